From an optimization exercise on the open Yosys and OpenROAD flow, aimed at small area, a short achievable clock period and few clock cycles per item; shortcuts taken in it are not production practice.
RTL that was checked went through simulation tests only; none was proved equivalent to the original.
Order is by start time. A run may have started before the one above it ended, and the first run may already hold edits.
The series may have gaps, and a smaller design here may also do less where the tests do not look.
The RTL of runs 4, 5, 7 and 8 was laid out without a check of its function.
Power figures rest on the tool's default switching activity, not on a simulated workload.

==> flow/design.v <==
module eyeriss_conv (
	input clk,
	input reset,
	input [15:0] act_in,
	input [15:0] filt_in,
	input load_en_wght,
	input load_en_act,
	input start,
	output [47:0] pe_out,
	output logic compute_done,
	output logic load_done
);
	logic [15:0] act_q, filt_q;
	always_ff @(posedge clk) begin
		act_q <= act_in;
		filt_q <= filt_in;
	end
	logic la_act, lw_act, a_valid, w_valid;
	logic [4:0] lcnt;
	logic lw_fin;
	assign lw_fin = lw_act && lcnt == 5'd9;
	always_ff @(posedge clk) begin
		if (reset) begin
			la_act <= 1'b0;
			lw_act <= 1'b0;
			a_valid <= 1'b0;
			w_valid <= 1'b0;
			load_done <= 1'b0;
			lcnt <= 5'd0;
		end else begin
			load_done <= 1'b0;
			if (load_en_act) begin
				la_act <= 1'b1;
				a_valid <= 1'b0;
				lcnt <= 5'd1;
			end else if (load_en_wght) begin
				lw_act <= 1'b1;
				w_valid <= 1'b0;
				lcnt <= 5'd1;
			end else begin
				lcnt <= lcnt + 5'd1;
				if (la_act) begin
					load_done <= lcnt == 5'd24;
					if (lcnt == 5'd25) begin
						la_act <= 1'b0;
						a_valid <= 1'b1;
					end
				end
				if (lw_act) begin
					load_done <= lcnt == 5'd8;
					if (lcnt == 5'd9) begin
						lw_act <= 1'b0;
						w_valid <= 1'b1;
					end
				end
			end
		end
	end
	logic [15:0] W [0:8];
	always_ff @(posedge clk) begin
		if (lw_act) begin
			W[0] <= filt_q;
			for (int k = 1; k < 9; k++) W[k] <= W[k-1];
		end
	end
	logic [15:0] A [0:24];
	logic [15:0] src;
	logic rot;
	assign src = la_act ? act_q : A[24];
	always_ff @(posedge clk) begin
		if (la_act || rot) begin
			A[0] <= src;
			for (int k = 1; k < 25; k++) A[k] <= A[k-1];
		end
	end
	logic run, live, req;
	logic [5:0] e;
	logic [2:0] rdy, rdy_nx;
	logic ld, awe, afirst, alast;
	logic [2:0] xs0, xs1, xs2;
	logic [1:0] wsel, arow;
	logic [3:0] aidx;
	logic [15:0] xn0, xn1, xn2;
	localparam int EMAX = 34;
	always_comb begin
		ld = 1'b0; xs0 = 3'd0; xs1 = 3'd0; xs2 = 3'd0; wsel = 2'd0;
		awe = 1'b0; aidx = 4'd0; afirst = 1'b0; arow = 2'd0; alast = 1'b0;
		case (e)
			6'd3: begin ld = 1'b1; xs0 = 3'd0; xs1 = 3'd0; xs2 = 3'd0; wsel = 2'd0; end
			6'd4: begin ld = 1'b1; xs0 = 3'd0; xs1 = 3'd0; xs2 = 3'd0; wsel = 2'd0; end
			6'd5: begin ld = 1'b1; xs0 = 3'd0; xs1 = 3'd0; xs2 = 3'd0; wsel = 2'd0; awe = 1'b1; aidx = 4'd0; arow = 2'd0; afirst = 1'b1; end
			6'd6: begin awe = 1'b1; aidx = 4'd1; arow = 2'd0; afirst = 1'b1; end
			6'd7: begin awe = 1'b1; aidx = 4'd2; arow = 2'd0; afirst = 1'b1; end
			6'd8: begin ld = 1'b1; xs0 = 3'd0; xs1 = 3'd0; xs2 = 3'd0; wsel = 2'd1; end
			6'd9: begin wsel = 2'd0; end
			6'd10: begin ld = 1'b1; xs0 = 3'd1; xs1 = 3'd1; xs2 = 3'd1; wsel = 2'd1; awe = 1'b1; aidx = 4'd0; arow = 2'd0; end
			6'd11: begin wsel = 2'd0; awe = 1'b1; aidx = 4'd3; arow = 2'd1; afirst = 1'b1; end
			6'd12: begin ld = 1'b1; xs0 = 3'd2; xs1 = 3'd2; xs2 = 3'd2; wsel = 2'd1; awe = 1'b1; aidx = 4'd1; arow = 2'd0; end
			6'd13: begin wsel = 2'd0; awe = 1'b1; aidx = 4'd4; arow = 2'd1; afirst = 1'b1; end
			6'd14: begin ld = 1'b1; xs0 = 3'd1; xs1 = 3'd1; xs2 = 3'd1; wsel = 2'd2; awe = 1'b1; aidx = 4'd2; arow = 2'd0; end
			6'd15: begin wsel = 2'd1; awe = 1'b1; aidx = 4'd5; arow = 2'd1; afirst = 1'b1; end
			6'd16: begin wsel = 2'd0; awe = 1'b1; aidx = 4'd0; arow = 2'd0; end
			6'd17: begin ld = 1'b1; xs0 = 3'd3; xs1 = 3'd3; xs2 = 3'd3; wsel = 2'd2; awe = 1'b1; aidx = 4'd3; arow = 2'd1; end
			6'd18: begin wsel = 2'd1; awe = 1'b1; aidx = 4'd6; arow = 2'd2; afirst = 1'b1; end
			6'd19: begin wsel = 2'd0; awe = 1'b1; aidx = 4'd1; arow = 2'd0; end
			6'd20: begin ld = 1'b1; xs0 = 3'd4; xs1 = 3'd4; xs2 = 3'd4; wsel = 2'd2; awe = 1'b1; aidx = 4'd4; arow = 2'd1; end
			6'd21: begin wsel = 2'd1; awe = 1'b1; aidx = 4'd7; arow = 2'd2; afirst = 1'b1; end
			6'd22: begin wsel = 2'd0; awe = 1'b1; aidx = 4'd2; arow = 2'd0; alast = 1'b1; end
			6'd23: begin ld = 1'b1; xs0 = 3'd4; xs1 = 3'd4; xs2 = 3'd4; wsel = 2'd2; awe = 1'b1; aidx = 4'd5; arow = 2'd1; end
			6'd24: begin wsel = 2'd1; awe = 1'b1; aidx = 4'd8; arow = 2'd2; afirst = 1'b1; end
			6'd25: begin ld = 1'b1; xs0 = 3'd5; xs1 = 3'd5; xs2 = 3'd5; wsel = 2'd2; awe = 1'b1; aidx = 4'd3; arow = 2'd1; end
			6'd26: begin wsel = 2'd1; awe = 1'b1; aidx = 4'd6; arow = 2'd2; end
			6'd27: begin ld = 1'b1; xs0 = 3'd5; xs1 = 3'd5; xs2 = 3'd5; wsel = 2'd2; awe = 1'b1; aidx = 4'd4; arow = 2'd1; end
			6'd28: begin wsel = 2'd1; awe = 1'b1; aidx = 4'd7; arow = 2'd2; end
			6'd29: begin ld = 1'b1; xs0 = 3'd3; xs1 = 3'd3; xs2 = 3'd3; wsel = 2'd2; awe = 1'b1; aidx = 4'd5; arow = 2'd1; alast = 1'b1; end
			6'd30: begin ld = 1'b1; xs0 = 3'd2; xs1 = 3'd2; xs2 = 3'd2; wsel = 2'd2; awe = 1'b1; aidx = 4'd8; arow = 2'd2; end
			6'd31: begin ld = 1'b1; xs0 = 3'd1; xs1 = 3'd1; xs2 = 3'd1; wsel = 2'd2; awe = 1'b1; aidx = 4'd6; arow = 2'd2; end
			6'd32: begin awe = 1'b1; aidx = 4'd7; arow = 2'd2; end
			6'd33: begin awe = 1'b1; aidx = 4'd8; arow = 2'd2; alast = 1'b1; end
			default: ;
		endcase
	end
	always_comb begin
		case (xs0)
			3'd0: xn0 = A[1];
			3'd1: xn0 = A[2];
			3'd2: xn0 = A[3];
			3'd3: xn0 = A[4];
			3'd4: xn0 = A[6];
			default: xn0 = A[7];
		endcase
	end
	always_comb begin
		case (xs1)
			3'd0: xn1 = A[0];
			3'd1: xn1 = A[1];
			3'd2: xn1 = A[2];
			3'd3: xn1 = A[3];
			3'd4: xn1 = A[5];
			default: xn1 = A[6];
		endcase
	end
	always_comb begin
		case (xs2)
			3'd0: xn2 = src;
			3'd1: xn2 = A[0];
			3'd2: xn2 = A[1];
			3'd3: xn2 = A[2];
			3'd4: xn2 = A[4];
			default: xn2 = A[5];
		endcase
	end
	assign rot = run && !live && e <= 6'd25;
	always_comb begin
		rdy_nx = rdy;
		if (run && awe && alast && !req) rdy_nx[arow] = 1'b1;
		if (load_en_act || lw_fin) rdy_nx = 3'b000;
	end
	always_ff @(posedge clk) begin
		if (reset) begin
			run <= 1'b0;
			live <= 1'b0;
			req <= 1'b0;
			e <= 6'd0;
			rdy <= 3'b000;
		end else begin
			rdy <= rdy_nx;
			if (run) begin
				e <= e + 6'd1;
				if (e == EMAX) run <= 1'b0;
			end
			if (load_en_act) begin
				run <= w_valid;
				live <= 1'b1;
				e <= 6'd1;
				req <= 1'b0;
			end else if (lw_fin) begin
				req <= a_valid;
			end else if (req && !la_act && !rot) begin
				run <= 1'b1;
				live <= 1'b0;
				e <= 6'd1;
				req <= 1'b0;
			end
		end
	end
	logic [15:0] x0, x1, x2, w0, w1, w2;
	always_ff @(posedge clk) begin
		if (ld) begin
			x0 <= xn0;
			x1 <= xn1;
			x2 <= xn2;
		end
		case (wsel)
			2'd0: begin w0 <= W[8]; w1 <= W[7]; w2 <= W[6]; end
			2'd1: begin w0 <= W[5]; w1 <= W[4]; w2 <= W[3]; end
			default: begin w0 <= W[2]; w1 <= W[1]; w2 <= W[0]; end
		endcase
	end
	logic [15:0] dot;
	always_ff @(posedge clk)
		dot <= x0 * w0 + x1 * w1 + x2 * w2;
	logic [15:0] O [0:8];
	logic [15:0] acc_old, acc_new;
	assign acc_old = afirst ? 16'd0 : O[aidx];
	assign acc_new = acc_old + dot;
	always_ff @(posedge clk) begin
		for (int n = 0; n < 9; n++)
			if (run && awe && aidx == n) O[n] <= acc_new;
	end
	logic [1:0] row_cnt, row_disp;
	logic pend;
	always_ff @(posedge clk) begin
		if (reset) begin
			row_cnt <= 2'd0;
			row_disp <= 2'd0;
			pend <= 1'b0;
			compute_done <= 1'b0;
		end else if (start) begin
			row_disp <= row_cnt;
			row_cnt <= (row_cnt == 2'd2) ? 2'd0 : row_cnt + 2'd1;
			compute_done <= rdy_nx[row_cnt];
			pend <= !rdy_nx[row_cnt];
		end else if (pend) begin
			compute_done <= rdy_nx[row_disp];
			pend <= !rdy_nx[row_disp];
		end else begin
			compute_done <= 1'b0;
		end
	end
	assign pe_out = (row_disp == 2'd0) ? {O[2], O[1], O[0]} :
	                (row_disp == 2'd1) ? {O[5], O[4], O[3]} :
	                                     {O[8], O[7], O[6]};
endmodule
==> flow/run.sh <==
#!/bin/bash
# synth_recipe.tcl (not shown) runs the flow's synth.tcl, then flattens the netlist and writes it again
# the make line also repeats each setting of config.mk as NAME=value (left out here)
make -C /OpenROAD-flow-scripts/flow DESIGN_CONFIG=/design/flow/config.mk WORK_HOME=/design/flow/orfs CLKGATE_MAP_FILE= SYNTH_SCRIPT=/design/flow/synth_recipe.tcl finish
==> flow/config.mk <==
export PLATFORM = sky130hd
export DESIGN_NAME = eyeriss_conv
export DESIGN_NICKNAME = eyeriss_conv
export VERILOG_FILES = /design/flow/design.v
export SDC_FILE = /design/flow/constraint.sdc
export NUM_CORES = 4
export LEC_CHECK = 0
export CAP_MARGIN = 20
export CORE_MARGIN = 2
export CORE_UTILIZATION = 45
export SLEW_MARGIN = 20
==> flow/constraint.sdc <==
create_clock -name core_clock -period 10.0 [get_ports {clk}]
set_input_delay 2.0000 -clock core_clock [delete_from_list [all_inputs] [get_ports {clk}]]
set_output_delay 2.0000 -clock core_clock [all_outputs]
set_load 0.01 [all_outputs]
==> results by group, run 1 <==
Run status
  • Status: complete, no violations

Timing
  • Min Clock Period, post-route: around 7100 ps
  • Hold Vio Cnt, Final: 0
  • Post-route setup slack: 2860 ps
  • Final period utilization: between 70% and 80%
  • Unrepaired setup endpoints after global routing: false
  • Worst slew pin tran: 1070 ps
  • Max-slew headroom: 28.6%
  • Hold_ws: between 400 and 500 ps
  • Final TNS setup: 0 ps
  • Max Slew Vio Count: 0
  • FMAX: approximately 0.14 GHz
  • Skew final: about 61 ps
  • Finish-stage setup viols: 0

Synthesis
  • Synthesized area per cell: roughly 13 um2
  • Netlist cell types: 76
  • Number of synthesized flops with an enable pin: around 740
  • Synth Net Count: 3902
  • Seq/Total Area, Yosys: ~55%
  • Compound-Gate Fraction of Synth Area: 6.09%
  • Synth Area in Simple Gates: around 8.8%
  • Primary FF master, synth: edfxtp_1
  • Yosys top cell by area: edfxtp_1
  • Adder-cell share of the synthesized area: 17.6%
  • Gate count after technology mapping: roughly 3.4k
  • Synth Area in XOR/XNOR: about 2.5%
  • #FFs+latches synth: 860
  • Mux share of post-synthesis cell area: between 4 and 5%
  • Async SR Flop Fraction: 0%
  • Cell Area, Synth: ~44000 um2
  • YS warnings: 4
  • Area contributors post-synth: edfxtp_1 (50%), fa_1 (13%), dfxtp_1 (5.6%)
  • Largest family of logic cells by synthesized area: adder cells
  • Post-synth top area share: approximately 50%

Route
  • Antenna-violating nets left: 0
  • WL/cell: 20.5 um
  • Via count: between 20k and 30k
  • Vias per cell: 5.22
  • 1st-iter DRT viols: ~2k
  • DRC: 0
  • Drt pass-1 iters: 7
  • Routed WL: between 90000 and 100000 um

GRT
  • GR Layer Usage met2: around a third
  • Gr usage total: roughly 20%
  • Pin count of the biggest net entering global routing: between 100 and 150
  • Vias in the first global route: around 26k
  • Initial antenna violation count: 0
  • Overflow left after global routing: 0
  • GRT Max-Usage Layer: met2
  • Met1 usage: a little over a quarter
  • First-pass GRT wire length: 154000 um
  • M3 GR Usage: a little over 3%

Critical path
  • Crit path to: dot[15]
  • CP endpoint kind: flip-flop
  • R2R depth: 21
  • Setup Crit Path Kind: reg2reg
  • Worst r2r src: w1[1]
  • Reg2reg end: dot[15]
  • R2r setup slk: approximately 2900 ps
  • Critical path origin: w1[1]
  • CP startpoint kind: flip-flop
  • Crit path DAT: 7740 ps
  • Req. time, crit path: 10600 ps
  • Worst-path maximum fanout: 15

Clock network
  • Skew-Pair Late Insertion Delay: ~700 ps
  • CTS H-tree depth: 3
  • CTS Root Cell: clkbuf_16
  • Clock Pin Slew Worst Setup and Hold Paths: about 60 ps
  • CTS Buf Count: 90
  • CTS-repair resized insts: 0
  • # Post-CTS Setup Buffers: 0
  • Clock tree sinks: 860
  • Post-CTS Hold Fix Bufs: 0
  • Clock tree buffer depth: 3
  • CTS tree: yes

Floorplanning
  • IO Pins: 87
  • Die span in y: ~320 um
  • Initial Utilization: between 40% and 50%
  • Die area: just over 100000 um2
  • # rows: between 100 and 150
  • Core Area: around 100000 um2
  • Width of the die: between 300 and 400 um

Finish
  • Final nets: between 3k and 4k
  • Register area: 24600 um2
  • Multi-input combinational cell area: 17800 um2
  • Fin cells: between 4k and 5k
  • Share of cells above drive strength 1: between 7 and 8%
  • Fillcell total: ~8.3k
  • Layout area overhead: 12.0%

Power and ir drop
  • VDD IR-drop max: just under 0.6 mV
  • Leakage: roughly 0.018 uW
  • Pwr Density: 245 nW/um2

Placement
  • Placer Congestion: approximately 0.9
  • Cell Count Post-Placement: about 4.7k
  • IO buf count: 86
  • Pre-CTS WS: 2860 ps
  • DPL Wire Length: ~69000 um

Hold path
  • Tightest Hold Check Type: reg2reg
  • Worst hold stages: 0

Run
  • Max_cap viols: 0
==> cell type report <==
class	count	share of cell area [%]
inverters	395	3.00
flip-flops and latches	860	49.5
well taps	1287	3.24
repair buffers	131	2.51
diodes	1	0.00504
clock buffers	119	4.88
multi-input cells	2016	35.8
clock inverters	45	1.05
==> report_power, final <==
group | switching [uW] | internal, uW | total [uW] | leakage (uW)
Combinational | 2450 | 1970 | 4430 | 0.00914
Sequential | 99.5 | 4330 | 4430 | 0.00792
Clock | 1420 | 1910 | 3330 | 0.00143
==> logic make-up (layout without fill, tap and decap cells) <==
family          count (synthesis)  after routing
compound gates                430            430
flops                         860            860
simple gates                  803            803
fa+ha+maj                     451            451
mux                           207            207
other cells                     0              1
xor+xnor                      125            125
buf+inv                       538            690
==> cells in the final DEF, fill, tap and decap left out, types with 27 or more instances in the layout <==
cell type | synthesis | layout
xnor2_1 | 102 | 102
nand2_1 | 356 | 356
mux2_2 | 54 | 54
edfxtp_1 | 736 | 736
clkdlybuf4s50_1 | 0 | 86
ha_1 | 162 | 162
buf_4 | 12 | 41
a21oi_1 | 82 | 80
nor2_1 | 76 | 66
o21ai_0 | 174 | 174
a221oi_1 | 27 | 27
dfxtp_1 | 124 | 121
and2_1 | 273 | 273
mux2i_1 | 153 | 153
inv_1 | 395 | 394
clkbuf_16 | 0 | 92
a22oi_1 | 29 | 29
fa_1 | 289 | 289
nor3_1 | 34 | 30
==> registers in the layout (all words and copies together), names as in the netlist, 2 cells and up <==
signal    flops
e             6
row_cnt       2
rdy           3
row_disp      2
filt_q       16
W           144
x1           16
x0           16
act_q        16
dot          16
w1           16
w2           16
w0           16
lcnt          5
A           400
x2           16
O           144
==> through the flow <==
step	total power [uW]	util [%]	area, um2
2_1_floorplan	7850	-	44400
3_3_place_gp	8850	47.6	46700
3_5_place_dp	8920	47.6	46700
4_1_cts	12300	50.6	49600
5_1_grt	13000	50.7	49700
6_report	12200	50.7	49700
==> how the worst min path moves through the flow <==
stage                           to       start
final                      W[0][1]   filt_q[1]
after global routing      W[0][11]  filt_q[11]
after CTS                  W[0][1]   filt_q[1]
after detailed placement  W[0][14]  filt_q[14]
after global placement     W[0][2]   filt_q[2]
after floorplan            W[0][0]   filt_q[0]
==> critical path: stages (launching register included) <==
cell and delay, ps:
dfxtp_1 730, nand2_1 160, fa_1 540, fa_1 540, inv_1 50, fa_1 490, inv_1 50, fa_1 530
inv_1 50, fa_1 540, fa_1 440, fa_1 470, fa_1 490, inv_1 50, fa_1 480, inv_1 50
ha_1 360, and3_1 220, a211o_1 310, a21o_1 190, a21oi_1 170, xnor2_1 130
==> layer usage <==
| layer | vias to the layer above | wire length [um] |
|---|---|---|
| met3 | 150 | 4680 |
| met1 | 12700 | 43900 |
| li1 | 11800 | - |
| met4 | 0 | 3020 |
| met5 | - | 0 |
| met2 | 636 | 47900 |
==> synth_stat cells (all sizes together) (3+ instances only) <==
master  count
edfxtp    736
inv       395
nand2     357
fa        289
and2      273
o21ai     179
ha        162
mux2i     153
dfxtp     124
xnor2     102
clkbuf     88
a21oi      83
nor2       78
buf        55
mux2       54
nor3       36
a22oi      30
a221oi     27
a31oi      26
xor2       23
a21o       15
a222oi     14
nand2b     14
nand3      14
nor2b      11
o22ai      10
a211oi      6
o21a        4
o221ai      4
or3         4
a32oi       3
nand4       3
o211ai      3
Testbench counts, summed over its fixed seeds: cycles 7,730, rows 576.
==> run 2: changes to the inputs <==
==> flow/design.v (replaced) <==
module MAC (
	input clk,
	input [15:0] x0, x1, x2,
	input [23:0] e0, e1, e2,
	output logic [15:0] dot
);
	wire p1, p2, p3, p4, p5, p6, p7, p8, p9, p10, p11, p12, p13, p14, p15, p16, p17, p18, p19, p20, p21, p22, p23, p24, p25, p26, p27, p28, p29, p30, p31, p32, p33, p34, p35, p36, p37, p38, p39, p40, p41, p42, p43, p44, p45, p46, p47, p48, p49, p50, p51, p52, p53, p54, p55, p56, p57, p58, p59, p60, p61, p62, p63, p64, p65, p66, p67, p68, p69, p70, p71, p72, p73, p74, p75, p76, p77, p78, p79, p80, p81, p82, p83, p84, p85, p86, p87, p88, p89, p90, p91, p92, p93, p94, p95, p96, p97, p98, p99, p100, p101, p102, p103, p104, p105, p106, p107, p108, p109, p110, p111, p112, p113, p114, p115, p116, p117, p118, p119, p120, p121, p122, p123, p124, p125, p126, p127, p128, p129, p130, p131, p132, p133, p134, p135, p136, p137, p138, p139, p140, p141, p142, p143, p144, p145, p146, p147, p148, p149, p150, p151, p152, p153, p154, p155, p156, p157, p158, p159, p160, p161, p162, p163, p164, p165, p166, p167, p168, p169, p170, p171, p172, p173, p174, p175, p176, p177, p178, p179, p180, p181, p182, p183, p184, p185, p186, p187, p188, p189, p190, p191, p192, p193, p194, p195, p196, p197, p198, p199, p200, p201, p202, p203, p204, p205, p206, p207, p208, p209, p210, p211, p212, p213, p214, p215, p216, s217, c218, s219, c220, s221, c222, s223, c224, s225, c226, s227, c228, s229, c230, s231, c232, s233, c234, s235, c236, s237, c238, s239, c240, s241, c242, s243, s245, s247, s249, s251, s253, s255, c256, s257, c258, s259, c260, s261, c262, s263, c264, s265, c266, s267, c268, s269, c270, s271, c272, s273, c274, s275, c276, s277, c278, s279, c280, s281, c282, s283, c284, s285, c286, s287, c288, s289, c290, s291, c292, s293, c294, s295, c296, s297, c298, s299, c300, s301, c302, s303, c304, s305, c306, s307, c308, s309, c310, s311, c312, s313, c314, s315, c316, s317, c318, s319, c320, s321, c322, s323, c324, s325, c326, s327, s329, s331, s333, s335, s337, s339, c340, s341, c342, s343, c344, s345, c346, s347, c348, s349, c350, s351, c352, s353, c354, s355, c356, s357, c358, s359, c360, s361, c362, s363, c364, s365, c366, s367, c368, s369, c370, s371, c372, s373, c374, s375, c376, s377, c378, s379, c380, s381, c382, s383, c384, s385, c386, s387, c388, s389, c390, s391, c392, s393, c394, s395, c396, s397, c398, s399, c400, s401, c402, s403, c404, s405, c406, s407, c408, s409, c410, s411, c412, s413, c414, s415, s417, s419, s421, s423, c424, s425, c426, s427, c428, s429, c430, s431, c432, s433, c434, s435, c436, s437, c438, s439, c440, s441, c442, s443, c444, s445, c446, s447, c448, s449, c450, s451, c452, s453, c454, s455, c456, s457, c458, s459, c460, s461, c462, s463, c464, s465, c466, s467, c468, s469, c470, s471, c472, s473, c474, s475, c476, s477, c478, s479, c480, s481, c482, s483, c484, s485, c486, s487, c488, s489, c490, s491, c492, s493, s495, s497, s499, c500, s501, c502, s503, c504, s505, c506, s507, c508, s509, c510, s511, c512, s513, c514, s515, c516, s517, c518, s519, c520, s521, c522, s523, c524, s525, c526, s527, c528, s529, c530, s531, c532, s533, c534, s535, c536, s537, c538, s539, c540, s541, c542, s543, c544, s545, c546, s547, c548, s549, c550, s551, s553, s555, c556, s557, c558, s559, c560, s561, c562, s563, c564, s565, c566, s567, c568, s569, c570, s571, c572, s573, c574, s575, c576, s577, c578, s579, c580, s581, c582, s583, c584, s585, s587, c588, s589, c590, s591, c592, s593, c594, s595, c596, s597, c598, s599, c600, s601, c602, s603, c604, s605, c606, s607, c608, s609, c610, s611, c612, s613, c614, s615, c616, s617;
	logic ra0, ra1, ra2, ra3, ra4, ra5, ra6, ra7, ra8, ra9, ra10, ra11, ra12, ra13, ra14, ra15, ra16, ra17, ra18, ra19, ra20, ra21, ra22, ra23, ra24, ra25, ra26, ra27, ra28, ra29, ra30, ra31, ra32, ra33, ra34, ra35, ra36, ra37, ra38, ra39, ra40, ra41, ra42, ra43, ra44, ra45, ra46, ra47, ra48, ra49, ra50, ra51, ra52, ra53, ra54, ra55, ra56, ra57, ra58, ra59, ra60, ra61, ra62, ra63, ra64, ra65, ra66, ra67, ra68, ra69, ra70, ra71, ra72, ra73, ra74, ra75, ra76, ra77, ra78, ra79, ra80, ra81, ra82, ra83, ra84, ra85, ra86, ra87, ra88, ra89, ra90, ra91, ra92;
	assign p1 = (e0[0] & x0[0]) ^ e0[2];
	assign p2 = ((e0[0] & x0[1]) | (e0[1] & x0[0])) ^ e0[2];
	assign p3 = ((e0[0] & x0[2]) | (e0[1] & x0[1])) ^ e0[2];
	assign p4 = ((e0[0] & x0[3]) | (e0[1] & x0[2])) ^ e0[2];
	assign p5 = ((e0[0] & x0[4]) | (e0[1] & x0[3])) ^ e0[2];
	assign p6 = ((e0[0] & x0[5]) | (e0[1] & x0[4])) ^ e0[2];
	assign p7 = ((e0[0] & x0[6]) | (e0[1] & x0[5])) ^ e0[2];
	assign p8 = ((e0[0] & x0[7]) | (e0[1] & x0[6])) ^ e0[2];
	assign p9 = ((e0[0] & x0[8]) | (e0[1] & x0[7])) ^ e0[2];
	assign p10 = ((e0[0] & x0[9]) | (e0[1] & x0[8])) ^ e0[2];
	assign p11 = ((e0[0] & x0[10]) | (e0[1] & x0[9])) ^ e0[2];
	assign p12 = ((e0[0] & x0[11]) | (e0[1] & x0[10])) ^ e0[2];
	assign p13 = ((e0[0] & x0[12]) | (e0[1] & x0[11])) ^ e0[2];
	assign p14 = ((e0[0] & x0[13]) | (e0[1] & x0[12])) ^ e0[2];
	assign p15 = ((e0[0] & x0[14]) | (e0[1] & x0[13])) ^ e0[2];
	assign p16 = ((e0[0] & x0[15]) | (e0[1] & x0[14])) ^ e0[2];
	assign p17 = (e0[3] & x0[0]) ^ e0[5];
	assign p18 = ((e0[3] & x0[1]) | (e0[4] & x0[0])) ^ e0[5];
	assign p19 = ((e0[3] & x0[2]) | (e0[4] & x0[1])) ^ e0[5];
	assign p20 = ((e0[3] & x0[3]) | (e0[4] & x0[2])) ^ e0[5];
	assign p21 = ((e0[3] & x0[4]) | (e0[4] & x0[3])) ^ e0[5];
	assign p22 = ((e0[3] & x0[5]) | (e0[4] & x0[4])) ^ e0[5];
	assign p23 = ((e0[3] & x0[6]) | (e0[4] & x0[5])) ^ e0[5];
	assign p24 = ((e0[3] & x0[7]) | (e0[4] & x0[6])) ^ e0[5];
	assign p25 = ((e0[3] & x0[8]) | (e0[4] & x0[7])) ^ e0[5];
	assign p26 = ((e0[3] & x0[9]) | (e0[4] & x0[8])) ^ e0[5];
	assign p27 = ((e0[3] & x0[10]) | (e0[4] & x0[9])) ^ e0[5];
	assign p28 = ((e0[3] & x0[11]) | (e0[4] & x0[10])) ^ e0[5];
	assign p29 = ((e0[3] & x0[12]) | (e0[4] & x0[11])) ^ e0[5];
	assign p30 = ((e0[3] & x0[13]) | (e0[4] & x0[12])) ^ e0[5];
	assign p31 = (e0[6] & x0[0]) ^ e0[8];
	assign p32 = ((e0[6] & x0[1]) | (e0[7] & x0[0])) ^ e0[8];
	assign p33 = ((e0[6] & x0[2]) | (e0[7] & x0[1])) ^ e0[8];
	assign p34 = ((e0[6] & x0[3]) | (e0[7] & x0[2])) ^ e0[8];
	assign p35 = ((e0[6] & x0[4]) | (e0[7] & x0[3])) ^ e0[8];
	assign p36 = ((e0[6] & x0[5]) | (e0[7] & x0[4])) ^ e0[8];
	assign p37 = ((e0[6] & x0[6]) | (e0[7] & x0[5])) ^ e0[8];
	assign p38 = ((e0[6] & x0[7]) | (e0[7] & x0[6])) ^ e0[8];
	assign p39 = ((e0[6] & x0[8]) | (e0[7] & x0[7])) ^ e0[8];
	assign p40 = ((e0[6] & x0[9]) | (e0[7] & x0[8])) ^ e0[8];
	assign p41 = ((e0[6] & x0[10]) | (e0[7] & x0[9])) ^ e0[8];
	assign p42 = ((e0[6] & x0[11]) | (e0[7] & x0[10])) ^ e0[8];
	assign p43 = (e0[9] & x0[0]) ^ e0[11];
	assign p44 = ((e0[9] & x0[1]) | (e0[10] & x0[0])) ^ e0[11];
	assign p45 = ((e0[9] & x0[2]) | (e0[10] & x0[1])) ^ e0[11];
	assign p46 = ((e0[9] & x0[3]) | (e0[10] & x0[2])) ^ e0[11];
	assign p47 = ((e0[9] & x0[4]) | (e0[10] & x0[3])) ^ e0[11];
	assign p48 = ((e0[9] & x0[5]) | (e0[10] & x0[4])) ^ e0[11];
	assign p49 = ((e0[9] & x0[6]) | (e0[10] & x0[5])) ^ e0[11];
	assign p50 = ((e0[9] & x0[7]) | (e0[10] & x0[6])) ^ e0[11];
	assign p51 = ((e0[9] & x0[8]) | (e0[10] & x0[7])) ^ e0[11];
	assign p52 = ((e0[9] & x0[9]) | (e0[10] & x0[8])) ^ e0[11];
	assign p53 = (e0[12] & x0[0]) ^ e0[14];
	assign p54 = ((e0[12] & x0[1]) | (e0[13] & x0[0])) ^ e0[14];
	assign p55 = ((e0[12] & x0[2]) | (e0[13] & x0[1])) ^ e0[14];
	assign p56 = ((e0[12] & x0[3]) | (e0[13] & x0[2])) ^ e0[14];
	assign p57 = ((e0[12] & x0[4]) | (e0[13] & x0[3])) ^ e0[14];
	assign p58 = ((e0[12] & x0[5]) | (e0[13] & x0[4])) ^ e0[14];
	assign p59 = ((e0[12] & x0[6]) | (e0[13] & x0[5])) ^ e0[14];
	assign p60 = ((e0[12] & x0[7]) | (e0[13] & x0[6])) ^ e0[14];
	assign p61 = (e0[15] & x0[0]) ^ e0[17];
	assign p62 = ((e0[15] & x0[1]) | (e0[16] & x0[0])) ^ e0[17];
	assign p63 = ((e0[15] & x0[2]) | (e0[16] & x0[1])) ^ e0[17];
	assign p64 = ((e0[15] & x0[3]) | (e0[16] & x0[2])) ^ e0[17];
	assign p65 = ((e0[15] & x0[4]) | (e0[16] & x0[3])) ^ e0[17];
	assign p66 = ((e0[15] & x0[5]) | (e0[16] & x0[4])) ^ e0[17];
	assign p67 = (e0[18] & x0[0]) ^ e0[20];
	assign p68 = ((e0[18] & x0[1]) | (e0[19] & x0[0])) ^ e0[20];
	assign p69 = ((e0[18] & x0[2]) | (e0[19] & x0[1])) ^ e0[20];
	assign p70 = ((e0[18] & x0[3]) | (e0[19] & x0[2])) ^ e0[20];
	assign p71 = (e0[21] & x0[0]) ^ e0[23];
	assign p72 = ((e0[21] & x0[1]) | (e0[22] & x0[0])) ^ e0[23];
	assign p73 = (e1[0] & x1[0]) ^ e1[2];
	assign p74 = ((e1[0] & x1[1]) | (e1[1] & x1[0])) ^ e1[2];
	assign p75 = ((e1[0] & x1[2]) | (e1[1] & x1[1])) ^ e1[2];
	assign p76 = ((e1[0] & x1[3]) | (e1[1] & x1[2])) ^ e1[2];
	assign p77 = ((e1[0] & x1[4]) | (e1[1] & x1[3])) ^ e1[2];
	assign p78 = ((e1[0] & x1[5]) | (e1[1] & x1[4])) ^ e1[2];
	assign p79 = ((e1[0] & x1[6]) | (e1[1] & x1[5])) ^ e1[2];
	assign p80 = ((e1[0] & x1[7]) | (e1[1] & x1[6])) ^ e1[2];
	assign p81 = ((e1[0] & x1[8]) | (e1[1] & x1[7])) ^ e1[2];
	assign p82 = ((e1[0] & x1[9]) | (e1[1] & x1[8])) ^ e1[2];
	assign p83 = ((e1[0] & x1[10]) | (e1[1] & x1[9])) ^ e1[2];
	assign p84 = ((e1[0] & x1[11]) | (e1[1] & x1[10])) ^ e1[2];
	assign p85 = ((e1[0] & x1[12]) | (e1[1] & x1[11])) ^ e1[2];
	assign p86 = ((e1[0] & x1[13]) | (e1[1] & x1[12])) ^ e1[2];
	assign p87 = ((e1[0] & x1[14]) | (e1[1] & x1[13])) ^ e1[2];
	assign p88 = ((e1[0] & x1[15]) | (e1[1] & x1[14])) ^ e1[2];
	assign p89 = (e1[3] & x1[0]) ^ e1[5];
	assign p90 = ((e1[3] & x1[1]) | (e1[4] & x1[0])) ^ e1[5];
	assign p91 = ((e1[3] & x1[2]) | (e1[4] & x1[1])) ^ e1[5];
	assign p92 = ((e1[3] & x1[3]) | (e1[4] & x1[2])) ^ e1[5];
	assign p93 = ((e1[3] & x1[4]) | (e1[4] & x1[3])) ^ e1[5];
	assign p94 = ((e1[3] & x1[5]) | (e1[4] & x1[4])) ^ e1[5];
	assign p95 = ((e1[3] & x1[6]) | (e1[4] & x1[5])) ^ e1[5];
	assign p96 = ((e1[3] & x1[7]) | (e1[4] & x1[6])) ^ e1[5];
	assign p97 = ((e1[3] & x1[8]) | (e1[4] & x1[7])) ^ e1[5];
	assign p98 = ((e1[3] & x1[9]) | (e1[4] & x1[8])) ^ e1[5];
	assign p99 = ((e1[3] & x1[10]) | (e1[4] & x1[9])) ^ e1[5];
	assign p100 = ((e1[3] & x1[11]) | (e1[4] & x1[10])) ^ e1[5];
	assign p101 = ((e1[3] & x1[12]) | (e1[4] & x1[11])) ^ e1[5];
	assign p102 = ((e1[3] & x1[13]) | (e1[4] & x1[12])) ^ e1[5];
	assign p103 = (e1[6] & x1[0]) ^ e1[8];
	assign p104 = ((e1[6] & x1[1]) | (e1[7] & x1[0])) ^ e1[8];
	assign p105 = ((e1[6] & x1[2]) | (e1[7] & x1[1])) ^ e1[8];
	assign p106 = ((e1[6] & x1[3]) | (e1[7] & x1[2])) ^ e1[8];
	assign p107 = ((e1[6] & x1[4]) | (e1[7] & x1[3])) ^ e1[8];
	assign p108 = ((e1[6] & x1[5]) | (e1[7] & x1[4])) ^ e1[8];
	assign p109 = ((e1[6] & x1[6]) | (e1[7] & x1[5])) ^ e1[8];
	assign p110 = ((e1[6] & x1[7]) | (e1[7] & x1[6])) ^ e1[8];
	assign p111 = ((e1[6] & x1[8]) | (e1[7] & x1[7])) ^ e1[8];
	assign p112 = ((e1[6] & x1[9]) | (e1[7] & x1[8])) ^ e1[8];
	assign p113 = ((e1[6] & x1[10]) | (e1[7] & x1[9])) ^ e1[8];
	assign p114 = ((e1[6] & x1[11]) | (e1[7] & x1[10])) ^ e1[8];
	assign p115 = (e1[9] & x1[0]) ^ e1[11];
	assign p116 = ((e1[9] & x1[1]) | (e1[10] & x1[0])) ^ e1[11];
	assign p117 = ((e1[9] & x1[2]) | (e1[10] & x1[1])) ^ e1[11];
	assign p118 = ((e1[9] & x1[3]) | (e1[10] & x1[2])) ^ e1[11];
	assign p119 = ((e1[9] & x1[4]) | (e1[10] & x1[3])) ^ e1[11];
	assign p120 = ((e1[9] & x1[5]) | (e1[10] & x1[4])) ^ e1[11];
	assign p121 = ((e1[9] & x1[6]) | (e1[10] & x1[5])) ^ e1[11];
	assign p122 = ((e1[9] & x1[7]) | (e1[10] & x1[6])) ^ e1[11];
	assign p123 = ((e1[9] & x1[8]) | (e1[10] & x1[7])) ^ e1[11];
	assign p124 = ((e1[9] & x1[9]) | (e1[10] & x1[8])) ^ e1[11];
	assign p125 = (e1[12] & x1[0]) ^ e1[14];
	assign p126 = ((e1[12] & x1[1]) | (e1[13] & x1[0])) ^ e1[14];
	assign p127 = ((e1[12] & x1[2]) | (e1[13] & x1[1])) ^ e1[14];
	assign p128 = ((e1[12] & x1[3]) | (e1[13] & x1[2])) ^ e1[14];
	assign p129 = ((e1[12] & x1[4]) | (e1[13] & x1[3])) ^ e1[14];
	assign p130 = ((e1[12] & x1[5]) | (e1[13] & x1[4])) ^ e1[14];
	assign p131 = ((e1[12] & x1[6]) | (e1[13] & x1[5])) ^ e1[14];
	assign p132 = ((e1[12] & x1[7]) | (e1[13] & x1[6])) ^ e1[14];
	assign p133 = (e1[15] & x1[0]) ^ e1[17];
	assign p134 = ((e1[15] & x1[1]) | (e1[16] & x1[0])) ^ e1[17];
	assign p135 = ((e1[15] & x1[2]) | (e1[16] & x1[1])) ^ e1[17];
	assign p136 = ((e1[15] & x1[3]) | (e1[16] & x1[2])) ^ e1[17];
	assign p137 = ((e1[15] & x1[4]) | (e1[16] & x1[3])) ^ e1[17];
	assign p138 = ((e1[15] & x1[5]) | (e1[16] & x1[4])) ^ e1[17];
	assign p139 = (e1[18] & x1[0]) ^ e1[20];
	assign p140 = ((e1[18] & x1[1]) | (e1[19] & x1[0])) ^ e1[20];
	assign p141 = ((e1[18] & x1[2]) | (e1[19] & x1[1])) ^ e1[20];
	assign p142 = ((e1[18] & x1[3]) | (e1[19] & x1[2])) ^ e1[20];
	assign p143 = (e1[21] & x1[0]) ^ e1[23];
	assign p144 = ((e1[21] & x1[1]) | (e1[22] & x1[0])) ^ e1[23];
	assign p145 = (e2[0] & x2[0]) ^ e2[2];
	assign p146 = ((e2[0] & x2[1]) | (e2[1] & x2[0])) ^ e2[2];
	assign p147 = ((e2[0] & x2[2]) | (e2[1] & x2[1])) ^ e2[2];
	assign p148 = ((e2[0] & x2[3]) | (e2[1] & x2[2])) ^ e2[2];
	assign p149 = ((e2[0] & x2[4]) | (e2[1] & x2[3])) ^ e2[2];
	assign p150 = ((e2[0] & x2[5]) | (e2[1] & x2[4])) ^ e2[2];
	assign p151 = ((e2[0] & x2[6]) | (e2[1] & x2[5])) ^ e2[2];
	assign p152 = ((e2[0] & x2[7]) | (e2[1] & x2[6])) ^ e2[2];
	assign p153 = ((e2[0] & x2[8]) | (e2[1] & x2[7])) ^ e2[2];
	assign p154 = ((e2[0] & x2[9]) | (e2[1] & x2[8])) ^ e2[2];
	assign p155 = ((e2[0] & x2[10]) | (e2[1] & x2[9])) ^ e2[2];
	assign p156 = ((e2[0] & x2[11]) | (e2[1] & x2[10])) ^ e2[2];
	assign p157 = ((e2[0] & x2[12]) | (e2[1] & x2[11])) ^ e2[2];
	assign p158 = ((e2[0] & x2[13]) | (e2[1] & x2[12])) ^ e2[2];
	assign p159 = ((e2[0] & x2[14]) | (e2[1] & x2[13])) ^ e2[2];
	assign p160 = ((e2[0] & x2[15]) | (e2[1] & x2[14])) ^ e2[2];
	assign p161 = (e2[3] & x2[0]) ^ e2[5];
	assign p162 = ((e2[3] & x2[1]) | (e2[4] & x2[0])) ^ e2[5];
	assign p163 = ((e2[3] & x2[2]) | (e2[4] & x2[1])) ^ e2[5];
	assign p164 = ((e2[3] & x2[3]) | (e2[4] & x2[2])) ^ e2[5];
	assign p165 = ((e2[3] & x2[4]) | (e2[4] & x2[3])) ^ e2[5];
	assign p166 = ((e2[3] & x2[5]) | (e2[4] & x2[4])) ^ e2[5];
	assign p167 = ((e2[3] & x2[6]) | (e2[4] & x2[5])) ^ e2[5];
	assign p168 = ((e2[3] & x2[7]) | (e2[4] & x2[6])) ^ e2[5];
	assign p169 = ((e2[3] & x2[8]) | (e2[4] & x2[7])) ^ e2[5];
	assign p170 = ((e2[3] & x2[9]) | (e2[4] & x2[8])) ^ e2[5];
	assign p171 = ((e2[3] & x2[10]) | (e2[4] & x2[9])) ^ e2[5];
	assign p172 = ((e2[3] & x2[11]) | (e2[4] & x2[10])) ^ e2[5];
	assign p173 = ((e2[3] & x2[12]) | (e2[4] & x2[11])) ^ e2[5];
	assign p174 = ((e2[3] & x2[13]) | (e2[4] & x2[12])) ^ e2[5];
	assign p175 = (e2[6] & x2[0]) ^ e2[8];
	assign p176 = ((e2[6] & x2[1]) | (e2[7] & x2[0])) ^ e2[8];
	assign p177 = ((e2[6] & x2[2]) | (e2[7] & x2[1])) ^ e2[8];
	assign p178 = ((e2[6] & x2[3]) | (e2[7] & x2[2])) ^ e2[8];
	assign p179 = ((e2[6] & x2[4]) | (e2[7] & x2[3])) ^ e2[8];
	assign p180 = ((e2[6] & x2[5]) | (e2[7] & x2[4])) ^ e2[8];
	assign p181 = ((e2[6] & x2[6]) | (e2[7] & x2[5])) ^ e2[8];
	assign p182 = ((e2[6] & x2[7]) | (e2[7] & x2[6])) ^ e2[8];
	assign p183 = ((e2[6] & x2[8]) | (e2[7] & x2[7])) ^ e2[8];
	assign p184 = ((e2[6] & x2[9]) | (e2[7] & x2[8])) ^ e2[8];
	assign p185 = ((e2[6] & x2[10]) | (e2[7] & x2[9])) ^ e2[8];
	assign p186 = ((e2[6] & x2[11]) | (e2[7] & x2[10])) ^ e2[8];
	assign p187 = (e2[9] & x2[0]) ^ e2[11];
	assign p188 = ((e2[9] & x2[1]) | (e2[10] & x2[0])) ^ e2[11];
	assign p189 = ((e2[9] & x2[2]) | (e2[10] & x2[1])) ^ e2[11];
	assign p190 = ((e2[9] & x2[3]) | (e2[10] & x2[2])) ^ e2[11];
	assign p191 = ((e2[9] & x2[4]) | (e2[10] & x2[3])) ^ e2[11];
	assign p192 = ((e2[9] & x2[5]) | (e2[10] & x2[4])) ^ e2[11];
	assign p193 = ((e2[9] & x2[6]) | (e2[10] & x2[5])) ^ e2[11];
	assign p194 = ((e2[9] & x2[7]) | (e2[10] & x2[6])) ^ e2[11];
	assign p195 = ((e2[9] & x2[8]) | (e2[10] & x2[7])) ^ e2[11];
	assign p196 = ((e2[9] & x2[9]) | (e2[10] & x2[8])) ^ e2[11];
	assign p197 = (e2[12] & x2[0]) ^ e2[14];
	assign p198 = ((e2[12] & x2[1]) | (e2[13] & x2[0])) ^ e2[14];
	assign p199 = ((e2[12] & x2[2]) | (e2[13] & x2[1])) ^ e2[14];
	assign p200 = ((e2[12] & x2[3]) | (e2[13] & x2[2])) ^ e2[14];
	assign p201 = ((e2[12] & x2[4]) | (e2[13] & x2[3])) ^ e2[14];
	assign p202 = ((e2[12] & x2[5]) | (e2[13] & x2[4])) ^ e2[14];
	assign p203 = ((e2[12] & x2[6]) | (e2[13] & x2[5])) ^ e2[14];
	assign p204 = ((e2[12] & x2[7]) | (e2[13] & x2[6])) ^ e2[14];
	assign p205 = (e2[15] & x2[0]) ^ e2[17];
	assign p206 = ((e2[15] & x2[1]) | (e2[16] & x2[0])) ^ e2[17];
	assign p207 = ((e2[15] & x2[2]) | (e2[16] & x2[1])) ^ e2[17];
	assign p208 = ((e2[15] & x2[3]) | (e2[16] & x2[2])) ^ e2[17];
	assign p209 = ((e2[15] & x2[4]) | (e2[16] & x2[3])) ^ e2[17];
	assign p210 = ((e2[15] & x2[5]) | (e2[16] & x2[4])) ^ e2[17];
	assign p211 = (e2[18] & x2[0]) ^ e2[20];
	assign p212 = ((e2[18] & x2[1]) | (e2[19] & x2[0])) ^ e2[20];
	assign p213 = ((e2[18] & x2[2]) | (e2[19] & x2[1])) ^ e2[20];
	assign p214 = ((e2[18] & x2[3]) | (e2[19] & x2[2])) ^ e2[20];
	assign p215 = (e2[21] & x2[0]) ^ e2[23];
	assign p216 = ((e2[21] & x2[1]) | (e2[22] & x2[0])) ^ e2[23];
	assign s217 = p11 ^ p25 ^ p37;
	assign c218 = (p11 & p25) | (p11 & p37) | (p25 & p37);
	assign s219 = p13 ^ p27 ^ p39;
	assign c220 = (p13 & p27) | (p13 & p39) | (p27 & p39);
	assign s221 = p49 ^ p57 ^ p63;
	assign c222 = (p49 & p57) | (p49 & p63) | (p57 & p63);
	assign s223 = p67 ^ e0[20];
	assign c224 = p67 & e0[20];
	assign s225 = p14 ^ p28 ^ p40;
	assign c226 = (p14 & p28) | (p14 & p40) | (p28 & p40);
	assign s227 = p50 ^ p58 ^ p64;
	assign c228 = (p50 & p58) | (p50 & p64) | (p58 & p64);
	assign s229 = p68 ^ p86;
	assign c230 = p68 & p86;
	assign s231 = p15 ^ p29 ^ p41;
	assign c232 = (p15 & p29) | (p15 & p41) | (p29 & p41);
	assign s233 = p51 ^ p59 ^ p65;
	assign c234 = (p51 & p59) | (p51 & p65) | (p59 & p65);
	assign s235 = p69 ^ p71 ^ e0[23];
	assign c236 = (p69 & p71) | (p69 & e0[23]) | (p71 & e0[23]);
	assign s237 = p87 ^ p101 ^ p113;
	assign c238 = (p87 & p101) | (p87 & p113) | (p101 & p113);
	assign s239 = p123 ^ p131 ^ p137;
	assign c240 = (p123 & p131) | (p123 & p137) | (p131 & p137);
	assign s241 = p141 ^ p143;
	assign c242 = p141 & p143;
	assign s243 = p16 ^ p30 ^ p42;
	assign s245 = p52 ^ p60 ^ p66;
	assign s247 = p70 ^ p72 ^ p88;
	assign s249 = p102 ^ p114 ^ p124;
	assign s251 = p132 ^ p138 ^ p142;
	assign s253 = p144 ^ p160;
	assign s255 = p7 ^ p21 ^ p33;
	assign c256 = (p7 & p21) | (p7 & p33) | (p21 & p33);
	assign s257 = p9 ^ p23 ^ p35;
	assign c258 = (p9 & p23) | (p9 & p35) | (p23 & p35);
	assign s259 = p45 ^ p53 ^ e0[14];
	assign c260 = (p45 & p53) | (p45 & e0[14]) | (p53 & e0[14]);
	assign s261 = p81 ^ p95;
	assign c262 = p81 & p95;
	assign s263 = p10 ^ p24 ^ p36;
	assign c264 = (p10 & p24) | (p10 & p36) | (p24 & p36);
	assign s265 = p46 ^ p54 ^ p82;
	assign c266 = (p46 & p54) | (p46 & p82) | (p54 & p82);
	assign s267 = p96 ^ p108;
	assign c268 = p96 & p108;
	assign s269 = s217 ^ p47 ^ p55;
	assign c270 = (s217 & p47) | (s217 & p55) | (p47 & p55);
	assign s271 = p61 ^ e0[17] ^ p83;
	assign c272 = (p61 & e0[17]) | (p61 & p83) | (e0[17] & p83);
	assign s273 = p97 ^ p109 ^ p119;
	assign c274 = (p97 & p109) | (p97 & p119) | (p109 & p119);
	assign s275 = p127 ^ p133 ^ e1[17];
	assign c276 = (p127 & p133) | (p127 & e1[17]) | (p133 & e1[17]);
	assign s277 = p155 ^ p169;
	assign c278 = p155 & p169;
	assign s279 = p12 ^ p26 ^ p38;
	assign c280 = (p12 & p26) | (p12 & p38) | (p26 & p38);
	assign s281 = p48 ^ p56 ^ p62;
	assign c282 = (p48 & p56) | (p48 & p62) | (p56 & p62);
	assign s283 = p84 ^ p98 ^ p110;
	assign c284 = (p84 & p98) | (p84 & p110) | (p98 & p110);
	assign s285 = p120 ^ p128 ^ p134;
	assign c286 = (p120 & p128) | (p120 & p134) | (p128 & p134);
	assign s287 = p156 ^ p170 ^ p182;
	assign c288 = (p156 & p170) | (p156 & p182) | (p170 & p182);
	assign s289 = p192 ^ p200;
	assign c290 = p192 & p200;
	assign s291 = s219 ^ s221 ^ s223;
	assign c292 = (s219 & s221) | (s219 & s223) | (s221 & s223);
	assign s293 = p85 ^ p99 ^ p111;
	assign c294 = (p85 & p99) | (p85 & p111) | (p99 & p111);
	assign s295 = p121 ^ p129 ^ p135;
	assign c296 = (p121 & p129) | (p121 & p135) | (p129 & p135);
	assign s297 = p139 ^ e1[20] ^ p157;
	assign c298 = (p139 & e1[20]) | (p139 & p157) | (e1[20] & p157);
	assign s299 = p171 ^ p183 ^ p193;
	assign c300 = (p171 & p183) | (p171 & p193) | (p183 & p193);
	assign s301 = p201 ^ p207 ^ p211;
	assign c302 = (p201 & p207) | (p201 & p211) | (p207 & p211);
	assign s303 = s225 ^ s227 ^ s229;
	assign c304 = (s225 & s227) | (s225 & s229) | (s227 & s229);
	assign s305 = p100 ^ p112 ^ p122;
	assign c306 = (p100 & p112) | (p100 & p122) | (p112 & p122);
	assign s307 = p130 ^ p136 ^ p140;
	assign c308 = (p130 & p136) | (p130 & p140) | (p136 & p140);
	assign s309 = p158 ^ p172 ^ p184;
	assign c310 = (p158 & p172) | (p158 & p184) | (p172 & p184);
	assign s311 = p194 ^ p202 ^ p208;
	assign c312 = (p194 & p202) | (p194 & p208) | (p202 & p208);
	assign s313 = p212 ^ c220 ^ c222;
	assign c314 = (p212 & c220) | (p212 & c222) | (c220 & c222);
	assign s315 = s231 ^ s233 ^ s235;
	assign c316 = (s231 & s233) | (s231 & s235) | (s233 & s235);
	assign s317 = s237 ^ s239 ^ s241;
	assign c318 = (s237 & s239) | (s237 & s241) | (s239 & s241);
	assign s319 = e1[23] ^ p159 ^ p173;
	assign c320 = (e1[23] & p159) | (e1[23] & p173) | (p159 & p173);
	assign s321 = p185 ^ p195 ^ p203;
	assign c322 = (p185 & p195) | (p185 & p203) | (p195 & p203);
	assign s323 = p209 ^ p213 ^ p215;
	assign c324 = (p209 & p213) | (p209 & p215) | (p213 & p215);
	assign s325 = e2[23] ^ c226 ^ c228;
	assign c326 = (e2[23] & c226) | (e2[23] & c228) | (c226 & c228);
	assign s327 = s243 ^ s245 ^ s247;
	assign s329 = s249 ^ s251 ^ s253;
	assign s331 = p174 ^ p186 ^ p196;
	assign s333 = p204 ^ p210 ^ p214;
	assign s335 = p216 ^ c232 ^ c234;
	assign s337 = c236 ^ c238 ^ c240;
	assign s339 = p5 ^ p19 ^ p31;
	assign c340 = (p5 & p19) | (p5 & p31) | (p19 & p31);
	assign s341 = e0[8] ^ p77;
	assign c342 = e0[8] & p77;
	assign s343 = p6 ^ p20 ^ p32;
	assign c344 = (p6 & p20) | (p6 & p32) | (p20 & p32);
	assign s345 = s255 ^ p43 ^ e0[11];
	assign c346 = (s255 & p43) | (s255 & e0[11]) | (p43 & e0[11]);
	assign s347 = p79 ^ p93 ^ p105;
	assign c348 = (p79 & p93) | (p79 & p105) | (p93 & p105);
	assign s349 = p115 ^ e1[11];
	assign c350 = p115 & e1[11];
	assign s351 = p8 ^ p22 ^ p34;
	assign c352 = (p8 & p22) | (p8 & p34) | (p22 & p34);
	assign s353 = p44 ^ p80 ^ p94;
	assign c354 = (p44 & p80) | (p44 & p94) | (p80 & p94);
	assign s355 = p106 ^ p116 ^ p152;
	assign c356 = (p106 & p116) | (p106 & p152) | (p116 & p152);
	assign s357 = p166 ^ p178;
	assign c358 = p166 & p178;
	assign s359 = s257 ^ s259 ^ s261;
	assign c360 = (s257 & s259) | (s257 & s261) | (s259 & s261);
	assign s361 = p107 ^ p117 ^ p125;
	assign c362 = (p107 & p117) | (p107 & p125) | (p117 & p125);
	assign s363 = e1[14] ^ p153 ^ p167;
	assign c364 = (e1[14] & p153) | (e1[14] & p167) | (p153 & p167);
	assign s365 = p179 ^ p189 ^ p197;
	assign c366 = (p179 & p189) | (p179 & p197) | (p189 & p197);
	assign s367 = s263 ^ s265 ^ s267;
	assign c368 = (s263 & s265) | (s263 & s267) | (s265 & s267);
	assign s369 = p118 ^ p126 ^ p154;
	assign c370 = (p118 & p126) | (p118 & p154) | (p126 & p154);
	assign s371 = p168 ^ p180 ^ p190;
	assign c372 = (p168 & p180) | (p168 & p190) | (p180 & p190);
	assign s373 = p198 ^ c258 ^ c260;
	assign c374 = (p198 & c258) | (p198 & c260) | (c258 & c260);
	assign s375 = s269 ^ s271 ^ s273;
	assign c376 = (s269 & s271) | (s269 & s273) | (s271 & s273);
	assign s377 = s275 ^ s277 ^ p181;
	assign c378 = (s275 & s277) | (s275 & p181) | (s277 & p181);
	assign s379 = p191 ^ p199 ^ p205;
	assign c380 = (p191 & p199) | (p191 & p205) | (p199 & p205);
	assign s381 = e2[17] ^ c264 ^ c266;
	assign c382 = (e2[17] & c264) | (e2[17] & c266) | (c264 & c266);
	assign s383 = s279 ^ s281 ^ s283;
	assign c384 = (s279 & s281) | (s279 & s283) | (s281 & s283);
	assign s385 = s285 ^ s287 ^ s289;
	assign c386 = (s285 & s287) | (s285 & s289) | (s287 & s289);
	assign s387 = p206 ^ c218 ^ c270;
	assign c388 = (p206 & c218) | (p206 & c270) | (c218 & c270);
	assign s389 = c272 ^ c274 ^ c276;
	assign c390 = (c272 & c274) | (c272 & c276) | (c274 & c276);
	assign s391 = s291 ^ s293 ^ s295;
	assign c392 = (s291 & s293) | (s291 & s295) | (s293 & s295);
	assign s393 = s297 ^ s299 ^ s301;
	assign c394 = (s297 & s299) | (s297 & s301) | (s299 & s301);
	assign s395 = e2[20] ^ c280 ^ c282;
	assign c396 = (e2[20] & c280) | (e2[20] & c282) | (c280 & c282);
	assign s397 = c284 ^ c286 ^ c288;
	assign c398 = (c284 & c286) | (c284 & c288) | (c286 & c288);
	assign s399 = s303 ^ s305 ^ s307;
	assign c400 = (s303 & s305) | (s303 & s307) | (s305 & s307);
	assign s401 = s309 ^ s311 ^ s313;
	assign c402 = (s309 & s311) | (s309 & s313) | (s311 & s313);
	assign s403 = c224 ^ c292 ^ c294;
	assign c404 = (c224 & c292) | (c224 & c294) | (c292 & c294);
	assign s405 = c296 ^ c298 ^ c300;
	assign c406 = (c296 & c298) | (c296 & c300) | (c298 & c300);
	assign s407 = s315 ^ s317 ^ s319;
	assign c408 = (s315 & s317) | (s315 & s319) | (s317 & s319);
	assign s409 = s321 ^ s323 ^ s325;
	assign c410 = (s321 & s323) | (s321 & s325) | (s323 & s325);
	assign s411 = c230 ^ c304 ^ c306;
	assign c412 = (c230 & c304) | (c230 & c306) | (c304 & c306);
	assign s413 = c308 ^ c310 ^ c312;
	assign c414 = (c308 & c310) | (c308 & c312) | (c310 & c312);
	assign s415 = s327 ^ s329 ^ s331;
	assign s417 = s333 ^ s335 ^ s337;
	assign s419 = c242 ^ c316 ^ c318;
	assign s421 = c320 ^ c322 ^ c324;
	assign s423 = p3 ^ p17 ^ e0[5];
	assign c424 = (p3 & p17) | (p3 & e0[5]) | (p17 & e0[5]);
	assign s425 = p75 ^ p89;
	assign c426 = p75 & p89;
	assign s427 = p4 ^ p18 ^ p76;
	assign c428 = (p4 & p18) | (p4 & p76) | (p18 & p76);
	assign s429 = s339 ^ s341 ^ p91;
	assign c430 = (s339 & s341) | (s339 & p91) | (s341 & p91);
	assign s431 = p103 ^ e1[8] ^ p149;
	assign c432 = (p103 & e1[8]) | (p103 & p149) | (e1[8] & p149);
	assign s433 = s343 ^ p78 ^ p92;
	assign c434 = (s343 & p78) | (s343 & p92) | (p78 & p92);
	assign s435 = p104 ^ p150 ^ p164;
	assign c436 = (p104 & p150) | (p104 & p164) | (p150 & p164);
	assign s437 = p176 ^ c340;
	assign c438 = p176 & c340;
	assign s439 = s345 ^ s347 ^ s349;
	assign c440 = (s345 & s347) | (s345 & s349) | (s347 & s349);
	assign s441 = p151 ^ p165 ^ p177;
	assign c442 = (p151 & p165) | (p151 & p177) | (p165 & p177);
	assign s443 = p187 ^ e2[11] ^ c344;
	assign c444 = (p187 & e2[11]) | (p187 & c344) | (e2[11] & c344);
	assign s445 = s351 ^ s353 ^ s355;
	assign c446 = (s351 & s353) | (s351 & s355) | (s353 & s355);
	assign s447 = s357 ^ p188 ^ c256;
	assign c448 = (s357 & p188) | (s357 & c256) | (p188 & c256);
	assign s449 = c346 ^ c348 ^ c350;
	assign c450 = (c346 & c348) | (c346 & c350) | (c348 & c350);
	assign s451 = s359 ^ s361 ^ s363;
	assign c452 = (s359 & s361) | (s359 & s363) | (s361 & s363);
	assign s453 = s365 ^ e2[14] ^ c352;
	assign c454 = (s365 & e2[14]) | (s365 & c352) | (e2[14] & c352);
	assign s455 = c354 ^ c356 ^ c358;
	assign c456 = (c354 & c356) | (c354 & c358) | (c356 & c358);
	assign s457 = s367 ^ s369 ^ s371;
	assign c458 = (s367 & s369) | (s367 & s371) | (s369 & s371);
	assign s459 = s373 ^ c262 ^ c360;
	assign c460 = (s373 & c262) | (s373 & c360) | (c262 & c360);
	assign s461 = c362 ^ c364 ^ c366;
	assign c462 = (c362 & c364) | (c362 & c366) | (c364 & c366);
	assign s463 = s375 ^ s377 ^ s379;
	assign c464 = (s375 & s377) | (s375 & s379) | (s377 & s379);
	assign s465 = s381 ^ c268 ^ c368;
	assign c466 = (s381 & c268) | (s381 & c368) | (c268 & c368);
	assign s467 = c370 ^ c372 ^ c374;
	assign c468 = (c370 & c372) | (c370 & c374) | (c372 & c374);
	assign s469 = s383 ^ s385 ^ s387;
	assign c470 = (s383 & s385) | (s383 & s387) | (s385 & s387);
	assign s471 = s389 ^ c278 ^ c376;
	assign c472 = (s389 & c278) | (s389 & c376) | (c278 & c376);
	assign s473 = c378 ^ c380 ^ c382;
	assign c474 = (c378 & c380) | (c378 & c382) | (c380 & c382);
	assign s475 = s391 ^ s393 ^ s395;
	assign c476 = (s391 & s393) | (s391 & s395) | (s393 & s395);
	assign s477 = s397 ^ c290 ^ c384;
	assign c478 = (s397 & c290) | (s397 & c384) | (c290 & c384);
	assign s479 = c386 ^ c388 ^ c390;
	assign c480 = (c386 & c388) | (c386 & c390) | (c388 & c390);
	assign s481 = s399 ^ s401 ^ s403;
	assign c482 = (s399 & s401) | (s399 & s403) | (s401 & s403);
	assign s483 = s405 ^ c302 ^ c392;
	assign c484 = (s405 & c302) | (s405 & c392) | (c302 & c392);
	assign s485 = c394 ^ c396 ^ c398;
	assign c486 = (c394 & c396) | (c394 & c398) | (c396 & c398);
	assign s487 = s407 ^ s409 ^ s411;
	assign c488 = (s407 & s409) | (s407 & s411) | (s409 & s411);
	assign s489 = s413 ^ c314 ^ c400;
	assign c490 = (s413 & c314) | (s413 & c400) | (c314 & c400);
	assign s491 = c402 ^ c404 ^ c406;
	assign c492 = (c402 & c404) | (c402 & c406) | (c404 & c406);
	assign s493 = s415 ^ s417 ^ s419;
	assign s495 = s421 ^ c326 ^ c408;
	assign s497 = c410 ^ c412 ^ c414;
	assign s499 = ra0 ^ ra1 ^ ra2;
	assign c500 = (ra0 & ra1) | (ra0 & ra2) | (ra1 & ra2);
	assign s501 = ra9 ^ ra10 ^ ra11;
	assign c502 = (ra9 & ra10) | (ra9 & ra11) | (ra10 & ra11);
	assign s503 = ra15 ^ ra16 ^ ra17;
	assign c504 = (ra15 & ra16) | (ra15 & ra17) | (ra16 & ra17);
	assign s505 = ra18 ^ ra19;
	assign c506 = ra18 & ra19;
	assign s507 = ra21 ^ ra22 ^ ra23;
	assign c508 = (ra21 & ra22) | (ra21 & ra23) | (ra22 & ra23);
	assign s509 = ra24 ^ ra25 ^ ra26;
	assign c510 = (ra24 & ra25) | (ra24 & ra26) | (ra25 & ra26);
	assign s511 = ra27 ^ ra28 ^ ra29;
	assign c512 = (ra27 & ra28) | (ra27 & ra29) | (ra28 & ra29);
	assign s513 = ra30 ^ ra31 ^ ra32;
	assign c514 = (ra30 & ra31) | (ra30 & ra32) | (ra31 & ra32);
	assign s515 = ra33 ^ ra34 ^ ra35;
	assign c516 = (ra33 & ra34) | (ra33 & ra35) | (ra34 & ra35);
	assign s517 = ra36 ^ ra37 ^ ra38;
	assign c518 = (ra36 & ra37) | (ra36 & ra38) | (ra37 & ra38);
	assign s519 = ra39 ^ ra40 ^ ra41;
	assign c520 = (ra39 & ra40) | (ra39 & ra41) | (ra40 & ra41);
	assign s521 = ra42 ^ ra43 ^ ra44;
	assign c522 = (ra42 & ra43) | (ra42 & ra44) | (ra43 & ra44);
	assign s523 = ra45 ^ ra46 ^ ra47;
	assign c524 = (ra45 & ra46) | (ra45 & ra47) | (ra46 & ra47);
	assign s525 = ra48 ^ ra49 ^ ra50;
	assign c526 = (ra48 & ra49) | (ra48 & ra50) | (ra49 & ra50);
	assign s527 = ra51 ^ ra52 ^ ra53;
	assign c528 = (ra51 & ra52) | (ra51 & ra53) | (ra52 & ra53);
	assign s529 = ra54 ^ ra55 ^ ra56;
	assign c530 = (ra54 & ra55) | (ra54 & ra56) | (ra55 & ra56);
	assign s531 = ra57 ^ ra58 ^ ra59;
	assign c532 = (ra57 & ra58) | (ra57 & ra59) | (ra58 & ra59);
	assign s533 = ra60 ^ ra61 ^ ra62;
	assign c534 = (ra60 & ra61) | (ra60 & ra62) | (ra61 & ra62);
	assign s535 = ra63 ^ ra64 ^ ra65;
	assign c536 = (ra63 & ra64) | (ra63 & ra65) | (ra64 & ra65);
	assign s537 = ra66 ^ ra67 ^ ra68;
	assign c538 = (ra66 & ra67) | (ra66 & ra68) | (ra67 & ra68);
	assign s539 = ra69 ^ ra70 ^ ra71;
	assign c540 = (ra69 & ra70) | (ra69 & ra71) | (ra70 & ra71);
	assign s541 = ra72 ^ ra73 ^ ra74;
	assign c542 = (ra72 & ra73) | (ra72 & ra74) | (ra73 & ra74);
	assign s543 = ra75 ^ ra76 ^ ra77;
	assign c544 = (ra75 & ra76) | (ra75 & ra77) | (ra76 & ra77);
	assign s545 = ra78 ^ ra79 ^ ra80;
	assign c546 = (ra78 & ra79) | (ra78 & ra80) | (ra79 & ra80);
	assign s547 = ra81 ^ ra82 ^ ra83;
	assign c548 = (ra81 & ra82) | (ra81 & ra83) | (ra82 & ra83);
	assign s549 = ra84 ^ ra85 ^ ra86;
	assign c550 = (ra84 & ra85) | (ra84 & ra86) | (ra85 & ra86);
	assign s551 = ra87 ^ ra88 ^ ra89;
	assign s553 = ra90 ^ ra91 ^ ra92;
	assign s555 = s499 ^ ra3;
	assign c556 = s499 & ra3;
	assign s557 = ra6 ^ ra7 ^ ra8;
	assign c558 = (ra6 & ra7) | (ra6 & ra8) | (ra7 & ra8);
	assign s559 = s501 ^ ra12 ^ ra13;
	assign c560 = (s501 & ra12) | (s501 & ra13) | (ra12 & ra13);
	assign s561 = s503 ^ s505 ^ ra20;
	assign c562 = (s503 & s505) | (s503 & ra20) | (s505 & ra20);
	assign s563 = s507 ^ s509 ^ c504;
	assign c564 = (s507 & s509) | (s507 & c504) | (s509 & c504);
	assign s565 = s511 ^ s513 ^ c508;
	assign c566 = (s511 & s513) | (s511 & c508) | (s513 & c508);
	assign s567 = s515 ^ s517 ^ c512;
	assign c568 = (s515 & s517) | (s515 & c512) | (s517 & c512);
	assign s569 = s519 ^ s521 ^ c516;
	assign c570 = (s519 & s521) | (s519 & c516) | (s521 & c516);
	assign s571 = s523 ^ s525 ^ c520;
	assign c572 = (s523 & s525) | (s523 & c520) | (s525 & c520);
	assign s573 = s527 ^ s529 ^ c524;
	assign c574 = (s527 & s529) | (s527 & c524) | (s529 & c524);
	assign s575 = s531 ^ s533 ^ c528;
	assign c576 = (s531 & s533) | (s531 & c528) | (s533 & c528);
	assign s577 = s535 ^ s537 ^ c532;
	assign c578 = (s535 & s537) | (s535 & c532) | (s537 & c532);
	assign s579 = s539 ^ s541 ^ c536;
	assign c580 = (s539 & s541) | (s539 & c536) | (s541 & c536);
	assign s581 = s543 ^ s545 ^ c540;
	assign c582 = (s543 & s545) | (s543 & c540) | (s545 & c540);
	assign s583 = s547 ^ s549 ^ c544;
	assign c584 = (s547 & s549) | (s547 & c544) | (s549 & c544);
	assign s585 = s551 ^ s553 ^ c548;
	assign s587 = s555 ^ ra4;
	assign c588 = s555 & ra4;
	assign s589 = s557 ^ c500 ^ c556;
	assign c590 = (s557 & c500) | (s557 & c556) | (c500 & c556);
	assign s591 = s559 ^ ra14 ^ c558;
	assign c592 = (s559 & ra14) | (s559 & c558) | (ra14 & c558);
	assign s593 = s561 ^ c502 ^ c560;
	assign c594 = (s561 & c502) | (s561 & c560) | (c502 & c560);
	assign s595 = s563 ^ c506 ^ c562;
	assign c596 = (s563 & c506) | (s563 & c562) | (c506 & c562);
	assign s597 = s565 ^ c510 ^ c564;
	assign c598 = (s565 & c510) | (s565 & c564) | (c510 & c564);
	assign s599 = s567 ^ c514 ^ c566;
	assign c600 = (s567 & c514) | (s567 & c566) | (c514 & c566);
	assign s601 = s569 ^ c518 ^ c568;
	assign c602 = (s569 & c518) | (s569 & c568) | (c518 & c568);
	assign s603 = s571 ^ c522 ^ c570;
	assign c604 = (s571 & c522) | (s571 & c570) | (c522 & c570);
	assign s605 = s573 ^ c526 ^ c572;
	assign c606 = (s573 & c526) | (s573 & c572) | (c526 & c572);
	assign s607 = s575 ^ c530 ^ c574;
	assign c608 = (s575 & c530) | (s575 & c574) | (c530 & c574);
	assign s609 = s577 ^ c534 ^ c576;
	assign c610 = (s577 & c534) | (s577 & c576) | (c534 & c576);
	assign s611 = s579 ^ c538 ^ c578;
	assign c612 = (s579 & c538) | (s579 & c578) | (c538 & c578);
	assign s613 = s581 ^ c542 ^ c580;
	assign c614 = (s581 & c542) | (s581 & c580) | (c542 & c580);
	assign s615 = s583 ^ c546 ^ c582;
	assign c616 = (s583 & c546) | (s583 & c582) | (c546 & c582);
	assign s617 = s585 ^ c550 ^ c584;
	always_ff @(posedge clk) begin
		ra0 <= p1;
		ra1 <= e0[2];
		ra2 <= p73;
		ra3 <= e1[2];
		ra4 <= p145;
		ra5 <= e2[2];
		ra6 <= p2;
		ra7 <= p74;
		ra8 <= p146;
		ra9 <= s423;
		ra10 <= s425;
		ra11 <= e1[5];
		ra12 <= p147;
		ra13 <= p161;
		ra14 <= e2[5];
		ra15 <= s427;
		ra16 <= p90;
		ra17 <= p148;
		ra18 <= p162;
		ra19 <= c424;
		ra20 <= c426;
		ra21 <= s429;
		ra22 <= s431;
		ra23 <= p163;
		ra24 <= p175;
		ra25 <= e2[8];
		ra26 <= c428;
		ra27 <= s433;
		ra28 <= s435;
		ra29 <= s437;
		ra30 <= c342;
		ra31 <= c430;
		ra32 <= c432;
		ra33 <= s439;
		ra34 <= s441;
		ra35 <= s443;
		ra36 <= c434;
		ra37 <= c436;
		ra38 <= c438;
		ra39 <= s445;
		ra40 <= s447;
		ra41 <= s449;
		ra42 <= c440;
		ra43 <= c442;
		ra44 <= c444;
		ra45 <= s451;
		ra46 <= s453;
		ra47 <= s455;
		ra48 <= c446;
		ra49 <= c448;
		ra50 <= c450;
		ra51 <= s457;
		ra52 <= s459;
		ra53 <= s461;
		ra54 <= c452;
		ra55 <= c454;
		ra56 <= c456;
		ra57 <= s463;
		ra58 <= s465;
		ra59 <= s467;
		ra60 <= c458;
		ra61 <= c460;
		ra62 <= c462;
		ra63 <= s469;
		ra64 <= s471;
		ra65 <= s473;
		ra66 <= c464;
		ra67 <= c466;
		ra68 <= c468;
		ra69 <= s475;
		ra70 <= s477;
		ra71 <= s479;
		ra72 <= c470;
		ra73 <= c472;
		ra74 <= c474;
		ra75 <= s481;
		ra76 <= s483;
		ra77 <= s485;
		ra78 <= c476;
		ra79 <= c478;
		ra80 <= c480;
		ra81 <= s487;
		ra82 <= s489;
		ra83 <= s491;
		ra84 <= c482;
		ra85 <= c484;
		ra86 <= c486;
		ra87 <= s493;
		ra88 <= s495;
		ra89 <= s497;
		ra90 <= c488;
		ra91 <= c490;
		ra92 <= c492;
		dot <= {s617, s615, s613, s611, s609, s607, s605, s603, s601, s599, s597, s595, s593, s591, s589, s587} + {c616, c614, c612, c610, c608, c606, c604, c602, c600, c598, c596, c594, c592, c590, c588, ra5};
	end
endmodule
module eyeriss_conv (
	input clk,
	input reset,
	input [15:0] act_in,
	input [15:0] filt_in,
	input load_en_wght,
	input load_en_act,
	input start,
	output [47:0] pe_out,
	output logic compute_done,
	output logic load_done
);
	logic [15:0] act_q, filt_q;
	always_ff @(posedge clk) begin
		act_q <= act_in;
		filt_q <= filt_in;
	end
	logic la_act, lw_act, a_valid, w_valid;
	logic [4:0] lcnt;
	logic lw_fin;
	assign lw_fin = lw_act && lcnt == 5'd9;
	always_ff @(posedge clk) begin
		if (reset) begin
			la_act <= 1'b0;
			lw_act <= 1'b0;
			a_valid <= 1'b0;
			w_valid <= 1'b0;
			load_done <= 1'b0;
			lcnt <= 5'd0;
		end else begin
			load_done <= 1'b0;
			if (load_en_act) begin
				la_act <= 1'b1;
				a_valid <= 1'b0;
				lcnt <= 5'd1;
			end else if (load_en_wght) begin
				lw_act <= 1'b1;
				w_valid <= 1'b0;
				lcnt <= 5'd1;
			end else begin
				lcnt <= lcnt + 5'd1;
				if (la_act) begin
					load_done <= lcnt == 5'd24;
					if (lcnt == 5'd25) begin
						la_act <= 1'b0;
						a_valid <= 1'b1;
					end
				end
				if (lw_act) begin
					load_done <= lcnt == 5'd8;
					if (lcnt == 5'd9) begin
						lw_act <= 1'b0;
						w_valid <= 1'b1;
					end
				end
			end
		end
	end
	logic [15:0] W [0:8];
	always_ff @(posedge clk) begin
		if (lw_act) begin
			W[0] <= filt_q;
			for (int k = 1; k < 9; k++) W[k] <= W[k-1];
		end
	end
	logic [15:0] A [0:24];
	logic [15:0] src;
	logic [4:0] ph;
	assign src = la_act ? act_q : A[24];
	always_ff @(posedge clk) begin
		A[0] <= src;
		for (int k = 1; k < 25; k++) A[k] <= A[k-1];
	end
	always_ff @(posedge clk) begin
		if (la_act && lcnt == 5'd25) ph <= 5'd0;
		else ph <= (ph == 5'd24) ? 5'd0 : ph + 5'd1;
	end
	logic run, live, req;
	logic [5:0] e;
	logic [2:0] rdy, rdy_nx;
	logic ld, awe, afirst, alast, ld_n, awe_n, afirst_n, alast_n;
	logic [2:0] xs0, xs1, xs2, xs0_n, xs1_n, xs2_n;
	logic [1:0] wsel, arow, wsel_n, arow_n;
	logic [3:0] aidx, aidx_n;
	logic restart;
	logic [15:0] xn0, xn1, xn2;
	localparam int EMAX = 35;
	always_comb begin
		ld_n = 1'b0; xs0_n = 3'd0; xs1_n = 3'd0; xs2_n = 3'd0; wsel_n = 2'd0;
		awe_n = 1'b0; aidx_n = 4'd0; afirst_n = 1'b0; arow_n = 2'd0; alast_n = 1'b0;
		case (e)
			6'd2: begin ld_n = 1'b1; xs0_n = 3'd0; xs1_n = 3'd0; xs2_n = 3'd0; wsel_n = 2'd0; end
			6'd3: begin ld_n = 1'b1; xs0_n = 3'd0; xs1_n = 3'd0; xs2_n = 3'd0; wsel_n = 2'd0; end
			6'd4: begin ld_n = 1'b1; xs0_n = 3'd0; xs1_n = 3'd0; xs2_n = 3'd0; wsel_n = 2'd0; end
			6'd5: begin awe_n = 1'b1; aidx_n = 4'd0; arow_n = 2'd0; afirst_n = 1'b1; end
			6'd6: begin awe_n = 1'b1; aidx_n = 4'd1; arow_n = 2'd0; afirst_n = 1'b1; end
			6'd7: begin ld_n = 1'b1; xs0_n = 3'd0; xs1_n = 3'd0; xs2_n = 3'd0; wsel_n = 2'd1; awe_n = 1'b1; aidx_n = 4'd2; arow_n = 2'd0; afirst_n = 1'b1; end
			6'd8: begin wsel_n = 2'd0; end
			6'd9: begin ld_n = 1'b1; xs0_n = 3'd1; xs1_n = 3'd1; xs2_n = 3'd1; wsel_n = 2'd1; end
			6'd10: begin wsel_n = 2'd0; awe_n = 1'b1; aidx_n = 4'd0; arow_n = 2'd0; end
			6'd11: begin ld_n = 1'b1; xs0_n = 3'd2; xs1_n = 3'd2; xs2_n = 3'd2; wsel_n = 2'd1; awe_n = 1'b1; aidx_n = 4'd3; arow_n = 2'd1; afirst_n = 1'b1; end
			6'd12: begin wsel_n = 2'd0; awe_n = 1'b1; aidx_n = 4'd1; arow_n = 2'd0; end
			6'd13: begin ld_n = 1'b1; xs0_n = 3'd1; xs1_n = 3'd1; xs2_n = 3'd1; wsel_n = 2'd2; awe_n = 1'b1; aidx_n = 4'd4; arow_n = 2'd1; afirst_n = 1'b1; end
			6'd14: begin wsel_n = 2'd1; awe_n = 1'b1; aidx_n = 4'd2; arow_n = 2'd0; end
			6'd15: begin wsel_n = 2'd0; awe_n = 1'b1; aidx_n = 4'd5; arow_n = 2'd1; afirst_n = 1'b1; end
			6'd16: begin ld_n = 1'b1; xs0_n = 3'd3; xs1_n = 3'd3; xs2_n = 3'd3; wsel_n = 2'd2; awe_n = 1'b1; aidx_n = 4'd0; arow_n = 2'd0; end
			6'd17: begin wsel_n = 2'd1; awe_n = 1'b1; aidx_n = 4'd3; arow_n = 2'd1; end
			6'd18: begin wsel_n = 2'd0; awe_n = 1'b1; aidx_n = 4'd6; arow_n = 2'd2; afirst_n = 1'b1; end
			6'd19: begin ld_n = 1'b1; xs0_n = 3'd4; xs1_n = 3'd4; xs2_n = 3'd4; wsel_n = 2'd2; awe_n = 1'b1; aidx_n = 4'd1; arow_n = 2'd0; end
			6'd20: begin wsel_n = 2'd1; awe_n = 1'b1; aidx_n = 4'd4; arow_n = 2'd1; end
			6'd21: begin wsel_n = 2'd0; awe_n = 1'b1; aidx_n = 4'd7; arow_n = 2'd2; afirst_n = 1'b1; end
			6'd22: begin ld_n = 1'b1; xs0_n = 3'd4; xs1_n = 3'd4; xs2_n = 3'd4; wsel_n = 2'd2; awe_n = 1'b1; aidx_n = 4'd2; arow_n = 2'd0; alast_n = 1'b1; end
			6'd23: begin wsel_n = 2'd1; awe_n = 1'b1; aidx_n = 4'd5; arow_n = 2'd1; end
			6'd24: begin ld_n = 1'b1; xs0_n = 3'd5; xs1_n = 3'd5; xs2_n = 3'd5; wsel_n = 2'd2; awe_n = 1'b1; aidx_n = 4'd8; arow_n = 2'd2; afirst_n = 1'b1; end
			6'd25: begin wsel_n = 2'd1; awe_n = 1'b1; aidx_n = 4'd3; arow_n = 2'd1; end
			6'd26: begin ld_n = 1'b1; xs0_n = 3'd6; xs1_n = 3'd6; xs2_n = 3'd6; wsel_n = 2'd2; awe_n = 1'b1; aidx_n = 4'd6; arow_n = 2'd2; end
			6'd27: begin wsel_n = 2'd1; awe_n = 1'b1; aidx_n = 4'd4; arow_n = 2'd1; end
			6'd28: begin ld_n = 1'b1; xs0_n = 3'd5; xs1_n = 3'd5; xs2_n = 3'd5; wsel_n = 2'd2; awe_n = 1'b1; aidx_n = 4'd7; arow_n = 2'd2; end
			6'd29: begin ld_n = 1'b1; xs0_n = 3'd5; xs1_n = 3'd5; xs2_n = 3'd5; wsel_n = 2'd2; awe_n = 1'b1; aidx_n = 4'd5; arow_n = 2'd1; alast_n = 1'b1; end
			6'd30: begin ld_n = 1'b1; xs0_n = 3'd5; xs1_n = 3'd5; xs2_n = 3'd5; wsel_n = 2'd2; awe_n = 1'b1; aidx_n = 4'd8; arow_n = 2'd2; end
			6'd31: begin awe_n = 1'b1; aidx_n = 4'd6; arow_n = 2'd2; end
			6'd32: begin awe_n = 1'b1; aidx_n = 4'd7; arow_n = 2'd2; end
			6'd33: begin awe_n = 1'b1; aidx_n = 4'd8; arow_n = 2'd2; alast_n = 1'b1; end
			default: ;
		endcase
	end
	always_comb begin
		case (xs0)
			3'd0: xn0 = A[1];
			3'd1: xn0 = A[2];
			3'd2: xn0 = A[3];
			3'd3: xn0 = A[4];
			3'd4: xn0 = A[6];
			3'd5: xn0 = A[7];
			default: xn0 = A[8];
		endcase
	end
	always_comb begin
		case (xs1)
			3'd0: xn1 = A[0];
			3'd1: xn1 = A[1];
			3'd2: xn1 = A[2];
			3'd3: xn1 = A[3];
			3'd4: xn1 = A[5];
			3'd5: xn1 = A[6];
			default: xn1 = A[7];
		endcase
	end
	always_comb begin
		case (xs2)
			3'd0: xn2 = src;
			3'd1: xn2 = A[0];
			3'd2: xn2 = A[1];
			3'd3: xn2 = A[2];
			3'd4: xn2 = A[4];
			3'd5: xn2 = A[5];
			default: xn2 = A[6];
		endcase
	end
	assign restart = load_en_act || (!lw_fin && req && !la_act && ph == 5'd24);
	always_ff @(posedge clk) begin
		if (reset || restart) begin
			ld <= 1'b0; xs0 <= 3'd0; xs1 <= 3'd0; xs2 <= 3'd0; wsel <= 2'd0;
			awe <= 1'b0; aidx <= 4'd0; afirst <= 1'b0; arow <= 2'd0; alast <= 1'b0;
		end else begin
			ld <= ld_n; xs0 <= xs0_n; xs1 <= xs1_n; xs2 <= xs2_n; wsel <= wsel_n;
			awe <= awe_n; aidx <= aidx_n; afirst <= afirst_n; arow <= arow_n; alast <= alast_n;
		end
	end
	always_comb begin
		rdy_nx = rdy;
		if (run && awe && alast && !req) rdy_nx[arow] = 1'b1;
		if (load_en_act || lw_fin) rdy_nx = 3'b000;
	end
	always_ff @(posedge clk) begin
		if (reset) begin
			run <= 1'b0;
			live <= 1'b0;
			req <= 1'b0;
			e <= 6'd0;
			rdy <= 3'b000;
		end else begin
			rdy <= rdy_nx;
			if (run) begin
				e <= e + 6'd1;
				if (e == EMAX) run <= 1'b0;
			end
			if (load_en_act) begin
				run <= w_valid;
				live <= 1'b1;
				e <= 6'd1;
				req <= 1'b0;
			end else if (lw_fin) begin
				req <= a_valid;
			end else if (req && !la_act && ph == 5'd24) begin
				run <= 1'b1;
				live <= 1'b0;
				e <= 6'd1;
				req <= 1'b0;
			end
		end
	end
	function automatic [23:0] booth(input [15:0] w);
		logic [16:0] ww;
		ww = {w, 1'b0};
		for (int m = 0; m < 8; m++) begin
			booth[3*m]   = ww[2*m+1] ^ ww[2*m];
			booth[3*m+1] = (ww[2*m+2] & ~ww[2*m+1] & ~ww[2*m]) | (~ww[2*m+2] & ww[2*m+1] & ww[2*m]);
			booth[3*m+2] = ww[2*m+2];
		end
	endfunction
	logic [15:0] x0, x1, x2;
	logic [23:0] e0, e1, e2;
	always_ff @(posedge clk) begin
		if (ld) begin
			x0 <= xn0;
			x1 <= xn1;
			x2 <= xn2;
		end
		case (wsel)
			2'd0: begin e0 <= booth(W[8]); e1 <= booth(W[7]); e2 <= booth(W[6]); end
			2'd1: begin e0 <= booth(W[5]); e1 <= booth(W[4]); e2 <= booth(W[3]); end
			default: begin e0 <= booth(W[2]); e1 <= booth(W[1]); e2 <= booth(W[0]); end
		endcase
	end
	logic [15:0] dot;
	MAC mac (.clk(clk), .x0(x0), .x1(x1), .x2(x2), .e0(e0), .e1(e1), .e2(e2), .dot(dot));
	logic [15:0] O [0:8];
	logic [15:0] acc_old, acc_new;
	assign acc_old = afirst ? 16'd0 : O[aidx];
	assign acc_new = acc_old + dot;
	always_ff @(posedge clk) begin
		for (int n = 0; n < 9; n++)
			if (run && awe && aidx == n) O[n] <= acc_new;
	end
	logic [1:0] row_cnt, row_disp;
	logic pend;
	always_ff @(posedge clk) begin
		if (reset) begin
			row_cnt <= 2'd0;
			row_disp <= 2'd0;
			pend <= 1'b0;
			compute_done <= 1'b0;
		end else if (start) begin
			row_disp <= row_cnt;
			row_cnt <= (row_cnt == 2'd2) ? 2'd0 : row_cnt + 2'd1;
			compute_done <= rdy_nx[row_cnt];
			pend <= !rdy_nx[row_cnt];
		end else if (pend) begin
			compute_done <= rdy_nx[row_disp];
			pend <= !rdy_nx[row_disp];
		end else begin
			compute_done <= 1'b0;
		end
	end
	assign pe_out = (row_disp == 2'd0) ? {O[2], O[1], O[0]} :
	                (row_disp == 2'd1) ? {O[5], O[4], O[3]} :
	                                     {O[8], O[7], O[6]};
endmodule
--- a/flow/config.mk
+++ b/flow/config.mk
@@ -6,6 +6,8 @@
 export NUM_CORES = 4
 export LEC_CHECK = 0
+export ABC_CLOCK_PERIOD_IN_PS = 3000
 export CAP_MARGIN = 20
 export CORE_MARGIN = 2
 export CORE_UTILIZATION = 45
+export SETUP_SLACK_MARGIN = 5
 export SLEW_MARGIN = 20
==> run 2 against run 1 <==
Still clean on timing, DRC and antenna; worst setup slack better by 2200 ps; core utilization rose by 0.62 points; power increased by 5.4%; synthesized area fell by 5.7%; worst hold slack worse by 84 ps; die area is 5.7% lower; critical endpoint is now pe_out[46]; largest cell class unchanged.
==> results by group, run 2 <==
Run status
  • Status: complete, no violations (unchanged)

Route
  • Vias per cell: 5.39 (was 5.22)
  • WL/cell: 20.1 um (was 20.5 um)
  • Routed WL: 99200 um (was 99500 um)
  • 1st-iter DRT viols: 2478 (was 2035)
  • Antenna-violating nets left: 0 (unchanged)
  • DRC: 0 (unchanged)
  • Via count: 26.6k (was 25.4k)
  • Drt pass-1 iters: 6 (was 7)

Floorplanning
  • Initial Utilization: 45.5% (was 45.3%)
  • Die span in y: 309 um (was 318 um)
  • # rows: 111 (was 115)
  • Width of the die: 309 um (was 318 um)
  • IO Pins: 87 (unchanged)
  • Die area: 95400 um2 (was 101000 um2)
  • Core Area: 91900 um2 (was 98000 um2)

Finish
  • Register area: 23300 um2 (was 24600 um2)
  • Largest regs: A x400, O x144, W x144 (unchanged)
  • Largest register FFs: 400 (unchanged)
  • Final nets: 3857 (was 3982)
  • Share of cells above drive strength 1: 8.29% (was 7.46%)
  • Layout area overhead: 12.8% (was 12.0%)
  • Most flops, register: A (unchanged)
  • N_diodes: 0 (was 1)
  • Leading cell type in the layout, fill and taps excluded: dfxtp_1 (was edfxtp_1)
  • Fillcell total: 8071 (was 8342)
  • Commonest non-fill, non-tap cells in the layout: dfxtp_1 (651), edfxtp_1 (336), nand2_1 (256), nor2_1 (233), a22oi_1 (221) (was edfxtp_1 (736), inv_1 (394), nand2_1 (356), fa_1 (289), and2_1 (273))
  • Multi-input combinational cell area: 16900 um2 (was 17800 um2)
  • Fin cells: 4934 (was 4854)

Timing
  • Hold Vio Cnt, Final: 0 (unchanged)
  • Min Clock Period, post-route: 4890 ps (was 7140 ps)
  • Unrepaired setup endpoints after global routing: false (unchanged)
  • Max Slew Vio Count: 0 (unchanged)
  • Finish-stage setup viols: 0 (unchanged)
  • Final period utilization: 48.9% (was 71.4%)
  • Max-slew headroom: 23.4% (was 28.6%)
  • Worst slew pin tran: 1140 ps (was 1070 ps)
  • Skew final: 42.1 ps (was 61.4 ps)
  • Final TNS setup: 0 ps (unchanged)
  • FMAX: 0.204 GHz (was 0.140 GHz)

Critical path
  • Setup Crit Path Kind: reg2out (was reg2reg)
  • Crit path DAT: 2890 ps (was 7740 ps)
  • Worst-path maximum fanout: 51 (was 15)
  • CP startpoint kind: flip-flop (unchanged)
  • Crit-path leading delay family: buffers and inverters (was adder cells)
  • CP max stage delay: 670 ps (was 730 ps)
  • Critical Path, Cell by Cell: buf_4, mux2i_1, o21ai_0, clkdlybuf4s50_1 (was nand2_1, fa_1, fa_1, inv_1, fa_1, inv_1, fa_1, inv_1, fa_1, fa_1, fa_1, fa_1, inv_1, fa_1, inv_1, ha_1, and3_1, a211o_1, a21o_1, a21oi_1, xnor2_1)
  • Critical path origin: row_disp[0] (was w1[1])
  • Req. time, crit path: 8000 ps (was 10600 ps)
  • CP endpoint kind: primary output (was flip-flop)
  • WP buf/inv: 2 (was 5)
  • Worst r2r src: aidx[3] (was w1[1])
  • CP max stage cell: buf_4 (was dfxtp_1)

Power and ir drop
  • Switching Share: 31.3% (was 32.6%)
  • Leakage: 0.0177 uW (was 0.0185 uW)
  • VDD IR-drop max: 0.278 mV (was 0.582 mV)
  • Pwr Density: 272 nW/um2 (was 245 nW/um2)
  • Switching power: 4020 uW (was 3970 uW)
  • Comb pwr share: 31.4% (was 36.3%)
  • Flop pwr share: 39.5% (was 36.4%)
  • Pint: 8810 uW (was 8210 uW)
  • Clock power frac: 29.1% (was 27.3%)

Clock network
  • Skew-Pair Late Insertion Delay: 670 ps (was 700 ps)
  • CTS Root Cell: clkbuf_16 (unchanged)
  • Clock Pin Slew Worst Setup and Hold Paths: 70 ps (was 60 ps)
  • CTS H-tree depth: 3 (unchanged)
  • Post-CTS Hold Fix Bufs: 0 (unchanged)
  • CTS Buf Count: 98 (was 90)
  • Clock tree sinks: 996 (was 860)
  • CTS tree: yes (unchanged)
  • Clock tree buffer depth: 3 (unchanged)

GRT
  • Vias in the first global route: 26.3k (was 25.7k)
  • Pin count of the biggest net entering global routing: 100 (was 115)
  • First-pass GRT wire length: 154000 um (about the same)
  • Gr usage total: 20.9% (was 19.9%)
  • Overflow left after global routing: 0 (unchanged)
  • Initial antenna violation count: 0 (unchanged)

Synthesis
  • #FFs+latches synth: 996 (was 860)
  • Compound-Gate Fraction of Synth Area: 13.2% (was 6.09%)
  • Synth Net Count: 3830 (was 3902)
  • Synth Area in Simple Gates: 6.06% (was 8.82%)
  • Async SR Flop Fraction: 0% (unchanged)
  • Number of synthesized flops with an enable pin: 336 (was 736)
  • Cell Area, Synth: 41800 um2 (was 44400 um2)
  • Primary FF master, synth: dfxtp_1 (was edfxtp_1)
  • Mux share of post-synthesis cell area: 4.02% (was 4.82%)
  • Synth Area in XOR/XNOR: 7.72% (was 2.47%)
  • Adder-cell share of the synthesized area: 9.17% (was 17.6%)
  • Gate count after technology mapping: 3580 (was 3414)
  • Seq/Total Area, Yosys: 55.7% (was 55.4%)
  • Most frequent cell after synthesis: dfxtp_1 (was edfxtp_1)
  • YS warnings: 5 (was 4)
  • Netlist cell types: 69 (was 76)
  • Area contributors post-synth: dfxtp_1 (32%), edfxtp_1 (24%), fa_1 (7.5%) (was edfxtp_1 (50%), fa_1 (13%), dfxtp_1 (5.6%))
  • Yosys top cell by area: dfxtp_1 (was edfxtp_1)
  • Largest family of logic cells by synthesized area: compound AO/OA/AOI/OAI gates (was adder cells)
  • Synthesized area per cell: 11.7 um2 (was 13.0 um2)
  • Post-synth top area share: 31.6% (was 49.8%)
  • Commonest cells in the netlist: dfxtp_1 (660), edfxtp_1 (336), nand2_1 (256) (was edfxtp_1 (736), inv_1 (395), nand2_1 (356))

Placement
  • Placer Congestion: 0.893 (was 0.887)
  • Cell Count Post-Placement: 4746 (was 4685)
  • DPL Wire Length: 67200 um (was 68900 um)
  • IO buf count: 86 (unchanged)

Run
  • Max_cap viols: 0 (unchanged)

Hold path
  • Tightest Hold Check Type: reg2reg (unchanged)
  • Hold Path Origin: A[12][12] (was filt_q[1])
==> run 2: cell types whose count changed after synthesis, moves of 159 or more <==
cell,before,now
and2_1,273,3
nor2_1,76,235
inv_1,395,211
edfxtp_1,736,336
a22oi_1,29,221
dfxtp_1,124,660
==> run 2: worst register-to-register path: stages, from the launching register on <==
cell and delay (ps):
dfxtp_1 670, nand2b_1 550, nor3_2 70, buf_4 240, a221oi_1 320, a31oi_1 130
ha_1 240, inv_1 70, fa_1 210, inv_1 50, a21oi_1 170, o21bai_1 120
a21o_1 210, a221o_1 380, a211oi_1 270, o21bai_1 140, xor2_1 480
==> run 2: final timing paths <==
kind / to / slack [ps] / depth (start not counted)
worst max-delay path: pe_out[46] / 5110 / 4
worst min register to register: A[13][12] / 320 / 0
worst min-delay path: A[13][12] / 320 / 0
worst max register to register: O[0][14] / 5380 / 16
==> run 2: area by class of cell <==
class | count | share of cell area (%)
tap | 1243 | 3.30
timing repair buffer | 136 | 2.61
clock buffer | 139 | 6.19
sequential | 996 | 49.4
multi-input combinational | 2160 | 35.8
inverter | 215 | 1.71
clock inverter | 45 | 0.965
==> run 2: what timing repair did <==
action,in CTS,in global routing
gates resized for setup,0,1
endpoints found under the setup margin,0,45
buffers inserted,0,4
==> run 2: cells by family (layout without fill, tap and decap cells) <==
kind of cell,Yosys count,count (layout)
simple gates,596,596
mux,159,159
compound gates,827,827
xor+xnor,365,365
flops,996,996
buf+inv,424,535
fa+ha+maj,213,213
==> run 2: metrics by stage <==
| stage | hold WS, ps | worst slack (ps) | util, % | total power (uW) | area (um2) |
|---|---|---|---|---|---|
| 2_1_floorplan | 310 | 6320 | - | 8220 | 41800 |
| 3_3_place_gp | 310 | 5200 | 47.6 | 9210 | 43800 |
| 3_5_place_dp | 312 | 5070 | 47.6 | 9280 | 43800 |
| 4_1_cts | 321 | 5020 | 51.3 | 13000 | 47100 |
| 5_1_grt | 325 | 5000 | 51.3 | 13700 | 47200 |
| 6_report | 318 | 5110 | 51.3 | 12800 | 47200 |
==> run 2: power groups by stage <==
stage | logic (uW) | registers [uW] | clock network [uW]
floorplan | 3180 | 5040 | 0
global placement | 4060 | 5150 | 0
detailed placement | 4130 | 5150 | 0
CTS | 4150 | 5070 | 3830
global route | 4630 | 5110 | 3990
finish | 4030 | 5070 | 3740
==> run 2: metal layers <==
layer | vias up | wire length, um | global-route usage, %
met5 | - | 0 | 0
met4 | 0 | 3850 | 9.02
met3 | 207 | 5700 | 2.73
met2 | 911 | 46200 | 33.8
met1 | 12900 | 43500 | 28.2
li1 | 12600 | - | -
Testbench counts for the RTL of run 2, summed over its fixed seeds: cycles 7,922, rows 576.
==> run 3: changes to the inputs <==
--- a/flow/config.mk
+++ b/flow/config.mk
@@ -6,8 +6,6 @@
 export NUM_CORES = 4
 export LEC_CHECK = 0
-export ABC_CLOCK_PERIOD_IN_PS = 3000
 export CAP_MARGIN = 20
 export CORE_MARGIN = 2
 export CORE_UTILIZATION = 45
-export SETUP_SLACK_MARGIN = 5
 export SLEW_MARGIN = 20
==> run 3 against run 2 <==
Still clean; largest cell class unchanged; worst hold slack worse by 0.74 ps; largest power group unchanged; first-iteration DRC count rose by 13%; clock skew fell by 2.6 ps; power grew 0.76%; flip-flop and latch count unchanged; critical endpoint is now pe_out[29]; combinational power is 1% higher; core utilization grew 0.080 points.
==> results by group, run 3 <==
Synthesis
  • Netlist cell types: 69 (unchanged)
  • Cell Area, Synth: 41800 um2 (unchanged)
  • Synth Net Count: 3830 (unchanged)
  • Async SR Flop Fraction: 0% (unchanged)
  • Number of synthesized flops with an enable pin: 336 (unchanged)
  • #FFs+latches synth: 996 (unchanged)
  • Commonest cells in the netlist: dfxtp_1 (660), edfxtp_1 (336), nand2_1 (256) (unchanged)
  • Primary FF master, synth: dfxtp_1 (unchanged)
  • Yosys top cell by area: dfxtp_1 (unchanged)
  • Post-synth top area share: 31.6% (unchanged)
  • Most frequent cell after synthesis: dfxtp_1 (unchanged)
  • Synthesized area per cell: 11.7 um2 (unchanged)
  • YS warnings: 5 (unchanged)
  • Seq/Total Area, Yosys: 55.7% (unchanged)
  • Area contributors post-synth: dfxtp_1 (32%), edfxtp_1 (24%), fa_1 (7.5%) (unchanged)
  • Gate count after technology mapping: 3580 (unchanged)

GRT
  • Vias in the first global route: 26.6k (was 26.3k)
  • Pin count of the biggest net entering global routing: 91 (was 100)
  • Gr usage total: 21.0% (was 20.9%)
  • First-pass GRT wire length: 155000 um (was 154000 um)
  • Overflow left after global routing: 0 (unchanged)
  • Initial antenna violation count: 0 (unchanged)

Critical path
  • CP endpoint kind: primary output (unchanged)
  • Critical path origin: row_disp[0] (unchanged)
  • CP startpoint kind: flip-flop (unchanged)
  • Crit path DAT: 2950 ps (was 2890 ps)
  • Worst r2r src: aidx[3] (unchanged)
  • Critical Path, Cell by Cell: buf_4, mux2i_1, o21ai_0, clkdlybuf4s50_1 (unchanged)
  • CP max stage cell: buf_4 (unchanged)
  • CP max stage delay: 660 ps (was 670 ps)
  • Req. time, crit path: 8000 ps (about the same)
  • Setup Crit Path Kind: reg2out (unchanged)
  • R2R depth: 16 (unchanged)
  • Worst-path maximum fanout: 48 (was 51)

Clock network
  • CTS-repair resized insts: 0 (unchanged)
  • CTS H-tree depth: 3 (unchanged)
  • CTS Root Cell: clkbuf_16 (unchanged)
  • Clock tree buffer depth: 3 (unchanged)
  • CTS tree: yes (unchanged)
  • CTS Buf Count: 99 (was 98)
  • Clock Pin Slew Worst Setup and Hold Paths: 60 ps (was 70 ps)
  • Skew-Pair Late Insertion Delay: 680 ps (was 670 ps)
  • # Post-CTS Setup Buffers: 0 (unchanged)
  • Post-CTS Hold Fix Bufs: 0 (unchanged)
  • Clock tree sinks: 996 (unchanged)

Timing
  • Min Clock Period, post-route: 4950 ps (was 4890 ps)
  • Hold_ws: 318 ps (about the same)
  • Max-slew headroom: 26.4% (was 23.4%)
  • Finish-stage setup viols: 0 (unchanged)
  • Unrepaired setup endpoints after global routing: false (unchanged)
  • Hold Vio Cnt, Final: 0 (unchanged)
  • Worst slew pin tran: 1100 ps (was 1140 ps)
  • Final TNS setup: 0 ps (unchanged)
  • Final period utilization: 49.5% (was 48.9%)
  • Skew final: 39.5 ps (was 42.1 ps)
  • FMAX: 0.202 GHz (was 0.204 GHz)
  • Max Slew Vio Count: 0 (unchanged)

Finish
  • Largest regs: A x400, O x144, W x144 (unchanged)
  • Fin cells: 4938 (was 4934)
  • Share of cells above drive strength 1: 8.25% (was 8.29%)
  • Fillcell total: 8078 (was 8071)
  • Leading cell type in the layout, fill and taps excluded: dfxtp_1 (unchanged)
  • Final nets: 3859 (was 3857)
  • Core Util, Final: 51.4% (was 51.3%)
  • Commonest non-fill, non-tap cells in the layout: dfxtp_1 (650), edfxtp_1 (336), nand2_1 (256), nor2_1 (235), a22oi_1 (221) (was dfxtp_1 (651), edfxtp_1 (336), nand2_1 (256), nor2_1 (233), a22oi_1 (221))
  • N_diodes: 0 (unchanged)
  • Multi-input combinational cell area: 16900 um2 (about the same)
  • Layout area overhead: 13.0% (was 12.8%)
  • Largest register FFs: 400 (unchanged)
  • Most flops, register: A (unchanged)
  • Register area: 23300 um2 (about the same)

Run status
  • Status: complete, no violations (unchanged)

Route
  • DRC: 0 (unchanged)
  • Antenna-violating nets left: 0 (unchanged)
  • Via count: 26.5k (was 26.6k)
  • Routed WL: 99500 um (was 99200 um)
  • Drt pass-1 iters: 7 (was 6)
  • 1st-iter DRT viols: 2795 (was 2478)
  • Vias per cell: 5.36 (was 5.39)
  • WL/cell: 20.2 um (was 20.1 um)

Floorplanning
  • Width of the die: 309 um (unchanged)
  • Core Area: 91900 um2 (unchanged)
  • Initial Utilization: 45.5% (unchanged)
  • Die span in y: 309 um (unchanged)
  • # rows: 111 (unchanged)
  • Die area: 95400 um2 (unchanged)
  • IO Pins: 87 (unchanged)

Placement
  • IO buf count: 86 (unchanged)
  • Placer Congestion: 0.886 (was 0.893)
  • DPL Wire Length: 67700 um (was 67200 um)
  • Cell Count Post-Placement: 4751 (was 4746)

Power and ir drop
  • Pwr Total: 12900 uW (was 12800 uW)
  • Pwr Density: 274 nW/um2 (was 272 nW/um2)
  • Leakage: 0.0177 uW (about the same)
  • VDD IR-drop max: 0.242 mV (was 0.278 mV)

Hold path
  • Hold Path Origin: A[23][12] (was A[12][12])
  • Tightest Hold Check Type: reg2reg (unchanged)
  • Worst hold stages: 0 (unchanged)

Run
  • Max_cap viols: 0 (unchanged)
run 3: cell counts after synthesis:
No cell type changed its count.
run 3: cell families (layout without fill, tap and decap cells):
| logic type | count (synthesis) | after routing | synth area share, % |
|---|---|---|---|
| AO/OA/AOI/OAI | 827 | 827 | 13.2 |
| flip-flops | 996 | 996 | 55.7 |
| adder cells (fa/ha/maj) | 213 | 213 | 9.17 |
| XOR/XNOR | 365 | 365 | 7.72 |
| multiplexers | 159 | 159 | 4.02 |
| buffers and inverters | 424 | 539 | 4.09 |
| AND/OR/NAND/NOR | 596 | 596 | 6.06 |
run 3: path summary, 6_finish.rpt:
path	end	slack (ps)
worst min register to register	A[24][12]	320
worst max-delay path	pe_out[29]	5050
worst max register to register	O[1][14]	5400
worst min-delay path	A[24][12]	320
run 3: where the power goes:
part           switching, uW  internal (uW)
combinational           2230           1840
clock                   1590           2210
sequential               246           4820
total                   4070           8870
run 3: layer usage:
layer  vias to the layer above  track usage (%)  routed length, um
li1                      12600                -                  -
met1                     12900             28.2              44000
met2                       825             34.6              46800
met3                       209             2.54               5070
met4                         0             8.17               3650
met5                         -                0                  0
run 3: cell type report:
cell class / instances / area share (%)
sequential: 996 / 49.4
clock buffer: 138 / 6.16
timing repair buffer: 137 / 2.63
clock inverter: 49 / 1.15
tap: 1243 / 3.29
multi-input combinational: 2160 / 35.7
inverter: 215 / 1.71
run 3: stage by stage:
stage,worst slack (ps),instance area [um2]
2_1_floorplan,4690,41800
3_3_place_gp,5600,43800
3_5_place_dp,5490,43800
4_1_cts,5100,47300
5_1_grt,4950,47300
6_report,5050,47300
run 3: worst max-delay path: cells and delay by family, from the launching register on:
kind,cells,cell delay [ps]
AOI/OAI and AO/OA,1,380
DFF,1,340
buffers and inverters,2,1280
muxes,1,170
==> run 4: changes to the inputs <==
--- a/flow/design.v
+++ b/flow/design.v
@@ -784,4 +784,5 @@
 	logic [3:0] aidx, aidx_n;
 	logic restart;
+	logic [8:0] awr, ard;	 
 	logic [15:0] xn0, xn1, xn2;
 	localparam int EMAX = 35;
@@ -863,5 +864,10 @@
 			ld <= 1'b0; xs0 <= 3'd0; xs1 <= 3'd0; xs2 <= 3'd0; wsel <= 2'd0;
 			awe <= 1'b0; aidx <= 4'd0; afirst <= 1'b0; arow <= 2'd0; alast <= 1'b0;
+			awr <= 9'd0; ard <= 9'd0;
 		end else begin
+			for (int n = 0; n < 9; n++) begin
+				awr[n] <= awe_n && aidx_n == n;
+				ard[n] <= awe_n && !afirst_n && aidx_n == n;
+			end
 			ld <= ld_n; xs0 <= xs0_n; xs1 <= xs1_n; xs2 <= xs2_n; wsel <= wsel_n;
 			awe <= awe_n; aidx <= aidx_n; afirst <= afirst_n; arow <= arow_n; alast <= alast_n;
@@ -928,11 +934,15 @@
 	logic [15:0] O [0:8];
 	logic [15:0] acc_old, acc_new;
-	assign acc_old = afirst ? 16'd0 : O[aidx];
+	always_comb begin
+		acc_old = 16'd0;
+		for (int n = 0; n < 9; n++) acc_old = acc_old | ({16{ard[n]}} & O[n]);
+	end
 	assign acc_new = acc_old + dot;
 	always_ff @(posedge clk) begin
 		for (int n = 0; n < 9; n++)
-			if (run && awe && aidx == n) O[n] <= acc_new;
+			if (run && awr[n]) O[n] <= acc_new;
 	end
 	logic [1:0] row_cnt, row_disp;
+	logic [2:0] rs;	 
 	logic pend;
 	always_ff @(posedge clk) begin
@@ -940,8 +950,10 @@
 			row_cnt <= 2'd0;
 			row_disp <= 2'd0;
+			rs <= 3'b001;
 			pend <= 1'b0;
 			compute_done <= 1'b0;
 		end else if (start) begin
 			row_disp <= row_cnt;
+			rs <= {row_cnt == 2'd2, row_cnt == 2'd1, row_cnt == 2'd0};
 			row_cnt <= (row_cnt == 2'd2) ? 2'd0 : row_cnt + 2'd1;
 			compute_done <= rdy_nx[row_cnt];
@@ -954,6 +966,6 @@
 		end
 	end
-	assign pe_out = (row_disp == 2'd0) ? {O[2], O[1], O[0]} :
-	                (row_disp == 2'd1) ? {O[5], O[4], O[3]} :
-	                                     {O[8], O[7], O[6]};
+	assign pe_out = ({48{rs[0]}} & {O[2], O[1], O[0]}) |
+	                ({48{rs[1]}} & {O[5], O[4], O[3]}) |
+	                ({48{rs[2]}} & {O[8], O[7], O[6]});
 endmodule
==> flow/flow/run.sh (new file) <==
#!/bin/bash
# The standard ORFS flow, with repair_timing aiming for a larger setup margin
# (the clock period and constraints are unchanged).
set -euo pipefail
MARGIN=$(cat flow/margin.txt)
bash standard.sh SETUP_SLACK_MARGIN=$MARGIN finish > standard.log 2>&1
==> flow/flow/margin.txt (new file) <==
6.5
==> flow/standard.sh (new file) <==
#!/bin/bash
# synth_recipe.tcl (not shown) runs the flow's synth.tcl, then flattens the netlist and writes it again
# the make line also repeats each setting of config.mk as NAME=value (left out here)
make -C /OpenROAD-flow-scripts/flow DESIGN_CONFIG=/design/flow/config.mk WORK_HOME=/design/flow/orfs CLKGATE_MAP_FILE= SYNTH_SCRIPT=/design/flow/synth_recipe.tcl "${@:-finish}"
--- a/flow/config.mk
+++ b/flow/config.mk
@@ -6,4 +6,5 @@
 export NUM_CORES = 4
 export LEC_CHECK = 0
+export ABC_CLOCK_PERIOD_IN_PS = 3000
 export CAP_MARGIN = 20
 export CORE_MARGIN = 2
removed: flow/run.sh
==> run 4 against run 3 <==
Critical path depth increased by 1; worst setup slack better by 950 ps; sequential power down 1%; synthesized cell count shrank 0.17%; fmax increased by 24%; final cell count increased by 0.67%; critical path type unchanged; largest cell class unchanged; largest power group unchanged.
==> results by group, run 4 <==
Finish
  • Multi-input combinational cell area: 16800 um2 (was 16900 um2)
  • Largest register FFs: 400 (unchanged)
  • N_diodes: 0 (unchanged)
  • Leading cell type in the layout, fill and taps excluded: dfxtp_1 (unchanged)
  • Fillcell total: 8060 (was 8078)
  • Final nets: 3880 (was 3859)
  • Largest regs: A x400, O x144, W x144 (unchanged)
  • Layout area overhead: 14.5% (was 13.0%)
  • Register area: 23700 um2 (was 23300 um2)
  • Most flops, register: A (unchanged)
  • Share of cells above drive strength 1: 12.3% (was 8.25%)
  • Core Util, Final: 51.8% (was 51.4%)
  • Fin area: 48100 um2 (was 47300 um2)
  • Commonest non-fill, non-tap cells in the layout: dfxtp_1 (639), edfxtp_1 (336), inv_1 (253), nor2_1 (239), a22oi_1 (224) (was dfxtp_1 (650), edfxtp_1 (336), nand2_1 (256), nor2_1 (235), a22oi_1 (221))

Synthesis
  • Async SR Flop Fraction: 0% (unchanged)
  • Synth Area in Simple Gates: 6.07% (was 6.06%)
  • Synth Net Count: 3823 (was 3830)
  • Primary FF master, synth: dfxtp_1 (unchanged)
  • Area contributors post-synth: dfxtp_1 (32%), edfxtp_1 (24%), fa_1 (7.4%) (was dfxtp_1 (32%), edfxtp_1 (24%), fa_1 (7.5%))
  • Post-synth top area share: 32.2% (was 31.6%)
  • Adder-cell share of the synthesized area: 9.10% (was 9.17%)
  • Number of synthesized flops with an enable pin: 336 (unchanged)
  • Compound-Gate Fraction of Synth Area: 13.6% (was 13.2%)
  • Most frequent cell after synthesis: dfxtp_1 (unchanged)
  • Netlist cell types: 79 (was 69)
  • #FFs+latches synth: 1011 (was 996)
  • Mux share of post-synthesis cell area: 2.97% (was 4.02%)
  • Largest family of logic cells by synthesized area: compound AO/OA/AOI/OAI gates (unchanged)
  • Synth Area in XOR/XNOR: 7.56% (was 7.72%)
  • Commonest cells in the netlist: dfxtp_1 (675), edfxtp_1 (336), inv_1 (257) (was dfxtp_1 (660), edfxtp_1 (336), nand2_1 (256))
  • Cell Area, Synth: 42000 um2 (was 41800 um2)
  • Gate count after technology mapping: 3574 (was 3580)
  • Seq/Total Area, Yosys: 56.2% (was 55.7%)
  • Yosys top cell by area: dfxtp_1 (unchanged)
  • Synthesized area per cell: 11.8 um2 (was 11.7 um2)
  • YS warnings: 5 (unchanged)

Clock network
  • Skew-Pair Late Insertion Delay: 710 ps (was 680 ps)
  • CTS Root Cell: clkbuf_16 (unchanged)
  • CTS H-tree depth: 3 (unchanged)
  • Clock Pin Slew Worst Setup and Hold Paths: 60 ps (about the same)
  • CTS Buf Count: 102 (was 99)
  • Clock tree buffer depth: 3 (unchanged)
  • Clock tree sinks: 1011 (was 996)
  • CTS tree: yes (unchanged)

Route
  • 1st-iter DRT viols: 2919 (was 2795)
  • Drt pass-1 iters: 9 (was 7)
  • Via count: 27.1k (was 26.5k)
  • DRC: 0 (unchanged)
  • Antenna-violating nets left: 0 (unchanged)
  • Routed WL: 102000 um (was 99500 um)
  • Vias per cell: 5.45 (was 5.36)
  • WL/cell: 20.6 um (was 20.2 um)

Hold path
  • Tightest Hold Check Type: reg2reg (unchanged)
  • Worst hold stages: 0 (unchanged)
  • Hold Path Origin: A[13][11] (was A[23][12])

Floorplanning
  • Die span in y: 310 um (was 309 um)
  • IO Pins: 87 (unchanged)
  • Width of the die: 310 um (was 309 um)
  • Core Area: 92900 um2 (was 91900 um2)
  • Initial Utilization: 45.2% (was 45.5%)
  • # rows: 112 (was 111)
  • Die area: 95800 um2 (was 95400 um2)

Power and ir drop
  • Pwr Density: 288 nW/um2 (was 274 nW/um2)
  • VDD IR-drop max: 0.478 mV (was 0.242 mV)
  • Leakage: 0.0184 uW (was 0.0177 uW)

Critical path
  • WP buf/inv: 4 (was 2)
  • CP max stage delay: 400 ps (was 660 ps)
  • Worst r2r src: mac.ra59 (was aidx[3])
  • Critical path origin: rs[0] (was row_disp[0])
  • R2r setup slk: 6410 ps (was 5400 ps)
  • R2R depth: 13 (was 16)
  • Worst-path maximum fanout: 6 (was 48)
  • Req. time, crit path: 8000 ps (about the same)
  • Crit path DAT: 2000 ps (was 2950 ps)
  • Critical Path, Cell by Cell: buf_8, clkbuf_16, a222oi_1, inv_1, buf_2 (was buf_4, mux2i_1, o21ai_0, clkdlybuf4s50_1)
  • CP endpoint kind: primary output (unchanged)
  • CP max stage cell: dfxtp_4 (was buf_4)
  • Crit-path leading delay family: buffers and inverters (unchanged)
  • Worst path depth: 5 (was 4)
  • CP startpoint kind: flip-flop (unchanged)
  • Setup Crit Path Kind: reg2out (unchanged)

GRT
  • Pin count of the biggest net entering global routing: 96 (was 91)
  • Initial antenna violation count: 0 (unchanged)
  • First-pass GRT wire length: 158000 um (was 155000 um)
  • Vias in the first global route: 26.4k (was 26.6k)
  • Overflow left after global routing: 0 (unchanged)
  • Gr usage total: 21.3% (was 21.0%)

Timing
  • Final period utilization: 40.0% (was 49.5%)
  • Hold_ws: 314 ps (was 318 ps)
  • Finish-stage setup viols: 0 (unchanged)
  • Unrepaired setup endpoints after global routing: true (was false)
  • Max Slew Vio Count: 0 (unchanged)
  • Worst slew pin tran: 1170 ps (was 1100 ps)
  • Final TNS setup: 0 ps (unchanged)
  • Max-slew headroom: 22.1% (was 26.4%)
  • Hold Vio Cnt, Final: 0 (unchanged)
  • Min Clock Period, post-route: 4000 ps (was 4950 ps)
  • Skew final: 76.8 ps (was 39.5 ps)
  • FMAX: 0.250 GHz (was 0.202 GHz)

Placement
  • IO buf count: 86 (unchanged)
  • DPL Wire Length: 66900 um (was 67700 um)
  • Placer Congestion: 0.887 (was 0.886)
  • Dpl cell area: 43800 um2 (about the same)

Run
  • Max_cap viols: 0 (unchanged)

Run status
  • Status: complete, no violations (unchanged)
-- run 4: cell types whose count changed in the layout (fill, tap and decap cells not counted), sizes merged, moves of 16 or more --
cell | before | now
a222oi | 15 | 64
a31oi | 23 | 7
buf | 51 | 120
clkdlybuf4s50 | 86 | 35
inv | 219 | 263
mux2i | 114 | 66
nand2 | 256 | 211
o21ai | 151 | 93
-- run 4: worst reg2reg max path: stages, from the launching register on --
cell	delay [ps]
dfxtp_1	300
inv_1	50
fa_1	530
inv_1	50
fa_1	490
fa_1	610
ha_4	240
a21o_1	190
a21oi_2	120
o21ai_1	100
a221o_1	380
a21o_1	200
a21oi_2	140
xnor2_1	70
-- run 4: routing by layer --
| layer | up-vias | track usage, % | wire [um] |
|---|---|---|---|
| met3 | 210 | 3.08 | 6330 |
| met1 | 13200 | 29.2 | 45200 |
| met4 | 0 | 8.41 | 3670 |
| li1 | 12700 | - | - |
| met2 | 1020 | 34.2 | 47000 |
| met5 | - | 0 | 0 |
-- run 4: path summary, 6_finish.rpt --
| kind | endpoint |
|---|---|
| worst min-delay path | A[14][11] |
| worst min register to register | A[14][11] |
| worst max register to register | mac.dot[15] |
| worst max-delay path | pe_out[35] |
-- run 4: power by group --
| part | internal, uW | switching [uW] |
|---|---|---|
| Clock | 2350 | 1610 |
| Combinational | 2420 | 2470 |
| Sequential | 4770 | 239 |
| Total | 9540 | 4330 |
-- run 4: stage by stage --
step / instances / total power [uW] / worst slack, ps
finish: 4971 / 13900 / 6000
global route: 4971 / 14700 / 5910
CTS: 4945 / 13700 / 5980
detailed placement: 4731 / 9290 / 5490
global placement: 4731 / 9240 / 5580
floorplan: 3574 / 8260 / 6470
-- run 4: final cells by class --
| type | instances | area share [%] |
|---|---|---|
| Clock inverter | 43 | 1.10 |
| Tap cell | 1254 | 3.26 |
| Timing Repair Buffer | 164 | 3.01 |
| Clock buffer | 147 | 6.42 |
| Multi-Input combinational cell | 2090 | 35.0 |
| Inverter | 262 | 2.04 |
| Sequential cell | 1011 | 49.2 |
-- run 4: cell families after synthesis --
group | Yosys count
adder cells (fa/ha/maj) | 212
multiplexers | 115
buffers and inverters | 474
XOR/XNOR | 362
AND/OR/NAND/NOR | 584
AO/OA/AOI/OAI | 816
flip-flops | 1011
-- run 4: what timing repair did --
action / in CTS / in global routing
setup endpoints to repair: 142 / 134
hold buffers: 0 / 0
gates cloned: 4 / 2
setup buffers: 20 / 24
pin swaps: 82 / 53
hold endpoints to repair: 0 / 0
resized for setup: 239 / 43
==> run 5: changes to the inputs <==
--- a/flow/design.v
+++ b/flow/design.v
@@ -966,6 +966,16 @@
 		end
 	end
-	assign pe_out = ({48{rs[0]}} & {O[2], O[1], O[0]}) |
-	                ({48{rs[1]}} & {O[5], O[4], O[3]}) |
-	                ({48{rs[2]}} & {O[8], O[7], O[6]});
+	logic [2:0] sel;
+	logic [47:0] pe_q;
+	assign sel = start ? {row_cnt == 2'd2, row_cnt == 2'd1, row_cnt == 2'd0} : rs;
+	always_ff @(posedge clk) begin
+		for (int i = 0; i < 3; i++) begin
+			logic [15:0] v;
+			v = 16'd0;
+			for (int R = 0; R < 3; R++)
+				v = v | ({16{sel[R]}} & ((run && awr[3*R+i]) ? acc_new : O[3*R+i]));
+			pe_q[16*i +: 16] <= v;
+		end
+	end
+	assign pe_out = pe_q;
 endmodule
==> run 5 against run 4 <==
Still clean on timing, DRC and antenna; worst hold slack improved by 7.1 ps; core utilization rose by 0.45 points; non-clock buffer count rose by 18; clock-buffer cell count fell by 2.
==> results by group, run 5 <==
Run status
  • Status: complete, no violations (unchanged)

Critical path
  • CP max stage cell: fa_1 (was dfxtp_4)
  • Setup Crit Path Kind: reg2reg (was reg2out)
  • Req. time, crit path: 10600 ps (was 8000 ps)
  • CP max stage delay: 560 ps (was 400 ps)
  • Critical Path, Cell by Cell: fa_1, inv_2, fa_1, inv_1, fa_1, ha_4, a21o_1, a21o_1, a2111oi_4, o21ai_2, o41a_1, a21o_1, a21oi_2, xnor2_1 (was buf_8, clkbuf_16, a222oi_1, inv_1, buf_2)
  • WP buf/inv: 2 (was 4)
  • Crit-path leading delay family: adder cells (was buffers and inverters)
  • CP startpoint kind: flip-flop (unchanged)
  • Worst-path maximum fanout: 2 (was 6)
  • Crit path DAT: 4550 ps (was 2000 ps)
  • CP endpoint kind: flip-flop (was primary output)

Route
  • Antenna-violating nets left: 0 (unchanged)
  • Drt pass-1 iters: 7 (was 9)
  • Vias per cell: 5.39 (was 5.45)
  • 1st-iter DRT viols: 2516 (was 2919)
  • Routed WL: 107000 um (was 102000 um)
  • WL/cell: 20.0 um (was 20.6 um)
  • Met2 wire length: 49900 um (was 47000 um)
  • Via count: 28.8k (was 27.1k)
  • Top Layer Used: met4 (unchanged)
  • Met3 wire length: 6180 um (was 6330 um)
  • DRC: 0 (unchanged)
  • WL met1: 46800 um (was 45200 um)

Synthesis
  • Gate count after technology mapping: 3937 (was 3574)
  • Synth Net Count: 4190 (was 3823)
  • Synthesized area per cell: 10.9 um2 (was 11.8 um2)
  • Seq/Total Area, Yosys: 53.9% (was 56.2%)
  • Primary FF master, synth: dfxtp_1 (unchanged)
  • Commonest cells in the netlist: dfxtp_1 (868), nand2_1 (383), nor2_1 (274) (was dfxtp_1 (675), edfxtp_1 (336), inv_1 (257))
  • #FFs+latches synth: 1060 (was 1011)
  • Yosys top cell by area: dfxtp_1 (unchanged)
  • Area contributors post-synth: dfxtp_1 (40%), edfxtp_1 (13%), fa_1 (7.3%) (was dfxtp_1 (32%), edfxtp_1 (24%), fa_1 (7.4%))
  • Post-synth top area share: 40.4% (was 32.2%)
  • YS warnings: 5 (unchanged)
  • Number of synthesized flops with an enable pin: 192 (was 336)
  • Netlist cell types: 68 (was 79)
  • Async SR Flop Fraction: 0% (unchanged)
  • Cell Area, Synth: 43000 um2 (was 42000 um2)
  • Most frequent cell after synthesis: dfxtp_1 (unchanged)

GRT
  • Pin count of the biggest net entering global routing: 81 (was 96)
  • Initial antenna violation count: 0 (unchanged)
  • Gr usage total: 21.6% (was 21.3%)
  • First-pass GRT wire length: 166000 um (was 158000 um)
  • Overflow left after global routing: 0 (unchanged)
  • Vias in the first global route: 28.4k (was 26.4k)

Floorplanning
  • IO Pins: 87 (unchanged)
  • Core Area: 94900 um2 (was 92900 um2)
  • Die area: 98000 um2 (was 95800 um2)
  • Die span in y: 313 um (was 310 um)
  • # rows: 113 (was 112)
  • Initial Utilization: 45.3% (was 45.2%)
  • Width of the die: 313 um (was 310 um)

Clock network
  • Clock tree sinks: 1060 (was 1011)
  • Clock Pin Slew Worst Setup and Hold Paths: 60 ps (about the same)
  • Post-CTS Hold Fix Bufs: 0 (unchanged)
  • CTS H-tree depth: 3 (unchanged)
  • CTS tree: yes (unchanged)
  • Clock tree buffer depth: 3 (unchanged)
  • CTS Buf Count: 106 (was 102)
  • Skew-Pair Late Insertion Delay: 710 ps (about the same)
  • CTS Root Cell: clkbuf_16 (unchanged)

Timing
  • Final period utilization: 39.5% (was 40.0%)
  • Skew final: 45.6 ps (was 76.8 ps)
  • Unrepaired setup endpoints after global routing: true (unchanged)
  • Worst slew pin tran: 1120 ps (was 1170 ps)
  • FMAX: 0.253 GHz (was 0.250 GHz)
  • Hold_ws: 321 ps (was 314 ps)
  • Max-slew headroom: 24.8% (was 22.1%)
  • Final TNS setup: 0 ps (unchanged)
  • Finish-stage setup viols: 0 (unchanged)
  • Max Slew Vio Count: 0 (unchanged)
  • Min Clock Period, post-route: 3950 ps (was 4000 ps)
  • Hold Vio Cnt, Final: 0 (unchanged)

Hold path
  • Tightest Hold Check Type: reg2reg (unchanged)

Placement
  • DPL Wire Length: 71800 um (was 66900 um)
  • Placer Congestion: 0.897 (was 0.887)
  • IO buf count: 86 (unchanged)

Finish
  • Largest register FFs: 400 (unchanged)
  • Fillcell total: 8286 (was 8060)
  • Share of cells above drive strength 1: 11.0% (was 12.3%)
  • Commonest non-fill, non-tap cells in the layout: dfxtp_1 (840), nand2_1 (380), nor2_1 (272), a22oi_1 (237), o21ai_0 (202) (was dfxtp_1 (639), edfxtp_1 (336), inv_1 (253), nor2_1 (239), a22oi_1 (224))
  • Most flops, register: A (unchanged)
  • Leading cell type in the layout, fill and taps excluded: dfxtp_1 (unchanged)
  • Layout area overhead: 15.4% (was 14.5%)
  • Final nets: 4241 (was 3880)
  • Largest regs: A x400, O x144, W x144 (unchanged)

Power and ir drop
  • Pwr Density: 283 nW/um2 (was 288 nW/um2)
  • Leakage: 0.0193 uW (was 0.0184 uW)
  • VDD IR-drop max: 0.331 mV (was 0.478 mV)

Run
  • Max_cap viols: 0 (unchanged)
-- run 5: layout make-up --
class / instances / area [um2] / share of cell area (%)
Sequential cell: 1060 / 23200 / 46.8
Inverter: 174 / 653 / 1.32
Antenna cell: 1 / 2.50 / 0.00505
Clock buffer: 145 / 3090 / 6.22
Tap cell: 1265 / 1580 / 3.19
Clock inverter: 49 / 637 / 1.28
Multi-Input combinational cell: 2464 / 18700 / 37.8
Timing Repair Buffer: 182 / 1710 / 3.44
-- run 5: layer usage --
metal / up-vias / track usage, %
li1: 13800 / -
met1: 13800 / 28.8
met2: 939 / 35.3
met3: 223 / 3.06
met4: 0 / 9.17
met5: - / 0
-- run 5: power breakdown --
group / leakage [uW] / internal (uW) / switching [uW]
clock: 0.00182 / 2410 / 1710
combinational: 0.00846 / 2410 / 2450
sequential: 0.00898 / 4790 / 247
-- run 5: repair_timing --
| action | CTS | global route |
|---|---|---|
| gates cloned | 1 | 3 |
| buffers inserted | 28 | 23 |
| pin swaps | 14 | 40 |
| endpoints found under the setup margin | 180 | 121 |
| gates resized for setup | 100 | 98 |
-- run 5: logic make-up after synthesis --
family,count (synthesis),synth area share [%]
xor+xnor,361,7.36
flops,1060,53.9
fa+ha+maj,216,9.02
mux,138,3.58
simple gates,770,7.33
compound gates,978,15.1
buf+inv,414,3.72
-- run 5: worst paths after layout --
check                start          end  slack [ps]  depth (start not counted)
hold / removal    A[20][6]     A[21][6]         320                          0
setup / recovery  mac.ra11  mac.dot[14]        6050                         14
hold reg to reg   A[20][6]     A[21][6]         320                          0
setup reg to reg  mac.ra11  mac.dot[14]        6050                         14
-- run 5: through the flow --
step,util [%],setup WS [ps],cells,total power (uW),cell area [um2]
floorplan,-,6260,3937,8240,43000
global placement,47.3,5490,5090,9140,44800
detailed placement,47.3,5440,5090,9220,44800
CTS,51.7,6040,5313,13800,49000
global route,52.3,5880,5339,15000,49600
finish,52.3,6050,5340,14000,49600
==> run 6: changes to the inputs <==
--- a/flow/design.v
+++ b/flow/design.v
@@ -3,5 +3,5 @@
 	input [15:0] x0, x1, x2,
 	input [23:0] e0, e1, e2,
-	output logic [15:0] dot
+	output logic [15:0] ds, dc
 );
 	wire p1, p2, p3, p4, p5, p6, p7, p8, p9, p10, p11, p12, p13, p14, p15, p16, p17, p18, p19, p20, p21, p22, p23, p24, p25, p26, p27, p28, p29, p30, p31, p32, p33, p34, p35, p36, p37, p38, p39, p40, p41, p42, p43, p44, p45, p46, p47, p48, p49, p50, p51, p52, p53, p54, p55, p56, p57, p58, p59, p60, p61, p62, p63, p64, p65, p66, p67, p68, p69, p70, p71, p72, p73, p74, p75, p76, p77, p78, p79, p80, p81, p82, p83, p84, p85, p86, p87, p88, p89, p90, p91, p92, p93, p94, p95, p96, p97, p98, p99, p100, p101, p102, p103, p104, p105, p106, p107, p108, p109, p110, p111, p112, p113, p114, p115, p116, p117, p118, p119, p120, p121, p122, p123, p124, p125, p126, p127, p128, p129, p130, p131, p132, p133, p134, p135, p136, p137, p138, p139, p140, p141, p142, p143, p144, p145, p146, p147, p148, p149, p150, p151, p152, p153, p154, p155, p156, p157, p158, p159, p160, p161, p162, p163, p164, p165, p166, p167, p168, p169, p170, p171, p172, p173, p174, p175, p176, p177, p178, p179, p180, p181, p182, p183, p184, p185, p186, p187, p188, p189, p190, p191, p192, p193, p194, p195, p196, p197, p198, p199, p200, p201, p202, p203, p204, p205, p206, p207, p208, p209, p210, p211, p212, p213, p214, p215, p216, s217, c218, s219, c220, s221, c222, s223, c224, s225, c226, s227, c228, s229, c230, s231, c232, s233, c234, s235, c236, s237, c238, s239, c240, s241, c242, s243, s245, s247, s249, s251, s253, s255, c256, s257, c258, s259, c260, s261, c262, s263, c264, s265, c266, s267, c268, s269, c270, s271, c272, s273, c274, s275, c276, s277, c278, s279, c280, s281, c282, s283, c284, s285, c286, s287, c288, s289, c290, s291, c292, s293, c294, s295, c296, s297, c298, s299, c300, s301, c302, s303, c304, s305, c306, s307, c308, s309, c310, s311, c312, s313, c314, s315, c316, s317, c318, s319, c320, s321, c322, s323, c324, s325, c326, s327, s329, s331, s333, s335, s337, s339, c340, s341, c342, s343, c344, s345, c346, s347, c348, s349, c350, s351, c352, s353, c354, s355, c356, s357, c358, s359, c360, s361, c362, s363, c364, s365, c366, s367, c368, s369, c370, s371, c372, s373, c374, s375, c376, s377, c378, s379, c380, s381, c382, s383, c384, s385, c386, s387, c388, s389, c390, s391, c392, s393, c394, s395, c396, s397, c398, s399, c400, s401, c402, s403, c404, s405, c406, s407, c408, s409, c410, s411, c412, s413, c414, s415, s417, s419, s421, s423, c424, s425, c426, s427, c428, s429, c430, s431, c432, s433, c434, s435, c436, s437, c438, s439, c440, s441, c442, s443, c444, s445, c446, s447, c448, s449, c450, s451, c452, s453, c454, s455, c456, s457, c458, s459, c460, s461, c462, s463, c464, s465, c466, s467, c468, s469, c470, s471, c472, s473, c474, s475, c476, s477, c478, s479, c480, s481, c482, s483, c484, s485, c486, s487, c488, s489, c490, s491, c492, s493, s495, s497, s499, c500, s501, c502, s503, c504, s505, c506, s507, c508, s509, c510, s511, c512, s513, c514, s515, c516, s517, c518, s519, c520, s521, c522, s523, c524, s525, c526, s527, c528, s529, c530, s531, c532, s533, c534, s535, c536, s537, c538, s539, c540, s541, c542, s543, c544, s545, c546, s547, c548, s549, c550, s551, s553, s555, c556, s557, c558, s559, c560, s561, c562, s563, c564, s565, c566, s567, c568, s569, c570, s571, c572, s573, c574, s575, c576, s577, c578, s579, c580, s581, c582, s583, c584, s585, s587, c588, s589, c590, s591, c592, s593, c594, s595, c596, s597, c598, s599, c600, s601, c602, s603, c604, s605, c606, s607, c608, s609, c610, s611, c612, s613, c614, s615, c616, s617;
@@ -696,5 +696,6 @@
 		ra91 <= c490;
 		ra92 <= c492;
-		dot <= {s617, s615, s613, s611, s609, s607, s605, s603, s601, s599, s597, s595, s593, s591, s589, s587} + {c616, c614, c612, c610, c608, c606, c604, c602, c600, c598, c596, c594, c592, c590, c588, ra5};
+		ds <= {s617, s615, s613, s611, s609, s607, s605, s603, s601, s599, s597, s595, s593, s591, s589, s587};
+		dc <= {c616, c614, c612, c610, c608, c606, c604, c602, c600, c598, c596, c594, c592, c590, c588, ra5};
 	end
 endmodule
@@ -779,10 +780,10 @@
 	logic [5:0] e;
 	logic [2:0] rdy, rdy_nx;
-	logic ld, awe, afirst, alast, ld_n, awe_n, afirst_n, alast_n;
-	logic [2:0] xs0, xs1, xs2, xs0_n, xs1_n, xs2_n;
-	logic [1:0] wsel, arow, wsel_n, arow_n;
-	logic [3:0] aidx, aidx_n;
+	logic ld, awe, afirst, alast, ld_n, awe_n, afirst_n, alast_n, p_ld, p_awe, p_afirst, p_alast;
+	logic [2:0] xs0, xs1, xs2, xs0_n, xs1_n, xs2_n, p_xs0, p_xs1, p_xs2;
+	logic [1:0] wsel, arow, wsel_n, arow_n, p_wsel, p_arow;
+	logic [3:0] aidx, aidx_n, p_aidx;
 	logic restart;
-	logic [8:0] awr, ard;	 
+	logic [8:0] awr;	 
 	logic [15:0] xn0, xn1, xn2;
 	localparam int EMAX = 35;
@@ -791,36 +792,36 @@
 		awe_n = 1'b0; aidx_n = 4'd0; afirst_n = 1'b0; arow_n = 2'd0; alast_n = 1'b0;
 		case (e)
+			6'd1: begin ld_n = 1'b1; xs0_n = 3'd0; xs1_n = 3'd0; xs2_n = 3'd0; wsel_n = 2'd0; end
 			6'd2: begin ld_n = 1'b1; xs0_n = 3'd0; xs1_n = 3'd0; xs2_n = 3'd0; wsel_n = 2'd0; end
 			6'd3: begin ld_n = 1'b1; xs0_n = 3'd0; xs1_n = 3'd0; xs2_n = 3'd0; wsel_n = 2'd0; end
-			6'd4: begin ld_n = 1'b1; xs0_n = 3'd0; xs1_n = 3'd0; xs2_n = 3'd0; wsel_n = 2'd0; end
-			6'd5: begin awe_n = 1'b1; aidx_n = 4'd0; arow_n = 2'd0; afirst_n = 1'b1; end
-			6'd6: begin awe_n = 1'b1; aidx_n = 4'd1; arow_n = 2'd0; afirst_n = 1'b1; end
-			6'd7: begin ld_n = 1'b1; xs0_n = 3'd0; xs1_n = 3'd0; xs2_n = 3'd0; wsel_n = 2'd1; awe_n = 1'b1; aidx_n = 4'd2; arow_n = 2'd0; afirst_n = 1'b1; end
-			6'd8: begin wsel_n = 2'd0; end
-			6'd9: begin ld_n = 1'b1; xs0_n = 3'd1; xs1_n = 3'd1; xs2_n = 3'd1; wsel_n = 2'd1; end
-			6'd10: begin wsel_n = 2'd0; awe_n = 1'b1; aidx_n = 4'd0; arow_n = 2'd0; end
-			6'd11: begin ld_n = 1'b1; xs0_n = 3'd2; xs1_n = 3'd2; xs2_n = 3'd2; wsel_n = 2'd1; awe_n = 1'b1; aidx_n = 4'd3; arow_n = 2'd1; afirst_n = 1'b1; end
-			6'd12: begin wsel_n = 2'd0; awe_n = 1'b1; aidx_n = 4'd1; arow_n = 2'd0; end
-			6'd13: begin ld_n = 1'b1; xs0_n = 3'd1; xs1_n = 3'd1; xs2_n = 3'd1; wsel_n = 2'd2; awe_n = 1'b1; aidx_n = 4'd4; arow_n = 2'd1; afirst_n = 1'b1; end
-			6'd14: begin wsel_n = 2'd1; awe_n = 1'b1; aidx_n = 4'd2; arow_n = 2'd0; end
-			6'd15: begin wsel_n = 2'd0; awe_n = 1'b1; aidx_n = 4'd5; arow_n = 2'd1; afirst_n = 1'b1; end
-			6'd16: begin ld_n = 1'b1; xs0_n = 3'd3; xs1_n = 3'd3; xs2_n = 3'd3; wsel_n = 2'd2; awe_n = 1'b1; aidx_n = 4'd0; arow_n = 2'd0; end
-			6'd17: begin wsel_n = 2'd1; awe_n = 1'b1; aidx_n = 4'd3; arow_n = 2'd1; end
-			6'd18: begin wsel_n = 2'd0; awe_n = 1'b1; aidx_n = 4'd6; arow_n = 2'd2; afirst_n = 1'b1; end
-			6'd19: begin ld_n = 1'b1; xs0_n = 3'd4; xs1_n = 3'd4; xs2_n = 3'd4; wsel_n = 2'd2; awe_n = 1'b1; aidx_n = 4'd1; arow_n = 2'd0; end
-			6'd20: begin wsel_n = 2'd1; awe_n = 1'b1; aidx_n = 4'd4; arow_n = 2'd1; end
-			6'd21: begin wsel_n = 2'd0; awe_n = 1'b1; aidx_n = 4'd7; arow_n = 2'd2; afirst_n = 1'b1; end
-			6'd22: begin ld_n = 1'b1; xs0_n = 3'd4; xs1_n = 3'd4; xs2_n = 3'd4; wsel_n = 2'd2; awe_n = 1'b1; aidx_n = 4'd2; arow_n = 2'd0; alast_n = 1'b1; end
-			6'd23: begin wsel_n = 2'd1; awe_n = 1'b1; aidx_n = 4'd5; arow_n = 2'd1; end
-			6'd24: begin ld_n = 1'b1; xs0_n = 3'd5; xs1_n = 3'd5; xs2_n = 3'd5; wsel_n = 2'd2; awe_n = 1'b1; aidx_n = 4'd8; arow_n = 2'd2; afirst_n = 1'b1; end
-			6'd25: begin wsel_n = 2'd1; awe_n = 1'b1; aidx_n = 4'd3; arow_n = 2'd1; end
-			6'd26: begin ld_n = 1'b1; xs0_n = 3'd6; xs1_n = 3'd6; xs2_n = 3'd6; wsel_n = 2'd2; awe_n = 1'b1; aidx_n = 4'd6; arow_n = 2'd2; end
-			6'd27: begin wsel_n = 2'd1; awe_n = 1'b1; aidx_n = 4'd4; arow_n = 2'd1; end
-			6'd28: begin ld_n = 1'b1; xs0_n = 3'd5; xs1_n = 3'd5; xs2_n = 3'd5; wsel_n = 2'd2; awe_n = 1'b1; aidx_n = 4'd7; arow_n = 2'd2; end
-			6'd29: begin ld_n = 1'b1; xs0_n = 3'd5; xs1_n = 3'd5; xs2_n = 3'd5; wsel_n = 2'd2; awe_n = 1'b1; aidx_n = 4'd5; arow_n = 2'd1; alast_n = 1'b1; end
-			6'd30: begin ld_n = 1'b1; xs0_n = 3'd5; xs1_n = 3'd5; xs2_n = 3'd5; wsel_n = 2'd2; awe_n = 1'b1; aidx_n = 4'd8; arow_n = 2'd2; end
-			6'd31: begin awe_n = 1'b1; aidx_n = 4'd6; arow_n = 2'd2; end
-			6'd32: begin awe_n = 1'b1; aidx_n = 4'd7; arow_n = 2'd2; end
-			6'd33: begin awe_n = 1'b1; aidx_n = 4'd8; arow_n = 2'd2; alast_n = 1'b1; end
+			6'd4: begin awe_n = 1'b1; aidx_n = 4'd0; arow_n = 2'd0; afirst_n = 1'b1; end
+			6'd5: begin awe_n = 1'b1; aidx_n = 4'd1; arow_n = 2'd0; afirst_n = 1'b1; end
+			6'd6: begin ld_n = 1'b1; xs0_n = 3'd0; xs1_n = 3'd0; xs2_n = 3'd0; wsel_n = 2'd1; awe_n = 1'b1; aidx_n = 4'd2; arow_n = 2'd0; afirst_n = 1'b1; end
+			6'd7: begin wsel_n = 2'd0; end
+			6'd8: begin ld_n = 1'b1; xs0_n = 3'd1; xs1_n = 3'd1; xs2_n = 3'd1; wsel_n = 2'd1; end
+			6'd9: begin wsel_n = 2'd0; awe_n = 1'b1; aidx_n = 4'd0; arow_n = 2'd0; end
+			6'd10: begin ld_n = 1'b1; xs0_n = 3'd2; xs1_n = 3'd2; xs2_n = 3'd2; wsel_n = 2'd1; awe_n = 1'b1; aidx_n = 4'd3; arow_n = 2'd1; afirst_n = 1'b1; end
+			6'd11: begin wsel_n = 2'd0; awe_n = 1'b1; aidx_n = 4'd1; arow_n = 2'd0; end
+			6'd12: begin ld_n = 1'b1; xs0_n = 3'd1; xs1_n = 3'd1; xs2_n = 3'd1; wsel_n = 2'd2; awe_n = 1'b1; aidx_n = 4'd4; arow_n = 2'd1; afirst_n = 1'b1; end
+			6'd13: begin wsel_n = 2'd1; awe_n = 1'b1; aidx_n = 4'd2; arow_n = 2'd0; end
+			6'd14: begin wsel_n = 2'd0; awe_n = 1'b1; aidx_n = 4'd5; arow_n = 2'd1; afirst_n = 1'b1; end
+			6'd15: begin ld_n = 1'b1; xs0_n = 3'd3; xs1_n = 3'd3; xs2_n = 3'd3; wsel_n = 2'd2; awe_n = 1'b1; aidx_n = 4'd0; arow_n = 2'd0; end
+			6'd16: begin wsel_n = 2'd1; awe_n = 1'b1; aidx_n = 4'd3; arow_n = 2'd1; end
+			6'd17: begin wsel_n = 2'd0; awe_n = 1'b1; aidx_n = 4'd6; arow_n = 2'd2; afirst_n = 1'b1; end
+			6'd18: begin ld_n = 1'b1; xs0_n = 3'd4; xs1_n = 3'd4; xs2_n = 3'd4; wsel_n = 2'd2; awe_n = 1'b1; aidx_n = 4'd1; arow_n = 2'd0; end
+			6'd19: begin wsel_n = 2'd1; awe_n = 1'b1; aidx_n = 4'd4; arow_n = 2'd1; end
+			6'd20: begin wsel_n = 2'd0; awe_n = 1'b1; aidx_n = 4'd7; arow_n = 2'd2; afirst_n = 1'b1; end
+			6'd21: begin ld_n = 1'b1; xs0_n = 3'd4; xs1_n = 3'd4; xs2_n = 3'd4; wsel_n = 2'd2; awe_n = 1'b1; aidx_n = 4'd2; arow_n = 2'd0; alast_n = 1'b1; end
+			6'd22: begin wsel_n = 2'd1; awe_n = 1'b1; aidx_n = 4'd5; arow_n = 2'd1; end
+			6'd23: begin ld_n = 1'b1; xs0_n = 3'd5; xs1_n = 3'd5; xs2_n = 3'd5; wsel_n = 2'd2; awe_n = 1'b1; aidx_n = 4'd8; arow_n = 2'd2; afirst_n = 1'b1; end
+			6'd24: begin wsel_n = 2'd1; awe_n = 1'b1; aidx_n = 4'd3; arow_n = 2'd1; end
+			6'd25: begin ld_n = 1'b1; xs0_n = 3'd6; xs1_n = 3'd6; xs2_n = 3'd6; wsel_n = 2'd2; awe_n = 1'b1; aidx_n = 4'd6; arow_n = 2'd2; end
+			6'd26: begin wsel_n = 2'd1; awe_n = 1'b1; aidx_n = 4'd4; arow_n = 2'd1; end
+			6'd27: begin ld_n = 1'b1; xs0_n = 3'd5; xs1_n = 3'd5; xs2_n = 3'd5; wsel_n = 2'd2; awe_n = 1'b1; aidx_n = 4'd7; arow_n = 2'd2; end
+			6'd28: begin ld_n = 1'b1; xs0_n = 3'd5; xs1_n = 3'd5; xs2_n = 3'd5; wsel_n = 2'd2; awe_n = 1'b1; aidx_n = 4'd5; arow_n = 2'd1; alast_n = 1'b1; end
+			6'd29: begin ld_n = 1'b1; xs0_n = 3'd5; xs1_n = 3'd5; xs2_n = 3'd5; wsel_n = 2'd2; awe_n = 1'b1; aidx_n = 4'd8; arow_n = 2'd2; end
+			6'd30: begin awe_n = 1'b1; aidx_n = 4'd6; arow_n = 2'd2; end
+			6'd31: begin awe_n = 1'b1; aidx_n = 4'd7; arow_n = 2'd2; end
+			6'd32: begin awe_n = 1'b1; aidx_n = 4'd8; arow_n = 2'd2; alast_n = 1'b1; end
 			default: ;
 		endcase
@@ -862,14 +863,15 @@
 	always_ff @(posedge clk) begin
 		if (reset || restart) begin
+			p_ld <= 1'b0; p_xs0 <= 3'd0; p_xs1 <= 3'd0; p_xs2 <= 3'd0; p_wsel <= 2'd0;
+			p_awe <= 1'b0; p_aidx <= 4'd0; p_afirst <= 1'b0; p_arow <= 2'd0; p_alast <= 1'b0;
 			ld <= 1'b0; xs0 <= 3'd0; xs1 <= 3'd0; xs2 <= 3'd0; wsel <= 2'd0;
 			awe <= 1'b0; aidx <= 4'd0; afirst <= 1'b0; arow <= 2'd0; alast <= 1'b0;
-			awr <= 9'd0; ard <= 9'd0;
+			awr <= 9'd0;
 		end else begin
-			for (int n = 0; n < 9; n++) begin
-				awr[n] <= awe_n && aidx_n == n;
-				ard[n] <= awe_n && !afirst_n && aidx_n == n;
-			end
-			ld <= ld_n; xs0 <= xs0_n; xs1 <= xs1_n; xs2 <= xs2_n; wsel <= wsel_n;
-			awe <= awe_n; aidx <= aidx_n; afirst <= afirst_n; arow <= arow_n; alast <= alast_n;
+			p_ld <= ld_n; p_xs0 <= xs0_n; p_xs1 <= xs1_n; p_xs2 <= xs2_n; p_wsel <= wsel_n;
+			p_awe <= awe_n; p_aidx <= aidx_n; p_afirst <= afirst_n; p_arow <= arow_n; p_alast <= alast_n;
+			ld <= p_ld; xs0 <= p_xs0; xs1 <= p_xs1; xs2 <= p_xs2; wsel <= p_wsel;
+			awe <= p_awe; aidx <= p_aidx; afirst <= p_afirst; arow <= p_arow; alast <= p_alast;
+			for (int n = 0; n < 9; n++) awr[n] <= p_awe && p_aidx == n;
 		end
 	end
@@ -930,13 +932,16 @@
 		endcase
 	end
-	logic [15:0] dot;
-	MAC mac (.clk(clk), .x0(x0), .x1(x1), .x2(x2), .e0(e0), .e1(e1), .e2(e2), .dot(dot));
+	logic [15:0] ds, dc;
+	MAC mac (.clk(clk), .x0(x0), .x1(x1), .x2(x2), .e0(e0), .e1(e1), .e2(e2), .ds(ds), .dc(dc));
 	logic [15:0] O [0:8];
-	logic [15:0] acc_old, acc_new;
-	always_comb begin
-		acc_old = 16'd0;
-		for (int n = 0; n < 9; n++) acc_old = acc_old | ({16{ard[n]}} & O[n]);
+	logic [15:0] acc_pre, acc_new;
+	always_ff @(posedge clk) begin
+		logic [15:0] v;
+		v = 16'd0;
+		for (int n = 0; n < 9; n++)
+			v = v | ({16{p_awe && !p_afirst && p_aidx == n}} & O[n]);
+		acc_pre <= v;
 	end
-	assign acc_new = acc_old + dot;
+	assign acc_new = acc_pre + ds + dc;
 	always_ff @(posedge clk) begin
 		for (int n = 0; n < 9; n++)
==> flow/flow/run.sh (replaced) <==
#!/bin/bash
# The standard ORFS flow with two changes to how the layout is made (the clock
# period and constraints are unchanged):
#  - repair_timing aims for the setup margin in flow/margin.txt;
#  - ports are buffered with buf_4 instead of the default buffer cell.
set -euo pipefail
MARGIN=$(cat flow/margin.txt)
bash standard.sh SETUP_SLACK_MARGIN=$MARGIN "BUFFER_PORTS_ARGS=-buffer_cell sky130_fd_sc_hd__buf_4" finish > standard.log 2>&1
==> flow/flow/margin.txt (replaced) <==
6.7
==> run 6 against run 5 <==
Clock skew fell by 19 ps; die area rose by 1.4%; sequential power rose by 3%; combinational power fell by 37%; still clean; worst setup slack improved by 640 ps; critical path depth fell by 4; synthesized cell count fell by 0.97%; fmax rose by 19%; final cell count fell by 0.11%.
==> results by group, run 6 <==
Power and ir drop
  • Comb pwr share: 24.5% (was 34.7%)
  • Leakage: 0.0189 uW (was 0.0193 uW)
  • Switching Share: 31.0% (was 31.4%)
  • Pint: 8660 uW (was 9620 uW)
  • Switching power: 3890 uW (was 4410 uW)
  • VDD IR-drop max: 0.165 mV (was 0.331 mV)
  • Flop pwr share: 41.5% (was 35.9%)
  • Pwr Density: 251 nW/um2 (was 283 nW/um2)
  • Clock power frac: 34.0% (was 29.4%)

Critical path
  • CP most frequent cell: fa_1
  • WP buf/inv: 4 (was 2)
  • Req. time, crit path: 10580 ps (was 10600 ps)
  • Setup Crit Path Kind: reg2reg (unchanged)
  • Critical path origin: x0[6] (was mac.ra11)
  • Worst-path maximum fanout: 8 (was 2)
  • Worst path depth: 10 (was 14)
  • R2r setup slk: 6690 ps (was 6050 ps)
  • Worst r2r src: x0[6] (was mac.ra11)
  • Crit-path leading delay family: adder cells (unchanged)
  • CP startpoint kind: flip-flop (unchanged)
  • Crit path to: mac.ra75 (was mac.dot[14])
  • Reg2reg end: mac.ra75 (was mac.dot[14])
  • CP max stage cell: fa_1 (unchanged)
  • CP max stage delay: 540 ps (was 560 ps)
  • Crit path DAT: 3890 ps (was 4550 ps)
  • R2R depth: 10 (was 14)
  • CP endpoint kind: flip-flop (unchanged)
  • Critical Path, Cell by Cell: buf_4, a22oi_2, xor2_2, fa_1, inv_2, fa_1, inv_1, fa_1, inv_1, fa_1 (was fa_1, inv_2, fa_1, inv_1, fa_1, ha_4, a21o_1, a21o_1, a2111oi_4, o21ai_2, o41a_1, a21o_1, a21oi_2, xnor2_1)

Placement
  • DPL Wire Length: 73800 um (was 71800 um)
  • Placer Congestion: 0.920 (was 0.897)
  • IO buf count: 86 (unchanged)
  • Cell Count Post-Placement: 5072 (was 5090)
  • Dpl cell area: 45300 um2 (was 44800 um2)

Timing
  • FMAX: 0.302 GHz (was 0.253 GHz)
  • Skew final: 26.6 ps (was 45.6 ps)
  • Min Clock Period, post-route: 3310 ps (was 3950 ps)
  • Final period utilization: 33.1% (was 39.5%)
  • Finish-stage setup viols: 0 (unchanged)
  • Worst slew pin tran: 1220 ps (was 1120 ps)
  • Unrepaired setup endpoints after global routing: true (unchanged)
  • Max-slew headroom: 18.3% (was 24.8%)
  • Final TNS setup: 0 ps (unchanged)
  • Hold Vio Cnt, Final: 0 (unchanged)
  • Max Slew Vio Count: 0 (unchanged)

Synthesis
  • Yosys top cell by area: dfxtp_1 (unchanged)
  • Post-synth top area share: 41.6% (was 40.4%)
  • YS warnings: 5 (unchanged)
  • Number of synthesized flops with an enable pin: 192 (unchanged)
  • Area contributors post-synth: dfxtp_1 (42%), edfxtp_1 (13%), fa_1 (7.8%) (was dfxtp_1 (40%), edfxtp_1 (13%), fa_1 (7.3%))
  • Cell Area, Synth: 43600 um2 (was 43000 um2)
  • Commonest cells in the netlist: dfxtp_1 (906), nand2_1 (373), a22oi_1 (259) (was dfxtp_1 (868), nand2_1 (383), nor2_1 (274))
  • Primary FF master, synth: dfxtp_1 (unchanged)
  • Async SR Flop Fraction: 0% (unchanged)
  • Gate count after technology mapping: 3899 (was 3937)
  • Synth Net Count: 4149 (was 4190)
  • Synthesized area per cell: 11.2 um2 (was 10.9 um2)
  • Netlist cell types: 83 (was 68)
  • Most frequent cell after synthesis: dfxtp_1 (unchanged)
  • Seq/Total Area, Yosys: 54.9% (was 53.9%)
  • #FFs+latches synth: 1098 (was 1060)

Finish
  • Share of cells above drive strength 1: 13.5% (was 11.0%)
  • Largest register FFs: 400 (unchanged)
  • N_diodes: 0 (was 1)
  • Leading cell type in the layout, fill and taps excluded: dfxtp_1 (unchanged)
  • Fin area: 49900 um2 (was 49600 um2)
  • Fin cells: 5334 (was 5340)
  • Commonest non-fill, non-tap cells in the layout: dfxtp_1 (874), nand2_1 (372), a22oi_1 (240), nor2_1 (238), xnor2_1 (228) (was dfxtp_1 (840), nand2_1 (380), nor2_1 (272), a22oi_1 (237), o21ai_0 (202))
  • Layout area overhead: 14.6% (was 15.4%)
  • Most flops, register: A (unchanged)
  • Final nets: 4213 (was 4241)
  • Fillcell total: 8501 (was 8286)
  • Largest regs: A x400, O x144, W x144 (unchanged)

Route
  • Drt pass-1 iters: 8 (was 7)
  • Routed WL: 111000 um (was 107000 um)
  • WL/cell: 20.8 um (was 20.0 um)
  • 1st-iter DRT viols: 2580 (was 2516)
  • Antenna-violating nets left: 0 (unchanged)
  • Vias per cell: 5.53 (was 5.39)
  • DRC: 0 (unchanged)
  • Via count: 29.5k (was 28.8k)

Clock network
  • CTS Root Cell: clkbuf_16 (unchanged)
  • Skew-Pair Late Insertion Delay: 700 ps (was 710 ps)
  • CTS tree: yes (unchanged)
  • Clock tree sinks: 1098 (was 1060)
  • CTS Buf Count: 111 (was 106)
  • Clock Pin Slew Worst Setup and Hold Paths: 70 ps (was 60 ps)
  • CTS H-tree depth: 3 (unchanged)
  • Clock tree buffer depth: 3 (unchanged)
  • Post-CTS Hold Fix Bufs: 0 (unchanged)

GRT
  • Overflow left after global routing: 0 (unchanged)
  • Pin count of the biggest net entering global routing: 92 (was 81)
  • First-pass GRT wire length: 170000 um (was 166000 um)
  • Vias in the first global route: 28.5k (was 28.4k)
  • Gr usage total: 22.1% (was 21.6%)
  • Initial antenna violation count: 1 (was 0)

Floorplanning
  • Core Area: 96300 um2 (was 94900 um2)
  • Die span in y: 315 um (was 313 um)
  • IO Pins: 87 (unchanged)
  • # rows: 114 (was 113)
  • Width of the die: 315 um (was 313 um)
  • Initial Utilization: 45.2% (was 45.3%)
  • Die area: 99300 um2 (was 98000 um2)

Run
  • Max_cap viols: 0 (unchanged)

Run status
  • Status: complete, no violations (unchanged)

Hold path
  • Tightest Hold Check Type: reg2reg (unchanged)
==> run 6: cell type report <==
class | instances | area (um2) | area share, %
well taps | 1276 | 1600 | 3.20
inverters | 132 | 500 | 1.00
flip-flops and latches | 1098 | 24000 | 48.0
repair buffers | 184 | 1410 | 2.82
clock buffers | 158 | 3280 | 6.57
clock inverters | 50 | 577 | 1.16
multi-input cells | 2436 | 18600 | 37.3
==> run 6: logic make-up after synthesis <==
group                    synth area share, %
buffers and inverters                   3.24
flip-flops                              54.9
multiplexers                            3.95
AO/OA/AOI/OAI                           14.5
adder cells (fa/ha/maj)                 9.05
XOR/XNOR                                6.94
AND/OR/NAND/NOR                         7.49
==> run 6: routing by layer <==
metal / wire (um) / global-route usage (%)
met5: 0 / 0
met4: 3590 / 7.45
met3: 7890 / 3.89
met2: 50500 / 34.9
met1: 49100 / 30.6
==> run 6: power by group through the flow <==
stage	clock (uW)	sequential [uW]	combinational, uW
5_1_grt	4540	5260	3460
2_1_floorplan	0	5210	2010
3_3_place_gp	0	5300	2720
3_5_place_dp	0	5310	2760
4_1_cts	4360	5210	2850
6_report	4260	5210	3080
==> run 6: per-stage QoR <==
stage	power [uW]	hold slack [ps]	setup WS, ps	util [%]
floorplan	7220	310	6700	-
global placement	8020	310	6130	47.1
detailed placement	8070	312	6080	47.1
CTS	12400	319	6700	51.3
global route	13300	326	6570	51.9
finish	12600	318	6690	51.9
==> run 6: worst min path at each step <==
stage               startpoint   endpoint  cells past startpoint
floorplan              A[9][0]   A[10][0]                      0
global placement      A[16][8]   A[17][8]                      0
detailed placement    A[12][3]   A[13][3]                      0
CTS                  A[17][13]  A[18][13]                      0
global route          A[20][9]   A[21][9]                      0
finish               A[13][13]  A[14][13]                      0
==> run 6: repair_timing <==
| action | 4_1_cts | 5_1_grt |
|---|---|---|
| pin swaps | 2 | 35 |
| cloned | 0 | 3 |
| endpoints found under the setup margin | 55 | 47 |
| resized for setup | 24 | 53 |
| buffers inserted | 17 | 33 |
| hold endpoints to repair | 0 | 0 |
==> run 6: worst reg2reg max path: cells and delay by family, from the launching register on <==
kind,cells,cell delay (ps)
AOI/OAI and AO/OA,1,170
DFF,1,530
buffers and inverters,4,380
adders and majority gates,4,2010
xor gates and xnor gates,1,110
Testbench counts for the RTL of run 6, summed over its fixed seeds: cycles 7,922, rows 576.
==> run 7: changes to the inputs <==
--- a/flow/design.v
+++ b/flow/design.v
@@ -6,5 +6,5 @@
 );
 	wire p1, p2, p3, p4, p5, p6, p7, p8, p9, p10, p11, p12, p13, p14, p15, p16, p17, p18, p19, p20, p21, p22, p23, p24, p25, p26, p27, p28, p29, p30, p31, p32, p33, p34, p35, p36, p37, p38, p39, p40, p41, p42, p43, p44, p45, p46, p47, p48, p49, p50, p51, p52, p53, p54, p55, p56, p57, p58, p59, p60, p61, p62, p63, p64, p65, p66, p67, p68, p69, p70, p71, p72, p73, p74, p75, p76, p77, p78, p79, p80, p81, p82, p83, p84, p85, p86, p87, p88, p89, p90, p91, p92, p93, p94, p95, p96, p97, p98, p99, p100, p101, p102, p103, p104, p105, p106, p107, p108, p109, p110, p111, p112, p113, p114, p115, p116, p117, p118, p119, p120, p121, p122, p123, p124, p125, p126, p127, p128, p129, p130, p131, p132, p133, p134, p135, p136, p137, p138, p139, p140, p141, p142, p143, p144, p145, p146, p147, p148, p149, p150, p151, p152, p153, p154, p155, p156, p157, p158, p159, p160, p161, p162, p163, p164, p165, p166, p167, p168, p169, p170, p171, p172, p173, p174, p175, p176, p177, p178, p179, p180, p181, p182, p183, p184, p185, p186, p187, p188, p189, p190, p191, p192, p193, p194, p195, p196, p197, p198, p199, p200, p201, p202, p203, p204, p205, p206, p207, p208, p209, p210, p211, p212, p213, p214, p215, p216, s217, c218, s219, c220, s221, c222, s223, c224, s225, c226, s227, c228, s229, c230, s231, c232, s233, c234, s235, c236, s237, c238, s239, c240, s241, c242, s243, s245, s247, s249, s251, s253, s255, c256, s257, c258, s259, c260, s261, c262, s263, c264, s265, c266, s267, c268, s269, c270, s271, c272, s273, c274, s275, c276, s277, c278, s279, c280, s281, c282, s283, c284, s285, c286, s287, c288, s289, c290, s291, c292, s293, c294, s295, c296, s297, c298, s299, c300, s301, c302, s303, c304, s305, c306, s307, c308, s309, c310, s311, c312, s313, c314, s315, c316, s317, c318, s319, c320, s321, c322, s323, c324, s325, c326, s327, s329, s331, s333, s335, s337, s339, c340, s341, c342, s343, c344, s345, c346, s347, c348, s349, c350, s351, c352, s353, c354, s355, c356, s357, c358, s359, c360, s361, c362, s363, c364, s365, c366, s367, c368, s369, c370, s371, c372, s373, c374, s375, c376, s377, c378, s379, c380, s381, c382, s383, c384, s385, c386, s387, c388, s389, c390, s391, c392, s393, c394, s395, c396, s397, c398, s399, c400, s401, c402, s403, c404, s405, c406, s407, c408, s409, c410, s411, c412, s413, c414, s415, s417, s419, s421, s423, c424, s425, c426, s427, c428, s429, c430, s431, c432, s433, c434, s435, c436, s437, c438, s439, c440, s441, c442, s443, c444, s445, c446, s447, c448, s449, c450, s451, c452, s453, c454, s455, c456, s457, c458, s459, c460, s461, c462, s463, c464, s465, c466, s467, c468, s469, c470, s471, c472, s473, c474, s475, c476, s477, c478, s479, c480, s481, c482, s483, c484, s485, c486, s487, c488, s489, c490, s491, c492, s493, s495, s497, s499, c500, s501, c502, s503, c504, s505, c506, s507, c508, s509, c510, s511, c512, s513, c514, s515, c516, s517, c518, s519, c520, s521, c522, s523, c524, s525, c526, s527, c528, s529, c530, s531, c532, s533, c534, s535, c536, s537, c538, s539, c540, s541, c542, s543, c544, s545, c546, s547, c548, s549, c550, s551, s553, s555, c556, s557, c558, s559, c560, s561, c562, s563, c564, s565, c566, s567, c568, s569, c570, s571, c572, s573, c574, s575, c576, s577, c578, s579, c580, s581, c582, s583, c584, s585, s587, c588, s589, c590, s591, c592, s593, c594, s595, c596, s597, c598, s599, c600, s601, c602, s603, c604, s605, c606, s607, c608, s609, c610, s611, c612, s613, c614, s615, c616, s617;
-	logic ra0, ra1, ra2, ra3, ra4, ra5, ra6, ra7, ra8, ra9, ra10, ra11, ra12, ra13, ra14, ra15, ra16, ra17, ra18, ra19, ra20, ra21, ra22, ra23, ra24, ra25, ra26, ra27, ra28, ra29, ra30, ra31, ra32, ra33, ra34, ra35, ra36, ra37, ra38, ra39, ra40, ra41, ra42, ra43, ra44, ra45, ra46, ra47, ra48, ra49, ra50, ra51, ra52, ra53, ra54, ra55, ra56, ra57, ra58, ra59, ra60, ra61, ra62, ra63, ra64, ra65, ra66, ra67, ra68, ra69, ra70, ra71, ra72, ra73, ra74, ra75, ra76, ra77, ra78, ra79, ra80, ra81, ra82, ra83, ra84, ra85, ra86, ra87, ra88, ra89, ra90, ra91, ra92;
+	logic ra0, ra1, ra2, ra3, ra4, ra5, ra6, ra7, ra8, ra9, ra10, ra11, ra12, ra13, ra14, ra15, ra16, ra17, ra18, ra19, ra20, ra21, ra22, ra23, ra24, ra25, ra26, ra27, ra28, ra29, ra30, ra31, ra32, ra33, ra34, ra35, ra36, ra37, ra38, ra39, ra40, ra41, ra42, ra43, ra44, ra45, ra46, ra47, ra48, ra49, ra50, ra51, ra52, ra53, ra54, ra55, ra56, ra57, ra58, ra59, ra60, ra61, ra62, ra63, ra64, ra65, ra66, ra67, ra68, ra69, ra70, ra71, ra72, ra73, ra74, ra75, ra76, ra77, ra78, ra79, ra80, ra81, ra82, ra83, ra84, ra85, ra86, ra87, ra88, ra89, ra90, ra91, ra92, ra93, ra94, ra95, ra96, ra97, ra98, ra99, ra100, ra101, ra102, ra103, ra104, ra105, ra106, ra107, ra108, ra109, ra110, ra111, ra112, ra113, ra114, ra115, ra116, ra117, ra118, ra119, ra120, ra121, ra122, ra123, ra124, ra125, ra126, ra127, ra128, ra129, ra130, ra131;
 	assign p1 = (e0[0] & x0[0]) ^ e0[2];
 	assign p2 = ((e0[0] & x0[1]) | (e0[1] & x0[0])) ^ e0[2];
@@ -413,139 +413,139 @@
 	assign s419 = c242 ^ c316 ^ c318;
 	assign s421 = c320 ^ c322 ^ c324;
-	assign s423 = p3 ^ p17 ^ e0[5];
-	assign c424 = (p3 & p17) | (p3 & e0[5]) | (p17 & e0[5]);
-	assign s425 = p75 ^ p89;
-	assign c426 = p75 & p89;
-	assign s427 = p4 ^ p18 ^ p76;
-	assign c428 = (p4 & p18) | (p4 & p76) | (p18 & p76);
-	assign s429 = s339 ^ s341 ^ p91;
-	assign c430 = (s339 & s341) | (s339 & p91) | (s341 & p91);
-	assign s431 = p103 ^ e1[8] ^ p149;
-	assign c432 = (p103 & e1[8]) | (p103 & p149) | (e1[8] & p149);
-	assign s433 = s343 ^ p78 ^ p92;
-	assign c434 = (s343 & p78) | (s343 & p92) | (p78 & p92);
-	assign s435 = p104 ^ p150 ^ p164;
-	assign c436 = (p104 & p150) | (p104 & p164) | (p150 & p164);
-	assign s437 = p176 ^ c340;
-	assign c438 = p176 & c340;
-	assign s439 = s345 ^ s347 ^ s349;
-	assign c440 = (s345 & s347) | (s345 & s349) | (s347 & s349);
-	assign s441 = p151 ^ p165 ^ p177;
-	assign c442 = (p151 & p165) | (p151 & p177) | (p165 & p177);
-	assign s443 = p187 ^ e2[11] ^ c344;
-	assign c444 = (p187 & e2[11]) | (p187 & c344) | (e2[11] & c344);
-	assign s445 = s351 ^ s353 ^ s355;
-	assign c446 = (s351 & s353) | (s351 & s355) | (s353 & s355);
-	assign s447 = s357 ^ p188 ^ c256;
-	assign c448 = (s357 & p188) | (s357 & c256) | (p188 & c256);
-	assign s449 = c346 ^ c348 ^ c350;
-	assign c450 = (c346 & c348) | (c346 & c350) | (c348 & c350);
-	assign s451 = s359 ^ s361 ^ s363;
-	assign c452 = (s359 & s361) | (s359 & s363) | (s361 & s363);
-	assign s453 = s365 ^ e2[14] ^ c352;
-	assign c454 = (s365 & e2[14]) | (s365 & c352) | (e2[14] & c352);
-	assign s455 = c354 ^ c356 ^ c358;
-	assign c456 = (c354 & c356) | (c354 & c358) | (c356 & c358);
-	assign s457 = s367 ^ s369 ^ s371;
-	assign c458 = (s367 & s369) | (s367 & s371) | (s369 & s371);
-	assign s459 = s373 ^ c262 ^ c360;
-	assign c460 = (s373 & c262) | (s373 & c360) | (c262 & c360);
-	assign s461 = c362 ^ c364 ^ c366;
-	assign c462 = (c362 & c364) | (c362 & c366) | (c364 & c366);
-	assign s463 = s375 ^ s377 ^ s379;
-	assign c464 = (s375 & s377) | (s375 & s379) | (s377 & s379);
-	assign s465 = s381 ^ c268 ^ c368;
-	assign c466 = (s381 & c268) | (s381 & c368) | (c268 & c368);
-	assign s467 = c370 ^ c372 ^ c374;
-	assign c468 = (c370 & c372) | (c370 & c374) | (c372 & c374);
-	assign s469 = s383 ^ s385 ^ s387;
-	assign c470 = (s383 & s385) | (s383 & s387) | (s385 & s387);
-	assign s471 = s389 ^ c278 ^ c376;
-	assign c472 = (s389 & c278) | (s389 & c376) | (c278 & c376);
-	assign s473 = c378 ^ c380 ^ c382;
-	assign c474 = (c378 & c380) | (c378 & c382) | (c380 & c382);
-	assign s475 = s391 ^ s393 ^ s395;
-	assign c476 = (s391 & s393) | (s391 & s395) | (s393 & s395);
-	assign s477 = s397 ^ c290 ^ c384;
-	assign c478 = (s397 & c290) | (s397 & c384) | (c290 & c384);
-	assign s479 = c386 ^ c388 ^ c390;
-	assign c480 = (c386 & c388) | (c386 & c390) | (c388 & c390);
-	assign s481 = s399 ^ s401 ^ s403;
-	assign c482 = (s399 & s401) | (s399 & s403) | (s401 & s403);
-	assign s483 = s405 ^ c302 ^ c392;
-	assign c484 = (s405 & c302) | (s405 & c392) | (c302 & c392);
-	assign s485 = c394 ^ c396 ^ c398;
-	assign c486 = (c394 & c396) | (c394 & c398) | (c396 & c398);
-	assign s487 = s407 ^ s409 ^ s411;
-	assign c488 = (s407 & s409) | (s407 & s411) | (s409 & s411);
-	assign s489 = s413 ^ c314 ^ c400;
-	assign c490 = (s413 & c314) | (s413 & c400) | (c314 & c400);
-	assign s491 = c402 ^ c404 ^ c406;
-	assign c492 = (c402 & c404) | (c402 & c406) | (c404 & c406);
-	assign s493 = s415 ^ s417 ^ s419;
-	assign s495 = s421 ^ c326 ^ c408;
-	assign s497 = c410 ^ c412 ^ c414;
+	assign s423 = ra9 ^ ra10 ^ ra11;
+	assign c424 = (ra9 & ra10) | (ra9 & ra11) | (ra10 & ra11);
+	assign s425 = ra12 ^ ra13;
+	assign c426 = ra12 & ra13;
+	assign s427 = ra18 ^ ra19 ^ ra20;
+	assign c428 = (ra18 & ra19) | (ra18 & ra20) | (ra19 & ra20);
+	assign s429 = ra24 ^ ra25 ^ ra26;
+	assign c430 = (ra24 & ra25) | (ra24 & ra26) | (ra25 & ra26);
+	assign s431 = ra27 ^ ra28 ^ ra29;
+	assign c432 = (ra27 & ra28) | (ra27 & ra29) | (ra28 & ra29);
+	assign s433 = ra33 ^ ra34 ^ ra35;
+	assign c434 = (ra33 & ra34) | (ra33 & ra35) | (ra34 & ra35);
+	assign s435 = ra36 ^ ra37 ^ ra38;
+	assign c436 = (ra36 & ra37) | (ra36 & ra38) | (ra37 & ra38);
+	assign s437 = ra39 ^ ra40;
+	assign c438 = ra39 & ra40;
+	assign s439 = ra42 ^ ra43 ^ ra44;
+	assign c440 = (ra42 & ra43) | (ra42 & ra44) | (ra43 & ra44);
+	assign s441 = ra45 ^ ra46 ^ ra47;
+	assign c442 = (ra45 & ra46) | (ra45 & ra47) | (ra46 & ra47);
+	assign s443 = ra48 ^ ra49 ^ ra50;
+	assign c444 = (ra48 & ra49) | (ra48 & ra50) | (ra49 & ra50);
+	assign s445 = ra51 ^ ra52 ^ ra53;
+	assign c446 = (ra51 & ra52) | (ra51 & ra53) | (ra52 & ra53);
+	assign s447 = ra54 ^ ra55 ^ ra56;
+	assign c448 = (ra54 & ra55) | (ra54 & ra56) | (ra55 & ra56);
+	assign s449 = ra57 ^ ra58 ^ ra59;
+	assign c450 = (ra57 & ra58) | (ra57 & ra59) | (ra58 & ra59);
+	assign s451 = ra60 ^ ra61 ^ ra62;
+	assign c452 = (ra60 & ra61) | (ra60 & ra62) | (ra61 & ra62);
+	assign s453 = ra63 ^ ra64 ^ ra65;
+	assign c454 = (ra63 & ra64) | (ra63 & ra65) | (ra64 & ra65);
+	assign s455 = ra66 ^ ra67 ^ ra68;
+	assign c456 = (ra66 & ra67) | (ra66 & ra68) | (ra67 & ra68);
+	assign s457 = ra69 ^ ra70 ^ ra71;
+	assign c458 = (ra69 & ra70) | (ra69 & ra71) | (ra70 & ra71);
+	assign s459 = ra72 ^ ra73 ^ ra74;
+	assign c460 = (ra72 & ra73) | (ra72 & ra74) | (ra73 & ra74);
+	assign s461 = ra75 ^ ra76 ^ ra77;
+	assign c462 = (ra75 & ra76) | (ra75 & ra77) | (ra76 & ra77);
+	assign s463 = ra78 ^ ra79 ^ ra80;
+	assign c464 = (ra78 & ra79) | (ra78 & ra80) | (ra79 & ra80);
+	assign s465 = ra81 ^ ra82 ^ ra83;
+	assign c466 = (ra81 & ra82) | (ra81 & ra83) | (ra82 & ra83);
+	assign s467 = ra84 ^ ra85 ^ ra86;
+	assign c468 = (ra84 & ra85) | (ra84 & ra86) | (ra85 & ra86);
+	assign s469 = ra87 ^ ra88 ^ ra89;
+	assign c470 = (ra87 & ra88) | (ra87 & ra89) | (ra88 & ra89);
+	assign s471 = ra90 ^ ra91 ^ ra92;
+	assign c472 = (ra90 & ra91) | (ra90 & ra92) | (ra91 & ra92);
+	assign s473 = ra93 ^ ra94 ^ ra95;
+	assign c474 = (ra93 & ra94) | (ra93 & ra95) | (ra94 & ra95);
+	assign s475 = ra96 ^ ra97 ^ ra98;
+	assign c476 = (ra96 & ra97) | (ra96 & ra98) | (ra97 & ra98);
+	assign s477 = ra99 ^ ra100 ^ ra101;
+	assign c478 = (ra99 & ra100) | (ra99 & ra101) | (ra100 & ra101);
+	assign s479 = ra102 ^ ra103 ^ ra104;
+	assign c480 = (ra102 & ra103) | (ra102 & ra104) | (ra103 & ra104);
+	assign s481 = ra105 ^ ra106 ^ ra107;
+	assign c482 = (ra105 & ra106) | (ra105 & ra107) | (ra106 & ra107);
+	assign s483 = ra108 ^ ra109 ^ ra110;
+	assign c484 = (ra108 & ra109) | (ra108 & ra110) | (ra109 & ra110);
+	assign s485 = ra111 ^ ra112 ^ ra113;
+	assign c486 = (ra111 & ra112) | (ra111 & ra113) | (ra112 & ra113);
+	assign s487 = ra114 ^ ra115 ^ ra116;
+	assign c488 = (ra114 & ra115) | (ra114 & ra116) | (ra115 & ra116);
+	assign s489 = ra117 ^ ra118 ^ ra119;
+	assign c490 = (ra117 & ra118) | (ra117 & ra119) | (ra118 & ra119);
+	assign s491 = ra120 ^ ra121 ^ ra122;
+	assign c492 = (ra120 & ra121) | (ra120 & ra122) | (ra121 & ra122);
+	assign s493 = ra123 ^ ra124 ^ ra125;
+	assign s495 = ra126 ^ ra127 ^ ra128;
+	assign s497 = ra129 ^ ra130 ^ ra131;
 	assign s499 = ra0 ^ ra1 ^ ra2;
 	assign c500 = (ra0 & ra1) | (ra0 & ra2) | (ra1 & ra2);
-	assign s501 = ra9 ^ ra10 ^ ra11;
-	assign c502 = (ra9 & ra10) | (ra9 & ra11) | (ra10 & ra11);
-	assign s503 = ra15 ^ ra16 ^ ra17;
-	assign c504 = (ra15 & ra16) | (ra15 & ra17) | (ra16 & ra17);
-	assign s505 = ra18 ^ ra19;
-	assign c506 = ra18 & ra19;
-	assign s507 = ra21 ^ ra22 ^ ra23;
-	assign c508 = (ra21 & ra22) | (ra21 & ra23) | (ra22 & ra23);
-	assign s509 = ra24 ^ ra25 ^ ra26;
-	assign c510 = (ra24 & ra25) | (ra24 & ra26) | (ra25 & ra26);
-	assign s511 = ra27 ^ ra28 ^ ra29;
-	assign c512 = (ra27 & ra28) | (ra27 & ra29) | (ra28 & ra29);
-	assign s513 = ra30 ^ ra31 ^ ra32;
-	assign c514 = (ra30 & ra31) | (ra30 & ra32) | (ra31 & ra32);
-	assign s515 = ra33 ^ ra34 ^ ra35;
-	assign c516 = (ra33 & ra34) | (ra33 & ra35) | (ra34 & ra35);
-	assign s517 = ra36 ^ ra37 ^ ra38;
-	assign c518 = (ra36 & ra37) | (ra36 & ra38) | (ra37 & ra38);
-	assign s519 = ra39 ^ ra40 ^ ra41;
-	assign c520 = (ra39 & ra40) | (ra39 & ra41) | (ra40 & ra41);
-	assign s521 = ra42 ^ ra43 ^ ra44;
-	assign c522 = (ra42 & ra43) | (ra42 & ra44) | (ra43 & ra44);
-	assign s523 = ra45 ^ ra46 ^ ra47;
-	assign c524 = (ra45 & ra46) | (ra45 & ra47) | (ra46 & ra47);
-	assign s525 = ra48 ^ ra49 ^ ra50;
-	assign c526 = (ra48 & ra49) | (ra48 & ra50) | (ra49 & ra50);
-	assign s527 = ra51 ^ ra52 ^ ra53;
-	assign c528 = (ra51 & ra52) | (ra51 & ra53) | (ra52 & ra53);
-	assign s529 = ra54 ^ ra55 ^ ra56;
-	assign c530 = (ra54 & ra55) | (ra54 & ra56) | (ra55 & ra56);
-	assign s531 = ra57 ^ ra58 ^ ra59;
-	assign c532 = (ra57 & ra58) | (ra57 & ra59) | (ra58 & ra59);
-	assign s533 = ra60 ^ ra61 ^ ra62;
-	assign c534 = (ra60 & ra61) | (ra60 & ra62) | (ra61 & ra62);
-	assign s535 = ra63 ^ ra64 ^ ra65;
-	assign c536 = (ra63 & ra64) | (ra63 & ra65) | (ra64 & ra65);
-	assign s537 = ra66 ^ ra67 ^ ra68;
-	assign c538 = (ra66 & ra67) | (ra66 & ra68) | (ra67 & ra68);
-	assign s539 = ra69 ^ ra70 ^ ra71;
-	assign c540 = (ra69 & ra70) | (ra69 & ra71) | (ra70 & ra71);
-	assign s541 = ra72 ^ ra73 ^ ra74;
-	assign c542 = (ra72 & ra73) | (ra72 & ra74) | (ra73 & ra74);
-	assign s543 = ra75 ^ ra76 ^ ra77;
-	assign c544 = (ra75 & ra76) | (ra75 & ra77) | (ra76 & ra77);
-	assign s545 = ra78 ^ ra79 ^ ra80;
-	assign c546 = (ra78 & ra79) | (ra78 & ra80) | (ra79 & ra80);
-	assign s547 = ra81 ^ ra82 ^ ra83;
-	assign c548 = (ra81 & ra82) | (ra81 & ra83) | (ra82 & ra83);
-	assign s549 = ra84 ^ ra85 ^ ra86;
-	assign c550 = (ra84 & ra85) | (ra84 & ra86) | (ra85 & ra86);
-	assign s551 = ra87 ^ ra88 ^ ra89;
-	assign s553 = ra90 ^ ra91 ^ ra92;
+	assign s501 = s423 ^ s425 ^ ra14;
+	assign c502 = (s423 & s425) | (s423 & ra14) | (s425 & ra14);
+	assign s503 = s427 ^ ra21 ^ ra22;
+	assign c504 = (s427 & ra21) | (s427 & ra22) | (ra21 & ra22);
+	assign s505 = ra23 ^ c424;
+	assign c506 = ra23 & c424;
+	assign s507 = s429 ^ s431 ^ ra30;
+	assign c508 = (s429 & s431) | (s429 & ra30) | (s431 & ra30);
+	assign s509 = ra31 ^ ra32 ^ c428;
+	assign c510 = (ra31 & ra32) | (ra31 & c428) | (ra32 & c428);
+	assign s511 = s433 ^ s435 ^ s437;
+	assign c512 = (s433 & s435) | (s433 & s437) | (s435 & s437);
+	assign s513 = ra41 ^ c430 ^ c432;
+	assign c514 = (ra41 & c430) | (ra41 & c432) | (c430 & c432);
+	assign s515 = s439 ^ s441 ^ s443;
+	assign c516 = (s439 & s441) | (s439 & s443) | (s441 & s443);
+	assign s517 = c434 ^ c436 ^ c438;
+	assign c518 = (c434 & c436) | (c434 & c438) | (c436 & c438);
+	assign s519 = s445 ^ s447 ^ s449;
+	assign c520 = (s445 & s447) | (s445 & s449) | (s447 & s449);
+	assign s521 = c440 ^ c442 ^ c444;
+	assign c522 = (c440 & c442) | (c440 & c444) | (c442 & c444);
+	assign s523 = s451 ^ s453 ^ s455;
+	assign c524 = (s451 & s453) | (s451 & s455) | (s453 & s455);
+	assign s525 = c446 ^ c448 ^ c450;
+	assign c526 = (c446 & c448) | (c446 & c450) | (c448 & c450);
+	assign s527 = s457 ^ s459 ^ s461;
+	assign c528 = (s457 & s459) | (s457 & s461) | (s459 & s461);
+	assign s529 = c452 ^ c454 ^ c456;
+	assign c530 = (c452 & c454) | (c452 & c456) | (c454 & c456);
+	assign s531 = s463 ^ s465 ^ s467;
+	assign c532 = (s463 & s465) | (s463 & s467) | (s465 & s467);
+	assign s533 = c458 ^ c460 ^ c462;
+	assign c534 = (c458 & c460) | (c458 & c462) | (c460 & c462);
+	assign s535 = s469 ^ s471 ^ s473;
+	assign c536 = (s469 & s471) | (s469 & s473) | (s471 & s473);
+	assign s537 = c464 ^ c466 ^ c468;
+	assign c538 = (c464 & c466) | (c464 & c468) | (c466 & c468);
+	assign s539 = s475 ^ s477 ^ s479;
+	assign c540 = (s475 & s477) | (s475 & s479) | (s477 & s479);
+	assign s541 = c470 ^ c472 ^ c474;
+	assign c542 = (c470 & c472) | (c470 & c474) | (c472 & c474);
+	assign s543 = s481 ^ s483 ^ s485;
+	assign c544 = (s481 & s483) | (s481 & s485) | (s483 & s485);
+	assign s545 = c476 ^ c478 ^ c480;
+	assign c546 = (c476 & c478) | (c476 & c480) | (c478 & c480);
+	assign s547 = s487 ^ s489 ^ s491;
+	assign c548 = (s487 & s489) | (s487 & s491) | (s489 & s491);
+	assign s549 = c482 ^ c484 ^ c486;
+	assign c550 = (c482 & c484) | (c482 & c486) | (c484 & c486);
+	assign s551 = s493 ^ s495 ^ s497;
+	assign s553 = c488 ^ c490 ^ c492;
 	assign s555 = s499 ^ ra3;
 	assign c556 = s499 & ra3;
 	assign s557 = ra6 ^ ra7 ^ ra8;
 	assign c558 = (ra6 & ra7) | (ra6 & ra8) | (ra7 & ra8);
-	assign s559 = s501 ^ ra12 ^ ra13;
-	assign c560 = (s501 & ra12) | (s501 & ra13) | (ra12 & ra13);
-	assign s561 = s503 ^ s505 ^ ra20;
-	assign c562 = (s503 & s505) | (s503 & ra20) | (s505 & ra20);
+	assign s559 = s501 ^ ra15 ^ ra16;
+	assign c560 = (s501 & ra15) | (s501 & ra16) | (ra15 & ra16);
+	assign s561 = s503 ^ s505 ^ c426;
+	assign c562 = (s503 & s505) | (s503 & c426) | (s505 & c426);
 	assign s563 = s507 ^ s509 ^ c504;
 	assign c564 = (s507 & s509) | (s507 & c504) | (s509 & c504);
@@ -575,6 +575,6 @@
 	assign s589 = s557 ^ c500 ^ c556;
 	assign c590 = (s557 & c500) | (s557 & c556) | (c500 & c556);
-	assign s591 = s559 ^ ra14 ^ c558;
-	assign c592 = (s559 & ra14) | (s559 & c558) | (ra14 & c558);
+	assign s591 = s559 ^ ra17 ^ c558;
+	assign c592 = (s559 & ra17) | (s559 & c558) | (ra17 & c558);
 	assign s593 = s561 ^ c502 ^ c560;
 	assign c594 = (s561 & c502) | (s561 & c560) | (c502 & c560);
@@ -612,88 +612,127 @@
 		ra7 <= p74;
 		ra8 <= p146;
-		ra9 <= s423;
-		ra10 <= s425;
-		ra11 <= e1[5];
-		ra12 <= p147;
-		ra13 <= p161;
-		ra14 <= e2[5];
-		ra15 <= s427;
-		ra16 <= p90;
-		ra17 <= p148;
-		ra18 <= p162;
-		ra19 <= c424;
-		ra20 <= c426;
-		ra21 <= s429;
-		ra22 <= s431;
-		ra23 <= p163;
-		ra24 <= p175;
-		ra25 <= e2[8];
-		ra26 <= c428;
-		ra27 <= s433;
-		ra28 <= s435;
-		ra29 <= s437;
-		ra30 <= c342;
-		ra31 <= c430;
-		ra32 <= c432;
-		ra33 <= s439;
-		ra34 <= s441;
-		ra35 <= s443;
-		ra36 <= c434;
-		ra37 <= c436;
-		ra38 <= c438;
-		ra39 <= s445;
-		ra40 <= s447;
-		ra41 <= s449;
-		ra42 <= c440;
-		ra43 <= c442;
-		ra44 <= c444;
-		ra45 <= s451;
-		ra46 <= s453;
-		ra47 <= s455;
-		ra48 <= c446;
-		ra49 <= c448;
-		ra50 <= c450;
-		ra51 <= s457;
-		ra52 <= s459;
-		ra53 <= s461;
-		ra54 <= c452;
-		ra55 <= c454;
-		ra56 <= c456;
-		ra57 <= s463;
-		ra58 <= s465;
-		ra59 <= s467;
-		ra60 <= c458;
-		ra61 <= c460;
-		ra62 <= c462;
-		ra63 <= s469;
-		ra64 <= s471;
-		ra65 <= s473;
-		ra66 <= c464;
-		ra67 <= c466;
-		ra68 <= c468;
-		ra69 <= s475;
-		ra70 <= s477;
-		ra71 <= s479;
-		ra72 <= c470;
-		ra73 <= c472;
-		ra74 <= c474;
-		ra75 <= s481;
-		ra76 <= s483;
-		ra77 <= s485;
-		ra78 <= c476;
-		ra79 <= c478;
-		ra80 <= c480;
-		ra81 <= s487;
-		ra82 <= s489;
-		ra83 <= s491;
-		ra84 <= c482;
-		ra85 <= c484;
-		ra86 <= c486;
-		ra87 <= s493;
-		ra88 <= s495;
-		ra89 <= s497;
-		ra90 <= c488;
-		ra91 <= c490;
-		ra92 <= c492;
+		ra9 <= p3;
+		ra10 <= p17;
+		ra11 <= e0[5];
+		ra12 <= p75;
+		ra13 <= p89;
+		ra14 <= e1[5];
+		ra15 <= p147;
+		ra16 <= p161;
+		ra17 <= e2[5];
+		ra18 <= p4;
+		ra19 <= p18;
+		ra20 <= p76;
+		ra21 <= p90;
+		ra22 <= p148;
+		ra23 <= p162;
+		ra24 <= s339;
+		ra25 <= s341;
+		ra26 <= p91;
+		ra27 <= p103;
+		ra28 <= e1[8];
+		ra29 <= p149;
+		ra30 <= p163;
+		ra31 <= p175;
+		ra32 <= e2[8];
+		ra33 <= s343;
+		ra34 <= p78;
+		ra35 <= p92;
+		ra36 <= p104;
+		ra37 <= p150;
+		ra38 <= p164;
+		ra39 <= p176;
+		ra40 <= c340;
+		ra41 <= c342;
+		ra42 <= s345;
+		ra43 <= s347;
+		ra44 <= s349;
+		ra45 <= p151;
+		ra46 <= p165;
+		ra47 <= p177;
+		ra48 <= p187;
+		ra49 <= e2[11];
+		ra50 <= c344;
+		ra51 <= s351;
+		ra52 <= s353;
+		ra53 <= s355;
+		ra54 <= s357;
+		ra55 <= p188;
+		ra56 <= c256;
+		ra57 <= c346;
+		ra58 <= c348;
+		ra59 <= c350;
+		ra60 <= s359;
+		ra61 <= s361;
+		ra62 <= s363;
+		ra63 <= s365;
+		ra64 <= e2[14];
+		ra65 <= c352;
+		ra66 <= c354;
+		ra67 <= c356;
+		ra68 <= c358;
+		ra69 <= s367;
+		ra70 <= s369;
+		ra71 <= s371;
+		ra72 <= s373;
+		ra73 <= c262;
+		ra74 <= c360;
+		ra75 <= c362;
+		ra76 <= c364;
+		ra77 <= c366;
+		ra78 <= s375;
+		ra79 <= s377;
+		ra80 <= s379;
+		ra81 <= s381;
+		ra82 <= c268;
+		ra83 <= c368;
+		ra84 <= c370;
+		ra85 <= c372;
+		ra86 <= c374;
+		ra87 <= s383;
+		ra88 <= s385;
+		ra89 <= s387;
+		ra90 <= s389;
+		ra91 <= c278;
+		ra92 <= c376;
+		ra93 <= c378;
+		ra94 <= c380;
+		ra95 <= c382;
+		ra96 <= s391;
+		ra97 <= s393;
+		ra98 <= s395;
+		ra99 <= s397;
+		ra100 <= c290;
+		ra101 <= c384;
+		ra102 <= c386;
+		ra103 <= c388;
+		ra104 <= c390;
+		ra105 <= s399;
+		ra106 <= s401;
+		ra107 <= s403;
+		ra108 <= s405;
+		ra109 <= c302;
+		ra110 <= c392;
+		ra111 <= c394;
+		ra112 <= c396;
+		ra113 <= c398;
+		ra114 <= s407;
+		ra115 <= s409;
+		ra116 <= s411;
+		ra117 <= s413;
+		ra118 <= c314;
+		ra119 <= c400;
+		ra120 <= c402;
+		ra121 <= c404;
+		ra122 <= c406;
+		ra123 <= s415;
+		ra124 <= s417;
+		ra125 <= s419;
+		ra126 <= s421;
+		ra127 <= c326;
+		ra128 <= c408;
+		ra129 <= c410;
+		ra130 <= c412;
+		ra131 <= c414;
 		ds <= {s617, s615, s613, s611, s609, s607, s605, s603, s601, s599, s597, s595, s593, s591, s589, s587};
 		dc <= {c616, c614, c612, c610, c608, c606, c604, c602, c600, c598, c596, c594, c592, c590, c588, ra5};
==> flow/flow/margin.txt (replaced) <==
6.8
--- a/flow/config.mk
+++ b/flow/config.mk
@@ -9,4 +9,4 @@
 export CAP_MARGIN = 20
 export CORE_MARGIN = 2
-export CORE_UTILIZATION = 45
+export CORE_UTILIZATION = 65
 export SLEW_MARGIN = 20
==> run 7 against run 6 <==
Still clean; first-iteration DRC count up 52%; synthesized area up 2.8%; cell area up 0.36%; flip-flop and latch count up 39; non-clock buffer count down 28; clock power down 5%; worst setup slack better by 78 ps; sequential power up 4%; via count up 6.1%; clock-buffer cell count down 11; clock skew up 30 ps; synthesized cell count up 2.7%; critical path type is now reg2out.
==> results by group, run 7 <==
Finish
  • Core Util, Final: 73.3% (was 51.9%)
  • N_diodes: 0 (unchanged)
  • Largest regs: A x400, O x144, W x144 (unchanged)
  • Final nets: 4280 (was 4213)
  • Fillcell total: 4504 (was 8501)
  • Commonest non-fill, non-tap cells in the layout: dfxtp_1 (919), nand2_1 (347), o21ai_0 (244), xnor2_1 (238) (was dfxtp_1 (874), nand2_1 (372), a22oi_1 (240), nor2_1 (238), xnor2_1 (228))
  • Fin area: 50100 um2 (was 49900 um2)
  • Most flops, register: A (unchanged)
  • Share of cells above drive strength 1: 12.4% (was 13.5%)
  • Largest register FFs: 400 (unchanged)
  • Layout area overhead: 11.9% (was 14.6%)
  • Leading cell type in the layout, fill and taps excluded: dfxtp_1 (unchanged)

GRT
  • Overflow left after global routing: 0 (unchanged)
  • Gr usage total: 34.8% (was 22.1%)
  • Initial antenna violation count: 8 (was 1)
  • Vias in the first global route: 30.9k (was 28.5k)
  • First-pass GRT wire length: 188000 um (was 170000 um)
  • Pin count of the biggest net entering global routing: 86 (was 92)

Critical path
  • Critical path origin: pe_q[47] (was x0[6])
  • WP buf/inv: 1 (was 4)
  • Worst r2r src: mac.ds[10] (was x0[6])
  • Req. time, crit path: 8000 ps (was 10580 ps)
  • Crit path to: pe_out[47] (was mac.ra75)
  • R2R depth: 9 (was 10)
  • CP max stage delay: 370 ps (was 540 ps)
  • Setup Crit Path Kind: reg2out (was reg2reg)
  • Crit path DAT: 1230 ps (was 3890 ps)
  • R2r setup slk: 6780 ps (was 6690 ps)
  • CP startpoint kind: flip-flop (unchanged)
  • Reg2reg end: pe_q[47] (was mac.ra75)
  • Critical Path, Cell by Cell: buf_4 (was buf_4, a22oi_2, xor2_2, fa_1, inv_2, fa_1, inv_1, fa_1, inv_1, fa_1)
  • CP max stage cell: dfxtp_1 (was fa_1)
  • CP endpoint kind: primary output (was flip-flop)
  • Crit-path leading delay family: flip-flops (was adder cells)
  • Worst path depth: 1 (was 10)
  • Worst-path maximum fanout: 1 (was 8)

Timing
  • Post-route setup slack: 6770 ps (was 6690 ps)
  • Skew final: 56.9 ps (was 26.6 ps)
  • Max Slew Vio Count: 0 (unchanged)
  • Worst slew pin tran: 1200 ps (was 1220 ps)
  • Min Clock Period, post-route: 3230 ps (was 3310 ps)
  • FMAX: 0.310 GHz (was 0.302 GHz)
  • Final TNS setup: 0 ps (unchanged)
  • Final period utilization: 32.3% (was 33.1%)
  • Hold Vio Cnt, Final: 0 (unchanged)
  • Max-slew headroom: 19.6% (was 18.3%)
  • Unrepaired setup endpoints after global routing: true (unchanged)
  • Finish-stage setup viols: 0 (unchanged)

Synthesis
  • Primary FF master, synth: dfxtp_1 (unchanged)
  • YS warnings: 5 (unchanged)
  • Most frequent cell after synthesis: dfxtp_1 (unchanged)
  • Netlist cell types: 79 (was 83)
  • Number of synthesized flops with an enable pin: 192 (unchanged)
  • Cell Area, Synth: 44800 um2 (was 43600 um2)
  • Synth Net Count: 4256 (was 4149)
  • Gate count after technology mapping: 4003 (was 3899)
  • Async SR Flop Fraction: 0% (unchanged)
  • Post-synth top area share: 42.3% (was 41.6%)
  • Area contributors post-synth: dfxtp_1 (42%), edfxtp_1 (13%), fa_1 (7.7%) (was dfxtp_1 (42%), edfxtp_1 (13%), fa_1 (7.8%))
  • Synthesized area per cell: 11.2 um2 (about the same)
  • Seq/Total Area, Yosys: 55.1% (was 54.9%)
  • Yosys top cell by area: dfxtp_1 (unchanged)
  • #FFs+latches synth: 1137 (was 1098)
  • Commonest cells in the netlist: dfxtp_1 (945), nand2_1 (347), o21ai_0 (251) (was dfxtp_1 (906), nand2_1 (373), a22oi_1 (259))

Route
  • WL/cell: 24.8 um (was 20.8 um)
  • WL met1: 52600 um (was 49100 um)
  • Via count: 31.3k (was 29.5k)
  • Vias per cell: 6.25 (was 5.53)
  • 1st-iter DRT viols: 3924 (was 2580)
  • Met2 wire length: 54700 um (was 50500 um)
  • Top Layer Used: met5 (was met4)
  • Met3 wire length: 12100 um (was 7890 um)
  • DRC: 0 (unchanged)
  • Antenna-violating nets left: 0 (unchanged)
  • Routed WL: 124000 um (was 111000 um)
  • Drt pass-1 iters: 6 (was 8)

Floorplanning
  • IO Pins: 87 (unchanged)
  • Die span in y: 266 um (was 315 um)
  • Initial Utilization: 65.5% (was 45.2%)
  • Width of the die: 266 um (was 315 um)
  • Die area: 71000 um2 (was 99300 um2)
  • # rows: 96 (was 114)
  • Core Area: 68300 um2 (was 96300 um2)

Power and ir drop
  • Clock power frac: 30.7% (was 34.0%)
  • Flop pwr share: 41.0% (was 41.5%)
  • Comb pwr share: 28.3% (was 24.5%)
  • Pwr Total: 13200 uW (was 12600 uW)
  • Switching power: 4380 uW (was 3890 uW)
  • Pint: 8840 uW (was 8660 uW)
  • Switching Share: 33.1% (was 31.0%)
  • Leakage: 0.0193 uW (was 0.0189 uW)
  • VDD IR-drop max: 0.336 mV (was 0.165 mV)
  • Pwr Density: 264 nW/um2 (was 251 nW/um2)

Clock network
  • Clock Pin Slew Worst Setup and Hold Paths: 70 ps (about the same)
  • Clock tree sinks: 1137 (was 1098)
  • CTS Root Cell: clkbuf_16 (unchanged)
  • Skew-Pair Late Insertion Delay: 710 ps (was 700 ps)
  • CTS tree: yes (unchanged)
  • CTS Buf Count: 106 (was 111)
  • Clock tree buffer depth: 3 (unchanged)
  • CTS H-tree depth: 3 (unchanged)

Placement
  • Dpl cell area: 46100 um2 (was 45300 um2)
  • Placer Congestion: 0.951 (was 0.920)
  • IO buf count: 86 (unchanged)
  • DPL Wire Length: 83600 um (was 73800 um)
  • Pre-CTS WS: 5900 ps (was 6080 ps)

Hold path
  • Tightest Hold Check Type: reg2reg (unchanged)

Run status
  • Status: complete, no violations (unchanged)

Run
  • Max_cap viols: 0 (unchanged)
-- run 7: cell types whose count changed in the layout (fill, tap and decap cells not counted), sizes merged, moves of 14 or more --
| cell | delta |
|---|---|
| inv | +60 |
| dfxtp | +39 |
| buf | -29 |
| a22oi | -26 |
| nand2 | -26 |
| o21ai | +26 |
| o22ai | -18 |
| xnor2 | +14 |
| xor2 | -14 |
-- run 7: area by class of cell --
class | count | area (um2) | area share, %
inverters | 195 | 738 | 1.47
flip-flops and latches | 1137 | 24700 | 49.4
multi-input cells | 2431 | 18700 | 37.4
well taps | 882 | 1100 | 2.20
clock inverters | 54 | 554 | 1.11
repair buffers | 156 | 1240 | 2.47
clock buffers | 147 | 3000 | 5.99
-- run 7: metal layers --
metal	vias up	GRT usage [%]
li1	13900	-
met1	15300	50.8
met2	1734	52.1
met3	318	6.37
met4	8	12.8
met5	-	0
-- run 7: how the worst min path moves through the flow --
stage	start	end	slack (ps)	cells past startpoint
after detailed placement	A[14][0]	A[15][0]	310	0
after CTS	A[11][15]	A[12][15]	320	0
after global placement	A[20][5]	A[21][5]	310	0
after global routing	A[12][0]	A[13][0]	330	0
final	A[21][14]	A[22][14]	320	0
after floorplan	A[9][0]	A[10][0]	310	0
-- run 7: power by group through the flow --
stage                     Combinational [uW]  Clock [uW]  Sequential, uW
final                                   3740        4060            5410
after global routing                    4080        4260            5450
after CTS                               3550        4090            5410
after detailed placement                3290           0            5500
after global placement                  3250           0            5470
after floorplan                         2290           0            5370
-- run 7: repair_timing --
action                                  CTS  global route
gates cloned                              1             1
gates resized for setup                  38            28
endpoints found under the setup margin  108            92
hold buffers                              0             0
pin swaps                                 2             9
setup buffers                             9            10
-- run 7: kinds of logic after synthesis --
family / share of synthesized area, %
buffers and inverters: 3.69
DFF: 55.1
AOI/OAI and AO/OA: 14.1
adders and majority gates: 8.94
xor gates and xnor gates: 6.76
and+or+nand+nor: 7.09
muxes: 4.25
-- run 7: per-stage QoR --
stage,instances,hold slack [ps]
3_3_place_gp,4780,310
6_report,5002,324
3_5_place_dp,4780,312
5_1_grt,5002,328
4_1_cts,4991,324
2_1_floorplan,4003,310
==> run 8: changes to the inputs <==
--- a/flow/design.v
+++ b/flow/design.v
@@ -751,9 +751,4 @@
 	output logic load_done
 );
-	logic [15:0] act_q, filt_q;
-	always_ff @(posedge clk) begin
-		act_q <= act_in;
-		filt_q <= filt_in;
-	end
 	logic la_act, lw_act, a_valid, w_valid;
 	logic [4:0] lcnt;
@@ -799,19 +794,17 @@
 	logic [15:0] W [0:8];
 	always_ff @(posedge clk) begin
-		if (lw_act) begin
-			W[0] <= filt_q;
+		if (load_en_wght || (lw_act && lcnt != 5'd9)) begin
+			W[0] <= filt_in;
 			for (int k = 1; k < 9; k++) W[k] <= W[k-1];
 		end
 	end
 	logic [15:0] A [0:24];
-	logic [15:0] src;
 	logic [4:0] ph;
-	assign src = la_act ? act_q : A[24];
 	always_ff @(posedge clk) begin
-		A[0] <= src;
+		A[0] <= (load_en_act || (la_act && lcnt != 5'd25)) ? act_in : A[24];
 		for (int k = 1; k < 25; k++) A[k] <= A[k-1];
 	end
 	always_ff @(posedge clk) begin
-		if (la_act && lcnt == 5'd25) ph <= 5'd0;
+		if (la_act && lcnt == 5'd24) ph <= 5'd0;
 		else ph <= (ph == 5'd24) ? 5'd0 : ph + 5'd1;
 	end
@@ -868,36 +861,36 @@
 	always_comb begin
 		case (xs0)
-			3'd0: xn0 = A[1];
-			3'd1: xn0 = A[2];
-			3'd2: xn0 = A[3];
-			3'd3: xn0 = A[4];
-			3'd4: xn0 = A[6];
-			3'd5: xn0 = A[7];
-			default: xn0 = A[8];
+			3'd0: xn0 = A[2];
+			3'd1: xn0 = A[3];
+			3'd2: xn0 = A[4];
+			3'd3: xn0 = A[5];
+			3'd4: xn0 = A[7];
+			3'd5: xn0 = A[8];
+			default: xn0 = A[9];
 		endcase
 	end
 	always_comb begin
 		case (xs1)
-			3'd0: xn1 = A[0];
-			3'd1: xn1 = A[1];
-			3'd2: xn1 = A[2];
-			3'd3: xn1 = A[3];
-			3'd4: xn1 = A[5];
-			3'd5: xn1 = A[6];
-			default: xn1 = A[7];
+			3'd0: xn1 = A[1];
+			3'd1: xn1 = A[2];
+			3'd2: xn1 = A[3];
+			3'd3: xn1 = A[4];
+			3'd4: xn1 = A[6];
+			3'd5: xn1 = A[7];
+			default: xn1 = A[8];
 		endcase
 	end
 	always_comb begin
 		case (xs2)
-			3'd0: xn2 = src;
-			3'd1: xn2 = A[0];
-			3'd2: xn2 = A[1];
-			3'd3: xn2 = A[2];
-			3'd4: xn2 = A[4];
-			3'd5: xn2 = A[5];
-			default: xn2 = A[6];
+			3'd0: xn2 = A[0];
+			3'd1: xn2 = A[1];
+			3'd2: xn2 = A[2];
+			3'd3: xn2 = A[3];
+			3'd4: xn2 = A[5];
+			3'd5: xn2 = A[6];
+			default: xn2 = A[7];
 		endcase
 	end
-	assign restart = load_en_act || (!lw_fin && req && !la_act && ph == 5'd24);
+	assign restart = load_en_act || (!lw_fin && req && !la_act && ph == 5'd0);
 	always_ff @(posedge clk) begin
 		if (reset || restart) begin
@@ -940,5 +933,5 @@
 			end else if (lw_fin) begin
 				req <= a_valid;
-			end else if (req && !la_act && ph == 5'd24) begin
+			end else if (req && !la_act && ph == 5'd0) begin
 				run <= 1'b1;
 				live <= 1'b0;
==> run 8 against run 7 <==
Still clean; non-clock buffer count down 12; synthesized cell count fell by 1.8%; sequential power is 3% higher; global-route usage fell by 1.3 points; worst hold slack about the same; via count is 2.3% lower; combinational power grew 31%; first-iteration DRC count shrank 13%; register-to-register slack about the same; flip-flop and latch count decreased by 32; critical path depth increased by 10; core utilization grew 0.25 points; critical path type is now reg2reg.
==> results by group, run 8 <==
Finish
  • Layout area overhead: 12.2% (was 11.9%)
  • Share of cells above drive strength 1: 12.2% (was 12.4%)
  • Final nets: 4204 (was 4280)
  • Fin cells: 4919 (was 5002)
  • Largest regs: A x400, O x144, W x144 (unchanged)
  • Commonest non-fill, non-tap cells in the layout: dfxtp_1 (877), nand2_1 (360), xnor2_1 (244), o21ai_0 (243), a22oi_1 (231) (was dfxtp_1 (919), nand2_1 (347), o21ai_0 (244), xnor2_1 (238))
  • Most flops, register: A (unchanged)
  • Leading cell type in the layout, fill and taps excluded: dfxtp_1 (unchanged)
  • Largest register FFs: 400 (unchanged)

Route
  • Drt pass-1 iters: 7 (was 6)
  • 1st-iter DRT viols: 3396 (was 3924)
  • Via count: 30.6k (was 31.3k)
  • DRC: 0 (unchanged)
  • Vias per cell: 6.21 (was 6.25)
  • WL/cell: 24.0 um (was 24.8 um)
  • Antenna-violating nets left: 0 (unchanged)
  • Routed WL: 118000 um (was 124000 um)

GRT
  • Gr usage total: 33.5% (was 34.8%)
  • Overflow left after global routing: 0 (unchanged)
  • First-pass GRT wire length: 180000 um (was 188000 um)
  • Initial antenna violation count: 5 (was 8)
  • Vias in the first global route: 30.5k (was 30.9k)
  • Pin count of the biggest net entering global routing: 85 (was 86)

Power and ir drop
  • Leakage: 0.0191 uW (was 0.0193 uW)
  • Pwr Density: 297 nW/um2 (was 264 nW/um2)
  • Pint: 9580 uW (was 8840 uW)
  • VDD IR-drop max: 0.270 mV (was 0.336 mV)
  • Comb pwr share: 33.4% (was 28.3%)
  • Switching Share: 34.6% (was 33.1%)
  • Switching power: 5060 uW (was 4380 uW)
  • Flop pwr share: 38.2% (was 41.0%)
  • Clock power frac: 28.5% (was 30.7%)

Floorplanning
  • Die span in y: 264 um (was 266 um)
  • Initial Utilization: 65.5% (about the same)
  • Die area: 69800 um2 (was 71000 um2)
  • Core Area: 67200 um2 (was 68300 um2)
  • IO Pins: 87 (unchanged)
  • # rows: 95 (was 96)
  • Width of the die: 264 um (was 266 um)

Clock network
  • Skew-Pair Late Insertion Delay: 700 ps (was 710 ps)
  • Clock tree sinks: 1105 (was 1137)
  • CTS Buf Count: 106 (unchanged)
  • Post-CTS Hold Fix Bufs: 0 (unchanged)
  • Clock Pin Slew Worst Setup and Hold Paths: 70 ps (about the same)
  • CTS Root Cell: clkbuf_16 (unchanged)
  • CTS tree: yes (unchanged)
  • Clock tree buffer depth: 3 (unchanged)
  • CTS H-tree depth: 3 (unchanged)

Timing
  • Worst slew pin tran: 1050 ps (was 1200 ps)
  • Hold Vio Cnt, Final: 0 (unchanged)
  • Unrepaired setup endpoints after global routing: true (unchanged)
  • Max-slew headroom: 29.7% (was 19.6%)
  • Hold_ws: 324 ps (about the same)
  • FMAX: 0.311 GHz (was 0.310 GHz)
  • Min Clock Period, post-route: 3210 ps (was 3230 ps)
  • Final TNS setup: 0 ps (unchanged)
  • Skew final: 69.4 ps (was 56.9 ps)
  • Max Slew Vio Count: 0 (unchanged)
  • Finish-stage setup viols: 0 (unchanged)
  • Final period utilization: 32.1% (was 32.3%)

Hold path
  • Tightest Hold Check Type: reg2reg (unchanged)

Synthesis
  • Yosys top cell by area: dfxtp_1 (unchanged)
  • Cell Area, Synth: 44000 um2 (was 44800 um2)
  • Seq/Total Area, Yosys: 54.6% (was 55.1%)
  • Synthesized area per cell: 11.2 um2 (about the same)
  • Post-synth top area share: 41.5% (was 42.3%)
  • Commonest cells in the netlist: dfxtp_1 (913), nand2_1 (362), o21ai_0 (249) (was dfxtp_1 (945), nand2_1 (347), o21ai_0 (251))
  • Most frequent cell after synthesis: dfxtp_1 (unchanged)
  • Synth Net Count: 4183 (was 4256)
  • Area contributors post-synth: dfxtp_1 (42%), edfxtp_1 (13%), fa_1 (7.9%) (was dfxtp_1 (42%), edfxtp_1 (13%), fa_1 (7.7%))
  • Mux share of post-synthesis cell area: 4.16% (was 4.25%)
  • Primary FF master, synth: dfxtp_1 (unchanged)
  • Gate count after technology mapping: 3930 (was 4003)
  • Largest family of logic cells by synthesized area: compound AO/OA/AOI/OAI gates (unchanged)
  • Synth Area in XOR/XNOR: 6.96% (was 6.76%)
  • Async SR Flop Fraction: 0% (unchanged)
  • Adder-cell share of the synthesized area: 9.09% (was 8.94%)
  • Synth Area in Simple Gates: 7.18% (was 7.09%)
  • YS warnings: 5 (unchanged)
  • Netlist cell types: 81 (was 79)
  • Compound-Gate Fraction of Synth Area: 14.4% (was 14.1%)
  • #FFs+latches synth: 1105 (was 1137)
  • Number of synthesized flops with an enable pin: 192 (unchanged)

Critical path
  • Crit path DAT: 3740 ps (was 1230 ps)
  • CP startpoint kind: flip-flop (unchanged)
  • CP endpoint kind: flip-flop (was primary output)
  • Setup Crit Path Kind: reg2reg (was reg2out)
  • Worst-path maximum fanout: 5 (was 1)
  • Req. time, crit path: 10530 ps (was 8000 ps)

Placement
  • Cell Count Post-Placement: 4708 (was 4780)
  • Placer Congestion: 0.947 (was 0.951)
  • DPL Wire Length: 80500 um (was 83600 um)
  • IO buf count: 86 (unchanged)

Run
  • Max_cap viols: 0 (unchanged)

Run status
  • Status: complete, no violations (unchanged)
## run 8: changes by cell type in the layout (fill, tap and decap cells not counted), sizes merged, moves of 19 or more
cell and delta:
a221o +25, o22ai +24, a21oi -19, clkinv -19, dfxtp -32
## run 8: worst max-delay path, cell delays in order, from the launching register on
cell	delay, ps
dfxtp_1	320
fa_1	510
ha_2	200
inv_2	60
fa_2	230
nor2b_4	50
o31a_4	300
o2111a_2	300
o21ai_2	180
mux2_4	340
nor3b_1	160
a2111o_1	400
## run 8: power by group through the flow
stage	registers (uW)	logic (uW)	clock network [uW]
after global placement	5640	4430	0
final	5590	4890	4170
after floorplan	5470	3250	0
after global routing	5650	5430	4380
after CTS	5590	4850	4210
after detailed placement	5680	4620	0
## run 8: worst paths after layout
kind              startpoint         to  slack [ps]  cells past startpoint
hold reg to reg    A[22][13]  A[23][13]         320                      0
setup reg to reg   mac.dc[1]   pe_q[31]        6790                     11
setup / recovery   mac.dc[1]   pe_q[31]        6790                     11
hold / removal     A[22][13]  A[23][13]         320                      0
## run 8: layout make-up
| type | instances | area, um2 |
|---|---|---|
| antenna | 3 | 7.51 |
| clock buffer | 152 | 3080 |
| clock inverter | 48 | 623 |
| fill | 4487 | 17800 |
| inverter | 174 | 656 |
| multi-input combinational | 2420 | 18600 |
| sequential | 1105 | 24100 |
| tap | 873 | 1090 |
| timing repair buffer | 144 | 1180 |
## run 8: cells by family (layout without fill, tap and decap cells)
family / Yosys count / in the layout
flip-flops: 1105 / 1105
AO/OA/AOI/OAI: 961 / 961
AND/OR/NAND/NOR: 738 / 738
buffers and inverters: 405 / 518
XOR/XNOR: 348 / 348
adder cells (fa/ha/maj): 216 / 216
multiplexers: 157 / 157
other: 0 / 3
## run 8: through the flow
stage	total power, uW	setup slack, ps	instance area [um2]	util, %
global route	15500	6720	49400	73.5
global placement	10100	6050	45400	67.5
floorplan	8730	6600	44200	-
detailed placement	10300	6010	45400	67.6
CTS	14600	6790	49300	73.5
finish	14600	6790	49400	73.6
## run 8: metal layers
layer / wire [um] / vias up / track usage [%]
met1: 46300 / 14900 / 43.2
met2: 56600 / 1597 / 55.7
met5: 13 / - / 0
li1: - / 13700 / -
met3: 8910 / 312 / 4.85
met4: 5960 / 2 / 16.5
## run 8: repair_timing
| action | 4_1_cts | 5_1_grt |
|---|---|---|
| buffers inserted | 6 | 2 |
| resized for setup | 68 | 9 |
| setup endpoints to repair | 160 | 51 |
| pin swaps | 8 | 1 |
==> run 9: changes to the inputs <==
--- a/flow/design.v
+++ b/flow/design.v
@@ -800,7 +800,9 @@
 	end
 	logic [15:0] A [0:24];
+	logic [15:0] ain;	 
 	logic [4:0] ph;
+	assign ain = (load_en_act || (la_act && lcnt != 5'd25)) ? act_in : A[24];
 	always_ff @(posedge clk) begin
-		A[0] <= (load_en_act || (la_act && lcnt != 5'd25)) ? act_in : A[24];
+		A[0] <= ain;
 		for (int k = 1; k < 25; k++) A[k] <= A[k-1];
 	end
@@ -819,41 +821,40 @@
 	logic [8:0] awr;	 
 	logic [15:0] xn0, xn1, xn2;
-	localparam int EMAX = 35;
+	localparam int EMAX = 34;
 	always_comb begin
 		ld_n = 1'b0; xs0_n = 3'd0; xs1_n = 3'd0; xs2_n = 3'd0; wsel_n = 2'd0;
 		awe_n = 1'b0; aidx_n = 4'd0; afirst_n = 1'b0; arow_n = 2'd0; alast_n = 1'b0;
 		case (e)
-			6'd1: begin ld_n = 1'b1; xs0_n = 3'd0; xs1_n = 3'd0; xs2_n = 3'd0; wsel_n = 2'd0; end
-			6'd2: begin ld_n = 1'b1; xs0_n = 3'd0; xs1_n = 3'd0; xs2_n = 3'd0; wsel_n = 2'd0; end
-			6'd3: begin ld_n = 1'b1; xs0_n = 3'd0; xs1_n = 3'd0; xs2_n = 3'd0; wsel_n = 2'd0; end
+			6'd1: begin ld_n = 1'b1; xs0_n = 3'd1; xs1_n = 3'd1; xs2_n = 3'd1; wsel_n = 2'd0; end
+			6'd2: begin ld_n = 1'b1; xs0_n = 3'd1; xs1_n = 3'd1; xs2_n = 3'd1; wsel_n = 2'd0; end
+			6'd3: begin ld_n = 1'b1; xs0_n = 3'd1; xs1_n = 3'd1; xs2_n = 3'd1; wsel_n = 2'd0; end
 			6'd4: begin awe_n = 1'b1; aidx_n = 4'd0; arow_n = 2'd0; afirst_n = 1'b1; end
-			6'd5: begin awe_n = 1'b1; aidx_n = 4'd1; arow_n = 2'd0; afirst_n = 1'b1; end
-			6'd6: begin ld_n = 1'b1; xs0_n = 3'd0; xs1_n = 3'd0; xs2_n = 3'd0; wsel_n = 2'd1; awe_n = 1'b1; aidx_n = 4'd2; arow_n = 2'd0; afirst_n = 1'b1; end
-			6'd7: begin wsel_n = 2'd0; end
-			6'd8: begin ld_n = 1'b1; xs0_n = 3'd1; xs1_n = 3'd1; xs2_n = 3'd1; wsel_n = 2'd1; end
-			6'd9: begin wsel_n = 2'd0; awe_n = 1'b1; aidx_n = 4'd0; arow_n = 2'd0; end
-			6'd10: begin ld_n = 1'b1; xs0_n = 3'd2; xs1_n = 3'd2; xs2_n = 3'd2; wsel_n = 2'd1; awe_n = 1'b1; aidx_n = 4'd3; arow_n = 2'd1; afirst_n = 1'b1; end
-			6'd11: begin wsel_n = 2'd0; awe_n = 1'b1; aidx_n = 4'd1; arow_n = 2'd0; end
-			6'd12: begin ld_n = 1'b1; xs0_n = 3'd1; xs1_n = 3'd1; xs2_n = 3'd1; wsel_n = 2'd2; awe_n = 1'b1; aidx_n = 4'd4; arow_n = 2'd1; afirst_n = 1'b1; end
-			6'd13: begin wsel_n = 2'd1; awe_n = 1'b1; aidx_n = 4'd2; arow_n = 2'd0; end
-			6'd14: begin wsel_n = 2'd0; awe_n = 1'b1; aidx_n = 4'd5; arow_n = 2'd1; afirst_n = 1'b1; end
-			6'd15: begin ld_n = 1'b1; xs0_n = 3'd3; xs1_n = 3'd3; xs2_n = 3'd3; wsel_n = 2'd2; awe_n = 1'b1; aidx_n = 4'd0; arow_n = 2'd0; end
-			6'd16: begin wsel_n = 2'd1; awe_n = 1'b1; aidx_n = 4'd3; arow_n = 2'd1; end
-			6'd17: begin wsel_n = 2'd0; awe_n = 1'b1; aidx_n = 4'd6; arow_n = 2'd2; afirst_n = 1'b1; end
-			6'd18: begin ld_n = 1'b1; xs0_n = 3'd4; xs1_n = 3'd4; xs2_n = 3'd4; wsel_n = 2'd2; awe_n = 1'b1; aidx_n = 4'd1; arow_n = 2'd0; end
-			6'd19: begin wsel_n = 2'd1; awe_n = 1'b1; aidx_n = 4'd4; arow_n = 2'd1; end
-			6'd20: begin wsel_n = 2'd0; awe_n = 1'b1; aidx_n = 4'd7; arow_n = 2'd2; afirst_n = 1'b1; end
-			6'd21: begin ld_n = 1'b1; xs0_n = 3'd4; xs1_n = 3'd4; xs2_n = 3'd4; wsel_n = 2'd2; awe_n = 1'b1; aidx_n = 4'd2; arow_n = 2'd0; alast_n = 1'b1; end
-			6'd22: begin wsel_n = 2'd1; awe_n = 1'b1; aidx_n = 4'd5; arow_n = 2'd1; end
-			6'd23: begin ld_n = 1'b1; xs0_n = 3'd5; xs1_n = 3'd5; xs2_n = 3'd5; wsel_n = 2'd2; awe_n = 1'b1; aidx_n = 4'd8; arow_n = 2'd2; afirst_n = 1'b1; end
-			6'd24: begin wsel_n = 2'd1; awe_n = 1'b1; aidx_n = 4'd3; arow_n = 2'd1; end
-			6'd25: begin ld_n = 1'b1; xs0_n = 3'd6; xs1_n = 3'd6; xs2_n = 3'd6; wsel_n = 2'd2; awe_n = 1'b1; aidx_n = 4'd6; arow_n = 2'd2; end
-			6'd26: begin wsel_n = 2'd1; awe_n = 1'b1; aidx_n = 4'd4; arow_n = 2'd1; end
-			6'd27: begin ld_n = 1'b1; xs0_n = 3'd5; xs1_n = 3'd5; xs2_n = 3'd5; wsel_n = 2'd2; awe_n = 1'b1; aidx_n = 4'd7; arow_n = 2'd2; end
-			6'd28: begin ld_n = 1'b1; xs0_n = 3'd5; xs1_n = 3'd5; xs2_n = 3'd5; wsel_n = 2'd2; awe_n = 1'b1; aidx_n = 4'd5; arow_n = 2'd1; alast_n = 1'b1; end
-			6'd29: begin ld_n = 1'b1; xs0_n = 3'd5; xs1_n = 3'd5; xs2_n = 3'd5; wsel_n = 2'd2; awe_n = 1'b1; aidx_n = 4'd8; arow_n = 2'd2; end
-			6'd30: begin awe_n = 1'b1; aidx_n = 4'd6; arow_n = 2'd2; end
-			6'd31: begin awe_n = 1'b1; aidx_n = 4'd7; arow_n = 2'd2; end
-			6'd32: begin awe_n = 1'b1; aidx_n = 4'd8; arow_n = 2'd2; alast_n = 1'b1; end
+			6'd5: begin ld_n = 1'b1; xs0_n = 3'd0; xs1_n = 3'd0; xs2_n = 3'd0; wsel_n = 2'd1; awe_n = 1'b1; aidx_n = 4'd1; arow_n = 2'd0; afirst_n = 1'b1; end
+			6'd6: begin wsel_n = 2'd0; awe_n = 1'b1; aidx_n = 4'd2; arow_n = 2'd0; afirst_n = 1'b1; end
+			6'd7: begin ld_n = 1'b1; xs0_n = 3'd1; xs1_n = 3'd1; xs2_n = 3'd1; wsel_n = 2'd1; end
+			6'd8: begin wsel_n = 2'd0; awe_n = 1'b1; aidx_n = 4'd0; arow_n = 2'd0; end
+			6'd9: begin ld_n = 1'b1; xs0_n = 3'd2; xs1_n = 3'd2; xs2_n = 3'd2; wsel_n = 2'd1; awe_n = 1'b1; aidx_n = 4'd3; arow_n = 2'd1; afirst_n = 1'b1; end
+			6'd10: begin wsel_n = 2'd0; awe_n = 1'b1; aidx_n = 4'd1; arow_n = 2'd0; end
+			6'd11: begin ld_n = 1'b1; xs0_n = 3'd1; xs1_n = 3'd1; xs2_n = 3'd1; wsel_n = 2'd2; awe_n = 1'b1; aidx_n = 4'd4; arow_n = 2'd1; afirst_n = 1'b1; end
+			6'd12: begin wsel_n = 2'd1; awe_n = 1'b1; aidx_n = 4'd2; arow_n = 2'd0; end
+			6'd13: begin wsel_n = 2'd0; awe_n = 1'b1; aidx_n = 4'd5; arow_n = 2'd1; afirst_n = 1'b1; end
+			6'd14: begin ld_n = 1'b1; xs0_n = 3'd3; xs1_n = 3'd3; xs2_n = 3'd3; wsel_n = 2'd2; awe_n = 1'b1; aidx_n = 4'd0; arow_n = 2'd0; end
+			6'd15: begin wsel_n = 2'd1; awe_n = 1'b1; aidx_n = 4'd3; arow_n = 2'd1; end
+			6'd16: begin wsel_n = 2'd0; awe_n = 1'b1; aidx_n = 4'd6; arow_n = 2'd2; afirst_n = 1'b1; end
+			6'd17: begin ld_n = 1'b1; xs0_n = 3'd4; xs1_n = 3'd4; xs2_n = 3'd4; wsel_n = 2'd2; awe_n = 1'b1; aidx_n = 4'd1; arow_n = 2'd0; end
+			6'd18: begin wsel_n = 2'd1; awe_n = 1'b1; aidx_n = 4'd4; arow_n = 2'd1; end
+			6'd19: begin wsel_n = 2'd0; awe_n = 1'b1; aidx_n = 4'd7; arow_n = 2'd2; afirst_n = 1'b1; end
+			6'd20: begin ld_n = 1'b1; xs0_n = 3'd4; xs1_n = 3'd4; xs2_n = 3'd4; wsel_n = 2'd2; awe_n = 1'b1; aidx_n = 4'd2; arow_n = 2'd0; alast_n = 1'b1; end
+			6'd21: begin wsel_n = 2'd1; awe_n = 1'b1; aidx_n = 4'd5; arow_n = 2'd1; end
+			6'd22: begin ld_n = 1'b1; xs0_n = 3'd5; xs1_n = 3'd5; xs2_n = 3'd5; wsel_n = 2'd2; awe_n = 1'b1; aidx_n = 4'd8; arow_n = 2'd2; afirst_n = 1'b1; end
+			6'd23: begin wsel_n = 2'd1; awe_n = 1'b1; aidx_n = 4'd3; arow_n = 2'd1; end
+			6'd24: begin ld_n = 1'b1; xs0_n = 3'd6; xs1_n = 3'd6; xs2_n = 3'd6; wsel_n = 2'd2; awe_n = 1'b1; aidx_n = 4'd6; arow_n = 2'd2; end
+			6'd25: begin wsel_n = 2'd1; awe_n = 1'b1; aidx_n = 4'd4; arow_n = 2'd1; end
+			6'd26: begin ld_n = 1'b1; xs0_n = 3'd5; xs1_n = 3'd5; xs2_n = 3'd5; wsel_n = 2'd2; awe_n = 1'b1; aidx_n = 4'd7; arow_n = 2'd2; end
+			6'd27: begin ld_n = 1'b1; xs0_n = 3'd5; xs1_n = 3'd5; xs2_n = 3'd5; wsel_n = 2'd2; awe_n = 1'b1; aidx_n = 4'd5; arow_n = 2'd1; alast_n = 1'b1; end
+			6'd28: begin ld_n = 1'b1; xs0_n = 3'd5; xs1_n = 3'd5; xs2_n = 3'd5; wsel_n = 2'd2; awe_n = 1'b1; aidx_n = 4'd8; arow_n = 2'd2; end
+			6'd29: begin awe_n = 1'b1; aidx_n = 4'd6; arow_n = 2'd2; end
+			6'd30: begin awe_n = 1'b1; aidx_n = 4'd7; arow_n = 2'd2; end
+			6'd31: begin awe_n = 1'b1; aidx_n = 4'd8; arow_n = 2'd2; alast_n = 1'b1; end
 			default: ;
 		endcase
@@ -861,33 +862,33 @@
 	always_comb begin
 		case (xs0)
-			3'd0: xn0 = A[2];
-			3'd1: xn0 = A[3];
-			3'd2: xn0 = A[4];
-			3'd3: xn0 = A[5];
-			3'd4: xn0 = A[7];
-			3'd5: xn0 = A[8];
-			default: xn0 = A[9];
+			3'd0: xn0 = A[1];
+			3'd1: xn0 = A[2];
+			3'd2: xn0 = A[3];
+			3'd3: xn0 = A[4];
+			3'd4: xn0 = A[6];
+			3'd5: xn0 = A[7];
+			default: xn0 = A[8];
 		endcase
 	end
 	always_comb begin
 		case (xs1)
-			3'd0: xn1 = A[1];
-			3'd1: xn1 = A[2];
-			3'd2: xn1 = A[3];
-			3'd3: xn1 = A[4];
-			3'd4: xn1 = A[6];
-			3'd5: xn1 = A[7];
-			default: xn1 = A[8];
+			3'd0: xn1 = A[0];
+			3'd1: xn1 = A[1];
+			3'd2: xn1 = A[2];
+			3'd3: xn1 = A[3];
+			3'd4: xn1 = A[5];
+			3'd5: xn1 = A[6];
+			default: xn1 = A[7];
 		endcase
 	end
 	always_comb begin
 		case (xs2)
-			3'd0: xn2 = A[0];
-			3'd1: xn2 = A[1];
-			3'd2: xn2 = A[2];
-			3'd3: xn2 = A[3];
-			3'd4: xn2 = A[5];
-			3'd5: xn2 = A[6];
-			default: xn2 = A[7];
+			3'd0: xn2 = ain;
+			3'd1: xn2 = A[0];
+			3'd2: xn2 = A[1];
+			3'd3: xn2 = A[2];
+			3'd4: xn2 = A[4];
+			3'd5: xn2 = A[5];
+			default: xn2 = A[6];
 		endcase
 	end
==> run 9 against run 8 <==
Still clean; worst hold slack got worse by 7.8 ps; fmax decreased by 1.2%; sequential power about the same; critical endpoint is now pe_q[15]; largest power group unchanged.
==> results by group, run 9 <==
Finish
  • Multi-input combinational cell area: 18600 um2 (about the same)
  • Leading cell type in the layout, fill and taps excluded: dfxtp_1 (unchanged)
  • Commonest non-fill, non-tap cells in the layout: dfxtp_1 (885), nand2_1 (334), nor2_1 (258), xnor2_1 (243), a22oi_1 (243) (was dfxtp_1 (877), nand2_1 (360), xnor2_1 (244), o21ai_0 (243), a22oi_1 (231))
  • Register area: 24100 um2 (about the same)
  • N_diodes: 0 (was 3)
  • Largest regs: A x400, O x144, W x144 (unchanged)
  • Largest register FFs: 400 (unchanged)
  • Fin cells: 4915 (was 4919)
  • Fillcell total: 4540 (was 4487)
  • Share of cells above drive strength 1: 12.9% (was 12.2%)
  • Most flops, register: A (unchanged)
  • Layout area overhead: 12.4% (was 12.2%)
  • Final nets: 4203 (was 4204)

Floorplanning
  • Initial Utilization: 65.5% (about the same)
  • Core Area: 67000 um2 (was 67200 um2)
  • Die span in y: 264 um (about the same)
  • Width of the die: 264 um (about the same)
  • Die area: 69700 um2 (was 69800 um2)
  • IO Pins: 87 (unchanged)
  • # rows: 95 (unchanged)

Power and ir drop
  • Flop pwr share: 37.5% (was 38.2%)
  • Switching power: 5250 uW (was 5060 uW)
  • Leakage: 0.0193 uW (was 0.0191 uW)
  • Comb pwr share: 34.5% (was 33.4%)
  • Clock power frac: 28.0% (was 28.5%)
  • Pint: 9680 uW (was 9580 uW)
  • Switching Share: 35.2% (was 34.6%)
  • VDD IR-drop max: 0.325 mV (was 0.270 mV)
  • Pwr Density: 302 nW/um2 (was 297 nW/um2)

Clock network
  • Clock tree buffer depth: 3 (unchanged)
  • CTS Root Cell: clkbuf_16 (unchanged)
  • CTS H-tree depth: 3 (unchanged)
  • Clock tree sinks: 1105 (unchanged)
  • CTS tree: yes (unchanged)
  • Post-CTS Hold Fix Bufs: 0 (unchanged)
  • Skew-Pair Late Insertion Delay: 710 ps (was 700 ps)
  • Clock Pin Slew Worst Setup and Hold Paths: 60 ps (was 70 ps)
  • CTS Buf Count: 105 (was 106)

Synthesis
  • Most frequent cell after synthesis: dfxtp_1 (unchanged)
  • Async SR Flop Fraction: 0% (unchanged)
  • Adder-cell share of the synthesized area: 8.99% (was 9.09%)
  • Compound-Gate Fraction of Synth Area: 14.1% (was 14.4%)
  • Yosys top cell by area: dfxtp_1 (unchanged)
  • Largest family of logic cells by synthesized area: compound AO/OA/AOI/OAI gates (unchanged)
  • Synth Area in Simple Gates: 7.47% (was 7.18%)
  • Synth Net Count: 4182 (was 4183)
  • Netlist cell types: 81 (unchanged)
  • Gate count after technology mapping: 3933 (was 3930)
  • Number of synthesized flops with an enable pin: 192 (unchanged)
  • Post-synth top area share: 41.6% (was 41.5%)
  • Primary FF master, synth: dfxtp_1 (unchanged)
  • Seq/Total Area, Yosys: 54.7% (was 54.6%)
  • Cell Area, Synth: 43900 um2 (was 44000 um2)
  • Synth Area in XOR/XNOR: 7.01% (was 6.96%)
  • Area contributors post-synth: dfxtp_1 (42%), edfxtp_1 (13%), fa_1 (7.9%) (unchanged)
  • #FFs+latches synth: 1105 (unchanged)
  • Commonest cells in the netlist: dfxtp_1 (913), nand2_1 (335), nor2_1 (267) (was dfxtp_1 (913), nand2_1 (362), o21ai_0 (249))
  • Mux share of post-synthesis cell area: 3.98% (was 4.16%)
  • Synthesized area per cell: 11.2 um2 (about the same)
  • YS warnings: 5 (unchanged)

Route
  • Vias per cell: 6.23 (was 6.21)
  • 1st-iter DRT viols: 3631 (was 3396)
  • Antenna-violating nets left: 0 (unchanged)
  • Routed WL: 121000 um (was 118000 um)
  • DRC: 0 (unchanged)
  • Via count: 30.6k (about the same)
  • WL/cell: 24.7 um (was 24.0 um)
  • Drt pass-1 iters: 9 (was 7)

Critical path
  • Setup Crit Path Kind: reg2reg (unchanged)
  • Req. time, crit path: 10590 ps (was 10530 ps)
  • CP endpoint kind: flip-flop (unchanged)
  • CP startpoint kind: flip-flop (unchanged)
  • Worst-path maximum fanout: 6 (was 5)
  • Crit path DAT: 3830 ps (was 3740 ps)

Timing
  • Max Slew Vio Count: 0 (unchanged)
  • Worst slew pin tran: 1180 ps (was 1050 ps)
  • Final TNS setup: 0 ps (unchanged)
  • Post-route setup slack: 6750 ps (was 6790 ps)
  • Skew final: 52.0 ps (was 69.4 ps)
  • Finish-stage setup viols: 0 (unchanged)
  • Final period utilization: 32.5% (was 32.1%)
  • Unrepaired setup endpoints after global routing: true (unchanged)
  • Max-slew headroom: 21.1% (was 29.7%)
  • Hold Vio Cnt, Final: 0 (unchanged)
  • FMAX: 0.308 GHz (was 0.311 GHz)
  • Min Clock Period, post-route: 3250 ps (was 3210 ps)

Run status
  • Status: complete, no violations (unchanged)

Placement
  • Placer Congestion: 0.949 (was 0.947)
  • Cell Count Post-Placement: 4709 (was 4708)
  • DPL Wire Length: 80900 um (was 80500 um)
  • IO buf count: 86 (unchanged)
  • Pre-CTS WS: 5850 ps (was 6010 ps)

GRT
  • First-pass GRT wire length: 184000 um (was 180000 um)
  • Gr usage total: 34.6% (was 33.5%)
  • Pin count of the biggest net entering global routing: 84 (was 85)
  • Overflow left after global routing: 0 (unchanged)
  • Initial antenna violation count: 11 (was 5)
  • Vias in the first global route: 30.4k (was 30.5k)

Run
  • Max_cap viols: 0 (unchanged)

Hold path
  • Tightest Hold Check Type: reg2reg (unchanged)
==> run 9: cell types whose count changed after synthesis, moves of 16 or more <==
cell | previous run | this run
a221oi_1 | 11 | 40
mux2_2 | 67 | 92
inv_1 | 170 | 186
nand3_1 | 16 | 43
nor2_1 | 226 | 267
o21ai_0 | 249 | 198
nand2_1 | 362 | 335
o22ai_1 | 47 | 27
a221o_1 | 33 | 16
==> run 9: metrics by stage <==
stage / hold slack [ps] / utilization (%) / power, uW / cell area (um2)
floorplan: 310 / - / 8730 / 44100
global placement: 309 / 67.7 / 10300 / 45400
detailed placement: 312 / 67.7 / 10500 / 45400
CTS: 315 / 73.4 / 14700 / 49200
global route: 315 / 73.7 / 15700 / 49400
finish: 316 / 73.7 / 14900 / 49400
==> run 9: worst paths after layout <==
| path | slack (ps) | depth (start not counted) | to | start |
|---|---|---|---|---|
| min | 320 | 0 | A[23][0] | A[22][0] |
| max | 6750 | 11 | pe_q[15] | acc_pre[1] |
| min reg2reg | 320 | 0 | A[23][0] | A[22][0] |
| max reg2reg | 6750 | 11 | pe_q[15] | acc_pre[1] |
==> run 9: repair_timing <==
item / CTS / global route
cloned: 1 / 0
setup buffers: 0 / 10
endpoints found under the setup margin: 145 / 163
resized for setup: 23 / 30
pin swaps: 1 / 11
==> run 9: area by class of cell <==
cell class	count	share of cell area (%)
inverters	188	1.44
repair buffers	149	2.38
clock buffers	147	6.38
clock inverters	48	1.16
flip-flops and latches	1105	48.8
well taps	873	2.21
multi-input cells	2405	37.7
==> run 9: power groups by stage <==
stage	Sequential, uW	Combinational (uW)	Clock [uW]
3_3_place_gp	5650	4620	0
6_report	5600	5160	4170
3_5_place_dp	5680	4790	0
2_1_floorplan	5470	3260	0
4_1_cts	5590	4930	4210
5_1_grt	5650	5660	4380
==> run 9: critical path, cell delays in order, from the launching register on <==
cell	delay, ps
dfxtp_2	320
fa_1	530
ha_2	190
inv_2	40
fa_2	370
nor2b_2	150
o31a_1	270
o21ai_4	130
o31ai_4	390
a211o_4	250
a41oi_2	140
a221o_1	370
==> run 9: cell families after synthesis <==
family,count (synthesis)
buf+inv,424
mux,163
compound gates,915
fa+ha+maj,212
simple gates,765
xor+xnor,349
flops,1105
==> run 9: per-layer routing <==
metal / vias up / global-route usage, % / part of all wire (%)
met1: 14900 / 47.3 / 40
met5: - / 0 / 0.036
li1: 13700 / - / -
met4: 6 / 17.2 / 5.4
met3: 340 / 7.13 / 10
met2: 1660 / 52.7 / 44
Testbench counts for the RTL of run 9, summed over its fixed seeds: cycles 7,730, rows 576.
==> run 10: changes to the inputs <==
--- a/flow/config.mk
+++ b/flow/config.mk
@@ -10,3 +10,5 @@
 export CORE_MARGIN = 2
 export CORE_UTILIZATION = 65
+export CTS_CLUSTER_DIAMETER = 80
+export CTS_CLUSTER_SIZE = 30
 export SLEW_MARGIN = 20
==> run 10 against run 9 <==
Still clean; power shrank 11%; synthesized cell count unchanged; synthesized area is the same; global-route usage fell by 1.1 points; critical endpoint unchanged; highest routed layer unchanged.
==> results by group, run 10 <==
Finish
  • Largest regs: A x400, O x144, W x144 (unchanged)
  • Final nets: 4149 (was 4203)
  • Largest register FFs: 400 (unchanged)
  • N_diodes: 0 (unchanged)
  • Share of cells above drive strength 1: 10.5% (was 12.9%)
  • Layout area overhead: 7.63% (was 12.4%)
  • Fillcell total: 4803 (was 4540)
  • Commonest non-fill, non-tap cells in the layout: dfxtp_1 (887), nand2_1 (334), nor2_1 (258), xnor2_1 (243), a22oi_1 (243) (was dfxtp_1 (885), nand2_1 (334), nor2_1 (258), xnor2_1 (243), a22oi_1 (243))
  • Most flops, register: A (unchanged)
  • Register area: 24100 um2 (about the same)
  • Multi-input combinational cell area: 18600 um2 (about the same)
  • Leading cell type in the layout, fill and taps excluded: dfxtp_1 (unchanged)

Clock network
  • Clock tree sinks: 1105 (unchanged)
  • CTS H-tree depth: 2 (was 3)
  • Post-CTS Hold Fix Bufs: 0 (unchanged)
  • Clock Pin Slew Worst Setup and Hold Paths: 120 ps (was 60 ps)
  • CTS Buf Count: 47 (was 105)
  • Skew-Pair Late Insertion Delay: 670 ps (was 710 ps)
  • Clock tree buffer depth: 3 (unchanged)
  • CTS tree: yes (unchanged)
  • CTS Root Cell: clkbuf_16 (unchanged)

Placement
  • IO buf count: 86 (unchanged)
  • DPL Wire Length: 80900 um (unchanged)
  • Placer Congestion: 0.949 (unchanged)
  • Pre-CTS WS: 5850 ps (unchanged)

Synthesis
  • Seq/Total Area, Yosys: 54.7% (unchanged)
  • Area contributors post-synth: dfxtp_1 (42%), edfxtp_1 (13%), fa_1 (7.9%) (unchanged)
  • Most frequent cell after synthesis: dfxtp_1 (unchanged)
  • Synthesized area per cell: 11.2 um2 (unchanged)
  • Cell Area, Synth: 43900 um2 (unchanged)
  • Yosys top cell by area: dfxtp_1 (unchanged)
  • Primary FF master, synth: dfxtp_1 (unchanged)
  • Commonest cells in the netlist: dfxtp_1 (913), nand2_1 (335), nor2_1 (267) (unchanged)
  • Number of synthesized flops with an enable pin: 192 (unchanged)
  • Post-synth top area share: 41.6% (unchanged)
  • YS warnings: 5 (unchanged)
  • Gate count after technology mapping: 3933 (unchanged)
  • #FFs+latches synth: 1105 (unchanged)
  • Netlist cell types: 81 (unchanged)
  • Async SR Flop Fraction: 0% (unchanged)
  • Synth Net Count: 4182 (unchanged)

Run status
  • Status: complete, no violations (unchanged)

Power and ir drop
  • Leakage: 0.0182 uW (was 0.0193 uW)
  • Pwr Total: 13200 uW (was 14900 uW)
  • Pwr Density: 280 nW/um2 (was 302 nW/um2)
  • VDD IR-drop max: 0.336 mV (was 0.325 mV)

Timing
  • Skew final: 38.9 ps (was 52.0 ps)
  • Final TNS setup: 0 ps (unchanged)
  • Post-route setup slack: 6790 ps (was 6750 ps)
  • Min Clock Period, post-route: 3210 ps (was 3250 ps)
  • Worst slew pin tran: 1170 ps (was 1180 ps)
  • Max Slew Vio Count: 0 (unchanged)
  • FMAX: 0.312 GHz (was 0.308 GHz)
  • Unrepaired setup endpoints after global routing: true (unchanged)
  • Finish-stage setup viols: 0 (unchanged)
  • Max-slew headroom: 21.9% (was 21.1%)
  • Final period utilization: 32.1% (was 32.5%)
  • Hold Vio Cnt, Final: 0 (unchanged)

GRT
  • Overflow left after global routing: 0 (unchanged)
  • Initial antenna violation count: 9 (was 11)
  • Pin count of the biggest net entering global routing: 84 (unchanged)
  • Gr usage total: 33.5% (was 34.6%)
  • Vias in the first global route: 29.3k (was 30.4k)
  • First-pass GRT wire length: 178000 um (was 184000 um)

Hold path
  • Min-Delay Endpoint: A[24][3] (was A[23][0])
  • Tightest Hold Check Type: reg2reg (unchanged)
  • Hold Path Origin: A[23][3] (was A[22][0])
  • Worst hold stages: 0 (unchanged)

Floorplanning
  • Core Area: 67000 um2 (unchanged)
  • Initial Utilization: 65.5% (unchanged)
  • # rows: 95 (unchanged)
  • Die span in y: 264 um (unchanged)
  • Die area: 69700 um2 (unchanged)
  • IO Pins: 87 (unchanged)
  • Width of the die: 264 um (unchanged)

Route
  • Drt pass-1 iters: 9 (unchanged)
  • Routed WL: 118000 um (was 121000 um)
  • WL/cell: 24.5 um (was 24.7 um)
  • 1st-iter DRT viols: 3650 (was 3631)
  • Vias per cell: 6.28 (was 6.23)
  • Via count: 30.2k (was 30.6k)
  • Antenna-violating nets left: 0 (unchanged)
  • DRC: 0 (unchanged)

Run
  • Max_cap viols: 0 (unchanged)

Critical path
  • Critical Path, Cell by Cell: fa_1, ha_2, inv_1, fa_2, nor2b_2, o31a_1, o21ai_4, o31ai_4, a211o_4, a41oi_2, a221o_1 (was fa_1, ha_2, inv_2, fa_2, nor2b_2, o31a_1, o21ai_4, o31ai_4, a211o_4, a41oi_2, a221o_1)
  • Crit path DAT: 3760 ps (was 3830 ps)
  • Reg2reg end: pe_q[15] (unchanged)
  • Worst-path maximum fanout: 6 (unchanged)
  • CP endpoint kind: flip-flop (unchanged)
  • Req. time, crit path: 10560 ps (was 10590 ps)
  • CP startpoint kind: flip-flop (unchanged)
  • R2r setup slk: 6790 ps (was 6750 ps)
  • Worst r2r src: mac.ds[1] (was acc_pre[1])
  • CP max stage cell: fa_1 (unchanged)
  • CP max stage delay: 540 ps (was 530 ps)
  • Setup Crit Path Kind: reg2reg (unchanged)
  • R2R depth: 11 (unchanged)
-- run 10: stage by stage --
stage	instances	hold slack, ps	instance area [um2]	utilization (%)
finish	4807	318	47300	70.5
global route	4807	319	47300	70.5
CTS	4796	319	47000	70.2
detailed placement	4709	312	45400	67.7
global placement	4709	309	45400	67.7
floorplan	3933	310	44100	-
-- run 10: layer usage --
| metal | up-vias | routed length [um] | track usage (%) |
|---|---|---|---|
| li1 | 13600 | - | - |
| met1 | 14600 | 48200 | 47.1 |
| met2 | 1697 | 52200 | 51.2 |
| met3 | 290 | 11400 | 5.66 |
| met4 | 2 | 6010 | 15.2 |
| met5 | - | 13 | 0 |
-- run 10: kinds of logic after synthesis --
group | after synthesis | synth area share, %
simple gates | 765 | 7.47
fa+ha+maj | 212 | 8.99
xor+xnor | 349 | 7.01
mux | 163 | 3.98
flops | 1105 | 54.7
compound gates | 915 | 14.1
buf+inv | 424 | 3.68
-- run 10: critical path: cells and delay by family, from the launching register on --
family | cells | cell delay, ps
buffers and inverters | 1 | 50
AO/OA/AOI/OAI | 6 | 1500
flip-flops | 1 | 340
adder cells (fa/ha/maj) | 3 | 1080
AND/OR/NAND/NOR | 1 | 150
-- run 10: timing repair --
action,4_1_cts,5_1_grt
cloned,1,0
endpoints found under the setup margin,151,150
gates resized for setup,28,27
pin swaps,8,10
buffers inserted,3,11
-- run 10: worst max path at each step --
stage	startpoint	endpoint	slack, ps	cells after the start
global placement	load_en_wght	W[0][11]	5900	3
global route	mac.ds[0]	pe_q[15]	6720	14
finish	mac.ds[1]	pe_q[15]	6790	11
CTS	mac.ds[2]	O[6][12]	6560	9
floorplan	start	pe_q[13]	6630	7
detailed placement	load_en_wght	W[0][10]	5850	3
-- run 10: final cells by class --
class,instances,area share [%]
clock buffers,63,2.64
clock inverters,20,0.659
inverters,188,1.50
multi-input cells,2405,39.4
flip-flops and latches,1105,50.9
well taps,873,2.31
repair buffers,153,2.53
-- run 10: report_power, final --
part / internal (uW) / switching [uW] / total (uW)
Clock: 989 / 1450 / 2440
Combinational: 2160 / 3050 / 5210
Sequential: 5150 / 439 / 5590
Total: 8300 / 4940 / 13200
==> run 11: changes to the inputs <==
--- a/flow/config.mk
+++ b/flow/config.mk
@@ -9,6 +9,4 @@
 export CAP_MARGIN = 20
 export CORE_MARGIN = 2
-export CORE_UTILIZATION = 65
-export CTS_CLUSTER_DIAMETER = 80
-export CTS_CLUSTER_SIZE = 30
+export CORE_UTILIZATION = 75
 export SLEW_MARGIN = 20
==> run 11 against run 10 <==
Wire length grew 25%; critical path type unchanged; via count grew 13%; die area shrank 13%; synthesized area is the same; fmax shrank 4.7%; global-route usage grew 13 points; largest cell class unchanged; clock-buffer cell count grew 74; synthesized cell count is the same.
==> results by group, run 11 <==
Run status
  • Status: complete, no violations (unchanged)

Floorplanning
  • IO Pins: 87 (unchanged)
  • Die span in y: 246 um (was 264 um)
  • Core Area: 57800 um2 (was 67000 um2)
  • Die area: 60500 um2 (was 69700 um2)
  • # rows: 88 (was 95)
  • Width of the die: 246 um (was 264 um)
  • Initial Utilization: 76.0% (was 65.5%)

Finish
  • Share of cells above drive strength 1: 12.8% (was 10.5%)
  • Largest regs: A x400, O x144, W x144 (unchanged)
  • Fin cells: 4811 (was 4807)
  • Most flops, register: A (unchanged)
  • Register area: 24100 um2 (about the same)
  • Commonest non-fill, non-tap cells in the layout: dfxtp_1 (883), nand2_1 (332), nor2_1 (259), a22oi_1 (243), xnor2_1 (241) (was dfxtp_1 (887), nand2_1 (334), nor2_1 (258), xnor2_1 (243), a22oi_1 (243))
  • Final nets: 4198 (was 4149)
  • Layout area overhead: 11.8% (was 7.63%)
  • Fillcell total: 2769 (was 4803)
  • Leading cell type in the layout, fill and taps excluded: dfxtp_1 (unchanged)
  • Multi-input combinational cell area: 18700 um2 (was 18600 um2)
  • Largest register FFs: 400 (unchanged)

Synthesis
  • Number of synthesized flops with an enable pin: 192 (unchanged)
  • Async SR Flop Fraction: 0% (unchanged)
  • Gate count after technology mapping: 3933 (unchanged)
  • Cell Area, Synth: 43900 um2 (unchanged)
  • Synth Net Count: 4182 (unchanged)
  • YS warnings: 5 (unchanged)
  • Post-synth top area share: 41.6% (unchanged)
  • Netlist cell types: 81 (unchanged)
  • Primary FF master, synth: dfxtp_1 (unchanged)
  • #FFs+latches synth: 1105 (unchanged)
  • Seq/Total Area, Yosys: 54.7% (unchanged)
  • Synthesized area per cell: 11.2 um2 (unchanged)
  • Area contributors post-synth: dfxtp_1 (42%), edfxtp_1 (13%), fa_1 (7.9%) (unchanged)
  • Commonest cells in the netlist: dfxtp_1 (913), nand2_1 (335), nor2_1 (267) (unchanged)
  • Most frequent cell after synthesis: dfxtp_1 (unchanged)
  • Yosys top cell by area: dfxtp_1 (unchanged)

Critical path
  • CP max stage cell: fa_1 (unchanged)
  • Crit path DAT: 3950 ps (was 3760 ps)
  • CP startpoint kind: flip-flop (unchanged)
  • Worst r2r src: mac.ds[8] (was mac.ds[1])
  • Crit-path leading delay family: compound AO/OA/AOI/OAI gates (unchanged)
  • R2r setup slk: 6630 ps (was 6790 ps)
  • WP buf/inv: 0 (was 1)
  • R2R depth: 8 (was 11)
  • CP endpoint kind: flip-flop (unchanged)
  • Worst-path maximum fanout: 12 (was 6)
  • Reg2reg end: pe_q[13] (was pe_q[15])
  • Setup Crit Path Kind: reg2reg (unchanged)
  • CP max stage delay: 520 ps (was 540 ps)
  • CP most frequent cell: o21ai_4
  • Req. time, crit path: 10590 ps (was 10560 ps)
  • Critical Path, Cell by Cell: fa_1, ha_1, a2111o_1, o21ai_4, o21ai_4, a2111oi_4, nor2_4, a221o_1 (was fa_1, ha_2, inv_1, fa_2, nor2b_2, o31a_1, o21ai_4, o31ai_4, a211o_4, a41oi_2, a221o_1)

GRT
  • GRT Max-Usage Layer: met2 (unchanged)
  • Vias in the first global route: 34.1k (was 29.3k)
  • First-pass GRT wire length: 211000 um (was 178000 um)
  • Overflow left after global routing: 0 (unchanged)
  • Pin count of the biggest net entering global routing: 76 (was 84)
  • Gr usage total: 46.8% (was 33.5%)
  • M3 GR Usage: 16.0% (was 5.66%)
  • GR Layer Usage met2: 71.4% (was 51.2%)
  • Met1 usage: 56.4% (was 47.1%)
  • Initial antenna violation count: 12 (was 9)

Hold path
  • Tightest Hold Check Type: reg2reg (unchanged)
  • Min-Delay Endpoint: A[21][2] (was A[24][3])
  • Hold Path Origin: A[20][2] (was A[23][3])
  • Worst hold stages: 0 (unchanged)

Placement
  • IO buf count: 86 (unchanged)
  • DPL Wire Length: 84400 um (was 80900 um)
  • Cell Count Post-Placement: 4597 (was 4709)
  • Placer Congestion: 0.982 (was 0.949)

Route
  • Antenna-violating nets left: 0 (unchanged)
  • DRC: 0 (unchanged)
  • Vias per cell: 7.09 (was 6.28)
  • WL/cell: 30.6 um (was 24.5 um)
  • 1st-iter DRT viols: 6298 (was 3650)
  • Via count: 34.1k (was 30.2k)
  • Drt pass-1 iters: 10 (was 9)
  • Routed WL: 147000 um (was 118000 um)

Power and ir drop
  • Switching Share: 38.1% (was 37.3%)
  • Flop pwr share: 36.7% (was 42.2%)
  • VDD IR-drop max: 0.692 mV (was 0.336 mV)
  • Pwr Density: 316 nW/um2 (was 280 nW/um2)
  • Comb pwr share: 36.7% (was 39.4%)
  • Leakage: 0.0192 uW (was 0.0182 uW)
  • Switching power: 5910 uW (was 4940 uW)
  • Pint: 9610 uW (was 8300 uW)
  • Clock power frac: 26.6% (was 18.4%)

Timing
  • Max-slew headroom: 18.5% (was 21.9%)
  • Final period utilization: 33.7% (was 32.1%)
  • Final TNS setup: 0 ps (unchanged)
  • Finish-stage setup viols: 0 (unchanged)
  • Hold_ws: 318 ps (about the same)
  • Worst slew pin tran: 1220 ps (was 1170 ps)
  • FMAX: 0.297 GHz (was 0.312 GHz)
  • Hold Vio Cnt, Final: 0 (unchanged)
  • Unrepaired setup endpoints after global routing: true (unchanged)
  • Skew final: 68.0 ps (was 38.9 ps)
  • Min Clock Period, post-route: 3370 ps (was 3210 ps)
  • Max Slew Vio Count: 0 (unchanged)

Clock network
  • CTS tree: yes (unchanged)
  • Clock tree buffer depth: 3 (unchanged)
  • Skew-Pair Late Insertion Delay: 720 ps (was 670 ps)
  • Clock Pin Slew Worst Setup and Hold Paths: 80 ps (was 120 ps)
  • CTS Root Cell: clkbuf_16 (unchanged)
  • CTS Buf Count: 102 (was 47)
  • Clock tree sinks: 1105 (unchanged)
  • Post-CTS Hold Fix Bufs: 0 (unchanged)
  • CTS H-tree depth: 3 (was 2)

Run
  • Max_cap viols: 0 (unchanged)
[run 11: worst max path at each step]
| stage | slack [ps] | startpoint | to | depth (start not counted) |
|---|---|---|---|---|
| 6_report | 6630 | mac.ds[8] | pe_q[13] | 8 |
| 5_1_grt | 6650 | mac.ds[8] | pe_q[13] | 8 |
| 4_1_cts | 6740 | mac.ds[0] | pe_q[23] | 13 |
| 3_5_place_dp | 5860 | load_en_wght | W[2][9] | 3 |
| 3_3_place_gp | 5920 | load_en_wght | W[2][15] | 3 |
| 2_1_floorplan | 6630 | start | pe_q[13] | 7 |
[run 11: power by group through the flow]
stage               Sequential [uW]  Clock (uW)  Combinational [uW]
floorplan                      5470           0                3260
global placement               5650           0                4550
detailed placement             5700           0                4850
CTS                            5640        4010                5210
global route                   5710        4240                6030
finish                         5690        4130                5700
[run 11: cell type report]
type / count / area share [%]
flip-flops and latches: 1105 / 49.1
inverters: 188 / 1.45
clock inverters: 56 / 1.25
well taps: 765 / 1.95
multi-input cells: 2405 / 38.0
diodes: 8 / 0.0408
repair buffers: 147 / 2.43
clock buffers: 137 / 5.81
[run 11: routing by layer]
| metal | share of wire [%] | vias up |
|---|---|---|
| met5 | 0.033 | - |
| met4 | 8.8 | 8 |
| met3 | 15 | 987 |
| met2 | 44 | 3416 |
| met1 | 33 | 16000 |
| li1 | - | 13700 |
[run 11: cell families after synthesis]
group | synth area share [%]
and+or+nand+nor | 7.47
DFF | 54.7
buffers and inverters | 3.68
adders and majority gates | 8.99
muxes | 3.98
AOI/OAI and AO/OA | 14.1
xor gates and xnor gates | 7.01
[run 11: what timing repair did]
item	in CTS	in global routing
buffers inserted	2	10
gates resized for setup	28	47
pin swaps	4	7
gates cloned	1	0
endpoints found under the setup margin	149	104
[run 11: metrics by stage]
stage	cell area [um2]	power, uW	util [%]	worst slack [ps]
floorplan	44100	8730	-	6630
global placement	45200	10200	78.2	5920
detailed placement	45200	10600	78.2	5860
CTS	48800	14900	84.4	6740
global route	49100	16000	84.9	6650
finish	49100	15500	85.0	6630
==> run 12: changes to the inputs <==
--- a/flow/design.v
+++ b/flow/design.v
@@ -976,5 +976,8 @@
 		acc_pre <= v;
 	end
-	assign acc_new = acc_pre + ds + dc;
+	logic [15:0] cs_s, cs_c;
+	assign cs_s = acc_pre ^ ds ^ dc;
+	assign cs_c = {(acc_pre[14:0] & ds[14:0]) | (acc_pre[14:0] & dc[14:0]) | (ds[14:0] & dc[14:0]), 1'b0};
+	assign acc_new = cs_s + cs_c;
 	always_ff @(posedge clk) begin
 		for (int n = 0; n < 9; n++)
@@ -1010,8 +1013,12 @@
 		for (int i = 0; i < 3; i++) begin
 			logic [15:0] v;
+			logic hit;
 			v = 16'd0;
-			for (int R = 0; R < 3; R++)
-				v = v | ({16{sel[R]}} & ((run && awr[3*R+i]) ? acc_new : O[3*R+i]));
-			pe_q[16*i +: 16] <= v;
+			hit = 1'b0;
+			for (int R = 0; R < 3; R++) begin
+				v = v | ({16{sel[R]}} & O[3*R+i]);
+				hit = hit | (sel[R] && awr[3*R+i]);
+			end
+			pe_q[16*i +: 16] <= (run && hit) ? acc_new : v;
 		end
 	end
==> flow/flow/margin.txt (replaced) <==
7.0
--- a/flow/config.mk
+++ b/flow/config.mk
@@ -9,4 +9,6 @@
 export CAP_MARGIN = 20
 export CORE_MARGIN = 2
-export CORE_UTILIZATION = 75
+export CORE_UTILIZATION = 65
+export CTS_CLUSTER_DIAMETER = 60
+export CTS_CLUSTER_SIZE = 24
 export SLEW_MARGIN = 20
==> run 12 against run 11 <==
Still clean; clock skew decreased by 22 ps; via count decreased by 17%; power decreased by 11%; final cell count decreased by 5.4%; global-route usage decreased by 15 points; critical path depth decreased by 7; register-to-register slack improved by 410 ps; core utilization decreased by 13 points; critical endpoint is now pe_out[23]; highest routed layer unchanged.
==> results by group, run 12 <==
Hold path
  • Tightest Hold Check Type: reg2reg (unchanged)
  • Hold Path Origin: mac.ra5 (was A[20][2])

Power and ir drop
  • Comb pwr share: 35.8% (was 36.7%)
  • Clock power frac: 19.9% (was 26.6%)
  • Switching power: 4900 uW (was 5910 uW)
  • Switching Share: 35.3% (was 38.1%)
  • Pwr Total: 13900 uW (was 15500 uW)
  • Pwr Density: 287 nW/um2 (was 316 nW/um2)
  • Leakage: 0.0187 uW (was 0.0192 uW)
  • Flop pwr share: 44.4% (was 36.7%)
  • Pint: 8990 uW (was 9610 uW)
  • VDD IR-drop max: 0.259 mV (was 0.692 mV)

Finish
  • Fillcell total: 4610 (was 2769)
  • Most flops, register: A (unchanged)
  • Final nets: 3881 (was 4198)
  • Largest register FFs: 400 (unchanged)
  • Register area: 25600 um2 (was 24100 um2)
  • Commonest non-fill, non-tap cells in the layout: dfxtp_1 (706), edfxtp_1 (336), a22oi_1 (252), xnor2_1 (246), nor2_1 (233) (was dfxtp_1 (883), nand2_1 (332), nor2_1 (259), a22oi_1 (243), xnor2_1 (241))
  • Largest regs: A x400, O x144, W x144 (unchanged)
  • Leading cell type in the layout, fill and taps excluded: dfxtp_1 (unchanged)
  • Multi-input combinational cell area: 17200 um2 (was 18700 um2)
  • Share of cells above drive strength 1: 12.6% (was 12.8%)
  • Layout area overhead: 9.66% (was 11.8%)
  • Fin area: 48500 um2 (was 49100 um2)

Synthesis
  • Yosys top cell by area: dfxtp_1 (unchanged)
  • Synthesized area per cell: 12.2 um2 (was 11.2 um2)
  • Most frequent cell after synthesis: dfxtp_1 (unchanged)
  • Async SR Flop Fraction: 0% (unchanged)
  • Cell Area, Synth: 44200 um2 (was 43900 um2)
  • Largest family of logic cells by synthesized area: compound AO/OA/AOI/OAI gates (unchanged)
  • Synth Net Count: 3860 (was 4182)
  • Commonest cells in the netlist: dfxtp_1 (769), edfxtp_1 (336), xnor2_1 (255) (was dfxtp_1 (913), nand2_1 (335), nor2_1 (267))
  • YS warnings: 5 (unchanged)
  • Gate count after technology mapping: 3611 (was 3933)
  • Synth Area in XOR/XNOR: 6.92% (was 7.01%)
  • Seq/Total Area, Yosys: 57.7% (was 54.7%)
  • Netlist cell types: 81 (unchanged)
  • Adder-cell share of the synthesized area: 8.94% (was 8.99%)
  • Mux share of post-synthesis cell area: 3.75% (was 3.98%)
  • #FFs+latches synth: 1105 (unchanged)
  • Synth Area in Simple Gates: 6.24% (was 7.47%)
  • Post-synth top area share: 34.8% (was 41.6%)
  • Area contributors post-synth: dfxtp_1 (35%), edfxtp_1 (23%), fa_1 (7.8%) (was dfxtp_1 (42%), edfxtp_1 (13%), fa_1 (7.9%))
  • Number of synthesized flops with an enable pin: 336 (was 192)
  • Primary FF master, synth: dfxtp_1 (unchanged)
  • Compound-Gate Fraction of Synth Area: 12.3% (was 14.1%)

Critical path
  • Critical path origin: pe_q[23] (was mac.ds[8])
  • WP buf/inv: 1 (was 0)
  • Crit path DAT: 1190 ps (was 3950 ps)
  • Critical Path, Cell by Cell: buf_6 (was fa_1, ha_1, a2111o_1, o21ai_4, o21ai_4, a2111oi_4, nor2_4, a221o_1)
  • CP endpoint kind: primary output (was flip-flop)
  • Worst r2r src: mac.ds[5] (was mac.ds[8])
  • Worst-path maximum fanout: 1 (was 12)
  • Req. time, crit path: 8000 ps (was 10590 ps)
  • Crit-path leading delay family: flip-flops (was compound AO/OA/AOI/OAI gates)
  • CP startpoint kind: flip-flop (unchanged)
  • CP max stage cell: dfxtp_2 (was fa_1)
  • Setup Crit Path Kind: reg2out (was reg2reg)
  • CP max stage delay: 380 ps (was 520 ps)

Route
  • Antenna-violating nets left: 0 (unchanged)
  • WL/cell: 25.1 um (was 30.6 um)
  • 1st-iter DRT viols: 3656 (was 6298)
  • DRC: 0 (unchanged)
  • Routed WL: 114000 um (was 147000 um)
  • Drt pass-1 iters: 10 (unchanged)
  • Via count: 28.4k (was 34.1k)
  • Vias per cell: 6.24 (was 7.09)

Timing
  • Finish-stage setup viols: 0 (unchanged)
  • Max-slew headroom: 23.2% (was 18.5%)
  • Worst slew pin tran: 1150 ps (was 1220 ps)
  • FMAX: 0.314 GHz (was 0.297 GHz)
  • Hold Vio Cnt, Final: 0 (unchanged)
  • Unrepaired setup endpoints after global routing: true (unchanged)
  • Final TNS setup: 0 ps (unchanged)
  • Final period utilization: 31.9% (was 33.7%)
  • Min Clock Period, post-route: 3190 ps (was 3370 ps)
  • Post-route setup slack: 6810 ps (was 6630 ps)
  • Max Slew Vio Count: 0 (unchanged)
  • Skew final: 45.7 ps (was 68.0 ps)

Clock network
  • Clock tree buffer depth: 3 (unchanged)
  • CTS Buf Count: 61 (was 102)
  • Clock Pin Slew Worst Setup and Hold Paths: 90 ps (was 80 ps)
  • CTS Root Cell: clkbuf_16 (unchanged)
  • Clock tree sinks: 1105 (unchanged)
  • CTS H-tree depth: 2 (was 3)
  • CTS tree: yes (unchanged)
  • Skew-Pair Late Insertion Delay: 690 ps (was 720 ps)

GRT
  • First-pass GRT wire length: 170000 um (was 211000 um)
  • Overflow left after global routing: 0 (unchanged)
  • Initial antenna violation count: 4 (was 12)
  • Vias in the first global route: 27.9k (was 34.1k)
  • Gr usage total: 32.1% (was 46.8%)
  • Pin count of the biggest net entering global routing: 91 (was 76)

Floorplanning
  • Initial Utilization: 65.7% (was 76.0%)
  • Die span in y: 265 um (was 246 um)
  • IO Pins: 87 (unchanged)
  • # rows: 95 (was 88)
  • Width of the die: 265 um (was 246 um)
  • Die area: 70100 um2 (was 60500 um2)
  • Core Area: 67300 um2 (was 57800 um2)

Placement
  • Placer Congestion: 0.915 (was 0.982)
  • IO buf count: 86 (unchanged)
  • DPL Wire Length: 75700 um (was 84400 um)
  • Dpl cell area: 45400 um2 (was 45200 um2)
  • Pre-CTS WS: 5730 ps (was 5860 ps)

Run status
  • Status: complete, no violations (unchanged)

Run
  • Max_cap viols: 0 (unchanged)
-- run 12: changes by cell type after synthesis, sizes merged, moves of 32 or more --
cell | before | now
nand2 | 335 | 165
dfxtp | 913 | 769
edfxtp | 192 | 336
o21ai | 210 | 104
clkbuf | 193 | 121
buf | 43 | 88
mux2 | 92 | 52
a222oi | 36 | 70
inv | 186 | 218
-- run 12: through the flow --
stage | hold slack [ps] | utilization (%) | cells
floorplan | 310 | - | 3611
global placement | 310 | 67.5 | 4405
CTS | 317 | 71.4 | 4525
global route | 321 | 72.0 | 4551
finish | 317 | 72.0 | 4553
detailed placement | 312 | 67.5 | 4406
-- run 12: layout make-up --
| cell class | instances | area share (%) |
|---|---|---|
| multi-input combinational | 2078 | 35.5 |
| timing repair inverter | 2 | 0.0310 |
| timing repair buffer | 166 | 3.59 |
| sequential | 1105 | 52.8 |
| tap | 873 | 2.25 |
| clock buffer | 76 | 3.35 |
| antenna | 2 | 0.0103 |
| clock inverter | 33 | 0.785 |
| inverter | 218 | 1.70 |
-- run 12: cells by family (layout without fill, tap and decap cells) --
kind of cell	after synthesis	count (layout)
flip-flops	1105	1105
AO/OA/AOI/OAI	784	784
AND/OR/NAND/NOR	581	581
buffers and inverters	428	495
XOR/XNOR	348	348
adder cells (fa/ha/maj)	212	212
multiplexers	153	153
other	0	2
-- run 12: final timing paths --
path	to	slack, ps	cells after the start
max	pe_out[23]	6810	1
min	mac.dc[0]	320	0
max reg2reg	O[5][12]	7040	9
min reg2reg	mac.dc[0]	320	0
-- run 12: layer usage --
metal / share of wire, % / GRT usage, % / vias up
li1: - / - / 12700
met1: 41 / 45.6 / 14000
met2: 46 / 50.4 / 1517
met3: 9.1 / 5.03 / 252
met4: 4.1 / 12.1 / 2
met5: 0.011 / 0 / -
-- run 12: what timing repair did --
| item | in CTS | in global routing |
|---|---|---|
| endpoints found under the hold margin | 0 | 0 |
| hold buffers | 0 | 0 |
| pin swaps | 3 | 12 |
| buffers inserted | 6 | 20 |
| gates resized for setup | 125 | 46 |
| gates cloned | 4 | 6 |
| setup endpoints to repair | 274 | 172 |
-- run 12: power groups by stage --
| stage | combinational (uW) | sequential, uW | clock (uW) |
|---|---|---|---|
| final | 4970 | 6160 | 2760 |
| after global placement | 4320 | 6230 | 0 |
| after floorplan | 3240 | 6020 | 0 |
| after CTS | 4720 | 6160 | 2800 |
| after global routing | 5570 | 6220 | 2950 |
| after detailed placement | 4570 | 6250 | 0 |
Testbench counts for the RTL of run 12, summed over its fixed seeds: cycles 7,730, rows 576.
==> run 13: changes to the inputs <==
==> flow/flow/margin.txt (replaced) <==
6.8
==> run 13 against run 12 <==
Still clean on timing, DRC and antenna; non-clock buffer count is 30 lower; final cell count decreased by 0.44%; cell area fell by 1.3%; register-to-register slack worse by 150 ps; sequential power about the same; critical path type unchanged; critical endpoint is now pe_out[34].
==> results by group, run 13 <==
Finish
  • Largest register FFs: 400 (unchanged)
  • Largest regs: A x400, O x144, W x144 (unchanged)
  • Most flops, register: A (unchanged)
  • Share of cells above drive strength 1: 9.81% (was 12.6%)
  • Leading cell type in the layout, fill and taps excluded: dfxtp_1 (unchanged)
  • Commonest non-fill, non-tap cells in the layout: dfxtp_1 (759), edfxtp_1 (336), a22oi_1 (252), xnor2_1 (251), nor2_1 (232) (was dfxtp_1 (706), edfxtp_1 (336), a22oi_1 (252), xnor2_1 (246), nor2_1 (233))
  • Final nets: 3857 (was 3881)
  • Layout area overhead: 8.27% (was 9.66%)

Placement
  • IO buf count: 86 (unchanged)
  • Placer Congestion: 0.910 (was 0.915)
  • DPL Wire Length: 75700 um (about the same)

Timing
  • Skew final: 27.2 ps (was 45.7 ps)
  • Finish-stage setup viols: 0 (unchanged)
  • Hold Vio Cnt, Final: 0 (unchanged)
  • Final TNS setup: 0 ps (unchanged)
  • Unrepaired setup endpoints after global routing: false (was true)
  • FMAX: 0.312 GHz (was 0.314 GHz)
  • Max-slew headroom: 19.8% (was 23.2%)
  • Max Slew Vio Count: 0 (unchanged)
  • Final period utilization: 32.0% (was 31.9%)
  • Worst slew pin tran: 1190 ps (was 1150 ps)
  • Min Clock Period, post-route: 3200 ps (was 3190 ps)
  • Hold_ws: 324 ps (was 317 ps)

Clock network
  • Post-CTS Hold Fix Bufs: 0 (unchanged)
  • Clock tree buffer depth: 3 (unchanged)
  • CTS H-tree depth: 3 (was 2)
  • CTS Root Cell: clkbuf_16 (unchanged)
  • CTS tree: yes (unchanged)
  • Clock tree sinks: 1105 (unchanged)
  • Clock Pin Slew Worst Setup and Hold Paths: 90 ps (about the same)
  • CTS Buf Count: 68 (was 61)
  • Skew-Pair Late Insertion Delay: 650 ps (was 690 ps)

Hold path
  • Tightest Hold Check Type: reg2reg (unchanged)
  • Worst hold stages: 0 (unchanged)

Floorplanning
  • Die area: 70100 um2 (unchanged)
  • Width of the die: 265 um (unchanged)
  • # rows: 95 (unchanged)
  • Initial Utilization: 65.7% (unchanged)
  • Core Area: 67300 um2 (unchanged)
  • IO Pins: 87 (unchanged)
  • Die span in y: 265 um (unchanged)

Route
  • Antenna-violating nets left: 0 (unchanged)
  • DRC: 0 (unchanged)
  • 1st-iter DRT viols: 3587 (was 3656)
  • Drt pass-1 iters: 12 (was 10)
  • Vias per cell: 6.24 (about the same)
  • Via count: 28.3k (was 28.4k)
  • Routed WL: 114000 um (about the same)
  • WL/cell: 25.2 um (was 25.1 um)

Synthesis
  • Async SR Flop Fraction: 0% (unchanged)
  • Yosys top cell by area: dfxtp_1 (unchanged)
  • Netlist cell types: 81 (unchanged)
  • Synthesized area per cell: 12.2 um2 (unchanged)
  • Post-synth top area share: 34.8% (unchanged)
  • Seq/Total Area, Yosys: 57.7% (unchanged)
  • YS warnings: 5 (unchanged)
  • Gate count after technology mapping: 3611 (unchanged)
  • Area contributors post-synth: dfxtp_1 (35%), edfxtp_1 (23%), fa_1 (7.8%) (unchanged)
  • Most frequent cell after synthesis: dfxtp_1 (unchanged)
  • Synth Net Count: 3860 (unchanged)
  • Number of synthesized flops with an enable pin: 336 (unchanged)
  • Primary FF master, synth: dfxtp_1 (unchanged)
  • Cell Area, Synth: 44200 um2 (unchanged)
  • Commonest cells in the netlist: dfxtp_1 (769), edfxtp_1 (336), xnor2_1 (255) (unchanged)
  • #FFs+latches synth: 1105 (unchanged)

Critical path
  • Req. time, crit path: 8000 ps (about the same)
  • R2r setup slk: 6890 ps (was 7040 ps)
  • Crit path DAT: 1200 ps (was 1190 ps)
  • CP max stage delay: 420 ps (was 380 ps)
  • Worst-path maximum fanout: 1 (unchanged)
  • R2R depth: 11 (was 9)
  • Setup Crit Path Kind: reg2out (unchanged)
  • Worst path depth: 1 (unchanged)
  • CP endpoint kind: primary output (unchanged)
  • Crit-path leading delay family: flip-flops (unchanged)
  • WP buf/inv: 1 (unchanged)
  • CP max stage cell: dfxtp_1 (was dfxtp_2)
  • CP startpoint kind: flip-flop (unchanged)
  • Critical Path, Cell by Cell: buf_4 (was buf_6)

Power and ir drop
  • Pwr Density: 293 nW/um2 (was 287 nW/um2)
  • Leakage: 0.0184 uW (was 0.0187 uW)
  • VDD IR-drop max: 0.299 mV (was 0.259 mV)

GRT
  • Gr usage total: 32.4% (was 32.1%)
  • Pin count of the biggest net entering global routing: 85 (was 91)
  • Overflow left after global routing: 0 (unchanged)
  • Initial antenna violation count: 1 (was 4)
  • Vias in the first global route: 28.1k (was 27.9k)
  • First-pass GRT wire length: 171000 um (was 170000 um)

Run status
  • Status: complete, no violations (unchanged)

Run
  • Max_cap viols: 0 (unchanged)
==> run 13: changes by cell type in the layout (fill, tap and decap cells not counted), moves of 10 or more <==
cell,previous run,this run
buf_4,92,129
buf_6,55,1
dfxtp_1,706,759
dfxtp_2,53,6
mux2_1,0,10
mux2_4,10,0
==> run 13: routing by layer <==
layer	share of wire [%]	track usage, %	vias up	routed length, um
met5	0	0	-	0
met4	4.2	13.8	0	4810
met3	8.7	5.45	236	9920
met2	46	50.7	1409	52400
met1	41	45.0	14000	46900
li1	-	-	12700	-
==> run 13: worst register-to-register path, cell delays in order (launching register included) <==
cell      delay [ps]
dfxtp_1          320
fa_1             530
ha_1             160
inv_1             60
fa_1             420
nor2b_1          160
o21a_1           190
o211ai_2         150
a31oi_2          270
a31oi_1          160
xor2_2           310
inv_2            130
==> run 13: final timing paths <==
path              startpoint          to
setup / recovery    pe_q[34]  pe_out[34]
hold / removal      A[10][8]    A[11][8]
hold reg to reg     A[10][8]    A[11][8]
setup reg to reg   mac.ds[1]    O[8][13]
==> run 13: area by class of cell <==
class	count	area [um2]
Clock buffer	82	1800
Fill cell	4674	19400
Timing Repair Buffer	136	1080
Sequential cell	1105	25500
Tap cell	873	1090
Antenna cell	1	2.50
Inverter	218	818
Clock inverter	39	533
Multi-Input combinational cell	2079	17000
==> run 13: power by group <==
| group | switching (uW) | internal, uW |
|---|---|---|
| registers | 456 | 5700 |
| clock network | 1610 | 1450 |
| logic | 2910 | 1880 |
| total | 4980 | 9030 |
==> run 13: logic make-up (layout without fill, tap and decap cells) <==
family	Yosys count	count (layout)	share of synthesized area (%)
buffers and inverters	428	475	4.14
XOR/XNOR	348	348	6.92
adder cells (fa/ha/maj)	212	212	8.94
multiplexers	153	153	3.75
AO/OA/AOI/OAI	784	785	12.3
AND/OR/NAND/NOR	581	581	6.24
other	0	1	0
flip-flops	1105	1105	57.7
==> run 13: what timing repair did <==
item                                    CTS  global route
resized for setup                         8            19
setup buffers                             2             0
cloned                                    1             0
hold endpoints to repair                  0             0
pin swaps                                 1             0
endpoints found under the setup margin  132            92
==> run 13: stage by stage <==
step	std cells	total power (uW)	area, um2	util, %	setup slack [ps]
finish	4533	14000	47800	71.1	6800
global route	4532	14900	47800	71.1	6780
CTS	4532	14000	47700	71.0	6800
detailed placement	4408	10900	45400	67.4	5750
global placement	4407	10700	45300	67.4	5790
floorplan	3611	9250	44200	-	6650
==> run 14: changes to the inputs <==
--- a/flow/config.mk
+++ b/flow/config.mk
@@ -11,4 +11,4 @@
 export CORE_UTILIZATION = 65
 export CTS_CLUSTER_DIAMETER = 60
-export CTS_CLUSTER_SIZE = 24
+export CTS_CLUSTER_SIZE = 30
 export SLEW_MARGIN = 20
==> run 14 against run 13 <==
Largest cell class unchanged; clock power decreased by 5%; still clean; highest routed layer unchanged; cell area is 0.30% lower; wire length down 0.38%; core utilization is 0.21 points lower; final cell count fell by 0.24%; non-clock buffer count up 2.
==> results by group, run 14 <==
Timing
  • Max Slew Vio Count: 0 (unchanged)
  • Max-slew headroom: 22.4% (was 19.8%)
  • Hold_ws: 328 ps (was 324 ps)
  • Min Clock Period, post-route: 3180 ps (was 3200 ps)
  • Skew final: 39.1 ps (was 27.2 ps)
  • FMAX: 0.314 GHz (was 0.312 GHz)
  • Unrepaired setup endpoints after global routing: false (unchanged)
  • Hold Vio Cnt, Final: 0 (unchanged)
  • Final period utilization: 31.8% (was 32.0%)
  • Final TNS setup: 0 ps (unchanged)
  • Finish-stage setup viols: 0 (unchanged)
  • Worst slew pin tran: 1160 ps (was 1190 ps)
  • Post-route setup slack: 6820 ps (was 6800 ps)

Route
  • WL/cell: 25.1 um (was 25.2 um)
  • DRC: 0 (unchanged)
  • Routed WL: 114000 um (about the same)
  • Via count: 28.1k (was 28.3k)
  • Vias per cell: 6.21 (was 6.24)
  • 1st-iter DRT viols: 3682 (was 3587)
  • Antenna-violating nets left: 0 (unchanged)
  • Drt pass-1 iters: 10 (was 12)

Clock network
  • CTS tree: yes (unchanged)
  • Clock tree buffer depth: 3 (unchanged)
  • Clock tree sinks: 1105 (unchanged)
  • Clock Pin Slew Worst Setup and Hold Paths: 100 ps (was 90 ps)
  • CTS Buf Count: 60 (was 68)
  • Skew-Pair Late Insertion Delay: 680 ps (was 650 ps)
  • CTS Root Cell: clkbuf_16 (unchanged)
  • CTS H-tree depth: 2 (was 3)

Floorplanning
  • Core Area: 67300 um2 (unchanged)
  • Die span in y: 265 um (unchanged)
  • Die area: 70100 um2 (unchanged)
  • # rows: 95 (unchanged)
  • Initial Utilization: 65.7% (unchanged)
  • Width of the die: 265 um (unchanged)
  • IO Pins: 87 (unchanged)

GRT
  • Overflow left after global routing: 0 (unchanged)
  • Initial antenna violation count: 3 (was 1)
  • Pin count of the biggest net entering global routing: 85 (unchanged)
  • Gr usage total: 31.9% (was 32.4%)
  • Vias in the first global route: 27.9k (was 28.1k)
  • First-pass GRT wire length: 170000 um (was 171000 um)

Critical path
  • CP endpoint kind: primary output (unchanged)
  • Critical Path, Cell by Cell: buf_4 (unchanged)
  • CP max stage cell: dfxtp_1 (unchanged)
  • Worst r2r src: mac.ds[0] (was mac.ds[1])
  • Worst path depth: 1 (unchanged)
  • CP startpoint kind: flip-flop (unchanged)
  • Worst-path maximum fanout: 1 (unchanged)
  • Crit path DAT: 1180 ps (was 1200 ps)
  • Reg2reg end: O[3][13] (was O[8][13])
  • CP max stage delay: 370 ps (was 420 ps)
  • Req. time, crit path: 8000 ps (about the same)
  • R2R depth: 13 (was 11)
  • Setup Crit Path Kind: reg2out (unchanged)
  • WP buf/inv: 1 (unchanged)
  • Crit-path leading delay family: flip-flops (unchanged)
  • R2r setup slk: 6910 ps (was 6890 ps)

Power and ir drop
  • Pwr Density: 291 nW/um2 (was 293 nW/um2)
  • Leakage: 0.0184 uW (about the same)
  • VDD IR-drop max: 0.296 mV (was 0.299 mV)

Finish
  • Commonest non-fill, non-tap cells in the layout: dfxtp_1 (748), edfxtp_1 (336), a22oi_1 (252), xnor2_1 (251), nor2_1 (232) (was dfxtp_1 (759), edfxtp_1 (336), a22oi_1 (252), xnor2_1 (251), nor2_1 (232))
  • Leading cell type in the layout, fill and taps excluded: dfxtp_1 (unchanged)
  • Fillcell total: 4677 (was 4674)
  • Share of cells above drive strength 1: 10.1% (was 9.81%)
  • Final nets: 3851 (was 3857)
  • Largest register FFs: 400 (unchanged)
  • Most flops, register: A (unchanged)
  • Fin area: 47700 um2 (was 47800 um2)
  • Core Util, Final: 70.9% (was 71.1%)
  • Layout area overhead: 7.95% (was 8.27%)
  • Largest regs: A x400, O x144, W x144 (unchanged)

Synthesis
  • Commonest cells in the netlist: dfxtp_1 (769), edfxtp_1 (336), xnor2_1 (255) (unchanged)
  • YS warnings: 5 (unchanged)
  • Most frequent cell after synthesis: dfxtp_1 (unchanged)
  • Seq/Total Area, Yosys: 57.7% (unchanged)
  • #FFs+latches synth: 1105 (unchanged)
  • Post-synth top area share: 34.8% (unchanged)
  • Primary FF master, synth: dfxtp_1 (unchanged)
  • Gate count after technology mapping: 3611 (unchanged)
  • Area contributors post-synth: dfxtp_1 (35%), edfxtp_1 (23%), fa_1 (7.8%) (unchanged)
  • Synthesized area per cell: 12.2 um2 (unchanged)
  • Async SR Flop Fraction: 0% (unchanged)
  • Number of synthesized flops with an enable pin: 336 (unchanged)
  • Synth Net Count: 3860 (unchanged)
  • Yosys top cell by area: dfxtp_1 (unchanged)
  • Cell Area, Synth: 44200 um2 (unchanged)
  • Netlist cell types: 81 (unchanged)

Run status
  • Status: complete, no violations (unchanged)

Placement
  • IO buf count: 86 (unchanged)
  • Dpl cell area: 45400 um2 (unchanged)
  • Pre-CTS WS: 5750 ps (unchanged)
  • Placer Congestion: 0.910 (unchanged)
  • DPL Wire Length: 75700 um (unchanged)

Hold path
  • Hold Path Origin: A[15][1] (was A[10][8])
  • Tightest Hold Check Type: reg2reg (unchanged)
  • Min-Delay Endpoint: A[16][1] (was A[11][8])
  • Worst hold stages: 0 (unchanged)

Run
  • Max_cap viols: 0 (unchanged)
## run 14: what timing repair did
action / 4_1_cts / 5_1_grt
cloned: 0 / 2
pin swaps: 1 / 3
resized for setup: 15 / 22
setup endpoints to repair: 139 / 172
hold buffers: 0 / 0
buffers inserted: 2 / 0
## run 14: how the worst max path moves through the flow
stage                  from  slack (ps)          to
4_1_cts            pe_q[16]        6800  pe_out[16]
6_report           pe_q[32]        6820  pe_out[32]
5_1_grt           mac.ds[0]        6780    O[5][11]
3_5_place_dp          start        5750     pe_q[8]
3_3_place_gp          start        5790     pe_q[8]
2_1_floorplan  load_en_wght        6650     W[0][0]
## run 14: final cells by class
| type | count | area, um2 | area share [%] |
|---|---|---|---|
| flip-flops and latches | 1105 | 25500 | 53.5 |
| multi-input cells | 2079 | 17000 | 35.7 |
| clock buffers | 63 | 1530 | 3.22 |
| repair buffers | 138 | 1110 | 2.33 |
| well taps | 873 | 1090 | 2.29 |
| inverters | 218 | 818 | 1.72 |
| clock inverters | 45 | 609 | 1.28 |
| diodes | 1 | 2.50 | 0.00525 |
## run 14: routing by layer
metal	global-route usage (%)	share of wire (%)
met5	0	0
met2	50.1	46
met1	44.9	41
met3	5.01	8.5
met4	12.9	4.5
## run 14: through the flow
step	cells	total power, uW
3_5_place_dp	4408	10900
6_report	4522	13900
5_1_grt	4521	14700
2_1_floorplan	3611	9250
4_1_cts	4518	13800
3_3_place_gp	4407	10700
## run 14: power breakdown
part           switching [uW]  internal, uW  total (uW)
logic                    2920          1890        4810
clock network            1640          1260        2900
registers                 456          5700        6150
total                    5020          8850       13900
## run 14: kinds of logic (layout without fill, tap and decap cells)
| group | count (synthesis) | count (layout) | synth area share [%] |
|---|---|---|---|
| other | 0 | 1 | 0 |
| buffers and inverters | 428 | 464 | 4.14 |
| DFF | 1105 | 1105 | 57.7 |
| and+or+nand+nor | 581 | 581 | 6.24 |
| xor gates and xnor gates | 348 | 348 | 6.92 |
| adders and majority gates | 212 | 212 | 8.94 |
| muxes | 153 | 153 | 3.75 |
| AOI/OAI and AO/OA | 784 | 785 | 12.3 |
==> run 15: changes to the inputs <==
--- a/flow/config.mk
+++ b/flow/config.mk
@@ -6,4 +6,5 @@
 export NUM_CORES = 4
 export LEC_CHECK = 0
+export ABC_AREA = 1
 export ABC_CLOCK_PERIOD_IN_PS = 3000
 export CAP_MARGIN = 20
@@ -11,4 +12,4 @@
 export CORE_UTILIZATION = 65
 export CTS_CLUSTER_DIAMETER = 60
-export CTS_CLUSTER_SIZE = 30
+export CTS_CLUSTER_SIZE = 24
 export SLEW_MARGIN = 20
==> run 15 against run 14 <==
Still clean; worst hold slack worse by 5.5 ps; sequential power shrank 2%; combinational power is 4.4% lower; fmax decreased by 0.62%; clock skew shrank 4.8 ps; cell area rose by 0.37%; non-clock buffer count shrank 20.
==> results by group, run 15 <==
Run status
  • Status: complete, no violations (unchanged)

Critical path
  • CP max stage cell: dfxtp_1 (unchanged)
  • CP endpoint kind: primary output (unchanged)
  • Critical Path, Cell by Cell: buf_4 (unchanged)
  • Crit path DAT: 1200 ps (was 1180 ps)
  • CP startpoint kind: flip-flop (unchanged)
  • R2r setup slk: 6840 ps (was 6910 ps)
  • R2R depth: 6 (was 13)
  • Worst-path maximum fanout: 1 (unchanged)
  • Req. time, crit path: 8000 ps (about the same)
  • WP buf/inv: 1 (unchanged)
  • CP max stage delay: 410 ps (was 370 ps)
  • Critical path origin: pe_q[18] (was pe_q[32])
  • Crit-path leading delay family: flip-flops (unchanged)
  • Setup Crit Path Kind: reg2out (unchanged)
  • Reg2reg end: mac.ra114 (was O[3][13])
  • Worst r2r src: e1[11] (was mac.ds[0])

Finish
  • Commonest non-fill, non-tap cells in the layout: dfxtp_1 (756), inv_1 (657), nand2_1 (619), edfxtp_1 (336), o22ai_1 (283) (was dfxtp_1 (748), edfxtp_1 (336), a22oi_1 (252), xnor2_1 (251), nor2_1 (232))
  • Share of cells above drive strength 1: 6.81% (was 10.1%)
  • Most flops, register: A (unchanged)
  • Layout area overhead: 8.78% (was 7.95%)
  • Fin cells: 5150 (was 4522)
  • Largest register FFs: 400 (unchanged)
  • Fin area: 47900 um2 (was 47700 um2)
  • Core Util, Final: 71.3% (was 70.9%)
  • Largest regs: A x400, O x144, W x144 (unchanged)
  • Fillcell total: 4921 (was 4677)
  • Leading cell type in the layout, fill and taps excluded: dfxtp_1 (unchanged)
  • Final nets: 4477 (was 3851)

Synthesis
  • Primary FF master, synth: dfxtp_1 (unchanged)
  • Most frequent cell after synthesis: dfxtp_1 (unchanged)
  • Number of synthesized flops with an enable pin: 336 (unchanged)
  • Gate count after technology mapping: 4182 (was 3611)
  • Post-synth top area share: 35.0% (was 34.8%)
  • #FFs+latches synth: 1105 (unchanged)
  • Netlist cell types: 60 (was 81)
  • Yosys top cell by area: dfxtp_1 (unchanged)
  • YS warnings: 5 (unchanged)
  • Seq/Total Area, Yosys: 57.9% (was 57.7%)
  • Commonest cells in the netlist: dfxtp_1 (769), inv_1 (657), nand2_1 (620) (was dfxtp_1 (769), edfxtp_1 (336), xnor2_1 (255))
  • Async SR Flop Fraction: 0% (unchanged)
  • Cell Area, Synth: 44000 um2 (was 44200 um2)
  • Area contributors post-synth: dfxtp_1 (35%), edfxtp_1 (23%), fa_1 (7.9%) (was dfxtp_1 (35%), edfxtp_1 (23%), fa_1 (7.8%))
  • Synth Net Count: 4431 (was 3860)
  • Synthesized area per cell: 10.5 um2 (was 12.2 um2)

Clock network
  • Clock tree sinks: 1105 (unchanged)
  • Skew-Pair Late Insertion Delay: 660 ps (was 680 ps)
  • Clock tree buffer depth: 3 (unchanged)
  • CTS Buf Count: 67 (was 60)
  • CTS Root Cell: clkbuf_16 (unchanged)
  • CTS tree: yes (unchanged)
  • Clock Pin Slew Worst Setup and Hold Paths: 90 ps (was 100 ps)
  • CTS H-tree depth: 3 (was 2)

Timing
  • Final TNS setup: 0 ps (unchanged)
  • Max Slew Vio Count: 0 (unchanged)
  • Worst slew pin tran: 1080 ps (was 1160 ps)
  • Skew final: 34.3 ps (was 39.1 ps)
  • Unrepaired setup endpoints after global routing: false (unchanged)
  • Final period utilization: 32.0% (was 31.8%)
  • Hold_ws: 323 ps (was 328 ps)
  • Finish-stage setup viols: 0 (unchanged)
  • Hold Vio Cnt, Final: 0 (unchanged)
  • Min Clock Period, post-route: 3200 ps (was 3180 ps)
  • Max-slew headroom: 28.0% (was 22.4%)
  • FMAX: 0.312 GHz (was 0.314 GHz)

GRT
  • Initial antenna violation count: 6 (was 3)
  • Gr usage total: 32.7% (was 31.9%)
  • Overflow left after global routing: 0 (unchanged)
  • Vias in the first global route: 28.9k (was 27.9k)
  • Pin count of the biggest net entering global routing: 84 (was 85)
  • First-pass GRT wire length: 172000 um (was 170000 um)

Route
  • WL/cell: 22.0 um (was 25.1 um)
  • Vias per cell: 5.86 (was 6.21)
  • Drt pass-1 iters: 6 (was 10)
  • Via count: 30.2k (was 28.1k)
  • 1st-iter DRT viols: 3525 (was 3682)
  • DRC: 0 (unchanged)
  • Routed WL: 113000 um (was 114000 um)
  • Antenna-violating nets left: 0 (unchanged)

Floorplanning
  • Die span in y: 264 um (was 265 um)
  • # rows: 95 (unchanged)
  • Die area: 69800 um2 (was 70100 um2)
  • Initial Utilization: 65.5% (was 65.7%)
  • IO Pins: 87 (unchanged)
  • Width of the die: 264 um (was 265 um)
  • Core Area: 67200 um2 (was 67300 um2)

Placement
  • Dpl cell area: 45300 um2 (was 45400 um2)
  • Placer Congestion: 0.972 (was 0.910)
  • IO buf count: 86 (unchanged)
  • Cell Count Post-Placement: 5023 (was 4408)
  • DPL Wire Length: 78800 um (was 75700 um)

Hold path
  • Hold Path Origin: A[15][8] (was A[15][1])
  • Min-Delay Endpoint: A[16][8] (was A[16][1])
  • Worst hold stages: 0 (unchanged)
  • Tightest Hold Check Type: reg2reg (unchanged)

Power and ir drop
  • Clock power frac: 22.5% (was 20.9%)
  • Pwr Density: 286 nW/um2 (was 291 nW/um2)
  • Switching Share: 35.8% (was 36.2%)
  • VDD IR-drop max: 0.310 mV (was 0.296 mV)
  • Comb pwr share: 33.6% (was 34.7%)
  • Flop pwr share: 43.9% (was 44.4%)
  • Leakage: 0.0207 uW (was 0.0184 uW)
  • Switching power: 4900 uW (was 5020 uW)
  • Pint: 8800 uW (was 8850 uW)

Run
  • Max_cap viols: 0 (unchanged)
[run 15: cell types whose count changed in the layout (fill, tap and decap cells not counted), sizes merged, moves of 94 or more]
cell | before | now
a22oi | 252 | 9
inv | 246 | 683
mux2i | 96 | 0
nand2 | 165 | 626
o21ai | 104 | 198
o22ai | 23 | 283
xnor2 | 256 | 34
xor2 | 92 | 208
[run 15: metal layers]
layer  global-route usage (%)  vias to the layer above  share of wire [%]
li1                         -                    13900                  -
met3                     6.74                      282                9.6
met1                     46.7                    14400                 42
met4                     13.5                        0                4.5
met2                     49.0                     1537                 43
met5                        0                        -                  0
[run 15: cell type report]
type	instances	area, um2	share of cell area [%]
clock inverter	36	572	1.19
sequential	1105	25500	53.3
clock buffer	81	1790	3.74
antenna	1	2.50	0.00523
multi-input combinational	2248	15400	32.1
inverter	688	2630	5.49
timing repair buffer	118	910	1.90
tap	873	1090	2.28
[run 15: cell families after synthesis]
family | count (synthesis) | share of synthesized area, %
fa+ha+maj | 212 | 8.98
mux | 3 | 0.0768
xor+xnor | 242 | 4.82
buf+inv | 829 | 7.31
flops | 1105 | 57.9
simple gates | 969 | 8.88
compound gates | 822 | 12.0
[run 15: how the worst max path moves through the flow]
| stage | to | cells past startpoint |
|---|---|---|
| final | pe_out[18] | 1 |
| after global placement | pe_q[42] | 10 |
| after global routing | pe_out[18] | 1 |
| after detailed placement | pe_q[44] | 10 |
| after floorplan | x2[10] | 7 |
| after CTS | pe_out[16] | 1 |
[run 15: stage by stage]
stage,worst slack (ps),total power [uW]
after floorplan,6810,9030
after global placement,5470,10500
after detailed placement,5420,10600
after CTS,6800,13700
after global routing,6800,14600
final,6800,13700
[run 15: what timing repair did]
action,4_1_cts,5_1_grt
resized for setup,17,22
pin swaps,0,1
setup buffers,0,8
hold buffers,0,0
endpoints found under the setup margin,156,68
[run 15: power by group through the flow]
stage          Clock [uW]  Sequential [uW]  Combinational (uW)
5_1_grt              3270             6070                5250
3_5_place_dp            0             6110                4530
2_1_floorplan           0             5980                3050
6_report             3090             6020                4600
4_1_cts              3110             6020                4600
3_3_place_gp            0             6100                4420
==> run 16: changes to the inputs <==
--- a/flow/config.mk
+++ b/flow/config.mk
@@ -6,9 +6,8 @@
 export NUM_CORES = 4
 export LEC_CHECK = 0
-export ABC_AREA = 1
 export ABC_CLOCK_PERIOD_IN_PS = 3000
 export CAP_MARGIN = 20
 export CORE_MARGIN = 2
-export CORE_UTILIZATION = 65
+export CORE_UTILIZATION = 70
 export CTS_CLUSTER_DIAMETER = 60
 export CTS_CLUSTER_SIZE = 24
==> run 16 against run 15 <==
Final cell count fell by 13%; power rose by 0.94%; global-route usage up 1.8 points; clock-buffer cell count decreased by 3; critical endpoint unchanged; highest routed layer unchanged.
==> results by group, run 16 <==
Run status
  • Status: complete, no violations (unchanged)

Timing
  • Hold_ws: 326 ps (was 323 ps)
  • Max Slew Vio Count: 0 (unchanged)
  • Post-route setup slack: 6810 ps (was 6800 ps)
  • Min Clock Period, post-route: 3190 ps (was 3200 ps)
  • Worst slew pin tran: 1190 ps (was 1080 ps)
  • Skew final: 52.1 ps (was 34.3 ps)
  • Finish-stage setup viols: 0 (unchanged)
  • FMAX: 0.313 GHz (was 0.312 GHz)
  • Max-slew headroom: 20.4% (was 28.0%)
  • Unrepaired setup endpoints after global routing: true (was false)
  • Final TNS setup: 0 ps (unchanged)
  • Hold Vio Cnt, Final: 0 (unchanged)
  • Final period utilization: 31.9% (was 32.0%)

Hold path
  • Tightest Hold Check Type: reg2reg (unchanged)
  • Worst hold stages: 0 (unchanged)
  • Hold Path Origin: A[22][6] (was A[15][8])
  • Min-Delay Endpoint: A[23][6] (was A[16][8])

Synthesis
  • Yosys top cell by area: dfxtp_1 (unchanged)
  • YS warnings: 5 (unchanged)
  • Cell Area, Synth: 44200 um2 (was 44000 um2)
  • Number of synthesized flops with an enable pin: 336 (unchanged)
  • Primary FF master, synth: dfxtp_1 (unchanged)
  • #FFs+latches synth: 1105 (unchanged)
  • Gate count after technology mapping: 3611 (was 4182)
  • Post-synth top area share: 34.8% (was 35.0%)
  • Netlist cell types: 81 (was 60)
  • Synthesized area per cell: 12.2 um2 (was 10.5 um2)
  • Area contributors post-synth: dfxtp_1 (35%), edfxtp_1 (23%), fa_1 (7.8%) (was dfxtp_1 (35%), edfxtp_1 (23%), fa_1 (7.9%))
  • Seq/Total Area, Yosys: 57.7% (was 57.9%)
  • Commonest cells in the netlist: dfxtp_1 (769), edfxtp_1 (336), xnor2_1 (255) (was dfxtp_1 (769), inv_1 (657), nand2_1 (620))
  • Most frequent cell after synthesis: dfxtp_1 (unchanged)
  • Async SR Flop Fraction: 0% (unchanged)
  • Synth Net Count: 3860 (was 4431)

Critical path
  • R2R depth: 7 (was 6)
  • WP buf/inv: 1 (unchanged)
  • R2r setup slk: 6910 ps (was 6840 ps)
  • Req. time, crit path: 8000 ps (about the same)
  • Critical Path, Cell by Cell: buf_4 (unchanged)
  • CP startpoint kind: flip-flop (unchanged)
  • CP max stage cell: dfxtp_1 (unchanged)
  • CP endpoint kind: primary output (unchanged)
  • CP max stage delay: 380 ps (was 410 ps)
  • Crit-path leading delay family: flip-flops (unchanged)
  • Reg2reg end: mac.ra78 (was mac.ra114)
  • Worst r2r src: e0[0] (was e1[11])
  • Crit path DAT: 1190 ps (was 1200 ps)
  • Setup Crit Path Kind: reg2out (unchanged)
  • Worst-path maximum fanout: 1 (unchanged)

Run
  • Max_cap viols: 0 (unchanged)

Floorplanning
  • Die area: 65100 um2 (was 69800 um2)
  • Die span in y: 255 um (was 264 um)
  • # rows: 92 (was 95)
  • Core Area: 62700 um2 (was 67200 um2)
  • Width of the die: 255 um (was 264 um)
  • IO Pins: 87 (unchanged)
  • Initial Utilization: 70.4% (was 65.5%)

Clock network
  • CTS Root Cell: clkbuf_16 (unchanged)
  • CTS Buf Count: 58 (was 67)
  • Clock Pin Slew Worst Setup and Hold Paths: 90 ps (about the same)
  • Clock tree sinks: 1105 (unchanged)
  • CTS tree: yes (unchanged)
  • Skew-Pair Late Insertion Delay: 690 ps (was 660 ps)
  • Clock tree buffer depth: 3 (unchanged)
  • CTS H-tree depth: 2 (was 3)
  • Post-CTS Hold Fix Bufs: 0 (unchanged)

Finish
  • Share of cells above drive strength 1: 9.80% (was 6.81%)
  • Commonest non-fill, non-tap cells in the layout: dfxtp_1 (748), edfxtp_1 (336), a22oi_1 (252), xnor2_1 (249), nor2_1 (231) (was dfxtp_1 (756), inv_1 (657), nand2_1 (619), edfxtp_1 (336), o22ai_1 (283))
  • Leading cell type in the layout, fill and taps excluded: dfxtp_1 (unchanged)
  • Largest regs: A x400, O x144, W x144 (unchanged)
  • Core Util, Final: 75.7% (was 71.3%)
  • Most flops, register: A (unchanged)
  • Final nets: 3848 (was 4477)
  • Largest register FFs: 400 (unchanged)
  • Layout area overhead: 7.46% (was 8.78%)

Route
  • 1st-iter DRT viols: 3610 (was 3525)
  • Via count: 28.4k (was 30.2k)
  • Antenna-violating nets left: 0 (unchanged)
  • Drt pass-1 iters: 11 (was 6)
  • Vias per cell: 6.32 (was 5.86)
  • DRC: 0 (unchanged)
  • Routed WL: 113000 um (about the same)
  • WL/cell: 25.1 um (was 22.0 um)

GRT
  • Overflow left after global routing: 0 (unchanged)
  • Initial antenna violation count: 3 (was 6)
  • Vias in the first global route: 27.7k (was 28.9k)
  • First-pass GRT wire length: 168000 um (was 172000 um)
  • Gr usage total: 34.5% (was 32.7%)
  • Pin count of the biggest net entering global routing: 83 (was 84)

Power and ir drop
  • Pwr Total: 13800 uW (was 13700 uW)
  • VDD IR-drop max: 0.279 mV (was 0.310 mV)
  • Pwr Density: 291 nW/um2 (was 286 nW/um2)
  • Leakage: 0.0183 uW (was 0.0207 uW)

Placement
  • DPL Wire Length: 75900 um (was 78800 um)
  • Placer Congestion: 0.948 (was 0.972)
  • IO buf count: 86 (unchanged)
  • Pre-CTS WS: 5570 ps (was 5420 ps)
-- run 16: changes by cell type after synthesis, sizes merged, moves of 41 or more --
cell,delta
xnor2,+222
a21oi,+79
nand2,-461
o21ai,-94
nand3,-84
xor2,-116
o22ai,-260
nor2,+42
mux2i,+96
inv,-450
a222oi,+70
o211ai,-41
a22oi,+243
mux2,+49
-- run 16: what timing repair did --
item | in CTS | in global routing
gates resized for setup | 28 | 15
setup buffers | 2 | 4
setup endpoints to repair | 158 | 73
hold endpoints to repair | 0 | 0
pin swaps | 1 | 3
-- run 16: where the power goes --
| part | internal (uW) | total [uW] | switching (uW) |
|---|---|---|---|
| clock network | 1250 | 2750 | 1490 |
| registers | 5700 | 6140 | 440 |
| logic | 1960 | 4950 | 2980 |
-- run 16: kinds of logic after synthesis --
group                    share of synthesized area (%)
AO/OA/AOI/OAI                                     12.3
buffers and inverters                             4.14
AND/OR/NAND/NOR                                   6.24
XOR/XNOR                                          6.92
adder cells (fa/ha/maj)                           8.94
flip-flops                                        57.7
multiplexers                                      3.75
-- run 16: worst max-delay path by stage --
stage	start	to	slack, ps	depth (start not counted)
floorplan	load_en_wght	W[0][0]	6650	1
global placement	start	pe_q[36]	5620	9
detailed placement	start	pe_q[36]	5570	9
CTS	pe_q[44]	pe_out[44]	6800	1
global route	mac.ds[0]	O[7][13]	6800	13
finish	pe_q[18]	pe_out[18]	6810	1
-- run 16: final cells by class --
type / instances / area (um2)
Antenna cell: 1 / 2.50
Clock buffer: 78 / 1570
Multi-Input combinational cell: 2078 / 17100
Clock inverter: 26 / 383
Tap cell: 846 / 1060
Sequential cell: 1105 / 25500
Inverter: 218 / 818
Fill cell: 3933 / 15300
Timing Repair Buffer: 138 / 1070
-- run 16: metrics by stage --
stage | cells | area (um2)
global placement | 4378 | 45300
global route | 4489 | 47500
floorplan | 3611 | 44200
detailed placement | 4379 | 45300
finish | 4490 | 47500
CTS | 4485 | 47400
-- run 16: layer usage --
layer | share of wire (%) | global-route usage (%) | up-vias
met3 | 9.3 | 6.27 | 288
met2 | 46 | 54.7 | 1617
met1 | 39 | 46.8 | 13900
met5 | 0 | 0 | -
li1 | - | - | 12600
met4 | 4.9 | 15.3 | 0

-- port drivers added, routing unchanged --
Ports are ideal in the flow. The routed layouts listed here were re-timed in OpenROAD. Step 1 assumes that a clkbuf_16 drives the clock port and a buf_2 every other input. Step 2, shift: input delay + t, output delay - t, t = (earliest + latest rising clock arrival at the registers) / 2. This alone moves slack from input paths to output paths. a / b / c = no drivers / after step 1 / after step 2; a / b = the first two.
run | t (ns) | setup WS [ns] | worst hold slack (ns) | slew at the worst register clock pin (ns) | cell pins on the clock port's net
run 1 | 0.732 | 2.865 / 2.865 / 2.865 | 0.403 / 0.403 / 0.403 | 0.06 / 0.06 | 1
run 2 | 0.718 | 5.107 / 5.041 / 5.378 | 0.318 / 0.318 / 0.318 | 0.07 / 0.07 | 1
run 3 | 0.731 | 5.048 / 4.980 / 5.395 | 0.318 / 0.318 / 0.318 | 0.07 / 0.07 | 1
run 4 | 0.738 | 5.997 / 5.930 / 6.032 | 0.314 / 0.314 / 0.314 | 0.07 / 0.07 | 1
run 5 | 0.765 | 6.053 / 6.053 / 5.921 | 0.321 / 0.321 / 0.321 | 0.07 / 0.07 | 1
run 6 | 0.764 | 6.694 / 6.682 / 6.152 | 0.318 / 0.318 / 0.318 | 0.07 / 0.07 | 1
run 7 | 0.745 | 6.772 / 6.705 / 6.122 | 0.324 / 0.324 / 0.324 | 0.07 / 0.07 | 1
run 8 | 0.727 | 6.789 / 6.758 / 6.183 | 0.324 / 0.324 / 0.324 | 0.07 / 0.07 | 1
run 9 | 0.754 | 6.751 / 6.746 / 6.142 | 0.316 / 0.316 / 0.316 | 0.07 / 0.07 | 1
run 10 | 0.716 | 6.793 / 6.753 / 6.131 | 0.318 / 0.318 / 0.318 | 0.12 / 0.12 | 1
run 11 | 0.757 | 6.634 / 6.634 / 6.054 | 0.318 / 0.318 / 0.318 | 0.10 / 0.10 | 1
run 12 | 0.740 | 6.814 / 6.744 / 6.358 | 0.317 / 0.317 / 0.317 | 0.10 / 0.10 | 1
run 13 | 0.708 | 6.797 / 6.731 / 6.230 | 0.324 / 0.324 / 0.324 | 0.10 / 0.10 | 1
run 14 | 0.728 | 6.820 / 6.756 / 6.158 | 0.328 / 0.328 / 0.328 | 0.11 / 0.11 | 1
run 15 | 0.714 | 6.800 / 6.733 / 6.214 | 0.323 / 0.323 / 0.323 | 0.09 / 0.09 | 1
run 16 | 0.732 | 6.808 / 6.742 / 6.161 | 0.326 / 0.326 / 0.326 | 0.10 / 0.10 | 1
After both steps every run listed still meets setup and hold.
